Source: an optimization exercise on an open RTL-to-GDS flow (aim: small area). Production flows keep margins and buffers that such runs may drop. The RTL was checked by simulation tests, not by an equivalence proof against the original design. Runs are listed by start time; runs that overlapped did not see each other's results, and the first one shown may already differ from the original design. Not every run is shown, and edits may drop behaviour that the tests do not exercise. No activity file was given, so power comes from the tool's default toggle rates.

### fir8dec_coeff.hex
// memory init data
// Auto-generated by write_memh.py
ffff
0000
0000
0000
0001
0002
0003
0003
0003
0003
0001
ffff
fffd
fffa
fff7
fff6
fff6
fff8
fffd
0003
0009
0010
0016
0018
0017
0011
0007
fffa
ffeb
ffdc
ffd2
ffcd
ffd0
ffdd
fff2
000d
002a
0046
005a
0062
005a
0042
001a
ffe8
ffb2
ff82
ff5f
ff53
ff62
ff8e
ffd3
002a
0085
00d6
010f
0121
0106
00bb
0048
ffbb
ff28
fea6
fe4e
fe33
fe61
fed9
ff8f
006d
0152
021a
029f
02c5
027c
01c2
00aa
ff59
fdff
fcd3
fc0d
fbd6
fc47
fd60
ff03
00fb
02ff
04bc
05e2
0631
0588
03e6
0176
fe87
fb85
f8eb
f72f
f6b2
f7ab
fa1c
fdca
0244
06e7
0afb
0dc6
0eab
0d45
097d
0399
fc37
f44a
ecfe
e794
e540
e6fc
ed67
f8a3
084d
1b7c
30d2
469d
5b05
6c3b
78ae
7f36
7f36
78ae
6c3b
5b05
469d
30d2
1b7c
084d
f8a3
ed67
e6fc
e540
e794
ecfe
f44a
fc37
0399
097d
0d45
0eab
0dc6
0afb
06e7
0244
fdca
fa1c
f7ab
f6b2
f72f
f8eb
fb85
fe87
0176
03e6
0588
0631
05e2
04bc
02ff
00fb
ff03
fd60
fc47
fbd6
fc0d
fcd3
fdff
ff59
00aa
01c2
027c
02c5
029f
021a
0152
006d
ff8f
fed9
fe61
fe33
fe4e
fea6
ff28
ffbb
0048
00bb
0106
0121
010f
00d6
0085
002a
ffd3
ff8e
ff62
ff53
ff5f
ff82
ffb2
ffe8
001a
0042
005a
0062
005a
0046
002a
000d
fff2
ffdd
ffd0
ffcd
ffd2
ffdc
ffeb
fffa
0007
0011
0017
0018
0016
0010
0009
0003
fffd
fff8
fff6
fff6
fff7
fffa
fffd
ffff
0001
0003
0003
0003
0003
0002
0001
0000
0000
0000
ffff
0000
0000
0000
0000
0000
0000
0000
0000
0000
0000
### r2p_phi_lut.hex
// memory init data
// Auto-generated by write_memh.py
2000
12e4
09fb
0511
028b
0146
00a3
0051
0029
0014
000a
0005
0003
0001
0001
0000
### sine_table_1k.hex
// memory init data
// Auto-generated by write_memh.py
0019
004b
007e
00b0
00e2
0114
0147
0179
01ab
01dd
0210
0242
0274
02a7
02d9
030b
033d
0370
03a2
03d4
0406
0438
046b
049d
04cf
0501
0534
0566
0598
05ca
05fc
062f
0661
0693
06c5
06f7
072a
075c
078e
07c0
07f2
0825
0857
0889
08bb
08ed
091f
0951
0984
09b6
09e8
0a1a
0a4c
0a7e
0ab0
0ae2
0b14
0b46
0b78
0bab
0bdd
0c0f
0c41
0c73
0ca5
0cd7
0d09
0d3b
0d6d
0d9f
0dd1
0e03
0e35
0e67
0e99
0eca
0efc
0f2e
0f60
0f92
0fc4
0ff6
1028
105a
108b
10bd
10ef
1121
1153
1185
11b6
11e8
121a
124c
127d
12af
12e1
1312
1344
1376
13a8
13d9
140b
143c
146e
14a0
14d1
1503
1534
1566
1598
15c9
15fb
162c
165e
168f
16c1
16f2
1724
1755
1786
17b8
17e9
181b
184c
187d
18af
18e0
1911
1942
1974
19a5
19d6
1a07
1a39
1a6a
1a9b
1acc
1afd
1b2e
1b60
1b91
1bc2
1bf3
1c24
1c55
1c86
1cb7
1ce8
1d19
1d4a
1d7b
1dac
1ddc
1e0d
1e3e
1e6f
1ea0
1ed1
1f01
1f32
1f63
1f94
1fc4
1ff5
2026
2056
2087
20b7
20e8
2119
2149
217a
21aa
21db
220b
223c
226c
229c
22cd
22fd
232e
235e
238e
23be
23ef
241f
244f
247f
24af
24e0
2510
2540
2570
25a0
25d0
2600
2630
2660
2690
26c0
26f0
2720
274f
277f
27af
27df
280f
283e
286e
289e
28cd
28fd
292d
295c
298c
29bb
29eb
2a1a
2a4a
2a79
2aa8
2ad8
2b07
2b37
2b66
2b95
2bc4
2bf4
2c23
2c52
2c81
2cb0
2cdf
2d0e
2d3d
2d6c
2d9b
2dca
2df9
2e28
2e57
2e86
2eb5
2ee3
2f12
2f41
2f70
2f9e
2fcd
2ffc
302a
3059
3087
30b6
30e4
3113
3141
316f
319e
31cc
31fa
3229
3257
3285
32b3
32e1
330f
333e
336c
339a
33c8
33f6
3423
3451
347f
34ad
34db
3509
3536
3564
3592
35bf
35ed
361a
3648
3676
36a3
36d0
36fe
372b
3759
3786
37b3
37e0
380e
383b
3868
3895
38c2
38ef
391c
3949
3976
39a3
39d0
39fd
3a29
3a56
3a83
3ab0
3adc
3b09
3b35
3b62
3b8e
3bbb
3be7
3c14
3c40
3c6c
3c99
3cc5
3cf1
3d1d
3d4a
3d76
3da2
3dce
3dfa
3e26
3e52
3e7d
3ea9
3ed5
3f01
3f2d
3f58
3f84
3fb0
3fdb
4007
4032
405e
4089
40b5
40e0
410b
4136
4162
418d
41b8
41e3
420e
4239
4264
428f
42ba
42e5
4310
433b
4365
4390
43bb
43e5
4410
443b
4465
448f
44ba
44e4
450f
4539
4563
458d
45b8
45e2
460c
4636
4660
468a
46b4
46de
4707
4731
475b
4785
47ae
47d8
4802
482b
4855
487e
48a7
48d1
48fa
4923
494d
4976
499f
49c8
49f1
4a1a
4a43
4a6c
4a95
4abe
4ae6
4b0f
4b38
4b61
4b89
4bb2
4bda
4c03
4c2b
4c53
4c7c
4ca4
4ccc
4cf4
4d1d
4d45
4d6d
4d95
4dbd
4de5
4e0d
4e34
4e5c
4e84
4eab
4ed3
4efb
4f22
4f4a
4f71
4f99
4fc0
4fe7
500e
5036
505d
5084
50ab
50d2
50f9
5120
5147
516d
5194
51bb
51e2
5208
522f
5255
527c
52a2
52c8
52ef
5315
533b
5361
5387
53ae
53d4
53fa
541f
5445
546b
5491
54b7
54dc
5502
5527
554d
5572
5598
55bd
55e2
5608
562d
5652
5677
569c
56c1
56e6
570b
5730
5754
5779
579e
57c2
57e7
580c
5830
5854
5879
589d
58c1
58e5
590a
592e
5952
5976
599a
59bd
59e1
5a05
5a29
5a4c
5a70
5a94
5ab7
5ada
5afe
5b21
5b44
5b68
5b8b
5bae
5bd1
5bf4
5c17
5c3a
5c5d
5c7f
5ca2
5cc5
5ce7
5d0a
5d2c
5d4f
5d71
5d94
5db6
5dd8
5dfa
5e1c
5e3e
5e60
5e82
5ea4
5ec6
5ee8
5f09
5f2b
5f4d
5f6e
5f90
5fb1
5fd2
5ff4
6015
6036
6057
6078
6099
60ba
60db
60fc
611d
613d
615e
617f
619f
61c0
61e0
6200
6221
6241
6261
6281
62a1
62c1
62e1
6301
6321
6341
6360
6380
63a0
63bf
63df
63fe
641d
643d
645c
647b
649a
64b9
64d8
64f7
6516
6535
6554
6572
6591
65af
65ce
65ec
660b
6629
6647
6666
6684
66a2
66c0
66de
66fc
6719
6737
6755
6772
6790
67ae
67cb
67e8
6806
6823
6840
685d
687a
6897
68b4
68d1
68ee
690b
6927
6944
6961
697d
699a
69b6
69d2
69ee
6a0b
6a27
6a43
6a5f
6a7b
6a97
6ab2
6ace
6aea
6b05
6b21
6b3c
6b58
6b73
6b8e
6baa
6bc5
6be0
6bfb
6c16
6c31
6c4c
6c66
6c81
6c9c
6cb6
6cd1
6ceb
6d06
6d20
6d3a
6d54
6d6e
6d88
6da2
6dbc
6dd6
6df0
6e0a
6e23
6e3d
6e56
6e70
6e89
6ea2
6ebc
6ed5
6eee
6f07
6f20
6f39
6f52
6f6b
6f83
6f9c
6fb4
6fcd
6fe5
6ffe
7016
702e
7046
705f
7077
708f
70a6
70be
70d6
70ee
7105
711d
7134
714c
7163
717a
7192
71a9
71c0
71d7
71ee
7205
721c
7232
7249
7260
7276
728d
72a3
72b9
72d0
72e6
72fc
7312
7328
733e
7354
7369
737f
7395
73aa
73c0
73d5
73eb
7400
7415
742a
743f
7454
7469
747e
7493
74a8
74bc
74d1
74e5
74fa
750e
7522
7537
754b
755f
7573
7587
759b
75ae
75c2
75d6
75e9
75fd
7610
7624
7637
764a
765e
7671
7684
7697
76a9
76bc
76cf
76e2
76f4
7707
7719
772c
773e
7750
7762
7774
7786
7798
77aa
77bc
77ce
77df
77f1
7803
7814
7825
7837
7848
7859
786a
787b
788c
789d
78ae
78be
78cf
78e0
78f0
7901
7911
7921
7931
7941
7952
7962
7971
7981
7991
79a1
79b0
79c0
79cf
79df
79ee
79fd
7a0d
7a1c
7a2b
7a3a
7a49
7a57
7a66
7a75
7a83
7a92
7aa0
7aaf
7abd
7acb
7ad9
7ae7
7af5
7b03
7b11
7b1f
7b2d
7b3a
7b48
7b55
7b63
7b70
7b7d
7b8b
7b98
7ba5
7bb2
7bbf
7bcb
7bd8
7be5
7bf1
7bfe
7c0a
7c17
7c23
7c2f
7c3b
7c47
7c53
7c5f
7c6b
7c77
7c83
7c8e
7c9a
7ca5
7cb1
7cbc
7cc7
7cd2
7cdd
7ce8
7cf3
7cfe
7d09
7d14
7d1e
7d29
7d33
7d3e
7d48
7d52
7d5c
7d67
7d71
7d7b
7d84
7d8e
7d98
7da2
7dab
7db5
7dbe
7dc8
7dd1
7dda
7de3
7dec
7df5
7dfe
7e07
7e10
7e18
7e21
7e29
7e32
7e3a
7e42
7e4b
7e53
7e5b
7e63
7e6b
7e73
7e7a
7e82
7e8a
7e91
7e99
7ea0
7ea7
7eaf
7eb6
7ebd
7ec4
7ecb
7ed2
7ed8
7edf
7ee6
7eec
7ef3
7ef9
7eff
7f05
7f0c
7f12
7f18
7f1e
7f23
7f29
7f2f
7f35
7f3a
7f40
7f45
7f4a
7f50
7f55
7f5a
7f5f
7f64
7f69
7f6d
7f72
7f77
7f7b
7f80
7f84
7f88
7f8d
7f91
7f95
7f99
7f9d
7fa1
7fa4
7fa8
7fac
7faf
7fb3
7fb6
7fb9
7fbd
7fc0
7fc3
7fc6
7fc9
7fcc
7fce
7fd1
7fd4
7fd6
7fd9
7fdb
7fdd
7fe0
7fe2
7fe4
7fe6
7fe8
7fea
7feb
7fed
7fef
7ff0
7ff2
7ff3
7ff5
7ff6
7ff7
7ff8
7ff9
7ffa
7ffb
7ffc
7ffc
7ffd
7ffd
7ffe
7ffe
7fff
7fff
7fff
7fff
### run.sh
#!/bin/bash
# synth_recipe.tcl (not shown) runs the flow's synth.tcl, then flattens the netlist and writes it again
# the make line also repeats each setting of config.mk as NAME=value (left out here)
make -C /OpenROAD-flow-scripts/flow DESIGN_CONFIG=/design/flow/config.mk WORK_HOME=/design/flow/orfs CLKGATE_MAP_FILE= SYNTH_SCRIPT=/design/flow/synth_recipe.tcl finish
### config.mk
export PLATFORM = sky130hd
export DESIGN_NAME = sdr_rx
export DESIGN_NICKNAME = sdr_rx
export VERILOG_FILES = /design/flow/design.v
export SDC_FILE = /design/flow/constraint.sdc
export NUM_CORES = 8
export LEC_CHECK = 0
export CAP_MARGIN = 20
export CORE_MARGIN = 2
export CORE_UTILIZATION = 35
export SLEW_MARGIN = 20
export SYNTH_MEMORY_MAX_BITS = 32768
### constraint.sdc
create_clock -name core_clock -period 12.5 [get_ports {clk}]
set_input_delay 2.5000 -clock core_clock [delete_from_list [all_inputs] [get_ports {clk}]]
set_output_delay 2.5000 -clock core_clock [all_outputs]
set_load 0.01 [all_outputs]
### design.v
module sat(in, out);
	parameter isz = 17;				 
	parameter osz = 12;				 
	input signed [isz-1:0] in;		 
	output reg signed [osz-1:0] out;	 
	wire min =  in[isz-1] & ~&in[isz-2:osz-1];
	wire max = ~in[isz-1] &  |in[isz-2:osz-1];
	always @(min or max or in)
		case({max,min})
			2'b01:		out = {1'b1,{osz-1{1'b0}}};		 
			2'b10:		out = {1'b0,{osz-1{1'b1}}};		 
			default:	out = in[osz-1:0];				 
		endcase
endmodule
module sat_flag(in, out, flag);
	parameter isz = 17;				 
	parameter osz = 12;				 
	input signed [isz-1:0] in;		 
	output reg signed [osz-1:0] out;	 
	output flag;                     
	wire min =  in[isz-1] & ~&in[isz-2:osz-1];
	wire max = ~in[isz-1] &  |in[isz-2:osz-1];
	always @(min or max or in)
		case({max,min})
			2'b01:		out = {1'b1,{osz-1{1'b0}}};		 
			2'b10:		out = {1'b0,{osz-1{1'b1}}};		 
			default:	out = in[osz-1:0];				 
		endcase
    assign flag = max | min;
endmodule
module tuner_slice_1k #(
    parameter dsz = 14,
              psz = 12
)
(
    input clk, reset, shf_90,
    input signed [dsz-1:0] in,
    input [psz-1:0] phs,
    output reg signed [dsz-1:0] out
);
    wire [1:0] p_quad = phs[psz-1:psz-2] + {1'b0,shf_90};
    reg [1:0] quad;
    reg [psz-3:0] addr;
    reg sincos_sign;
    always @(posedge clk)
    begin
        if(reset == 1'b1)
        begin
            quad <= 2'b0;
            addr <= 8'b0;
            sincos_sign <= 1'b0;
        end
        else
        begin
            quad <= p_quad;
            addr <= phs[psz-3:0] ^ {psz-2{p_quad[0]}};
            sincos_sign <= quad[1];
        end
    end
    reg signed [15:0] sine_lut[0:1023];
    reg signed [15:0] sincos_raw;
    initial
    begin
        $readmemh("sine_table_1k.hex", sine_lut);
    end
    always @(posedge clk)
    begin
        sincos_raw <= sine_lut[addr];
    end
    reg signed [15:0] sincos_p, sincos;
    reg sincos_sign_d1;
    always @(posedge clk)
    begin
        if(reset == 1'b1)
        begin
            sincos <= 16'h0000;
            sincos_p <= 16'h0000;
            sincos_sign_d1 <= 0;
        end
        else
        begin
            sincos_sign_d1 <= sincos_sign;
            sincos_p <= sincos_raw;
            sincos <= sincos_sign_d1 ? -sincos_p : sincos_p;
        end
    end
    reg signed [dsz+16-1:0] mult;
    reg signed [dsz+1:0] out_rnd;
    wire signed [dsz-1:0] out_sat;
    sat #(.isz(dsz+1),.osz(dsz))
        u_sat(.in(out_rnd[dsz+1:1]),.out(out_sat));
    always @(posedge clk)
    begin
        if(reset == 1'b1)
        begin
            mult <= 0;
            out_rnd <= 0;
            out <= 0;
        end
        else
        begin
            mult <= in * sincos;
            out_rnd <= mult[dsz+16-1:14] + 1;
            out <= out_sat;
        end
    end
endmodule
module tuner_2 #(
    parameter dsz = 14,
              fsz = 26,
              psz = 12
)
(
    input clk, reset,
    input signed [dsz-1:0] in,
    input [fsz-1:0] frq,
    input ns_ena,
    output signed [dsz-1:0] i_out, q_out
);
    reg [fsz-1:0] acc;
    always @(posedge clk)
    begin
        if(reset == 1'b1)
        begin
            acc <= {fsz{1'b0}};
        end
        else
        begin
            acc <= acc + frq;
        end
    end
    reg [fsz-1:0] ns_acc;
    reg [psz-1:0] phs;
    wire [fsz-1:0] res = ns_acc[fsz-psz-1:0];
    always @(posedge clk)
    begin
        if(reset == 1'b1)
        begin
            ns_acc <= {fsz{1'b0}};
			phs <= 0;
        end
        else
        begin
            ns_acc <= acc + {{psz{res[fsz-psz-1]}},res};
			phs <= ns_ena ? ns_acc[fsz-1:fsz-psz] : acc[fsz-1:fsz-psz];
        end
    end
    tuner_slice_1k #(
        .dsz(dsz),
        .psz(psz)
    )
    u_slice_i(
        .clk(clk),
        .reset(reset),
        .shf_90(1'b1),
        .in(in),
        .phs(phs),
        .out(i_out)
    );
    tuner_slice_1k #(
        .dsz(dsz),
        .psz(psz)
    )
    u_slice_q(
        .clk(clk),
        .reset(reset),
        .shf_90(1'b0),
        .in(in),
        .phs(phs),
        .out(q_out)
    );
endmodule
module cic_dec_4 #(
	parameter NUM_STAGES = 4,						 
	          STG_GSZ = 8,							 
	          ISZ = 10,								 
	          ASZ = (ISZ + (NUM_STAGES * STG_GSZ)),	 
	          LSZ = 23,                              
              HSZ = ASZ - LSZ,                       
              OSZ = ASZ	                             
)
(
	input clk,						 
	input reset,					 
	input ena_out,					 
	input signed [ISZ-1:0] x,	     
	output signed [OSZ-1:0] y,	     
	output valid					 
);	
	wire signed [ASZ-1:0] x_sx = {{ASZ-ISZ{x[ISZ-1]}},x};
    wire signed [LSZ-1:0] x_sx_l = x_sx[LSZ-1:0];
    reg signed [HSZ-1:0] x_sx_h;
    always @(posedge clk)
        x_sx_h <= x_sx[ASZ-1:HSZ];
	reg signed [LSZ:0] integrator_l[0:NUM_STAGES-1];
	reg signed [HSZ-1:0] integrator_h[0:NUM_STAGES-1];
	always @(posedge clk)
	begin
		if(reset == 1'b1)
		begin
			integrator_l[0] <= 0;
			integrator_h[0] <= 0;
		end
		else
		begin
			integrator_l[0] <= integrator_l[0][LSZ-1:0] + x_sx_l;
            integrator_h[0] <= integrator_h[0] + x_sx_h + integrator_l[0][LSZ];
		end
	end
	generate
		genvar i;
		for(i=1;i<NUM_STAGES;i=i+1)
		begin
			always @(posedge clk)
			begin
				if(reset == 1'b1)
                begin
					integrator_l[i] <= 0;
					integrator_h[i] <= 0;
                end
				else
                begin
					integrator_l[i] <= integrator_l[i][LSZ-1:0] + integrator_l[i-1][LSZ-1:0];
					integrator_h[i] <= integrator_h[i] + integrator_h[i-1] + integrator_l[i][LSZ];
                end
			end
		end
	endgenerate
    reg signed [LSZ-1:0] low_pipe;
    always @(posedge clk)
        low_pipe <= integrator_l[NUM_STAGES-1];
    wire signed [ASZ-1:0] integrator_out = {integrator_h[NUM_STAGES-1],low_pipe};
	reg [NUM_STAGES:0] comb_ena;
	reg signed [OSZ-1:0] comb_diff[0:NUM_STAGES];
	reg signed [OSZ-1:0] comb_dly[0:NUM_STAGES];
	always @(posedge clk)
	begin
		if(reset == 1'b1)
		begin
			comb_ena <= {NUM_STAGES+2{1'b0}};
			comb_diff[0] <= {OSZ{1'b0}};
			comb_dly[0] <= {OSZ{1'b0}};
		end
		else
        begin
            if(ena_out == 1'b1)
            begin
                comb_diff[0] <= integrator_out>>>(ASZ-OSZ);
                comb_dly[0] <= comb_diff[0];
            end
            comb_ena <= {comb_ena[NUM_STAGES:0],ena_out};
        end
	end
	generate
		genvar j;
		for(j=1;j<=NUM_STAGES;j=j+1)
		begin
			always @(posedge clk)
			begin
				if(reset == 1'b1)
				begin
					comb_diff[j] <= {OSZ{1'b0}};
					comb_dly[j] <= {OSZ{1'b0}};
				end
				else if(comb_ena[j-1] == 1'b1)
				begin
					comb_diff[j] <= comb_diff[j-1] - comb_dly[j-1];
					comb_dly[j] <= comb_diff[j];
				end
			end
		end
	endgenerate
	assign y = comb_diff[NUM_STAGES];
	assign valid = comb_ena[NUM_STAGES];
endmodule
module fir8dec_par #(
	parameter isz = 16,					 
	          osz = 16,					 
	          psz = 8,					 
              csz = 16,                  
              clen = 246,                
              agrw = 3                   
)
(
	input clk,								 
	input reset,							 
	input ena,								 
	input signed [isz-1:0] iin, qin,    	 
	output reg valid,                   	 
	output reg signed [osz-1:0] iout,qout	 
);	
    reg [psz-1:0] w_addr;
    always @(posedge clk)
    begin
        if(reset == 1'b1)
        begin
            w_addr <= 0;
        end
        else
        begin
            if(ena == 1'b1)
            begin
                w_addr <= w_addr + 1;
            end
        end
    end
    localparam sm_wait = 2'b00;
    localparam sm_mac  = 2'b01;
    localparam sm_dmp  = 2'b10;
    reg [1:0] state;
    reg ena_d1;
    reg coeff_end, mac_ena, dump;
    reg [psz-1:0] r_addr;
    reg [psz-1:0] c_addr;
    always @(posedge clk)
    begin
        if(reset == 1'b1)
        begin
            state <= sm_wait;
            ena_d1 <= 1'b0;
            mac_ena <= 1'b0;
            dump <= 1'b0;
            r_addr <= {psz+1{1'd0}};
            c_addr <= {psz{1'd0}};
            coeff_end <= 1'b0;
        end
        else
        begin
            ena_d1 <= ena;
            case(state)
                sm_wait :
                begin
                    if(ena_d1 & (w_addr[2:0] == 3'b111))
                    begin
                        state <= sm_mac;
                        mac_ena <= 1'b1;
                        r_addr <= w_addr;
                        c_addr <= {psz{1'd0}};
                        coeff_end <= 1'b0;
                    end
                end
                sm_mac :
                begin
                    if(!coeff_end)
                    begin
                        r_addr <= r_addr - 1;
                        c_addr <= c_addr + 1;
						coeff_end <= (c_addr == clen);
                    end
                    else
                    begin
                        state <= sm_dmp;
                        mac_ena <= 1'b0;
                        dump <= 1'b1;
                    end
                end
                sm_dmp :
                begin
                    state <= sm_wait;
                    dump <= 1'b0;
                end
                default :
                begin
                    state <= sm_wait;
                    mac_ena <= 1'b0;
                    dump <= 1'b0;
                end
            endcase
        end
    end
    reg [psz-1:0] r_addr_d;
	reg signed [2*isz-1:0] buf_mem [255:0];
	reg signed [isz-1:0] ird, qrd;
	always @(posedge clk)  
	begin
        if(ena == 1'b1)
        begin
            buf_mem[w_addr] <= {iin,qin};
        end
	end
    reg [255:0] buf_wr;
    always @(posedge clk)
    begin
        if(reset == 1'b1)
            buf_wr <= 256'd0;
        else if(ena == 1'b1)
            buf_wr[w_addr] <= 1'b1;
    end
	always @(posedge clk)  
	begin
        r_addr_d <= r_addr;
		{ird,qrd} <= buf_wr[r_addr_d] ? buf_mem[r_addr_d] : {2*isz{1'b0}};
	end
    reg [psz-1:0] c_addr_d;
    reg signed [csz-1:0] coeff_rom[0:255];
    reg signed [csz-1:0] c_data  ;
    initial
    begin
        $readmemh("fir8dec_coeff.hex", coeff_rom);
    end
    always @(posedge clk)
    begin
        c_addr_d <= c_addr;
        c_data <= coeff_rom[c_addr_d];
    end
    reg [2:0] mac_ena_pipe;
    reg [2:0] dump_pipe;
    reg signed [csz+isz-1:0] imult, qmult;
    reg signed [csz+isz+agrw-1:0] iacc, qacc;
    wire signed [csz+isz+agrw-1:0] rnd_const = 1<<(csz+1);
    wire signed [osz-1:0] isat, qsat;
    sat #(.isz(agrw+osz-2), .osz(osz))
        u_isat(.in(iacc[csz+isz+agrw-1:csz+2]), .out(isat));
    sat #(.isz(agrw+osz-2), .osz(osz))
        u_qsat(.in(qacc[csz+isz+agrw-1:csz+2]), .out(qsat));
    always @(posedge clk)
    begin
        if(reset == 1'b1)
        begin
            mac_ena_pipe <= 3'b000;
            dump_pipe <= 3'b000;
            imult <= {csz+isz{1'b0}};
            qmult <= {csz+isz{1'b0}};
            iacc <= rnd_const;
            qacc <= rnd_const;
            valid <= 1'b0;
			iout <= {osz{1'b0}};
			qout <= {osz{1'b0}};
        end
        else
        begin
            mac_ena_pipe <= {mac_ena_pipe[1:0],mac_ena};
            dump_pipe <= {dump_pipe[1:0],dump};
            imult <= ird * c_data;
            qmult <= qrd * c_data;
            if(mac_ena_pipe[1] == 1'b1)
            begin
                iacc <= iacc + {{agrw{imult[csz+isz-1]}},imult};
                qacc <= qacc + {{agrw{qmult[csz+isz-1]}},qmult};
            end
            else
            begin
                iacc <= rnd_const;
                qacc <= rnd_const;
            end
            if(dump_pipe[1] == 1'b1)
            begin
                iout <= isat;
                qout <= qsat;
            end
            valid <= dump_pipe[1];
        end
    end
endmodule
`default_nettype none
module ddc_14 #(
    parameter isz = 14,  
              fsz = 26,  
              osz = 16,  
              gsz = 8    
)
(
    input clk, reset,
    input signed [isz-1:0] in,
	input [1:0] dr,
	input [fsz-1:0] frq,
    input [3:0] cic_shf,
    input ns_ena,
    output reg [6:0] sathld,
    output valid,
    output signed [osz-1:0] i_out, q_out,
    output diag
);
	reg [gsz-1:0] drate;
	always @(posedge clk)
		case(dr)
			2'b00: drate = 8'd255;		 
			2'b01: drate = 8'd127;		 
			2'b10: drate = 8'd63;		 
			2'b11: drate = 8'd32;		 
			default: drate = 8'd255;
		endcase
    reg [gsz-1:0] dcnt;
    reg ena_cic;
    always @(posedge clk)
    begin
        if(reset == 1'b1)
        begin
            dcnt <= 0;
            ena_cic <= 1'b0;
        end
        else
        begin
			if(dcnt == 0)
			begin
				dcnt <= drate;
				ena_cic <= 1'b1;
			end
			else
			begin
				dcnt <= dcnt - 1;
				ena_cic <= 1'b0;
			end
       end
    end
    wire signed [isz-1:0] tuner_i, tuner_q;
    tuner_2 #(
        .dsz(isz),
        .fsz(fsz)
    )
    u_tuner(
        .clk(clk),
        .reset(reset),
        .in(in),
        .frq(frq),
        .ns_ena(ns_ena),
        .i_out(tuner_i),
        .q_out(tuner_q)
    );
    parameter cicsz = 21;    
    wire cic_v;
    wire signed [cicsz-1:0] cic_i;
    cic_dec_4 #(
        .NUM_STAGES(4),		 
	    .STG_GSZ(gsz),		 
	    .ISZ(isz),           
        .OSZ(cicsz)          
    )
    u_cic_i(
        .clk(clk),				 
        .reset(reset),			 
        .ena_out(ena_cic),		 
        .x(tuner_i),	         
        .y(cic_i),	             
        .valid(cic_v)			 
    );
    assign diag = cic_i[cicsz-1];
    wire signed [cicsz-1:0] cic_q;
    cic_dec_4 #(
        .NUM_STAGES(4),		 
	    .STG_GSZ(gsz),		 
	    .ISZ(isz),           
        .OSZ(cicsz)          
    )
    u_cic_q(
        .clk(clk),				 
        .reset(reset),			 
        .ena_out(ena_cic),		 
        .x(tuner_q),	         
        .y(cic_q),	             
        .valid()			     
    );	
    reg signed [cicsz+6:0] cic_i_shf, cic_q_shf;
    reg signed [osz-1:0] cic_i_trim, cic_q_trim;
    wire signed [osz-1:0] cic_i_sat, cic_q_sat;
    wire isatflg, qsatflg;
    reg satval;
    reg [6:0] satcnt, satsum;
    sat_flag #(.isz(osz+7), .osz(osz))
        u_sat_i(.in(cic_i_shf[cicsz+6:cicsz-osz]), .out(cic_i_sat), .flag(isatflg));
    sat_flag #(.isz(osz+7), .osz(osz))
        u_sat_q(.in(cic_q_shf[cicsz+6:cicsz-osz]), .out(cic_q_sat), .flag(qsatflg));
    always @(posedge clk)
    begin
        cic_i_shf <= cic_i<<<cic_shf;
        cic_q_shf <= cic_q<<<cic_shf;
        cic_i_trim <= cic_i_sat;
        cic_q_trim <= cic_q_sat;
        if(reset == 1'b1)
        begin
            satcnt <= 0;
			satval <= 0;
            satsum <= 0;
            sathld <= 0;
        end
        else
        begin
 			satcnt <= satcnt + 1;
			satval <= isatflg|qsatflg;
            satsum <= satsum + {6'd0,satval};
            if(satcnt == 7'h7f)
            begin
                sathld <= satsum;
                satsum <= 0;
            end
        end
    end
	fir8dec_par #(
        .isz(osz),           
	    .osz(osz)            
    )
	u_fir(
		.clk(clk),								 
		.reset(reset),							 
		.ena(cic_v),							 
		.iin(cic_i_trim), .qin(cic_q_trim),    	 
		.valid(valid),                   		 
		.iout(i_out), .qout(q_out)				 
	);
endmodule
`default_nettype none
module r2p #(
    parameter dsz = 16,  
    parameter psz = 16   
)
(
    input clk, reset,
    input signed [dsz-1:0] x, y,
    input ena,
    output reg valid,
    output reg [dsz-1:0] mag,
    output reg signed [psz-1:0] angle
);
    parameter iterations = 16;
    parameter gsz = 4;       
    parameter k = 39796;     
    reg signed [dsz-1:0] xi, yi;
    reg signed [psz-1:0] ai;
    reg ena_d1;
    always @(posedge clk)
    begin
        if(reset)
        begin
            ena_d1 <= 1'b0;
        end
        else
        begin
            if(ena)
            begin
                xi <= x[dsz-1] ? -x : x;
                yi <= x[dsz-1] ? -y : y;
                ai <= x[dsz-1] ? {1'b1,{dsz-1{1'b0}}} : 0;
            end
            ena_d1 <= ena;
        end
    end
    reg State, run_d1;
    reg [3:0] itr, itr_d1;
    wire run = State;
    always @(posedge clk)
    begin
        if(reset)
        begin
            State <= 0;
            itr <= 0;
            itr_d1 <= 0;
            run_d1 <= 0;
        end
        else
        begin
            case(State)
                1'b0:    
                begin
                    if(ena_d1)
                    begin
                        State <= 1'b1;
                        itr <= 4'd0;
                    end
                end
                1'b1:    
                begin
                    if(&itr)
                        State <= 1'b0;
                    else
                        itr <= itr + 4'd1;
                end
            endcase
            itr_d1 <= itr;
            run_d1 <= run;
        end
    end
    reg signed [psz-1:0] phi;
    reg signed [psz-1:0] LUT[0:iterations-1];
    initial
       $readmemh("r2p_phi_lut.hex", LUT);
    always @(posedge clk)
    begin
        if(reset)
            phi <= 0;
        else
            phi <= LUT[itr];
    end
    reg signed [dsz+gsz+1:0] xacc;
    reg signed [dsz+gsz:0] yacc;
    reg signed [psz-1:0] aacc;
    wire signed [dsz+gsz+1:0] sx = xacc>>>itr_d1;
    wire signed [dsz+gsz:0] sy = yacc>>>itr_d1;
    always @(posedge clk)
    begin
        if(reset)
        begin
            xacc <= 0;
            yacc <= 0;
            aacc <= 0;
        end
        else
        begin
            if(run & ~run_d1)
            begin
                xacc <= xi<<gsz;
                yacc <= yi<<gsz;
                aacc <= ai;
            end
            else if(run_d1)
            begin
                if(yacc[dsz+gsz])
                begin
                    xacc <= xacc - sy;
                    yacc <= yacc + sx;
                    aacc <= aacc - phi;
                end
                else
                begin
                    xacc <= xacc + sy;
                    yacc <= yacc - sx;
                    aacc <= aacc + phi;
                end                
            end
        end
    end
    reg [1:0] done;
    reg [2*dsz:0] mscale;
    wire [dsz:0] uxacc = xacc>>>gsz;
    always @(posedge clk)
    begin
        if(reset)
        begin
            done <= 0;
            mscale <= 0;
            mag <= 0;
            angle <= 0;
            valid <= 0;
        end
        else
        begin
            done <= {done[0],(~run&run_d1)};
            valid <= done[1];
            if(done[0])
                mscale <= uxacc*k;
            if(done[1])
            begin
                angle <= aacc;
                mag <= mscale>>dsz;
            end
        end
    end
endmodule
`default_nettype none
module dcb #(
    parameter dsz = 16,          
    parameter dc_coeff = 10      
)
(
    input clk, reset,
    input signed [dsz-1:0] in,
    input ena,
    output valid,
    output reg signed [dsz-1:0] out
);
    reg signed [dsz+dc_coeff:0] dcb_acc;
    reg signed [dsz:0] dcb_out;
    reg [1:0] valid_pipe;
    always @(posedge clk)
    begin
        if(reset)
        begin
            dcb_acc <= 0;
            dcb_out <= 0;
            valid_pipe <= 0;
        end
        else
        begin
            if(ena)
            begin
                dcb_acc <= dcb_acc + dcb_out;
                dcb_out <= in - (dcb_acc>>>dc_coeff);
            end
            valid_pipe <= {valid_pipe[0],ena};
        end
    end
    wire signed [dsz-1:0] sat_out;
    sat #(
        .isz(dsz+1),
        .osz(dsz)
    )
    u_sat(
        .in(dcb_out),
        .out(sat_out)
    );
    always @(posedge clk)
    begin
        if(reset)
            out <= 0;
        else
            out <= sat_out;
    end
    assign valid = valid_pipe[1];
endmodule
`default_nettype none
module demods #(
    parameter dsz = 16  
)
(
    input clk, reset,
    input signed [dsz-1:0] i, q,
    input ena,
	input [2:0] dtype,
    output reg valid,
    output reg signed [dsz-1:0] l_out, r_out
);
    wire signed [dsz-1:0] mag, angle;
    wire r2p_v;
    r2p #(
        .dsz(dsz),
        .psz(dsz)
    )
    u_r2p(
        .clk(clk),
        .reset(reset),
        .x(i), .y(q),
        .ena(ena),
        .mag(mag), .angle(angle),
        .valid(r2p_v)
    );
    wire signed [dsz-1:0] am;
    wire am_v;
    dcb #(
        .dsz(dsz),
        .dc_coeff(10)
    )
    u_am_dcb(
        .clk(clk),
        .reset(reset),
        .in(mag),
        .ena(r2p_v),
        .out(am),
        .valid(am_v)
    );
    reg signed [dsz-1:0] angle_d1, rfrq;
    reg r2p_v_d1;
    always @(posedge clk)
        if(reset)
        begin
            angle_d1 <= 0;
            rfrq <= 0;
            r2p_v_d1 <= 0;
        end
        else
        begin
            if(r2p_v)
            begin
                angle_d1 <= angle;
                rfrq <= angle - angle_d1;
            end
            r2p_v_d1 <= r2p_v;
        end
    wire signed [dsz-1:0] rfm;
    wire rfm_v;
    dcb #(
        .dsz(dsz),
        .dc_coeff(10)
    )
    u_fm_dcb(
        .clk(clk),
        .reset(reset),
        .in(rfrq),
        .ena(r2p_v_d1),
        .out(rfm),
        .valid(rfm_v)
    );
    reg signed [dsz+2:0] nbfm_de_acc;
    reg nbfm_v;
    always @(posedge clk)
    begin
        if(reset)
        begin
            nbfm_de_acc <= 0;
            nbfm_v <= 0;
        end
        else
        begin
            if(rfm_v)
                nbfm_de_acc <= nbfm_de_acc - (nbfm_de_acc>>7) + rfm;
            nbfm_v <= rfm_v;            
        end
    end
    wire signed [dsz-1:0] nbfm = nbfm_de_acc>>3;
    always @(posedge clk)
    begin
        if(reset)
        begin
            l_out <= 0;
            r_out <= 0;
            valid <= 0;
        end
        else
        begin
            case(dtype)
                3'd0:    
                begin
                    l_out <= am;
                    r_out <= am;
                    valid <= am_v;
                end
                3'd2:    
                begin
                    l_out <= nbfm;
                    r_out <= nbfm;
                    valid <= nbfm_v;
                end
                3'd6:    
                begin
                    l_out <= i;
                    r_out <= q;
                    valid <= ena;
                end
                default:
                begin
                    l_out <= i;
                    r_out <= q;
                    valid <= ena;
                end
            endcase
        end
    end
endmodule
`default_nettype none
module sdr_rx (
    input wire clk,
    input wire reset,
    input wire signed [9:0] adc_in,
    input wire [1:0] dr,
    input wire [25:0] frq,
    input wire [3:0] cic_shf,
    input wire ns_ena,
    input wire [2:0] demod_type,
    output wire [6:0] sathld,
    output wire diag,
    output wire valid,
    output wire signed [15:0] l_out,
    output wire signed [15:0] r_out
);
    wire ddc_valid;
    wire signed [15:0] ddc_i, ddc_q;
    ddc_14 #(
        .isz(10),
        .fsz(26),
        .osz(16)
    )
    u_ddc(
        .clk(clk),
        .reset(reset),
        .in(adc_in),
        .dr(dr),
        .frq(frq),
        .cic_shf(cic_shf),
        .ns_ena(ns_ena),
        .sathld(sathld),
        .valid(ddc_valid),
        .i_out(ddc_i),
        .q_out(ddc_q),
        .diag(diag)
    );
    demods u_demod(
        .clk(clk),
        .reset(reset),
        .i(ddc_i),
        .q(ddc_q),
        .ena(ddc_valid),
        .dtype(demod_type),
        .valid(valid),
        .l_out(l_out),
        .r_out(r_out)
    );
endmodule
`default_nettype wire
==> metrics.md, run 1 <==
| Metric | Value |
|---|---|
| Max-cap violations | 0 |
| Area Overhead vs Synth | 12.9% |
| Post-synthesis mux area share | approximately 15% |
| Syn_area_per_cell | 14.9 µm² |
| Leading cell type in the layout, fill and taps excluded | edfxtp_1 |
| Status | complete, no violations |
| CP top delay family | adder cells |
| Crit end category | flip-flop |
| PwrDens | 154 nW/µm² |
| CTS tree | built |
| Synth Area in Compound Gates | approximately 6.4% |
| Static Leak | roughly 180 nW |
| GRT Util Overall | 20.3% |
| CP required | approximately 14000 ps |
| Register area | 286000 µm² |
| Wire per inst | 28.1 µm |
| Chip height | around 1200 µm |
| Vias in the first global route | 287000 |
| Fmax | between 100 and 150 MHz |
| Slew headroom | about an eighth |
| Routability Congestion | roughly 0.95 |
| Fin util | 39.6% |
| Die area | ~1400000 µm² |
| Post-synth EDFFs | roughly 8200 |
| Setup TNS Final | 0 ps |
| Gr ovfl total | 0 |
| Part of the power in registers | a little under half |
| Power Internal | approximately 60 mW |
| Htree depth | 7 |
| VDD IR-drop max | about 0.11 mV |
| Setup ws final | ~3700 ps |
| Multi-input gate area | approximately 180000 µm² |
| Routed wire length | 1430000 µm |
| Residual DRC | 0 |
| Antenna-violating nets left | 0 |
| Combinational power share | 13.2% |
| CTS buffer count | around 1200 |
| R2R setup slack | 5100 ps |
| Crit share post-route | about 70% |
| Arrival time at the worst endpoint | 9820 ps |
| Via Count | 286000 |
| Synth Flop Type | edfxtp_1 |
| CTS resizes | 0 |
| Ys async rst share | 0% |
| XOR/XNOR share of the synthesized area | under 10% |
| CTS root buf | clkbuf_16 |
| Final hold slack | 363 ps |
| Nature of the critical path startpoint | input port |
| Final setup fails | 0 |
| Share of layout cells above drive strength 1 | approximately 18% |
| # IOs | 89 |
| Cell Rows | roughly 430 |
| Post-synthesis adder-cell area fraction | 7.34% |
| Sequential fraction of the synthesis area | just over 60% |
| WS Path Type | input port to flip-flop |
| Fin cells | 50900 |
| Cell Chain, Critical Path | clkdlybuf4s50_1 -> buf_4 -> nand2_1 -> fa_1 -> inv_1 -> fa_1 -> inv_1 -> fa_1 -> inv_1 -> fa_1 -> fa_1 -> ha_1 -> a21oi_1 -> o221ai_1 -> a2111oi_0 -> o21ai_0 -> o41a_1 -> a211o_1 -> o31ai_1 -> xnor2_1 -> nor2_1 |
| PnR Total Power | roughly 82 mW |
| Initial core utilization | approximately a third |
| Crit-path slowest cell | clkdlybuf4s50_1 |
| Sum of buffers and inverters on the critical path | 5 |
| Switch share | 26.5% |
| First-pass GRT wire length | between 2000000 and 2500000 µm |
| Hold Crit Class | flip-flop to flip-flop |
| Placeable Area | approximately 1400000 µm² |
| Initial drt markers | between 30000 and 40000 |
| Design area | approximately 530000 µm² |
| Largest net degree at the start of global routing | 224 |
| Number of synthesis warnings | 15 |
| Area after DPL | around 500000 µm² |
| Most frequent cells in the layout | 8225 x edfxtp_1, 2868 x mux4_2, 2578 x nor2_1, 1885 x dfxtp_1, 1610 x a21oi_1 |
| Setup slack at placement | ~2500 ps |
| Clock transition at the registers of the reported paths | approximately 60 ps |
| Seq cells post-synth | approximately 10000 |
| Post-Syn Nets | 34000 |
| Clock share of power | between 30% and 40% |
| DR vias/cell | between 5 and 6 |
| Synth unique cells | 96 |
| Psw | 21.8 mW |
| # Post-CTS Setup Buffers | 0 |
| Area share of and/or/nand/nor cells after synthesis | under 10% |
| Sink Count | just over 10000 |
| Dpl hpwl | between 800000 and 900000 µm |
| Layout fillers | between 100k and 150k |
| Largest stage delay, worst path | approximately 880 ps |
| Die X | approximately 1200 µm |
| Worst-skew pair later-pin latency | roughly 1300 ps |
| Gate Count Post-Synth | about 32000 |
| Pre-antenna DRT Iters | 9 |
| Final net count | approximately 34000 |
| Largest family of logic cells by synthesized area | multiplexers |
| Final hold violations | 0 |
| Clock Skew | ~140 ps |
| Port bufs | 88 |
| CTS Hold Bufs | 0 |
| Mapped Area | roughly 470000 µm² |
| Initial antenna violation count | between 100 and 150 |
| Placed cells | roughly 50000 |
| Clock Path Buffers | 6 |
| Slew @ Worst Pin | around 1300 ps |
| Crit path top cell by count | fa_1 |
| Max Fanout on Critical Path | 20 |
| Slew Viols, Final | 0 |
| Fin crit period | 8760 ps |
| RSZ-0062 raised after global routing | no |
worst register-to-register path: cells and delay by family, from the launching register on:
family / cells / cell delay (ps)
buffers and inverters: 5 / 260
AO/OA/AOI/OAI: 7 / 2120
flip-flops: 1 / 890
AND/OR/NAND/NOR: 4 / 710
adder cells (fa/ha/maj): 7 / 3330
metal layers:
layer | share of wire, % | vias to the layer above | routed length (µm) | global-route usage (%)
met5 | 0.026 | - | 373 | 0
met4 | 3.9 | 52 | 55100 | 7.10
met3 | 8.8 | 2558 | 126000 | 4.06
met2 | 47 | 13100 | 669000 | 32.8
met1 | 41 | 149000 | 580000 | 27.5
li1 | - | 121000 | - | -
kinds of logic (layout without fill, tap and decap cells):
family,Yosys count,after routing
buffers and inverters,3433,4463
muxes,3509,3509
other,0,106
adders and majority gates,2209,2209
and+or+nand+nor,6689,6689
DFF,10200,10200
AOI/OAI and AO/OA,4815,4815
xor gates and xnor gates,887,887
registers in the layout, summed over array words and instances (netlist names), 84 cells and up:
| signal | flops |
|---|---|
| u_ddc.u_cic_i.comb_dly | 84 |
| u_ddc.u_cic_q.comb_dly | 84 |
| u_ddc.u_cic_i.comb_diff | 105 |
| u_ddc.u_cic_q.comb_diff | 105 |
| u_ddc.u_fir.buf_mem | 8192 |
| u_ddc.u_cic_i.integrator_l | 96 |
| u_ddc.u_cic_q.integrator_l | 96 |
| u_ddc.u_fir.buf_wr | 256 |
power groups by stage:
stage | sequential [mW] | combinational [mW] | clock, mW
final | 38.9 | 10.9 | 32.5
after global routing | 38.9 | 11.6 | 34.4
after CTS | 38.9 | 10.6 | 33.1
after detailed placement | 39.6 | 10.5 | 0
after global placement | 39.6 | 10.4 | 0
after floorplan | 39.8 | 6.27 | 0
synth_stat cells (all sizes together), types with 61 or more instances:
library cell / n / share of area, %
a31oi: 193 / 0.25
a21oi: 1610 / 1.7
xor2: 359 / 0.66
clkbuf: 1313 / 1.0
inv: 1622 / 1.3
nor2b: 328 / 0.43
o21a: 145 / 0.23
xnor2: 528 / 0.98
o21ai: 1026 / 1.1
nand4: 61 / 0.081
buf: 489 / 0.44
ha: 1256 / 3.3
nand2b: 224 / 0.30
o31ai: 103 / 0.16
nor3: 425 / 0.45
mux4: 2885 / 14
edfxtp: 8225 / 52
o22ai: 97 / 0.13
a21o: 307 / 0.49
o211ai: 178 / 0.28
nand3: 338 / 0.36
nor2: 2847 / 2.3
a211oi: 336 / 0.53
and3: 151 / 0.20
and2: 485 / 0.64
nand2: 1521 / 1.2
mux2i: 566 / 1.2
dfxtp: 1957 / 8.3
o311ai: 80 / 0.15
o21bai: 80 / 0.13
a311oi: 69 / 0.13
or3: 113 / 0.15
fa: 951 / 4.0
area by class of cell:
class,instances,area share [%]
Sequential cell,10200,53.5
Multi-Input combinational cell,18100,33.0
Tap cell,18000,4.21
Antenna cell,106,0.0496
Clock buffer,1450,5.81
Inverter,1631,1.15
Clock inverter,529,0.871
Timing Repair Buffer,853,1.37
worst paths after layout:
path / endpoint / depth (start not counted) / from
max reg2reg: u_ddc.u_fir.imult[31] / 23 / u_ddc.u_fir.ird[6]
max: u_ddc.u_tuner.u_slice_i.mult[25] / 21 / adc_in[1]
min reg2reg: u_ddc.u_cic_i.low_pipe[22] / 0 / u_ddc.u_cic_i.integrator_l[3][22]
min: u_ddc.u_cic_i.low_pipe[22] / 0 / u_ddc.u_cic_i.integrator_l[3][22]
==> run 2, diff against run 1 <==
--- a/design.v
+++ b/design.v
@@ -276,9 +276,7 @@
 module fir8dec_par #(
 	parameter isz = 16,					 
 	          osz = 16,					 
-	          psz = 8,					 
               csz = 16,                  
-              clen = 246,                
               agrw = 3                   
 )
 (
@@ -287,170 +285,101 @@
 	input ena,								 
 	input signed [isz-1:0] iin, qin,    	 
 	output reg valid,                   	 
-	output reg signed [osz-1:0] iout,qout	 
-);	
-    reg [psz-1:0] w_addr;
+	output signed [osz-1:0] iout,qout	     
+);
+    localparam asz = csz+isz+agrw;
+    localparam signed [asz-1:0] rnd_const = 1<<(csz+1);
+    reg signed [isz-1:0] xi, xq;     
+    reg [2:0] jcnt;                  
+    reg [4:0] d;                     
+    reg lc;                          
+    reg [4:0] pc;
+    reg fst;                         
     always @(posedge clk)
     begin
+        if(ena == 1'b1)
+        begin
+            xi <= iin;
+            xq <= qin;
+        end
         if(reset == 1'b1)
         begin
-            w_addr <= 0;
+            jcnt <= 3'd0;
+            d <= 5'd0;
+            lc <= 1'b0;
+            pc <= 5'd0;
+            fst <= 1'b1;
         end
         else
         begin
             if(ena == 1'b1)
+                jcnt <= jcnt + 3'd1;
+            d <= d + 5'd1 - {4'd0, (ena == 1'b1) && (jcnt == 3'd7)};
+            if(ena == 1'b1)
             begin
-                w_addr <= w_addr + 1;
+                lc <= 1'b1;
+                pc <= 5'd0;
+            end
+            else if(lc == 1'b1)
+            begin
+                pc <= pc + 5'd1;
+                if(pc == 5'd31)
+                begin
+                    lc <= 1'b0;
+                    fst <= 1'b0;
+                end
             end
         end
     end
-    localparam sm_wait = 2'b00;
-    localparam sm_mac  = 2'b01;
-    localparam sm_dmp  = 2'b10;
-    reg [1:0] state;
-    reg ena_d1;
-    reg coeff_end, mac_ena, dump;
-    reg [psz-1:0] r_addr;
-    reg [psz-1:0] c_addr;
+    reg signed [csz-1:0] coeff_rom[0:255];
+    initial
+    begin
+        $readmemh("fir8dec_coeff.hex", coeff_rom);
+    end
+    wire [7:0] c_addr = {d + 5'd2, 3'b000} - {5'd0, jcnt};
+    reg signed [csz-1:0] c_data;
+    reg init, emit;
     always @(posedge clk)
     begin
         if(reset == 1'b1)
         begin
-            state <= sm_wait;
-            ena_d1 <= 1'b0;
-            mac_ena <= 1'b0;
-            dump <= 1'b0;
-            r_addr <= {psz+1{1'd0}};
-            c_addr <= {psz{1'd0}};
-            coeff_end <= 1'b0;
+            c_data <= {csz{1'b0}};
+            init <= 1'b0;
+            emit <= 1'b0;
         end
         else
         begin
-            ena_d1 <= ena;
-            case(state)
-                sm_wait :
-                begin
-                    if(ena_d1 & (w_addr[2:0] == 3'b111))
-                    begin
-                        state <= sm_mac;
-                        mac_ena <= 1'b1;
-                        r_addr <= w_addr;
-                        c_addr <= {psz{1'd0}};
-                        coeff_end <= 1'b0;
-                    end
-                end
-                sm_mac :
-                begin
-                    if(!coeff_end)
-                    begin
-                        r_addr <= r_addr - 1;
-                        c_addr <= c_addr + 1;
-						coeff_end <= (c_addr == clen);
-                    end
-                    else
-                    begin
-                        state <= sm_dmp;
-                        mac_ena <= 1'b0;
-                        dump <= 1'b1;
-                    end
-                end
-                sm_dmp :
-                begin
-                    state <= sm_wait;
-                    dump <= 1'b0;
-                end
-                default :
-                begin
-                    state <= sm_wait;
-                    mac_ena <= 1'b0;
-                    dump <= 1'b0;
-                end
-            endcase
+            c_data <= lc ? coeff_rom[c_addr] : {csz{1'b0}};
+            init <= lc & (fst | (c_addr == 8'd0));
+            emit <= lc & (c_addr == 8'd4);
         end
     end
-    reg [psz-1:0] r_addr_d;
-	reg signed [2*isz-1:0] buf_mem [255:0];
-	reg signed [isz-1:0] ird, qrd;
-	always @(posedge clk)  
-	begin
-        if(ena == 1'b1)
-        begin
-            buf_mem[w_addr] <= {iin,qin};
-        end
-	end
-    reg [255:0] buf_wr;
+    reg signed [asz-1:0] iring[0:31];
+    reg signed [asz-1:0] qring[0:31];
+    wire signed [asz-1:0] ibase = init ? rnd_const : iring[0];
+    wire signed [asz-1:0] qbase = init ? rnd_const : qring[0];
+    integer n;
     always @(posedge clk)
     begin
-        if(reset == 1'b1)
-            buf_wr <= 256'd0;
-        else if(ena == 1'b1)
-            buf_wr[w_addr] <= 1'b1;
-    end
-	always @(posedge clk)  
-	begin
-        r_addr_d <= r_addr;
-		{ird,qrd} <= buf_wr[r_addr_d] ? buf_mem[r_addr_d] : {2*isz{1'b0}};
-	end
-    reg [psz-1:0] c_addr_d;
-    reg signed [csz-1:0] coeff_rom[0:255];
-    reg signed [csz-1:0] c_data  ;
-    initial
-    begin
-        $readmemh("fir8dec_coeff.hex", coeff_rom);
-    end
-    always @(posedge clk)
-    begin
-        c_addr_d <= c_addr;
-        c_data <= coeff_rom[c_addr_d];
+        for(n=0;n<31;n=n+1)
+        begin
+            iring[n] <= iring[n+1];
+            qring[n] <= qring[n+1];
+        end
+        iring[31] <= ibase + xi * c_data;
+        qring[31] <= qbase + xq * c_data;
     end
-    reg [2:0] mac_ena_pipe;
-    reg [2:0] dump_pipe;
-    reg signed [csz+isz-1:0] imult, qmult;
-    reg signed [csz+isz+agrw-1:0] iacc, qacc;
-    wire signed [csz+isz+agrw-1:0] rnd_const = 1<<(csz+1);
-    wire signed [osz-1:0] isat, qsat;
-    sat #(.isz(agrw+osz-2), .osz(osz))
-        u_isat(.in(iacc[csz+isz+agrw-1:csz+2]), .out(isat));
-    sat #(.isz(agrw+osz-2), .osz(osz))
-        u_qsat(.in(qacc[csz+isz+agrw-1:csz+2]), .out(qsat));
     always @(posedge clk)
     begin
         if(reset == 1'b1)
-        begin
-            mac_ena_pipe <= 3'b000;
-            dump_pipe <= 3'b000;
-            imult <= {csz+isz{1'b0}};
-            qmult <= {csz+isz{1'b0}};
-            iacc <= rnd_const;
-            qacc <= rnd_const;
             valid <= 1'b0;
-			iout <= {osz{1'b0}};
-			qout <= {osz{1'b0}};
-        end
         else
-        begin
-            mac_ena_pipe <= {mac_ena_pipe[1:0],mac_ena};
-            dump_pipe <= {dump_pipe[1:0],dump};
-            imult <= ird * c_data;
-            qmult <= qrd * c_data;
-            if(mac_ena_pipe[1] == 1'b1)
-            begin
-                iacc <= iacc + {{agrw{imult[csz+isz-1]}},imult};
-                qacc <= qacc + {{agrw{qmult[csz+isz-1]}},qmult};
-            end
-            else
-            begin
-                iacc <= rnd_const;
-                qacc <= rnd_const;
-            end
-            if(dump_pipe[1] == 1'b1)
-            begin
-                iout <= isat;
-                qout <= qsat;
-            end
-            valid <= dump_pipe[1];
-        end
+            valid <= emit;
     end
+    sat #(.isz(agrw+osz-2), .osz(osz))
+        u_isat(.in(iring[31][asz-1:csz+2]), .out(iout));
+    sat #(.isz(agrw+osz-2), .osz(osz))
+        u_qsat(.in(qring[31][asz-1:csz+2]), .out(qout));
 endmodule
 `default_nettype none
 module ddc_14 #(
==> run 2 against run 1 <==
Total power fell by 57%. Routed wire length fell by 62%. Global-route usage fell by 1.1 points. Count of clock-buffer cells in the layout fell by 940. Setup slack improved by 210 ps. Combinational power fell by 14%. Cell area fell by 60%. Highest routed layer unchanged.
==> metrics.md, run 2 <==
| Metric | Value |
|---|---|
| PwrDens | approximately 160 nW/µm² |
| Initial core utilization | a little over a third |
| Met3 WL | between 40000 and 50000 µm |
| Post-synth top cells | 3710 x dfxtp_1, 2187 x nor2_1, 1769 x inv_1, 1445 x nand2_1, 1366 x a21oi_1 |
| Initial antenna violation count | 33 |
| Fmax | roughly 120 MHz |
| CTS buffer count | 382 |
| Antenna-violating nets left | 0 |
| Top-count cell post-synth | dfxtp_1 |
| Wire per inst | 19.6 µm |
| Htree depth | 5 |
| Final net count | 22500 |
| # IOs | between 80 and 90 |
| CP required | roughly 13000 ps |
| Multi-input gate area | between 100000 and 150000 µm² |
| Gr ovfl total | 0 |
| VDD IR-drop max | between 0.1 and 0.15 mV |
| Crit share post-route | about two thirds |
| Area leader, netlist | dfxtp_1 |
| CTS root buf | clkbuf_16 |
| Most frequent cells in the layout | 3678 x dfxtp_1, 2178 x nor2_1, 1762 x inv_1, 1444 x nand2_1, 1366 x a21oi_1 |
| Static Leak | 89.9 nW |
| Crit end category | flip-flop |
| WS Path Type | input port to flip-flop |
| Leading cell type in the layout, fill and taps excluded | dfxtp_1 |
| Register area | between 70000 and 80000 µm² |
| Area Overhead vs Synth | 11.3% |
| RSZ-0062 raised after global routing | no |
| CTS resizes | 0 |
| Number of synthesis warnings | 19 |
| Largest regs | u_ddc.u_fir.iring: 1120 flops, u_ddc.u_fir.qring: 1120 flops |
| Via Count | about 140k |
| Max-cap violations | 0 |
| Post-synth EDFFs | 65 |
| Hold EP | u_ddc.u_fir.iring[26][11] |
| Placed cells | 27000 |
| Placeable Area | about 550000 µm² |
| Initial drt markers | 12900 |
| Fin cells | approximately 28000 |
| Status | complete, no violations |
| CTS Hold Bufs | 0 |
| Mapped Area | slightly below 200000 µm² |
| Sequential fraction of the synthesis area | between 30% and 40% |
| Synth unique cells | 88 |
| WL met1 | between 200000 and 250000 µm |
| Synth top area share | roughly two fifths |
| CTS tree | built |
| Slew Viols, Final | 0 |
| Max Used Layer | met5 |
| Max Fanout on Critical Path | 18 |
| Ys async rst share | 0% |
| Cell Rows | 272 |
| Startpoint of the worst hold path | u_ddc.u_fir.iring[27][11] |
| Seq cells post-synth | 3775 |
| Pre-antenna DRT Iters | 7 |
| Worst r2r src | u_ddc.u_fir.xi[10] |
| Port bufs | between 80 and 90 |
| Chip height | 745 µm |
| Worst-skew pair later-pin latency | 1040 ps |
| Die area | around 550000 µm² |
| Nature of the critical path startpoint | input port |
| Reg2Reg Depth | 22 |
| Crit path from | adc_in[6] |
| Slew headroom | between 10% and 20% |
| Final hold violations | 0 |
| First-pass GRT wire length | around 840000 µm |
| Hold Crit Class | flip-flop to flip-flop |
| Routability Congestion | 0.987 |
| Fin crit period | around 8600 ps |
| Slew @ Worst Pin | approximately 1300 ps |
| Die X | roughly 740 µm |
| Clock Path Buffers | 4 |
| Largest net degree at the start of global routing | 193 |
| Synth Flop Type | dfxtp_1 |
| Layout fillers | ~54000 |
| Share of layout cells above drive strength 1 | just under 6% |
| Clock Skew | ~120 ps |
| Met2 wire len | 234000 µm |
| Fin util | ~40% |
| Final setup fails | 0 |
| Setup TNS Final | 0 ps |
| Synth top area cells | dfxtp_1 39%, fa_1 11%, ha_1 8.0% |
| Residual DRC | 0 |
| Routed wire length | 545000 µm |
| Gate Count Post-Synth | 20500 |
| Sink Count | 3775 |
| GRT Util Overall | ~19% |
| Clock transition at the registers of the reported paths | 70 ps |
| Hold Path Depth | 0 |
| Post-Syn Nets | ~23000 |
| DR vias/cell | 5.21 |
| Dpl hpwl | 381000 µm |
| R2R setup slack | between 4000 and 5000 ps |
| Syn_area_per_cell | 9.37 µm² |
| Vias in the first global route | around 140k |
| Reg-to-Reg End | u_ddc.u_fir.iring[31][34] |
| # Post-CTS Setup Buffers | 0 |
| Arrival time at the worst endpoint | 9330 ps |
run 2: cell types whose count changed in the layout (fill, tap and decap cells not counted), moves of 93 or more:
cell / previous run / this run
a21oi_1: 1610 / 1366
buf_4: 706 / 251
clkbuf_1: 224 / 55
clkbuf_16: 1185 / 386
clkinv_1: 208 / 11
clkinv_2: 173 / 73
dfxtp_1: 1885 / 3678
edfxtp_1: 8225 / 65
fa_1: 951 / 1044
inv_1: 1608 / 1762
mux4_2: 2868 / 89
nor2_1: 2578 / 2178
nor2_4: 253 / 2
run 2: worst max-delay path by stage:
| stage | end | slack [ps] | depth (start not counted) |
|---|---|---|---|
| global route | u_ddc.u_tuner.u_slice_q.mult[25] | 3440 | 24 |
| detailed placement | u_ddc.u_tuner.u_slice_q.mult[25] | 2950 | 23 |
| floorplan | u_ddc.u_tuner.u_slice_q.mult[25] | 4430 | 20 |
| global placement | u_ddc.u_tuner.u_slice_q.mult[25] | 2860 | 23 |
| CTS | u_ddc.u_tuner.u_slice_q.mult[25] | 3990 | 23 |
| finish | u_ddc.u_tuner.u_slice_q.mult[25] | 3940 | 23 |
run 2: cell type report:
class | instances | share of cell area, %
clock buffer | 510 | 5.06
multi-input combinational | 13900 | 49.2
sequential | 3775 | 35.7
clock inverter | 200 | 1.26
antenna | 28 | 0.0328
inverter | 1782 | 3.13
timing repair buffer | 346 | 1.34
tap | 7261 | 4.25
run 2: kinds of logic (layout without fill, tap and decap cells):
kind of cell	after synthesis	after routing	synth area share, %
muxes	679	679	4.15
buffers and inverters	2852	2838	5.60
other	0	28	0
adders and majority gates	2279	2279	18.9
AOI/OAI and AO/OA	4469	4469	14.6
xor gates and xnor gates	818	818	3.73
and+or+nand+nor	5630	5630	13.3
DFF	3775	3775	39.7
run 2: through the flow:
step,area (µm²),worst slack (ps),power (mW),hold slack [ps]
after floorplan,192000,4430,19.8,310
after global placement,200000,2860,23.0,310
after detailed placement,200000,2950,23.0,312
after CTS,214000,3990,35.2,207
after global routing,214000,3440,36.7,224
final,214000,3940,35.1,224
run 2: critical path, stage by stage:
cell and delay, ps:
clkdlybuf4s50_1 750, buf_4 380, and2_1 170, fa_1 490, inv_1 60, fa_1 530, inv_1 50, fa_1 500
inv_1 50, fa_1 470, fa_1 500, inv_1 40, ha_1 160, or3_1 340, a221oi_1 230, o211ai_1 190
a221oi_1 660, o211ai_1 290, a311oi_1 420, o31ai_1 170, a21oi_1 190, xnor2_1 130, nor2_1 50
run 2: power breakdown:
part	internal (mW)	switching (mW)
Combinational	3.12	6.23
Clock	7.12	4.88
Sequential	13.1	0.662
Total	23.4	11.8
run 2: layer usage:
layer,GRT usage (%),up-vias
li1,-,68800
met1,26.1,69100
met2,29.6,5404
met3,3.76,1520
met4,8.38,10
met5,0,-
==> run 3, diff against run 2 <==
--- a/design.v
+++ b/design.v
@@ -12,6 +12,27 @@
 			default:	out = in[osz-1:0];				 
 		endcase
 endmodule
+module rca #(
+    parameter W = 8
+)
+(
+    input [W-1:0] a, b,
+    input ci,
+    output [W-1:0] s,
+    output co
+);
+    wire [W:0] c;
+    assign c[0] = ci;
+    genvar i;
+    generate
+        for(i=0;i<W;i=i+1)
+        begin: g
+            assign s[i] = a[i] ^ b[i] ^ c[i];
+            assign c[i+1] = (a[i] & b[i]) | (c[i] & (a[i] ^ b[i]));
+        end
+    endgenerate
+    assign co = c[W];
+endmodule
 module sat_flag(in, out, flag);
 	parameter isz = 17;				 
 	parameter osz = 12;				 
@@ -171,107 +192,78 @@
     );
 endmodule
 module cic_dec_4 #(
-	parameter NUM_STAGES = 4,						 
-	          STG_GSZ = 8,							 
-	          ISZ = 10,								 
-	          ASZ = (ISZ + (NUM_STAGES * STG_GSZ)),	 
+	parameter ISZ = 10,								 
+	          ASZ = 42,	                             
 	          LSZ = 23,                              
               HSZ = ASZ - LSZ,                       
-              OSZ = ASZ	                             
+              OSZ = 21	                             
 )
 (
 	input clk,						 
 	input reset,					 
 	input ena_out,					 
+	input [3:0] stp,                 
 	input signed [ISZ-1:0] x,	     
-	output signed [OSZ-1:0] y,	     
-	output valid					 
-);	
-	wire signed [ASZ-1:0] x_sx = {{ASZ-ISZ{x[ISZ-1]}},x};
-    wire signed [LSZ-1:0] x_sx_l = x_sx[LSZ-1:0];
-    reg signed [HSZ-1:0] x_sx_h;
-    always @(posedge clk)
-        x_sx_h <= x_sx[ASZ-1:HSZ];
-	reg signed [LSZ:0] integrator_l[0:NUM_STAGES-1];
-	reg signed [HSZ-1:0] integrator_h[0:NUM_STAGES-1];
+	output reg signed [OSZ-1:0] y	 
+);
+	reg [LSZ:0] il0, il1, il2, il3;
+	reg [HSZ-1:0] ih0, ih1, ih2, ih3;
+    reg xs_d;
+    wire [LSZ-1:0] sl0, sl1, sl2, sl3;
+    wire cl0, cl1, cl2, cl3;
+    wire [HSZ-1:0] sh0, sh1, sh2, sh3;
+    rca #(.W(LSZ)) u_l0(.a(il0[LSZ-1:0]), .b({{LSZ-ISZ{x[ISZ-1]}},x}), .ci(1'b0), .s(sl0), .co(cl0));
+    rca #(.W(LSZ)) u_l1(.a(il1[LSZ-1:0]), .b(il0[LSZ-1:0]), .ci(1'b0), .s(sl1), .co(cl1));
+    rca #(.W(LSZ)) u_l2(.a(il2[LSZ-1:0]), .b(il1[LSZ-1:0]), .ci(1'b0), .s(sl2), .co(cl2));
+    rca #(.W(LSZ)) u_l3(.a(il3[LSZ-1:0]), .b(il2[LSZ-1:0]), .ci(1'b0), .s(sl3), .co(cl3));
+    rca #(.W(HSZ)) u_h0(.a(ih0), .b({HSZ{xs_d}}), .ci(il0[LSZ]), .s(sh0), .co());
+    rca #(.W(HSZ)) u_h1(.a(ih1), .b(ih0), .ci(il1[LSZ]), .s(sh1), .co());
+    rca #(.W(HSZ)) u_h2(.a(ih2), .b(ih1), .ci(il2[LSZ]), .s(sh2), .co());
+    rca #(.W(HSZ)) u_h3(.a(ih3), .b(ih2), .ci(il3[LSZ]), .s(sh3), .co());
 	always @(posedge clk)
 	begin
+        xs_d <= x[ISZ-1];
 		if(reset == 1'b1)
 		begin
-			integrator_l[0] <= 0;
-			integrator_h[0] <= 0;
+			il0 <= 0; il1 <= 0; il2 <= 0; il3 <= 0;
+			ih0 <= 0; ih1 <= 0; ih2 <= 0; ih3 <= 0;
 		end
 		else
 		begin
-			integrator_l[0] <= integrator_l[0][LSZ-1:0] + x_sx_l;
-            integrator_h[0] <= integrator_h[0] + x_sx_h + integrator_l[0][LSZ];
+            il0 <= {cl0, sl0}; il1 <= {cl1, sl1}; il2 <= {cl2, sl2}; il3 <= {cl3, sl3};
+            ih0 <= sh0; ih1 <= sh1; ih2 <= sh2; ih3 <= sh3;
 		end
 	end
-	generate
-		genvar i;
-		for(i=1;i<NUM_STAGES;i=i+1)
-		begin
-			always @(posedge clk)
-			begin
-				if(reset == 1'b1)
-                begin
-					integrator_l[i] <= 0;
-					integrator_h[i] <= 0;
-                end
-				else
-                begin
-					integrator_l[i] <= integrator_l[i][LSZ-1:0] + integrator_l[i-1][LSZ-1:0];
-					integrator_h[i] <= integrator_h[i] + integrator_h[i-1] + integrator_l[i][LSZ];
-                end
-			end
-		end
-	endgenerate
-    reg signed [LSZ-1:0] low_pipe;
+    reg [ASZ-OSZ-HSZ-1:0] low_pipe;
     always @(posedge clk)
-        low_pipe <= integrator_l[NUM_STAGES-1];
-    wire signed [ASZ-1:0] integrator_out = {integrator_h[NUM_STAGES-1],low_pipe};
-	reg [NUM_STAGES:0] comb_ena;
-	reg signed [OSZ-1:0] comb_diff[0:NUM_STAGES];
-	reg signed [OSZ-1:0] comb_dly[0:NUM_STAGES];
+        low_pipe <= il3[LSZ-1:ASZ-OSZ];
+    wire [OSZ-1:0] integrator_top = {ih3, low_pipe};
+	reg [OSZ-1:0] acc;
+	reg [OSZ-1:0] dly0, dly1, dly2, dly3;
+    wire [OSZ-1:0] dif;
+    rca #(.W(OSZ)) u_c(.a(acc), .b(~dly0), .ci(1'b1), .s(dif), .co());
+    wire shift = |stp;
 	always @(posedge clk)
 	begin
+        if(ena_out == 1'b1)
+            acc <= integrator_top;
+        else if(shift)
+            acc <= dif;
 		if(reset == 1'b1)
 		begin
-			comb_ena <= {NUM_STAGES+2{1'b0}};
-			comb_diff[0] <= {OSZ{1'b0}};
-			comb_dly[0] <= {OSZ{1'b0}};
+            dly0 <= 0; dly1 <= 0; dly2 <= 0; dly3 <= 0;
+            y <= 0;
 		end
 		else
         begin
-            if(ena_out == 1'b1)
+            if(shift)
             begin
-                comb_diff[0] <= integrator_out>>>(ASZ-OSZ);
-                comb_dly[0] <= comb_diff[0];
+                dly0 <= dly1; dly1 <= dly2; dly2 <= dly3; dly3 <= acc;
             end
-            comb_ena <= {comb_ena[NUM_STAGES:0],ena_out};
+            if(stp[3])
+                y <= dif;
         end
 	end
-	generate
-		genvar j;
-		for(j=1;j<=NUM_STAGES;j=j+1)
-		begin
-			always @(posedge clk)
-			begin
-				if(reset == 1'b1)
-				begin
-					comb_diff[j] <= {OSZ{1'b0}};
-					comb_dly[j] <= {OSZ{1'b0}};
-				end
-				else if(comb_ena[j-1] == 1'b1)
-				begin
-					comb_diff[j] <= comb_diff[j-1] - comb_dly[j-1];
-					comb_dly[j] <= comb_diff[j];
-				end
-			end
-		end
-	endgenerate
-	assign y = comb_diff[NUM_STAGES];
-	assign valid = comb_ena[NUM_STAGES];
 endmodule
 module fir8dec_par #(
 	parameter isz = 16,					 
@@ -411,12 +403,16 @@
 		endcase
     reg [gsz-1:0] dcnt;
     reg ena_cic;
+    reg [3:0] comb_stp;
+    wire [gsz-1:0] dcnt_m1;
+    rca #(.W(gsz)) u_dcnt(.a(dcnt), .b({gsz{1'b1}}), .ci(1'b0), .s(dcnt_m1), .co());
     always @(posedge clk)
     begin
         if(reset == 1'b1)
         begin
             dcnt <= 0;
             ena_cic <= 1'b0;
+            comb_stp <= 4'd0;
         end
         else
         begin
@@ -427,9 +423,10 @@
 			end
 			else
 			begin
-				dcnt <= dcnt - 1;
+				dcnt <= dcnt_m1;
 				ena_cic <= 1'b0;
 			end
+            comb_stp <= {comb_stp[2:0], ena_cic};
        end
     end
     wire signed [isz-1:0] tuner_i, tuner_q;
@@ -446,55 +443,44 @@
         .i_out(tuner_i),
         .q_out(tuner_q)
     );
-    parameter cicsz = 21;    
-    wire cic_v;
-    wire signed [cicsz-1:0] cic_i;
-    cic_dec_4 #(
-        .NUM_STAGES(4),		 
-	    .STG_GSZ(gsz),		 
-	    .ISZ(isz),           
-        .OSZ(cicsz)          
-    )
+    parameter cicsz = 21;
+    wire signed [cicsz-1:0] cic_i, cic_q;
+    cic_dec_4 #(.ISZ(isz), .ASZ(isz+4*gsz), .OSZ(cicsz))
     u_cic_i(
-        .clk(clk),				 
-        .reset(reset),			 
-        .ena_out(ena_cic),		 
-        .x(tuner_i),	         
-        .y(cic_i),	             
-        .valid(cic_v)			 
+        .clk(clk),
+        .reset(reset),
+        .ena_out(ena_cic),
+        .stp(comb_stp),
+        .x(tuner_i),
+        .y(cic_i)
     );
     assign diag = cic_i[cicsz-1];
-    wire signed [cicsz-1:0] cic_q;
-    cic_dec_4 #(
-        .NUM_STAGES(4),		 
-	    .STG_GSZ(gsz),		 
-	    .ISZ(isz),           
-        .OSZ(cicsz)          
-    )
+    cic_dec_4 #(.ISZ(isz), .ASZ(isz+4*gsz), .OSZ(cicsz))
     u_cic_q(
-        .clk(clk),				 
-        .reset(reset),			 
-        .ena_out(ena_cic),		 
-        .x(tuner_q),	         
-        .y(cic_q),	             
-        .valid()			     
-    );	
-    reg signed [cicsz+6:0] cic_i_shf, cic_q_shf;
-    reg signed [osz-1:0] cic_i_trim, cic_q_trim;
+        .clk(clk),
+        .reset(reset),
+        .ena_out(ena_cic),
+        .stp(comb_stp),
+        .x(tuner_q),
+        .y(cic_q)
+    );
+    wire signed [cicsz+6:0] cic_i_shf = cic_i<<<cic_shf;
+    wire signed [cicsz+6:0] cic_q_shf = cic_q<<<cic_shf;
     wire signed [osz-1:0] cic_i_sat, cic_q_sat;
     wire isatflg, qsatflg;
+    reg satflg_d;
     reg satval;
     reg [6:0] satcnt, satsum;
+    wire [6:0] satcnt_p1, satsum_p;
+    rca #(.W(7)) u_satcnt(.a(satcnt), .b(7'd0), .ci(1'b1), .s(satcnt_p1), .co());
+    rca #(.W(7)) u_satsum(.a(satsum), .b(7'd0), .ci(satval), .s(satsum_p), .co());
     sat_flag #(.isz(osz+7), .osz(osz))
         u_sat_i(.in(cic_i_shf[cicsz+6:cicsz-osz]), .out(cic_i_sat), .flag(isatflg));
     sat_flag #(.isz(osz+7), .osz(osz))
         u_sat_q(.in(cic_q_shf[cicsz+6:cicsz-osz]), .out(cic_q_sat), .flag(qsatflg));
     always @(posedge clk)
     begin
-        cic_i_shf <= cic_i<<<cic_shf;
-        cic_q_shf <= cic_q<<<cic_shf;
-        cic_i_trim <= cic_i_sat;
-        cic_q_trim <= cic_q_sat;
+        satflg_d <= isatflg|qsatflg;
         if(reset == 1'b1)
         begin
             satcnt <= 0;
@@ -504,9 +490,9 @@
         end
         else
         begin
- 			satcnt <= satcnt + 1;
-			satval <= isatflg|qsatflg;
-            satsum <= satsum + {6'd0,satval};
+ 			satcnt <= satcnt_p1;
+			satval <= satflg_d;
+            satsum <= satsum_p;
             if(satcnt == 7'h7f)
             begin
                 sathld <= satsum;
@@ -521,8 +507,8 @@
 	u_fir(
 		.clk(clk),								 
 		.reset(reset),							 
-		.ena(cic_v),							 
-		.iin(cic_i_trim), .qin(cic_q_trim),    	 
+		.ena(comb_stp[3]),						 
+		.iin(cic_i_sat), .qin(cic_q_sat),    	 
 		.valid(valid),                   		 
 		.iout(i_out), .qout(q_out)				 
 	);
--- a/config.mk
+++ b/config.mk
@@ -5,6 +5,7 @@
 export SDC_FILE = /design/flow/constraint.sdc
 export NUM_CORES = 8
 export LEC_CHECK = 0
+export ABC_AREA = 1
 export CAP_MARGIN = 20
 export CORE_MARGIN = 2
 export CORE_UTILIZATION = 35
==> run 3 against run 2 <==
Critical path depth is 4 higher. Via count is 11% lower. Count of clock-buffer cells in the layout is 24 lower. Largest cell class unchanged. Largest power group unchanged.
==> metrics.md, run 3 <==
| Metric | Value |
|---|---|
| Status | complete, no violations |
| Area Overhead vs Synth | 11.7% |
| Slew Viols, Final | 0 |
| Initial core utilization | 35.2% |
| GRT Util Overall | about a fifth |
| Initial drt markers | ~11000 |
| Seq cells post-synth | about 3600 |
| Largest regs | u_ddc.u_fir.iring: 1120 flops, u_ddc.u_fir.qring: 1120 flops |
| Share of layout cells above drive strength 1 | between 5 and 6% |
| CTS root buf | clkbuf_16 |
| Sequential fraction of the synthesis area | roughly 42% |
| PwrDens | about 190 nW/µm² |
| Antenna-violating nets left | 0 |
| Area leader, netlist | dfxtp_1 |
| Cell Rows | between 200 and 300 |
| Clock transition at the registers of the reported paths | ~70 ps |
| First-pass GRT wire length | ~770000 µm |
| Sink Count | about 3600 |
| Gate Count Post-Synth | 19400 |
| CTS tree | built |
| Die area | a little under 500000 µm² |
| Port bufs | 88 |
| CTS resizes | 0 |
| Largest net degree at the start of global routing | approximately 170 |
| Slew @ Worst Pin | ~1300 ps |
| # IOs | between 80 and 90 |
| Post-Syn Nets | 21600 |
| Arrival time at the worst endpoint | between 10000 and 15000 ps |
| RSZ-0062 raised after global routing | no |
| # Post-CTS Setup Buffers | 0 |
| Max Fanout on Critical Path | 2 |
| Ys async rst share | 0% |
| Setup TNS Final | 0 ps |
| Synth top area share | approximately two fifths |
| CTS Hold Bufs | 0 |
| Crit share post-route | between 80% and 90% |
| Fmax | between 90 and 100 MHz |
| Synth top area cells | dfxtp_1 41%, fa_1 16%, nand2_1 7.5% |
| Gr ovfl total | 0 |
| CP required | ~13000 ps |
| Most frequent cells in the layout | 3446 x dfxtp_1, 3421 x nand2_1, 2887 x inv_1, 1669 x nor2_1, 1371 x fa_1 |
| Hold Path Depth | 0 |
| Final hold violations | 0 |
| Placeable Area | just under 500000 µm² |
| Design area | 191000 µm² |
| VDD IR-drop max | about 0.16 mV |
| Via Count | between 100k and 150k |
| PnR Total Power | 35.7 mW |
| Dpl hpwl | roughly 360000 µm |
| Residual DRC | 0 |
| Synth unique cells | 74 |
| Leading cell type in the layout, fill and taps excluded | dfxtp_1 |
| Die X | roughly 700 µm |
| Static Leak | 87.7 nW |
| Wire per inst | 19.2 µm |
| Worst-skew pair later-pin latency | 1000 ps |
| Final net count | 21400 |
| Hold Crit Class | flip-flop to flip-flop |
| DR vias/cell | around 5.0 |
| Crit end category | flip-flop |
| Pre-antenna DRT Iters | 8 |
| Synth Flop Type | dfxtp_1 |
| CTS buffer count | about 360 |
| Layout fillers | between 40000 and 50000 |
| Slew headroom | 15.5% |
| Max-cap violations | 0 |
| Clock Skew | ~110 ps |
| Number of synthesis warnings | 15 |
| Mapped Area | 171000 µm² |
| Final setup fails | 0 |
| Syn_area_per_cell | 8.82 µm² |
| Chip height | roughly 700 µm |
| Top-count cell post-synth | dfxtp_1 |
| Routability Congestion | between 1 and 1.5 |
| Vias in the first global route | around 130k |
| Post-synth EDFFs | approximately 110 |
| Htree depth | 5 |
| Post-synth top cells | 3464 x dfxtp_1, 3424 x nand2_1, 2894 x inv_1, 1686 x nor2_1, 1371 x fa_1 |
| Initial antenna violation count | 19 |
| Routed wire length | between 400000 and 500000 µm |
| Reg2Reg Depth | 27 |
| Clock Path Buffers | 4 |
| Area after DPL | between 150000 and 200000 µm² |
| Nature of the critical path startpoint | flip-flop |
| Fin crit period | about 11000 ps |
| WS Path Type | flip-flop to flip-flop |
run 3: final timing paths:
path,slack [ps],from,to
hold reg to reg,240,u_ddc.u_fir.qring[26][22],u_ddc.u_fir.qring[25][22]
setup / recovery,1900,u_ddc.u_cic_q.il2[0],u_ddc.u_cic_q.il3[22]
hold / removal,240,u_ddc.u_fir.qring[26][22],u_ddc.u_fir.qring[25][22]
setup reg to reg,1900,u_ddc.u_cic_q.il2[0],u_ddc.u_cic_q.il3[22]
run 3: critical path, stage by stage (launching register included):
cell and delay (ps):
dfxtp_1 320, ha_1 220, fa_1 450, fa_1 460
fa_1 460, fa_1 460, fa_1 470, fa_1 460
fa_1 460, fa_1 460, fa_1 460, fa_1 470
fa_1 460, fa_1 460, fa_1 450, fa_1 460
fa_1 460, fa_1 460, fa_1 470, fa_1 460
fa_1 430, inv_1 90, fa_1 180, inv_1 60
fa_1 410, inv_1 90, fa_1 390, nor2_1 100
run 3: through the flow:
stage | setup slack (ps) | hold slack, ps | std cells | util, %
after global routing | 1400 | 229 | 26000 | 39.3
after floorplan | 2150 | 310 | 19400 | -
final | 1900 | 242 | 26000 | 39.3
after CTS | 1760 | 220 | 26000 | 39.3
after global placement | 1730 | 310 | 25300 | 36.6
after detailed placement | 1770 | 312 | 25300 | 36.6
run 3: layer usage:
layer	track usage, %	part of all wire, %
met1	27.5	45
met5	0	0.024
met2	30.0	42
met3	4.40	8.5
met4	8.49	4.8
run 3: layout make-up:
cell class                      count  area (µm²)  share of cell area [%]
Multi-Input combinational cell  12100       84200                    44.1
Antenna cell                        9        22.5                  0.0118
Inverter                         2937       11000                    5.78
Tap cell                         6450        8070                    4.23
Sequential cell                  3571       72600                    38.0
Timing Repair Buffer              275        2300                    1.20
Clock inverter                    176        2430                    1.27
Clock buffer                      486       10300                    5.39
run 3: cells by family (layout without fill, tap and decap cells):
| family | count (synthesis) | count (layout) | share of synthesized area [%] |
|---|---|---|---|
| AOI/OAI and AO/OA | 3258 | 3258 | 10.7 |
| xor gates and xnor gates | 302 | 302 | 1.57 |
| adders and majority gates | 2146 | 2146 | 21.7 |
| buffers and inverters | 3712 | 3874 | 8.34 |
| DFF | 3571 | 3571 | 42.5 |
| muxes | 11 | 11 | 0.0644 |
| other | 0 | 9 | 0 |
| and+or+nand+nor | 6370 | 6370 | 15.2 |
run 3: power by group:
| group | switching, mW | internal (mW) | leakage (nW) |
|---|---|---|---|
| clock network | 4.64 | 6.58 | 6.20 |
| logic | 6.14 | 2.76 | 52.1 |
| registers | 1.16 | 14.4 | 29.4 |
==> run 4, diff against run 3 <==
--- a/design.v
+++ b/design.v
@@ -50,84 +50,764 @@
     assign flag = max | min;
 endmodule
 module tuner_slice_1k #(
-    parameter dsz = 14,
+    parameter dsz = 10,
               psz = 12
 )
 (
-    input clk, reset, shf_90,
+    input clk, clr,
+    input [psz-3:0] addr,
+    input neg,
     input signed [dsz-1:0] in,
-    input [psz-1:0] phs,
-    output reg signed [dsz-1:0] out
+    output reg [dsz-1:0] v,
+    output reg s
 );
-    wire [1:0] p_quad = phs[psz-1:psz-2] + {1'b0,shf_90};
-    reg [1:0] quad;
-    reg [psz-3:0] addr;
-    reg sincos_sign;
-    always @(posedge clk)
-    begin
-        if(reset == 1'b1)
-        begin
-            quad <= 2'b0;
-            addr <= 8'b0;
-            sincos_sign <= 1'b0;
-        end
-        else
-        begin
-            quad <= p_quad;
-            addr <= phs[psz-3:0] ^ {psz-2{p_quad[0]}};
-            sincos_sign <= quad[1];
-        end
-    end
     reg signed [15:0] sine_lut[0:1023];
-    reg signed [15:0] sincos_raw;
     initial
     begin
         $readmemh("sine_table_1k.hex", sine_lut);
     end
+    reg [14:0] t;
+    reg neg_d;
     always @(posedge clk)
     begin
-        sincos_raw <= sine_lut[addr];
-    end
-    reg signed [15:0] sincos_p, sincos;
-    reg sincos_sign_d1;
-    always @(posedge clk)
-    begin
-        if(reset == 1'b1)
-        begin
-            sincos <= 16'h0000;
-            sincos_p <= 16'h0000;
-            sincos_sign_d1 <= 0;
-        end
+        if(clr)
+            t <= 15'd0;
         else
-        begin
-            sincos_sign_d1 <= sincos_sign;
-            sincos_p <= sincos_raw;
-            sincos <= sincos_sign_d1 ? -sincos_p : sincos_p;
-        end
+            t <= sine_lut[addr][14:0];
+        neg_d <= neg;
     end
-    reg signed [dsz+16-1:0] mult;
-    reg signed [dsz+1:0] out_rnd;
-    wire signed [dsz-1:0] out_sat;
-    sat #(.isz(dsz+1),.osz(dsz))
-        u_sat(.in(out_rnd[dsz+1:1]),.out(out_sat));
+    wire [24:0] p;
+    tmul_mac u_mul(.x(t), .c(in), .base({10'd0, ~neg_d, {14{neg_d}}}), .y(p));
     always @(posedge clk)
     begin
-        if(reset == 1'b1)
-        begin
-            mult <= 0;
-            out_rnd <= 0;
-            out <= 0;
-        end
-        else
-        begin
-            mult <= in * sincos;
-            out_rnd <= mult[dsz+16-1:14] + 1;
-            out <= out_sat;
-        end
+        v <= p[24:15];
+        s <= neg_d;
     end
 endmodule
+module tmul_mac (
+    input [14:0] x,
+    input [9:0] c,
+    input [24:0] base,
+    output [24:0] y
+);
+    wire neg1;
+    wire one2;
+    wire two3;
+    wire pp4;
+    wire pp5;
+    wire pp6;
+    wire pp7;
+    wire pp8;
+    wire pp9;
+    wire pp10;
+    wire pp11;
+    wire pp12;
+    wire pp13;
+    wire pp14;
+    wire pp15;
+    wire pp16;
+    wire pp17;
+    wire pp18;
+    wire pp19;
+    wire pp20;
+    wire ps21;
+    wire neg22;
+    wire one23;
+    wire two24;
+    wire pp25;
+    wire pp26;
+    wire pp27;
+    wire pp28;
+    wire pp29;
+    wire pp30;
+    wire pp31;
+    wire pp32;
+    wire pp33;
+    wire pp34;
+    wire pp35;
+    wire pp36;
+    wire pp37;
+    wire pp38;
+    wire pp39;
+    wire pp40;
+    wire pp41;
+    wire ps42;
+    wire neg43;
+    wire one44;
+    wire two45;
+    wire pp46;
+    wire pp47;
+    wire pp48;
+    wire pp49;
+    wire pp50;
+    wire pp51;
+    wire pp52;
+    wire pp53;
+    wire pp54;
+    wire pp55;
+    wire pp56;
+    wire pp57;
+    wire pp58;
+    wire pp59;
+    wire pp60;
+    wire pp61;
+    wire pp62;
+    wire ps63;
+    wire neg64;
+    wire one65;
+    wire two66;
+    wire pp67;
+    wire pp68;
+    wire pp69;
+    wire pp70;
+    wire pp71;
+    wire pp72;
+    wire pp73;
+    wire pp74;
+    wire pp75;
+    wire pp76;
+    wire pp77;
+    wire pp78;
+    wire pp79;
+    wire pp80;
+    wire pp81;
+    wire pp82;
+    wire pp83;
+    wire ps84;
+    wire neg85;
+    wire one86;
+    wire two87;
+    wire pp88;
+    wire pp89;
+    wire pp90;
+    wire pp91;
+    wire pp92;
+    wire pp93;
+    wire pp94;
+    wire pp95;
+    wire pp96;
+    wire pp97;
+    wire pp98;
+    wire pp99;
+    wire pp100;
+    wire pp101;
+    wire pp102;
+    wire pp103;
+    wire pp104;
+    wire ps105;
+    wire s106;
+    wire c107;
+    wire s108;
+    wire c109;
+    wire s110;
+    wire c111;
+    wire s112;
+    wire c113;
+    wire s114;
+    wire c115;
+    wire s116;
+    wire c117;
+    wire s118;
+    wire c119;
+    wire s120;
+    wire c121;
+    wire s122;
+    wire c123;
+    wire s124;
+    wire c125;
+    wire s126;
+    wire c127;
+    wire s128;
+    wire c129;
+    wire s130;
+    wire c131;
+    wire s132;
+    wire c133;
+    wire s134;
+    wire c135;
+    wire s136;
+    wire c137;
+    wire s138;
+    wire c139;
+    wire s140;
+    wire c141;
+    wire s142;
+    wire c143;
+    wire s144;
+    wire c145;
+    wire s146;
+    wire c147;
+    wire s148;
+    wire c149;
+    wire s150;
+    wire c151;
+    wire s152;
+    wire c153;
+    wire s154;
+    wire c155;
+    wire s156;
+    wire c157;
+    wire s158;
+    wire c159;
+    wire s160;
+    wire c161;
+    wire s162;
+    wire c163;
+    wire s164;
+    wire c165;
+    wire s166;
+    wire c167;
+    wire s168;
+    wire c169;
+    wire s170;
+    wire c171;
+    wire s172;
+    wire c173;
+    wire s174;
+    wire c175;
+    wire s176;
+    wire c177;
+    wire s178;
+    wire c179;
+    wire s180;
+    wire c181;
+    wire s182;
+    wire c183;
+    wire s184;
+    wire c185;
+    wire s186;
+    wire c187;
+    wire s188;
+    wire c189;
+    wire s190;
+    wire c191;
+    wire s192;
+    wire c193;
+    wire s194;
+    wire c195;
+    wire s196;
+    wire c197;
+    wire s198;
+    wire c199;
+    wire s200;
+    wire c201;
+    wire s202;
+    wire c203;
+    wire s204;
+    wire c205;
+    wire s206;
+    wire c207;
+    wire s208;
+    wire c209;
+    wire s210;
+    wire c211;
+    wire s212;
+    wire c213;
+    wire s214;
+    wire c215;
+    wire s216;
+    wire c217;
+    wire s218;
+    wire c219;
+    wire s220;
+    wire c221;
+    wire s222;
+    wire c223;
+    wire s224;
+    wire c225;
+    wire s226;
+    wire c227;
+    wire s228;
+    wire c229;
+    wire s230;
+    wire c231;
+    wire s232;
+    wire c233;
+    wire s234;
+    wire c235;
+    wire s236;
+    wire c237;
+    wire s238;
+    wire c239;
+    wire s240;
+    wire c241;
+    wire s242;
+    wire c243;
+    wire s244;
+    wire c245;
+    wire s246;
+    wire c247;
+    wire s248;
+    wire c249;
+    wire s250;
+    wire c251;
+    wire s252;
+    wire c253;
+    wire s254;
+    wire c255;
+    wire s256;
+    wire c257;
+    wire s258;
+    wire c259;
+    wire s260;
+    wire c261;
+    wire s262;
+    wire c263;
+    wire s264;
+    wire c265;
+    wire s266;
+    wire c267;
+    wire s268;
+    wire c269;
+    wire s270;
+    wire c271;
+    wire s272;
+    wire c273;
+    wire s274;
+    wire c275;
+    wire s276;
+    wire c277;
+    wire s278;
+    wire c279;
+    wire s280;
+    wire c281;
+    wire s282;
+    wire c283;
+    wire fs284;
+    wire fc285;
+    wire fs286;
+    wire fc287;
+    wire fs288;
+    wire fc289;
+    wire fs290;
+    wire fc291;
+    wire fs292;
+    wire fc293;
+    wire fs294;
+    wire fc295;
+    wire fs296;
+    wire fc297;
+    wire fs298;
+    wire fc299;
+    wire fs300;
+    wire fc301;
+    wire fs302;
+    wire fc303;
+    wire fs304;
+    wire fc305;
+    wire fs306;
+    wire fc307;
+    wire fs308;
+    wire fc309;
+    wire fs310;
+    wire fc311;
+    wire fs312;
+    wire fc313;
+    wire fs314;
+    wire fc315;
+    wire fs316;
+    wire fc317;
+    wire h318;
+    wire h319;
+    wire h320;
+    wire h321;
+    wire h322;
+    wire h323;
+    wire h324;
+    wire h325;
+    wire h326;
+    wire h327;
+    wire h328;
+    wire h329;
+    wire h330;
+    wire h331;
+    wire h332;
+    wire h333;
+    wire h334;
+    wire h335;
+    wire h336;
+    wire h337;
+    wire h338;
+    wire h339;
+    wire h340;
+    wire h341;
+    wire h342;
+    wire h343;
+    wire h344;
+    wire h345;
+    wire h346;
+    wire h347;
+    wire h348;
+    wire h349;
+    wire y350;
+    wire y351;
+    wire y352;
+    wire y353;
+    wire y354;
+    wire y355;
+    wire y356;
+    wire y357;
+    assign neg1 = c[1];
+    assign one2 = c[0] ^ 1'b0;
+    assign two3 = (c[1] & ~c[0] & ~1'b0) | (~c[1] & c[0] & 1'b0);
+    assign pp4 = ((one2 & x[0]) | (two3 & 1'b0)) ^ neg1;
+    assign pp5 = ((one2 & x[1]) | (two3 & x[0])) ^ neg1;
+    assign pp6 = ((one2 & x[2]) | (two3 & x[1])) ^ neg1;
+    assign pp7 = ((one2 & x[3]) | (two3 & x[2])) ^ neg1;
+    assign pp8 = ((one2 & x[4]) | (two3 & x[3])) ^ neg1;
+    assign pp9 = ((one2 & x[5]) | (two3 & x[4])) ^ neg1;
+    assign pp10 = ((one2 & x[6]) | (two3 & x[5])) ^ neg1;
+    assign pp11 = ((one2 & x[7]) | (two3 & x[6])) ^ neg1;
+    assign pp12 = ((one2 & x[8]) | (two3 & x[7])) ^ neg1;
+    assign pp13 = ((one2 & x[9]) | (two3 & x[8])) ^ neg1;
+    assign pp14 = ((one2 & x[10]) | (two3 & x[9])) ^ neg1;
+    assign pp15 = ((one2 & x[11]) | (two3 & x[10])) ^ neg1;
+    assign pp16 = ((one2 & x[12]) | (two3 & x[11])) ^ neg1;
+    assign pp17 = ((one2 & x[13]) | (two3 & x[12])) ^ neg1;
+    assign pp18 = ((one2 & x[14]) | (two3 & x[13])) ^ neg1;
+    assign pp19 = ((one2 & 1'b0) | (two3 & x[14])) ^ neg1;
+    assign pp20 = ((one2 & 1'b0) | (two3 & 1'b0)) ^ neg1;
+    assign ps21 = ~pp20;
+    assign neg22 = c[3];
+    assign one23 = c[2] ^ c[1];
+    assign two24 = (c[3] & ~c[2] & ~c[1]) | (~c[3] & c[2] & c[1]);
+    assign pp25 = ((one23 & x[0]) | (two24 & 1'b0)) ^ neg22;
+    assign pp26 = ((one23 & x[1]) | (two24 & x[0])) ^ neg22;
+    assign pp27 = ((one23 & x[2]) | (two24 & x[1])) ^ neg22;
+    assign pp28 = ((one23 & x[3]) | (two24 & x[2])) ^ neg22;
+    assign pp29 = ((one23 & x[4]) | (two24 & x[3])) ^ neg22;
+    assign pp30 = ((one23 & x[5]) | (two24 & x[4])) ^ neg22;
+    assign pp31 = ((one23 & x[6]) | (two24 & x[5])) ^ neg22;
+    assign pp32 = ((one23 & x[7]) | (two24 & x[6])) ^ neg22;
+    assign pp33 = ((one23 & x[8]) | (two24 & x[7])) ^ neg22;
+    assign pp34 = ((one23 & x[9]) | (two24 & x[8])) ^ neg22;
+    assign pp35 = ((one23 & x[10]) | (two24 & x[9])) ^ neg22;
+    assign pp36 = ((one23 & x[11]) | (two24 & x[10])) ^ neg22;
+    assign pp37 = ((one23 & x[12]) | (two24 & x[11])) ^ neg22;
+    assign pp38 = ((one23 & x[13]) | (two24 & x[12])) ^ neg22;
+    assign pp39 = ((one23 & x[14]) | (two24 & x[13])) ^ neg22;
+    assign pp40 = ((one23 & 1'b0) | (two24 & x[14])) ^ neg22;
+    assign pp41 = ((one23 & 1'b0) | (two24 & 1'b0)) ^ neg22;
+    assign ps42 = ~pp41;
+    assign neg43 = c[5];
+    assign one44 = c[4] ^ c[3];
+    assign two45 = (c[5] & ~c[4] & ~c[3]) | (~c[5] & c[4] & c[3]);
+    assign pp46 = ((one44 & x[0]) | (two45 & 1'b0)) ^ neg43;
+    assign pp47 = ((one44 & x[1]) | (two45 & x[0])) ^ neg43;
+    assign pp48 = ((one44 & x[2]) | (two45 & x[1])) ^ neg43;
+    assign pp49 = ((one44 & x[3]) | (two45 & x[2])) ^ neg43;
+    assign pp50 = ((one44 & x[4]) | (two45 & x[3])) ^ neg43;
+    assign pp51 = ((one44 & x[5]) | (two45 & x[4])) ^ neg43;
+    assign pp52 = ((one44 & x[6]) | (two45 & x[5])) ^ neg43;
+    assign pp53 = ((one44 & x[7]) | (two45 & x[6])) ^ neg43;
+    assign pp54 = ((one44 & x[8]) | (two45 & x[7])) ^ neg43;
+    assign pp55 = ((one44 & x[9]) | (two45 & x[8])) ^ neg43;
+    assign pp56 = ((one44 & x[10]) | (two45 & x[9])) ^ neg43;
+    assign pp57 = ((one44 & x[11]) | (two45 & x[10])) ^ neg43;
+    assign pp58 = ((one44 & x[12]) | (two45 & x[11])) ^ neg43;
+    assign pp59 = ((one44 & x[13]) | (two45 & x[12])) ^ neg43;
+    assign pp60 = ((one44 & x[14]) | (two45 & x[13])) ^ neg43;
+    assign pp61 = ((one44 & 1'b0) | (two45 & x[14])) ^ neg43;
+    assign pp62 = ((one44 & 1'b0) | (two45 & 1'b0)) ^ neg43;
+    assign ps63 = ~pp62;
+    assign neg64 = c[7];
+    assign one65 = c[6] ^ c[5];
+    assign two66 = (c[7] & ~c[6] & ~c[5]) | (~c[7] & c[6] & c[5]);
+    assign pp67 = ((one65 & x[0]) | (two66 & 1'b0)) ^ neg64;
+    assign pp68 = ((one65 & x[1]) | (two66 & x[0])) ^ neg64;
+    assign pp69 = ((one65 & x[2]) | (two66 & x[1])) ^ neg64;
+    assign pp70 = ((one65 & x[3]) | (two66 & x[2])) ^ neg64;
+    assign pp71 = ((one65 & x[4]) | (two66 & x[3])) ^ neg64;
+    assign pp72 = ((one65 & x[5]) | (two66 & x[4])) ^ neg64;
+    assign pp73 = ((one65 & x[6]) | (two66 & x[5])) ^ neg64;
+    assign pp74 = ((one65 & x[7]) | (two66 & x[6])) ^ neg64;
+    assign pp75 = ((one65 & x[8]) | (two66 & x[7])) ^ neg64;
+    assign pp76 = ((one65 & x[9]) | (two66 & x[8])) ^ neg64;
+    assign pp77 = ((one65 & x[10]) | (two66 & x[9])) ^ neg64;
+    assign pp78 = ((one65 & x[11]) | (two66 & x[10])) ^ neg64;
+    assign pp79 = ((one65 & x[12]) | (two66 & x[11])) ^ neg64;
+    assign pp80 = ((one65 & x[13]) | (two66 & x[12])) ^ neg64;
+    assign pp81 = ((one65 & x[14]) | (two66 & x[13])) ^ neg64;
+    assign pp82 = ((one65 & 1'b0) | (two66 & x[14])) ^ neg64;
+    assign pp83 = ((one65 & 1'b0) | (two66 & 1'b0)) ^ neg64;
+    assign ps84 = ~pp83;
+    assign neg85 = c[9];
+    assign one86 = c[8] ^ c[7];
+    assign two87 = (c[9] & ~c[8] & ~c[7]) | (~c[9] & c[8] & c[7]);
+    assign pp88 = ((one86 & x[0]) | (two87 & 1'b0)) ^ neg85;
+    assign pp89 = ((one86 & x[1]) | (two87 & x[0])) ^ neg85;
+    assign pp90 = ((one86 & x[2]) | (two87 & x[1])) ^ neg85;
+    assign pp91 = ((one86 & x[3]) | (two87 & x[2])) ^ neg85;
+    assign pp92 = ((one86 & x[4]) | (two87 & x[3])) ^ neg85;
+    assign pp93 = ((one86 & x[5]) | (two87 & x[4])) ^ neg85;
+    assign pp94 = ((one86 & x[6]) | (two87 & x[5])) ^ neg85;
+    assign pp95 = ((one86 & x[7]) | (two87 & x[6])) ^ neg85;
+    assign pp96 = ((one86 & x[8]) | (two87 & x[7])) ^ neg85;
+    assign pp97 = ((one86 & x[9]) | (two87 & x[8])) ^ neg85;
+    assign pp98 = ((one86 & x[10]) | (two87 & x[9])) ^ neg85;
+    assign pp99 = ((one86 & x[11]) | (two87 & x[10])) ^ neg85;
+    assign pp100 = ((one86 & x[12]) | (two87 & x[11])) ^ neg85;
+    assign pp101 = ((one86 & x[13]) | (two87 & x[12])) ^ neg85;
+    assign pp102 = ((one86 & x[14]) | (two87 & x[13])) ^ neg85;
+    assign pp103 = ((one86 & 1'b0) | (two87 & x[14])) ^ neg85;
+    assign pp104 = ((one86 & 1'b0) | (two87 & 1'b0)) ^ neg85;
+    assign ps105 = ~pp104;
+    assign s106 = neg1 ^ base[0] ^ pp4;
+    assign c107 = (neg1 & base[0]) | (pp4 & (neg1 ^ base[0]));
+    assign s108 = base[1] ^ pp5 ^ c107;
+    assign c109 = (base[1] & pp5) | (c107 & (base[1] ^ pp5));
+    assign s110 = neg22 ^ base[2] ^ pp6;
+    assign c111 = (neg22 & base[2]) | (pp6 & (neg22 ^ base[2]));
+    assign s112 = pp25 ^ c109 ^ s110;
+    assign c113 = (pp25 & c109) | (s110 & (pp25 ^ c109));
+    assign s114 = base[3] ^ pp7 ^ pp26;
+    assign c115 = (base[3] & pp7) | (pp26 & (base[3] ^ pp7));
+    assign s116 = c111 ^ s114 ^ c113;
+    assign c117 = (c111 & s114) | (c113 & (c111 ^ s114));
+    assign s118 = neg43 ^ base[4] ^ pp8;
+    assign c119 = (neg43 & base[4]) | (pp8 & (neg43 ^ base[4]));
+    assign s120 = pp27 ^ pp46 ^ c115;
+    assign c121 = (pp27 & pp46) | (c115 & (pp27 ^ pp46));
+    assign s122 = s118 ^ s120 ^ c117;
+    assign c123 = (s118 & s120) | (c117 & (s118 ^ s120));
+    assign s124 = base[5] ^ pp9 ^ pp28;
+    assign c125 = (base[5] & pp9) | (pp28 & (base[5] ^ pp9));
+    assign s126 = pp47 ^ c119 ^ c121;
+    assign c127 = (pp47 & c119) | (c121 & (pp47 ^ c119));
+    assign s128 = s124 ^ s126 ^ c123;
+    assign c129 = (s124 & s126) | (c123 & (s124 ^ s126));
+    assign s130 = neg64 ^ base[6] ^ pp10;
+    assign c131 = (neg64 & base[6]) | (pp10 & (neg64 ^ base[6]));
+    assign s132 = pp29 ^ pp48 ^ pp67;
+    assign c133 = (pp29 & pp48) | (pp67 & (pp29 ^ pp48));
+    assign s134 = c125 ^ s130 ^ s132;
+    assign c135 = (c125 & s130) | (s132 & (c125 ^ s130));
+    assign s136 = c127 ^ s134 ^ c129;
+    assign c137 = (c127 & s134) | (c129 & (c127 ^ s134));
+    assign s138 = base[7] ^ pp11 ^ pp30;
+    assign c139 = (base[7] & pp11) | (pp30 & (base[7] ^ pp11));
+    assign s140 = pp49 ^ pp68 ^ c131;
+    assign c141 = (pp49 & pp68) | (c131 & (pp49 ^ pp68));
+    assign s142 = c133 ^ s138 ^ c135;
+    assign c143 = (c133 & s138) | (c135 & (c133 ^ s138));
+    assign s144 = s140 ^ s142 ^ c137;
+    assign c145 = (s140 & s142) | (c137 & (s140 ^ s142));
+    assign s146 = neg85 ^ base[8] ^ pp12;
+    assign c147 = (neg85 & base[8]) | (pp12 & (neg85 ^ base[8]));
+    assign s148 = pp31 ^ pp50 ^ pp69;
+    assign c149 = (pp31 & pp50) | (pp69 & (pp31 ^ pp50));
+    assign s150 = pp88 ^ c139 ^ c141;
+    assign c151 = (pp88 & c139) | (c141 & (pp88 ^ c139));
+    assign s152 = s146 ^ s148 ^ c143;
+    assign c153 = (s146 & s148) | (c143 & (s146 ^ s148));
+    assign s154 = s150 ^ s152 ^ c145;
+    assign c155 = (s150 & s152) | (c145 & (s150 ^ s152));
+    assign s156 = base[9] ^ pp13 ^ pp32;
+    assign c157 = (base[9] & pp13) | (pp32 & (base[9] ^ pp13));
+    assign s158 = pp51 ^ pp70 ^ pp89;
+    assign c159 = (pp51 & pp70) | (pp89 & (pp51 ^ pp70));
+    assign s160 = c147 ^ c149 ^ s156;
+    assign c161 = (c147 & c149) | (s156 & (c147 ^ c149));
+    assign s162 = s158 ^ c151 ^ s160;
+    assign c163 = (s158 & c151) | (s160 & (s158 ^ c151));
+    assign s164 = c153 ^ s162 ^ c155;
+    assign c165 = (c153 & s162) | (c155 & (c153 ^ s162));
+    assign s166 = base[10] ^ pp14 ^ pp33;
+    assign c167 = (base[10] & pp14) | (pp33 & (base[10] ^ pp14));
+    assign s168 = pp52 ^ pp71 ^ pp90;
+    assign c169 = (pp52 & pp71) | (pp90 & (pp52 ^ pp71));
+    assign s170 = c157 ^ c159 ^ s166;
+    assign c171 = (c157 & c159) | (s166 & (c157 ^ c159));
+    assign s172 = s168 ^ c161 ^ s170;
+    assign c173 = (s168 & c161) | (s170 & (s168 ^ c161));
+    assign s174 = c163 ^ s172 ^ c165;
+    assign c175 = (c163 & s172) | (c165 & (c163 ^ s172));
+    assign s176 = base[11] ^ pp15 ^ pp34;
+    assign c177 = (base[11] & pp15) | (pp34 & (base[11] ^ pp15));
+    assign s178 = pp53 ^ pp72 ^ pp91;
+    assign c179 = (pp53 & pp72) | (pp91 & (pp53 ^ pp72));
+    assign s180 = c167 ^ c169 ^ s176;
+    assign c181 = (c167 & c169) | (s176 & (c167 ^ c169));
+    assign s182 = s178 ^ c171 ^ s180;
+    assign c183 = (s178 & c171) | (s180 & (s178 ^ c171));
+    assign s184 = c173 ^ s182 ^ c175;
+    assign c185 = (c173 & s182) | (c175 & (c173 ^ s182));
+    assign s186 = base[12] ^ pp16 ^ pp35;
+    assign c187 = (base[12] & pp16) | (pp35 & (base[12] ^ pp16));
+    assign s188 = pp54 ^ pp73 ^ pp92;
+    assign c189 = (pp54 & pp73) | (pp92 & (pp54 ^ pp73));
+    assign s190 = c177 ^ c179 ^ s186;
+    assign c191 = (c177 & c179) | (s186 & (c177 ^ c179));
+    assign s192 = s188 ^ c181 ^ s190;
+    assign c193 = (s188 & c181) | (s190 & (s188 ^ c181));
+    assign s194 = c183 ^ s192 ^ c185;
+    assign c195 = (c183 & s192) | (c185 & (c183 ^ s192));
+    assign s196 = base[13] ^ pp17 ^ pp36;
+    assign c197 = (base[13] & pp17) | (pp36 & (base[13] ^ pp17));
+    assign s198 = pp55 ^ pp74 ^ pp93;
+    assign c199 = (pp55 & pp74) | (pp93 & (pp55 ^ pp74));
+    assign s200 = c187 ^ c189 ^ s196;
+    assign c201 = (c187 & c189) | (s196 & (c187 ^ c189));
+    assign s202 = s198 ^ c191 ^ s200;
+    assign c203 = (s198 & c191) | (s200 & (s198 ^ c191));
+    assign s204 = c193 ^ s202 ^ c195;
+    assign c205 = (c193 & s202) | (c195 & (c193 ^ s202));
+    assign s206 = base[14] ^ pp18 ^ pp37;
+    assign c207 = (base[14] & pp18) | (pp37 & (base[14] ^ pp18));
+    assign s208 = pp56 ^ pp75 ^ pp94;
+    assign c209 = (pp56 & pp75) | (pp94 & (pp56 ^ pp75));
+    assign s210 = c197 ^ c199 ^ s206;
+    assign c211 = (c197 & c199) | (s206 & (c197 ^ c199));
+    assign s212 = s208 ^ c201 ^ s210;
+    assign c213 = (s208 & c201) | (s210 & (s208 ^ c201));
+    assign s214 = c203 ^ s212 ^ c205;
+    assign c215 = (c203 & s212) | (c205 & (c203 ^ s212));
+    assign s216 = base[15] ^ pp19 ^ pp38;
+    assign c217 = (base[15] & pp19) | (pp38 & (base[15] ^ pp19));
+    assign s218 = pp57 ^ pp76 ^ pp95;
+    assign c219 = (pp57 & pp76) | (pp95 & (pp57 ^ pp76));
+    assign s220 = c207 ^ c209 ^ s216;
+    assign c221 = (c207 & c209) | (s216 & (c207 ^ c209));
+    assign s222 = s218 ^ c211 ^ s220;
+    assign c223 = (s218 & c211) | (s220 & (s218 ^ c211));
+    assign s224 = c213 ^ s222 ^ c215;
+    assign c225 = (c213 & s222) | (c215 & (c213 ^ s222));
+    assign s226 = base[16] ^ 1'b1 ^ ps21;
+    assign c227 = (base[16] & 1'b1) | (ps21 & (base[16] ^ 1'b1));
+    assign s228 = pp39 ^ pp58 ^ pp77;
+    assign c229 = (pp39 & pp58) | (pp77 & (pp39 ^ pp58));
+    assign s230 = pp96 ^ c217 ^ c219;
+    assign c231 = (pp96 & c217) | (c219 & (pp96 ^ c217));
+    assign s232 = s226 ^ s228 ^ c221;
+    assign c233 = (s226 & s228) | (c221 & (s226 ^ s228));
+    assign s234 = s230 ^ c223 ^ s232;
+    assign c235 = (s230 & c223) | (s232 & (s230 ^ c223));
+    assign s236 = base[17] ^ 1'b1 ^ pp40;
+    assign c237 = (base[17] & 1'b1) | (pp40 & (base[17] ^ 1'b1));
+    assign s238 = pp59 ^ pp78 ^ pp97;
+    assign c239 = (pp59 & pp78) | (pp97 & (pp59 ^ pp78));
+    assign s240 = c227 ^ c229 ^ c231;
+    assign c241 = (c227 & c229) | (c231 & (c227 ^ c229));
+    assign s242 = s236 ^ s238 ^ c233;
+    assign c243 = (s236 & s238) | (c233 & (s236 ^ s238));
+    assign s244 = s240 ^ c235 ^ s242;
+    assign c245 = (s240 & c235) | (s242 & (s240 ^ c235));
+    assign s246 = base[18] ^ ps42 ^ pp60;
+    assign c247 = (base[18] & ps42) | (pp60 & (base[18] ^ ps42));
+    assign s248 = pp79 ^ pp98 ^ c237;
+    assign c249 = (pp79 & pp98) | (c237 & (pp79 ^ pp98));
+    assign s250 = c239 ^ s246 ^ c241;
+    assign c251 = (c239 & s246) | (c241 & (c239 ^ s246));
+    assign s252 = s248 ^ c243 ^ s250;
+    assign c253 = (s248 & c243) | (s250 & (s248 ^ c243));
+    assign s254 = base[19] ^ 1'b1 ^ pp61;
+    assign c255 = (base[19] & 1'b1) | (pp61 & (base[19] ^ 1'b1));
+    assign s256 = pp80 ^ pp99 ^ c247;
+    assign c257 = (pp80 & pp99) | (c247 & (pp80 ^ pp99));
+    assign s258 = c249 ^ s254 ^ s256;
+    assign c259 = (c249 & s254) | (s256 & (c249 ^ s254));
+    assign s260 = c251 ^ s258 ^ c253;
+    assign c261 = (c251 & s258) | (c253 & (c251 ^ s258));
+    assign s262 = base[20] ^ ps63 ^ pp81;
+    assign c263 = (base[20] & ps63) | (pp81 & (base[20] ^ ps63));
+    assign s264 = pp100 ^ c255 ^ c257;
+    assign c265 = (pp100 & c255) | (c257 & (pp100 ^ c255));
+    assign s266 = s262 ^ c259 ^ s264;
+    assign c267 = (s262 & c259) | (s264 & (s262 ^ c259));
+    assign s268 = base[21] ^ 1'b1 ^ pp82;
+    assign c269 = (base[21] & 1'b1) | (pp82 & (base[21] ^ 1'b1));
+    assign s270 = pp101 ^ c263 ^ s268;
+    assign c271 = (pp101 & c263) | (s268 & (pp101 ^ c263));
+    assign s272 = c265 ^ s270 ^ c267;
+    assign c273 = (c265 & s270) | (c267 & (c265 ^ s270));
+    assign s274 = base[22] ^ ps84 ^ pp102;
+    assign c275 = (base[22] & ps84) | (pp102 & (base[22] ^ ps84));
+    assign s276 = c269 ^ s274 ^ c271;
+    assign c277 = (c269 & s274) | (c271 & (c269 ^ s274));
+    assign s278 = base[23] ^ 1'b1 ^ pp103;
+    assign c279 = (base[23] & 1'b1) | (pp103 & (base[23] ^ 1'b1));
+    assign s280 = c275 ^ s278 ^ c277;
+    assign c281 = (c275 & s278) | (c277 & (c275 ^ s278));
+    assign s282 = base[24] ^ ps105 ^ c279;
+    assign c283 = (base[24] & ps105) | (c279 & (base[24] ^ ps105));
+    assign fs284 = s106 ^ 1'b0 ^ 1'b0;
+    assign fc285 = (s106 & 1'b0) | (1'b0 & (s106 ^ 1'b0));
+    assign fs286 = s108 ^ 1'b0 ^ fc285;
+    assign fc287 = (s108 & 1'b0) | (fc285 & (s108 ^ 1'b0));
+    assign fs288 = s112 ^ 1'b0 ^ fc287;
+    assign fc289 = (s112 & 1'b0) | (fc287 & (s112 ^ 1'b0));
+    assign fs290 = s116 ^ 1'b0 ^ fc289;
+    assign fc291 = (s116 & 1'b0) | (fc289 & (s116 ^ 1'b0));
+    assign fs292 = s122 ^ 1'b0 ^ fc291;
+    assign fc293 = (s122 & 1'b0) | (fc291 & (s122 ^ 1'b0));
+    assign fs294 = s128 ^ 1'b0 ^ fc293;
+    assign fc295 = (s128 & 1'b0) | (fc293 & (s128 ^ 1'b0));
+    assign fs296 = s136 ^ 1'b0 ^ fc295;
+    assign fc297 = (s136 & 1'b0) | (fc295 & (s136 ^ 1'b0));
+    assign fs298 = s144 ^ 1'b0 ^ fc297;
+    assign fc299 = (s144 & 1'b0) | (fc297 & (s144 ^ 1'b0));
+    assign fs300 = s154 ^ 1'b0 ^ fc299;
+    assign fc301 = (s154 & 1'b0) | (fc299 & (s154 ^ 1'b0));
+    assign fs302 = s164 ^ 1'b0 ^ fc301;
+    assign fc303 = (s164 & 1'b0) | (fc301 & (s164 ^ 1'b0));
+    assign fs304 = s174 ^ 1'b0 ^ fc303;
+    assign fc305 = (s174 & 1'b0) | (fc303 & (s174 ^ 1'b0));
+    assign fs306 = s184 ^ 1'b0 ^ fc305;
+    assign fc307 = (s184 & 1'b0) | (fc305 & (s184 ^ 1'b0));
+    assign fs308 = s194 ^ 1'b0 ^ fc307;
+    assign fc309 = (s194 & 1'b0) | (fc307 & (s194 ^ 1'b0));
+    assign fs310 = s204 ^ 1'b0 ^ fc309;
+    assign fc311 = (s204 & 1'b0) | (fc309 & (s204 ^ 1'b0));
+    assign fs312 = s214 ^ 1'b0 ^ fc311;
+    assign fc313 = (s214 & 1'b0) | (fc311 & (s214 ^ 1'b0));
+    assign fs314 = s224 ^ 1'b0 ^ fc313;
+    assign fc315 = (s224 & 1'b0) | (fc313 & (s224 ^ 1'b0));
+    assign fs316 = c225 ^ s234 ^ fc315;
+    assign fc317 = (c225 & s234) | (fc315 & (c225 ^ s234));
+    assign h318 = s244 ^ 1'b0 ^ 1'b0;
+    assign h319 = (s244 & 1'b0) | (1'b0 & (s244 ^ 1'b0));
+    assign h320 = s244 ^ 1'b0 ^ 1'b1;
+    assign h321 = (s244 & 1'b0) | (1'b1 & (s244 ^ 1'b0));
+    assign h322 = c245 ^ s252 ^ h319;
+    assign h323 = (c245 & s252) | (h319 & (c245 ^ s252));
+    assign h324 = c245 ^ s252 ^ h321;
+    assign h325 = (c245 & s252) | (h321 & (c245 ^ s252));
+    assign h326 = s260 ^ 1'b0 ^ h323;
+    assign h327 = (s260 & 1'b0) | (h323 & (s260 ^ 1'b0));
+    assign h328 = s260 ^ 1'b0 ^ h325;
+    assign h329 = (s260 & 1'b0) | (h325 & (s260 ^ 1'b0));
+    assign h330 = c261 ^ s266 ^ h327;
+    assign h331 = (c261 & s266) | (h327 & (c261 ^ s266));
+    assign h332 = c261 ^ s266 ^ h329;
+    assign h333 = (c261 & s266) | (h329 & (c261 ^ s266));
+    assign h334 = s272 ^ 1'b0 ^ h331;
+    assign h335 = (s272 & 1'b0) | (h331 & (s272 ^ 1'b0));
+    assign h336 = s272 ^ 1'b0 ^ h333;
+    assign h337 = (s272 & 1'b0) | (h333 & (s272 ^ 1'b0));
+    assign h338 = c273 ^ s276 ^ h335;
+    assign h339 = (c273 & s276) | (h335 & (c273 ^ s276));
+    assign h340 = c273 ^ s276 ^ h337;
+    assign h341 = (c273 & s276) | (h337 & (c273 ^ s276));
+    assign h342 = s280 ^ 1'b0 ^ h339;
+    assign h343 = (s280 & 1'b0) | (h339 & (s280 ^ 1'b0));
+    assign h344 = s280 ^ 1'b0 ^ h341;
+    assign h345 = (s280 & 1'b0) | (h341 & (s280 ^ 1'b0));
+    assign h346 = c281 ^ s282 ^ h343;
+    assign h347 = (c281 & s282) | (h343 & (c281 ^ s282));
+    assign h348 = c281 ^ s282 ^ h345;
+    assign h349 = (c281 & s282) | (h345 & (c281 ^ s282));
+    assign y350 = fc317 ? h320 : h318;
+    assign y351 = fc317 ? h324 : h322;
+    assign y352 = fc317 ? h328 : h326;
+    assign y353 = fc317 ? h332 : h330;
+    assign y354 = fc317 ? h336 : h334;
+    assign y355 = fc317 ? h340 : h338;
+    assign y356 = fc317 ? h344 : h342;
+    assign y357 = fc317 ? h348 : h346;
+    assign y = {y357, y356, y355, y354, y353, y352, y351, y350, fs316, fs314, fs312, fs310, fs308, fs306, fs304, fs302, fs300, fs298, fs296, fs294, fs292, fs290, fs288, fs286, fs284};
+endmodule
 module tuner_2 #(
-    parameter dsz = 14,
+    parameter dsz = 10,
               fsz = 26,
               psz = 12
 )
@@ -136,47 +816,75 @@
     input signed [dsz-1:0] in,
     input [fsz-1:0] frq,
     input ns_ena,
-    output signed [dsz-1:0] i_out, q_out
+    output [dsz-1:0] i_v, q_v,       
+    output i_s, q_s                  
 );
-    reg [fsz-1:0] acc;
+    localparam lsz = fsz - psz;      
+    reg [4:0] rd;
+    always @(posedge clk)
+        rd <= {rd[3:0], reset};
+    wire rst_lo = reset | (|rd[3:0]);
+    wire rst_hi = rst_lo | rd[4];
+    reg [lsz-1:0] acc_l, ns_l;
+    reg acc_c, ns_c;
+    reg [psz-1:0] acc_h, ns_h;
+    wire [lsz-1:0] acc_l_s, ns_l_s;
+    wire acc_l_c, ns_l_c;
+    wire [psz-1:0] acc_h_s, ns_h_s;
+    rca #(.W(lsz)) u_al(.a(acc_l), .b(frq[lsz-1:0]), .ci(1'b0), .s(acc_l_s), .co(acc_l_c));
+    rca #(.W(psz)) u_ah(.a(acc_h), .b(frq[fsz-1:lsz]), .ci(acc_c), .s(acc_h_s), .co());
+    rca #(.W(lsz)) u_nl(.a(acc_l), .b(ns_l), .ci(1'b0), .s(ns_l_s), .co(ns_l_c));
+    rca #(.W(psz)) u_nh(.a(acc_h), .b({psz{1'b0}}), .ci(ns_c), .s(ns_h_s), .co());
     always @(posedge clk)
     begin
-        if(reset == 1'b1)
+        if(rst_lo)
         begin
-            acc <= {fsz{1'b0}};
+            acc_l <= 0; acc_c <= 1'b0;
+            ns_l <= 0; ns_c <= 1'b0;
         end
         else
         begin
-            acc <= acc + frq;
+            acc_l <= acc_l_s; acc_c <= acc_l_c;
+            ns_l <= ns_l_s; ns_c <= ns_l_c;
         end
-    end
-    reg [fsz-1:0] ns_acc;
-    reg [psz-1:0] phs;
-    wire [fsz-1:0] res = ns_acc[fsz-psz-1:0];
-    always @(posedge clk)
-    begin
-        if(reset == 1'b1)
+        if(rst_hi)
         begin
-            ns_acc <= {fsz{1'b0}};
-			phs <= 0;
+            acc_h <= 0;
+            ns_h <= 0;
         end
         else
         begin
-            ns_acc <= acc + {{psz{res[fsz-psz-1]}},res};
-			phs <= ns_ena ? ns_acc[fsz-1:fsz-psz] : acc[fsz-1:fsz-psz];
+            acc_h <= acc_h_s;
+            ns_h <= ns_h_s;
         end
     end
+    wire [psz-1:0] phs = ns_ena ? ns_h : acc_h;
+    reg [psz-3:0] addr;
+    reg sq, si;
+    always @(posedge clk)
+    begin
+        addr <= phs[psz-3:0] ^ {psz-2{phs[psz-2]}};
+        sq <= phs[psz-1];
+        si <= phs[psz-1] ^ phs[psz-2];
+    end
+    reg signed [dsz-1:0] in_d1, in_d2;
+    always @(posedge clk)
+    begin
+        in_d1 <= in;
+        in_d2 <= in_d1;
+    end
     tuner_slice_1k #(
         .dsz(dsz),
         .psz(psz)
     )
     u_slice_i(
         .clk(clk),
-        .reset(reset),
-        .shf_90(1'b1),
-        .in(in),
-        .phs(phs),
-        .out(i_out)
+        .clr(rst_hi),
+        .addr(~addr),
+        .neg(si),
+        .in(in_d2),
+        .v(i_v),
+        .s(i_s)
     );
     tuner_slice_1k #(
         .dsz(dsz),
@@ -184,11 +892,12 @@
     )
     u_slice_q(
         .clk(clk),
-        .reset(reset),
-        .shf_90(1'b0),
-        .in(in),
-        .phs(phs),
-        .out(q_out)
+        .clr(rst_hi),
+        .addr(addr),
+        .neg(sq),
+        .in(in_d2),
+        .v(q_v),
+        .s(q_s)
     );
 endmodule
 module cic_dec_4 #(
@@ -203,7 +912,8 @@
 	input reset,					 
 	input ena_out,					 
 	input [3:0] stp,                 
-	input signed [ISZ-1:0] x,	     
+	input [ISZ-1:0] xv,	             
+	input xs,
 	output reg signed [OSZ-1:0] y	 
 );
 	reg [LSZ:0] il0, il1, il2, il3;
@@ -212,7 +922,8 @@
     wire [LSZ-1:0] sl0, sl1, sl2, sl3;
     wire cl0, cl1, cl2, cl3;
     wire [HSZ-1:0] sh0, sh1, sh2, sh3;
-    rca #(.W(LSZ)) u_l0(.a(il0[LSZ-1:0]), .b({{LSZ-ISZ{x[ISZ-1]}},x}), .ci(1'b0), .s(sl0), .co(cl0));
+    wire xcin = xs & ~(xv == {1'b1, {ISZ-1{1'b0}}});
+    rca #(.W(LSZ)) u_l0(.a(il0[LSZ-1:0]), .b({{LSZ-ISZ{xv[ISZ-1]}},xv} ^ {LSZ{xs}}), .ci(xcin), .s(sl0), .co(cl0));
     rca #(.W(LSZ)) u_l1(.a(il1[LSZ-1:0]), .b(il0[LSZ-1:0]), .ci(1'b0), .s(sl1), .co(cl1));
     rca #(.W(LSZ)) u_l2(.a(il2[LSZ-1:0]), .b(il1[LSZ-1:0]), .ci(1'b0), .s(sl2), .co(cl2));
     rca #(.W(LSZ)) u_l3(.a(il3[LSZ-1:0]), .b(il2[LSZ-1:0]), .ci(1'b0), .s(sl3), .co(cl3));
@@ -222,14 +933,15 @@
     rca #(.W(HSZ)) u_h3(.a(ih3), .b(ih2), .ci(il3[LSZ]), .s(sh3), .co());
 	always @(posedge clk)
 	begin
-        xs_d <= x[ISZ-1];
 		if(reset == 1'b1)
 		begin
+            xs_d <= 1'b0;
 			il0 <= 0; il1 <= 0; il2 <= 0; il3 <= 0;
 			ih0 <= 0; ih1 <= 0; ih2 <= 0; ih3 <= 0;
 		end
 		else
 		begin
+            xs_d <= xv[ISZ-1] ^ xs;
             il0 <= {cl0, sl0}; il1 <= {cl1, sl1}; il2 <= {cl2, sl2}; il3 <= {cl3, sl3};
             ih0 <= sh0; ih1 <= sh1; ih2 <= sh2; ih3 <= sh3;
 		end
@@ -358,9 +1070,12 @@
             iring[n] <= iring[n+1];
             qring[n] <= qring[n+1];
         end
-        iring[31] <= ibase + xi * c_data;
-        qring[31] <= qbase + xq * c_data;
+        iring[31] <= inext;
+        qring[31] <= qnext;
     end
+    wire [asz-1:0] inext, qnext;
+    booth_mac u_imac(.x(xi), .c(c_data), .base(ibase), .y(inext));
+    booth_mac u_qmac(.x(xq), .c(c_data), .base(qbase), .y(qnext));
     always @(posedge clk)
     begin
         if(reset == 1'b1)
@@ -373,6 +1088,1156 @@
     sat #(.isz(agrw+osz-2), .osz(osz))
         u_qsat(.in(qring[31][asz-1:csz+2]), .out(qout));
 endmodule
+module booth_mac (
+    input [15:0] x,
+    input [15:0] c,
+    input [34:0] base,
+    output [34:0] y
+);
+    wire neg1;
+    wire one2;
+    wire two3;
+    wire pp4;
+    wire pp5;
+    wire pp6;
+    wire pp7;
+    wire pp8;
+    wire pp9;
+    wire pp10;
+    wire pp11;
+    wire pp12;
+    wire pp13;
+    wire pp14;
+    wire pp15;
+    wire pp16;
+    wire pp17;
+    wire pp18;
+    wire pp19;
+    wire pp20;
+    wire ps21;
+    wire neg22;
+    wire one23;
+    wire two24;
+    wire pp25;
+    wire pp26;
+    wire pp27;
+    wire pp28;
+    wire pp29;
+    wire pp30;
+    wire pp31;
+    wire pp32;
+    wire pp33;
+    wire pp34;
+    wire pp35;
+    wire pp36;
+    wire pp37;
+    wire pp38;
+    wire pp39;
+    wire pp40;
+    wire pp41;
+    wire ps42;
+    wire neg43;
+    wire one44;
+    wire two45;
+    wire pp46;
+    wire pp47;
+    wire pp48;
+    wire pp49;
+    wire pp50;
+    wire pp51;
+    wire pp52;
+    wire pp53;
+    wire pp54;
+    wire pp55;
+    wire pp56;
+    wire pp57;
+    wire pp58;
+    wire pp59;
+    wire pp60;
+    wire pp61;
+    wire pp62;
+    wire ps63;
+    wire neg64;
+    wire one65;
+    wire two66;
+    wire pp67;
+    wire pp68;
+    wire pp69;
+    wire pp70;
+    wire pp71;
+    wire pp72;
+    wire pp73;
+    wire pp74;
+    wire pp75;
+    wire pp76;
+    wire pp77;
+    wire pp78;
+    wire pp79;
+    wire pp80;
+    wire pp81;
+    wire pp82;
+    wire pp83;
+    wire ps84;
+    wire neg85;
+    wire one86;
+    wire two87;
+    wire pp88;
+    wire pp89;
+    wire pp90;
+    wire pp91;
+    wire pp92;
+    wire pp93;
+    wire pp94;
+    wire pp95;
+    wire pp96;
+    wire pp97;
+    wire pp98;
+    wire pp99;
+    wire pp100;
+    wire pp101;
+    wire pp102;
+    wire pp103;
+    wire pp104;
+    wire ps105;
+    wire neg106;
+    wire one107;
+    wire two108;
+    wire pp109;
+    wire pp110;
+    wire pp111;
+    wire pp112;
+    wire pp113;
+    wire pp114;
+    wire pp115;
+    wire pp116;
+    wire pp117;
+    wire pp118;
+    wire pp119;
+    wire pp120;
+    wire pp121;
+    wire pp122;
+    wire pp123;
+    wire pp124;
+    wire pp125;
+    wire ps126;
+    wire neg127;
+    wire one128;
+    wire two129;
+    wire pp130;
+    wire pp131;
+    wire pp132;
+    wire pp133;
+    wire pp134;
+    wire pp135;
+    wire pp136;
+    wire pp137;
+    wire pp138;
+    wire pp139;
+    wire pp140;
+    wire pp141;
+    wire pp142;
+    wire pp143;
+    wire pp144;
+    wire pp145;
+    wire pp146;
+    wire ps147;
+    wire neg148;
+    wire one149;
+    wire two150;
+    wire pp151;
+    wire pp152;
+    wire pp153;
+    wire pp154;
+    wire pp155;
+    wire pp156;
+    wire pp157;
+    wire pp158;
+    wire pp159;
+    wire pp160;
+    wire pp161;
+    wire pp162;
+    wire pp163;
+    wire pp164;
+    wire pp165;
+    wire pp166;
+    wire pp167;
+    wire ps168;
+    wire s169;
+    wire c170;
+    wire s171;
+    wire c172;
+    wire s173;
+    wire c174;
+    wire s175;
+    wire c176;
+    wire s177;
+    wire c178;
+    wire s179;
+    wire c180;
+    wire s181;
+    wire c182;
+    wire s183;
+    wire c184;
+    wire s185;
+    wire c186;
+    wire s187;
+    wire c188;
+    wire s189;
+    wire c190;
+    wire s191;
+    wire c192;
+    wire s193;
+    wire c194;
+    wire s195;
+    wire c196;
+    wire s197;
+    wire c198;
+    wire s199;
+    wire c200;
+    wire s201;
+    wire c202;
+    wire s203;
+    wire c204;
+    wire s205;
+    wire c206;
+    wire s207;
+    wire c208;
+    wire s209;
+    wire c210;
+    wire s211;
+    wire c212;
+    wire s213;
+    wire c214;
+    wire s215;
+    wire c216;
+    wire s217;
+    wire c218;
+    wire s219;
+    wire c220;
+    wire s221;
+    wire c222;
+    wire s223;
+    wire c224;
+    wire s225;
+    wire c226;
+    wire s227;
+    wire c228;
+    wire s229;
+    wire c230;
+    wire s231;
+    wire c232;
+    wire s233;
+    wire c234;
+    wire s235;
+    wire c236;
+    wire s237;
+    wire c238;
+    wire s239;
+    wire c240;
+    wire s241;
+    wire c242;
+    wire s243;
+    wire c244;
+    wire s245;
+    wire c246;
+    wire s247;
+    wire c248;
+    wire s249;
+    wire c250;
+    wire s251;
+    wire c252;
+    wire s253;
+    wire c254;
+    wire s255;
+    wire c256;
+    wire s257;
+    wire c258;
+    wire s259;
+    wire c260;
+    wire s261;
+    wire c262;
+    wire s263;
+    wire c264;
+    wire s265;
+    wire c266;
+    wire s267;
+    wire c268;
+    wire s269;
+    wire c270;
+    wire s271;
+    wire c272;
+    wire s273;
+    wire c274;
+    wire s275;
+    wire c276;
+    wire s277;
+    wire c278;
+    wire s279;
+    wire c280;
+    wire s281;
+    wire c282;
+    wire s283;
+    wire c284;
+    wire s285;
+    wire c286;
+    wire s287;
+    wire c288;
+    wire s289;
+    wire c290;
+    wire s291;
+    wire c292;
+    wire s293;
+    wire c294;
+    wire s295;
+    wire c296;
+    wire s297;
+    wire c298;
+    wire s299;
+    wire c300;
+    wire s301;
+    wire c302;
+    wire s303;
+    wire c304;
+    wire s305;
+    wire c306;
+    wire s307;
+    wire c308;
+    wire s309;
+    wire c310;
+    wire s311;
+    wire c312;
+    wire s313;
+    wire c314;
+    wire s315;
+    wire c316;
+    wire s317;
+    wire c318;
+    wire s319;
+    wire c320;
+    wire s321;
+    wire c322;
+    wire s323;
+    wire c324;
+    wire s325;
+    wire c326;
+    wire s327;
+    wire c328;
+    wire s329;
+    wire c330;
+    wire s331;
+    wire c332;
+    wire s333;
+    wire c334;
+    wire s335;
+    wire c336;
+    wire s337;
+    wire c338;
+    wire s339;
+    wire c340;
+    wire s341;
+    wire c342;
+    wire s343;
+    wire c344;
+    wire s345;
+    wire c346;
+    wire s347;
+    wire c348;
+    wire s349;
+    wire c350;
+    wire s351;
+    wire c352;
+    wire s353;
+    wire c354;
+    wire s355;
+    wire c356;
+    wire s357;
+    wire c358;
+    wire s359;
+    wire c360;
+    wire s361;
+    wire c362;
+    wire s363;
+    wire c364;
+    wire s365;
+    wire c366;
+    wire s367;
+    wire c368;
+    wire s369;
+    wire c370;
+    wire s371;
+    wire c372;
+    wire s373;
+    wire c374;
+    wire s375;
+    wire c376;
+    wire s377;
+    wire c378;
+    wire s379;
+    wire c380;
+    wire s381;
+    wire c382;
+    wire s383;
+    wire c384;
+    wire s385;
+    wire c386;
+    wire s387;
+    wire c388;
+    wire s389;
+    wire c390;
+    wire s391;
+    wire c392;
+    wire s393;
+    wire c394;
+    wire s395;
+    wire c396;
+    wire s397;
+    wire c398;
+    wire s399;
+    wire c400;
+    wire s401;
+    wire c402;
+    wire s403;
+    wire c404;
+    wire s405;
+    wire c406;
+    wire s407;
+    wire c408;
+    wire s409;
+    wire c410;
+    wire s411;
+    wire c412;
+    wire s413;
+    wire c414;
+    wire s415;
+    wire c416;
+    wire s417;
+    wire c418;
+    wire s419;
+    wire c420;
+    wire s421;
+    wire c422;
+    wire s423;
+    wire c424;
+    wire s425;
+    wire c426;
+    wire s427;
+    wire c428;
+    wire s429;
+    wire c430;
+    wire s431;
+    wire c432;
+    wire s433;
+    wire c434;
+    wire s435;
+    wire c436;
+    wire s437;
+    wire c438;
+    wire s439;
+    wire c440;
+    wire s441;
+    wire c442;
+    wire s443;
+    wire c444;
+    wire s445;
+    wire c446;
+    wire s447;
+    wire c448;
+    wire s449;
+    wire c450;
+    wire s451;
+    wire c452;
+    wire s453;
+    wire c454;
+    wire s455;
+    wire c456;
+    wire s457;
+    wire c458;
+    wire s459;
+    wire c460;
+    wire s461;
+    wire c462;
+    wire fs463;
+    wire fc464;
+    wire fs465;
+    wire fc466;
+    wire fs467;
+    wire fc468;
+    wire fs469;
+    wire fc470;
+    wire fs471;
+    wire fc472;
+    wire fs473;
+    wire fc474;
+    wire fs475;
+    wire fc476;
+    wire fs477;
+    wire fc478;
+    wire fs479;
+    wire fc480;
+    wire fs481;
+    wire fc482;
+    wire fs483;
+    wire fc484;
+    wire fs485;
+    wire fc486;
+    wire fs487;
+    wire fc488;
+    wire fs489;
+    wire fc490;
+    wire fs491;
+    wire fc492;
+    wire fs493;
+    wire fc494;
+    wire fs495;
+    wire fc496;
+    wire fs497;
+    wire fc498;
+    wire fs499;
+    wire fc500;
+    wire fs501;
+    wire fc502;
+    wire fs503;
+    wire fc504;
+    wire fs505;
+    wire fc506;
+    wire h507;
+    wire h508;
+    wire h509;
+    wire h510;
+    wire h511;
+    wire h512;
+    wire h513;
+    wire h514;
+    wire h515;
+    wire h516;
+    wire h517;
+    wire h518;
+    wire h519;
+    wire h520;
+    wire h521;
+    wire h522;
+    wire h523;
+    wire h524;
+    wire h525;
+    wire h526;
+    wire h527;
+    wire h528;
+    wire h529;
+    wire h530;
+    wire h531;
+    wire h532;
+    wire h533;
+    wire h534;
+    wire h535;
+    wire h536;
+    wire h537;
+    wire h538;
+    wire h539;
+    wire h540;
+    wire h541;
+    wire h542;
+    wire h543;
+    wire h544;
+    wire h545;
+    wire h546;
+    wire h547;
+    wire h548;
+    wire h549;
+    wire h550;
+    wire h551;
+    wire h552;
+    wire h553;
+    wire h554;
+    wire h555;
+    wire h556;
+    wire h557;
+    wire h558;
+    wire y559;
+    wire y560;
+    wire y561;
+    wire y562;
+    wire y563;
+    wire y564;
+    wire y565;
+    wire y566;
+    wire y567;
+    wire y568;
+    wire y569;
+    wire y570;
+    wire y571;
+    assign neg1 = c[1];
+    assign one2 = c[0] ^ 1'b0;
+    assign two3 = (c[1] & ~c[0] & ~1'b0) | (~c[1] & c[0] & 1'b0);
+    assign pp4 = ((one2 & x[0]) | (two3 & 1'b0)) ^ neg1;
+    assign pp5 = ((one2 & x[1]) | (two3 & x[0])) ^ neg1;
+    assign pp6 = ((one2 & x[2]) | (two3 & x[1])) ^ neg1;
+    assign pp7 = ((one2 & x[3]) | (two3 & x[2])) ^ neg1;
+    assign pp8 = ((one2 & x[4]) | (two3 & x[3])) ^ neg1;
+    assign pp9 = ((one2 & x[5]) | (two3 & x[4])) ^ neg1;
+    assign pp10 = ((one2 & x[6]) | (two3 & x[5])) ^ neg1;
+    assign pp11 = ((one2 & x[7]) | (two3 & x[6])) ^ neg1;
+    assign pp12 = ((one2 & x[8]) | (two3 & x[7])) ^ neg1;
+    assign pp13 = ((one2 & x[9]) | (two3 & x[8])) ^ neg1;
+    assign pp14 = ((one2 & x[10]) | (two3 & x[9])) ^ neg1;
+    assign pp15 = ((one2 & x[11]) | (two3 & x[10])) ^ neg1;
+    assign pp16 = ((one2 & x[12]) | (two3 & x[11])) ^ neg1;
+    assign pp17 = ((one2 & x[13]) | (two3 & x[12])) ^ neg1;
+    assign pp18 = ((one2 & x[14]) | (two3 & x[13])) ^ neg1;
+    assign pp19 = ((one2 & x[15]) | (two3 & x[14])) ^ neg1;
+    assign pp20 = ((one2 & x[15]) | (two3 & x[15])) ^ neg1;
+    assign ps21 = ~pp20;
+    assign neg22 = c[3];
+    assign one23 = c[2] ^ c[1];
+    assign two24 = (c[3] & ~c[2] & ~c[1]) | (~c[3] & c[2] & c[1]);
+    assign pp25 = ((one23 & x[0]) | (two24 & 1'b0)) ^ neg22;
+    assign pp26 = ((one23 & x[1]) | (two24 & x[0])) ^ neg22;
+    assign pp27 = ((one23 & x[2]) | (two24 & x[1])) ^ neg22;
+    assign pp28 = ((one23 & x[3]) | (two24 & x[2])) ^ neg22;
+    assign pp29 = ((one23 & x[4]) | (two24 & x[3])) ^ neg22;
+    assign pp30 = ((one23 & x[5]) | (two24 & x[4])) ^ neg22;
+    assign pp31 = ((one23 & x[6]) | (two24 & x[5])) ^ neg22;
+    assign pp32 = ((one23 & x[7]) | (two24 & x[6])) ^ neg22;
+    assign pp33 = ((one23 & x[8]) | (two24 & x[7])) ^ neg22;
+    assign pp34 = ((one23 & x[9]) | (two24 & x[8])) ^ neg22;
+    assign pp35 = ((one23 & x[10]) | (two24 & x[9])) ^ neg22;
+    assign pp36 = ((one23 & x[11]) | (two24 & x[10])) ^ neg22;
+    assign pp37 = ((one23 & x[12]) | (two24 & x[11])) ^ neg22;
+    assign pp38 = ((one23 & x[13]) | (two24 & x[12])) ^ neg22;
+    assign pp39 = ((one23 & x[14]) | (two24 & x[13])) ^ neg22;
+    assign pp40 = ((one23 & x[15]) | (two24 & x[14])) ^ neg22;
+    assign pp41 = ((one23 & x[15]) | (two24 & x[15])) ^ neg22;
+    assign ps42 = ~pp41;
+    assign neg43 = c[5];
+    assign one44 = c[4] ^ c[3];
+    assign two45 = (c[5] & ~c[4] & ~c[3]) | (~c[5] & c[4] & c[3]);
+    assign pp46 = ((one44 & x[0]) | (two45 & 1'b0)) ^ neg43;
+    assign pp47 = ((one44 & x[1]) | (two45 & x[0])) ^ neg43;
+    assign pp48 = ((one44 & x[2]) | (two45 & x[1])) ^ neg43;
+    assign pp49 = ((one44 & x[3]) | (two45 & x[2])) ^ neg43;
+    assign pp50 = ((one44 & x[4]) | (two45 & x[3])) ^ neg43;
+    assign pp51 = ((one44 & x[5]) | (two45 & x[4])) ^ neg43;
+    assign pp52 = ((one44 & x[6]) | (two45 & x[5])) ^ neg43;
+    assign pp53 = ((one44 & x[7]) | (two45 & x[6])) ^ neg43;
+    assign pp54 = ((one44 & x[8]) | (two45 & x[7])) ^ neg43;
+    assign pp55 = ((one44 & x[9]) | (two45 & x[8])) ^ neg43;
+    assign pp56 = ((one44 & x[10]) | (two45 & x[9])) ^ neg43;
+    assign pp57 = ((one44 & x[11]) | (two45 & x[10])) ^ neg43;
+    assign pp58 = ((one44 & x[12]) | (two45 & x[11])) ^ neg43;
+    assign pp59 = ((one44 & x[13]) | (two45 & x[12])) ^ neg43;
+    assign pp60 = ((one44 & x[14]) | (two45 & x[13])) ^ neg43;
+    assign pp61 = ((one44 & x[15]) | (two45 & x[14])) ^ neg43;
+    assign pp62 = ((one44 & x[15]) | (two45 & x[15])) ^ neg43;
+    assign ps63 = ~pp62;
+    assign neg64 = c[7];
+    assign one65 = c[6] ^ c[5];
+    assign two66 = (c[7] & ~c[6] & ~c[5]) | (~c[7] & c[6] & c[5]);
+    assign pp67 = ((one65 & x[0]) | (two66 & 1'b0)) ^ neg64;
+    assign pp68 = ((one65 & x[1]) | (two66 & x[0])) ^ neg64;
+    assign pp69 = ((one65 & x[2]) | (two66 & x[1])) ^ neg64;
+    assign pp70 = ((one65 & x[3]) | (two66 & x[2])) ^ neg64;
+    assign pp71 = ((one65 & x[4]) | (two66 & x[3])) ^ neg64;
+    assign pp72 = ((one65 & x[5]) | (two66 & x[4])) ^ neg64;
+    assign pp73 = ((one65 & x[6]) | (two66 & x[5])) ^ neg64;
+    assign pp74 = ((one65 & x[7]) | (two66 & x[6])) ^ neg64;
+    assign pp75 = ((one65 & x[8]) | (two66 & x[7])) ^ neg64;
+    assign pp76 = ((one65 & x[9]) | (two66 & x[8])) ^ neg64;
+    assign pp77 = ((one65 & x[10]) | (two66 & x[9])) ^ neg64;
+    assign pp78 = ((one65 & x[11]) | (two66 & x[10])) ^ neg64;
+    assign pp79 = ((one65 & x[12]) | (two66 & x[11])) ^ neg64;
+    assign pp80 = ((one65 & x[13]) | (two66 & x[12])) ^ neg64;
+    assign pp81 = ((one65 & x[14]) | (two66 & x[13])) ^ neg64;
+    assign pp82 = ((one65 & x[15]) | (two66 & x[14])) ^ neg64;
+    assign pp83 = ((one65 & x[15]) | (two66 & x[15])) ^ neg64;
+    assign ps84 = ~pp83;
+    assign neg85 = c[9];
+    assign one86 = c[8] ^ c[7];
+    assign two87 = (c[9] & ~c[8] & ~c[7]) | (~c[9] & c[8] & c[7]);
+    assign pp88 = ((one86 & x[0]) | (two87 & 1'b0)) ^ neg85;
+    assign pp89 = ((one86 & x[1]) | (two87 & x[0])) ^ neg85;
+    assign pp90 = ((one86 & x[2]) | (two87 & x[1])) ^ neg85;
+    assign pp91 = ((one86 & x[3]) | (two87 & x[2])) ^ neg85;
+    assign pp92 = ((one86 & x[4]) | (two87 & x[3])) ^ neg85;
+    assign pp93 = ((one86 & x[5]) | (two87 & x[4])) ^ neg85;
+    assign pp94 = ((one86 & x[6]) | (two87 & x[5])) ^ neg85;
+    assign pp95 = ((one86 & x[7]) | (two87 & x[6])) ^ neg85;
+    assign pp96 = ((one86 & x[8]) | (two87 & x[7])) ^ neg85;
+    assign pp97 = ((one86 & x[9]) | (two87 & x[8])) ^ neg85;
+    assign pp98 = ((one86 & x[10]) | (two87 & x[9])) ^ neg85;
+    assign pp99 = ((one86 & x[11]) | (two87 & x[10])) ^ neg85;
+    assign pp100 = ((one86 & x[12]) | (two87 & x[11])) ^ neg85;
+    assign pp101 = ((one86 & x[13]) | (two87 & x[12])) ^ neg85;
+    assign pp102 = ((one86 & x[14]) | (two87 & x[13])) ^ neg85;
+    assign pp103 = ((one86 & x[15]) | (two87 & x[14])) ^ neg85;
+    assign pp104 = ((one86 & x[15]) | (two87 & x[15])) ^ neg85;
+    assign ps105 = ~pp104;
+    assign neg106 = c[11];
+    assign one107 = c[10] ^ c[9];
+    assign two108 = (c[11] & ~c[10] & ~c[9]) | (~c[11] & c[10] & c[9]);
+    assign pp109 = ((one107 & x[0]) | (two108 & 1'b0)) ^ neg106;
+    assign pp110 = ((one107 & x[1]) | (two108 & x[0])) ^ neg106;
+    assign pp111 = ((one107 & x[2]) | (two108 & x[1])) ^ neg106;
+    assign pp112 = ((one107 & x[3]) | (two108 & x[2])) ^ neg106;
+    assign pp113 = ((one107 & x[4]) | (two108 & x[3])) ^ neg106;
+    assign pp114 = ((one107 & x[5]) | (two108 & x[4])) ^ neg106;
+    assign pp115 = ((one107 & x[6]) | (two108 & x[5])) ^ neg106;
+    assign pp116 = ((one107 & x[7]) | (two108 & x[6])) ^ neg106;
+    assign pp117 = ((one107 & x[8]) | (two108 & x[7])) ^ neg106;
+    assign pp118 = ((one107 & x[9]) | (two108 & x[8])) ^ neg106;
+    assign pp119 = ((one107 & x[10]) | (two108 & x[9])) ^ neg106;
+    assign pp120 = ((one107 & x[11]) | (two108 & x[10])) ^ neg106;
+    assign pp121 = ((one107 & x[12]) | (two108 & x[11])) ^ neg106;
+    assign pp122 = ((one107 & x[13]) | (two108 & x[12])) ^ neg106;
+    assign pp123 = ((one107 & x[14]) | (two108 & x[13])) ^ neg106;
+    assign pp124 = ((one107 & x[15]) | (two108 & x[14])) ^ neg106;
+    assign pp125 = ((one107 & x[15]) | (two108 & x[15])) ^ neg106;
+    assign ps126 = ~pp125;
+    assign neg127 = c[13];
+    assign one128 = c[12] ^ c[11];
+    assign two129 = (c[13] & ~c[12] & ~c[11]) | (~c[13] & c[12] & c[11]);
+    assign pp130 = ((one128 & x[0]) | (two129 & 1'b0)) ^ neg127;
+    assign pp131 = ((one128 & x[1]) | (two129 & x[0])) ^ neg127;
+    assign pp132 = ((one128 & x[2]) | (two129 & x[1])) ^ neg127;
+    assign pp133 = ((one128 & x[3]) | (two129 & x[2])) ^ neg127;
+    assign pp134 = ((one128 & x[4]) | (two129 & x[3])) ^ neg127;
+    assign pp135 = ((one128 & x[5]) | (two129 & x[4])) ^ neg127;
+    assign pp136 = ((one128 & x[6]) | (two129 & x[5])) ^ neg127;
+    assign pp137 = ((one128 & x[7]) | (two129 & x[6])) ^ neg127;
+    assign pp138 = ((one128 & x[8]) | (two129 & x[7])) ^ neg127;
+    assign pp139 = ((one128 & x[9]) | (two129 & x[8])) ^ neg127;
+    assign pp140 = ((one128 & x[10]) | (two129 & x[9])) ^ neg127;
+    assign pp141 = ((one128 & x[11]) | (two129 & x[10])) ^ neg127;
+    assign pp142 = ((one128 & x[12]) | (two129 & x[11])) ^ neg127;
+    assign pp143 = ((one128 & x[13]) | (two129 & x[12])) ^ neg127;
+    assign pp144 = ((one128 & x[14]) | (two129 & x[13])) ^ neg127;
+    assign pp145 = ((one128 & x[15]) | (two129 & x[14])) ^ neg127;
+    assign pp146 = ((one128 & x[15]) | (two129 & x[15])) ^ neg127;
+    assign ps147 = ~pp146;
+    assign neg148 = c[15];
+    assign one149 = c[14] ^ c[13];
+    assign two150 = (c[15] & ~c[14] & ~c[13]) | (~c[15] & c[14] & c[13]);
+    assign pp151 = ((one149 & x[0]) | (two150 & 1'b0)) ^ neg148;
+    assign pp152 = ((one149 & x[1]) | (two150 & x[0])) ^ neg148;
+    assign pp153 = ((one149 & x[2]) | (two150 & x[1])) ^ neg148;
+    assign pp154 = ((one149 & x[3]) | (two150 & x[2])) ^ neg148;
+    assign pp155 = ((one149 & x[4]) | (two150 & x[3])) ^ neg148;
+    assign pp156 = ((one149 & x[5]) | (two150 & x[4])) ^ neg148;
+    assign pp157 = ((one149 & x[6]) | (two150 & x[5])) ^ neg148;
+    assign pp158 = ((one149 & x[7]) | (two150 & x[6])) ^ neg148;
+    assign pp159 = ((one149 & x[8]) | (two150 & x[7])) ^ neg148;
+    assign pp160 = ((one149 & x[9]) | (two150 & x[8])) ^ neg148;
+    assign pp161 = ((one149 & x[10]) | (two150 & x[9])) ^ neg148;
+    assign pp162 = ((one149 & x[11]) | (two150 & x[10])) ^ neg148;
+    assign pp163 = ((one149 & x[12]) | (two150 & x[11])) ^ neg148;
+    assign pp164 = ((one149 & x[13]) | (two150 & x[12])) ^ neg148;
+    assign pp165 = ((one149 & x[14]) | (two150 & x[13])) ^ neg148;
+    assign pp166 = ((one149 & x[15]) | (two150 & x[14])) ^ neg148;
+    assign pp167 = ((one149 & x[15]) | (two150 & x[15])) ^ neg148;
+    assign ps168 = ~pp167;
+    assign s169 = neg1 ^ base[0] ^ pp4;
+    assign c170 = (neg1 & base[0]) | (pp4 & (neg1 ^ base[0]));
+    assign s171 = base[1] ^ pp5 ^ c170;
+    assign c172 = (base[1] & pp5) | (c170 & (base[1] ^ pp5));
+    assign s173 = neg22 ^ base[2] ^ pp6;
+    assign c174 = (neg22 & base[2]) | (pp6 & (neg22 ^ base[2]));
+    assign s175 = pp25 ^ c172 ^ s173;
+    assign c176 = (pp25 & c172) | (s173 & (pp25 ^ c172));
+    assign s177 = base[3] ^ pp7 ^ pp26;
+    assign c178 = (base[3] & pp7) | (pp26 & (base[3] ^ pp7));
+    assign s179 = c174 ^ s177 ^ c176;
+    assign c180 = (c174 & s177) | (c176 & (c174 ^ s177));
+    assign s181 = neg43 ^ base[4] ^ pp8;
+    assign c182 = (neg43 & base[4]) | (pp8 & (neg43 ^ base[4]));
+    assign s183 = pp27 ^ pp46 ^ c178;
+    assign c184 = (pp27 & pp46) | (c178 & (pp27 ^ pp46));
+    assign s185 = s181 ^ s183 ^ c180;
+    assign c186 = (s181 & s183) | (c180 & (s181 ^ s183));
+    assign s187 = base[5] ^ pp9 ^ pp28;
+    assign c188 = (base[5] & pp9) | (pp28 & (base[5] ^ pp9));
+    assign s189 = pp47 ^ c182 ^ c184;
+    assign c190 = (pp47 & c182) | (c184 & (pp47 ^ c182));
+    assign s191 = s187 ^ s189 ^ c186;
+    assign c192 = (s187 & s189) | (c186 & (s187 ^ s189));
+    assign s193 = neg64 ^ base[6] ^ pp10;
+    assign c194 = (neg64 & base[6]) | (pp10 & (neg64 ^ base[6]));
+    assign s195 = pp29 ^ pp48 ^ pp67;
+    assign c196 = (pp29 & pp48) | (pp67 & (pp29 ^ pp48));
+    assign s197 = c188 ^ s193 ^ s195;
+    assign c198 = (c188 & s193) | (s195 & (c188 ^ s193));
+    assign s199 = c190 ^ s197 ^ c192;
+    assign c200 = (c190 & s197) | (c192 & (c190 ^ s197));
+    assign s201 = base[7] ^ pp11 ^ pp30;
+    assign c202 = (base[7] & pp11) | (pp30 & (base[7] ^ pp11));
+    assign s203 = pp49 ^ pp68 ^ c194;
+    assign c204 = (pp49 & pp68) | (c194 & (pp49 ^ pp68));
+    assign s205 = c196 ^ s201 ^ c198;
+    assign c206 = (c196 & s201) | (c198 & (c196 ^ s201));
+    assign s207 = s203 ^ s205 ^ c200;
+    assign c208 = (s203 & s205) | (c200 & (s203 ^ s205));
+    assign s209 = neg85 ^ base[8] ^ pp12;
+    assign c210 = (neg85 & base[8]) | (pp12 & (neg85 ^ base[8]));
+    assign s211 = pp31 ^ pp50 ^ pp69;
+    assign c212 = (pp31 & pp50) | (pp69 & (pp31 ^ pp50));
+    assign s213 = pp88 ^ c202 ^ c204;
+    assign c214 = (pp88 & c202) | (c204 & (pp88 ^ c202));
+    assign s215 = s209 ^ s211 ^ c206;
+    assign c216 = (s209 & s211) | (c206 & (s209 ^ s211));
+    assign s217 = s213 ^ s215 ^ c208;
+    assign c218 = (s213 & s215) | (c208 & (s213 ^ s215));
+    assign s219 = base[9] ^ pp13 ^ pp32;
+    assign c220 = (base[9] & pp13) | (pp32 & (base[9] ^ pp13));
+    assign s221 = pp51 ^ pp70 ^ pp89;
+    assign c222 = (pp51 & pp70) | (pp89 & (pp51 ^ pp70));
+    assign s223 = c210 ^ c212 ^ s219;
+    assign c224 = (c210 & c212) | (s219 & (c210 ^ c212));
+    assign s225 = s221 ^ c214 ^ s223;
+    assign c226 = (s221 & c214) | (s223 & (s221 ^ c214));
+    assign s227 = c216 ^ s225 ^ c218;
+    assign c228 = (c216 & s225) | (c218 & (c216 ^ s225));
+    assign s229 = neg106 ^ base[10] ^ pp14;
+    assign c230 = (neg106 & base[10]) | (pp14 & (neg106 ^ base[10]));
+    assign s231 = pp33 ^ pp52 ^ pp71;
+    assign c232 = (pp33 & pp52) | (pp71 & (pp33 ^ pp52));
+    assign s233 = pp90 ^ pp109 ^ c220;
+    assign c234 = (pp90 & pp109) | (c220 & (pp90 ^ pp109));
+    assign s235 = c222 ^ s229 ^ s231;
+    assign c236 = (c222 & s229) | (s231 & (c222 ^ s229));
+    assign s237 = c224 ^ s233 ^ s235;
+    assign c238 = (c224 & s233) | (s235 & (c224 ^ s233));
+    assign s239 = c226 ^ s237 ^ c228;
+    assign c240 = (c226 & s237) | (c228 & (c226 ^ s237));
+    assign s241 = base[11] ^ pp15 ^ pp34;
+    assign c242 = (base[11] & pp15) | (pp34 & (base[11] ^ pp15));
+    assign s243 = pp53 ^ pp72 ^ pp91;
+    assign c244 = (pp53 & pp72) | (pp91 & (pp53 ^ pp72));
+    assign s245 = pp110 ^ c230 ^ c232;
+    assign c246 = (pp110 & c230) | (c232 & (pp110 ^ c230));
+    assign s247 = c234 ^ s241 ^ s243;
+    assign c248 = (c234 & s241) | (s243 & (c234 ^ s241));
+    assign s249 = c236 ^ s245 ^ s247;
+    assign c250 = (c236 & s245) | (s247 & (c236 ^ s245));
+    assign s251 = c238 ^ s249 ^ c240;
+    assign c252 = (c238 & s249) | (c240 & (c238 ^ s249));
+    assign s253 = neg127 ^ base[12] ^ pp16;
+    assign c254 = (neg127 & base[12]) | (pp16 & (neg127 ^ base[12]));
+    assign s255 = pp35 ^ pp54 ^ pp73;
+    assign c256 = (pp35 & pp54) | (pp73 & (pp35 ^ pp54));
+    assign s257 = pp92 ^ pp111 ^ pp130;
+    assign c258 = (pp92 & pp111) | (pp130 & (pp92 ^ pp111));
+    assign s259 = c242 ^ c244 ^ c246;
+    assign c260 = (c242 & c244) | (c246 & (c242 ^ c244));
+    assign s261 = s253 ^ s255 ^ s257;
+    assign c262 = (s253 & s255) | (s257 & (s253 ^ s255));
+    assign s263 = c248 ^ s259 ^ s261;
+    assign c264 = (c248 & s259) | (s261 & (c248 ^ s259));
+    assign s265 = c250 ^ s263 ^ c252;
+    assign c266 = (c250 & s263) | (c252 & (c250 ^ s263));
+    assign s267 = base[13] ^ pp17 ^ pp36;
+    assign c268 = (base[13] & pp17) | (pp36 & (base[13] ^ pp17));
+    assign s269 = pp55 ^ pp74 ^ pp93;
+    assign c270 = (pp55 & pp74) | (pp93 & (pp55 ^ pp74));
+    assign s271 = pp112 ^ pp131 ^ c254;
+    assign c272 = (pp112 & pp131) | (c254 & (pp112 ^ pp131));
+    assign s273 = c256 ^ c258 ^ s267;
+    assign c274 = (c256 & c258) | (s267 & (c256 ^ c258));
+    assign s275 = s269 ^ c260 ^ c262;
+    assign c276 = (s269 & c260) | (c262 & (s269 ^ c260));
+    assign s277 = s271 ^ s273 ^ c264;
+    assign c278 = (s271 & s273) | (c264 & (s271 ^ s273));
+    assign s279 = s275 ^ s277 ^ c266;
+    assign c280 = (s275 & s277) | (c266 & (s275 ^ s277));
+    assign s281 = neg148 ^ base[14] ^ pp18;
+    assign c282 = (neg148 & base[14]) | (pp18 & (neg148 ^ base[14]));
+    assign s283 = pp37 ^ pp56 ^ pp75;
+    assign c284 = (pp37 & pp56) | (pp75 & (pp37 ^ pp56));
+    assign s285 = pp94 ^ pp113 ^ pp132;
+    assign c286 = (pp94 & pp113) | (pp132 & (pp94 ^ pp113));
+    assign s287 = pp151 ^ c268 ^ c270;
+    assign c288 = (pp151 & c268) | (c270 & (pp151 ^ c268));
+    assign s289 = c272 ^ s281 ^ s283;
+    assign c290 = (c272 & s281) | (s283 & (c272 ^ s281));
+    assign s291 = s285 ^ c274 ^ s287;
+    assign c292 = (s285 & c274) | (s287 & (s285 ^ c274));
+    assign s293 = c276 ^ s289 ^ s291;
+    assign c294 = (c276 & s289) | (s291 & (c276 ^ s289));
+    assign s295 = c278 ^ s293 ^ c280;
+    assign c296 = (c278 & s293) | (c280 & (c278 ^ s293));
+    assign s297 = base[15] ^ pp19 ^ pp38;
+    assign c298 = (base[15] & pp19) | (pp38 & (base[15] ^ pp19));
+    assign s299 = pp57 ^ pp76 ^ pp95;
+    assign c300 = (pp57 & pp76) | (pp95 & (pp57 ^ pp76));
+    assign s301 = pp114 ^ pp133 ^ pp152;
+    assign c302 = (pp114 & pp133) | (pp152 & (pp114 ^ pp133));
+    assign s303 = c282 ^ c284 ^ c286;
+    assign c304 = (c282 & c284) | (c286 & (c282 ^ c284));
+    assign s305 = c288 ^ s297 ^ s299;
+    assign c306 = (c288 & s297) | (s299 & (c288 ^ s297));
+    assign s307 = s301 ^ c290 ^ s303;
+    assign c308 = (s301 & c290) | (s303 & (s301 ^ c290));
+    assign s309 = c292 ^ s305 ^ s307;
+    assign c310 = (c292 & s305) | (s307 & (c292 ^ s305));
+    assign s311 = c294 ^ s309 ^ c296;
+    assign c312 = (c294 & s309) | (c296 & (c294 ^ s309));
+    assign s313 = base[16] ^ 1'b1 ^ ps21;
+    assign c314 = (base[16] & 1'b1) | (ps21 & (base[16] ^ 1'b1));
+    assign s315 = pp39 ^ pp58 ^ pp77;
+    assign c316 = (pp39 & pp58) | (pp77 & (pp39 ^ pp58));
+    assign s317 = pp96 ^ pp115 ^ pp134;
+    assign c318 = (pp96 & pp115) | (pp134 & (pp96 ^ pp115));
+    assign s319 = pp153 ^ c298 ^ c300;
+    assign c320 = (pp153 & c298) | (c300 & (pp153 ^ c298));
+    assign s321 = c302 ^ c304 ^ s313;
+    assign c322 = (c302 & c304) | (s313 & (c302 ^ c304));
+    assign s323 = s315 ^ s317 ^ c306;
+    assign c324 = (s315 & s317) | (c306 & (s315 ^ s317));
+    assign s325 = s319 ^ c308 ^ s321;
+    assign c326 = (s319 & c308) | (s321 & (s319 ^ c308));
+    assign s327 = s323 ^ c310 ^ s325;
+    assign c328 = (s323 & c310) | (s325 & (s323 ^ c310));
+    assign s329 = base[17] ^ 1'b1 ^ pp40;
+    assign c330 = (base[17] & 1'b1) | (pp40 & (base[17] ^ 1'b1));
+    assign s331 = pp59 ^ pp78 ^ pp97;
+    assign c332 = (pp59 & pp78) | (pp97 & (pp59 ^ pp78));
+    assign s333 = pp116 ^ pp135 ^ pp154;
+    assign c334 = (pp116 & pp135) | (pp154 & (pp116 ^ pp135));
+    assign s335 = c314 ^ c316 ^ c318;
+    assign c336 = (c314 & c316) | (c318 & (c314 ^ c316));
+    assign s337 = c320 ^ s329 ^ s331;
+    assign c338 = (c320 & s329) | (s331 & (c320 ^ s329));
+    assign s339 = s333 ^ c322 ^ s335;
+    assign c340 = (s333 & c322) | (s335 & (s333 ^ c322));
+    assign s341 = c324 ^ s337 ^ c326;
+    assign c342 = (c324 & s337) | (c326 & (c324 ^ s337));
+    assign s343 = s339 ^ c328 ^ s341;
+    assign c344 = (s339 & c328) | (s341 & (s339 ^ c328));
+    assign s345 = base[18] ^ ps42 ^ pp60;
+    assign c346 = (base[18] & ps42) | (pp60 & (base[18] ^ ps42));
+    assign s347 = pp79 ^ pp98 ^ pp117;
+    assign c348 = (pp79 & pp98) | (pp117 & (pp79 ^ pp98));
+    assign s349 = pp136 ^ pp155 ^ c330;
+    assign c350 = (pp136 & pp155) | (c330 & (pp136 ^ pp155));
+    assign s351 = c332 ^ c334 ^ c336;
+    assign c352 = (c332 & c334) | (c336 & (c332 ^ c334));
+    assign s353 = s345 ^ s347 ^ c338;
+    assign c354 = (s345 & s347) | (c338 & (s345 ^ s347));
+    assign s355 = s349 ^ c340 ^ s351;
+    assign c356 = (s349 & c340) | (s351 & (s349 ^ c340));
+    assign s357 = s353 ^ c342 ^ s355;
+    assign c358 = (s353 & c342) | (s355 & (s353 ^ c342));
+    assign s359 = base[19] ^ 1'b1 ^ pp61;
+    assign c360 = (base[19] & 1'b1) | (pp61 & (base[19] ^ 1'b1));
+    assign s361 = pp80 ^ pp99 ^ pp118;
+    assign c362 = (pp80 & pp99) | (pp118 & (pp80 ^ pp99));
+    assign s363 = pp137 ^ pp156 ^ c346;
+    assign c364 = (pp137 & pp156) | (c346 & (pp137 ^ pp156));
+    assign s365 = c348 ^ c350 ^ s359;
+    assign c366 = (c348 & c350) | (s359 & (c348 ^ c350));
+    assign s367 = s361 ^ c352 ^ s363;
+    assign c368 = (s361 & c352) | (s363 & (s361 ^ c352));
+    assign s369 = c354 ^ s365 ^ c356;
+    assign c370 = (c354 & s365) | (c356 & (c354 ^ s365));
+    assign s371 = s367 ^ c358 ^ s369;
+    assign c372 = (s367 & c358) | (s369 & (s367 ^ c358));
+    assign s373 = base[20] ^ ps63 ^ pp81;
+    assign c374 = (base[20] & ps63) | (pp81 & (base[20] ^ ps63));
+    assign s375 = pp100 ^ pp119 ^ pp138;
+    assign c376 = (pp100 & pp119) | (pp138 & (pp100 ^ pp119));
+    assign s377 = pp157 ^ c360 ^ c362;
+    assign c378 = (pp157 & c360) | (c362 & (pp157 ^ c360));
+    assign s379 = c364 ^ s373 ^ s375;
+    assign c380 = (c364 & s373) | (s375 & (c364 ^ s373));
+    assign s381 = c366 ^ s377 ^ c368;
+    assign c382 = (c366 & s377) | (c368 & (c366 ^ s377));
+    assign s383 = s379 ^ c370 ^ s381;
+    assign c384 = (s379 & c370) | (s381 & (s379 ^ c370));
+    assign s385 = base[21] ^ 1'b1 ^ pp82;
+    assign c386 = (base[21] & 1'b1) | (pp82 & (base[21] ^ 1'b1));
+    assign s387 = pp101 ^ pp120 ^ pp139;
+    assign c388 = (pp101 & pp120) | (pp139 & (pp101 ^ pp120));
+    assign s389 = pp158 ^ c374 ^ c376;
+    assign c390 = (pp158 & c374) | (c376 & (pp158 ^ c374));
+    assign s391 = c378 ^ s385 ^ s387;
+    assign c392 = (c378 & s385) | (s387 & (c378 ^ s385));
+    assign s393 = c380 ^ s389 ^ s391;
+    assign c394 = (c380 & s389) | (s391 & (c380 ^ s389));
+    assign s395 = c382 ^ s393 ^ c384;
+    assign c396 = (c382 & s393) | (c384 & (c382 ^ s393));
+    assign s397 = base[22] ^ ps84 ^ pp102;
+    assign c398 = (base[22] & ps84) | (pp102 & (base[22] ^ ps84));
+    assign s399 = pp121 ^ pp140 ^ pp159;
+    assign c400 = (pp121 & pp140) | (pp159 & (pp121 ^ pp140));
+    assign s401 = c386 ^ c388 ^ c390;
+    assign c402 = (c386 & c388) | (c390 & (c386 ^ c388));
+    assign s403 = s397 ^ s399 ^ c392;
+    assign c404 = (s397 & s399) | (c392 & (s397 ^ s399));
+    assign s405 = s401 ^ c394 ^ s403;
+    assign c406 = (s401 & c394) | (s403 & (s401 ^ c394));
+    assign s407 = base[23] ^ 1'b1 ^ pp103;
+    assign c408 = (base[23] & 1'b1) | (pp103 & (base[23] ^ 1'b1));
+    assign s409 = pp122 ^ pp141 ^ pp160;
+    assign c410 = (pp122 & pp141) | (pp160 & (pp122 ^ pp141));
+    assign s411 = c398 ^ c400 ^ s407;
+    assign c412 = (c398 & c400) | (s407 & (c398 ^ c400));
+    assign s413 = s409 ^ c402 ^ c404;
+    assign c414 = (s409 & c402) | (c404 & (s409 ^ c402));
+    assign s415 = s411 ^ c406 ^ s413;
+    assign c416 = (s411 & c406) | (s413 & (s411 ^ c406));
+    assign s417 = base[24] ^ ps105 ^ pp123;
+    assign c418 = (base[24] & ps105) | (pp123 & (base[24] ^ ps105));
+    assign s419 = pp142 ^ pp161 ^ c408;
+    assign c420 = (pp142 & pp161) | (c408 & (pp142 ^ pp161));
+    assign s421 = c410 ^ s417 ^ c412;
+    assign c422 = (c410 & s417) | (c412 & (c410 ^ s417));
+    assign s423 = s419 ^ c414 ^ s421;
+    assign c424 = (s419 & c414) | (s421 & (s419 ^ c414));
+    assign s425 = base[25] ^ 1'b1 ^ pp124;
+    assign c426 = (base[25] & 1'b1) | (pp124 & (base[25] ^ 1'b1));
+    assign s427 = pp143 ^ pp162 ^ c418;
+    assign c428 = (pp143 & pp162) | (c418 & (pp143 ^ pp162));
+    assign s429 = c420 ^ s425 ^ s427;
+    assign c430 = (c420 & s425) | (s427 & (c420 ^ s425));
+    assign s431 = c422 ^ s429 ^ c424;
+    assign c432 = (c422 & s429) | (c424 & (c422 ^ s429));
+    assign s433 = base[26] ^ ps126 ^ pp144;
+    assign c434 = (base[26] & ps126) | (pp144 & (base[26] ^ ps126));
+    assign s435 = pp163 ^ c426 ^ c428;
+    assign c436 = (pp163 & c426) | (c428 & (pp163 ^ c426));
+    assign s437 = s433 ^ c430 ^ s435;
+    assign c438 = (s433 & c430) | (s435 & (s433 ^ c430));
+    assign s439 = base[27] ^ 1'b1 ^ pp145;
+    assign c440 = (base[27] & 1'b1) | (pp145 & (base[27] ^ 1'b1));
+    assign s441 = pp164 ^ c434 ^ s439;
+    assign c442 = (pp164 & c434) | (s439 & (pp164 ^ c434));
+    assign s443 = c436 ^ s441 ^ c438;
+    assign c444 = (c436 & s441) | (c438 & (c436 ^ s441));
+    assign s445 = base[28] ^ ps147 ^ pp165;
+    assign c446 = (base[28] & ps147) | (pp165 & (base[28] ^ ps147));
+    assign s447 = c440 ^ s445 ^ c442;
+    assign c448 = (c440 & s445) | (c442 & (c440 ^ s445));
+    assign s449 = base[29] ^ 1'b1 ^ pp166;
+    assign c450 = (base[29] & 1'b1) | (pp166 & (base[29] ^ 1'b1));
+    assign s451 = c446 ^ s449 ^ c448;
+    assign c452 = (c446 & s449) | (c448 & (c446 ^ s449));
+    assign s453 = base[30] ^ ps168 ^ c450;
+    assign c454 = (base[30] & ps168) | (c450 & (base[30] ^ ps168));
+    assign s455 = base[31] ^ 1'b1 ^ c454;
+    assign c456 = (base[31] & 1'b1) | (c454 & (base[31] ^ 1'b1));
+    assign s457 = base[32] ^ 1'b1 ^ c456;
+    assign c458 = (base[32] & 1'b1) | (c456 & (base[32] ^ 1'b1));
+    assign s459 = base[33] ^ 1'b1 ^ c458;
+    assign c460 = (base[33] & 1'b1) | (c458 & (base[33] ^ 1'b1));
+    assign s461 = base[34] ^ 1'b1 ^ c460;
+    assign c462 = (base[34] & 1'b1) | (c460 & (base[34] ^ 1'b1));
+    assign fs463 = s169 ^ 1'b0 ^ 1'b0;
+    assign fc464 = (s169 & 1'b0) | (1'b0 & (s169 ^ 1'b0));
+    assign fs465 = s171 ^ 1'b0 ^ fc464;
+    assign fc466 = (s171 & 1'b0) | (fc464 & (s171 ^ 1'b0));
+    assign fs467 = s175 ^ 1'b0 ^ fc466;
+    assign fc468 = (s175 & 1'b0) | (fc466 & (s175 ^ 1'b0));
+    assign fs469 = s179 ^ 1'b0 ^ fc468;
+    assign fc470 = (s179 & 1'b0) | (fc468 & (s179 ^ 1'b0));
+    assign fs471 = s185 ^ 1'b0 ^ fc470;
+    assign fc472 = (s185 & 1'b0) | (fc470 & (s185 ^ 1'b0));
+    assign fs473 = s191 ^ 1'b0 ^ fc472;
+    assign fc474 = (s191 & 1'b0) | (fc472 & (s191 ^ 1'b0));
+    assign fs475 = s199 ^ 1'b0 ^ fc474;
+    assign fc476 = (s199 & 1'b0) | (fc474 & (s199 ^ 1'b0));
+    assign fs477 = s207 ^ 1'b0 ^ fc476;
+    assign fc478 = (s207 & 1'b0) | (fc476 & (s207 ^ 1'b0));
+    assign fs479 = s217 ^ 1'b0 ^ fc478;
+    assign fc480 = (s217 & 1'b0) | (fc478 & (s217 ^ 1'b0));
+    assign fs481 = s227 ^ 1'b0 ^ fc480;
+    assign fc482 = (s227 & 1'b0) | (fc480 & (s227 ^ 1'b0));
+    assign fs483 = s239 ^ 1'b0 ^ fc482;
+    assign fc484 = (s239 & 1'b0) | (fc482 & (s239 ^ 1'b0));
+    assign fs485 = s251 ^ 1'b0 ^ fc484;
+    assign fc486 = (s251 & 1'b0) | (fc484 & (s251 ^ 1'b0));
+    assign fs487 = s265 ^ 1'b0 ^ fc486;
+    assign fc488 = (s265 & 1'b0) | (fc486 & (s265 ^ 1'b0));
+    assign fs489 = s279 ^ 1'b0 ^ fc488;
+    assign fc490 = (s279 & 1'b0) | (fc488 & (s279 ^ 1'b0));
+    assign fs491 = s295 ^ 1'b0 ^ fc490;
+    assign fc492 = (s295 & 1'b0) | (fc490 & (s295 ^ 1'b0));
+    assign fs493 = s311 ^ 1'b0 ^ fc492;
+    assign fc494 = (s311 & 1'b0) | (fc492 & (s311 ^ 1'b0));
+    assign fs495 = c312 ^ s327 ^ fc494;
+    assign fc496 = (c312 & s327) | (fc494 & (c312 ^ s327));
+    assign fs497 = s343 ^ 1'b0 ^ fc496;
+    assign fc498 = (s343 & 1'b0) | (fc496 & (s343 ^ 1'b0));
+    assign fs499 = c344 ^ s357 ^ fc498;
+    assign fc500 = (c344 & s357) | (fc498 & (c344 ^ s357));
+    assign fs501 = s371 ^ 1'b0 ^ fc500;
+    assign fc502 = (s371 & 1'b0) | (fc500 & (s371 ^ 1'b0));
+    assign fs503 = c372 ^ s383 ^ fc502;
+    assign fc504 = (c372 & s383) | (fc502 & (c372 ^ s383));
+    assign fs505 = s395 ^ 1'b0 ^ fc504;
+    assign fc506 = (s395 & 1'b0) | (fc504 & (s395 ^ 1'b0));
+    assign h507 = c396 ^ s405 ^ 1'b0;
+    assign h508 = (c396 & s405) | (1'b0 & (c396 ^ s405));
+    assign h509 = c396 ^ s405 ^ 1'b1;
+    assign h510 = (c396 & s405) | (1'b1 & (c396 ^ s405));
+    assign h511 = s415 ^ 1'b0 ^ h508;
+    assign h512 = (s415 & 1'b0) | (h508 & (s415 ^ 1'b0));
+    assign h513 = s415 ^ 1'b0 ^ h510;
+    assign h514 = (s415 & 1'b0) | (h510 & (s415 ^ 1'b0));
+    assign h515 = c416 ^ s423 ^ h512;
+    assign h516 = (c416 & s423) | (h512 & (c416 ^ s423));
+    assign h517 = c416 ^ s423 ^ h514;
+    assign h518 = (c416 & s423) | (h514 & (c416 ^ s423));
+    assign h519 = s431 ^ 1'b0 ^ h516;
+    assign h520 = (s431 & 1'b0) | (h516 & (s431 ^ 1'b0));
+    assign h521 = s431 ^ 1'b0 ^ h518;
+    assign h522 = (s431 & 1'b0) | (h518 & (s431 ^ 1'b0));
+    assign h523 = c432 ^ s437 ^ h520;
+    assign h524 = (c432 & s437) | (h520 & (c432 ^ s437));
+    assign h525 = c432 ^ s437 ^ h522;
+    assign h526 = (c432 & s437) | (h522 & (c432 ^ s437));
+    assign h527 = s443 ^ 1'b0 ^ h524;
+    assign h528 = (s443 & 1'b0) | (h524 & (s443 ^ 1'b0));
+    assign h529 = s443 ^ 1'b0 ^ h526;
+    assign h530 = (s443 & 1'b0) | (h526 & (s443 ^ 1'b0));
+    assign h531 = c444 ^ s447 ^ h528;
+    assign h532 = (c444 & s447) | (h528 & (c444 ^ s447));
+    assign h533 = c444 ^ s447 ^ h530;
+    assign h534 = (c444 & s447) | (h530 & (c444 ^ s447));
+    assign h535 = s451 ^ 1'b0 ^ h532;
+    assign h536 = (s451 & 1'b0) | (h532 & (s451 ^ 1'b0));
+    assign h537 = s451 ^ 1'b0 ^ h534;
+    assign h538 = (s451 & 1'b0) | (h534 & (s451 ^ 1'b0));
+    assign h539 = c452 ^ s453 ^ h536;
+    assign h540 = (c452 & s453) | (h536 & (c452 ^ s453));
+    assign h541 = c452 ^ s453 ^ h538;
+    assign h542 = (c452 & s453) | (h538 & (c452 ^ s453));
+    assign h543 = s455 ^ 1'b0 ^ h540;
+    assign h544 = (s455 & 1'b0) | (h540 & (s455 ^ 1'b0));
+    assign h545 = s455 ^ 1'b0 ^ h542;
+    assign h546 = (s455 & 1'b0) | (h542 & (s455 ^ 1'b0));
+    assign h547 = s457 ^ 1'b0 ^ h544;
+    assign h548 = (s457 & 1'b0) | (h544 & (s457 ^ 1'b0));
+    assign h549 = s457 ^ 1'b0 ^ h546;
+    assign h550 = (s457 & 1'b0) | (h546 & (s457 ^ 1'b0));
+    assign h551 = s459 ^ 1'b0 ^ h548;
+    assign h552 = (s459 & 1'b0) | (h548 & (s459 ^ 1'b0));
+    assign h553 = s459 ^ 1'b0 ^ h550;
+    assign h554 = (s459 & 1'b0) | (h550 & (s459 ^ 1'b0));
+    assign h555 = s461 ^ 1'b0 ^ h552;
+    assign h556 = (s461 & 1'b0) | (h552 & (s461 ^ 1'b0));
+    assign h557 = s461 ^ 1'b0 ^ h554;
+    assign h558 = (s461 & 1'b0) | (h554 & (s461 ^ 1'b0));
+    assign y559 = fc506 ? h509 : h507;
+    assign y560 = fc506 ? h513 : h511;
+    assign y561 = fc506 ? h517 : h515;
+    assign y562 = fc506 ? h521 : h519;
+    assign y563 = fc506 ? h525 : h523;
+    assign y564 = fc506 ? h529 : h527;
+    assign y565 = fc506 ? h533 : h531;
+    assign y566 = fc506 ? h537 : h535;
+    assign y567 = fc506 ? h541 : h539;
+    assign y568 = fc506 ? h545 : h543;
+    assign y569 = fc506 ? h549 : h547;
+    assign y570 = fc506 ? h553 : h551;
+    assign y571 = fc506 ? h557 : h555;
+    assign y = {y571, y570, y569, y568, y567, y566, y565, y564, y563, y562, y561, y560, y559, fs505, fs503, fs501, fs499, fs497, fs495, fs493, fs491, fs489, fs487, fs485, fs483, fs481, fs479, fs477, fs475, fs473, fs471, fs469, fs467, fs465, fs463};
+endmodule
 `default_nettype none
 module ddc_14 #(
     parameter isz = 14,  
@@ -429,7 +2294,8 @@
             comb_stp <= {comb_stp[2:0], ena_cic};
        end
     end
-    wire signed [isz-1:0] tuner_i, tuner_q;
+    wire [isz-1:0] tuner_i, tuner_q;
+    wire tuner_i_s, tuner_q_s;
     tuner_2 #(
         .dsz(isz),
         .fsz(fsz)
@@ -440,8 +2306,8 @@
         .in(in),
         .frq(frq),
         .ns_ena(ns_ena),
-        .i_out(tuner_i),
-        .q_out(tuner_q)
+        .i_v(tuner_i), .i_s(tuner_i_s),
+        .q_v(tuner_q), .q_s(tuner_q_s)
     );
     parameter cicsz = 21;
     wire signed [cicsz-1:0] cic_i, cic_q;
@@ -451,7 +2317,7 @@
         .reset(reset),
         .ena_out(ena_cic),
         .stp(comb_stp),
-        .x(tuner_i),
+        .xv(tuner_i), .xs(tuner_i_s),
         .y(cic_i)
     );
     assign diag = cic_i[cicsz-1];
@@ -461,7 +2327,7 @@
         .reset(reset),
         .ena_out(ena_cic),
         .stp(comb_stp),
-        .x(tuner_q),
+        .xv(tuner_q), .xs(tuner_q_s),
         .y(cic_q)
     );
     wire signed [cicsz+6:0] cic_i_shf = cic_i<<<cic_shf;
==> run 4 against run 3 <==
Cell area is 13% lower. Still clean. Global-route usage is 3.1 points higher. Largest power group unchanged. Final cell count decreased by 17%. Maximum frequency down 9.8%.
==> metrics.md, run 4 <==
| Metric | Value |
|---|---|
| Setup TNS Final | 0 ps |
| Area Overhead vs Synth | 12.7% |
| Htree depth | 5 |
| Leading cell type in the layout, fill and taps excluded | dfxtp_1 |
| Final setup fails | 0 |
| Crit path from | u_ddc.u_fir.c_data[1] |
| Largest stage delay, worst path | roughly 700 ps |
| Arrival time at the worst endpoint | ~13000 ps |
| Wire per inst | between 20 and 25 µm |
| Ys async rst share | 0% |
| Final hold violations | 0 |
| Pre-antenna DRT Iters | 7 |
| Synth Flop Type | dfxtp_1 |
| Port bufs | about 90 |
| Share of layout cells above drive strength 1 | under 10% |
| Most frequent cells in the layout | 3351 x dfxtp_1, 1917 x inv_1, 1889 x nand2_1, 1488 x nor2_1, 1090 x o21ai_0 |
| Residual DRC | 0 |
| PwrDens | between 150 and 200 nW/µm² |
| First-pass GRT wire length | 729000 µm |
| Area leader, netlist | dfxtp_1 |
| Antenna-violating nets left | 0 |
| Initial drt markers | between 10000 and 15000 |
| Placeable Area | roughly 420000 µm² |
| Static Leak | 73.8 nW |
| CTS Hold Bufs | 0 |
| VDD IR-drop max | between 0.15 and 0.2 mV |
| # IOs | just under 90 |
| Stages on the worst setup path | 47 |
| Worst-skew pair later-pin latency | about 960 ps |
| Startpoint of the worst hold path | u_ddc.u_fir.qring[23][15] |
| Syn_area_per_cell | about 9.4 µm² |
| Hold Crit Class | flip-flop to flip-flop |
| Final net count | about 17000 |
| Slew @ Worst Pin | about 1300 ps |
| CP required | ~13000 ps |
| Initial antenna violation count | 35 |
| Cell Rows | approximately 240 |
| Nature of the critical path startpoint | flip-flop |
| GRT Util Overall | 23.0% |
| Die area | between 400000 and 500000 µm² |
| Clock Skew | just over 100 ps |
| Largest regs | u_ddc.u_fir.iring: 1120 flops, u_ddc.u_fir.qring: 1120 flops |
| Vias in the first global route | between 100k and 150k |
| Hold Path Depth | 0 |
| Clock transition at the registers of the reported paths | around 70 ps |
| Post-synth top cells | 3361 x dfxtp_1, 1925 x inv_1, 1892 x nand2_1, 1503 x nor2_1, 1101 x o21ai_0 |
| Seq cells post-synth | approximately 3500 |
| Sink Count | approximately 3500 |
| CTS tree | built |
| Number of synthesis warnings | 14 |
| Slew Viols, Final | 0 |
| Dpl hpwl | approximately 360000 µm |
| WS Path Type | flip-flop to flip-flop |
| Top-count cell post-synth | dfxtp_1 |
| Crit path top cell by count | fa_1 |
| Die X | 653 µm |
| Fin cells | between 20000 and 25000 |
| CP top delay family | adder cells |
| Routability Congestion | roughly 1.1 |
| Max-cap violations | 0 |
| Synth top area cells | dfxtp_1 46%, fa_1 13%, inv_1 4.9% |
| Synth unique cells | slightly above 80 |
| Sequential fraction of the synthesis area | 47.8% |
| Status | complete, no violations |
| Final hold slack | 252 ps |
| CTS buffer count | around 340 |
| Routed wire length | roughly 500000 µm |
| RSZ-0062 raised after global routing | no |
| Sum of buffers and inverters on the critical path | 8 |
| Clock Path Buffers | 4 |
| Largest net degree at the start of global routing | roughly 160 |
| Placed cells | between 20000 and 25000 |
| Mapped Area | about 150000 µm² |
| Fmax | around 85 MHz |
| Post-synth EDFFs | 107 |
| Crit-path slowest cell | o21ai_2 |
| Crit end category | flip-flop |
| Post-Syn Nets | 17100 |
| Initial core utilization | a little over a third |
| Via Count | around 110k |
| Worst r2r src | u_ddc.u_fir.c_data[1] |
| CTS root buf | clkbuf_16 |
| Crit share post-route | a little over nine tenths |
| DR vias/cell | approximately 5.1 |
| Max Fanout on Critical Path | 19 |
| Slew headroom | between 10 and 15% |
| Synth top area share | approximately 46% |
| Gr ovfl total | 0 |
| Chip height | between 600 and 700 µm |
| Reg2Reg Depth | 47 |
| Gate Count Post-Synth | approximately 16000 |
| Fin crit period | between 10000 and 15000 ps |
run 4: routing by layer:
metal | global-route usage, % | routed length (µm) | up-vias
li1 | - | - | 50800
met1 | 29.8 | 209000 | 52900
met2 | 34.8 | 213000 | 4573
met3 | 4.76 | 38700 | 1486
met4 | 15.0 | 38500 | 14
met5 | 0 | 96 | -
run 4: logic make-up after synthesis:
logic type / share of synthesized area (%)
and+or+nand+nor: 11.0
DFF: 47.8
AOI/OAI and AO/OA: 12.9
buffers and inverters: 7.19
adders and majority gates: 16.7
xor gates and xnor gates: 3.96
muxes: 0.452
run 4: timing repair:
item                       4_1_cts  5_1_grt
gates resized for setup          0        1
buffers inserted                 0        0
setup endpoints to repair        0        1
hold endpoints to repair         0        0
run 4: final cells by class:
| cell class | count | area (µm²) |
|---|---|---|
| fill | 41600 | 254000 |
| clock inverter | 134 | 1600 |
| sequential | 3468 | 70500 |
| multi-input combinational | 9454 | 66600 |
| inverter | 2024 | 7620 |
| clock buffer | 490 | 10000 |
| tap | 5520 | 6910 |
| antenna | 17 | 42.5 |
| timing repair buffer | 345 | 2870 |
run 4: worst paths after layout:
path              slack, ps                   endpoint
setup / recovery        750  u_ddc.u_fir.qring[31][34]
hold / removal          250  u_ddc.u_fir.qring[22][15]
setup reg to reg        750  u_ddc.u_fir.qring[31][34]
hold reg to reg         250  u_ddc.u_fir.qring[22][15]
run 4: stage by stage:
stage                     power, mW  setup WS [ps]  util [%]  instance area (µm²)
after floorplan                19.0           1620         -               147000
after global placement         21.0            748      36.8               154000
after detailed placement       21.2            618      36.8               154000
after CTS                      31.7            615      39.6               166000
after global routing           33.3           97.6      39.6               166000
final                          31.2            751      39.6               166000
run 4: power breakdown:
group	switching, mW	leakage [nW]	internal [mW]	total [mW]
sequential	1.11	28.7	14.5	15.6
clock	4.38	5.70	6.00	10.4
combinational	3.27	39.4	2.02	5.28
==> run 5, diff against run 4 <==
--- a/design.v
+++ b/design.v
@@ -33,6 +33,19 @@
     endgenerate
     assign co = c[W];
 endmodule
+module rcs #(
+    parameter W = 16,
+              L = 10
+)
+(
+    input [W-1:0] a, b,
+    input ci,
+    output [W-1:0] s
+);
+    wire cl;
+    rca #(.W(L)) u_l(.a(a[L-1:0]), .b(b[L-1:0]), .ci(ci), .s(s[L-1:0]), .co(cl));
+    assign s[W-1:L] = a[W-1:L] + b[W-1:L] + {{W-L-1{1'b0}}, cl};
+endmodule
 module sat_flag(in, out, flag);
 	parameter isz = 17;				 
 	parameter osz = 12;				 
@@ -2380,330 +2393,178 @@
 	);
 endmodule
 `default_nettype none
-module r2p #(
-    parameter dsz = 16,  
-    parameter psz = 16   
+module demods #(
+    parameter dsz = 16  
 )
 (
     input clk, reset,
-    input signed [dsz-1:0] x, y,
+    input signed [dsz-1:0] i, q,
     input ena,
+	input [2:0] dtype,
     output reg valid,
-    output reg [dsz-1:0] mag,
-    output reg signed [psz-1:0] angle
+    output signed [dsz-1:0] l_out, r_out
 );
-    parameter iterations = 16;
-    parameter gsz = 4;       
-    parameter k = 39796;     
-    reg signed [dsz-1:0] xi, yi;
-    reg signed [psz-1:0] ai;
-    reg ena_d1;
+    localparam gsz = 4;              
+    localparam xsz = dsz+gsz+2;      
+    localparam ysz = dsz+gsz+1;      
+    localparam [15:0] k = 16'd39796;  
+    wire am = (dtype == 3'd0);
+    wire fm = (dtype == 3'd2);
+    wire raw = ~am & ~fm;
+    reg act;
+    reg [5:0] c;
+    wire [5:0] c_p1;
+    rca #(.W(6)) u_c(.a(c), .b(6'd0), .ci(1'b1), .s(c_p1), .co());
+    wire ld = ena;                               
+    wire it = act & ~c[5] & ~c[4];               
+    wire ang = act & (c == 6'd16);
+    wire mg = act & (c >= 6'd16) & (c <= 6'd32);
+    wire dc = act & (c == 6'd33);
+    wire de = act & (c == 6'd34);
     always @(posedge clk)
     begin
         if(reset)
         begin
-            ena_d1 <= 1'b0;
+            act <= 1'b0;
+            c <= 6'd0;
+            valid <= 1'b0;
         end
         else
         begin
-            if(ena)
+            if(ena & ~raw)
             begin
-                xi <= x[dsz-1] ? -x : x;
-                yi <= x[dsz-1] ? -y : y;
-                ai <= x[dsz-1] ? {1'b1,{dsz-1{1'b0}}} : 0;
+                act <= 1'b1;
+                c <= 6'd0;
             end
-            ena_d1 <= ena;
+            else if(act)
+            begin
+                c <= c_p1;
+                if(de)
+                    act <= 1'b0;
+            end
+            valid <= (ena & raw) | de;
         end
     end
-    reg State, run_d1;
-    reg [3:0] itr, itr_d1;
-    wire run = State;
-    always @(posedge clk)
-    begin
-        if(reset)
-        begin
-            State <= 0;
-            itr <= 0;
-            itr_d1 <= 0;
-            run_d1 <= 0;
+    reg signed [xsz-1:0] xacc;
+    reg signed [ysz-1:0] yacc;
+    reg signed [dsz-1:0] aacc;
+    wire [3:0] itr = c[3:0];
+    wire signed [xsz-1:0] sx = xacc >>> itr;
+    wire signed [ysz-1:0] sy = yacc >>> itr;
+    reg [dsz-1:0] phi;
+    always @(*)
+        case(itr)
+            4'd0: phi = 16'h2000;
+            4'd1: phi = 16'h12e4;
+            4'd2: phi = 16'h09fb;
+            4'd3: phi = 16'h0511;
+            4'd4: phi = 16'h028b;
+            4'd5: phi = 16'h0146;
+            4'd6: phi = 16'h00a3;
+            4'd7: phi = 16'h0051;
+            4'd8: phi = 16'h0029;
+            4'd9: phi = 16'h0014;
+            4'd10: phi = 16'h000a;
+            4'd11: phi = 16'h0005;
+            4'd12: phi = 16'h0003;
+            4'd13: phi = 16'h0001;
+            4'd14: phi = 16'h0001;
+            default: phi = 16'h0000;
+        endcase
+    reg [dsz-1:0] angle_d1;
+    wire neg = i[dsz-1] & ~raw;
+    wire d = yacc[ysz-1];
+    wire [xsz-1:0] xa = ld ? {xsz{1'b0}} : xacc;
+    wire [xsz-1:0] xb = ld ? {{xsz-dsz-gsz{i[dsz-1]^neg}}, i ^ {dsz{neg}}, {gsz{neg}}}
+                           : {sy[ysz-1], sy} ^ {xsz{d}};
+    wire xc = ld ? neg : d;
+    wire [ysz-1:0] ya = ld ? {ysz{1'b0}} : yacc;
+    wire [ysz-1:0] yb = ld ? {{ysz-dsz-gsz{q[dsz-1]^neg}}, q ^ {dsz{neg}}, {gsz{neg}}}
+                           : sx[ysz-1:0] ^ {ysz{~d}};
+    wire yc = ld ? neg : ~d;
+    wire [dsz-1:0] aa = ld ? {dsz{1'b0}} : aacc;
+    wire [dsz-1:0] ab = ld ? {neg, {dsz-1{1'b0}}} : ang ? ~angle_d1 : phi ^ {dsz{d}};
+    wire ac = ld ? 1'b0 : ang ? 1'b1 : d;
+    wire [xsz-1:0] xs;
+    wire [ysz-1:0] ys;
+    wire [dsz-1:0] as;
+    rcs #(.W(xsz), .L(13)) u_xa(.a(xa), .b(xb), .ci(xc), .s(xs));
+    rcs #(.W(ysz), .L(13)) u_ya(.a(ya), .b(yb), .ci(yc), .s(ys));
+    rca #(.W(dsz)) u_aa(.a(aa), .b(ab), .ci(ac), .s(as), .co());
+    always @(posedge clk)
+    begin
+        if(ld)
+        begin
+            xacc <= {xs[dsz+gsz-1], xs[dsz+gsz-1], xs[dsz+gsz-1:0]};
+            yacc <= {ys[dsz+gsz-1], ys[dsz+gsz-1:0]};
+            aacc <= as;
+        end
+        else if(it)
+        begin
+            xacc <= xs;
+            yacc <= ys;
+            aacc <= as;
         end
-        else
-        begin
-            case(State)
-                1'b0:    
-                begin
-                    if(ena_d1)
-                    begin
-                        State <= 1'b1;
-                        itr <= 4'd0;
-                    end
-                end
-                1'b1:    
-                begin
-                    if(&itr)
-                        State <= 1'b0;
-                    else
-                        itr <= itr + 4'd1;
-                end
-            endcase
-            itr_d1 <= itr;
-            run_d1 <= run;
-        end
-    end
-    reg signed [psz-1:0] phi;
-    reg signed [psz-1:0] LUT[0:iterations-1];
-    initial
-       $readmemh("r2p_phi_lut.hex", LUT);
-    always @(posedge clk)
-    begin
-        if(reset)
-            phi <= 0;
-        else
-            phi <= LUT[itr];
-    end
-    reg signed [dsz+gsz+1:0] xacc;
-    reg signed [dsz+gsz:0] yacc;
-    reg signed [psz-1:0] aacc;
-    wire signed [dsz+gsz+1:0] sx = xacc>>>itr_d1;
-    wire signed [dsz+gsz:0] sy = yacc>>>itr_d1;
-    always @(posedge clk)
-    begin
+        else if(ang)
+            aacc <= as;              
         if(reset)
-        begin
-            xacc <= 0;
-            yacc <= 0;
-            aacc <= 0;
-        end
-        else
-        begin
-            if(run & ~run_d1)
-            begin
-                xacc <= xi<<gsz;
-                yacc <= yi<<gsz;
-                aacc <= ai;
-            end
-            else if(run_d1)
-            begin
-                if(yacc[dsz+gsz])
-                begin
-                    xacc <= xacc - sy;
-                    yacc <= yacc + sx;
-                    aacc <= aacc - phi;
-                end
-                else
-                begin
-                    xacc <= xacc + sy;
-                    yacc <= yacc - sx;
-                    aacc <= aacc + phi;
-                end                
-            end
-        end
+            angle_d1 <= 0;
+        else if(ang)
+            angle_d1 <= aacc;
     end
-    reg [1:0] done;
-    reg [2*dsz:0] mscale;
-    wire [dsz:0] uxacc = xacc>>>gsz;
+    reg [dsz:0] mag;
+    wire [4:0] b = c[4:0];           
+    wire [dsz:0] ux = xacc[dsz+gsz:gsz];
+    wire xbit = c[5] ? ux[dsz] : ux[b[3:0]];
+    wire [dsz:0] mag_s;
+    rca #(.W(dsz+1)) u_mg(.a(mag), .b({1'b0, k & {dsz{xbit}}}), .ci(1'b0), .s(mag_s), .co());
     always @(posedge clk)
     begin
-        if(reset)
-        begin
-            done <= 0;
-            mscale <= 0;
+        if(ld)
             mag <= 0;
-            angle <= 0;
-            valid <= 0;
-        end
-        else
-        begin
-            done <= {done[0],(~run&run_d1)};
-            valid <= done[1];
-            if(done[0])
-                mscale <= uxacc*k;
-            if(done[1])
-            begin
-                angle <= aacc;
-                mag <= mscale>>dsz;
-            end
-        end
+        else if(mg)
+            mag <= c[5] ? mag_s : {1'b0, mag_s[dsz:1]};
     end
-endmodule
-`default_nettype none
-module dcb #(
-    parameter dsz = 16,          
-    parameter dc_coeff = 10      
-)
-(
-    input clk, reset,
-    input signed [dsz-1:0] in,
-    input ena,
-    output valid,
-    output reg signed [dsz-1:0] out
-);
+    localparam dc_coeff = 10;
     reg signed [dsz+dc_coeff:0] dcb_acc;
     reg signed [dsz:0] dcb_out;
-    reg [1:0] valid_pipe;
+    wire [dsz-1:0] dcb_in = am ? mag[dsz-1:0] : aacc;
+    wire [dsz:0] dcb_out_s;
+    wire [dsz+dc_coeff:0] dcb_acc_s;
+    rca #(.W(dsz+1)) u_do(.a({dcb_in[dsz-1], dcb_in}), .b(~dcb_acc[dsz+dc_coeff:dc_coeff]), .ci(1'b1), .s(dcb_out_s), .co());
+    rcs #(.W(dsz+dc_coeff+1), .L(17)) u_da(.a(dcb_acc), .b({{dc_coeff{dcb_out[dsz]}}, dcb_out}), .ci(1'b0), .s(dcb_acc_s));
     always @(posedge clk)
     begin
         if(reset)
         begin
             dcb_acc <= 0;
             dcb_out <= 0;
-            valid_pipe <= 0;
         end
-        else
+        else if(dc)
         begin
-            if(ena)
-            begin
-                dcb_acc <= dcb_acc + dcb_out;
-                dcb_out <= in - (dcb_acc>>>dc_coeff);
-            end
-            valid_pipe <= {valid_pipe[0],ena};
+            dcb_acc <= dcb_acc_s;
+            dcb_out <= dcb_out_s;
         end
     end
-    wire signed [dsz-1:0] sat_out;
-    sat #(
-        .isz(dsz+1),
-        .osz(dsz)
-    )
-    u_sat(
-        .in(dcb_out),
-        .out(sat_out)
-    );
-    always @(posedge clk)
-    begin
-        if(reset)
-            out <= 0;
-        else
-            out <= sat_out;
-    end
-    assign valid = valid_pipe[1];
-endmodule
-`default_nettype none
-module demods #(
-    parameter dsz = 16  
-)
-(
-    input clk, reset,
-    input signed [dsz-1:0] i, q,
-    input ena,
-	input [2:0] dtype,
-    output reg valid,
-    output reg signed [dsz-1:0] l_out, r_out
-);
-    wire signed [dsz-1:0] mag, angle;
-    wire r2p_v;
-    r2p #(
-        .dsz(dsz),
-        .psz(dsz)
-    )
-    u_r2p(
-        .clk(clk),
-        .reset(reset),
-        .x(i), .y(q),
-        .ena(ena),
-        .mag(mag), .angle(angle),
-        .valid(r2p_v)
-    );
-    wire signed [dsz-1:0] am;
-    wire am_v;
-    dcb #(
-        .dsz(dsz),
-        .dc_coeff(10)
-    )
-    u_am_dcb(
-        .clk(clk),
-        .reset(reset),
-        .in(mag),
-        .ena(r2p_v),
-        .out(am),
-        .valid(am_v)
-    );
-    reg signed [dsz-1:0] angle_d1, rfrq;
-    reg r2p_v_d1;
-    always @(posedge clk)
-        if(reset)
-        begin
-            angle_d1 <= 0;
-            rfrq <= 0;
-            r2p_v_d1 <= 0;
-        end
-        else
-        begin
-            if(r2p_v)
-            begin
-                angle_d1 <= angle;
-                rfrq <= angle - angle_d1;
-            end
-            r2p_v_d1 <= r2p_v;
-        end
-    wire signed [dsz-1:0] rfm;
-    wire rfm_v;
-    dcb #(
-        .dsz(dsz),
-        .dc_coeff(10)
-    )
-    u_fm_dcb(
-        .clk(clk),
-        .reset(reset),
-        .in(rfrq),
-        .ena(r2p_v_d1),
-        .out(rfm),
-        .valid(rfm_v)
-    );
+    wire signed [dsz-1:0] dcb_sat;
+    sat #(.isz(dsz+1), .osz(dsz)) u_sat(.in(dcb_out), .out(dcb_sat));
     reg signed [dsz+2:0] nbfm_de_acc;
-    reg nbfm_v;
+    wire [dsz+2:0] de_t1, de_t2, de_s;
+    wire [dsz+2:0] de_b = ~{7'd0, nbfm_de_acc[dsz+2:7]};
+    wire [dsz+2:0] de_c = {{3{dcb_sat[dsz-1]}}, dcb_sat};
+    assign de_t1 = nbfm_de_acc ^ de_b ^ de_c;
+    assign de_t2 = (nbfm_de_acc & de_b) | (de_c & (nbfm_de_acc ^ de_b));
+    rca #(.W(dsz+3)) u_de(.a(de_t1), .b({de_t2[dsz+1:0], 1'b1}), .ci(1'b0), .s(de_s), .co());
     always @(posedge clk)
     begin
         if(reset)
-        begin
             nbfm_de_acc <= 0;
-            nbfm_v <= 0;
-        end
-        else
-        begin
-            if(rfm_v)
-                nbfm_de_acc <= nbfm_de_acc - (nbfm_de_acc>>7) + rfm;
-            nbfm_v <= rfm_v;            
-        end
-    end
-    wire signed [dsz-1:0] nbfm = nbfm_de_acc>>3;
-    always @(posedge clk)
-    begin
-        if(reset)
-        begin
-            l_out <= 0;
-            r_out <= 0;
-            valid <= 0;
-        end
-        else
-        begin
-            case(dtype)
-                3'd0:    
-                begin
-                    l_out <= am;
-                    r_out <= am;
-                    valid <= am_v;
-                end
-                3'd2:    
-                begin
-                    l_out <= nbfm;
-                    r_out <= nbfm;
-                    valid <= nbfm_v;
-                end
-                3'd6:    
-                begin
-                    l_out <= i;
-                    r_out <= q;
-                    valid <= ena;
-                end
-                default:
-                begin
-                    l_out <= i;
-                    r_out <= q;
-                    valid <= ena;
-                end
-            endcase
-        end
+        else if(de & fm)
+            nbfm_de_acc <= de_s;
     end
+    wire signed [dsz-1:0] dem = am ? dcb_sat : nbfm_de_acc[dsz+2:3];
+    assign l_out = raw ? xacc[dsz+gsz-1:gsz] : dem;
+    assign r_out = raw ? yacc[dsz+gsz-1:gsz] : dem;
 endmodule
 `default_nettype none
 module sdr_rx (
removed: r2p_phi_lut.hex
==> run 5 against run 4 <==
Combinational power fell by 16%. Routed wire length is 8.4% lower. Maximum frequency up 2.4%. Still clean.
==> metrics.md, run 5 <==
| Metric | Value |
|---|---|
| Status | complete, no violations |
| Clock Path Buffers | 4 |
| Slew Viols, Final | 0 |
| Initial antenna violation count | between 50 and 60 |
| RSZ-0062 raised after global routing | no |
| CTS resizes | 0 |
| Cell Rows | between 200 and 250 |
| Syn_area_per_cell | 9.84 µm² |
| Combinational power share | around 15% |
| Final hold slack | roughly 230 ps |
| Max Fanout on Critical Path | 14 |
| CTS Hold Bufs | 0 |
| Switch share | around 28% |
| Wire per inst | 24.6 µm |
| Reg-to-Reg End | u_ddc.u_fir.iring[31][34] |
| Dpl hpwl | 331000 µm |
| Die area | 380000 µm² |
| Reg2Reg Depth | 51 |
| VDD IR-drop max | between 0.1 and 0.15 mV |
| Fin crit period | between 10000 and 15000 ps |
| Hold EP | u_ddc.u_fir.iring[7][1] |
| Nature of the critical path startpoint | flip-flop |
| Gate Count Post-Synth | 13300 |
| Port bufs | between 80 and 90 |
| # IOs | 89 |
| Synth top area cells | dfxtp_1 48%, fa_1 14%, nand2_1 4.4% |
| Number of synthesis warnings | 10 |
| Area share of and/or/nand/nor cells after synthesis | roughly a tenth |
| Crit end category | flip-flop |
| Via Count | 95900 |
| Synth Area in Compound Gates | around 12% |
| Chip height | 617 µm |
| Share of layout cells above drive strength 1 | 6.84% |
| Gr ovfl total | 0 |
| R2R setup slack | between 1000 and 1500 ps |
| Die X | just over 600 µm |
| Sequential fraction of the synthesis area | 50.8% |
| Crit-path slowest cell | fa_1 |
| Design area | roughly 150000 µm² |
| GRT Util Overall | 23.6% |
| Setup TNS Final | 0 ps |
| Largest regs | u_ddc.u_fir.iring: 1120 flops, u_ddc.u_fir.qring: 1120 flops, u_demod.dcb_acc: 27 flops |
| Post-synth EDFFs | roughly 130 |
| DR vias/cell | roughly 5.2 |
| Slew headroom | about 14% |
| Post-synthesis mux area share | less than 1% |
| Worst-skew pair later-pin latency | between 900 and 1000 ps |
| Residual DRC | 0 |
| Hold Crit Class | flip-flop to flip-flop |
| CTS root buf | clkbuf_16 |
| Slew @ Worst Pin | ~1300 ps |
| Routed wire length | approximately 460000 µm |
| Hold Path Depth | 0 |
| PwrDens | slightly below 200 nW/µm² |
| Initial core utilization | between 30% and 40% |
| Largest stage delay, worst path | between 400 and 500 ps |
| Startpoint of the worst hold path | u_ddc.u_fir.iring[8][1] |
| Layout fillers | 36600 |
| Placeable Area | ~370000 µm² |
| # Post-CTS Setup Buffers | 0 |
| Top-count cell post-synth | dfxtp_1 |
| Post-synthesis adder-cell area fraction | around 16% |
| Part of the power in registers | 50.9% |
| Crit path top cell by count | fa_1 |
| Sink Count | ~3300 |
| Setup ws final | between 1000 and 1500 ps |
| Area Overhead vs Synth | 13.4% |
| Setup slack at placement | between 800 and 900 ps |
| Ys async rst share | 0% |
| Worst r2r src | u_ddc.u_fir.c_data[0] |
| Leading cell type in the layout, fill and taps excluded | dfxtp_1 |
| CP required | 13310 ps |
| Htree depth | 5 |
| Seq cells post-synth | approximately 3300 |
| Largest net degree at the start of global routing | between 150 and 200 |
| Post-synth top cells | 3136 x dfxtp_1, 1550 x nand2_1, 1513 x inv_1, 1251 x nor2_1, 1072 x o21ai_0 |
| Crit share post-route | 91.8% |
| XOR/XNOR share of the synthesized area | 3.55% |
| Mapped Area | roughly 130000 µm² |
| Vias in the first global route | slightly above 90000 |
| Static Leak | ~64 nW |
| Final hold violations | 0 |
| Synth unique cells | approximately 70 |
| Clock share of power | 33.9% |
| Fmax | 87.2 MHz |
| Post-Syn Nets | approximately 15000 |
| Synth top area share | between 40% and 50% |
| PnR Total Power | about 29 mW |
| Largest family of logic cells by synthesized area | adder cells |
| CTS buffer count | 325 |
| Area after DPL | between 100000 and 150000 µm² |
| Power Internal | 21.1 mW |
| Psw | 8.02 mW |
| Pre-antenna DRT Iters | 8 |
| Max-cap violations | 0 |
| Clock transition at the registers of the reported paths | roughly 70 ps |
| Final net count | ~15000 |
| Routability Congestion | around 1.1 |
| Initial drt markers | 10900 |
| Final setup fails | 0 |
| Antenna-violating nets left | 0 |
| CTS tree | built |
| First-pass GRT wire length | approximately 660000 µm |
| Most frequent cells in the layout | 3125 x dfxtp_1, 1544 x nand2_1, 1508 x inv_1, 1240 x nor2_1, 1062 x o21ai_0 |
| WS Path Type | flip-flop to flip-flop |
| Clock Skew | 100 ps |
| Area leader, netlist | dfxtp_1 |
| Crit path from | u_ddc.u_fir.c_data[0] |
| Synth Flop Type | dfxtp_1 |
| Arrival time at the worst endpoint | between 10000 and 15000 ps |
-- run 5: cell type report --
class,count,area [µm²],share of cell area [%]
inverters,1608,6050,4.06
clock buffers,460,9370,6.29
multi-input cells,7785,56000,37.6
flip-flops and latches,3269,66800,44.9
diodes,45,113,0.0756
clock inverters,132,1730,1.16
well taps,4972,6220,4.18
repair buffers,316,2670,1.79
-- run 5: routing by layer --
metal  global-route usage, %  share of wire, %  up-vias
met2                    32.2                39     5001
met1                    33.2                44    46500
met3                    7.75                11     1237
met5                       0             0.028        -
li1                        -                 -    43100
met4                    11.7               5.8       20
-- run 5: logic make-up (layout without fill, tap and decap cells) --
logic type	after synthesis	in the layout
xor+xnor	531	531
compound gates	2788	2788
buf+inv	2295	2516
other cells	0	45
fa+ha+maj	1152	1152
mux	70	70
simple gates	3244	3244
flops	3269	3269
-- run 5: through the flow --
stage | cells | utilization (%)
after floorplan | 13300 | -
after CTS | 18500 | 39.9
final | 18600 | 39.9
after global placement | 17900 | 36.9
after global routing | 18600 | 39.9
after detailed placement | 18000 | 36.9
-- run 5: how the worst max path moves through the flow --
stage / endpoint / slack (ps) / cells past startpoint
2_1_floorplan: u_demod.xacc[21] / 1450 / 32
3_3_place_gp: u_demod.xacc[21] / 1000 / 31
3_5_place_dp: u_demod.yacc[20] / 900 / 30
4_1_cts: u_ddc.u_fir.iring[31][34] / 960 / 51
5_1_grt: u_ddc.u_fir.iring[31][34] / 370 / 51
6_report: u_ddc.u_fir.iring[31][34] / 1030 / 51
-- run 5: critical path: cells and delay by family (launching register included) --
| kind | cells | cell delay (ps) |
|---|---|---|
| fa+ha+maj | 32 | 8780 |
| buf+inv | 12 | 1200 |
| xor+xnor | 3 | 550 |
| flops | 1 | 380 |
| simple gates | 2 | 240 |
| compound gates | 2 | 220 |
-- run 5: power groups by stage --
stage	Clock, mW	Combinational [mW]	Sequential (mW)
2_1_floorplan	0	3.22	14.5
3_3_place_gp	0	4.35	15.0
3_5_place_dp	0	4.44	15.1
4_1_cts	10.2	4.50	14.9
5_1_grt	10.6	5.26	15.1
6_report	9.87	4.43	14.8
==> run 6: too many edits to list; what changed since run 5 <==
design.v: 2618 -> 4947 lines; modules unchanged: 10
  tuner_slice_1k: edited, 35 -> 30 lines
  sine_oct: new, 2327 lines, shown in part
  tuner_2: edited, 94 -> 98 lines
  fir8dec_par: edited, 111 -> 114 lines
==> module tuner_slice_1k as of run 6 <==
module tuner_slice_1k #(
    parameter dsz = 10,
              psz = 12
)
(
    input clk, clr,
    input [14:0] tv,
    input neg,
    input signed [dsz-1:0] in,
    output reg [dsz-1:0] v,
    output reg s
);
    reg [14:0] t;
    reg neg_d;
    always @(posedge clk)
    begin
        if(clr)
            t <= 15'd0;
        else
            t <= tv;
        neg_d <= neg;
    end
    wire [24:0] p;
    tmul_mac u_mul(.x(t), .c(in), .base({10'd0, ~neg_d, {14{neg_d}}}), .y(p));
    always @(posedge clk)
    begin
        v <= p[24:15];
        s <= neg_d;
    end
endmodule
==> module sine_oct as of run 6, first 29 of 2327 lines <==
module sine_oct (
    input [8:0] x,
    output [14:0] lo, hi
);
    wire [29:0] y;
    assign lo = y[14:0];
    assign hi = y[29:15];
  wire new_n41, new_n42, new_n43, new_n44, new_n45, new_n46, new_n47,
    new_n48, new_n49, new_n50, new_n51, new_n52, new_n53, new_n54, new_n55,
    new_n56, new_n57, new_n58, new_n59, new_n60, new_n61, new_n62, new_n63,
    new_n64, new_n65, new_n66, new_n67, new_n68, new_n69, new_n70, new_n71,
    new_n72, new_n73, new_n74, new_n75, new_n76, new_n77, new_n78, new_n79,
    new_n80, new_n81, new_n82, new_n83, new_n84, new_n85, new_n86, new_n87,
    new_n88, new_n89, new_n90, new_n91, new_n92, new_n93, new_n94, new_n95,
    new_n96, new_n97, new_n98, new_n99, new_n100, new_n101, new_n102,
    new_n103, new_n104, new_n105, new_n106, new_n107, new_n108, new_n109,
    new_n110, new_n111, new_n112, new_n113, new_n114, new_n115, new_n116,
    new_n117, new_n118, new_n119, new_n120, new_n121, new_n122, new_n123,
    new_n124, new_n125, new_n126, new_n127, new_n128, new_n129, new_n130,
    new_n131, new_n132, new_n133, new_n134, new_n135, new_n136, new_n137,
    new_n138, new_n139, new_n140, new_n141, new_n142, new_n143, new_n144,
    new_n145, new_n146, new_n147, new_n148, new_n149, new_n150, new_n151,
    new_n152, new_n153, new_n154, new_n155, new_n156, new_n157, new_n158,
    new_n159, new_n160, new_n161, new_n162, new_n163, new_n164, new_n165,
    new_n166, new_n167, new_n168, new_n169, new_n170, new_n171, new_n172,
    new_n173, new_n174, new_n175, new_n176, new_n177, new_n178, new_n179,
    new_n180, new_n181, new_n182, new_n183, new_n184, new_n185, new_n186,
    new_n187, new_n188, new_n189, new_n190, new_n191, new_n192, new_n193,
    new_n194, new_n195, new_n196, new_n197, new_n198, new_n199, new_n200,
==> module tuner_2, changes in run 6 <==
@@ -51,14 +51,18 @@
         end
     end
     wire [psz-1:0] phs = ns_ena ? ns_h : acc_h;
-    reg [psz-3:0] addr;
+    reg [psz-4:0] x;
+    reg sw;
     reg sq, si;
     always @(posedge clk)
     begin
-        addr <= phs[psz-3:0] ^ {psz-2{phs[psz-2]}};
+        x <= phs[psz-4:0] ^ {psz-3{phs[psz-3]}};
+        sw <= phs[psz-3] ^ phs[psz-2];
         sq <= phs[psz-1];
         si <= phs[psz-1] ^ phs[psz-2];
     end
+    wire [14:0] t_lo, t_hi;
+    sine_oct u_rom(.x(x), .lo(t_lo), .hi(t_hi));
     reg signed [dsz-1:0] in_d1, in_d2;
     always @(posedge clk)
     begin
@@ -72,7 +76,7 @@
     u_slice_i(
         .clk(clk),
         .clr(rst_hi),
-        .addr(~addr),
+        .tv(sw ? t_lo : t_hi),
         .neg(si),
         .in(in_d2),
         .v(i_v),
@@ -85,7 +89,7 @@
     u_slice_q(
         .clk(clk),
         .clr(rst_hi),
-        .addr(addr),
+        .tv(sw ? t_hi : t_lo),
         .neg(sq),
         .in(in_d2),
         .v(q_v),
==> module fir8dec_par, changes in run 6 <==
@@ -62,6 +62,9 @@
         $readmemh("fir8dec_coeff.hex", coeff_rom);
     end
     wire [7:0] c_addr = {d + 5'd2, 3'b000} - {5'd0, jcnt};
+    wire [7:0] c_mirror = 8'd245 - c_addr;
+    wire [6:0] c_fold = (c_addr <= 8'd122) ? c_addr[6:0] : c_mirror[6:0];
+    wire c_zero = (c_addr >= 8'd246);
     reg signed [csz-1:0] c_data;
     reg init, emit;
     always @(posedge clk)
@@ -74,7 +77,7 @@
         end
         else
         begin
-            c_data <= lc ? coeff_rom[c_addr] : {csz{1'b0}};
+            c_data <= (lc & ~c_zero) ? coeff_rom[{1'b0, c_fold}] : {csz{1'b0}};
             init <= lc & (fst | (c_addr == 8'd0));
             emit <= lc & (c_addr == 8'd4);
         end
removed: sine_table_1k.hex
==> run 6 against run 5 <==
Core utilization rose by 0.13 points. Highest routed layer unchanged. Total power is 1.1% higher. Combinational power grew 8.1%. Sequential share of layout area grew 2.5 points.
==> metrics.md, run 6 <==
| Metric | Value |
|---|---|
| Hold Crit Class | flip-flop to flip-flop |
| CTS buffer count | 325 |
| Die area | ~360000 µm² |
| Status | complete, no violations |
| Syn_area_per_cell | about 10 µm² |
| Crit path top cell by count | fa_1 |
| Static Leak | about 60 nW |
| VDD IR-drop max | 0.151 mV |
| Via Count | between 70000 and 80000 |
| Clock transition at the registers of the reported paths | ~60 ps |
| Slew @ Worst Pin | approximately 1200 ps |
| Nature of the critical path startpoint | flip-flop |
| PnR Total Power | about 29 mW |
| Setup TNS Final | 0 ps |
| Dpl hpwl | ~220000 µm |
| Sequential fraction of the synthesis area | ~54% |
| Leading cell type in the layout, fill and taps excluded | dfxtp_1 |
| WS Path Type | flip-flop to flip-flop |
| First-pass GRT wire length | ~480000 µm |
| Pre-antenna DRT Iters | 6 |
| Clock Path Buffers | 4 |
| Area Overhead vs Synth | 14.0% |
| Worst-skew pair later-pin latency | 920 ps |
| Reg2Reg Depth | 51 |
| Initial drt markers | about 6500 |
| CTS resizes | 0 |
| Residual DRC | 0 |
| Antenna-violating nets left | 0 |
| Initial core utilization | about a third |
| Crit-path slowest cell | dfxtp_1 |
| Most frequent cells in the layout | 3127 x dfxtp_1, 1456 x inv_1, 1172 x nor2_1, 1144 x nand2_1, 926 x fa_1 |
| CTS root buf | clkbuf_16 |
| Sink Count | 3269 |
| Synth unique cells | between 70 and 80 |
| Final hold violations | 0 |
| GRT Util Overall | 17.1% |
| # IOs | slightly below 90 |
| Post-Syn Nets | approximately 13000 |
| Startpoint of the worst hold path | u_ddc.u_fir.iring[7][13] |
| Largest net degree at the start of global routing | around 120 |
| Cell Rows | 218 |
| Chip height | about 600 µm |
| Post-synth EDFFs | 133 |
| Placeable Area | between 300000 and 400000 µm² |
| Power Internal | 21.4 mW |
| Largest stage delay, worst path | approximately 440 ps |
| Reg-to-Reg End | u_ddc.u_fir.iring[31][34] |
| Crit path from | u_ddc.u_fir.c_data[1] |
| Initial antenna violation count | 19 |
| Port bufs | about 90 |
| Worst r2r src | u_ddc.u_fir.c_data[1] |
| Routability Congestion | about 0.99 |
| Post-synth top cells | 3136 x dfxtp_1, 1461 x inv_1, 1179 x nor2_1, 1147 x nand2_1, 928 x o21ai_0 |
| Clock Skew | 65.1 ps |
| Ys async rst share | 0% |
| Arrival time at the worst endpoint | between 10000 and 15000 ps |
| Area leader, netlist | dfxtp_1 |
| Seq cells post-synth | around 3300 |
| Crit end category | flip-flop |
| Top-count cell post-synth | dfxtp_1 |
| Synth top area share | about half |
| PwrDens | around 210 nW/µm² |
| Clock share of power | about a third |
| Final hold slack | around 270 ps |
| Crit path to | u_ddc.u_fir.iring[31][34] |
| Die X | 599 µm |
| Htree depth | 5 |
| CTS tree | built |
| CTS Hold Bufs | 0 |
| Fin util | about 40% |
| Final net count | between 10000 and 15000 |
| Mapped Area | approximately 120000 µm² |
| Psw | 8.06 mW |
| Fmax | between 80 and 90 MHz |
| Max-cap violations | 0 |
| Part of the power in registers | between 40% and 50% |
| Slew Viols, Final | 0 |
| Switch share | about 27% |
| RSZ-0062 raised after global routing | no |
| Vias in the first global route | around 80000 |
| Combinational power share | between 10% and 20% |
| DR vias/cell | between 4 and 5 |
| Wire per inst | 18.3 µm |
| Synth Flop Type | dfxtp_1 |
| CP required | about 13000 ps |
| Fin crit period | approximately 11000 ps |
| Largest regs | u_ddc.u_fir.iring: 1120 flops, u_ddc.u_fir.qring: 1120 flops, u_demod.dcb_acc: 27 flops |
| Share of layout cells above drive strength 1 | 6.72% |
| Routed wire length | slightly above 300000 µm |
| Crit share post-route | 91.2% |
| R2R setup slack | between 1000 and 1500 ps |
| Max Fanout on Critical Path | 27 |
| Synth top area cells | dfxtp_1 51%, fa_1 15%, inv_1 4.4% |
| # Post-CTS Setup Buffers | 0 |
| Final setup fails | 0 |
| Gate Count Post-Synth | 11800 |
| Number of synthesis warnings | 10 |
| Slew headroom | ~16% |
| Gr ovfl total | 0 |
run 6: per-stage QoR:
step | worst slack, ps | instances | instance area (µm²)
3_5_place_dp | 1060 | 16300 | 130000
4_1_cts | 1030 | 16900 | 141000
2_1_floorplan | 1570 | 11800 | 124000
6_report | 1100 | 16900 | 141000
5_1_grt | 411 | 16900 | 141000
3_3_place_gp | 1090 | 16300 | 130000
run 6: worst min-delay path by stage:
stage                                 to  slack, ps  depth (start not counted)
6_report        u_ddc.u_fir.iring[6][13]        270                          0
5_1_grt         u_ddc.u_fir.iring[6][13]        270                          0
4_1_cts         u_ddc.u_fir.iring[9][12]        270                          0
3_5_place_dp     u_ddc.u_fir.iring[2][4]        310                          0
3_3_place_gp   u_ddc.u_fir.qring[20][25]        310                          0
2_1_floorplan    u_ddc.u_fir.iring[0][0]        310                          0
run 6: logic make-up (layout without fill, tap and decap cells):
| family | count (synthesis) | count (layout) | synth area share, % |
|---|---|---|---|
| other | 0 | 9 | 0 |
| buffers and inverters | 2068 | 2369 | 6.32 |
| adders and majority gates | 1163 | 1163 | 17.4 |
| AOI/OAI and AO/OA | 2076 | 2076 | 9.50 |
| xor gates and xnor gates | 550 | 550 | 3.93 |
| and+or+nand+nor | 2651 | 2651 | 8.48 |
| DFF | 3269 | 3269 | 53.9 |
| muxes | 59 | 59 | 0.483 |
run 6: layout make-up:
type / instances / area [µm²]
Tap cell: 4730 / 5920
Timing Repair Buffer: 240 / 2020
Clock buffer: 466 / 9600
Clock inverter: 130 / 1660
Fill cell: 34300 / 211000
Multi-Input combinational cell: 6499 / 49300
Antenna cell: 9 / 22.5
Inverter: 1533 / 5770
Sequential cell: 3269 / 66800
run 6: critical path: cells and delay by family, from the launching register on:
kind | cells | cell delay, ps
adders and majority gates | 32 | 8770
buffers and inverters | 12 | 1160
xor gates and xnor gates | 3 | 470
DFF | 1 | 440
AOI/OAI and AO/OA | 2 | 230
and+or+nand+nor | 2 | 210
run 6: per-layer routing:
metal | vias to the layer above | share of wire, % | GRT usage, %
met1 | 38100 | 46 | 24.1
met3 | 750 | 7.0 | 3.28
met4 | 8 | 4.4 | 7.08
met5 | - | 0.018 | 0
met2 | 2690 | 42 | 25.7
li1 | 37700 | - | -
run 6: power by group through the flow:
stage	Combinational [mW]	Clock, mW	Sequential (mW)
2_1_floorplan	3.42	0	14.5
3_3_place_gp	4.76	0	14.8
3_5_place_dp	4.83	0	14.9
4_1_cts	4.89	10.3	14.7
5_1_grt	5.67	10.7	15.0
6_report	4.79	9.96	14.7
==> run 7, diff against run 6 <==
--- a/design.v
+++ b/design.v
@@ -3340,14 +3340,11 @@
     reg fst;                         
     always @(posedge clk)
     begin
-        if(ena == 1'b1)
-        begin
-            xi <= iin;
-            xq <= qin;
-        end
+        xi <= iin;
+        xq <= qin;
         if(reset == 1'b1)
         begin
-            jcnt <= 3'd0;
+            jcnt <= 3'd1;
             d <= 5'd0;
             lc <= 1'b0;
             pc <= 5'd0;
--- a/config.mk
+++ b/config.mk
@@ -9,5 +9,7 @@
 export CAP_MARGIN = 20
 export CORE_MARGIN = 2
 export CORE_UTILIZATION = 35
+export CTS_CLUSTER_DIAMETER = 100
+export CTS_CLUSTER_SIZE = 24
 export SLEW_MARGIN = 20
 export SYNTH_MEMORY_MAX_BITS = 32768
==> run 7 against run 6 <==
Count of clock-buffer cells in the layout is 270 lower. Setup slack worse by 56 ps. Highest routed layer unchanged. Combinational power is 4% higher. Core utilization is 1.9 points lower. Hold slack worse by 12 ps. Die area is 0.32% lower. First-iteration DRC count is 3.9% higher. Largest power group unchanged.
==> metrics.md, run 7 <==
| Metric | Value |
|---|---|
| Synth unique cells | between 60 and 70 |
| Clock transition at the registers of the reported paths | around 90 ps |
| Max Used Layer | met5 |
| Dpl hpwl | around 220000 µm |
| # IOs | 89 |
| DR vias/cell | roughly 4.8 |
| Placed cells | roughly 16000 |
| Stages on the worst setup path | 51 |
| Port bufs | slightly below 90 |
| Nature of the critical path startpoint | flip-flop |
| PwrDens | between 150 and 200 nW/µm² |
| Pre-antenna DRT Iters | 6 |
| VDD IR-drop max | ~0.13 mV |
| Layout fillers | approximately 35000 |
| Synth Area in Compound Gates | a little under a tenth |
| Gate Count Post-Synth | around 12000 |
| Largest stage delay, worst path | 420 ps |
| Clock Path Buffers | 4 |
| Area after DPL | between 100000 and 150000 µm² |
| Area leader, netlist | dfxtp_1 |
| Post-synthesis adder-cell area fraction | 17.4% |
| Fmax | approximately 87 MHz |
| Crit end category | flip-flop |
| # Post-CTS Setup Buffers | 0 |
| Chip height | 598 µm |
| Status | complete, no violations |
| WL met1 | ~140000 µm |
| Sequential fraction of the synthesis area | between 50% and 60% |
| Most frequent cells in the layout | 3161 x dfxtp_1, 1452 x inv_1, 1178 x nor2_1, 1143 x nand2_1, 956 x o21ai_0 |
| Area Overhead vs Synth | 8.78% |
| Max Fanout on Critical Path | 16 |
| Wire per inst | 18.7 µm |
| Hold Crit Class | flip-flop to flip-flop |
| Post-synthesis mux area share | 0.534% |
| Largest net degree at the start of global routing | 180 |
| Initial core utilization | a little over a third |
| R2R setup slack | 1050 ps |
| Initial drt markers | 6799 |
| Htree depth | 4 |
| Mapped Area | around 120000 µm² |
| Die area | around 360000 µm² |
| Final net count | 12900 |
| Share of layout cells above drive strength 1 | 3.86% |
| Synth Flop Type | dfxtp_1 |
| Largest family of logic cells by synthesized area | adder cells |
| Slew @ Worst Pin | ~1100 ps |
| Static Leak | between 50 and 60 nW |
| Worst r2r src | u_ddc.u_fir.c_data[1] |
| Arrival time at the worst endpoint | 12270 ps |
| Sum of buffers and inverters on the critical path | 12 |
| Initial antenna violation count | 34 |
| Top-count cell post-synth | dfxtp_1 |
| Slew Viols, Final | 0 |
| Worst-skew pair later-pin latency | between 900 and 1000 ps |
| Synth top area cells | dfxtp_1 51%, fa_1 15%, inv_1 4.4% |
| Final hold slack | between 200 and 300 ps |
| Design area | 134000 µm² |
| Routability Congestion | 1.03 |
| Final setup fails | 0 |
| Slew headroom | around a quarter |
| Crit share post-route | between 90 and 100% |
| Reg-to-Reg End | u_ddc.u_fir.qring[31][34] |
| Number of synthesis warnings | 10 |
| Post-synth top cells | 3168 x dfxtp_1, 1457 x inv_1, 1186 x nor2_1, 1144 x nand2_1, 963 x o21ai_0 |
| Routed wire length | between 300000 and 400000 µm |
| CP required | 13320 ps |
| Residual DRC | 0 |
| Setup TNS Final | 0 ps |
| Crit path from | u_ddc.u_fir.c_data[1] |
| Ys async rst share | 0% |
| CTS tree | built |
| Met3 WL | around 24000 µm |
| XOR/XNOR share of the synthesized area | under 10% |
| Via Count | approximately 80000 |
| WS Path Type | flip-flop to flip-flop |
| Fin cells | ~16000 |
| Met2 wire len | about 130000 µm |
| Reg2Reg Depth | 51 |
| Synth top area share | 51.4% |
| Fin crit period | 11450 ps |
| CTS root buf | clkbuf_16 |
| Setup slack at placement | roughly 950 ps |
| Max-cap violations | 0 |
| Placeable Area | 352000 µm² |
| Largest regs | u_ddc.u_fir.iring: 1120 flops, u_ddc.u_fir.qring: 1120 flops, u_demod.dcb_acc: 27 flops |
| Leading cell type in the layout, fill and taps excluded | dfxtp_1 |
| Die X | approximately 600 µm |
| CP top delay family | adder cells |
| Post-Syn Nets | between 10000 and 15000 |
| Clock Skew | roughly 90 ps |
| Antenna-violating nets left | 0 |
| Sink Count | 3269 |
| CTS resizes | 0 |
| CTS buffer count | 170 |
| Seq cells post-synth | about 3300 |
| CTS Hold Bufs | 0 |
| Crit path top cell by count | fa_1 |
| Syn_area_per_cell | around 10 µm² |
| Final hold violations | 0 |
| Crit path to | u_ddc.u_fir.qring[31][34] |
| Gr ovfl total | 0 |
| Setup ws final | between 1000 and 1500 ps |
| Crit-path slowest cell | fa_1 |
| Area share of and/or/nand/nor cells after synthesis | under 10% |
| Cell Rows | 218 |
| GRT Util Overall | about 17% |
| First-pass GRT wire length | around 470000 µm |
| RSZ-0062 raised after global routing | no |
| Vias in the first global route | approximately 76000 |
| Post-synth EDFFs | 101 |
[run 7: per-layer routing]
| metal | vias up | GRT usage, % |
|---|---|---|
| met4 | 10 | 6.96 |
| li1 | 37100 | - |
| met2 | 2816 | 25.6 |
| met3 | 702 | 3.14 |
| met5 | - | 0 |
| met1 | 37400 | 24.0 |
[run 7: worst reg2reg max path: cells and delay by family (launching register included)]
family | cells | cell delay [ps]
AOI/OAI and AO/OA | 2 | 200
xor gates and xnor gates | 3 | 440
adders and majority gates | 32 | 8750
buffers and inverters | 12 | 1210
DFF | 1 | 350
and+or+nand+nor | 2 | 460
[run 7: logic make-up after synthesis]
family,Yosys count
simple gates,2641
flops,3269
xor+xnor,551
buf+inv,2064
mux,65
compound gates,2083
fa+ha+maj,1163
[run 7: how the worst min path moves through the flow]
stage | endpoint | startpoint | slack, ps | depth (start not counted)
2_1_floorplan | u_ddc.u_fir.iring[0][0] | u_ddc.u_fir.iring[1][0] | 310 | 0
3_3_place_gp | u_ddc.u_fir.qring[25][29] | u_ddc.u_fir.qring[26][29] | 310 | 0
3_5_place_dp | u_ddc.u_fir.qring[27][11] | u_ddc.u_fir.qring[28][11] | 310 | 0
4_1_cts | u_ddc.u_fir.iring[19][9] | u_ddc.u_fir.iring[20][9] | 260 | 0
5_1_grt | u_ddc.u_fir.iring[19][9] | u_ddc.u_fir.iring[20][9] | 260 | 0
6_report | u_ddc.u_fir.iring[19][9] | u_ddc.u_fir.iring[20][9] | 260 | 0
[run 7: stage by stage]
step	total power [mW]	utilization, %
5_1_grt	27.6	38.2
6_report	25.7	38.2
4_1_cts	26.1	38.1
3_5_place_dp	20.1	36.7
2_1_floorplan	18.1	-
3_3_place_gp	19.9	36.7
[run 7: power by group]
part	switching (mW)	internal (mW)	total, mW	leakage (nW)
Clock	3.30	2.63	5.93	2.42
Sequential	1.13	13.7	14.8	27.0
Combinational	3.07	1.90	4.96	28.4
Total	7.50	18.2	25.7	57.9
[run 7: cell type report]
class,instances,area [µm²],area share [%]
flip-flops and latches,3269,66500,49.5
multi-input cells,6503,49300,36.7
well taps,4620,5780,4.31
inverters,1522,5720,4.26
clock buffers,196,4450,3.31
repair buffers,233,2010,1.50
clock inverters,35,543,0.404
diodes,8,20.0,0.0149
==> run 8, diff against run 7 <==
--- a/design.v
+++ b/design.v
@@ -3253,7 +3253,7 @@
 	input [3:0] stp,                 
 	input [ISZ-1:0] xv,	             
 	input xs,
-	output reg signed [OSZ-1:0] y	 
+	output signed [OSZ-1:0] y	     
 );
 	reg [LSZ:0] il0, il1, il2, il3;
 	reg [HSZ-1:0] ih0, ih1, ih2, ih3;
@@ -3291,30 +3291,24 @@
     wire [OSZ-1:0] integrator_top = {ih3, low_pipe};
 	reg [OSZ-1:0] acc;
 	reg [OSZ-1:0] dly0, dly1, dly2, dly3;
+    wire [OSZ-1:0] aop = ena_out ? integrator_top : acc;
     wire [OSZ-1:0] dif;
-    rca #(.W(OSZ)) u_c(.a(acc), .b(~dly0), .ci(1'b1), .s(dif), .co());
-    wire shift = |stp;
+    rca #(.W(OSZ)) u_c(.a(aop), .b(~dly0), .ci(1'b1), .s(dif), .co());
+    wire shift = ena_out | stp[0] | stp[1] | stp[2];
 	always @(posedge clk)
 	begin
-        if(ena_out == 1'b1)
-            acc <= integrator_top;
-        else if(shift)
+        if(shift)
             acc <= dif;
 		if(reset == 1'b1)
 		begin
             dly0 <= 0; dly1 <= 0; dly2 <= 0; dly3 <= 0;
-            y <= 0;
 		end
-		else
+		else if(shift)
         begin
-            if(shift)
-            begin
-                dly0 <= dly1; dly1 <= dly2; dly2 <= dly3; dly3 <= acc;
-            end
-            if(stp[3])
-                y <= dif;
+            dly0 <= dly1; dly1 <= dly2; dly2 <= dly3; dly3 <= aop;
         end
 	end
+    assign y = acc;
 endmodule
 module fir8dec_par #(
 	parameter isz = 16,					 
@@ -3340,8 +3334,11 @@
     reg fst;                         
     always @(posedge clk)
     begin
-        xi <= iin;
-        xq <= qin;
+        if(ena == 1'b1)
+        begin
+            xi <= iin;
+            xq <= qin;
+        end
         if(reset == 1'b1)
         begin
             jcnt <= 3'd1;
@@ -4659,7 +4656,13 @@
         .xv(tuner_i), .xs(tuner_i_s),
         .y(cic_i)
     );
-    assign diag = cic_i[cicsz-1];
+    reg diag_r;
+    always @(posedge clk)
+        if(reset == 1'b1)
+            diag_r <= 1'b0;
+        else if(comb_stp[3])
+            diag_r <= cic_i[cicsz-1];
+    assign diag = diag_r;
     cic_dec_4 #(.ISZ(isz), .ASZ(isz+4*gsz), .OSZ(cicsz))
     u_cic_q(
         .clk(clk),
@@ -4683,9 +4686,14 @@
         u_sat_i(.in(cic_i_shf[cicsz+6:cicsz-osz]), .out(cic_i_sat), .flag(isatflg));
     sat_flag #(.isz(osz+7), .osz(osz))
         u_sat_q(.in(cic_q_shf[cicsz+6:cicsz-osz]), .out(cic_q_sat), .flag(qsatflg));
+    reg satflg;
     always @(posedge clk)
     begin
-        satflg_d <= isatflg|qsatflg;
+        if(reset == 1'b1)
+            satflg <= 1'b0;
+        else if(comb_stp[3])
+            satflg <= isatflg|qsatflg;
+        satflg_d <= satflg;
         if(reset == 1'b1)
         begin
             satcnt <= 0;
==> run 8 against run 7 <==
Total power is 0.41% higher. Synthesized cell count shrank 1.1%. Count of clock-buffer cells in the layout up 2. Cell area shrank 0.52%. Sequential cell count shrank 40. Maximum frequency grew 0.47%. Clock power increased by 0.8%. Final cell count decreased by 0.74%. Critical endpoint unchanged. Largest power group unchanged.
==> metrics.md, run 8 <==
| Metric | Value |
|---|---|
| Status | complete, no violations |
| Die X | between 500 and 600 µm |
| GRT Util Overall | about 17% |
| Multi-input gate area | between 40000 and 50000 µm² |
| # Post-CTS Setup Buffers | 0 |
| Final setup fails | 0 |
| Slew @ Worst Pin | between 1000 and 1500 ps |
| Crit end category | flip-flop |
| Fin crit period | between 10000 and 15000 ps |
| Sequential fraction of the synthesis area | a little over half |
| Number of synthesis warnings | 10 |
| Routed wire length | between 300000 and 400000 µm |
| Layout fillers | ~34000 |
| Power Internal | roughly 18 mW |
| Wire per inst | approximately 19 µm |
| Setup TNS Final | 0 ps |
| Ys async rst share | 0% |
| Slew headroom | 20.8% |
| Pre-antenna DRT Iters | 6 |
| PwrDens | 193 nW/µm² |
| Worst-skew pair later-pin latency | 910 ps |
| Hold Crit Class | flip-flop to flip-flop |
| Arrival time at the worst endpoint | 12220 ps |
| Gr ovfl total | 0 |
| Crit-path slowest cell | o21ai_2 |
| Leading cell type in the layout, fill and taps excluded | dfxtp_1 |
| Share of layout cells above drive strength 1 | under 10% |
| Clock transition at the registers of the reported paths | 90 ps |
| Max Fanout on Critical Path | 15 |
| Area after DPL | between 100000 and 150000 µm² |
| Area leader, netlist | dfxtp_1 |
| Design area | 134000 µm² |
| Crit share post-route | 91.2% |
| Die area | between 300000 and 400000 µm² |
| Vias in the first global route | approximately 76000 |
| Gate Count Post-Synth | around 12000 |
| Nature of the critical path startpoint | flip-flop |
| DR vias/cell | 4.75 |
| CTS Hold Bufs | 0 |
| CTS buffer count | between 150 and 200 |
| Sink Count | 3229 |
| Most frequent cells in the layout | 3090 x dfxtp_1, 1449 x inv_1, 1180 x nor2_1, 1109 x nand2_1, 941 x o21ai_0 |
| Switch share | 29.3% |
| Synth unique cells | a little over 60 |
| RSZ-0062 raised after global routing | no |
| Synth top area share | between 50% and 60% |
| Syn_area_per_cell | ~10 µm² |
| Part of the power in registers | a little under three fifths |
| Routability Congestion | 1.01 |
| Htree depth | 4 |
| Final net count | 12800 |
| Via Count | just under 80000 |
| Dpl hpwl | about 220000 µm |
| Top-count cell post-synth | dfxtp_1 |
| Initial antenna violation count | 14 |
| Chip height | roughly 600 µm |
| # IOs | about 90 |
| Port bufs | between 80 and 90 |
| Residual DRC | 0 |
| Area Overhead vs Synth | 9.00% |
| Crit path top cell by count | fa_1 |
| Max-cap violations | 0 |
| Largest stage delay, worst path | 610 ps |
| Largest net degree at the start of global routing | approximately 160 |
| Clock Skew | approximately 110 ps |
| Clock share of power | a little under a quarter |
| CTS root buf | clkbuf_16 |
| Largest regs | u_ddc.u_fir.iring: 1120 flops, u_ddc.u_fir.qring: 1120 flops, u_demod.dcb_acc: 27 flops |
| CTS resizes | 0 |
| Seq cells post-synth | approximately 3200 |
| VDD IR-drop max | 0.132 mV |
| Post-synth EDFFs | between 100 and 150 |
| Clock Path Buffers | 4 |
| WS Path Type | flip-flop to flip-flop |
| Initial core utilization | a little over a third |
| Slew Viols, Final | 0 |
| CP required | 13320 ps |
| Final hold violations | 0 |
| Combinational power share | between 10% and 20% |
| Synth Flop Type | dfxtp_1 |
| Cell Rows | 217 |
| Mapped Area | ~120000 µm² |
| Initial drt markers | slightly below 7000 |
| Post-synth top cells | 3096 x dfxtp_1, 1455 x inv_1, 1188 x nor2_1, 1110 x nand2_1, 949 x o21ai_0 |
| Psw | about 7.6 mW |
| CTS tree | built |
| Synth top area cells | dfxtp_1 51%, fa_1 15%, inv_1 4.5% |
| Antenna-violating nets left | 0 |
| Placeable Area | ~350000 µm² |
| Register area | around 66000 µm² |
| Fmax | approximately 88 MHz |
| Static Leak | ~58 nW |
| First-pass GRT wire length | 466000 µm |
| Post-Syn Nets | between 10000 and 15000 |
## run 8: cell count changes after synthesis, sizes merged, moves of 19 or more
cell / before / now
o22ai: 463 / 438
edfxtp: 101 / 133
dfxtp: 3168 / 3096
nand2: 1145 / 1114
o21ai: 986 / 960
a21oi: 393 / 374
## run 8: area by class of cell
type	count	share of cell area (%)
flip-flops and latches	3229	49.4
multi-input cells	6436	36.7
repair buffers	248	1.58
well taps	4599	4.31
diodes	7	0.0131
clock buffers	198	3.29
clock inverters	41	0.497
inverters	1507	4.24
## run 8: worst paths after layout
check / startpoint / endpoint / slack (ps) / cells after the start
worst max-delay path: u_ddc.u_fir.c_data[1] / u_ddc.u_fir.qring[31][34] / 1100 / 47
worst min-delay path: u_ddc.u_fir.iring[29][16] / u_ddc.u_fir.iring[28][16] / 250 / 0
worst max register to register: u_ddc.u_fir.c_data[1] / u_ddc.u_fir.qring[31][34] / 1100 / 47
worst min register to register: u_ddc.u_fir.iring[29][16] / u_ddc.u_fir.iring[28][16] / 250 / 0
## run 8: cells by family after synthesis
logic type,count (synthesis),synth area share (%)
buffers and inverters,2039,6.29
XOR/XNOR,549,3.94
adder cells (fa/ha/maj),1163,17.5
multiplexers,65,0.537
AND/OR/NAND/NOR,2616,8.42
flip-flops,3229,53.8
AO/OA/AOI/OAI,2043,9.42
## run 8: per-layer routing
metal  global-route usage [%]  part of all wire [%]
met5                        0                 0.030
met4                     6.45                   4.3
met3                     3.11                   7.0
met2                     25.1                    42
met1                     24.4                    47
## run 8: power by group through the flow
stage | Sequential, mW | Clock (mW) | Combinational, mW
floorplan | 14.6 | 0 | 3.79
global placement | 15.0 | 0 | 5.01
detailed placement | 15.1 | 0 | 5.12
global route | 15.1 | 6.61 | 6.06
finish | 14.8 | 5.98 | 5.08
CTS | 14.8 | 6.25 | 5.17
## run 8: stage by stage
step / setup WS (ps) / hold WS, ps / std cells / util (%) / total power [mW]
detailed placement: 938 / 312 / 16000 / 36.8 / 20.2
CTS: 1030 / 254 / 16300 / 38.3 / 26.3
floorplan: 1550 / 310 / 11700 / - / 18.4
global placement: 996 / 310 / 16000 / 36.8 / 20.0
finish: 1100 / 249 / 16300 / 38.3 / 25.8
global route: 459 / 268 / 16300 / 38.3 / 27.8
## run 8: worst max-delay path, delay by kind of cell (launching register included)
family                     cells  cell delay [ps]
AOI/OAI and AO/OA              3              830
xor gates and xnor gates       3              520
buffers and inverters          8              460
and+or+nand+nor                2              210
DFF                            1              420
adders and majority gates     31             8950
==> run 9, diff against run 8 <==
==> flow/run.sh (new file) <==
#!/bin/bash
# Layout flow: the standard flow (standard.sh) with two changes.
#  1. Synthesis maps the logic with an area-oriented ABC script
#     (flow/abc_area_map.script) in place of ORFS's; the rest of synthesis
#     (synth_recipe.tcl and ORFS's synth.tcl) is unchanged, so the registers
#     are the standard synthesis's.
#  2. Clock tree synthesis clusters up to 24 sinks within 100 um per leaf
#     buffer and inserts no dummy loads.
# Logs: synth.log (synthesis), standard.log (the rest, via standard.sh);
# ORFS's own per-step logs are under orfs/logs.
set -euo pipefail
W=$(pwd)

# ORFS's synth.tcl, with our ABC script in place of the one ABC_AREA picks
sed 's#^source \$::env(SCRIPTS_DIR)/synth_preamble.tcl$#&\nset abc_args [lreplace $abc_args 1 1 '"$W"'/flow/abc_area_map.script]#' \
    "$FLOW_HOME/scripts/synth.tcl" > "$W/synth_custom.tcl"
grep -q 'abc_area_map.script' "$W/synth_custom.tcl"
sed 's#^source \$::env(SCRIPTS_DIR)/synth.tcl$#source '"$W"'/synth_custom.tcl#' synth_recipe.tcl > "$W/synth_recipe_custom.tcl"
grep -q 'synth_custom.tcl' "$W/synth_recipe_custom.tcl"

# standard.sh's make command, with our synthesis script, for synthesis only
MK=$(grep -m1 '^make -C' standard.sh)
MK=${MK%\"\$\{@:-finish\}\"}
MK=$(echo "$MK" | sed "s#SYNTH_SCRIPT=[^ ]*#SYNTH_SCRIPT=$W/synth_recipe_custom.tcl#")
eval "$MK synth" > synth.log 2>&1

# the rest of the standard flow
export CTS_ARGS="-sink_clustering_enable -repair_clock_nets -sink_clustering_size 24 -sink_clustering_max_diameter 100 -dont_use_dummy_load"
bash standard.sh > standard.log 2>&1
==> flow/abc_area_map.script (new file) <==
strash
balance
rewrite
refactor
balance
rewrite
rewrite -z
balance
refactor -z
rewrite -z
balance
dch
amap
topo
stime -c
buffer -c
upsize -c
dnsize -c
==> standard.sh (new file) <==
#!/bin/bash
# synth_recipe.tcl (not shown) runs the flow's synth.tcl, then flattens the netlist and writes it again
# the make line also repeats each setting of config.mk as NAME=value (left out here)
make -C /OpenROAD-flow-scripts/flow DESIGN_CONFIG=/design/flow/config.mk WORK_HOME=/design/flow/orfs CLKGATE_MAP_FILE= SYNTH_SCRIPT=/design/flow/synth_recipe.tcl "${@:-finish}"
--- a/config.mk
+++ b/config.mk
@@ -9,7 +9,5 @@
 export CAP_MARGIN = 20
 export CORE_MARGIN = 2
 export CORE_UTILIZATION = 35
-export CTS_CLUSTER_DIAMETER = 100
-export CTS_CLUSTER_SIZE = 24
 export SLEW_MARGIN = 20
 export SYNTH_MEMORY_MAX_BITS = 32768
removed: run.sh
==> run 9 against run 8 <==
Area after synthesis shrank 1.1%. Clock power is 9.9% lower. Sequential cell count is the same. First-iteration DRC count up 12%. Sequential share of layout area is 0.94 points higher. Die area down 1.1%. Via count down 0.75%. Critical endpoint unchanged.
==> metrics.md, run 9 <==
| Metric | Value |
|---|---|
| Synth top area share | 51.1% |
| Crit path from | u_ddc.u_fir.c_data[3] |
| Gate Count Post-Synth | 11000 |
| GRT Util Overall | between 10% and 20% |
| Area leader, netlist | dfxtp_1 |
| Initial core utilization | between 30% and 40% |
| Largest net degree at the start of global routing | between 100 and 150 |
| Synth Flop Type | dfxtp_1 |
| Largest regs | u_ddc.u_fir.iring: 1120 flops, u_ddc.u_fir.qring: 1120 flops, u_demod.dcb_acc: 27 flops |
| Startpoint of the worst hold path | u_ddc.u_fir.qring[18][6] |
| WS Path Type | flip-flop to flip-flop |
| Most frequent cells in the layout | 3089 x dfxtp_1, 1320 x nor2_1, 926 x fa_1, 883 x inv_1, 622 x o21ai_0 |
| Final hold violations | 0 |
| Fin cells | between 15000 and 20000 |
| Sequential fraction of the synthesis area | about 54% |
| Crit share post-route | about nine tenths |
| Share of layout cells above drive strength 1 | under 10% |
| CTS Hold Bufs | 0 |
| Syn_area_per_cell | approximately 11 µm² |
| Ys async rst share | 0% |
| Clock Skew | between 100 and 150 ps |
| Final net count | roughly 12000 |
| Layout fillers | 33800 |
| Area Overhead vs Synth | 8.16% |
| Register area | about 66000 µm² |
| First-pass GRT wire length | 451000 µm |
| # Post-CTS Setup Buffers | 0 |
| CTS tree | built |
| Initial drt markers | around 7700 |
| Initial antenna violation count | 14 |
| Placeable Area | roughly 350000 µm² |
| Slew @ Worst Pin | 1240 ps |
| Seq cells post-synth | 3229 |
| Synth unique cells | 80 |
| Fmax | just under 90 MHz |
| PwrDens | around 190 nW/µm² |
| Chip height | between 500 and 600 µm |
| Arrival time at the worst endpoint | between 10000 and 15000 ps |
| CTS resizes | 0 |
| CTS root buf | clkbuf_16 |
| Via Count | 76600 |
| Static Leak | 52.9 nW |
| Antenna-violating nets left | 0 |
| Clock transition at the registers of the reported paths | 90 ps |
| Post-synth top cells | 3096 x dfxtp_1, 1326 x nor2_1, 926 x fa_1, 887 x inv_1, 624 x o21ai_0 |
| Design area | roughly 130000 µm² |
| CP required | ~13000 ps |
| Max-cap violations | 0 |
| Post-Syn Nets | between 10000 and 15000 |
| Post-synth EDFFs | roughly 130 |
| Final hold slack | about 270 ps |
| Leading cell type in the layout, fill and taps excluded | dfxtp_1 |
| Crit-path slowest cell | dfxtp_1 |
| Residual DRC | 0 |
| Cell Rows | about 220 |
| Sink Count | ~3200 |
| Worst-skew pair later-pin latency | around 890 ps |
| # IOs | 89 |
| CTS buffer count | ~160 |
| Nature of the critical path startpoint | flip-flop |
| Slew headroom | 16.2% |
| Die area | between 300000 and 400000 µm² |
| RSZ-0062 raised after global routing | no |
| Crit end category | flip-flop |
| Setup TNS Final | 0 ps |
| Clock Path Buffers | 4 |
| Mapped Area | roughly 120000 µm² |
| Gr ovfl total | 0 |
| Max Fanout on Critical Path | 11 |
| Multi-input gate area | ~50000 µm² |
| Wire per inst | 18.9 µm |
| Vias in the first global route | between 70000 and 80000 |
| Die X | between 500 and 600 µm |
| Number of synthesis warnings | 10 |
| Area after DPL | 127000 µm² |
| Fin util | roughly 38% |
| VDD IR-drop max | between 0.1 and 0.15 mV |
| Top-count cell post-synth | dfxtp_1 |
| Crit path top cell by count | fa_1 |
| Synth top area cells | dfxtp_1 51%, fa_1 15%, nor2_1 4.1% |
| Status | complete, no violations |
| Port bufs | slightly below 90 |
| DR vias/cell | just under 5 |
| Final setup fails | 0 |
| Htree depth | 4 |
| Dpl hpwl | ~210000 µm |
| Slew Viols, Final | 0 |
| Fin crit period | 11440 ps |
| Routed wire length | between 200000 and 300000 µm |
| Routability Congestion | 1.04 |
| Worst r2r src | u_ddc.u_fir.c_data[3] |
| Largest stage delay, worst path | approximately 500 ps |
| Pre-antenna DRT Iters | 6 |
| Placed cells | approximately 15000 |
| Hold Crit Class | flip-flop to flip-flop |
run 9: cell count changes in the layout (fill, tap and decap cells not counted), moves of 114 or more:
cell / previous run / this run
nor3_1: 44 / 181
xor2_1: 491 / 2
nand3_1: 198 / 20
o221a_2: 0 / 206
a21oi_1: 372 / 486
inv_1: 1449 / 883
nand2_1: 1109 / 434
nor2_1: 1180 / 1320
nor2b_1: 0 / 363
o21ai_0: 941 / 622
o22ai_1: 438 / 607
run 9: path summary, 6_finish.rpt:
| check | to | slack (ps) | depth (start not counted) |
|---|---|---|---|
| worst min-delay path | u_ddc.u_fir.qring[17][6] | 270 | 0 |
| worst max-delay path | u_ddc.u_fir.qring[31][34] | 1060 | 49 |
| worst max register to register | u_ddc.u_fir.qring[31][34] | 1060 | 49 |
| worst min register to register | u_ddc.u_fir.qring[17][6] | 270 | 0 |
run 9: cell type report:
cell class,instances,share of cell area (%)
Antenna cell,6,0.0115
Clock buffer,164,3.13
Inverter,955,2.74
Multi-Input combinational cell,6224,37.7
Sequential cell,3229,50.3
Tap cell,4578,4.37
Timing Repair Buffer,260,1.67
run 9: worst max-delay path: cells and delay by family (launching register included):
| family | cells | cell delay (ps) |
|---|---|---|
| fa+ha+maj | 31 | 9010 |
| compound gates | 6 | 1020 |
| flops | 1 | 500 |
| buf+inv | 10 | 700 |
| simple gates | 2 | 180 |
run 9: cells by family (layout without fill, tap and decap cells):
logic type | count (synthesis) | after routing | synth area share, %
DFF | 3229 | 3229 | 54.4
and+or+nand+nor | 2497 | 2497 | 9.06
xor gates and xnor gates | 3 | 3 | 0.0217
AOI/OAI and AO/OA | 2561 | 2561 | 13.9
other | 0 | 6 | 0
buffers and inverters | 1557 | 1379 | 4.84
adders and majority gates | 1163 | 1163 | 17.7
run 9: power breakdown:
group          switching [mW]  leakage, nW  internal [mW]
sequential               1.16         26.6           13.2
clock                    3.05         2.02           2.34
combinational            3.33         24.3           2.34
run 9: layer usage:
layer  GRT usage (%)  up-vias  wire [µm]
li1                -    36400          -
met1            23.9    36800     135000
met2            24.4     2699     122000
met3            2.79      684      21100
met4            6.80        4      13900
met5               0        -         32
run 9: stage by stage:
step,total power [mW],worst slack (ps)
5_1_grt,27.2,329
4_1_cts,25.8,1000
3_5_place_dp,20.3,967
6_report,25.4,1060
2_1_floorplan,18.2,1540
3_3_place_gp,20.1,1060
==> run 10, diff against run 9 <==
--- a/flow/run.sh
+++ b/flow/run.sh
@@ -4,8 +4,8 @@
 #     (flow/abc_area_map.script) in place of ORFS's; the rest of synthesis
 #     (synth_recipe.tcl and ORFS's synth.tcl) is unchanged, so the registers
 #     are the standard synthesis's.
-#  2. Clock tree synthesis clusters up to 24 sinks within 100 um per leaf
-#     buffer and inserts no dummy loads.
+#  2. Clock tree synthesis clusters up to 28 sinks within 90 um per leaf
+#     buffer, uses clkbuf_8 above the leaves and inserts no dummy loads.
 # Logs: synth.log (synthesis), standard.log (the rest, via standard.sh);
 # ORFS's own per-step logs are under orfs/logs.
 set -euo pipefail
@@ -25,5 +25,5 @@
 eval "$MK synth" > synth.log 2>&1
 
 # the rest of the standard flow
-export CTS_ARGS="-sink_clustering_enable -repair_clock_nets -sink_clustering_size 24 -sink_clustering_max_diameter 100 -dont_use_dummy_load"
+export CTS_ARGS="-sink_clustering_enable -repair_clock_nets -sink_clustering_size 28 -sink_clustering_max_diameter 90 -tree_buf sky130_fd_sc_hd__clkbuf_8 -dont_use_dummy_load"
 bash standard.sh > standard.log 2>&1
==> run 10 against run 9 <==
Synthesized cell count is the same. Sequential power is essentially flat. Final cell count is essentially flat. Area after synthesis is the same. First-iteration DRC count grew 0.98%. Clock skew shrank 19 ps. Cell area shrank 0.24%. Register-to-register slack is essentially flat. Sequential share of layout area grew 0.12 points. Setup slack gained 1.8 ps. Critical endpoint unchanged. Highest routed layer is now met4.
==> metrics.md, run 10 <==
| Metric | Value |
|---|---|
| Most frequent cells in the layout | 3089 x dfxtp_1, 1320 x nor2_1, 926 x fa_1, 883 x inv_1, 622 x o21ai_0 |
| Static Leak | about 53 nW |
| Leading cell type in the layout, fill and taps excluded | dfxtp_1 |
| Fin crit period | 11440 ps |
| Routed wire length | just under 300000 µm |
| Synth Flop Type | dfxtp_1 |
| Slew @ Worst Pin | about 1200 ps |
| Area after DPL | 127000 µm² |
| Dpl hpwl | 209000 µm |
| Startpoint of the worst hold path | u_ddc.u_fir.iring[14][5] |
| Clock Path Buffers | 4 |
| Share of layout cells above drive strength 1 | 5.91% |
| Crit path top cell by count | fa_1 |
| Die X | ~600 µm |
| Fmax | about 90 MHz |
| Via Count | roughly 77000 |
| Post-synth top cells | 3096 x dfxtp_1, 1326 x nor2_1, 926 x fa_1, 887 x inv_1, 624 x o21ai_0 |
| Max-cap violations | 0 |
| CP required | around 13000 ps |
| RSZ-0062 raised after global routing | no |
| Post-synth EDFFs | roughly 130 |
| # IOs | around 90 |
| Placeable Area | approximately 350000 µm² |
| Seq cells post-synth | approximately 3200 |
| Slew Viols, Final | 0 |
| Nature of the critical path startpoint | flip-flop |
| Max Fanout on Critical Path | 11 |
| Wire per inst | between 15 and 20 µm |
| Largest net degree at the start of global routing | about 120 |
| Area Overhead vs Synth | 7.90% |
| Status | complete, no violations |
| Port bufs | a little under 90 |
| Reg-to-Reg End | u_ddc.u_fir.qring[31][34] |
| Vias in the first global route | about 74000 |
| Initial antenna violation count | 14 |
| Setup ws final | ~1100 ps |
| Crit end category | flip-flop |
| Setup TNS Final | 0 ps |
| Placed cells | about 15000 |
| Residual DRC | 0 |
| Initial drt markers | between 7000 and 8000 |
| Slew headroom | between 15 and 20% |
| Hold Crit Class | flip-flop to flip-flop |
| Ys async rst share | 0% |
| Synth unique cells | 80 |
| Worst-skew pair later-pin latency | 900 ps |
| PwrDens | just under 200 nW/µm² |
| Clock transition at the registers of the reported paths | about 100 ps |
| CTS Hold Bufs | 0 |
| GRT Util Overall | 16.4% |
| Antenna-violating nets left | 0 |
| Setup slack at placement | ~970 ps |
| Design area | around 130000 µm² |
| Pre-antenna DRT Iters | 6 |
| Chip height | slightly below 600 µm |
| Post-Syn Nets | around 12000 |
| First-pass GRT wire length | around 450000 µm |
| Sequential fraction of the synthesis area | roughly 54% |
| Die area | 351000 µm² |
| # Post-CTS Setup Buffers | 0 |
| Gr ovfl total | 0 |
| Crit-path slowest cell | dfxtp_1 |
| Syn_area_per_cell | ~11 µm² |
| Mapped Area | 121000 µm² |
| R2R setup slack | 1060 ps |
| CTS root buf | clkbuf_16 |
| Final setup fails | 0 |
| Final net count | around 12000 |
| DR vias/cell | roughly 5.0 |
| CTS resizes | 0 |
| Gate Count Post-Synth | around 11000 |
| Synth top area cells | dfxtp_1 51%, fa_1 15%, nor2_1 4.1% |
| Area leader, netlist | dfxtp_1 |
| Hold EP | u_ddc.u_fir.iring[13][5] |
| Crit share post-route | between 90 and 100% |
| Initial core utilization | between 30% and 40% |
| CTS buffer count | approximately 150 |
| Sink Count | between 3000 and 4000 |
| Largest stage delay, worst path | roughly 500 ps |
| Number of synthesis warnings | 10 |
| Hold Path Depth | 0 |
| VDD IR-drop max | between 0.15 and 0.2 mV |
| Synth top area share | 51.1% |
| Fin cells | 15400 |
| Arrival time at the worst endpoint | 12280 ps |
| Top-count cell post-synth | dfxtp_1 |
| Sum of buffers and inverters on the critical path | 10 |
| Routability Congestion | a little over 1 |
| CP top delay family | adder cells |
| Cell Rows | ~220 |
| WS Path Type | flip-flop to flip-flop |
| Worst r2r src | u_ddc.u_fir.c_data[3] |
| Reg2Reg Depth | 49 |
| Layout fillers | approximately 34000 |
| Clock Skew | 93.2 ps |
| CTS tree | built |
| Final hold violations | 0 |
| Htree depth | 4 |
| Largest regs | u_ddc.u_fir.iring: 1120 flops, u_ddc.u_fir.qring: 1120 flops, u_demod.dcb_acc: 27 flops |
-- run 10: through the flow --
stage                     utilization (%)  total power, mW  hold WS, ps
after floorplan                         -             18.2          310
after global placement               36.7             20.1          310
after detailed placement             36.7             20.3          312
after CTS                            37.8             25.5          260
after global routing                 37.9             27.0          249
final                                37.9             25.2          261
-- run 10: cell type report --
type	instances	area (µm²)	share of cell area [%]
Sequential cell	3229	66000	50.5
Multi-Input combinational cell	6224	49500	37.8
Clock buffer	153	3780	2.89
Timing Repair Buffer	260	2190	1.67
Tap cell	4578	5730	4.38
Antenna cell	9	22.5	0.0172
Inverter	955	3600	2.75
-- run 10: worst max-delay path by stage --
stage | start | end | slack, ps | cells past startpoint
4_1_cts | u_ddc.u_fir.xq[0] | u_ddc.u_fir.qring[31][34] | 1000 | 48
5_1_grt | u_ddc.u_fir.c_data[3] | u_ddc.u_fir.qring[31][34] | 320 | 49
6_report | u_ddc.u_fir.c_data[3] | u_ddc.u_fir.qring[31][34] | 1060 | 49
3_5_place_dp | u_ddc.u_fir.xq[0] | u_ddc.u_fir.qring[31][34] | 970 | 48
3_3_place_gp | u_ddc.u_fir.xq[0] | u_ddc.u_fir.qring[31][34] | 1060 | 49
2_1_floorplan | u_ddc.u_fir.c_data[3] | u_ddc.u_fir.qring[31][34] | 1540 | 51
-- run 10: where the power goes --
group	switching [mW]	internal [mW]	total [mW]	leakage, nW
clock	2.98	2.17	5.15	1.86
sequential	1.15	13.2	14.4	26.6
combinational	3.34	2.34	5.67	24.3
total	7.47	17.7	25.2	52.8
-- run 10: cells by family (layout without fill, tap and decap cells) --
| kind of cell | Yosys count | count (layout) | share of synthesized area, % |
|---|---|---|---|
| other | 0 | 9 | 0 |
| adder cells (fa/ha/maj) | 1163 | 1163 | 17.7 |
| AO/OA/AOI/OAI | 2561 | 2561 | 13.9 |
| flip-flops | 3229 | 3229 | 54.4 |
| XOR/XNOR | 3 | 3 | 0.0217 |
| buffers and inverters | 1557 | 1368 | 4.84 |
| AND/OR/NAND/NOR | 2497 | 2497 | 9.06 |
-- run 10: layer usage --
| metal | global-route usage, % | vias up | wire [µm] |
|---|---|---|---|
| li1 | - | 36400 | - |
| met1 | 23.9 | 36700 | 134000 |
| met2 | 24.3 | 2905 | 121000 |
| met3 | 2.61 | 719 | 21700 |
| met4 | 6.71 | 0 | 13700 |
| met5 | 0 | - | 0 |
==> run 11, diff against run 10 <==
--- a/flow/run.sh
+++ b/flow/run.sh
@@ -1,6 +1,7 @@
 #!/bin/bash
 # Layout flow: the standard flow (standard.sh) with two changes.
-#  1. Synthesis maps the logic with an area-oriented ABC script
+#  1. Synthesis maps the logic with an area-oriented ABC script, without
+#     buffering (the placement-time repair buffers what needs it),
 #     (flow/abc_area_map.script) in place of ORFS's; the rest of synthesis
 #     (synth_recipe.tcl and ORFS's synth.tcl) is unchanged, so the registers
 #     are the standard synthesis's.
==> flow/abc_area_map.script (replaced) <==
strash
balance
rewrite
refactor
balance
rewrite
rewrite -z
balance
refactor -z
rewrite -z
balance
dch
amap
topo
==> run 11 against run 10 <==
Still clean on timing, DRC and antenna. Synthesized cell count shrank 5.4%. Sequential cell count is the same. Non-clock buffer count grew 32. Core utilization grew 0.98 points. Combinational power grew 2%. Global-route usage grew 0.93 points. Largest power group unchanged.
==> metrics.md, run 11 <==
| Metric | Value |
|---|---|
| Share of layout cells above drive strength 1 | 3.71% |
| Slew headroom | roughly 17% |
| Sink Count | around 3200 |
| Met2 wire len | between 100000 and 150000 µm |
| CTS root buf | clkbuf_16 |
| Design area | around 130000 µm² |
| Synth top area share | between 50 and 60% |
| Met3 WL | ~21000 µm |
| WL met1 | between 100000 and 150000 µm |
| PwrDens | 193 nW/µm² |
| Syn_area_per_cell | 11.4 µm² |
| VDD IR-drop max | 0.126 mV |
| Initial core utilization | 35.2% |
| Antenna-violating nets left | 0 |
| RSZ-0062 raised after global routing | no |
| Max Used Layer | met5 |
| Crit-path slowest cell | fa_1 |
| Top-count cell post-synth | dfxtp_1 |
| PnR Total Power | between 20 and 30 mW |
| Sequential fraction of the synthesis area | 55.5% |
| GRT Util Overall | between 10% and 20% |
| Largest net degree at the start of global routing | slightly below 200 |
| Chip height | just under 600 µm |
| Cell Rows | around 210 |
| Final net count | 12100 |
| Most frequent cells in the layout | 3086 x dfxtp_1, 1325 x nor2_1, 944 x clkinv_1, 926 x fa_1, 638 x o21ai_0 |
| # IOs | between 80 and 90 |
| Synth Flop Type | dfxtp_1 |
| Initial drt markers | 7354 |
| Status | complete, no violations |
| Clock Path Buffers | 4 |
| Crit end category | flip-flop |
| Gr ovfl total | 0 |
| Initial antenna violation count | 20 |
| Vias in the first global route | 74000 |
| Max-cap violations | 0 |
| Routed wire length | approximately 300000 µm |
| Pre-antenna DRT Iters | 6 |
| Dpl hpwl | 216000 µm |
| First-pass GRT wire length | ~470000 µm |
| DR vias/cell | 4.98 |
| Leading cell type in the layout, fill and taps excluded | dfxtp_1 |
| Worst-skew pair later-pin latency | slightly above 900 ps |
| Crit share post-route | slightly above 90% |
| Synth top area cells | dfxtp_1 52%, fa_1 16%, nor2_1 4.2% |
| Slew Viols, Final | 0 |
| Post-Syn Nets | 11600 |
| Largest regs | u_ddc.u_fir.iring: 1120 flops, u_ddc.u_fir.qring: 1120 flops, u_demod.dcb_acc: 27 flops |
| Htree depth | 4 |
| Number of synthesis warnings | 10 |
| Fin crit period | 11660 ps |
| Routability Congestion | slightly above 1 |
| CTS buffer count | around 160 |
| Synth unique cells | 60 |
| Layout fillers | roughly 33000 |
| Clock Skew | ~100 ps |
| Area Overhead vs Synth | 10.2% |
| Post-synth top cells | 3096 x dfxtp_1, 1331 x nor2_1, 955 x clkinv_1, 926 x fa_1, 642 x o21ai_0 |
| Slew @ Worst Pin | 1230 ps |
| Gate Count Post-Synth | about 10000 |
| WS Path Type | flip-flop to flip-flop |
| Residual DRC | 0 |
| Die X | 587 µm |
| Mapped Area | 119000 µm² |
| Wire per inst | 19.7 µm |
| Clock transition at the registers of the reported paths | approximately 110 ps |
| Area leader, netlist | dfxtp_1 |
| Max Fanout on Critical Path | 11 |
| Nature of the critical path startpoint | flip-flop |
| Port bufs | between 80 and 90 |
| Hold Crit Class | flip-flop to flip-flop |
| CTS Hold Bufs | 0 |
| Area after DPL | 127000 µm² |
| Setup TNS Final | 0 ps |
| Static Leak | 49.9 nW |
| CP required | between 10000 and 15000 ps |
| Ys async rst share | 0% |
| Placeable Area | around 340000 µm² |
| Die area | between 300000 and 400000 µm² |
| Arrival time at the worst endpoint | 12490 ps |
| Fmax | about 86 MHz |
| Seq cells post-synth | 3229 |
| Largest stage delay, worst path | approximately 480 ps |
| Final hold violations | 0 |
| Post-synth EDFFs | about 130 |
| Final setup fails | 0 |
| Crit path top cell by count | fa_1 |
| Via Count | ~77000 |
| CTS tree | built |
==> run 11: where the power goes <==
part	switching, mW	internal (mW)
sequential	1.14	13.2
combinational	3.45	2.36
clock	2.99	2.19
total	7.58	17.7
==> run 11: logic make-up after synthesis <==
family          share of synthesized area [%]
compound gates                           14.1
xor+xnor                               0.0221
fa+ha+maj                                18.1
buf+inv                                  3.02
flops                                    55.5
simple gates                             9.22
==> run 11: critical path, delay by kind of cell (launching register included) <==
kind	cells	cell delay, ps
compound gates	6	960
fa+ha+maj	31	9060
buf+inv	9	760
flops	1	400
simple gates	3	410
==> run 11: path summary, 6_finish.rpt <==
path,start,endpoint,slack (ps),depth (start not counted)
setup / recovery,u_ddc.u_fir.c_data[1],u_ddc.u_fir.qring[31][34],840,49
hold / removal,u_ddc.u_fir.iring[15][20],u_ddc.u_fir.iring[14][20],250,0
setup reg to reg,u_ddc.u_fir.c_data[1],u_ddc.u_fir.qring[31][34],840,49
hold reg to reg,u_ddc.u_fir.iring[15][20],u_ddc.u_fir.iring[14][20],250,0
==> run 11: timing repair <==
action / CTS / global route
setup endpoints to repair: 0 / 1
resized for setup: 0 / 2
setup buffers: 0 / 0
endpoints found under the hold margin: 0 / 0
==> run 11: final cells by class <==
type / instances / area, µm² / area share (%)
Clock buffer: 155 / 3830 / 2.93
Tap cell: 4515 / 5650 / 4.31
Antenna cell: 13 / 32.5 / 0.0248
Timing Repair Buffer: 292 / 2440 / 1.86
Inverter: 955 / 3600 / 2.75
Multi-Input combinational cell: 6224 / 49400 / 37.7
Sequential cell: 3229 / 66000 / 50.4
==> run 11: through the flow <==
step	util, %	hold slack, ps	setup slack (ps)	instances
floorplan	-	310	103	10400
global placement	37.7	310	737	15200
detailed placement	37.7	312	691	15200
CTS	38.8	245	629	15400
global route	38.8	250	28.7	15400
finish	38.8	251	838	15400
==> run 11: metal layers <==
metal	vias to the layer above	track usage [%]
met4	6	5.99
li1	36500	-
met5	-	0
met2	2683	24.8
met1	36800	26.4
met3	569	2.71
==> run 12, diff against run 11 <==
--- a/flow/run.sh
+++ b/flow/run.sh
@@ -1,12 +1,12 @@
 #!/bin/bash
 # Layout flow: the standard flow (standard.sh) with two changes.
-#  1. Synthesis maps the logic with an area-oriented ABC script, without
-#     buffering (the placement-time repair buffers what needs it),
+#  1. Synthesis maps the logic with an area-oriented ABC script
 #     (flow/abc_area_map.script) in place of ORFS's; the rest of synthesis
 #     (synth_recipe.tcl and ORFS's synth.tcl) is unchanged, so the registers
 #     are the standard synthesis's.
 #  2. Clock tree synthesis clusters up to 28 sinks within 90 um per leaf
-#     buffer, uses clkbuf_8 above the leaves and inserts no dummy loads.
+#     buffer (clkbuf_16), uses clkbuf_4 above the leaves and inserts no
+#     dummy loads.
 # Logs: synth.log (synthesis), standard.log (the rest, via standard.sh);
 # ORFS's own per-step logs are under orfs/logs.
 set -euo pipefail
@@ -26,5 +26,5 @@
 eval "$MK synth" > synth.log 2>&1
 
 # the rest of the standard flow
-export CTS_ARGS="-sink_clustering_enable -repair_clock_nets -sink_clustering_size 28 -sink_clustering_max_diameter 90 -tree_buf sky130_fd_sc_hd__clkbuf_8 -dont_use_dummy_load"
+export CTS_ARGS="-sink_clustering_enable -repair_clock_nets -sink_clustering_size 28 -sink_clustering_max_diameter 90 -sink_clustering_buffer sky130_fd_sc_hd__clkbuf_16 -buf_list sky130_fd_sc_hd__clkbuf_4 -dont_use_dummy_load"
 bash standard.sh > standard.log 2>&1
--- a/flow/abc_area_map.script
+++ b/flow/abc_area_map.script
@@ -12,3 +12,7 @@
 dch
 amap
 topo
+stime -c
+buffer -c
+upsize -c
+dnsize -c
==> run 12 against run 11 <==
Largest power group unchanged. Routed wire length fell by 3.9%. Critical endpoint unchanged. Sequential cell count stayed put. Core utilization down 1.1 points. Sequential power barely moved. Highest routed layer unchanged. Cell area down 0.38%.
==> metrics.md, run 12 <==
| Metric | Value |
|---|---|
| Status | complete, no violations |
| Final net count | 12000 |
| Clock transition at the registers of the reported paths | approximately 100 ps |
| GRT Util Overall | around 16% |
| Setup ws final | between 1000 and 1500 ps |
| Sequential fraction of the synthesis area | 54.4% |
| PwrDens | around 190 nW/µm² |
| Crit-path slowest cell | dfxtp_1 |
| Register area | between 60000 and 70000 µm² |
| Static Leak | 52.6 nW |
| Share of layout cells above drive strength 1 | 5.91% |
| Setup slack at placement | about 970 ps |
| Worst r2r src | u_ddc.u_fir.c_data[3] |
| Area leader, netlist | dfxtp_1 |
| Nature of the critical path startpoint | flip-flop |
| Final hold violations | 0 |
| Die area | roughly 350000 µm² |
| VDD IR-drop max | ~0.20 mV |
| Arrival time at the worst endpoint | between 10000 and 15000 ps |
| Setup TNS Final | 0 ps |
| Area after DPL | 127000 µm² |
| Crit path from | u_ddc.u_fir.c_data[3] |
| CTS resizes | 0 |
| Clock Path Buffers | 4 |
| Fin crit period | approximately 11000 ps |
| Synth Flop Type | dfxtp_1 |
| Reg-to-Reg End | u_ddc.u_fir.qring[31][34] |
| Switch share | between 20% and 30% |
| Synth unique cells | 80 |
| Gate Count Post-Synth | between 10000 and 15000 |
| Final setup fails | 0 |
| Routability Congestion | roughly 1.0 |
| Crit end category | flip-flop |
| Design area | approximately 130000 µm² |
| Residual DRC | 0 |
| WS Path Type | flip-flop to flip-flop |
| R2R setup slack | between 1000 and 1500 ps |
| Worst-skew pair later-pin latency | 1420 ps |
| Syn_area_per_cell | between 10 and 15 µm² |
| Wire per inst | between 15 and 20 µm |
| Antenna-violating nets left | 0 |
| Largest regs | u_ddc.u_fir.iring: 1120 flops, u_ddc.u_fir.qring: 1120 flops, u_demod.dcb_acc: 27 flops |
| Die X | ~590 µm |
| Post-Syn Nets | roughly 12000 |
| Combinational power share | ~23% |
| Htree depth | 4 |
| Clock share of power | between 10% and 20% |
| Psw | 7.45 mW |
| Port bufs | 88 |
| Ys async rst share | 0% |
| Area Overhead vs Synth | 7.63% |
| Part of the power in registers | 57.6% |
| Synth top area share | between 50 and 60% |
| Max-cap violations | 0 |
| Initial antenna violation count | 18 |
| Leading cell type in the layout, fill and taps excluded | dfxtp_1 |
| Pre-antenna DRT Iters | 7 |
| Fin util | between 30% and 40% |
| Crit path top cell by count | fa_1 |
| Power Internal | around 17 mW |
| # Post-CTS Setup Buffers | 0 |
| Max Fanout on Critical Path | 11 |
| Multi-input gate area | approximately 49000 µm² |
| Crit share post-route | about nine tenths |
| Layout fillers | 33900 |
| Via Count | 76800 |
| Reg2Reg Depth | a little under 50 |
| Slew Viols, Final | 0 |
| Number of synthesis warnings | 10 |
| Routed wire length | 291000 µm |
| Fmax | 87.9 MHz |
| Placeable Area | 345000 µm² |
| Clock Skew | 224 ps |
| CTS buffer count | 153 |
| Post-synth EDFFs | between 100 and 150 |
| Mapped Area | ~120000 µm² |
| Largest stage delay, worst path | roughly 520 ps |
| Top-count cell post-synth | dfxtp_1 |
| Initial core utilization | 35.1% |
| Synth top area cells | dfxtp_1 51%, fa_1 15%, nor2_1 4.1% |
| Sink Count | around 3200 |
| Crit path to | u_ddc.u_fir.qring[31][34] |
| # IOs | 89 |
| CTS tree | built |
| CTS root buf | clkbuf_4 |
| Hold Crit Class | flip-flop to flip-flop |
| Vias in the first global route | between 70000 and 80000 |
| CP required | 13850 ps |
| Gr ovfl total | 0 |
| RSZ-0062 raised after global routing | no |
| CTS Hold Bufs | 0 |
| Initial drt markers | about 7900 |
| First-pass GRT wire length | roughly 450000 µm |
| Post-synth top cells | 3096 x dfxtp_1, 1326 x nor2_1, 926 x fa_1, 887 x inv_1, 624 x o21ai_0 |
| Cell Rows | about 220 |
| Dpl hpwl | about 210000 µm |
| Largest net degree at the start of global routing | 118 |
| Slew headroom | a little under a fifth |
| Most frequent cells in the layout | 3089 x dfxtp_1, 1320 x nor2_1, 926 x fa_1, 883 x inv_1, 622 x o21ai_0 |
| PnR Total Power | around 25 mW |
| Slew @ Worst Pin | around 1200 ps |
| Seq cells post-synth | between 3000 and 4000 |
| DR vias/cell | ~5.0 |
| Chip height | 592 µm |
## run 12: cell types whose count changed after synthesis, sizes merged
cell | before | now
inv | 0 | 904
clkbuf | 0 | 525
clkinv | 955 | 51
buf | 2 | 77
## run 12: logic make-up (layout without fill, tap and decap cells)
group	after synthesis	after routing	share of synthesized area [%]
flops	3229	3229	54.4
compound gates	2561	2561	13.9
simple gates	2497	2497	9.06
buf+inv	1557	1368	4.84
fa+ha+maj	1163	1163	17.7
xor+xnor	3	3	0.0217
other cells	0	11	0
## run 12: worst min path at each step
stage / start / endpoint / slack, ps / depth (start not counted)
finish: u_ddc.u_fir.iring[5][10] / u_ddc.u_fir.iring[4][10] / 180 / 0
global route: u_ddc.u_fir.iring[14][5] / u_ddc.u_fir.iring[13][5] / 170 / 0
CTS: u_ddc.u_fir.qring[25][7] / u_ddc.u_fir.qring[24][7] / 160 / 0
detailed placement: u_ddc.u_fir.iring[1][9] / u_ddc.u_fir.iring[0][9] / 310 / 0
global placement: u_ddc.u_fir.iring[24][2] / u_ddc.u_fir.iring[23][2] / 310 / 0
floorplan: u_ddc.u_fir.iring[1][0] / u_ddc.u_fir.iring[0][0] / 310 / 0
## run 12: power groups by stage
stage | clock [mW] | sequential (mW) | combinational, mW
detailed placement | 0 | 14.6 | 5.62
floorplan | 0 | 14.1 | 4.08
finish | 4.89 | 14.3 | 5.67
global placement | 0 | 14.6 | 5.53
global route | 5.47 | 14.7 | 6.56
CTS | 5.14 | 14.4 | 5.68
## run 12: critical path, delay by kind of cell (launching register included)
kind / cells / cell delay (ps)
adders and majority gates: 31 / 8990
AOI/OAI and AO/OA: 6 / 1030
DFF: 1 / 520
and+or+nand+nor: 2 / 180
buffers and inverters: 10 / 700
## run 12: cell type report
| type | instances | area share (%) |
|---|---|---|
| timing repair buffer | 260 | 1.68 |
| multi-input combinational | 6224 | 37.9 |
| tap | 4578 | 4.39 |
| sequential | 3229 | 50.6 |
| antenna | 11 | 0.0211 |
| inverter | 955 | 2.76 |
| clock buffer | 153 | 2.65 |
## run 12: per-stage QoR
stage | hold slack [ps] | cells
after floorplan | 310 | 11000
after global placement | 310 | 15200
after detailed placement | 312 | 15200
after CTS | 158 | 15400
after global routing | 169 | 15400
final | 176 | 15400
## run 12: layer usage
layer  track usage [%]  wire length [µm]
met5                 0                59
met4              6.63             13400
met3              2.66             20700
met2              24.3            122000
met1              23.9            135000
==> run 13, diff against run 12 <==
--- a/design.v
+++ b/design.v
@@ -3194,34 +3194,25 @@
         end
     end
     wire [psz-1:0] phs = ns_ena ? ns_h : acc_h;
-    reg [psz-4:0] x;
-    reg sw;
-    reg sq, si;
-    always @(posedge clk)
-    begin
-        x <= phs[psz-4:0] ^ {psz-3{phs[psz-3]}};
-        sw <= phs[psz-3] ^ phs[psz-2];
-        sq <= phs[psz-1];
-        si <= phs[psz-1] ^ phs[psz-2];
-    end
+    wire [psz-4:0] x = phs[psz-4:0] ^ {psz-3{phs[psz-3]}};
+    wire sw = phs[psz-3] ^ phs[psz-2];
+    wire sq = phs[psz-1];
+    wire si = phs[psz-1] ^ phs[psz-2];
     wire [14:0] t_lo, t_hi;
     sine_oct u_rom(.x(x), .lo(t_lo), .hi(t_hi));
-    reg signed [dsz-1:0] in_d1, in_d2;
+    reg signed [dsz-1:0] in_d1;
     always @(posedge clk)
-    begin
         in_d1 <= in;
-        in_d2 <= in_d1;
-    end
     tuner_slice_1k #(
         .dsz(dsz),
         .psz(psz)
     )
     u_slice_i(
         .clk(clk),
-        .clr(rst_hi),
+        .clr(rst_lo),
         .tv(sw ? t_lo : t_hi),
         .neg(si),
-        .in(in_d2),
+        .in(in_d1),
         .v(i_v),
         .s(i_s)
     );
@@ -3231,10 +3222,10 @@
     )
     u_slice_q(
         .clk(clk),
-        .clr(rst_hi),
+        .clr(rst_lo),
         .tv(sw ? t_hi : t_lo),
         .neg(sq),
-        .in(in_d2),
+        .in(in_d1),
         .v(q_v),
         .s(q_s)
     );
@@ -3294,7 +3285,7 @@
     wire [OSZ-1:0] aop = ena_out ? integrator_top : acc;
     wire [OSZ-1:0] dif;
     rca #(.W(OSZ)) u_c(.a(aop), .b(~dly0), .ci(1'b1), .s(dif), .co());
-    wire shift = ena_out | stp[0] | stp[1] | stp[2];
+    wire shift = ena_out | stp[0] | stp[1] | stp[2];    
 	always @(posedge clk)
 	begin
         if(shift)
@@ -4604,6 +4595,7 @@
 		endcase
     reg [gsz-1:0] dcnt;
     reg ena_cic;
+    wire ena_pre = (dcnt == 0);      
     reg [3:0] comb_stp;
     wire [gsz-1:0] dcnt_m1;
     rca #(.W(gsz)) u_dcnt(.a(dcnt), .b({gsz{1'b1}}), .ci(1'b0), .s(dcnt_m1), .co());
@@ -4651,8 +4643,8 @@
     u_cic_i(
         .clk(clk),
         .reset(reset),
-        .ena_out(ena_cic),
-        .stp(comb_stp),
+        .ena_out(ena_pre),
+        .stp({comb_stp[2:0], ena_cic}),
         .xv(tuner_i), .xs(tuner_i_s),
         .y(cic_i)
     );
@@ -4667,8 +4659,8 @@
     u_cic_q(
         .clk(clk),
         .reset(reset),
-        .ena_out(ena_cic),
-        .stp(comb_stp),
+        .ena_out(ena_pre),
+        .stp({comb_stp[2:0], ena_cic}),
         .xv(tuner_q), .xs(tuner_q_s),
         .y(cic_q)
     );
@@ -4816,15 +4808,22 @@
     wire [ysz-1:0] yb = ld ? {{ysz-dsz-gsz{q[dsz-1]^neg}}, q ^ {dsz{neg}}, {gsz{neg}}}
                            : sx[ysz-1:0] ^ {ysz{~d}};
     wire yc = ld ? neg : ~d;
-    wire [dsz-1:0] aa = ld ? {dsz{1'b0}} : aacc;
-    wire [dsz-1:0] ab = ld ? {neg, {dsz-1{1'b0}}} : ang ? ~angle_d1 : phi ^ {dsz{d}};
-    wire ac = ld ? 1'b0 : ang ? 1'b1 : d;
+    wire [4:0] b = c[4:0];           
+    wire [dsz:0] ux = xacc[dsz+gsz:gsz];
+    wire xbit = c[5] ? ux[dsz] : ux[b[3:0]];
+    wire mg_am = mg & am;
+    wire ang_fm = ang & ~am;
+    wire [dsz-1:0] aa = (ld | (mg_am & ~c[5] & (b[3:0] == 4'd0))) ? {dsz{1'b0}} : aacc;
+    wire [dsz-1:0] ab = ld ? {neg, {dsz-1{1'b0}}} : ang_fm ? ~angle_d1 :
+                        mg_am ? (k & {dsz{xbit}}) : phi ^ {dsz{d}};
+    wire ac = ld ? 1'b0 : ang_fm ? 1'b1 : mg_am ? 1'b0 : d;
     wire [xsz-1:0] xs;
     wire [ysz-1:0] ys;
     wire [dsz-1:0] as;
+    wire aco;
     rcs #(.W(xsz), .L(13)) u_xa(.a(xa), .b(xb), .ci(xc), .s(xs));
     rcs #(.W(ysz), .L(13)) u_ya(.a(ya), .b(yb), .ci(yc), .s(ys));
-    rca #(.W(dsz)) u_aa(.a(aa), .b(ab), .ci(ac), .s(as), .co());
+    rca #(.W(dsz)) u_aa(.a(aa), .b(ab), .ci(ac), .s(as), .co(aco));
     always @(posedge clk)
     begin
         if(ld)
@@ -4839,30 +4838,19 @@
             yacc <= ys;
             aacc <= as;
         end
-        else if(ang)
+        else if(ang_fm)
             aacc <= as;              
+        else if(mg_am)
+            aacc <= c[5] ? as : {aco, as[dsz-1:1]};
         if(reset)
             angle_d1 <= 0;
-        else if(ang)
+        else if(ang_fm)
             angle_d1 <= aacc;
     end
-    reg [dsz:0] mag;
-    wire [4:0] b = c[4:0];           
-    wire [dsz:0] ux = xacc[dsz+gsz:gsz];
-    wire xbit = c[5] ? ux[dsz] : ux[b[3:0]];
-    wire [dsz:0] mag_s;
-    rca #(.W(dsz+1)) u_mg(.a(mag), .b({1'b0, k & {dsz{xbit}}}), .ci(1'b0), .s(mag_s), .co());
-    always @(posedge clk)
-    begin
-        if(ld)
-            mag <= 0;
-        else if(mg)
-            mag <= c[5] ? mag_s : {1'b0, mag_s[dsz:1]};
-    end
     localparam dc_coeff = 10;
     reg signed [dsz+dc_coeff:0] dcb_acc;
     reg signed [dsz:0] dcb_out;
-    wire [dsz-1:0] dcb_in = am ? mag[dsz-1:0] : aacc;
+    wire [dsz-1:0] dcb_in = aacc;   
     wire [dsz:0] dcb_out_s;
     wire [dsz+dc_coeff:0] dcb_acc_s;
     rca #(.W(dsz+1)) u_do(.a({dcb_in[dsz-1], dcb_in}), .b(~dcb_acc[dsz+dc_coeff:dc_coeff]), .ci(1'b1), .s(dcb_out_s), .co());
==> run 13 against run 12 <==
Still clean on timing, DRC and antenna. Non-clock buffer count shrank 11. Routed wire length increased by 2.3%. Count of clock-buffer cells in the layout shrank 1. Clock power down 2%. Final cell count is 1.2% lower. Maximum frequency down 0.68%. Synthesized cell count decreased by 1.6%. Critical path type unchanged. Core utilization is essentially flat. Sequential power about the same. Via count down 1.2%. Clock skew increased by 89 ps. Combinational power increased by 7.6%.
==> metrics.md, run 13 <==
| Metric | Value |
|---|---|
| Post-synth EDFFs | between 100 and 150 |
| Residual DRC | 0 |
| First-pass GRT wire length | around 460000 µm |
| Setup slack at placement | between 500 and 600 ps |
| Mapped Area | 120000 µm² |
| Crit end category | flip-flop |
| Die area | 348000 µm² |
| Port bufs | 88 |
| CTS root buf | clkbuf_4 |
| Met2 Use GR | around a quarter |
| Wire per inst | ~20 µm |
| Grt peak-use layer | met2 |
| Routed wire length | approximately 300000 µm |
| Static Leak | 52.2 nW |
| Synth top area share | 51.0% |
| Crit share post-route | 91.6% |
| GRT Util Overall | 17.0% |
| Max-cap violations | 0 |
| Status | complete, no violations |
| Startpoint of the worst hold path | u_ddc.u_fir.qring[16][30] |
| Final setup fails | 0 |
| CP top delay family | adder cells |
| Sum of buffers and inverters on the critical path | 10 |
| CTS buffer count | around 150 |
| Crit path top cell by count | fa_1 |
| CP required | about 14000 ps |
| Dpl hpwl | about 210000 µm |
| Placeable Area | roughly 340000 µm² |
| DR vias/cell | 4.98 |
| Post-synth top cells | 3057 x dfxtp_1, 1232 x nor2_1, 919 x fa_1, 893 x inv_1, 628 x o22ai_1 |
| Met3 usage | around 2.6% |
| Seq cells post-synth | about 3200 |
| Arrival time at the worst endpoint | ~13000 ps |
| Cell Rows | 215 |
| Clock Path Buffers | 4 |
| Most frequent cells in the layout | 3053 x dfxtp_1, 1227 x nor2_1, 919 x fa_1, 890 x inv_1, 625 x o22ai_1 |
| Crit-path slowest cell | fa_1 |
| Via Count | about 76000 |
| Area leader, netlist | dfxtp_1 |
| Fmax | 87.3 MHz |
| Ys async rst share | 0% |
| Vias in the first global route | about 74000 |
| Slew Viols, Final | 0 |
| Area Overhead vs Synth | 7.60% |
| Fin crit period | approximately 11000 ps |
| Slew @ Worst Pin | 1130 ps |
| CTS tree | built |
| # IOs | slightly below 90 |
| Clock transition at the registers of the reported paths | approximately 110 ps |
| Synth Flop Type | dfxtp_1 |
| Chip height | a little under 600 µm |
| Share of layout cells above drive strength 1 | about 6.4% |
| Pre-antenna DRT Iters | 7 |
| Initial core utilization | between 30% and 40% |
| Syn_area_per_cell | 11.1 µm² |
| Worst-skew pair later-pin latency | 1490 ps |
| Post-Syn Nets | about 12000 |
| CTS resizes | 0 |
| Initial antenna violation count | 26 |
| Largest regs | u_ddc.u_fir.iring: 1120 flops, u_ddc.u_fir.qring: 1120 flops, u_demod.dcb_acc: 27 flops |
| Nature of the critical path startpoint | flip-flop |
| Htree depth | 4 |
| Slew headroom | roughly a quarter |
| Setup ws final | 1050 ps |
| Final hold violations | 0 |
| WS Path Type | flip-flop to flip-flop |
| Die X | just under 600 µm |
| Hold Crit Class | flip-flop to flip-flop |
| RSZ-0062 raised after global routing | no |
| Largest net degree at the start of global routing | between 100 and 150 |
| Top-count cell post-synth | dfxtp_1 |
| PwrDens | about 190 nW/µm² |
| Worst r2r src | u_ddc.u_fir.c_data[1] |
| Final net count | roughly 12000 |
| Synth unique cells | 81 |
| Leading cell type in the layout, fill and taps excluded | dfxtp_1 |
| Crit path from | u_ddc.u_fir.c_data[1] |
| Sink Count | between 3000 and 4000 |
| Initial drt markers | approximately 7200 |
| Number of synthesis warnings | 10 |
| Sequential fraction of the synthesis area | between 50% and 60% |
| Synth top area cells | dfxtp_1 51%, fa_1 15%, nor2_1 3.9% |
| Met1 Use GR | about a quarter |
| VDD IR-drop max | around 0.13 mV |
| Largest stage delay, worst path | 480 ps |
| Antenna-violating nets left | 0 |
| Layout fillers | 33600 |
| Max Fanout on Critical Path | 8 |
| Setup TNS Final | 0 ps |
| Gate Count Post-Synth | around 11000 |
| Routability Congestion | about 1.0 |
| Clock Skew | 313 ps |
| # Post-CTS Setup Buffers | 0 |
| Gr ovfl total | 0 |
| CTS Hold Bufs | 0 |
[run 13: cell types whose count changed after synthesis, moves of 21 or more]
cell	delta
dfxtp_1	-39
nor3_1	-27
o221ai_1	+24
o21ai_1	+23
clkbuf_1	-79
buf_2	+32
a21oi_1	-50
o21ai_0	-66
nor2_2	+21
nor2_1	-94
[run 13: cells by family after synthesis]
family / after synthesis / share of synthesized area, %
DFF: 3190 / 54.3
AOI/OAI and AO/OA: 2502 / 13.9
and+or+nand+nor: 2433 / 9.11
buffers and inverters: 1551 / 4.98
adders and majority gates: 1150 / 17.7
xor gates and xnor gates: 3 / 0.0219
[run 13: area by class of cell]
type | count | area (µm²) | area share, %
Timing Repair Buffer | 249 | 2110 | 1.63
Clock buffer | 152 | 3440 | 2.66
Multi-Input combinational cell | 6088 | 49100 | 38.0
Antenna cell | 15 | 37.5 | 0.0291
Tap cell | 4557 | 5700 | 4.41
Sequential cell | 3190 | 65200 | 50.5
Inverter | 971 | 3660 | 2.84
[run 13: power breakdown]
group          switching (mW)  leakage (nW)  internal (mW)
clock                    2.90          1.71           1.91
sequential               1.09          26.3           13.0
combinational            3.66          24.2           2.43
total                    7.65          52.2           17.3
[run 13: through the flow]
| stage | area, µm² | hold slack (ps) | utilization [%] | std cells | total power, mW |
|---|---|---|---|---|---|
| after floorplan | 120000 | 310 | - | 10800 | 18.2 |
| after global placement | 126000 | 310 | 36.7 | 15100 | 20.2 |
| after detailed placement | 126000 | 312 | 36.7 | 15100 | 20.4 |
| after CTS | 129000 | 4.73 | 37.7 | 15200 | 25.3 |
| after global routing | 129000 | 21.6 | 37.8 | 15200 | 26.8 |
| final | 129000 | 45.1 | 37.8 | 15200 | 25.0 |
[run 13: layer usage]
layer	vias up	part of all wire (%)	wire, µm
met1	36600	47	140000
li1	35800	-	-
met4	12	4.4	13000
met5	-	0.020	59
met2	2743	42	124000
met3	660	7.0	20700
[run 13: final timing paths]
kind	to	slack, ps	cells after the start
setup / recovery	u_ddc.u_fir.qring[31][34]	1050	49
hold / removal	u_ddc.u_fir.qring[15][30]	50	0
setup reg to reg	u_ddc.u_fir.qring[31][34]	1050	49
hold reg to reg	u_ddc.u_fir.qring[15][30]	50	0
==> run 14, diff against run 13 <==
--- a/design.v
+++ b/design.v
@@ -3285,18 +3285,15 @@
     wire [OSZ-1:0] aop = ena_out ? integrator_top : acc;
     wire [OSZ-1:0] dif;
     rca #(.W(OSZ)) u_c(.a(aop), .b(~dly0), .ci(1'b1), .s(dif), .co());
-    wire shift = ena_out | stp[0] | stp[1] | stp[2];    
+    wire shift = ena_out | stp[0] | stp[1] | stp[2];
 	always @(posedge clk)
 	begin
         if(shift)
             acc <= dif;
-		if(reset == 1'b1)
-		begin
-            dly0 <= 0; dly1 <= 0; dly2 <= 0; dly3 <= 0;
-		end
-		else if(shift)
+		if(shift | reset)
         begin
-            dly0 <= dly1; dly1 <= dly2; dly2 <= dly3; dly3 <= aop;
+            dly0 <= dly1; dly1 <= dly2; dly2 <= dly3;
+            dly3 <= aop & {OSZ{~reset}};
         end
 	end
     assign y = acc;
@@ -3372,18 +3369,9 @@
     reg init, emit;
     always @(posedge clk)
     begin
-        if(reset == 1'b1)
-        begin
-            c_data <= {csz{1'b0}};
-            init <= 1'b0;
-            emit <= 1'b0;
-        end
-        else
-        begin
-            c_data <= (lc & ~c_zero) ? coeff_rom[{1'b0, c_fold}] : {csz{1'b0}};
-            init <= lc & (fst | (c_addr == 8'd0));
-            emit <= lc & (c_addr == 8'd4);
-        end
+        c_data <= (lc & ~c_zero) ? coeff_rom[{1'b0, c_fold}] : {csz{1'b0}};
+        init <= lc & (fst | (c_addr == 8'd0));
+        emit <= lc & (c_addr == 8'd4);
     end
     reg signed [asz-1:0] iring[0:31];
     reg signed [asz-1:0] qring[0:31];
==> run 14 against run 13 <==
Register-to-register slack worse by 300 ps. Core utilization up 0.24 points. Sequential share of layout area up 1.3 points. Largest cell class unchanged. Sequential cell count unchanged. Sequential power up about 10%. Count of clock-buffer cells in the layout unchanged.
==> metrics.md, run 14 <==
| Metric | Value |
|---|---|
| Post-synth EDFFs | between 300 and 400 |
| Htree depth | 4 |
| Largest regs | u_ddc.u_fir.iring: 1120 flops, u_ddc.u_fir.qring: 1120 flops, u_demod.dcb_acc: 27 flops |
| # IOs | 89 |
| Setup slack at placement | 627 ps |
| Max Fanout on Critical Path | 31 |
| Setup ws final | around 750 ps |
| Crit path from | u_ddc.u_fir.c_data[1] |
| Crit end category | flip-flop |
| Wire per inst | 19.3 µm |
| Startpoint of the worst hold path | u_ddc.u_fir.iring[15][22] |
| Setup TNS Final | 0 ps |
| Worst r2r src | u_ddc.u_fir.c_data[1] |
| Synth top area share | between 40 and 50% |
| WS Path Type | flip-flop to flip-flop |
| Sum of buffers and inverters on the critical path | 11 |
| # Post-CTS Setup Buffers | 0 |
| Chip height | ~590 µm |
| RSZ-0062 raised after global routing | no |
| Initial antenna violation count | 20 |
| Met2 Use GR | between 20% and 30% |
| VDD IR-drop max | roughly 0.12 mV |
| Grt peak-use layer | met2 |
| Status | complete, no violations |
| CP top delay family | adder cells |
| Slew Viols, Final | 0 |
| Ys async rst share | 0% |
| Fmax | 85.1 MHz |
| Synth unique cells | ~80 |
| Final setup fails | 0 |
| Final hold violations | 0 |
| Max-cap violations | 0 |
| Post-synth top cells | 2889 x dfxtp_1, 1259 x nor2_1, 919 x fa_1, 911 x inv_1, 614 x o22ai_1 |
| Number of synthesis warnings | 10 |
| Via Count | approximately 75000 |
| Synth Flop Type | dfxtp_1 |
| Sequential fraction of the synthesis area | around 56% |
| Clock Path Buffers | 4 |
| Cell Rows | 214 |
| Gr ovfl total | 0 |
| Synth top area cells | dfxtp_1 48%, fa_1 15%, edfxtp_1 7.5% |
| Arrival time at the worst endpoint | between 10000 and 15000 ps |
| Crit-path slowest cell | fa_1 |
| Worst-skew pair later-pin latency | ~1600 ps |
| Clock Skew | roughly 350 ps |
| Met3 usage | under 10% |
| Slew @ Worst Pin | 1170 ps |
| Sink Count | between 3000 and 4000 |
| Largest net degree at the start of global routing | 97 |
| Port bufs | a little under 90 |
| Routability Congestion | 1.03 |
| First-pass GRT wire length | around 450000 µm |
| Mapped Area | around 120000 µm² |
| Dpl hpwl | 208000 µm |
| Syn_area_per_cell | around 11 µm² |
| Crit share post-route | approximately 94% |
| Most frequent cells in the layout | 2884 x dfxtp_1, 1251 x nor2_1, 919 x fa_1, 908 x inv_1, 610 x o22ai_1 |
| Final hold slack | between 40 and 50 ps |
| CTS root buf | clkbuf_4 |
| DR vias/cell | slightly below 5 |
| Pre-antenna DRT Iters | 6 |
| Placed cells | 14900 |
| Final net count | 11700 |
| Antenna-violating nets left | 0 |
| Area leader, netlist | dfxtp_1 |
| Initial core utilization | between 30% and 40% |
| Area Overhead vs Synth | 7.84% |
| Seq cells post-synth | 3190 |
| Nature of the critical path startpoint | flip-flop |
| GRT Util Overall | about 17% |
| Leading cell type in the layout, fill and taps excluded | dfxtp_1 |
| Crit path top cell by count | fa_1 |
| PwrDens | 203 nW/µm² |
| Clock transition at the registers of the reported paths | around 100 ps |
| CTS tree | built |
| Die area | between 300000 and 400000 µm² |
| Vias in the first global route | around 72000 |
| Placeable Area | roughly 340000 µm² |
| Post-Syn Nets | 11900 |
| CTS buffer count | around 150 |
| Routed wire length | a little under 300000 µm |
| Hold Crit Class | flip-flop to flip-flop |
| Top-count cell post-synth | dfxtp_1 |
| Static Leak | roughly 52 nW |
| Met1 Use GR | roughly a quarter |
| Initial drt markers | around 7300 |
| Fin cells | 15100 |
| Largest stage delay, worst path | 480 ps |
| Share of layout cells above drive strength 1 | slightly above 5% |
| PnR Total Power | between 20 and 30 mW |
| Slew headroom | 22.1% |
| Residual DRC | 0 |
| Fin crit period | about 12000 ps |
| Die X | 589 µm |
| CP required | roughly 14000 ps |
| Gate Count Post-Synth | roughly 11000 |
-- run 14: cell count changes after synthesis, sizes merged, moves of 19 or more --
cell / change
a21oi: -23
dfxtp: -168
clkbuf: -19
o221a: -125
edfxtp: +168
buf: -22
-- run 14: final timing paths --
kind                          endpoint  slack, ps  depth (start not counted)
min          u_ddc.u_fir.iring[14][22]         50                          0
max reg2reg  u_ddc.u_fir.iring[31][34]        750                         50
min reg2reg  u_ddc.u_fir.iring[14][22]         50                          0
max          u_ddc.u_fir.iring[31][34]        750                         50
-- run 14: cell type report --
type                       count  area [µm²]
fill                       33000      211000
sequential                  3190       66900
multi-input combinational   5938       47400
tap                         4536        5680
inverter                     986        3700
clock buffer                 152        3440
timing repair buffer         256        2170
antenna                       18        45.0
-- run 14: metrics by stage --
step           utilization (%)  instance area, µm²
2_1_floorplan                -              120000
3_3_place_gp              36.9              126000
3_5_place_dp              36.9              126000
4_1_cts                   38.0              129000
5_1_grt                   38.0              129000
6_report                  38.0              129000
-- run 14: per-layer routing --
metal  vias to the layer above  part of all wire [%]  wire length (µm)
li1                      35200                     -                 -
met2                      2785                    42            122000
met1                     36200                    46            136000
met3                       658                   7.2             21000
met4                         6                   4.7             13600
met5                         -                 0.014                40
-- run 14: cells by family (layout without fill, tap and decap cells) --
family	after synthesis	after routing	synth area share (%)
AO/OA/AOI/OAI	2350	2350	12.6
buffers and inverters	1525	1394	4.83
flip-flops	3190	3190	55.8
adder cells (fa/ha/maj)	1150	1150	17.8
XOR/XNOR	2	2	0.0146
other	0	18	0
AND/OR/NAND/NOR	2436	2436	9.07
-- run 14: worst register-to-register path: cells and delay by family, from the launching register on --
kind / cells / cell delay, ps
simple gates: 3 / 510
buf+inv: 11 / 1170
flops: 1 / 330
fa+ha+maj: 31 / 8970
compound gates: 5 / 650
-- run 14: power by group --
group          internal (mW)  leakage [nW]  switching, mW
Sequential              14.2          26.8           1.21
Combinational           2.41          23.7           3.68
Clock                   1.91          1.71           2.91
Total                   18.5          52.2           7.81
-- run 14: repair_timing --
action / in CTS / in global routing
hold buffers: 10 / 0
hold endpoints to repair: 10 / 0
gates resized for setup: 0 / 1
endpoints found under the setup margin: 0 / 1
==> run 15, diff against run 14 <==
--- a/design.v
+++ b/design.v
@@ -4573,7 +4573,7 @@
     output diag
 );
 	reg [gsz-1:0] drate;
-	always @(posedge clk)
+	always @(*)
 		case(dr)
 			2'b00: drate = 8'd255;		 
 			2'b01: drate = 8'd127;		 
==> run 15 against run 14 <==
Critical path type unchanged. Synthesized cell count rose by 0.21%. Maximum frequency increased by 0.60%. Count of clock-buffer cells in the layout up 2.
==> metrics.md, run 15 <==
| Metric | Value |
|---|---|
| Nature of the critical path startpoint | flip-flop |
| Synth unique cells | 75 |
| Residual DRC | 0 |
| Arrival time at the worst endpoint | 12960 ps |
| Fin crit period | roughly 12000 ps |
| CP required | 13780 ps |
| Crit-path slowest cell | inv_1 |
| Part of the power in registers | approximately 58% |
| CTS root buf | clkbuf_4 |
| Fin cells | 15100 |
| Initial core utilization | between 30% and 40% |
| Mapped Area | around 120000 µm² |
| Crit path to | u_ddc.u_fir.iring[31][34] |
| Port bufs | approximately 90 |
| Seq cells post-synth | ~3200 |
| Antenna-violating nets left | 0 |
| Reg-to-Reg End | u_ddc.u_fir.iring[31][34] |
| Vias in the first global route | between 70000 and 80000 |
| Sink Count | roughly 3200 |
| R2R setup slack | ~800 ps |
| CTS Hold Bufs | 0 |
| Clock transition at the registers of the reported paths | around 100 ps |
| Area after DPL | roughly 130000 µm² |
| Post-synth top cells | 2886 x dfxtp_1, 1274 x nor2_1, 919 x fa_1, 914 x inv_1, 610 x o22ai_1 |
| Die area | approximately 350000 µm² |
| Combinational power share | 23.9% |
| CTS tree | built |
| Wire per inst | ~19 µm |
| DR vias/cell | 4.90 |
| Met2 wire len | ~120000 µm |
| Clock Skew | around 190 ps |
| Synth top area cells | dfxtp_1 48%, fa_1 15%, edfxtp_1 7.5% |
| Crit end category | flip-flop |
| Ys async rst share | 0% |
| Dpl hpwl | about 210000 µm |
| Synth Flop Type | dfxtp_1 |
| Share of layout cells above drive strength 1 | between 5 and 6% |
| Static Leak | 52.4 nW |
| WS Path Type | flip-flop to flip-flop |
| Syn_area_per_cell | roughly 11 µm² |
| Hold Path Depth | 0 |
| Number of synthesis warnings | 10 |
| Final hold slack | 151 ps |
| Startpoint of the worst hold path | u_ddc.u_fir.qring[16][2] |
| First-pass GRT wire length | ~450000 µm |
| Final setup fails | 0 |
| Slew headroom | slightly above 20% |
| Initial drt markers | 6331 |
| WL met1 | around 130000 µm |
| Placed cells | 14900 |
| Crit path from | u_ddc.u_fir.c_data[3] |
| Crit path top cell by count | fa_1 |
| Htree depth | 4 |
| Routed wire length | about 290000 µm |
| Placeable Area | ~340000 µm² |
| Final net count | about 12000 |
| Largest net degree at the start of global routing | 173 |
| VDD IR-drop max | about 0.15 mV |
| Layout fillers | 33000 |
| # IOs | 89 |
| PwrDens | ~210 nW/µm² |
| Slew Viols, Final | 0 |
| Met3 WL | 19800 µm |
| Psw | between 7 and 8 mW |
| Setup TNS Final | 0 ps |
| Largest regs | u_ddc.u_fir.iring: 1120 flops, u_ddc.u_fir.qring: 1120 flops, u_demod.dcb_acc: 27 flops |
| Worst r2r src | u_ddc.u_fir.c_data[3] |
| Fmax | about 86 MHz |
| Clock Path Buffers | 4 |
| Clock share of power | between 10% and 20% |
| Chip height | around 600 µm |
| Via Count | between 70000 and 80000 |
| Slew @ Worst Pin | roughly 1200 ps |
| Area Overhead vs Synth | 7.98% |
| Routability Congestion | 0.990 |
| Die X | 589 µm |
| Gate Count Post-Synth | around 11000 |
| Synth top area share | 48.2% |
| Design area | around 130000 µm² |
| Post-Syn Nets | between 10000 and 15000 |
| CTS buffer count | about 150 |
| Pre-antenna DRT Iters | 6 |
| Cell Rows | between 200 and 250 |
| Switch share | 30.1% |
| Reg2Reg Depth | 47 |
| Post-synth EDFFs | around 300 |
| Status | complete, no violations |
| Sequential fraction of the synthesis area | a little under three fifths |
| Most frequent cells in the layout | 2883 x dfxtp_1, 1265 x nor2_1, 919 x fa_1, 912 x inv_1, 606 x o22ai_1 |
| Initial antenna violation count | 17 |
| GRT Util Overall | roughly 17% |
| Top-count cell post-synth | dfxtp_1 |
| Max Used Layer | met5 |
| Max Fanout on Critical Path | 19 |
| Gr ovfl total | 0 |
| Worst-skew pair later-pin latency | around 1400 ps |
| Hold Crit Class | flip-flop to flip-flop |
| Crit share post-route | about 93% |
| Leading cell type in the layout, fill and taps excluded | dfxtp_1 |
| RSZ-0062 raised after global routing | no |
| Largest stage delay, worst path | 540 ps |
| Final hold violations | 0 |
| Max-cap violations | 0 |
| Area leader, netlist | dfxtp_1 |
| Power Internal | approximately 19 mW |
[run 15: routing by layer]
metal,up-vias,track usage (%)
li1,35200,-
met1,35600,23.3
met2,2503,24.9
met3,672,2.76
met4,14,7.72
met5,-,0
[run 15: timing repair]
| item | in CTS | in global routing |
|---|---|---|
| setup buffers | 0 | 0 |
| resized for setup | 0 | 1 |
| setup endpoints to repair | 0 | 1 |
[run 15: power by group through the flow]
stage	combinational (mW)	sequential, mW	clock [mW]
final	6.34	15.4	4.86
after global routing	7.35	15.8	5.44
after floorplan	4.31	15.2	0
after detailed placement	6.31	15.7	0
after CTS	6.40	15.5	5.12
after global placement	6.21	15.6	0
[run 15: layout make-up]
class	count	area, µm²	share of cell area, %
flip-flops and latches	3187	66800	51.7
inverters	981	3680	2.85
repair buffers	270	2300	1.78
well taps	4536	5680	4.39
multi-input cells	5969	47300	36.6
clock buffers	154	3490	2.70
diodes	13	32.5	0.0252
[run 15: worst max-delay path, delay by kind of cell (launching register included)]
family          cells  cell delay (ps)
simple gates        3              240
buf+inv             8             1100
compound gates      7             1300
flops               1              370
fa+ha+maj          29             8500
[run 15: cells by family (layout without fill, tap and decap cells)]
| family | Yosys count | count (layout) | synth area share [%] |
|---|---|---|---|
| simple gates | 2469 | 2469 | 9.14 |
| xor+xnor | 1 | 1 | 0.00731 |
| flops | 3187 | 3187 | 55.8 |
| buf+inv | 1519 | 1405 | 4.83 |
| compound gates | 2349 | 2349 | 12.5 |
| fa+ha+maj | 1150 | 1150 | 17.8 |
| other cells | 0 | 13 | 0 |
[run 15: through the flow]
stage | util [%] | power [mW] | setup WS, ps
6_report | 38.0 | 26.6 | 817
5_1_grt | 38.0 | 28.6 | 78.6
4_1_cts | 38.0 | 27.0 | 643
3_5_place_dp | 37.0 | 22.0 | 710
3_3_place_gp | 37.0 | 21.8 | 724
2_1_floorplan | - | 19.5 | 1610
[run 15: worst min-delay path by stage]
| stage | to | slack, ps |
|---|---|---|
| 2_1_floorplan | u_ddc.u_fir.iring[0][0] | 310 |
| 3_3_place_gp | u_ddc.u_fir.iring[20][4] | 310 |
| 3_5_place_dp | u_ddc.u_fir.iring[1][15] | 310 |
| 4_1_cts | u_ddc.u_fir.qring[15][2] | 110 |
| 5_1_grt | u_ddc.u_fir.qring[12][14] | 120 |
| 6_report | u_ddc.u_fir.qring[15][2] | 150 |
==> run 16, diff against run 15 <==
--- a/design.v
+++ b/design.v
@@ -3285,15 +3285,18 @@
     wire [OSZ-1:0] aop = ena_out ? integrator_top : acc;
     wire [OSZ-1:0] dif;
     rca #(.W(OSZ)) u_c(.a(aop), .b(~dly0), .ci(1'b1), .s(dif), .co());
-    wire shift = ena_out | stp[0] | stp[1] | stp[2];
+    wire shift = ena_out | stp[0] | stp[1] | stp[2];    
 	always @(posedge clk)
 	begin
         if(shift)
             acc <= dif;
-		if(shift | reset)
+		if(reset == 1'b1)
+		begin
+            dly0 <= 0; dly1 <= 0; dly2 <= 0; dly3 <= 0;
+		end
+		else if(shift)
         begin
-            dly0 <= dly1; dly1 <= dly2; dly2 <= dly3;
-            dly3 <= aop & {OSZ{~reset}};
+            dly0 <= dly1; dly1 <= dly2; dly2 <= dly3; dly3 <= aop;
         end
 	end
     assign y = acc;
@@ -3369,9 +3372,18 @@
     reg init, emit;
     always @(posedge clk)
     begin
-        c_data <= (lc & ~c_zero) ? coeff_rom[{1'b0, c_fold}] : {csz{1'b0}};
-        init <= lc & (fst | (c_addr == 8'd0));
-        emit <= lc & (c_addr == 8'd4);
+        if(reset == 1'b1)
+        begin
+            c_data <= {csz{1'b0}};
+            init <= 1'b0;
+            emit <= 1'b0;
+        end
+        else
+        begin
+            c_data <= (lc & ~c_zero) ? coeff_rom[{1'b0, c_fold}] : {csz{1'b0}};
+            init <= lc & (fst | (c_addr == 8'd0));
+            emit <= lc & (c_addr == 8'd4);
+        end
     end
     reg signed [asz-1:0] iring[0:31];
     reg signed [asz-1:0] qring[0:31];
@@ -4573,7 +4585,7 @@
     output diag
 );
 	reg [gsz-1:0] drate;
-	always @(*)
+	always @(posedge clk)
 		case(dr)
 			2'b00: drate = 8'd255;		 
 			2'b01: drate = 8'd127;		 
--- a/config.mk
+++ b/config.mk
@@ -8,6 +8,6 @@
 export ABC_AREA = 1
 export CAP_MARGIN = 20
 export CORE_MARGIN = 2
-export CORE_UTILIZATION = 35
+export CORE_UTILIZATION = 70
 export SLEW_MARGIN = 20
 export SYNTH_MEMORY_MAX_BITS = 32768
==> run 16 against run 15 <==
The run now fails in 5_1_grt. Area after synthesis up 0.26%. Synthesized cell count is 1.4% higher.
==> metrics.md, run 16 <==
| Metric | Value |
|---|---|
| Post-synth top cells | 3057 x dfxtp_1, 1232 x nor2_1, 919 x fa_1, 893 x inv_1, 628 x o22ai_1 |
| Post-synth EDFFs | around 130 |
| Top-count cell post-synth | dfxtp_1 |
| Area after DPL | roughly 120000 µm² |
| CTS buffer count | between 100 and 150 |
| Post-synthesis mux area share | 0% |
| CTS Hold Bufs | 0 |
| Gate Count Post-Synth | 10800 |
| Number of synthesis warnings | 10 |
| Ys async rst share | 0% |
| Sink Count | between 3000 and 4000 |
| Routability Congestion | ~1.1 |
| Synth Area in Compound Gates | ~14% |
| Dpl hpwl | 282000 µm |
| XOR/XNOR share of the synthesized area | less than 1% |
| Initial core utilization | a little over two thirds |
| Cell Rows | 152 |
| # IOs | 89 |
| Sequential fraction of the synthesis area | between 50% and 60% |
| Error | [ERROR GRT-0116] Global routing finished with congestion. Check the congestion regions in the DRC Viewer. |
| Syn_area_per_cell | between 10 and 15 µm² |
| Chip height | about 420 µm |
| Failed at | 5_1_grt |
| Htree depth | 4 |
| Synth unique cells | 81 |
| Area leader, netlist | dfxtp_1 |
| Setup slack at placement | -1010 ps |
| Synth top area share | ~51% |
| Post-synthesis adder-cell area fraction | 17.7% |
| Synth top area cells | dfxtp_1 51%, fa_1 15%, nor2_1 3.9% |
| Status | did not finish |
| Mapped Area | ~120000 µm² |
| Area share of and/or/nand/nor cells after synthesis | a little under a tenth |
| Placed cells | about 13000 |
| CTS root buf | clkbuf_4 |
| Largest net degree at the start of global routing | ~130 |
| Synth Flop Type | dfxtp_1 |
| Post-Syn Nets | roughly 12000 |
| Die X | between 400 and 500 µm |
| Port bufs | 88 |
| Seq cells post-synth | between 3000 and 4000 |
| Largest family of logic cells by synthesized area | adder cells |
| Clock Path Buffers | 3 |
[run 16: changes by cell type after synthesis, moves of 31 or more]
cell	previous run	this run
a211oi_1	81	112
dfxtp_1	2886	3057
edfxtp_1	301	133
nor2_1	1274	1232
o21ai_0	606	558
o221a_2	79	192
[run 16: cells by family after synthesis]
kind of cell | Yosys count
DFF | 3190
AOI/OAI and AO/OA | 2502
and+or+nand+nor | 2433
xor gates and xnor gates | 3
adders and majority gates | 1150
buffers and inverters | 1551
[run 16: worst max-delay path by stage]
| stage | start | end | slack [ps] | depth (start not counted) |
|---|---|---|---|---|
| floorplan | demod_type[0] | u_demod.xacc[21] | 1590 | 33 |
| detailed placement | u_ddc.u_fir.c_data[1] | u_ddc.u_fir.qring[31][34] | -1010 | 53 |
| CTS | u_ddc.u_fir.c_data[0] | u_ddc.u_fir.iring[31][34] | 3 | 53 |
| global placement | u_ddc.u_fir.c_data[1] | u_ddc.u_fir.qring[31][34] | 710 | 51 |
[run 16: timing repair]
action | 4_1_cts
gates cloned | 0
buffers inserted | 6
gates resized for setup | 69
pin swaps | 8
endpoints found under the setup margin | 12
[run 16: power groups by stage]
stage / logic (mW) / registers (mW) / clock network, mW
floorplan: 4.40 / 13.8 / 0
global placement: 5.93 / 14.2 / 0
detailed placement: 6.88 / 14.6 / 0
CTS: 7.53 / 14.5 / 4.85
==> run 17, diff against run 16 <==
--- a/config.mk
+++ b/config.mk
@@ -8,6 +8,6 @@
 export ABC_AREA = 1
 export CAP_MARGIN = 20
 export CORE_MARGIN = 2
-export CORE_UTILIZATION = 70
+export CORE_UTILIZATION = 55
 export SLEW_MARGIN = 20
 export SYNTH_MEMORY_MAX_BITS = 32768
==> run 17 against run 16 <==
Now clean on timing, DRC and antenna. Area after synthesis stayed put. Synthesized cell count unchanged.
==> metrics.md, run 17 <==
| Metric | Value |
|---|---|
| CTS buffer count | approximately 150 |
| Die X | ~470 µm |
| Psw | approximately 7.8 mW |
| Slew Viols, Final | 0 |
| Sequential fraction of the synthesis area | 54.3% |
| Post-Syn Nets | 12000 |
| # IOs | 89 |
| Gr ovfl total | 0 |
| Slew headroom | between 15 and 20% |
| First-pass GRT wire length | around 480000 µm |
| Max-cap violations | 0 |
| CTS root buf | clkbuf_4 |
| Share of layout cells above drive strength 1 | 6.54% |
| Largest stage delay, worst path | a little under 500 ps |
| Clock share of power | 19.0% |
| Leading cell type in the layout, fill and taps excluded | dfxtp_1 |
| GRT Util Overall | between 20% and 30% |
| CP required | between 10000 and 15000 ps |
| Cell Rows | 171 |
| Synth Flop Type | dfxtp_1 |
| Gate Count Post-Synth | ~11000 |
| Crit share post-route | between 90% and 100% |
| Arrival time at the worst endpoint | ~13000 ps |
| Status | complete, no violations |
| Seq cells post-synth | roughly 3200 |
| Nature of the critical path startpoint | flip-flop |
| Setup slack at placement | approximately 810 ps |
| Max Fanout on Critical Path | 27 |
| Fin crit period | ~12000 ps |
| Static Leak | ~52 nW |
| Switch share | 31.1% |
| Area leader, netlist | dfxtp_1 |
| Via Count | ~78000 |
| PwrDens | 198 nW/µm² |
| Post-synth top cells | 3057 x dfxtp_1, 1232 x nor2_1, 919 x fa_1, 893 x inv_1, 628 x o22ai_1 |
| Final net count | approximately 12000 |
| Part of the power in registers | approximately 56% |
| Clock Skew | 242 ps |
| Ys async rst share | 0% |
| Post-synth EDFFs | between 100 and 150 |
| DR vias/cell | ~5.7 |
| Initial drt markers | about 7600 |
| Port bufs | between 80 and 90 |
| Setup ws final | 769 ps |
| WS Path Type | flip-flop to flip-flop |
| Synth unique cells | 81 |
| Pre-antenna DRT Iters | 7 |
| Setup TNS Final | 0 ps |
| Crit-path slowest cell | fa_1 |
| Final hold violations | 0 |
| Wire per inst | approximately 23 µm |
| Fmax | around 85 MHz |
| Antenna-violating nets left | 0 |
| VDD IR-drop max | approximately 0.16 mV |
| Syn_area_per_cell | between 10 and 15 µm² |
| Clock Path Buffers | 3 |
| Placed cells | ~13000 |
| Routability Congestion | roughly 1.0 |
| Area Overhead vs Synth | 5.88% |
| Largest regs | u_ddc.u_fir.iring: 1120 flops, u_ddc.u_fir.qring: 1120 flops, u_demod.dcb_acc: 27 flops |
| Sink Count | ~3200 |
| Htree depth | 4 |
| Clock transition at the registers of the reported paths | 110 ps |
| Chip height | approximately 470 µm |
| Most frequent cells in the layout | 3053 x dfxtp_1, 1226 x nor2_1, 919 x fa_1, 891 x inv_1, 625 x o22ai_1 |
| Power Internal | approximately 17 mW |
| Worst-skew pair later-pin latency | about 1400 ps |
| Hold Crit Class | flip-flop to flip-flop |
| CTS Hold Bufs | 0 |
| Placeable Area | approximately 220000 µm² |
| Largest net degree at the start of global routing | between 150 and 200 |
| # Post-CTS Setup Buffers | 0 |
| Die area | around 220000 µm² |
| Crit end category | flip-flop |
| CTS tree | built |
| Slew @ Worst Pin | around 1200 ps |
| Synth top area share | roughly 50% |
| Initial antenna violation count | 22 |
| RSZ-0062 raised after global routing | no |
| Fin util | 58.5% |
| Mapped Area | roughly 120000 µm² |
| Initial core utilization | between 50% and 60% |
| Dpl hpwl | 225000 µm |
| Combinational power share | between 20 and 25% |
| Routed wire length | between 300000 and 400000 µm |
| Residual DRC | 0 |
| Vias in the first global route | 77700 |
| Fin cells | about 14000 |
| Synth top area cells | dfxtp_1 51%, fa_1 15%, nor2_1 3.9% |
| Final setup fails | 0 |
| Number of synthesis warnings | 10 |
| CTS resizes | 0 |
| Crit path top cell by count | fa_1 |
| Top-count cell post-synth | dfxtp_1 |
run 17: cell counts after synthesis:
No cell type changed its count.
run 17: metal layers:
metal	part of all wire [%]	GRT usage (%)	vias to the layer above
li1	-	-	35800
met1	45	40.6	37900
met2	43	42.5	3066
met3	8.1	5.92	737
met4	4.4	11.2	14
met5	0.035	0	-
run 17: cells by family (layout without fill, tap and decap cells):
family / after synthesis / count (layout) / share of synthesized area [%]
DFF: 3190 / 3190 / 54.3
other: 0 / 14 / 0
adders and majority gates: 1150 / 1150 / 17.7
AOI/OAI and AO/OA: 2502 / 2502 / 13.9
and+or+nand+nor: 2433 / 2433 / 9.11
buffers and inverters: 1551 / 1380 / 4.98
xor gates and xnor gates: 3 / 3 / 0.0219
run 17: path summary, 6_finish.rpt:
check	depth (start not counted)	endpoint	slack, ps	startpoint
min	0	u_ddc.u_fir.iring[12][27]	150	u_ddc.u_fir.iring[13][27]
max	50	u_ddc.u_fir.iring[31][34]	770	u_ddc.u_fir.c_data[1]
max reg2reg	50	u_ddc.u_fir.iring[31][34]	770	u_ddc.u_fir.c_data[1]
min reg2reg	0	u_ddc.u_fir.iring[12][27]	150	u_ddc.u_fir.iring[13][27]
run 17: layout make-up:
class / instances / area, µm²
Tap cell: 2854 / 3570
Multi-Input combinational cell: 6088 / 49100
Antenna cell: 14 / 35.0
Timing Repair Buffer: 262 / 2220
Clock buffer: 147 / 3380
Fill cell: 17800 / 90000
Inverter: 971 / 3660
Sequential cell: 3190 / 65200
run 17: power by group through the flow:
stage          Sequential, mW  Combinational, mW  Clock (mW)
2_1_floorplan            13.8               4.40           0
3_3_place_gp             14.3               5.98           0
3_5_place_dp             14.4               6.14           0
4_1_cts                  14.2               6.22        4.94
5_1_grt                  14.4               7.15        5.25
6_report                 14.1               6.26        4.78
run 17: worst max-delay path: cells and delay by family (launching register included):
family	cells	cell delay, ps
flops	1	380
compound gates	5	700
fa+ha+maj	31	9170
simple gates	3	310
buf+inv	11	1100
run 17: per-stage QoR:
stage	hold WS [ps]	instance area (µm²)	power, mW
2_1_floorplan	310	120000	18.2
6_report	150	127000	25.2
5_1_grt	151	127000	26.8
4_1_cts	138	127000	25.3
3_3_place_gp	310	124000	20.3
3_5_place_dp	312	124000	20.5
==> run 18, diff against run 17 <==
--- a/flow/run.sh
+++ b/flow/run.sh
@@ -4,8 +4,8 @@
 #     (flow/abc_area_map.script) in place of ORFS's; the rest of synthesis
 #     (synth_recipe.tcl and ORFS's synth.tcl) is unchanged, so the registers
 #     are the standard synthesis's.
-#  2. Clock tree synthesis clusters up to 28 sinks within 90 um per leaf
-#     buffer (clkbuf_16), uses clkbuf_4 above the leaves and inserts no
+#  2. Clock tree synthesis clusters up to 18 sinks within 60 um per leaf
+#     buffer (clkbuf_8), uses clkbuf_4 above the leaves and inserts no
 #     dummy loads.
 # Logs: synth.log (synthesis), standard.log (the rest, via standard.sh);
 # ORFS's own per-step logs are under orfs/logs.
@@ -26,5 +26,5 @@
 eval "$MK synth" > synth.log 2>&1
 
 # the rest of the standard flow
-export CTS_ARGS="-sink_clustering_enable -repair_clock_nets -sink_clustering_size 28 -sink_clustering_max_diameter 90 -sink_clustering_buffer sky130_fd_sc_hd__clkbuf_16 -buf_list sky130_fd_sc_hd__clkbuf_4 -dont_use_dummy_load"
+export CTS_ARGS="-sink_clustering_enable -repair_clock_nets -sink_clustering_size 18 -sink_clustering_max_diameter 60 -sink_clustering_buffer sky130_fd_sc_hd__clkbuf_8 -buf_list sky130_fd_sc_hd__clkbuf_4 -dont_use_dummy_load"
 bash standard.sh > standard.log 2>&1
--- a/config.mk
+++ b/config.mk
@@ -8,6 +8,6 @@
 export ABC_AREA = 1
 export CAP_MARGIN = 20
 export CORE_MARGIN = 2
-export CORE_UTILIZATION = 55
+export CORE_UTILIZATION = 35
 export SLEW_MARGIN = 20
 export SYNTH_MEMORY_MAX_BITS = 32768
==> run 18 against run 17 <==
Non-clock buffer count is 13 lower. Critical path depth is 1 lower. Cell area is 1.3% higher. Die area is 57% higher. Area after synthesis stayed put. Sequential share of layout area is 0.66 points lower. Critical endpoint is now u_ddc.u_fir.qring[31][34]. Highest routed layer unchanged.
==> metrics.md, run 18 <==
| Metric | Value |
|---|---|
| PwrDens | ~190 nW/µm² |
| Placed cells | 15100 |
| Clock transition at the registers of the reported paths | 110 ps |
| Post-synth top cells | 3057 x dfxtp_1, 1232 x nor2_1, 919 x fa_1, 893 x inv_1, 628 x o22ai_1 |
| Final hold violations | 0 |
| Setup TNS Final | 0 ps |
| Post-Syn Nets | ~12000 |
| Final net count | roughly 12000 |
| Sequential fraction of the synthesis area | a little over half |
| CTS tree | built |
| Vias in the first global route | around 75000 |
| Gr ovfl total | 0 |
| Area leader, netlist | dfxtp_1 |
| Fin crit period | between 10000 and 15000 ps |
| CP required | approximately 14000 ps |
| Via Count | roughly 76000 |
| Residual DRC | 0 |
| GRT Util Overall | 17.1% |
| Post-synth EDFFs | roughly 130 |
| Gate Count Post-Synth | about 11000 |
| Slew headroom | between 20% and 30% |
| CTS root buf | clkbuf_4 |
| Initial core utilization | a little over a third |
| Fin util | 37.6% |
| Arrival time at the worst endpoint | about 13000 ps |
| Part of the power in registers | a little under three fifths |
| Final hold slack | a little under 90 ps |
| Slew @ Worst Pin | 1130 ps |
| Nature of the critical path startpoint | flip-flop |
| RSZ-0062 raised after global routing | no |
| Met3 usage | under 10% |
| Area Overhead vs Synth | 7.26% |
| Routability Congestion | about 1 |
| Synth unique cells | between 80 and 90 |
| Post-synthesis adder-cell area fraction | between 15 and 20% |
| Synth Flop Type | dfxtp_1 |
| PnR Total Power | ~25 mW |
| Seq cells post-synth | approximately 3200 |
| Initial antenna violation count | 25 |
| Leading cell type in the layout, fill and taps excluded | dfxtp_1 |
| Antenna-violating nets left | 0 |
| Design area | ~130000 µm² |
| Power Internal | 16.9 mW |
| Routed wire length | about 300000 µm |
| Crit share post-route | between 90% and 100% |
| Wire per inst | ~20 µm |
| Max-cap violations | 0 |
| # Post-CTS Setup Buffers | 0 |
| Psw | around 7.7 mW |
| Number of synthesis warnings | 10 |
| Crit end category | flip-flop |
| Largest stage delay, worst path | approximately 480 ps |
| Htree depth | 4 |
| Share of layout cells above drive strength 1 | ~7% |
| Switch share | between 30% and 40% |
| Slew Viols, Final | 0 |
| First-pass GRT wire length | around 460000 µm |
| Clock Skew | about 340 ps |
| Worst-skew pair later-pin latency | roughly 1500 ps |
| Die X | slightly below 600 µm |
| Met2 Use GR | between 20% and 30% |
| Dpl hpwl | between 200000 and 250000 µm |
| WS Path Type | flip-flop to flip-flop |
| Largest net degree at the start of global routing | between 100 and 150 |
| Pre-antenna DRT Iters | 9 |
| VDD IR-drop max | 0.141 mV |
| Reg2Reg Depth | 49 |
| Largest regs | u_ddc.u_fir.iring: 1120 flops, u_ddc.u_fir.qring: 1120 flops, u_demod.dcb_acc: 27 flops |
| Setup slack at placement | 544 ps |
| Setup ws final | roughly 1000 ps |
| Multi-input gate area | a little under 50000 µm² |
| CTS resizes | 0 |
| Port bufs | a little under 90 |
| Static Leak | around 52 nW |
| CTS Hold Bufs | 0 |
| Most frequent cells in the layout | 3053 x dfxtp_1, 1227 x nor2_1, 919 x fa_1, 890 x inv_1, 625 x o22ai_1 |
| Chip height | slightly below 600 µm |
| Initial drt markers | roughly 7300 |
| # IOs | a little under 90 |
| Hold Path Depth | 0 |
| Placeable Area | 342000 µm² |
| Grt peak-use layer | met2 |
| Synth top area cells | dfxtp_1 51%, fa_1 15%, nor2_1 3.9% |
| Area after DPL | 126000 µm² |
| Synth top area share | between 50% and 60% |
| Crit-path slowest cell | fa_1 |
| CTS buffer count | 230 |
| Area share of and/or/nand/nor cells after synthesis | a little under a tenth |
| Register area | ~65000 µm² |
| Syn_area_per_cell | approximately 11 µm² |
| DR vias/cell | between 4 and 5 |
| Cell Rows | 215 |
| Post-synthesis mux area share | 0% |
| Fin cells | 15300 |
| Top-count cell post-synth | dfxtp_1 |
| Crit path top cell by count | fa_1 |
| Final setup fails | 0 |
| Status | complete, no violations |
| Die area | 348000 µm² |
| Met1 Use GR | approximately a quarter |
| Largest family of logic cells by synthesized area | adder cells |
| Clock share of power | between 15 and 20% |
| Hold Crit Class | flip-flop to flip-flop |
| Fmax | 87.2 MHz |
| Ys async rst share | 0% |
| Mapped Area | ~120000 µm² |
| XOR/XNOR share of the synthesized area | 0.0219% |
| Sink Count | 3190 |
| Layout fillers | 33600 |
| Max Fanout on Critical Path | 8 |
| Synth Area in Compound Gates | roughly 14% |
| Combinational power share | 24.8% |
| Clock Path Buffers | 4 |
==> run 18: cell counts after synthesis <==
Identical to the previous run, type by type.
==> run 18: cells by family (layout without fill, tap and decap cells) <==
logic type / after synthesis / count (layout)
other: 0 / 12
AO/OA/AOI/OAI: 2502 / 2502
buffers and inverters: 1551 / 1450
XOR/XNOR: 3 / 3
AND/OR/NAND/NOR: 2433 / 2433
flip-flops: 3190 / 3190
adder cells (fa/ha/maj): 1150 / 1150
==> run 18: path summary, 6_finish.rpt <==
check,to,slack [ps],from
max,u_ddc.u_fir.qring[31][34],1040,u_ddc.u_fir.c_data[1]
min,u_ddc.u_fir.iring[11][20],90,u_ddc.u_fir.iring[12][20]
max reg2reg,u_ddc.u_fir.qring[31][34],1040,u_ddc.u_fir.c_data[1]
min reg2reg,u_ddc.u_fir.iring[11][20],90,u_ddc.u_fir.iring[12][20]
==> run 18: critical path, delay by kind of cell (launching register included) <==
kind / cells / cell delay (ps)
AND/OR/NAND/NOR: 3 / 610
flip-flops: 1 / 380
buffers and inverters: 10 / 860
AO/OA/AOI/OAI: 5 / 680
adder cells (fa/ha/maj): 31 / 9070
==> run 18: routing by layer <==
metal / vias up / wire, µm
li1: 35900 / -
met1: 36700 / 139000
met2: 2815 / 124000
met3: 735 / 22000
met4: 16 / 14000
met5: - / 92
==> run 18: power by group through the flow <==
stage	combinational (mW)	sequential (mW)	clock, mW
floorplan	4.40	13.8	0
global placement	5.96	14.3	0
detailed placement	6.04	14.3	0
CTS	6.11	14.1	4.74
global route	7.03	14.3	5.07
finish	6.09	14.0	4.46
==> run 18: layout make-up <==
class	count	share of cell area (%)
diodes	12	0.0233
clock buffers	230	2.36
inverters	971	2.84
multi-input cells	6088	38.1
flip-flops and latches	3190	50.6
well taps	4557	4.43
repair buffers	249	1.64

-- port drivers added, routing unchanged --
No port has a modelled driver above. Below, the same layouts with a new extraction and two added sets of constraints.
Step 1 assumes that a clkbuf_16 drives the clock port and a buf_2 every other input.
Step 2, shift: input delay + t, output delay - t, t = (earliest + latest rising clock arrival at the registers) / 2. This alone moves slack from input paths to output paths.
a / b / c = no drivers / after step 1 / after step 2; a / b = the first two.
| run | t (ns) | slack for setup (ns) | hold WS [ns] | clock arrival spread, ns |
|---|---|---|---|---|
| run 1 | 1.401 | 3.738 / 3.886 / 2.484 | 0.363 / 0.363 / 0.363 | 0.166 / 0.165 |
| run 2 | 1.080 | 3.944 / 4.032 / 2.952 | 0.224 / 0.224 / 0.224 | 0.138 / 0.138 |
| run 3 | 1.058 | 1.900 / 1.900 / 1.900 | 0.242 / 0.242 / 0.242 | 0.116 / 0.116 |
| run 4 | 1.017 | 0.751 / 0.751 / 0.751 | 0.252 / 0.252 / 0.252 | 0.107 / 0.106 |
| run 5 | 1.004 | 1.031 / 1.031 / 0.879 | 0.233 / 0.233 / 0.233 | 0.113 / 0.113 |
| run 6 | 0.988 | 1.103 / 1.103 / 1.037 | 0.272 / 0.272 / 0.272 | 0.082 / 0.082 |
| run 7 | 0.959 | 1.047 / 1.047 / 1.047 | 0.260 / 0.260 / 0.260 | 0.098 / 0.098 |
| run 8 | 0.944 | 1.101 / 1.101 / 1.101 | 0.249 / 0.249 / 0.249 | 0.111 / 0.112 |
| run 9 | 0.949 | 1.061 / 1.061 / 1.061 | 0.273 / 0.273 / 0.273 | 0.139 / 0.138 |
| run 10 | 0.972 | 1.063 / 1.063 / 1.063 | 0.261 / 0.261 / 0.261 | 0.117 / 0.117 |
| run 11 | 0.956 | 0.838 / 0.838 / 0.838 | 0.251 / 0.251 / 0.251 | 0.110 / 0.109 |
| run 12 | 1.426 | 1.128 / 1.128 / 1.128 | 0.176 / 0.176 / 0.176 | 0.279 / 0.278 |
| run 13 | 1.414 | 1.051 / 1.051 / 0.673 | 0.045 / 0.045 / 0.045 | 0.349 / 0.348 |
| run 14 | 1.477 | 0.747 / 0.747 / 0.747 | 0.047 / 0.047 / 0.047 | 0.359 / 0.360 |
| run 15 | 1.424 | 0.817 / 0.817 / 0.817 | 0.151 / 0.151 / 0.151 | 0.235 / 0.236 |
| run 17 | 1.393 | 0.769 / 0.769 / 0.769 | 0.150 / 0.150 / 0.150 | 0.261 / 0.261 |
| run 18 | 1.426 | 1.038 / 1.038 / 0.679 | 0.088 / 0.088 / 0.088 | 0.396 / 0.397 |
Clock arrivals are far apart in run 18, so t is only a midpoint there and step 2 fits no single register. The setup slack of run 1, which loses most, moves by +0.148 ns with the drivers and by -1.254 ns with both steps.
